From an optimization exercise on the open Yosys and OpenROAD flow, aimed at small area, a short achievable clock period and few clock cycles; shortcuts taken in it are not production practice. Where RTL was checked, it was by simulation tests only, not by an equivalence proof against the original. Order is by start time. A run may have started before the one above it ended, and the first run may already hold edits. The series may have gaps, and a smaller design here may also do less where the tests do not look. The RTL of runs 4 to 6 and 10 to 13 was laid out without a check of its function.

<file path="design.v">
module mult_generic #(parameter n = 18, parameter m = 36) (x, a, m1);
	input signed [n-1:0] x;
	input signed [m-1:0] a;
	output signed [59:0] m1;
	wire signed [m+n-1:0] temp;
	wire [5:0] sign_ext;	
	assign temp =  x * a;
	assign sign_ext = {6{temp[m+n-1]}};	
	assign m1 = {sign_ext, temp};
endmodule
module sum_generic #(parameter n = 60) (q, p, s);
	input signed [n-1:0] q, p;
	output signed [n-1:0] s;
	assign s = p + q;	
endmodule
module ff_gen_hab2 #(parameter n = 60) (rst, clk, hab, d, q);
	input rst, clk;
	input [1:0] hab;
	input [n-1:0] d;
	output [n-1:0] q;
	reg [n-1:0] qn, qp;
	always@* begin
		case(hab)
			0 : qn = 0; 
			1 : qn = d; 
			default : qn = qp;
		endcase
	end
	always@(posedge clk, posedge rst) begin
		if(rst)
			qp <= 0;
		else
			qp <= qn;	
	end
	assign q = qp;
endmodule
module contador #(parameter m = 6) (rst, clk, opc, n, z, i);
	input rst,clk;
	input [1:0] opc;
	input [m-1:0] n;
	output z;
	output [m-1:0] i;
	reg [m-1:0] qp, qn;
	always@*
		case(opc)
			0 : qn = 0; 
			1 : qn  = qp;
			2 : qn = qp -1;
			3 : qn = n;
			default : qn = qp;			
		endcase
	assign z = (qp == 0)? 1:0;
	always@(posedge clk, posedge rst)
		begin
			if(rst)
				qp <= 0;
			else
				qp <= qn;
		end
	assign i = qp;
endmodule
module fsm_mac (rst, clk, stf, z, lda, ldr, eof, opc);
	input rst, clk, stf, z;
	output reg [1:0] lda;
	output reg ldr, eof;
	output reg [1:0] opc;
	reg [2:0] qp, qn;
	always@(qp, stf, z) begin
		case(qp)
			0 : begin
				opc = 3; lda = 0; ldr = 0; eof = 1;
				if(stf)
					qn = 1;
				else
					qn = qp;
				end
			1 :	begin
				opc = 1; lda = 1; ldr = 0; eof = 0;
				qn = 2;
				end
			2 : begin
				opc = 1; lda = 2; ldr = 0; eof = 0;
				if(z)
					qn = 4;
				else
					qn = 3;
				end
			3 : begin
				opc = 2; lda = 2; ldr = 0; eof = 0;
				qn = 1;
				end
			4 : begin
				opc = 0; lda = 2; ldr = 1; eof = 0;
				qn = 0;
				end
			default : begin
				      opc = 0; lda = 0; ldr = 0; eof = 0; 
				      qn = 0;
					  end
		endcase
	end	
	always@(posedge rst, posedge clk) begin
		if(rst)
			qp <= 0;
		else
			qp <= qn;		
	end
endmodule
module ff_gen_hab #(parameter n  = 60) (rst, clk, hab, d, q);
	input rst, clk, hab;
	input [n-1:0] d;
	output [n-1:0] q;
	reg [n-1:0] qp;
	wire [n-1:0] qn;
	assign qn = (hab == 0) ? qp : d; 
	always@(posedge clk, posedge rst) begin
		if(rst)
			qp <= 0;
		else
			qp <= qn;
	end
	assign q = qp;
endmodule
module ajuste (r, s, y);
	input [59:0] r;
	input [5:0] s;
	output reg [17:0] y;
		always@*
		case(s)
			0 : y = r[17:0]; 
			1 : y = r[18:1]; 
			2 : y = r[19:2]; 
			3 : y = r[20:3];
			4 : y = r[21:4];
			5 :	y = r[22:5];
			6 :	y = r[23:6];
			7 : y = r[24:7];
			8 :	y = r[25:8];
			9 :	y = r[26:9];
			10 : y = r[27:10];
			11 : y = r[28:11];
			12 : y = r[29:12];
			13 : y = r[30:13];
			14 : y = r[31:14];
			15 : y = r[32:15];
			16 : y = r[33:16];
			17 : y = r[34:17];
			18 : y = r[35:18];
			19 : y = r[36:19];
			20 : y = r[37:20];
			21 : y = r[38:21];
			22 : y = r[39:22];
			23 : y = r[40:23];
			24 : y = r[41:24];
			25 : y = r[42:25];
			26 : y = r[43:26];
			27 : y = r[44:27];
			28 : y = r[45:28];
			29 : y = r[46:29];
			30 : y = r[47:30];
			31 : y = r[48:31];
			32 : y = r[49:32];
			33 : y = r[50:33];
			34 : y = r[51:34];
			35 : y = r[52:35];
			36 : y = r[53:36];
			37 : y = r[54:37];
			38 : y = r[55:38];
			39 : y = r[56:39];
			40 : y = r[57:40];
			41 : y = r[58:41];
			42 : y = r[59:42]; 
			default y = r[59:42];
		endcase
endmodule
module top_mac(rst, clk, stf, x, a, n, s, eof, i, y);
	input rst, clk, stf;
	input [17:0] x;
	input [35:0] a;
	input [5:0] n;
	input [5:0] s;
	output eof;
	output [5:0] i;
	output [17:0] y;
	wire [59:0] p, q, u, r;
	wire ldr, z;
	wire [1:0] opc, lda;
	mult_generic #(.n(18), .m(36)) mod_mult_generic (x, a, p);
	sum_generic  #(.n(60))         mod_sum_generic  (q, p, u); 
	ff_gen_hab2  #(.n(60))		   mod_ff_gen_hab2	(rst, clk, lda, u, q);
	contador	 #(.m(6))		   mod_contador     (rst, clk, opc, n, z, i);
	fsm_mac		 				   mod_fsm_mac      (rst, clk, stf, z, lda, ldr, eof, opc); 
	ff_gen_hab   #(.n(60))		   mod_ff_gen_hab   (rst, clk, ldr, q, r);
	ajuste      				   mod_ajuste       (r, s, y);
endmodule
</file>
<file path="run.sh">
#!/bin/bash
# synth_recipe.tcl (not shown) runs the flow's synth.tcl, then flattens the netlist and writes it again
# the make line also repeats each setting of config.mk as NAME=value (left out here)
make -C /OpenROAD-flow-scripts/flow DESIGN_CONFIG=/design/flow/config.mk WORK_HOME=/design/flow/orfs CLKGATE_MAP_FILE= SYNTH_SCRIPT=/design/flow/synth_recipe.tcl finish
</file>
<file path="config.mk">
export PLATFORM = sky130hd
export DESIGN_NAME = top_mac
export DESIGN_NICKNAME = top_mac
export VERILOG_FILES = /design/flow/design.v
export SDC_FILE = /design/flow/constraint.sdc
export NUM_CORES = 8
export LEC_CHECK = 0
export CAP_MARGIN = 20
export CORE_MARGIN = 2
export CORE_UTILIZATION = 40
export PLACE_DENSITY = 0.45
export SLEW_MARGIN = 20
</file>
<file path="constraint.sdc">
create_clock -name core_clock -period 9.0 [get_ports {clk}]
set_input_delay 1.8000 -clock core_clock [delete_from_list [all_inputs] [get_ports {clk}]]
set_output_delay 1.8000 -clock core_clock [all_outputs]
set_load 0.01 [all_outputs]
</file>
==> results of run 1 <==
[worst max path at each step]
stage,startpoint,endpoint,slack [ns]
final,x[10],mod_ff_gen_hab2.qp[52],0.42
after global routing,a[15],mod_ff_gen_hab2.qp[48],0.11
after CTS,x[10],mod_ff_gen_hab2.qp[48],0.44
after detailed placement,x[10],mod_ff_gen_hab2.qp[48],0.04
after global placement,x[10],mod_ff_gen_hab2.qp[52],0.09
after floorplan,x[0],mod_ff_gen_hab2.qp[52],0.85
[Yosys cell counts, drive strengths merged (3+ instances only)]
cell type and instances:
a21o 32, nor3 21, or4 3, and4 3, a41oi 3, o31ai 6, nor2 128, dfrtp 129
a222oi 11, o211ai 7, a22oi 146, a221oi 103, a21oi 84, nand3b 4, a211oi 14, nor4 18
o21ai 95, and2 247, o21bai 11, buf 47, nor3b 5, nand2b 13, nand2 492, nand3 37
nor2b 10, a31oi 16, o21a 3, a211o 3, mux2i 19, xnor2 32, nand4 65, or2 5
clkbuf 258, inv 665, xor2 27, a22o 93, ha 163, o2111ai 5, mux2 61, and3 11
fa 698
[state kept, by name, summed over array words and instances, names as in the netlist]
signal / count
mod_ff_gen_hab2.qp: 60
mod_contador.qp: 6
mod_fsm_mac.qp: 3
mod_ff_gen_hab.qp: 60
[routing by layer]
| metal | vias up | global-route usage | wire, um |
|---|---|---|---|
| met1 | 14800 | 0.397 | 52600 |
| met4 | 2 | 0.0909 | 4630 |
| met2 | 1400 | 0.471 | 57000 |
| met3 | 395 | 0.0630 | 10200 |
| met5 | - | 0 | 15 |
| li1 | 12300 | - | - |
[cells by family (layout without fill, tap and decap cells)]
logic type	count (synthesis)	in the layout	synth area share
xor+xnor	59	59	0.0151
fa+ha+maj	861	861	0.468
flops	129	129	0.0944
compound gates	649	649	0.139
simple gates	1067	1067	0.150
mux	80	80	0.0256
other cells	0	3	0
buf+inv	971	987	0.107
[cell type report]
cell class / count / area [um2]
Multi-Input combinational cell: 2716 / 27400
Sequential cell: 129 / 3230
Tap cell: 1144 / 1430
Antenna cell: 3 / 7.51
Clock buffer: 19 / 443
Inverter: 666 / 2500
Timing Repair Buffer: 289 / 2690
Fill cell: 8385 / 47100
Clock inverter: 13 / 151
[through the flow]
stage | hold slack, ns | utilization
3_3_place_gp | 0.493 | 0.438
4_1_cts | 0.514 | 0.445
5_1_grt | 0.534 | 0.445
6_report | 0.511 | 0.446
3_5_place_dp | 0.501 | 0.438
2_1_floorplan | 0.466 | -
[worst reg2reg max path, stage by stage, from the launching register on]
cell                       delay (ns)
sky130_fd_sc_hd__dfrtp_1         0.38
sky130_fd_sc_hd__inv_1           0.12
sky130_fd_sc_hd__fa_1            0.56
sky130_fd_sc_hd__inv_1           0.06
sky130_fd_sc_hd__fa_1            0.48
sky130_fd_sc_hd__fa_1            0.46
sky130_fd_sc_hd__fa_1            0.54
sky130_fd_sc_hd__fa_1            0.49
sky130_fd_sc_hd__ha_1            0.38
sky130_fd_sc_hd__a21oi_1         0.27
sky130_fd_sc_hd__o21ai_0         0.13
sky130_fd_sc_hd__a31oi_1         0.24
sky130_fd_sc_hd__o221ai_1        0.21
sky130_fd_sc_hd__o31ai_1         0.39
sky130_fd_sc_hd__nor3b_2         0.40
sky130_fd_sc_hd__o21ai_2         0.18
sky130_fd_sc_hd__a211o_1         0.29
==> notes.md, run 1 <==
STA
The setup slack after layout is ~0.42 ns. Setup repair after global routing left no endpoint under its margin. The worst clock skew is between 0.02 and 0.025 ns.

The number of pins with negative max-slew slack in the final report was 0. After layout, the minimum clock period comes to 8.58 ns. Setup total negative slack on the finished layout was measured at 0 ns. Measured against its own limit, the worst slew margin works out to 0.0864. The highest attainable clock frequency is between 100 and 150 MHz.

The number of setup violations in the final report is 0. At the pin with the least slew margin, the transition time is approximately 1.4 ns. The share of the clock period used by the worst path is 0.954. The final count of hold timing violations came to 0.

Setup path
The reg-to-reg startpoint is mod_ff_gen_hab2.qp[16]. The kind of critical path is in2reg. The endpoint type of the worst setup path is a register. The worst reg-to-reg path cell count is 16. The number of buffers and inverters on the critical path is 4.

The peak fanout along the critical path is 8. Counting stages on the worst path, the most repeated cell is sky130_fd_sc_hd__fa_1. The logic depth of the worst setup path including buffers is 21. The category of the worst setup path launch point is a primary input. Walking the worst path, the cells encountered are clkdlybuf4s50_1 > nand2_1 > fa_1 > inv_1 > fa_1 > inv_1 > fa_1 > inv_1 > fa_1 > fa_1 > fa_1 > fa_1 > ha_1 > a21oi_1 > o21ai_0 > a31oi_1 > o221ai_1 > o31ai_1 > nor3b_2 > o21ai_2 > a211o_1. The arrival time of data at the critical path endpoint is around 8.9 ns. The biggest cell delay along the critical path is between 0.8 and 0.9 ns. The worst register-to-register path ends at mod_ff_gen_hab2.qp[52]. STA puts the critical path data required time at between 9 and 10 ns.

Grouping stages by cell kind, the critical path spends the most delay in adder cells. The critical-path cell with the highest stage delay is sky130_fd_sc_hd__clkdlybuf4s50_1. The worst register-to-register path has a setup slack of between 3 and 4 ns.

Synth
The dominant cell type by area after synthesis is sky130_fd_sc_hd__fa_1. Synthesis instantiated 75 different standard cells from the library. The synthesized design contains 0 enable-type register cells. The cell count after synthesis is 3816. The number of storage elements in the synthesis netlist is about 130. The fraction of post-synthesis cell area in the top cell type by area is 0.409. The sequential share of the synthesized area is 0.0944. The Yosys step of the flow raised 5 warnings. The netlist area before placement is between 0.03 and 0.04 mm2. The synthesized area per cell is 8.96 um2.

Counting every net in the synthesized netlist gives approximately 4700. After synthesis, the share of flip-flops with an asynchronous set or reset is 1.00. In the post-synthesis netlist, the biggest area contributors are sky130_fd_sc_hd__fa_1 (41%), sky130_fd_sc_hd__dfrtp_1 (9.4%), sky130_fd_sc_hd__inv_1 (7.3%). Among all flip-flop cells after synthesis, the most frequent one is sky130_fd_sc_hd__dfrtp_1.

Die
The placeable core region is between 0.08 and 0.09 mm2. The number of I/O pins is 94. Measured along the y axis, the die boundary spans 296 um. The die is 296 um wide. In this run the core area contains 107 standard-cell rows. The die area is slightly below 0.09 mm2. The initial utilization of the core area, before any placement, comes to 0.402.

Final layout
The most frequent standard cell in the layout excluding fill and tap cells is sky130_fd_sc_hd__fa_1. The finished layout cell area is approximately 0.038 mm2. The share of layout cells above drive strength 1 is 0.0892.

Leaving out fill and tap cells, the most frequent cells in the layout are sky130_fd_sc_hd__fa_1 (698), sky130_fd_sc_hd__inv_1 (664), sky130_fd_sc_hd__nand2_1 (492), sky130_fd_sc_hd__and2_1 (246), sky130_fd_sc_hd__buf_4 (173). The final layout contains ~4700 nets. Relative to the synthesized area, the layout overhead comes to 10.7%.

Once layout is complete, the cells apart from fillers number 4979.

Global route
Entering global routing, the biggest net connects 75 pins. The overall track demand over capacity in global routing is 0.293. The total grt overflow is 0.

The via count of the first global-routing pass is 31600. The global-route wire length before repair is 196000 um. The number of antenna violations at the first check in global routing came to 4.

Placed design
After detailed placement, the total cell area comes to 0.0373 mm2. The congestion estimate from routability-driven global placement came to ~0.95. Timing analysis after detailed placement gives a worst setup slack of 0.0362 ns. The count of port buffers added during placement is just over 90. The placed wire-length estimate is about 94000 um. The number of cells after detailed placement is 4944.

Hold path
For hold timing, the worst endpoint is mod_ff_gen_hab.qp[41]. Along the worst hold path, the cell count comes to 1. The worst min-delay path class is reg2reg. The worst hold path begins at mod_ff_gen_hab.qp[41].

Clock tree
Clock latency on the worst-skew pair, taken at its later pin, is between 0.4 and 0.5 ns. The H-tree generated during clock tree synthesis spans 4 levels. In this run the clock root is driven by a sky130_fd_sc_hd__clkbuf_16. The clock drives roughly 130 sinks. Buffers inserted to repair hold after CTS numbered 0. TritonCTS built the clock tree. Once the clock tree was built, the setup fixing pass inserted 0 buffers. The maximum buffer depth of the clock tree is 2.

The total clock buffers created by CTS is 17. Once the clock tree was built, the resizer swapped 0 gates to a different size. The clock-pin transition on the worst setup and hold timing paths is around 0.06 ns.

Flow run
Across the run, the number of max-cap violations was 0.

Drt
The number of nets with antenna violations after detailed routing is 0. The number of DRC markers after the initial detailed-route iteration is about 3000. The total iterations of the first detailed-routing run is 8. After detailed routing, the total wire length is ~120000 um. The average detailed-routed wire length per instance is 25.0 um. The number of DRC violations after detailed routing is 0. The average vias per placed instance is slightly below 6.

The overall via count from detail_route is between 20000 and 30000.

Run status
The run finished with no timing, DRC or antenna violations.
Testbench counts, summed over its fixed seeds: cycles 97,730.
Power of run 1 is not shown: default switching activity piles up to over one toggle a cycle in this logic, so the estimate is an artifact.
==> run 2: too many edits to list; what changed since run 1 <==
design.v: 195 -> 1689 lines; modules unchanged: 0
  mult_generic: edited, 10 -> 1619 lines, shown in part
  sum_generic: edited, 5 -> 5 lines
  ajuste: edited, 52 -> 8 lines
  top_mac: edited, 20 -> 57 lines
  removed: ff_gen_hab2, contador, fsm_mac, ff_gen_hab
==> module mult_generic, changes in run 2, first 50 of 1629 lines <==
@@ -1,10 +1,1619 @@
-module mult_generic #(parameter n = 18, parameter m = 36) (x, a, m1);
-	input signed [n-1:0] x;
-	input signed [m-1:0] a;
-	output signed [59:0] m1;
-	wire signed [m+n-1:0] temp;
-	wire [5:0] sign_ext;	
-	assign temp =  x * a;
-	assign sign_ext = {6{temp[m+n-1]}};	
-	assign m1 = {sign_ext, temp};
+module mult_generic (x, a, en, keep, q0, q1, d0, d1);
+  input [17:0] x;
+  input [35:0] a;
+  input en, keep;
+  input [59:0] q0, q1;
+  output [59:0] d0, d1;
+  wire neg0, one0, two0;
+  wire [36:0] w0;
+  wire neg1, one1, two1;
+  wire [36:0] w1;
+  wire neg2, one2, two2;
+  wire [36:0] w2;
+  wire neg3, one3, two3;
+  wire [36:0] w3;
+  wire neg4, one4, two4;
+  wire [36:0] w4;
+  wire neg5, one5, two5;
+  wire [36:0] w5;
+  wire neg6, one6, two6;
+  wire [36:0] w6;
+  wire neg7, one7, two7;
+  wire [36:0] w7;
+  wire neg8, one8, two8;
+  wire [36:0] w8;
+  assign neg0 = en & x[1];
+  assign one0 = en & (x[0] ^ 1'b0);
+  assign two0 = en & ((x[1] & ~x[0] & ~1'b0) | (~x[1] & x[0] & 1'b0));
+  assign w0[0] = (one0 & a[0]) ^ neg0;
+  assign w0[1] = ((one0 & a[1]) | (two0 & a[0])) ^ neg0;
+  assign w0[2] = ((one0 & a[2]) | (two0 & a[1])) ^ neg0;
+  assign w0[3] = ((one0 & a[3]) | (two0 & a[2])) ^ neg0;
+  assign w0[4] = ((one0 & a[4]) | (two0 & a[3])) ^ neg0;
+  assign w0[5] = ((one0 & a[5]) | (two0 & a[4])) ^ neg0;
+  assign w0[6] = ((one0 & a[6]) | (two0 & a[5])) ^ neg0;
+  assign w0[7] = ((one0 & a[7]) | (two0 & a[6])) ^ neg0;
+  assign w0[8] = ((one0 & a[8]) | (two0 & a[7])) ^ neg0;
+  assign w0[9] = ((one0 & a[9]) | (two0 & a[8])) ^ neg0;
+  assign w0[10] = ((one0 & a[10]) | (two0 & a[9])) ^ neg0;
+  assign w0[11] = ((one0 & a[11]) | (two0 & a[10])) ^ neg0;
+  assign w0[12] = ((one0 & a[12]) | (two0 & a[11])) ^ neg0;
==> module sum_generic as of run 2 <==
module sum_generic (q, p, s);
	input [59:0] q, p;
	output [59:0] s;
	assign s = p + q;
endmodule
==> module ajuste as of run 2 <==
module ajuste (r, s, y);
	input [59:0] r;
	input [5:0] s;
	output [17:0] y;
	wire big = (s > 6'd42);
	wire [59:0] sh = r >> s;
	assign y = big ? r[59:42] : sh[17:0];
endmodule
==> module top_mac as of run 2 <==
module top_mac(rst, clk, stf, x, a, n, s, eof, i, y);
	input rst, clk, stf;
	input [17:0] x;
	input [35:0] a;
	input [5:0] n;
	input [5:0] s;
	output eof;
	output [5:0] i;
	output [17:0] y;
	localparam [59:0] M1 = 60'h095ffffffffffff;
	reg eof_q, init_q;
	reg [5:0] i_q;
	reg [59:0] q0;
	wire [59:0] q1, d0, d1, r;
	wire en = ~eof_q | stf;
	wire keep = ~(eof_q & (stf | init_q));
	mult_generic mod_mult (.x(x), .a(a), .en(en), .keep(keep), .q0(q0), .q1(q1), .d0(d0), .d1(d1));
	always @(posedge clk)
		q0 <= d0;
	genvar g;
	generate
		for (g = 0; g < 60; g = g + 1) begin : acc1
			if (M1[g]) begin : ff
				reg b;
				always @(posedge clk)
					b <= d1[g];
				assign q1[g] = b;
			end else begin : zero
				assign q1[g] = 1'b0;
			end
		end
	endgenerate
	always @(posedge clk, posedge rst) begin
		if (rst) begin
			eof_q <= 1'b1;
			init_q <= 1'b1;
			i_q <= 6'd0;
		end else begin
			init_q <= 1'b0;
			if (eof_q) begin
				if (stf && n != 6'd0) begin
					eof_q <= 1'b0;
					i_q <= n;
				end
			end else if (i_q == 6'd1) begin
				eof_q <= 1'b1;
				i_q <= 6'd0;
			end else begin
				i_q <= i_q - 6'd1;
			end
		end
	end
	sum_generic mod_sum (.q(q0), .p(q1), .s(r));
	ajuste mod_ajuste (.r(r), .s(s), .y(y));
	assign eof = eof_q;
	assign i = i_q;
endmodule
==> run 2 against run 1 <==
Die area decreased by 22%. Synthesized area decreased by 22%. Utilization decreased by 1.2 points. Wire length decreased by 15%. Critical path depth decreased by 8. Critical endpoint is now y[12]. Hold slack improved by 0.061 ns. Register-to-register slack improved by 0.37 ns. Clock skew decreased by 0.011 ns. Global-route usage increased by 2.0 points.
==> notes.md, run 2 <==
Synth
The synthesized net count is around 3700. The cell count after synthesis is about 3200. The synthesized area per cell is 8.37 um2. The number of enable-type register cells in the synthesized netlist is 0.

Of the post-synthesis cell area, the dominant cell type holds 0.262. Counting flops and latches in the post-synthesis netlist gives between 100 and 150. Counting instances in the post-synthesis netlist gives the leading cell types as sky130_fd_sc_hd__fa_1 (348), sky130_fd_sc_hd__inv_1 (314), sky130_fd_sc_hd__a22oi_1 (292). In the synthesized netlist the dominant register cell turns out to be sky130_fd_sc_hd__dfxtp_1.

The most common cell in the synthesized netlist is sky130_fd_sc_hd__fa_1. The number of warning messages in the yosys log is 1. After synthesis, the cell types taking the most area are sky130_fd_sc_hd__fa_1 (26%), sky130_fd_sc_hd__xnor2_1 (9.5%), sky130_fd_sc_hd__dfxtp_1 (8.4%). Of the synthesized area, sequential elements account for 0.0919. The dominant cell type by area after synthesis is sky130_fd_sc_hd__fa_1. In the synthesized netlist the async set-or-reset flop fraction comes to 0.0667. The number of library cell types mapped by synthesis is 105.

The netlist area before placement is around 0.027 mm2.

Die
The chip height is approximately 260 um. The total area inside the core boundary comes to 0.0657 mm2. The floorplan step defined a die boundary enclosing ~0.069 mm2. The initial utilization of the core area, before any placement, comes to 0.405.

The number of standard-cell rows in the floorplan is between 90 and 100. Measured along the x axis, the die boundary spans around 260 um. The number of I/O pins is between 90 and 100.

Setup path
The worst reg-to-reg path cell count is 15. STA puts the critical path data arrival time at just over 6 ns. At the worst endpoint, the required time is approximately 7.2 ns. The category of the worst setup path launch point is a register. The worst setup path is captured at an output port. The reg-to-reg startpoint is eof_q.

The kind of critical path is reg2out. Setup slack on the worst reg-to-reg path comes out at approximately 3.7 ns. The worst register-to-register path ends at q0[39]. The peak fanout along the critical path is 4.

Final layout
The largest registers in the layout are q0 (60), acc1.ff.b (52), i_q (6). The flip-flop count of the largest register after layout is 60. After filler insertion, the fill cell instance count of the layout stands at about 6600. In the final design database the tool counted roughly 3600 nets. The register containing the most flip-flops in the final layout is q0.

In the final layout, the multi-input gates occupy 0.0218 mm2. Of the cells placed in the final design, the portion with a size suffix greater than 1 is 0.0677. The area added between synthesis and finish is 7.02%. Leaving out fill and tap cells, the most frequent cell in the layout is sky130_fd_sc_hd__fa_1.

In the layout the commonest cells are sky130_fd_sc_hd__fa_1 (348), sky130_fd_sc_hd__inv_1 (312), sky130_fd_sc_hd__a22oi_1 (292), sky130_fd_sc_hd__xnor2_1 (290), sky130_fd_sc_hd__nand2_1 (283). The sequential cells in the finished layout cover a total of ~0.0024 mm2.

Placed design
At the end of routability-driven placement, the weighted congestion stood at 0.990. The count of port buffers added during placement is slightly above 90. The placed wire-length estimate is about 80000 um.

STA
The final count of hold timing violations is 0. The actual transition at the worst max-transition pin is 1.25 ns. Subtracting the final worst setup slack from the clock period gives about 7.8 ns. The number of pins with negative max-slew slack in the final report is 0. Setup repair after global routing left no endpoint under its margin. The normalized max-slew margin is 0.158. Based on the critical path, the design can be clocked at up to roughly 130 MHz.

In the finished design, the share of the clock period the worst path needs comes to 0.870. The number of setup violations in the final report is 0. In the final timing run, aggregate negative setup slack is 0 ns. The worst clock skew is ~0.011 ns.

Hold path
The worst hold path begins at i_q[4]. Counting instances, the worst hold path has a depth of 1. The tightest min-delay check is of the reg2reg type. The endpoint of the worst hold-timing path is i_q[4].

Clock tree
The clock latency reported for the late side of the worst-skew pair is 0.47 ns. The post-cts gate resize count is 0. TritonCTS built the clock tree. The count of hold-fix buffers inserted at cts is 0.

The clock root buffer is sky130_fd_sc_hd__clkbuf_16. In this run the post-CTS setup repair buffer count came out at 0. The clock-pin transition on the worst setup and hold timing paths is 0.07 ns. The clock drives between 100 and 150 sinks. Clock tree synthesis inserted a total of 17 buffers. The clock tree synthesis step divided the H-tree into 4 levels. The maximum buffer depth of the clock tree is 2.

Global route
The total overflow left after global routing is 0. The number of antenna violations at the first check in global routing is 0. The overall track demand over capacity in global routing is 0.313.

The global-route wire length before repair is around 160000 um. Entering global routing, the biggest net connects about 110 pins. The via count of the first global-routing pass is approximately 25000.

Drt
The overall via count from detail_route is approximately 24000. The number of nets with antenna violations after detailed routing is 0. After detailed routing, the average wire length per cell comes to between 20 and 30 um. The final routed wirelength across all metal layers is ~110000 um. The number of DRC markers after the initial detailed-route iteration is approximately 1900. The number of DRC violations after detailed routing is 0. Before antenna repair, the detailed router went through 6 iterations. The average vias per placed instance is roughly 6.

Run status
The flow ran to the end and the layout has no timing, DRC or antenna violations.

Flow run
Across the run, the number of max-cap violations was 0.
==> run 2: per-stage QoR <==
stage               utilization  cell area (um2)  setup WS, ns  hold slack, ns  instances
global placement          0.424            27900          1.76           0.552       3917
detailed placement        0.424            27900          1.81           0.556       3917
global route              0.433            28500          1.11           0.609       3949
finish                    0.433            28500          1.17           0.572       3950
floorplan                     -            26600          2.95           0.572       3177
CTS                       0.433            28500          1.28           0.570       3949
==> run 2: worst max-delay path by stage <==
stage                            start     to  slack, ns  cells past startpoint
after floorplan                   s[0]   y[5]       2.95                     12
after global placement            s[0]  y[14]       1.76                     12
after CTS                 acc1[2].ff.b  y[12]       1.28                     13
after global routing             q0[4]  y[12]       1.11                     13
final                     acc1[2].ff.b  y[12]       1.17                     13
after detailed placement          s[0]   y[8]       1.81                      9
==> run 2: final cells by class <==
type / count / share of cell area
clock inverters: 14 / 0.00488
inverters: 322 / 0.0425
flip-flops and latches: 120 / 0.0859
multi-input cells: 2461 / 0.766
repair buffers: 150 / 0.0471
clock buffers: 18 / 0.0154
well taps: 864 / 0.0380
diodes: 1 / 0.0000879
==> run 2: worst max-delay path, stage by stage (launching register included) <==
cell,delay (ns)
sky130_fd_sc_hd__dfxtp_1,0.32
sky130_fd_sc_hd__ha_1,0.35
sky130_fd_sc_hd__o211ai_1,0.17
sky130_fd_sc_hd__o21ai_1,0.52
sky130_fd_sc_hd__or4b_1,0.66
sky130_fd_sc_hd__a31oi_1,0.79
sky130_fd_sc_hd__xor2_1,0.30
sky130_fd_sc_hd__mux2_2,0.37
sky130_fd_sc_hd__o221ai_1,0.38
sky130_fd_sc_hd__o22ai_1,0.19
sky130_fd_sc_hd__mux2_2,0.31
sky130_fd_sc_hd__a221o_1,0.36
sky130_fd_sc_hd__o32a_1,0.35
sky130_fd_sc_hd__clkdlybuf4s50_1,0.48
==> run 2: kinds of logic (layout without fill, tap and decap cells) <==
family,Yosys count,count (layout),share of synthesized area
and+or+nand+nor,734,734,0.126
adders and majority gates,418,418,0.295
buffers and inverters,596,504,0.0907
other,1,2,0.000141
muxes,121,121,0.0541
DFF,120,120,0.0919
AOI/OAI and AO/OA,827,827,0.223
xor gates and xnor gates,360,360,0.119
==> run 2: metal layers <==
metal  share of wire  track usage  wire, um  up-vias
li1                -            -         -    10700
met1            0.45        0.433     47500    12300
met2            0.46        0.511     49100      999
met3           0.061       0.0399      6430      175
met4           0.029       0.0956      3110        0
met5               0            0         0        -
Testbench counts for the RTL of run 2, summed over its fixed seeds: cycles 32,262.
Power of run 2 is left out for the same reason.
==> run 3: changes to the inputs <==
--- a/config.mk
+++ b/config.mk
@@ -5,8 +5,10 @@
 export SDC_FILE = /design/flow/constraint.sdc
 export NUM_CORES = 8
 export LEC_CHECK = 0
+export ABC_CLOCK_PERIOD_IN_PS = 4500
 export CAP_MARGIN = 20
 export CORE_MARGIN = 2
 export CORE_UTILIZATION = 40
 export PLACE_DENSITY = 0.45
+export SETUP_SLACK_MARGIN = 4.0
 export SLEW_MARGIN = 20
==> run 3 against run 2 <==
Design area rose by 22%. Hold slack got worse by 0.0050 ns. Via count up 7.2%. Wire length up 15%. Utilization increased by 9.6 points. Largest cell class unchanged. Count of clock-buffer cells in the layout grew 4. Non-clock buffer count increased by 228. Fmax grew 19%. Worst setup slack better by 1.3 ns. Final cell count increased by 5.8%. Register-to-register slack better by 0.47 ns. Clock skew rose by 0.0084 ns.
==> notes.md, run 3 <==
Run status
The flow ran to the end and the layout has no timing, DRC or antenna violations.

Synth
The number of storage elements in the synthesis netlist is 120. The cell count after synthesis is approximately 3200. The async set-reset flop share out of synthesis is 0.0667. Among all cell types in the netlist, the one instantiated most often is sky130_fd_sc_hd__fa_1.

Of the post-synthesis cell area, the dominant cell type holds 0.262. The synthesized area per cell is between 8 and 9 um2. The leading register cell type out of synthesis is sky130_fd_sc_hd__dfxtp_1. Counting instances in the post-synthesis netlist gives the leading cell types as sky130_fd_sc_hd__fa_1 (348), sky130_fd_sc_hd__inv_1 (314), sky130_fd_sc_hd__a22oi_1 (292). The sequential share of the synthesized area is 0.0919. The largest total area in the synthesized netlist belongs to sky130_fd_sc_hd__fa_1. In this run, synthesis inferred 0 flip-flops with an integrated enable. When the netlist entered floorplanning its net count stood at between 3000 and 4000.

The number of library cell types mapped by synthesis is 105. The netlist area before placement is roughly 0.027 mm2. Sorting the synthesized cells by area gives the leading types as sky130_fd_sc_hd__fa_1 (26%), sky130_fd_sc_hd__xnor2_1 (9.5%), sky130_fd_sc_hd__dfxtp_1 (8.4%).

For this run, the number of Yosys warnings is 1.

Final layout
The share of layout cells above drive strength 1 is 0.322. The net count of the finished layout is 3791. The register with the most flip-flops in the layout has 60 of them. The finished layout holds approximately 4200 standard cells, fillers aside. The register containing the most flip-flops in the final layout is q0. The antenna diode count is 0. The filler cells instantiated in the layout total ~6000.

In the final layout, the multi-input gates occupy ~0.025 mm2. The largest registers in the layout are q0 (60), acc1.ff.b (52), i_q (6). The area added between synthesis and finish is 30.7%. The footprint of the flip-flops and latches is between 0.002 and 0.0025 mm2. Leaving out fill and tap cells, the most frequent cells in the layout are sky130_fd_sc_hd__nand2_1 (276), sky130_fd_sc_hd__inv_1 (259), sky130_fd_sc_hd__xnor2_1 (224), sky130_fd_sc_hd__fa_1 (203), sky130_fd_sc_hd__a22oi_1 (165). The most frequent standard cell in the layout excluding fill and tap cells is sky130_fd_sc_hd__nand2_1.

Drt
The number of DRC markers after the initial detailed-route iteration is ~2500. Before antenna repair, the detailed router went through 6 iterations. Dividing the detail-routed wire length by the instance count gives ~29 um. The final routed wirelength across all metal layers is 122000 um. The average vias per placed instance is 6.19. The overall via count from detail_route is 25900. The count of nets left with antenna violations once routing finished came out at 0.

The number of DRC violations after detailed routing is 0.

Die
After floorplanning, the core was sized to cover approximately 0.066 mm2. For this configuration, the core starts out at a cell density of 0.405. The number of standard-cell rows in the floorplan is 94. The number of I/O pins is 94. The floorplan step defined a die boundary enclosing 0.0686 mm2. In this run the horizontal extent of the chip is between 200 and 300 um.

The floorplan step set the die height to between 200 and 300 um.

Setup path
The category of the worst setup path launch point is a register. The critical path is of the reg2out type. Together, buffers and inverters on the worst path number 2.

The critical-path cell with the highest stage delay is sky130_fd_sc_hd__clkdlybuf4s50_1. The family with the most delay on the worst path is compound AO/OA/AOI/OAI gates. The endpoint identified for the worst register-to-register timing path is acc1[38].ff.b.

The worst reg-to-reg path cell count is 17. The endpoint type of the worst setup path is an output port. The biggest cell delay along the critical path is 0.54 ns. At the worst endpoint, the arrival time is roughly 4.8 ns. The startpoint identified for the worst register-to-register timing path is eof_q. The signal on the critical path passes through ha_4 > fa_2 > a21o_2 > a221o_2 > a21oi_4 > nor2_4 > o211ai_1 > nand3_2 > buf_4 > xor2_4 > mux2i_4 > a2111o_1 > a21boi_0 > nand3_1 > clkdlybuf4s50_1. The critical path required time is around 7.2 ns. For flop-to-flop paths, the worst setup slack is between 4 and 5 ns.

The peak fanout along the critical path is 7.

Global route
After global routing the overflow that remains totals 0. The largest net degree at the start of global routing is 113. The overall track demand over capacity in global routing is 0.340.

The via count of the first global-routing pass came to about 26000. The first global-routing pass estimated 172000 um of wire. The number of antenna violations at the first check in global routing came to 1.

Placed design
OpenSTA, run right after detailed placement, puts the worst setup slack at ~1.7 ns. The count of port buffers added during placement is slightly above 90. The routability congestion estimate is around 0.94. The placed wire-length estimate is ~80000 um. The number of cells after detailed placement is 3917.

Clock tree
The count of hold-fix buffers inserted at cts is 0. The clock root buffer is sky130_fd_sc_hd__clkbuf_16. The total clock buffers created by CTS is 17. The clock-pin transition on the worst setup and hold timing paths is roughly 0.060 ns. The tree built by TritonCTS fans out to 120 sinks. In this run the number of H-tree levels came out at 4. The clock latency reported for the late side of the worst-skew pair is roughly 0.49 ns. The CTS tree is built.

The maximum buffer depth of the clock tree is 2.

STA
The setup slack after layout is between 2 and 2.5 ns. After routing, the total negative slack on setup checks comes to 0 ns. Clock skew on the completed layout was measured at a little under 0.02 ns. At the pin with the least slew margin, the transition time is around 1.2 ns.

Static timing analysis puts the maximum clock frequency at ~150 MHz. The final count of hold timing violations was 0. The number of pins with negative max-slew slack in the final report came to 0.

The normalized max-slew margin is 0.210. Setup repair after global routing could not meet its margin everywhere. The clock period could shrink to 6.57 ns.

The number of setup violations in the final report is 0. The share of the clock period used by the worst path is 0.730.

Flow run
Max-cap violations in this run came to 0.

Hold path
The hold path startpoint is i_q[4]. The endpoint of the worst hold-timing path is i_q[4]. The hold path depth is 1. The tightest min-delay check is of the reg2reg type.
## run 3: repair_timing
item                       4_1_cts  5_1_grt
setup endpoints to repair      117       92
pin swaps                      217      182
buffers inserted               139       58
gates resized for setup        627      262
gates cloned                    23       12
## run 3: cell families (layout without fill, tap and decap cells)
| logic type | count (synthesis) | count (layout) | synth area share |
|---|---|---|---|
| AOI/OAI and AO/OA | 827 | 827 | 0.223 |
| xor gates and xnor gates | 360 | 360 | 0.119 |
| adders and majority gates | 418 | 418 | 0.295 |
| buffers and inverters | 596 | 732 | 0.0907 |
| DFF | 120 | 120 | 0.0919 |
| muxes | 121 | 121 | 0.0541 |
| other | 1 | 1 | 0.000141 |
| and+or+nand+nor | 734 | 738 | 0.126 |
## run 3: worst max path at each step
stage,slack [ns],depth (start not counted),end,startpoint
5_1_grt,2.31,15,y[17],acc1[0].ff.b
4_1_cts,2.47,15,y[15],acc1[0].ff.b
6_report,2.43,15,y[15],q0[0]
3_5_place_dp,1.67,9,y[12],s[1]
3_3_place_gp,1.69,9,y[12],s[1]
2_1_floorplan,3.50,9,y[17],s[0]
## run 3: through the flow
step	hold slack [ns]	cell area, um2	util
after floorplan	0.572	28000	-
after global placement	0.556	28500	0.434
after detailed placement	0.551	28500	0.434
after CTS	0.570	33000	0.502
after global routing	0.599	34800	0.529
final	0.567	34800	0.529
## run 3: routing by layer
metal  share of wire  GRT usage
met5        0.000066          0
met4           0.063      0.166
met3           0.077     0.0555
met2            0.45      0.540
met1            0.41      0.452
## run 3: area by class of cell
type / count / area share
Clock buffer: 22 / 0.0136
Timing Repair Buffer: 378 / 0.130
Tap cell: 864 / 0.0311
Multi-Input combinational cell: 2465 / 0.714
Clock inverter: 10 / 0.00342
Inverter: 322 / 0.0379
Sequential cell: 120 / 0.0704
## run 3: worst register-to-register path, stage by stage, from the launching register on
cell,delay (ns)
sky130_fd_sc_hd__dfstp_2,0.84
sky130_fd_sc_hd__nor2b_4,0.27
sky130_fd_sc_hd__buf_12,0.14
sky130_fd_sc_hd__buf_12,0.14
sky130_fd_sc_hd__buf_6,0.10
sky130_fd_sc_hd__buf_6,0.09
sky130_fd_sc_hd__nor2_4,0.05
sky130_fd_sc_hd__buf_12,0.15
sky130_fd_sc_hd__clkbuf_16,0.17
sky130_fd_sc_hd__buf_8,0.14
sky130_fd_sc_hd__a22oi_2,0.16
sky130_fd_sc_hd__xnor2_2,0.10
sky130_fd_sc_hd__fa_2,0.40
sky130_fd_sc_hd__fa_1,0.51
sky130_fd_sc_hd__inv_1,0.05
sky130_fd_sc_hd__fa_1,0.47
sky130_fd_sc_hd__fa_1,0.52
sky130_fd_sc_hd__fa_2,0.42
Power of run 3 is left out for the same reason.
==> run 4: changes to the inputs <==
==> design.v (replaced) <==
module mult_generic (x, a, en, keep, q0, q1, d0, d1);
  input [17:0] x;
  input [35:0] a;
  input en, keep;
  input [59:0] q0, q1;
  output [59:0] d0, d1;
  wire neg0, one0, two0;
  wire [36:0] w0;
  wire neg1, one1, two1;
  wire [36:0] w1;
  wire neg2, one2, two2;
  wire [36:0] w2;
  wire neg3, one3, two3;
  wire [36:0] w3;
  wire neg4, one4, two4;
  wire [36:0] w4;
  wire neg5, one5, two5;
  wire [36:0] w5;
  wire neg6, one6, two6;
  wire [36:0] w6;
  wire neg7, one7, two7;
  wire [36:0] w7;
  wire neg8, one8, two8;
  wire [36:0] w8;
  assign neg0 = en & x[1];
  assign one0 = en & (x[0] ^ 1'b0);
  assign two0 = en & ((x[1] & ~x[0] & ~1'b0) | (~x[1] & x[0] & 1'b0));
  assign w0[0] = (one0 & a[0]) ^ neg0;
  assign w0[1] = ((one0 & a[1]) | (two0 & a[0])) ^ neg0;
  assign w0[2] = ((one0 & a[2]) | (two0 & a[1])) ^ neg0;
  assign w0[3] = ((one0 & a[3]) | (two0 & a[2])) ^ neg0;
  assign w0[4] = ((one0 & a[4]) | (two0 & a[3])) ^ neg0;
  assign w0[5] = ((one0 & a[5]) | (two0 & a[4])) ^ neg0;
  assign w0[6] = ((one0 & a[6]) | (two0 & a[5])) ^ neg0;
  assign w0[7] = ((one0 & a[7]) | (two0 & a[6])) ^ neg0;
  assign w0[8] = ((one0 & a[8]) | (two0 & a[7])) ^ neg0;
  assign w0[9] = ((one0 & a[9]) | (two0 & a[8])) ^ neg0;
  assign w0[10] = ((one0 & a[10]) | (two0 & a[9])) ^ neg0;
  assign w0[11] = ((one0 & a[11]) | (two0 & a[10])) ^ neg0;
  assign w0[12] = ((one0 & a[12]) | (two0 & a[11])) ^ neg0;
  assign w0[13] = ((one0 & a[13]) | (two0 & a[12])) ^ neg0;
  assign w0[14] = ((one0 & a[14]) | (two0 & a[13])) ^ neg0;
  assign w0[15] = ((one0 & a[15]) | (two0 & a[14])) ^ neg0;
  assign w0[16] = ((one0 & a[16]) | (two0 & a[15])) ^ neg0;
  assign w0[17] = ((one0 & a[17]) | (two0 & a[16])) ^ neg0;
  assign w0[18] = ((one0 & a[18]) | (two0 & a[17])) ^ neg0;
  assign w0[19] = ((one0 & a[19]) | (two0 & a[18])) ^ neg0;
  assign w0[20] = ((one0 & a[20]) | (two0 & a[19])) ^ neg0;
  assign w0[21] = ((one0 & a[21]) | (two0 & a[20])) ^ neg0;
  assign w0[22] = ((one0 & a[22]) | (two0 & a[21])) ^ neg0;
  assign w0[23] = ((one0 & a[23]) | (two0 & a[22])) ^ neg0;
  assign w0[24] = ((one0 & a[24]) | (two0 & a[23])) ^ neg0;
  assign w0[25] = ((one0 & a[25]) | (two0 & a[24])) ^ neg0;
  assign w0[26] = ((one0 & a[26]) | (two0 & a[25])) ^ neg0;
  assign w0[27] = ((one0 & a[27]) | (two0 & a[26])) ^ neg0;
  assign w0[28] = ((one0 & a[28]) | (two0 & a[27])) ^ neg0;
  assign w0[29] = ((one0 & a[29]) | (two0 & a[28])) ^ neg0;
  assign w0[30] = ((one0 & a[30]) | (two0 & a[29])) ^ neg0;
  assign w0[31] = ((one0 & a[31]) | (two0 & a[30])) ^ neg0;
  assign w0[32] = ((one0 & a[32]) | (two0 & a[31])) ^ neg0;
  assign w0[33] = ((one0 & a[33]) | (two0 & a[32])) ^ neg0;
  assign w0[34] = ((one0 & a[34]) | (two0 & a[33])) ^ neg0;
  assign w0[35] = ((one0 & a[35]) | (two0 & a[34])) ^ neg0;
  assign w0[36] = ((one0 & a[35]) | (two0 & a[35])) ^ neg0;
  assign neg1 = en & x[3];
  assign one1 = en & (x[2] ^ x[1]);
  assign two1 = en & ((x[3] & ~x[2] & ~x[1]) | (~x[3] & x[2] & x[1]));
  assign w1[0] = (one1 & a[0]) ^ neg1;
  assign w1[1] = ((one1 & a[1]) | (two1 & a[0])) ^ neg1;
  assign w1[2] = ((one1 & a[2]) | (two1 & a[1])) ^ neg1;
  assign w1[3] = ((one1 & a[3]) | (two1 & a[2])) ^ neg1;
  assign w1[4] = ((one1 & a[4]) | (two1 & a[3])) ^ neg1;
  assign w1[5] = ((one1 & a[5]) | (two1 & a[4])) ^ neg1;
  assign w1[6] = ((one1 & a[6]) | (two1 & a[5])) ^ neg1;
  assign w1[7] = ((one1 & a[7]) | (two1 & a[6])) ^ neg1;
  assign w1[8] = ((one1 & a[8]) | (two1 & a[7])) ^ neg1;
  assign w1[9] = ((one1 & a[9]) | (two1 & a[8])) ^ neg1;
  assign w1[10] = ((one1 & a[10]) | (two1 & a[9])) ^ neg1;
  assign w1[11] = ((one1 & a[11]) | (two1 & a[10])) ^ neg1;
  assign w1[12] = ((one1 & a[12]) | (two1 & a[11])) ^ neg1;
  assign w1[13] = ((one1 & a[13]) | (two1 & a[12])) ^ neg1;
  assign w1[14] = ((one1 & a[14]) | (two1 & a[13])) ^ neg1;
  assign w1[15] = ((one1 & a[15]) | (two1 & a[14])) ^ neg1;
  assign w1[16] = ((one1 & a[16]) | (two1 & a[15])) ^ neg1;
  assign w1[17] = ((one1 & a[17]) | (two1 & a[16])) ^ neg1;
  assign w1[18] = ((one1 & a[18]) | (two1 & a[17])) ^ neg1;
  assign w1[19] = ((one1 & a[19]) | (two1 & a[18])) ^ neg1;
  assign w1[20] = ((one1 & a[20]) | (two1 & a[19])) ^ neg1;
  assign w1[21] = ((one1 & a[21]) | (two1 & a[20])) ^ neg1;
  assign w1[22] = ((one1 & a[22]) | (two1 & a[21])) ^ neg1;
  assign w1[23] = ((one1 & a[23]) | (two1 & a[22])) ^ neg1;
  assign w1[24] = ((one1 & a[24]) | (two1 & a[23])) ^ neg1;
  assign w1[25] = ((one1 & a[25]) | (two1 & a[24])) ^ neg1;
  assign w1[26] = ((one1 & a[26]) | (two1 & a[25])) ^ neg1;
  assign w1[27] = ((one1 & a[27]) | (two1 & a[26])) ^ neg1;
  assign w1[28] = ((one1 & a[28]) | (two1 & a[27])) ^ neg1;
  assign w1[29] = ((one1 & a[29]) | (two1 & a[28])) ^ neg1;
  assign w1[30] = ((one1 & a[30]) | (two1 & a[29])) ^ neg1;
  assign w1[31] = ((one1 & a[31]) | (two1 & a[30])) ^ neg1;
  assign w1[32] = ((one1 & a[32]) | (two1 & a[31])) ^ neg1;
  assign w1[33] = ((one1 & a[33]) | (two1 & a[32])) ^ neg1;
  assign w1[34] = ((one1 & a[34]) | (two1 & a[33])) ^ neg1;
  assign w1[35] = ((one1 & a[35]) | (two1 & a[34])) ^ neg1;
  assign w1[36] = ((one1 & a[35]) | (two1 & a[35])) ^ neg1;
  assign neg2 = en & x[5];
  assign one2 = en & (x[4] ^ x[3]);
  assign two2 = en & ((x[5] & ~x[4] & ~x[3]) | (~x[5] & x[4] & x[3]));
  assign w2[0] = (one2 & a[0]) ^ neg2;
  assign w2[1] = ((one2 & a[1]) | (two2 & a[0])) ^ neg2;
  assign w2[2] = ((one2 & a[2]) | (two2 & a[1])) ^ neg2;
  assign w2[3] = ((one2 & a[3]) | (two2 & a[2])) ^ neg2;
  assign w2[4] = ((one2 & a[4]) | (two2 & a[3])) ^ neg2;
  assign w2[5] = ((one2 & a[5]) | (two2 & a[4])) ^ neg2;
  assign w2[6] = ((one2 & a[6]) | (two2 & a[5])) ^ neg2;
  assign w2[7] = ((one2 & a[7]) | (two2 & a[6])) ^ neg2;
  assign w2[8] = ((one2 & a[8]) | (two2 & a[7])) ^ neg2;
  assign w2[9] = ((one2 & a[9]) | (two2 & a[8])) ^ neg2;
  assign w2[10] = ((one2 & a[10]) | (two2 & a[9])) ^ neg2;
  assign w2[11] = ((one2 & a[11]) | (two2 & a[10])) ^ neg2;
  assign w2[12] = ((one2 & a[12]) | (two2 & a[11])) ^ neg2;
  assign w2[13] = ((one2 & a[13]) | (two2 & a[12])) ^ neg2;
  assign w2[14] = ((one2 & a[14]) | (two2 & a[13])) ^ neg2;
  assign w2[15] = ((one2 & a[15]) | (two2 & a[14])) ^ neg2;
  assign w2[16] = ((one2 & a[16]) | (two2 & a[15])) ^ neg2;
  assign w2[17] = ((one2 & a[17]) | (two2 & a[16])) ^ neg2;
  assign w2[18] = ((one2 & a[18]) | (two2 & a[17])) ^ neg2;
  assign w2[19] = ((one2 & a[19]) | (two2 & a[18])) ^ neg2;
  assign w2[20] = ((one2 & a[20]) | (two2 & a[19])) ^ neg2;
  assign w2[21] = ((one2 & a[21]) | (two2 & a[20])) ^ neg2;
  assign w2[22] = ((one2 & a[22]) | (two2 & a[21])) ^ neg2;
  assign w2[23] = ((one2 & a[23]) | (two2 & a[22])) ^ neg2;
  assign w2[24] = ((one2 & a[24]) | (two2 & a[23])) ^ neg2;
  assign w2[25] = ((one2 & a[25]) | (two2 & a[24])) ^ neg2;
  assign w2[26] = ((one2 & a[26]) | (two2 & a[25])) ^ neg2;
  assign w2[27] = ((one2 & a[27]) | (two2 & a[26])) ^ neg2;
  assign w2[28] = ((one2 & a[28]) | (two2 & a[27])) ^ neg2;
  assign w2[29] = ((one2 & a[29]) | (two2 & a[28])) ^ neg2;
  assign w2[30] = ((one2 & a[30]) | (two2 & a[29])) ^ neg2;
  assign w2[31] = ((one2 & a[31]) | (two2 & a[30])) ^ neg2;
  assign w2[32] = ((one2 & a[32]) | (two2 & a[31])) ^ neg2;
  assign w2[33] = ((one2 & a[33]) | (two2 & a[32])) ^ neg2;
  assign w2[34] = ((one2 & a[34]) | (two2 & a[33])) ^ neg2;
  assign w2[35] = ((one2 & a[35]) | (two2 & a[34])) ^ neg2;
  assign w2[36] = ((one2 & a[35]) | (two2 & a[35])) ^ neg2;
  assign neg3 = en & x[7];
  assign one3 = en & (x[6] ^ x[5]);
  assign two3 = en & ((x[7] & ~x[6] & ~x[5]) | (~x[7] & x[6] & x[5]));
  assign w3[0] = (one3 & a[0]) ^ neg3;
  assign w3[1] = ((one3 & a[1]) | (two3 & a[0])) ^ neg3;
  assign w3[2] = ((one3 & a[2]) | (two3 & a[1])) ^ neg3;
  assign w3[3] = ((one3 & a[3]) | (two3 & a[2])) ^ neg3;
  assign w3[4] = ((one3 & a[4]) | (two3 & a[3])) ^ neg3;
  assign w3[5] = ((one3 & a[5]) | (two3 & a[4])) ^ neg3;
  assign w3[6] = ((one3 & a[6]) | (two3 & a[5])) ^ neg3;
  assign w3[7] = ((one3 & a[7]) | (two3 & a[6])) ^ neg3;
  assign w3[8] = ((one3 & a[8]) | (two3 & a[7])) ^ neg3;
  assign w3[9] = ((one3 & a[9]) | (two3 & a[8])) ^ neg3;
  assign w3[10] = ((one3 & a[10]) | (two3 & a[9])) ^ neg3;
  assign w3[11] = ((one3 & a[11]) | (two3 & a[10])) ^ neg3;
  assign w3[12] = ((one3 & a[12]) | (two3 & a[11])) ^ neg3;
  assign w3[13] = ((one3 & a[13]) | (two3 & a[12])) ^ neg3;
  assign w3[14] = ((one3 & a[14]) | (two3 & a[13])) ^ neg3;
  assign w3[15] = ((one3 & a[15]) | (two3 & a[14])) ^ neg3;
  assign w3[16] = ((one3 & a[16]) | (two3 & a[15])) ^ neg3;
  assign w3[17] = ((one3 & a[17]) | (two3 & a[16])) ^ neg3;
  assign w3[18] = ((one3 & a[18]) | (two3 & a[17])) ^ neg3;
  assign w3[19] = ((one3 & a[19]) | (two3 & a[18])) ^ neg3;
  assign w3[20] = ((one3 & a[20]) | (two3 & a[19])) ^ neg3;
  assign w3[21] = ((one3 & a[21]) | (two3 & a[20])) ^ neg3;
  assign w3[22] = ((one3 & a[22]) | (two3 & a[21])) ^ neg3;
  assign w3[23] = ((one3 & a[23]) | (two3 & a[22])) ^ neg3;
  assign w3[24] = ((one3 & a[24]) | (two3 & a[23])) ^ neg3;
  assign w3[25] = ((one3 & a[25]) | (two3 & a[24])) ^ neg3;
  assign w3[26] = ((one3 & a[26]) | (two3 & a[25])) ^ neg3;
  assign w3[27] = ((one3 & a[27]) | (two3 & a[26])) ^ neg3;
  assign w3[28] = ((one3 & a[28]) | (two3 & a[27])) ^ neg3;
  assign w3[29] = ((one3 & a[29]) | (two3 & a[28])) ^ neg3;
  assign w3[30] = ((one3 & a[30]) | (two3 & a[29])) ^ neg3;
  assign w3[31] = ((one3 & a[31]) | (two3 & a[30])) ^ neg3;
  assign w3[32] = ((one3 & a[32]) | (two3 & a[31])) ^ neg3;
  assign w3[33] = ((one3 & a[33]) | (two3 & a[32])) ^ neg3;
  assign w3[34] = ((one3 & a[34]) | (two3 & a[33])) ^ neg3;
  assign w3[35] = ((one3 & a[35]) | (two3 & a[34])) ^ neg3;
  assign w3[36] = ((one3 & a[35]) | (two3 & a[35])) ^ neg3;
  assign neg4 = en & x[9];
  assign one4 = en & (x[8] ^ x[7]);
  assign two4 = en & ((x[9] & ~x[8] & ~x[7]) | (~x[9] & x[8] & x[7]));
  assign w4[0] = (one4 & a[0]) ^ neg4;
  assign w4[1] = ((one4 & a[1]) | (two4 & a[0])) ^ neg4;
  assign w4[2] = ((one4 & a[2]) | (two4 & a[1])) ^ neg4;
  assign w4[3] = ((one4 & a[3]) | (two4 & a[2])) ^ neg4;
  assign w4[4] = ((one4 & a[4]) | (two4 & a[3])) ^ neg4;
  assign w4[5] = ((one4 & a[5]) | (two4 & a[4])) ^ neg4;
  assign w4[6] = ((one4 & a[6]) | (two4 & a[5])) ^ neg4;
  assign w4[7] = ((one4 & a[7]) | (two4 & a[6])) ^ neg4;
  assign w4[8] = ((one4 & a[8]) | (two4 & a[7])) ^ neg4;
  assign w4[9] = ((one4 & a[9]) | (two4 & a[8])) ^ neg4;
  assign w4[10] = ((one4 & a[10]) | (two4 & a[9])) ^ neg4;
  assign w4[11] = ((one4 & a[11]) | (two4 & a[10])) ^ neg4;
  assign w4[12] = ((one4 & a[12]) | (two4 & a[11])) ^ neg4;
  assign w4[13] = ((one4 & a[13]) | (two4 & a[12])) ^ neg4;
  assign w4[14] = ((one4 & a[14]) | (two4 & a[13])) ^ neg4;
  assign w4[15] = ((one4 & a[15]) | (two4 & a[14])) ^ neg4;
  assign w4[16] = ((one4 & a[16]) | (two4 & a[15])) ^ neg4;
  assign w4[17] = ((one4 & a[17]) | (two4 & a[16])) ^ neg4;
  assign w4[18] = ((one4 & a[18]) | (two4 & a[17])) ^ neg4;
  assign w4[19] = ((one4 & a[19]) | (two4 & a[18])) ^ neg4;
  assign w4[20] = ((one4 & a[20]) | (two4 & a[19])) ^ neg4;
  assign w4[21] = ((one4 & a[21]) | (two4 & a[20])) ^ neg4;
  assign w4[22] = ((one4 & a[22]) | (two4 & a[21])) ^ neg4;
  assign w4[23] = ((one4 & a[23]) | (two4 & a[22])) ^ neg4;
  assign w4[24] = ((one4 & a[24]) | (two4 & a[23])) ^ neg4;
  assign w4[25] = ((one4 & a[25]) | (two4 & a[24])) ^ neg4;
  assign w4[26] = ((one4 & a[26]) | (two4 & a[25])) ^ neg4;
  assign w4[27] = ((one4 & a[27]) | (two4 & a[26])) ^ neg4;
  assign w4[28] = ((one4 & a[28]) | (two4 & a[27])) ^ neg4;
  assign w4[29] = ((one4 & a[29]) | (two4 & a[28])) ^ neg4;
  assign w4[30] = ((one4 & a[30]) | (two4 & a[29])) ^ neg4;
  assign w4[31] = ((one4 & a[31]) | (two4 & a[30])) ^ neg4;
  assign w4[32] = ((one4 & a[32]) | (two4 & a[31])) ^ neg4;
  assign w4[33] = ((one4 & a[33]) | (two4 & a[32])) ^ neg4;
  assign w4[34] = ((one4 & a[34]) | (two4 & a[33])) ^ neg4;
  assign w4[35] = ((one4 & a[35]) | (two4 & a[34])) ^ neg4;
  assign w4[36] = ((one4 & a[35]) | (two4 & a[35])) ^ neg4;
  assign neg5 = en & x[11];
  assign one5 = en & (x[10] ^ x[9]);
  assign two5 = en & ((x[11] & ~x[10] & ~x[9]) | (~x[11] & x[10] & x[9]));
  assign w5[0] = (one5 & a[0]) ^ neg5;
  assign w5[1] = ((one5 & a[1]) | (two5 & a[0])) ^ neg5;
  assign w5[2] = ((one5 & a[2]) | (two5 & a[1])) ^ neg5;
  assign w5[3] = ((one5 & a[3]) | (two5 & a[2])) ^ neg5;
  assign w5[4] = ((one5 & a[4]) | (two5 & a[3])) ^ neg5;
  assign w5[5] = ((one5 & a[5]) | (two5 & a[4])) ^ neg5;
  assign w5[6] = ((one5 & a[6]) | (two5 & a[5])) ^ neg5;
  assign w5[7] = ((one5 & a[7]) | (two5 & a[6])) ^ neg5;
  assign w5[8] = ((one5 & a[8]) | (two5 & a[7])) ^ neg5;
  assign w5[9] = ((one5 & a[9]) | (two5 & a[8])) ^ neg5;
  assign w5[10] = ((one5 & a[10]) | (two5 & a[9])) ^ neg5;
  assign w5[11] = ((one5 & a[11]) | (two5 & a[10])) ^ neg5;
  assign w5[12] = ((one5 & a[12]) | (two5 & a[11])) ^ neg5;
  assign w5[13] = ((one5 & a[13]) | (two5 & a[12])) ^ neg5;
  assign w5[14] = ((one5 & a[14]) | (two5 & a[13])) ^ neg5;
  assign w5[15] = ((one5 & a[15]) | (two5 & a[14])) ^ neg5;
  assign w5[16] = ((one5 & a[16]) | (two5 & a[15])) ^ neg5;
  assign w5[17] = ((one5 & a[17]) | (two5 & a[16])) ^ neg5;
  assign w5[18] = ((one5 & a[18]) | (two5 & a[17])) ^ neg5;
  assign w5[19] = ((one5 & a[19]) | (two5 & a[18])) ^ neg5;
  assign w5[20] = ((one5 & a[20]) | (two5 & a[19])) ^ neg5;
  assign w5[21] = ((one5 & a[21]) | (two5 & a[20])) ^ neg5;
  assign w5[22] = ((one5 & a[22]) | (two5 & a[21])) ^ neg5;
  assign w5[23] = ((one5 & a[23]) | (two5 & a[22])) ^ neg5;
  assign w5[24] = ((one5 & a[24]) | (two5 & a[23])) ^ neg5;
  assign w5[25] = ((one5 & a[25]) | (two5 & a[24])) ^ neg5;
  assign w5[26] = ((one5 & a[26]) | (two5 & a[25])) ^ neg5;
  assign w5[27] = ((one5 & a[27]) | (two5 & a[26])) ^ neg5;
  assign w5[28] = ((one5 & a[28]) | (two5 & a[27])) ^ neg5;
  assign w5[29] = ((one5 & a[29]) | (two5 & a[28])) ^ neg5;
  assign w5[30] = ((one5 & a[30]) | (two5 & a[29])) ^ neg5;
  assign w5[31] = ((one5 & a[31]) | (two5 & a[30])) ^ neg5;
  assign w5[32] = ((one5 & a[32]) | (two5 & a[31])) ^ neg5;
  assign w5[33] = ((one5 & a[33]) | (two5 & a[32])) ^ neg5;
  assign w5[34] = ((one5 & a[34]) | (two5 & a[33])) ^ neg5;
  assign w5[35] = ((one5 & a[35]) | (two5 & a[34])) ^ neg5;
  assign w5[36] = ((one5 & a[35]) | (two5 & a[35])) ^ neg5;
  assign neg6 = en & x[13];
  assign one6 = en & (x[12] ^ x[11]);
  assign two6 = en & ((x[13] & ~x[12] & ~x[11]) | (~x[13] & x[12] & x[11]));
  assign w6[0] = (one6 & a[0]) ^ neg6;
  assign w6[1] = ((one6 & a[1]) | (two6 & a[0])) ^ neg6;
  assign w6[2] = ((one6 & a[2]) | (two6 & a[1])) ^ neg6;
  assign w6[3] = ((one6 & a[3]) | (two6 & a[2])) ^ neg6;
  assign w6[4] = ((one6 & a[4]) | (two6 & a[3])) ^ neg6;
  assign w6[5] = ((one6 & a[5]) | (two6 & a[4])) ^ neg6;
  assign w6[6] = ((one6 & a[6]) | (two6 & a[5])) ^ neg6;
  assign w6[7] = ((one6 & a[7]) | (two6 & a[6])) ^ neg6;
  assign w6[8] = ((one6 & a[8]) | (two6 & a[7])) ^ neg6;
  assign w6[9] = ((one6 & a[9]) | (two6 & a[8])) ^ neg6;
  assign w6[10] = ((one6 & a[10]) | (two6 & a[9])) ^ neg6;
  assign w6[11] = ((one6 & a[11]) | (two6 & a[10])) ^ neg6;
  assign w6[12] = ((one6 & a[12]) | (two6 & a[11])) ^ neg6;
  assign w6[13] = ((one6 & a[13]) | (two6 & a[12])) ^ neg6;
  assign w6[14] = ((one6 & a[14]) | (two6 & a[13])) ^ neg6;
  assign w6[15] = ((one6 & a[15]) | (two6 & a[14])) ^ neg6;
  assign w6[16] = ((one6 & a[16]) | (two6 & a[15])) ^ neg6;
  assign w6[17] = ((one6 & a[17]) | (two6 & a[16])) ^ neg6;
  assign w6[18] = ((one6 & a[18]) | (two6 & a[17])) ^ neg6;
  assign w6[19] = ((one6 & a[19]) | (two6 & a[18])) ^ neg6;
  assign w6[20] = ((one6 & a[20]) | (two6 & a[19])) ^ neg6;
  assign w6[21] = ((one6 & a[21]) | (two6 & a[20])) ^ neg6;
  assign w6[22] = ((one6 & a[22]) | (two6 & a[21])) ^ neg6;
  assign w6[23] = ((one6 & a[23]) | (two6 & a[22])) ^ neg6;
  assign w6[24] = ((one6 & a[24]) | (two6 & a[23])) ^ neg6;
  assign w6[25] = ((one6 & a[25]) | (two6 & a[24])) ^ neg6;
  assign w6[26] = ((one6 & a[26]) | (two6 & a[25])) ^ neg6;
  assign w6[27] = ((one6 & a[27]) | (two6 & a[26])) ^ neg6;
  assign w6[28] = ((one6 & a[28]) | (two6 & a[27])) ^ neg6;
  assign w6[29] = ((one6 & a[29]) | (two6 & a[28])) ^ neg6;
  assign w6[30] = ((one6 & a[30]) | (two6 & a[29])) ^ neg6;
  assign w6[31] = ((one6 & a[31]) | (two6 & a[30])) ^ neg6;
  assign w6[32] = ((one6 & a[32]) | (two6 & a[31])) ^ neg6;
  assign w6[33] = ((one6 & a[33]) | (two6 & a[32])) ^ neg6;
  assign w6[34] = ((one6 & a[34]) | (two6 & a[33])) ^ neg6;
  assign w6[35] = ((one6 & a[35]) | (two6 & a[34])) ^ neg6;
  assign w6[36] = ((one6 & a[35]) | (two6 & a[35])) ^ neg6;
  assign neg7 = en & x[15];
  assign one7 = en & (x[14] ^ x[13]);
  assign two7 = en & ((x[15] & ~x[14] & ~x[13]) | (~x[15] & x[14] & x[13]));
  assign w7[0] = (one7 & a[0]) ^ neg7;
  assign w7[1] = ((one7 & a[1]) | (two7 & a[0])) ^ neg7;
  assign w7[2] = ((one7 & a[2]) | (two7 & a[1])) ^ neg7;
  assign w7[3] = ((one7 & a[3]) | (two7 & a[2])) ^ neg7;
  assign w7[4] = ((one7 & a[4]) | (two7 & a[3])) ^ neg7;
  assign w7[5] = ((one7 & a[5]) | (two7 & a[4])) ^ neg7;
  assign w7[6] = ((one7 & a[6]) | (two7 & a[5])) ^ neg7;
  assign w7[7] = ((one7 & a[7]) | (two7 & a[6])) ^ neg7;
  assign w7[8] = ((one7 & a[8]) | (two7 & a[7])) ^ neg7;
  assign w7[9] = ((one7 & a[9]) | (two7 & a[8])) ^ neg7;
  assign w7[10] = ((one7 & a[10]) | (two7 & a[9])) ^ neg7;
  assign w7[11] = ((one7 & a[11]) | (two7 & a[10])) ^ neg7;
  assign w7[12] = ((one7 & a[12]) | (two7 & a[11])) ^ neg7;
  assign w7[13] = ((one7 & a[13]) | (two7 & a[12])) ^ neg7;
  assign w7[14] = ((one7 & a[14]) | (two7 & a[13])) ^ neg7;
  assign w7[15] = ((one7 & a[15]) | (two7 & a[14])) ^ neg7;
  assign w7[16] = ((one7 & a[16]) | (two7 & a[15])) ^ neg7;
  assign w7[17] = ((one7 & a[17]) | (two7 & a[16])) ^ neg7;
  assign w7[18] = ((one7 & a[18]) | (two7 & a[17])) ^ neg7;
  assign w7[19] = ((one7 & a[19]) | (two7 & a[18])) ^ neg7;
  assign w7[20] = ((one7 & a[20]) | (two7 & a[19])) ^ neg7;
  assign w7[21] = ((one7 & a[21]) | (two7 & a[20])) ^ neg7;
  assign w7[22] = ((one7 & a[22]) | (two7 & a[21])) ^ neg7;
  assign w7[23] = ((one7 & a[23]) | (two7 & a[22])) ^ neg7;
  assign w7[24] = ((one7 & a[24]) | (two7 & a[23])) ^ neg7;
  assign w7[25] = ((one7 & a[25]) | (two7 & a[24])) ^ neg7;
  assign w7[26] = ((one7 & a[26]) | (two7 & a[25])) ^ neg7;
  assign w7[27] = ((one7 & a[27]) | (two7 & a[26])) ^ neg7;
  assign w7[28] = ((one7 & a[28]) | (two7 & a[27])) ^ neg7;
  assign w7[29] = ((one7 & a[29]) | (two7 & a[28])) ^ neg7;
  assign w7[30] = ((one7 & a[30]) | (two7 & a[29])) ^ neg7;
  assign w7[31] = ((one7 & a[31]) | (two7 & a[30])) ^ neg7;
  assign w7[32] = ((one7 & a[32]) | (two7 & a[31])) ^ neg7;
  assign w7[33] = ((one7 & a[33]) | (two7 & a[32])) ^ neg7;
  assign w7[34] = ((one7 & a[34]) | (two7 & a[33])) ^ neg7;
  assign w7[35] = ((one7 & a[35]) | (two7 & a[34])) ^ neg7;
  assign w7[36] = ((one7 & a[35]) | (two7 & a[35])) ^ neg7;
  assign neg8 = en & x[17];
  assign one8 = en & (x[16] ^ x[15]);
  assign two8 = en & ((x[17] & ~x[16] & ~x[15]) | (~x[17] & x[16] & x[15]));
  assign w8[0] = (one8 & a[0]) ^ neg8;
  assign w8[1] = ((one8 & a[1]) | (two8 & a[0])) ^ neg8;
  assign w8[2] = ((one8 & a[2]) | (two8 & a[1])) ^ neg8;
  assign w8[3] = ((one8 & a[3]) | (two8 & a[2])) ^ neg8;
  assign w8[4] = ((one8 & a[4]) | (two8 & a[3])) ^ neg8;
  assign w8[5] = ((one8 & a[5]) | (two8 & a[4])) ^ neg8;
  assign w8[6] = ((one8 & a[6]) | (two8 & a[5])) ^ neg8;
  assign w8[7] = ((one8 & a[7]) | (two8 & a[6])) ^ neg8;
  assign w8[8] = ((one8 & a[8]) | (two8 & a[7])) ^ neg8;
  assign w8[9] = ((one8 & a[9]) | (two8 & a[8])) ^ neg8;
  assign w8[10] = ((one8 & a[10]) | (two8 & a[9])) ^ neg8;
  assign w8[11] = ((one8 & a[11]) | (two8 & a[10])) ^ neg8;
  assign w8[12] = ((one8 & a[12]) | (two8 & a[11])) ^ neg8;
  assign w8[13] = ((one8 & a[13]) | (two8 & a[12])) ^ neg8;
  assign w8[14] = ((one8 & a[14]) | (two8 & a[13])) ^ neg8;
  assign w8[15] = ((one8 & a[15]) | (two8 & a[14])) ^ neg8;
  assign w8[16] = ((one8 & a[16]) | (two8 & a[15])) ^ neg8;
  assign w8[17] = ((one8 & a[17]) | (two8 & a[16])) ^ neg8;
  assign w8[18] = ((one8 & a[18]) | (two8 & a[17])) ^ neg8;
  assign w8[19] = ((one8 & a[19]) | (two8 & a[18])) ^ neg8;
  assign w8[20] = ((one8 & a[20]) | (two8 & a[19])) ^ neg8;
  assign w8[21] = ((one8 & a[21]) | (two8 & a[20])) ^ neg8;
  assign w8[22] = ((one8 & a[22]) | (two8 & a[21])) ^ neg8;
  assign w8[23] = ((one8 & a[23]) | (two8 & a[22])) ^ neg8;
  assign w8[24] = ((one8 & a[24]) | (two8 & a[23])) ^ neg8;
  assign w8[25] = ((one8 & a[25]) | (two8 & a[24])) ^ neg8;
  assign w8[26] = ((one8 & a[26]) | (two8 & a[25])) ^ neg8;
  assign w8[27] = ((one8 & a[27]) | (two8 & a[26])) ^ neg8;
  assign w8[28] = ((one8 & a[28]) | (two8 & a[27])) ^ neg8;
  assign w8[29] = ((one8 & a[29]) | (two8 & a[28])) ^ neg8;
  assign w8[30] = ((one8 & a[30]) | (two8 & a[29])) ^ neg8;
  assign w8[31] = ((one8 & a[31]) | (two8 & a[30])) ^ neg8;
  assign w8[32] = ((one8 & a[32]) | (two8 & a[31])) ^ neg8;
  assign w8[33] = ((one8 & a[33]) | (two8 & a[32])) ^ neg8;
  assign w8[34] = ((one8 & a[34]) | (two8 & a[33])) ^ neg8;
  assign w8[35] = ((one8 & a[35]) | (two8 & a[34])) ^ neg8;
  assign w8[36] = ((one8 & a[35]) | (two8 & a[35])) ^ neg8;
  wire s7359, c7360;
  assign {c7360, s7359} = {1'b0, neg0} + {1'b0, (keep & q0[0])} + {1'b0, (keep & q1[0])};
  wire s7361, c7362;
  assign {c7362, s7361} = {1'b0, (keep & q0[1])} + {1'b0, (keep & q1[1])} + {1'b0, c7360};
  wire s7363, c7364;
  assign {c7364, s7363} = {1'b0, neg1} + {1'b0, (keep & q0[2])} + {1'b0, (keep & q1[2])};
  wire s7365, c7366;
  assign {c7366, s7365} = {1'b0, w0[2]} + {1'b0, w1[0]} + {1'b0, s7363};
  wire s7367, c7368;
  assign {c7368, s7367} = {1'b0, (keep & q0[3])} + {1'b0, (keep & q1[3])} + {1'b0, c7364};
  wire s7369, c7370;
  assign {c7370, s7369} = {1'b0, w0[3]} + {1'b0, w1[1]} + {1'b0, c7366};
  wire s7371, c7372;
  assign {c7372, s7371} = {1'b0, neg2} + {1'b0, (keep & q0[4])} + {1'b0, (keep & q1[4])};
  wire s7373, c7374;
  assign {c7374, s7373} = {1'b0, w0[4]} + {1'b0, w1[2]} + {1'b0, w2[0]};
  wire s7375, c7376;
  assign {c7376, s7375} = {1'b0, s7371} + {1'b0, c7368} + {1'b0, s7373};
  wire s7377, c7378;
  assign {c7378, s7377} = {1'b0, (keep & q0[5])} + {1'b0, (keep & q1[5])} + {1'b0, c7372};
  wire s7379, c7380;
  assign {c7380, s7379} = {1'b0, w0[5]} + {1'b0, w1[3]} + {1'b0, w2[1]};
  wire s7381, c7382;
  assign {c7382, s7381} = {1'b0, c7374} + {1'b0, s7377} + {1'b0, s7379};
  wire s7383, c7384;
  assign {c7384, s7383} = {1'b0, neg3} + {1'b0, (keep & q0[6])} + {1'b0, (keep & q1[6])};
  wire s7385, c7386;
  assign {c7386, s7385} = {1'b0, w0[6]} + {1'b0, w1[4]} + {1'b0, w2[2]};
  wire s7387, c7388;
  assign {c7388, s7387} = {1'b0, w3[0]} + {1'b0, s7383} + {1'b0, c7378};
  wire s7389, c7390;
  assign {c7390, s7389} = {1'b0, c7380} + {1'b0, s7385} + {1'b0, s7387};
  wire s7391, c7392;
  assign {c7392, s7391} = {1'b0, (keep & q0[7])} + {1'b0, (keep & q1[7])} + {1'b0, c7384};
  wire s7393, c7394;
  assign {c7394, s7393} = {1'b0, w0[7]} + {1'b0, w1[5]} + {1'b0, w2[3]};
  wire s7395, c7396;
  assign {c7396, s7395} = {1'b0, w3[1]} + {1'b0, c7386} + {1'b0, s7391};
  wire s7397, c7398;
  assign {c7398, s7397} = {1'b0, s7393} + {1'b0, c7388} + {1'b0, s7395};
  wire s7399, c7400;
  assign {c7400, s7399} = {1'b0, neg4} + {1'b0, (keep & q0[8])} + {1'b0, (keep & q1[8])};
  wire s7401, c7402;
  assign {c7402, s7401} = {1'b0, w0[8]} + {1'b0, w1[6]} + {1'b0, w2[4]};
  wire s7403, c7404;
  assign {c7404, s7403} = {1'b0, w3[2]} + {1'b0, w4[0]} + {1'b0, s7399};
  wire s7405, c7406;
  assign {c7406, s7405} = {1'b0, c7392} + {1'b0, c7394} + {1'b0, s7401};
  wire s7407, c7408;
  assign {c7408, s7407} = {1'b0, s7403} + {1'b0, c7396} + {1'b0, s7405};
  wire s7409, c7410;
  assign {c7410, s7409} = {1'b0, (keep & q0[9])} + {1'b0, (keep & q1[9])} + {1'b0, c7400};
  wire s7411, c7412;
  assign {c7412, s7411} = {1'b0, w0[9]} + {1'b0, w1[7]} + {1'b0, w2[5]};
  wire s7413, c7414;
  assign {c7414, s7413} = {1'b0, w3[3]} + {1'b0, w4[1]} + {1'b0, c7402};
  wire s7415, c7416;
  assign {c7416, s7415} = {1'b0, c7404} + {1'b0, s7409} + {1'b0, s7411};
  wire s7417, c7418;
  assign {c7418, s7417} = {1'b0, c7406} + {1'b0, s7413} + {1'b0, s7415};
  wire s7419, c7420;
  assign {c7420, s7419} = {1'b0, neg5} + {1'b0, (keep & q0[10])} + {1'b0, (keep & q1[10])};
  wire s7421, c7422;
  assign {c7422, s7421} = {1'b0, w0[10]} + {1'b0, w1[8]} + {1'b0, w2[6]};
  wire s7423, c7424;
  assign {c7424, s7423} = {1'b0, w3[4]} + {1'b0, w4[2]} + {1'b0, w5[0]};
  wire s7425, c7426;
  assign {c7426, s7425} = {1'b0, s7419} + {1'b0, c7410} + {1'b0, c7412};
  wire s7427, c7428;
  assign {c7428, s7427} = {1'b0, s7421} + {1'b0, s7423} + {1'b0, c7414};
  wire s7429, c7430;
  assign {c7430, s7429} = {1'b0, c7416} + {1'b0, s7425} + {1'b0, s7427};
  wire s7431, c7432;
  assign {c7432, s7431} = {1'b0, (keep & q0[11])} + {1'b0, (keep & q1[11])} + {1'b0, c7420};
  wire s7433, c7434;
  assign {c7434, s7433} = {1'b0, w0[11]} + {1'b0, w1[9]} + {1'b0, w2[7]};
  wire s7435, c7436;
  assign {c7436, s7435} = {1'b0, w3[5]} + {1'b0, w4[3]} + {1'b0, w5[1]};
  wire s7437, c7438;
  assign {c7438, s7437} = {1'b0, c7422} + {1'b0, c7424} + {1'b0, s7431};
  wire s7439, c7440;
  assign {c7440, s7439} = {1'b0, s7433} + {1'b0, s7435} + {1'b0, c7426};
  wire s7441, c7442;
  assign {c7442, s7441} = {1'b0, s7437} + {1'b0, c7428} + {1'b0, s7439};
  wire s7443, c7444;
  assign {c7444, s7443} = {1'b0, neg6} + {1'b0, (keep & q0[12])} + {1'b0, (keep & q1[12])};
  wire s7445, c7446;
  assign {c7446, s7445} = {1'b0, w0[12]} + {1'b0, w1[10]} + {1'b0, w2[8]};
  wire s7447, c7448;
  assign {c7448, s7447} = {1'b0, w3[6]} + {1'b0, w4[4]} + {1'b0, w5[2]};
  wire s7449, c7450;
  assign {c7450, s7449} = {1'b0, w6[0]} + {1'b0, s7443} + {1'b0, c7432};
  wire s7451, c7452;
  assign {c7452, s7451} = {1'b0, c7434} + {1'b0, c7436} + {1'b0, s7445};
  wire s7453, c7454;
  assign {c7454, s7453} = {1'b0, s7447} + {1'b0, c7438} + {1'b0, s7449};
  wire s7455, c7456;
  assign {c7456, s7455} = {1'b0, s7451} + {1'b0, c7440} + {1'b0, s7453};
  wire s7457, c7458;
  assign {c7458, s7457} = {1'b0, (keep & q0[13])} + {1'b0, (keep & q1[13])} + {1'b0, c7444};
  wire s7459, c7460;
  assign {c7460, s7459} = {1'b0, w0[13]} + {1'b0, w1[11]} + {1'b0, w2[9]};
  wire s7461, c7462;
  assign {c7462, s7461} = {1'b0, w3[7]} + {1'b0, w4[5]} + {1'b0, w5[3]};
  wire s7463, c7464;
  assign {c7464, s7463} = {1'b0, w6[1]} + {1'b0, c7446} + {1'b0, c7448};
  wire s7465, c7466;
  assign {c7466, s7465} = {1'b0, s7457} + {1'b0, s7459} + {1'b0, s7461};
  wire s7467, c7468;
  assign {c7468, s7467} = {1'b0, c7450} + {1'b0, c7452} + {1'b0, s7463};
  wire s7469, c7470;
  assign {c7470, s7469} = {1'b0, s7465} + {1'b0, c7454} + {1'b0, s7467};
  wire s7471, c7472;
  assign {c7472, s7471} = {1'b0, neg7} + {1'b0, (keep & q0[14])} + {1'b0, (keep & q1[14])};
  wire s7473, c7474;
  assign {c7474, s7473} = {1'b0, w0[14]} + {1'b0, w1[12]} + {1'b0, w2[10]};
  wire s7475, c7476;
  assign {c7476, s7475} = {1'b0, w3[8]} + {1'b0, w4[6]} + {1'b0, w5[4]};
  wire s7477, c7478;
  assign {c7478, s7477} = {1'b0, w6[2]} + {1'b0, w7[0]} + {1'b0, s7471};
  wire s7479, c7480;
  assign {c7480, s7479} = {1'b0, c7458} + {1'b0, c7460} + {1'b0, c7462};
  wire s7481, c7482;
  assign {c7482, s7481} = {1'b0, s7473} + {1'b0, s7475} + {1'b0, s7477};
  wire s7483, c7484;
  assign {c7484, s7483} = {1'b0, c7464} + {1'b0, c7466} + {1'b0, s7479};
  wire s7485, c7486;
  assign {c7486, s7485} = {1'b0, s7481} + {1'b0, c7468} + {1'b0, s7483};
  wire s7487, c7488;
  assign {c7488, s7487} = {1'b0, (keep & q0[15])} + {1'b0, (keep & q1[15])} + {1'b0, c7472};
  wire s7489, c7490;
  assign {c7490, s7489} = {1'b0, w0[15]} + {1'b0, w1[13]} + {1'b0, w2[11]};
  wire s7491, c7492;
  assign {c7492, s7491} = {1'b0, w3[9]} + {1'b0, w4[7]} + {1'b0, w5[5]};
  wire s7493, c7494;
  assign {c7494, s7493} = {1'b0, w6[3]} + {1'b0, w7[1]} + {1'b0, c7474};
  wire s7495, c7496;
  assign {c7496, s7495} = {1'b0, c7476} + {1'b0, c7478} + {1'b0, s7487};
  wire s7497, c7498;
  assign {c7498, s7497} = {1'b0, s7489} + {1'b0, s7491} + {1'b0, c7480};
  wire s7499, c7500;
  assign {c7500, s7499} = {1'b0, s7493} + {1'b0, c7482} + {1'b0, s7495};
  wire s7501, c7502;
  assign {c7502, s7501} = {1'b0, c7484} + {1'b0, s7497} + {1'b0, s7499};
  wire s7503, c7504;
  assign {c7504, s7503} = {1'b0, neg8} + {1'b0, (keep & q0[16])} + {1'b0, (keep & q1[16])};
  wire s7505, c7506;
  assign {c7506, s7505} = {1'b0, w0[16]} + {1'b0, w1[14]} + {1'b0, w2[12]};
  wire s7507, c7508;
  assign {c7508, s7507} = {1'b0, w3[10]} + {1'b0, w4[8]} + {1'b0, w5[6]};
  wire s7509, c7510;
  assign {c7510, s7509} = {1'b0, w6[4]} + {1'b0, w7[2]} + {1'b0, w8[0]};
  wire s7511, c7512;
  assign {c7512, s7511} = {1'b0, s7503} + {1'b0, c7488} + {1'b0, c7490};
  wire s7513, c7514;
  assign {c7514, s7513} = {1'b0, c7492} + {1'b0, s7505} + {1'b0, s7507};
  wire s7515, c7516;
  assign {c7516, s7515} = {1'b0, s7509} + {1'b0, c7494} + {1'b0, c7496};
  wire s7517, c7518;
  assign {c7518, s7517} = {1'b0, s7511} + {1'b0, s7513} + {1'b0, c7498};
  wire s7519, c7520;
  assign {c7520, s7519} = {1'b0, c7500} + {1'b0, s7515} + {1'b0, s7517};
  wire s7521, c7522;
  assign {c7522, s7521} = {1'b0, (keep & q0[17])} + {1'b0, (keep & q1[17])} + {1'b0, c7504};
  wire s7523, c7524;
  assign {c7524, s7523} = {1'b0, w0[17]} + {1'b0, w1[15]} + {1'b0, w2[13]};
  wire s7525, c7526;
  assign {c7526, s7525} = {1'b0, w3[11]} + {1'b0, w4[9]} + {1'b0, w5[7]};
  wire s7527, c7528;
  assign {c7528, s7527} = {1'b0, w6[5]} + {1'b0, w7[3]} + {1'b0, w8[1]};
  wire s7529, c7530;
  assign {c7530, s7529} = {1'b0, c7506} + {1'b0, c7508} + {1'b0, c7510};
  wire s7531, c7532;
  assign {c7532, s7531} = {1'b0, s7521} + {1'b0, s7523} + {1'b0, s7525};
  wire s7533, c7534;
  assign {c7534, s7533} = {1'b0, s7527} + {1'b0, c7512} + {1'b0, c7514};
  wire s7535, c7536;
  assign {c7536, s7535} = {1'b0, s7529} + {1'b0, s7531} + {1'b0, c7516};
  wire s7537, c7538;
  assign {c7538, s7537} = {1'b0, s7533} + {1'b0, c7518} + {1'b0, s7535};
  wire s7539, c7540;
  assign {c7540, s7539} = {1'b0, (keep & q0[18])} + {1'b0, (keep & q1[18])} + {1'b0, w0[18]};
  wire s7541, c7542;
  assign {c7542, s7541} = {1'b0, w1[16]} + {1'b0, w2[14]} + {1'b0, w3[12]};
  wire s7543, c7544;
  assign {c7544, s7543} = {1'b0, w4[10]} + {1'b0, w5[8]} + {1'b0, w6[6]};
  wire s7545, c7546;
  assign {c7546, s7545} = {1'b0, w7[4]} + {1'b0, w8[2]} + {1'b0, c7522};
  wire s7547, c7548;
  assign {c7548, s7547} = {1'b0, c7524} + {1'b0, c7526} + {1'b0, c7528};
  wire s7549, c7550;
  assign {c7550, s7549} = {1'b0, s7539} + {1'b0, s7541} + {1'b0, s7543};
  wire s7551, c7552;
  assign {c7552, s7551} = {1'b0, c7530} + {1'b0, s7545} + {1'b0, c7532};
  wire s7553, c7554;
  assign {c7554, s7553} = {1'b0, s7547} + {1'b0, s7549} + {1'b0, c7534};
  wire s7555, c7556;
  assign {c7556, s7555} = {1'b0, s7551} + {1'b0, c7536} + {1'b0, s7553};
  wire s7557, c7558;
  assign {c7558, s7557} = {1'b0, (keep & q0[19])} + {1'b0, (keep & q1[19])} + {1'b0, w0[19]};
  wire s7559, c7560;
  assign {c7560, s7559} = {1'b0, w1[17]} + {1'b0, w2[15]} + {1'b0, w3[13]};
  wire s7561, c7562;
  assign {c7562, s7561} = {1'b0, w4[11]} + {1'b0, w5[9]} + {1'b0, w6[7]};
  wire s7563, c7564;
  assign {c7564, s7563} = {1'b0, w7[5]} + {1'b0, w8[3]} + {1'b0, c7540};
  wire s7565, c7566;
  assign {c7566, s7565} = {1'b0, c7542} + {1'b0, c7544} + {1'b0, s7557};
  wire s7567, c7568;
  assign {c7568, s7567} = {1'b0, s7559} + {1'b0, s7561} + {1'b0, c7546};
  wire s7569, c7570;
  assign {c7570, s7569} = {1'b0, c7548} + {1'b0, c7550} + {1'b0, s7563};
  wire s7571, c7572;
  assign {c7572, s7571} = {1'b0, s7565} + {1'b0, s7567} + {1'b0, c7552};
  wire s7573, c7574;
  assign {c7574, s7573} = {1'b0, s7569} + {1'b0, c7554} + {1'b0, s7571};
  wire s7575, c7576;
  assign {c7576, s7575} = {1'b0, (keep & q0[20])} + {1'b0, (keep & q1[20])} + {1'b0, w0[20]};
  wire s7577, c7578;
  assign {c7578, s7577} = {1'b0, w1[18]} + {1'b0, w2[16]} + {1'b0, w3[14]};
  wire s7579, c7580;
  assign {c7580, s7579} = {1'b0, w4[12]} + {1'b0, w5[10]} + {1'b0, w6[8]};
  wire s7581, c7582;
  assign {c7582, s7581} = {1'b0, w7[6]} + {1'b0, w8[4]} + {1'b0, c7558};
  wire s7583, c7584;
  assign {c7584, s7583} = {1'b0, c7560} + {1'b0, c7562} + {1'b0, s7575};
  wire s7585, c7586;
  assign {c7586, s7585} = {1'b0, s7577} + {1'b0, s7579} + {1'b0, c7564};
  wire s7587, c7588;
  assign {c7588, s7587} = {1'b0, c7566} + {1'b0, s7581} + {1'b0, s7583};
  wire s7589, c7590;
  assign {c7590, s7589} = {1'b0, c7568} + {1'b0, c7570} + {1'b0, s7585};
  wire s7591, c7592;
  assign {c7592, s7591} = {1'b0, s7587} + {1'b0, c7572} + {1'b0, s7589};
  wire s7593, c7594;
  assign {c7594, s7593} = {1'b0, (keep & q0[21])} + {1'b0, (keep & q1[21])} + {1'b0, w0[21]};
  wire s7595, c7596;
  assign {c7596, s7595} = {1'b0, w1[19]} + {1'b0, w2[17]} + {1'b0, w3[15]};
  wire s7597, c7598;
  assign {c7598, s7597} = {1'b0, w4[13]} + {1'b0, w5[11]} + {1'b0, w6[9]};
  wire s7599, c7600;
  assign {c7600, s7599} = {1'b0, w7[7]} + {1'b0, w8[5]} + {1'b0, c7576};
  wire s7601, c7602;
  assign {c7602, s7601} = {1'b0, c7578} + {1'b0, c7580} + {1'b0, s7593};
  wire s7603, c7604;
  assign {c7604, s7603} = {1'b0, s7595} + {1'b0, s7597} + {1'b0, c7582};
  wire s7605, c7606;
  assign {c7606, s7605} = {1'b0, c7584} + {1'b0, s7599} + {1'b0, s7601};
  wire s7607, c7608;
  assign {c7608, s7607} = {1'b0, c7586} + {1'b0, s7603} + {1'b0, c7588};
  wire s7609, c7610;
  assign {c7610, s7609} = {1'b0, s7605} + {1'b0, c7590} + {1'b0, s7607};
  wire s7611, c7612;
  assign {c7612, s7611} = {1'b0, (keep & q0[22])} + {1'b0, (keep & q1[22])} + {1'b0, w0[22]};
  wire s7613, c7614;
  assign {c7614, s7613} = {1'b0, w1[20]} + {1'b0, w2[18]} + {1'b0, w3[16]};
  wire s7615, c7616;
  assign {c7616, s7615} = {1'b0, w4[14]} + {1'b0, w5[12]} + {1'b0, w6[10]};
  wire s7617, c7618;
  assign {c7618, s7617} = {1'b0, w7[8]} + {1'b0, w8[6]} + {1'b0, c7594};
  wire s7619, c7620;
  assign {c7620, s7619} = {1'b0, c7596} + {1'b0, c7598} + {1'b0, s7611};
  wire s7621, c7622;
  assign {c7622, s7621} = {1'b0, s7613} + {1'b0, s7615} + {1'b0, c7600};
  wire s7623, c7624;
  assign {c7624, s7623} = {1'b0, c7602} + {1'b0, s7617} + {1'b0, s7619};
  wire s7625, c7626;
  assign {c7626, s7625} = {1'b0, c7604} + {1'b0, s7621} + {1'b0, c7606};
  wire s7627, c7628;
  assign {c7628, s7627} = {1'b0, s7623} + {1'b0, c7608} + {1'b0, s7625};
  wire s7629, c7630;
  assign {c7630, s7629} = {1'b0, (keep & q0[23])} + {1'b0, (keep & q1[23])} + {1'b0, w0[23]};
  wire s7631, c7632;
  assign {c7632, s7631} = {1'b0, w1[21]} + {1'b0, w2[19]} + {1'b0, w3[17]};
  wire s7633, c7634;
  assign {c7634, s7633} = {1'b0, w4[15]} + {1'b0, w5[13]} + {1'b0, w6[11]};
  wire s7635, c7636;
  assign {c7636, s7635} = {1'b0, w7[9]} + {1'b0, w8[7]} + {1'b0, c7612};
  wire s7637, c7638;
  assign {c7638, s7637} = {1'b0, c7614} + {1'b0, c7616} + {1'b0, s7629};
  wire s7639, c7640;
  assign {c7640, s7639} = {1'b0, s7631} + {1'b0, s7633} + {1'b0, c7618};
  wire s7641, c7642;
  assign {c7642, s7641} = {1'b0, c7620} + {1'b0, s7635} + {1'b0, s7637};
  wire s7643, c7644;
  assign {c7644, s7643} = {1'b0, c7622} + {1'b0, s7639} + {1'b0, c7624};
  wire s7645, c7646;
  assign {c7646, s7645} = {1'b0, s7641} + {1'b0, c7626} + {1'b0, s7643};
  wire s7647, c7648;
  assign {c7648, s7647} = {1'b0, (keep & q0[24])} + {1'b0, (keep & q1[24])} + {1'b0, w0[24]};
  wire s7649, c7650;
  assign {c7650, s7649} = {1'b0, w1[22]} + {1'b0, w2[20]} + {1'b0, w3[18]};
  wire s7651, c7652;
  assign {c7652, s7651} = {1'b0, w4[16]} + {1'b0, w5[14]} + {1'b0, w6[12]};
  wire s7653, c7654;
  assign {c7654, s7653} = {1'b0, w7[10]} + {1'b0, w8[8]} + {1'b0, c7630};
  wire s7655, c7656;
  assign {c7656, s7655} = {1'b0, c7632} + {1'b0, c7634} + {1'b0, s7647};
  wire s7657, c7658;
  assign {c7658, s7657} = {1'b0, s7649} + {1'b0, s7651} + {1'b0, c7636};
  wire s7659, c7660;
  assign {c7660, s7659} = {1'b0, c7638} + {1'b0, s7653} + {1'b0, s7655};
  wire s7661, c7662;
  assign {c7662, s7661} = {1'b0, c7640} + {1'b0, s7657} + {1'b0, c7642};
  wire s7663, c7664;
  assign {c7664, s7663} = {1'b0, s7659} + {1'b0, c7644} + {1'b0, s7661};
  wire s7665, c7666;
  assign {c7666, s7665} = {1'b0, (keep & q0[25])} + {1'b0, (keep & q1[25])} + {1'b0, w0[25]};
  wire s7667, c7668;
  assign {c7668, s7667} = {1'b0, w1[23]} + {1'b0, w2[21]} + {1'b0, w3[19]};
  wire s7669, c7670;
  assign {c7670, s7669} = {1'b0, w4[17]} + {1'b0, w5[15]} + {1'b0, w6[13]};
  wire s7671, c7672;
  assign {c7672, s7671} = {1'b0, w7[11]} + {1'b0, w8[9]} + {1'b0, c7648};
  wire s7673, c7674;
  assign {c7674, s7673} = {1'b0, c7650} + {1'b0, c7652} + {1'b0, s7665};
  wire s7675, c7676;
  assign {c7676, s7675} = {1'b0, s7667} + {1'b0, s7669} + {1'b0, c7654};
  wire s7677, c7678;
  assign {c7678, s7677} = {1'b0, c7656} + {1'b0, s7671} + {1'b0, s7673};
  wire s7679, c7680;
  assign {c7680, s7679} = {1'b0, c7658} + {1'b0, s7675} + {1'b0, c7660};
  wire s7681, c7682;
  assign {c7682, s7681} = {1'b0, s7677} + {1'b0, c7662} + {1'b0, s7679};
  wire s7683, c7684;
  assign {c7684, s7683} = {1'b0, (keep & q0[26])} + {1'b0, (keep & q1[26])} + {1'b0, w0[26]};
  wire s7685, c7686;
  assign {c7686, s7685} = {1'b0, w1[24]} + {1'b0, w2[22]} + {1'b0, w3[20]};
  wire s7687, c7688;
  assign {c7688, s7687} = {1'b0, w4[18]} + {1'b0, w5[16]} + {1'b0, w6[14]};
  wire s7689, c7690;
  assign {c7690, s7689} = {1'b0, w7[12]} + {1'b0, w8[10]} + {1'b0, c7666};
  wire s7691, c7692;
  assign {c7692, s7691} = {1'b0, c7668} + {1'b0, c7670} + {1'b0, s7683};
  wire s7693, c7694;
  assign {c7694, s7693} = {1'b0, s7685} + {1'b0, s7687} + {1'b0, c7672};
  wire s7695, c7696;
  assign {c7696, s7695} = {1'b0, c7674} + {1'b0, s7689} + {1'b0, s7691};
  wire s7697, c7698;
  assign {c7698, s7697} = {1'b0, c7676} + {1'b0, s7693} + {1'b0, c7678};
  wire s7699, c7700;
  assign {c7700, s7699} = {1'b0, s7695} + {1'b0, c7680} + {1'b0, s7697};
  wire s7701, c7702;
  assign {c7702, s7701} = {1'b0, (keep & q0[27])} + {1'b0, (keep & q1[27])} + {1'b0, w0[27]};
  wire s7703, c7704;
  assign {c7704, s7703} = {1'b0, w1[25]} + {1'b0, w2[23]} + {1'b0, w3[21]};
  wire s7705, c7706;
  assign {c7706, s7705} = {1'b0, w4[19]} + {1'b0, w5[17]} + {1'b0, w6[15]};
  wire s7707, c7708;
  assign {c7708, s7707} = {1'b0, w7[13]} + {1'b0, w8[11]} + {1'b0, c7684};
  wire s7709, c7710;
  assign {c7710, s7709} = {1'b0, c7686} + {1'b0, c7688} + {1'b0, s7701};
  wire s7711, c7712;
  assign {c7712, s7711} = {1'b0, s7703} + {1'b0, s7705} + {1'b0, c7690};
  wire s7713, c7714;
  assign {c7714, s7713} = {1'b0, c7692} + {1'b0, s7707} + {1'b0, s7709};
  wire s7715, c7716;
  assign {c7716, s7715} = {1'b0, c7694} + {1'b0, s7711} + {1'b0, c7696};
  wire s7717, c7718;
  assign {c7718, s7717} = {1'b0, s7713} + {1'b0, c7698} + {1'b0, s7715};
  wire s7719, c7720;
  assign {c7720, s7719} = {1'b0, (keep & q0[28])} + {1'b0, (keep & q1[28])} + {1'b0, w0[28]};
  wire s7721, c7722;
  assign {c7722, s7721} = {1'b0, w1[26]} + {1'b0, w2[24]} + {1'b0, w3[22]};
  wire s7723, c7724;
  assign {c7724, s7723} = {1'b0, w4[20]} + {1'b0, w5[18]} + {1'b0, w6[16]};
  wire s7725, c7726;
  assign {c7726, s7725} = {1'b0, w7[14]} + {1'b0, w8[12]} + {1'b0, c7702};
  wire s7727, c7728;
  assign {c7728, s7727} = {1'b0, c7704} + {1'b0, c7706} + {1'b0, s7719};
  wire s7729, c7730;
  assign {c7730, s7729} = {1'b0, s7721} + {1'b0, s7723} + {1'b0, c7708};
  wire s7731, c7732;
  assign {c7732, s7731} = {1'b0, c7710} + {1'b0, s7725} + {1'b0, s7727};
  wire s7733, c7734;
  assign {c7734, s7733} = {1'b0, c7712} + {1'b0, s7729} + {1'b0, c7714};
  wire s7735, c7736;
  assign {c7736, s7735} = {1'b0, s7731} + {1'b0, c7716} + {1'b0, s7733};
  wire s7737, c7738;
  assign {c7738, s7737} = {1'b0, (keep & q0[29])} + {1'b0, (keep & q1[29])} + {1'b0, w0[29]};
  wire s7739, c7740;
  assign {c7740, s7739} = {1'b0, w1[27]} + {1'b0, w2[25]} + {1'b0, w3[23]};
  wire s7741, c7742;
  assign {c7742, s7741} = {1'b0, w4[21]} + {1'b0, w5[19]} + {1'b0, w6[17]};
  wire s7743, c7744;
  assign {c7744, s7743} = {1'b0, w7[15]} + {1'b0, w8[13]} + {1'b0, c7720};
  wire s7745, c7746;
  assign {c7746, s7745} = {1'b0, c7722} + {1'b0, c7724} + {1'b0, s7737};
  wire s7747, c7748;
  assign {c7748, s7747} = {1'b0, s7739} + {1'b0, s7741} + {1'b0, c7726};
  wire s7749, c7750;
  assign {c7750, s7749} = {1'b0, c7728} + {1'b0, s7743} + {1'b0, s7745};
  wire s7751, c7752;
  assign {c7752, s7751} = {1'b0, c7730} + {1'b0, s7747} + {1'b0, c7732};
  wire s7753, c7754;
  assign {c7754, s7753} = {1'b0, s7749} + {1'b0, c7734} + {1'b0, s7751};
  wire s7755, c7756;
  assign {c7756, s7755} = {1'b0, (keep & q0[30])} + {1'b0, (keep & q1[30])} + {1'b0, w0[30]};
  wire s7757, c7758;
  assign {c7758, s7757} = {1'b0, w1[28]} + {1'b0, w2[26]} + {1'b0, w3[24]};
  wire s7759, c7760;
  assign {c7760, s7759} = {1'b0, w4[22]} + {1'b0, w5[20]} + {1'b0, w6[18]};
  wire s7761, c7762;
  assign {c7762, s7761} = {1'b0, w7[16]} + {1'b0, w8[14]} + {1'b0, c7738};
  wire s7763, c7764;
  assign {c7764, s7763} = {1'b0, c7740} + {1'b0, c7742} + {1'b0, s7755};
  wire s7765, c7766;
  assign {c7766, s7765} = {1'b0, s7757} + {1'b0, s7759} + {1'b0, c7744};
  wire s7767, c7768;
  assign {c7768, s7767} = {1'b0, c7746} + {1'b0, s7761} + {1'b0, s7763};
  wire s7769, c7770;
  assign {c7770, s7769} = {1'b0, c7748} + {1'b0, s7765} + {1'b0, c7750};
  wire s7771, c7772;
  assign {c7772, s7771} = {1'b0, s7767} + {1'b0, c7752} + {1'b0, s7769};
  wire s7773, c7774;
  assign {c7774, s7773} = {1'b0, (keep & q0[31])} + {1'b0, (keep & q1[31])} + {1'b0, w0[31]};
  wire s7775, c7776;
  assign {c7776, s7775} = {1'b0, w1[29]} + {1'b0, w2[27]} + {1'b0, w3[25]};
  wire s7777, c7778;
  assign {c7778, s7777} = {1'b0, w4[23]} + {1'b0, w5[21]} + {1'b0, w6[19]};
  wire s7779, c7780;
  assign {c7780, s7779} = {1'b0, w7[17]} + {1'b0, w8[15]} + {1'b0, c7756};
  wire s7781, c7782;
  assign {c7782, s7781} = {1'b0, c7758} + {1'b0, c7760} + {1'b0, s7773};
  wire s7783, c7784;
  assign {c7784, s7783} = {1'b0, s7775} + {1'b0, s7777} + {1'b0, c7762};
  wire s7785, c7786;
  assign {c7786, s7785} = {1'b0, c7764} + {1'b0, s7779} + {1'b0, s7781};
  wire s7787, c7788;
  assign {c7788, s7787} = {1'b0, c7766} + {1'b0, s7783} + {1'b0, c7768};
  wire s7789, c7790;
  assign {c7790, s7789} = {1'b0, s7785} + {1'b0, c7770} + {1'b0, s7787};
  wire s7791, c7792;
  assign {c7792, s7791} = {1'b0, (keep & q0[32])} + {1'b0, (keep & q1[32])} + {1'b0, w0[32]};
  wire s7793, c7794;
  assign {c7794, s7793} = {1'b0, w1[30]} + {1'b0, w2[28]} + {1'b0, w3[26]};
  wire s7795, c7796;
  assign {c7796, s7795} = {1'b0, w4[24]} + {1'b0, w5[22]} + {1'b0, w6[20]};
  wire s7797, c7798;
  assign {c7798, s7797} = {1'b0, w7[18]} + {1'b0, w8[16]} + {1'b0, c7774};
  wire s7799, c7800;
  assign {c7800, s7799} = {1'b0, c7776} + {1'b0, c7778} + {1'b0, s7791};
  wire s7801, c7802;
  assign {c7802, s7801} = {1'b0, s7793} + {1'b0, s7795} + {1'b0, c7780};
  wire s7803, c7804;
  assign {c7804, s7803} = {1'b0, c7782} + {1'b0, s7797} + {1'b0, s7799};
  wire s7805, c7806;
  assign {c7806, s7805} = {1'b0, c7784} + {1'b0, s7801} + {1'b0, c7786};
  wire s7807, c7808;
  assign {c7808, s7807} = {1'b0, s7803} + {1'b0, c7788} + {1'b0, s7805};
  wire s7809, c7810;
  assign {c7810, s7809} = {1'b0, (keep & q0[33])} + {1'b0, (keep & q1[33])} + {1'b0, w0[33]};
  wire s7811, c7812;
  assign {c7812, s7811} = {1'b0, w1[31]} + {1'b0, w2[29]} + {1'b0, w3[27]};
  wire s7813, c7814;
  assign {c7814, s7813} = {1'b0, w4[25]} + {1'b0, w5[23]} + {1'b0, w6[21]};
  wire s7815, c7816;
  assign {c7816, s7815} = {1'b0, w7[19]} + {1'b0, w8[17]} + {1'b0, c7792};
  wire s7817, c7818;
  assign {c7818, s7817} = {1'b0, c7794} + {1'b0, c7796} + {1'b0, s7809};
  wire s7819, c7820;
  assign {c7820, s7819} = {1'b0, s7811} + {1'b0, s7813} + {1'b0, c7798};
  wire s7821, c7822;
  assign {c7822, s7821} = {1'b0, c7800} + {1'b0, s7815} + {1'b0, s7817};
  wire s7823, c7824;
  assign {c7824, s7823} = {1'b0, c7802} + {1'b0, s7819} + {1'b0, c7804};
  wire s7825, c7826;
  assign {c7826, s7825} = {1'b0, s7821} + {1'b0, c7806} + {1'b0, s7823};
  wire s7827, c7828;
  assign {c7828, s7827} = {1'b0, (keep & q0[34])} + {1'b0, (keep & q1[34])} + {1'b0, w0[34]};
  wire s7829, c7830;
  assign {c7830, s7829} = {1'b0, w1[32]} + {1'b0, w2[30]} + {1'b0, w3[28]};
  wire s7831, c7832;
  assign {c7832, s7831} = {1'b0, w4[26]} + {1'b0, w5[24]} + {1'b0, w6[22]};
  wire s7833, c7834;
  assign {c7834, s7833} = {1'b0, w7[20]} + {1'b0, w8[18]} + {1'b0, c7810};
  wire s7835, c7836;
  assign {c7836, s7835} = {1'b0, c7812} + {1'b0, c7814} + {1'b0, s7827};
  wire s7837, c7838;
  assign {c7838, s7837} = {1'b0, s7829} + {1'b0, s7831} + {1'b0, c7816};
  wire s7839, c7840;
  assign {c7840, s7839} = {1'b0, c7818} + {1'b0, s7833} + {1'b0, s7835};
  wire s7841, c7842;
  assign {c7842, s7841} = {1'b0, c7820} + {1'b0, s7837} + {1'b0, c7822};
  wire s7843, c7844;
  assign {c7844, s7843} = {1'b0, s7839} + {1'b0, c7824} + {1'b0, s7841};
  wire s7845, c7846;
  assign {c7846, s7845} = {1'b0, (keep & q0[35])} + {1'b0, (keep & q1[35])} + {1'b0, w0[35]};
  wire s7847, c7848;
  assign {c7848, s7847} = {1'b0, w1[33]} + {1'b0, w2[31]} + {1'b0, w3[29]};
  wire s7849, c7850;
  assign {c7850, s7849} = {1'b0, w4[27]} + {1'b0, w5[25]} + {1'b0, w6[23]};
  wire s7851, c7852;
  assign {c7852, s7851} = {1'b0, w7[21]} + {1'b0, w8[19]} + {1'b0, c7828};
  wire s7853, c7854;
  assign {c7854, s7853} = {1'b0, c7830} + {1'b0, c7832} + {1'b0, s7845};
  wire s7855, c7856;
  assign {c7856, s7855} = {1'b0, s7847} + {1'b0, s7849} + {1'b0, c7834};
  wire s7857, c7858;
  assign {c7858, s7857} = {1'b0, c7836} + {1'b0, s7851} + {1'b0, s7853};
  wire s7859, c7860;
  assign {c7860, s7859} = {1'b0, c7838} + {1'b0, s7855} + {1'b0, c7840};
  wire s7861, c7862;
  assign {c7862, s7861} = {1'b0, s7857} + {1'b0, c7842} + {1'b0, s7859};
  wire s7863, c7864;
  assign {c7864, s7863} = {1'b0, 1'b1} + {1'b0, (keep & q0[36])} + {1'b0, (keep & q1[36])};
  wire s7865, c7866;
  assign {c7866, s7865} = {1'b0, ~w0[36]} + {1'b0, w1[34]} + {1'b0, w2[32]};
  wire s7867, c7868;
  assign {c7868, s7867} = {1'b0, w3[30]} + {1'b0, w4[28]} + {1'b0, w5[26]};
  wire s7869, c7870;
  assign {c7870, s7869} = {1'b0, w6[24]} + {1'b0, w7[22]} + {1'b0, w8[20]};
  wire s7871, c7872;
  assign {c7872, s7871} = {1'b0, s7863} + {1'b0, c7846} + {1'b0, c7848};
  wire s7873, c7874;
  assign {c7874, s7873} = {1'b0, c7850} + {1'b0, s7865} + {1'b0, s7867};
  wire s7875, c7876;
  assign {c7876, s7875} = {1'b0, s7869} + {1'b0, c7852} + {1'b0, c7854};
  wire s7877, c7878;
  assign {c7878, s7877} = {1'b0, s7871} + {1'b0, s7873} + {1'b0, c7856};
  wire s7879, c7880;
  assign {c7880, s7879} = {1'b0, c7858} + {1'b0, s7875} + {1'b0, s7877};
  wire s7881, c7882;
  assign s7881 = c7860 ^ s7879;
  assign c7882 = c7860 & s7879;
  wire s7883, c7884;
  assign {c7884, s7883} = {1'b0, 1'b1} + {1'b0, (keep & q0[37])} + {1'b0, (keep & q1[37])};
  wire s7885, c7886;
  assign {c7886, s7885} = {1'b0, c7864} + {1'b0, w1[35]} + {1'b0, w2[33]};
  wire s7887, c7888;
  assign {c7888, s7887} = {1'b0, w3[31]} + {1'b0, w4[29]} + {1'b0, w5[27]};
  wire s7889, c7890;
  assign {c7890, s7889} = {1'b0, w6[25]} + {1'b0, w7[23]} + {1'b0, w8[21]};
  wire s7891, c7892;
  assign {c7892, s7891} = {1'b0, s7883} + {1'b0, c7866} + {1'b0, c7868};
  wire s7893, c7894;
  assign {c7894, s7893} = {1'b0, c7870} + {1'b0, s7885} + {1'b0, s7887};
  wire s7895, c7896;
  assign {c7896, s7895} = {1'b0, s7889} + {1'b0, c7872} + {1'b0, c7874};
  wire s7897, c7898;
  assign {c7898, s7897} = {1'b0, s7891} + {1'b0, s7893} + {1'b0, c7876};
  wire s7899, c7900;
  assign {c7900, s7899} = {1'b0, s7895} + {1'b0, c7878} + {1'b0, s7897};
  wire s7901, c7902;
  assign s7901 = c7880 ^ s7899;
  assign c7902 = c7880 & s7899;
  wire s7903, c7904;
  assign {c7904, s7903} = {1'b0, (keep & q0[38])} + {1'b0, (keep & q1[38])} + {1'b0, c7884};
  wire s7905, c7906;
  assign {c7906, s7905} = {1'b0, ~w1[36]} + {1'b0, w2[34]} + {1'b0, w3[32]};
  wire s7907, c7908;
  assign {c7908, s7907} = {1'b0, w4[30]} + {1'b0, w5[28]} + {1'b0, w6[26]};
  wire s7909, c7910;
  assign {c7910, s7909} = {1'b0, w7[24]} + {1'b0, w8[22]} + {1'b0, c7886};
  wire s7911, c7912;
  assign {c7912, s7911} = {1'b0, c7888} + {1'b0, c7890} + {1'b0, s7903};
  wire s7913, c7914;
  assign {c7914, s7913} = {1'b0, s7905} + {1'b0, s7907} + {1'b0, c7892};
  wire s7915, c7916;
  assign {c7916, s7915} = {1'b0, c7894} + {1'b0, s7909} + {1'b0, s7911};
  wire s7917, c7918;
  assign {c7918, s7917} = {1'b0, c7896} + {1'b0, s7913} + {1'b0, s7915};
  wire s7919, c7920;
  assign {c7920, s7919} = {1'b0, c7898} + {1'b0, s7917} + {1'b0, c7900};
  wire s7921, c7922;
  assign {c7922, s7921} = {1'b0, 1'b1} + {1'b0, (keep & q0[39])} + {1'b0, (keep & q1[39])};
  wire s7923, c7924;
  assign {c7924, s7923} = {1'b0, w2[35]} + {1'b0, w3[33]} + {1'b0, w4[31]};
  wire s7925, c7926;
  assign {c7926, s7925} = {1'b0, w5[29]} + {1'b0, w6[27]} + {1'b0, w7[25]};
  wire s7927, c7928;
  assign {c7928, s7927} = {1'b0, w8[23]} + {1'b0, s7921} + {1'b0, c7904};
  wire s7929, c7930;
  assign {c7930, s7929} = {1'b0, c7906} + {1'b0, c7908} + {1'b0, s7923};
  wire s7931, c7932;
  assign {c7932, s7931} = {1'b0, s7925} + {1'b0, c7910} + {1'b0, c7912};
  wire s7933, c7934;
  assign {c7934, s7933} = {1'b0, s7927} + {1'b0, s7929} + {1'b0, c7914};
  wire s7935, c7936;
  assign {c7936, s7935} = {1'b0, c7916} + {1'b0, s7931} + {1'b0, s7933};
  wire s7937, c7938;
  assign s7937 = c7918 ^ s7935;
  assign c7938 = c7918 & s7935;
  wire s7939, c7940;
  assign {c7940, s7939} = {1'b0, (keep & q0[40])} + {1'b0, (keep & q1[40])} + {1'b0, c7922};
  wire s7941, c7942;
  assign {c7942, s7941} = {1'b0, ~w2[36]} + {1'b0, w3[34]} + {1'b0, w4[32]};
  wire s7943, c7944;
  assign {c7944, s7943} = {1'b0, w5[30]} + {1'b0, w6[28]} + {1'b0, w7[26]};
  wire s7945, c7946;
  assign {c7946, s7945} = {1'b0, w8[24]} + {1'b0, c7924} + {1'b0, c7926};
  wire s7947, c7948;
  assign {c7948, s7947} = {1'b0, s7939} + {1'b0, s7941} + {1'b0, s7943};
  wire s7949, c7950;
  assign {c7950, s7949} = {1'b0, c7928} + {1'b0, c7930} + {1'b0, s7945};
  wire s7951, c7952;
  assign {c7952, s7951} = {1'b0, s7947} + {1'b0, c7932} + {1'b0, s7949};
  wire s7953, c7954;
  assign {c7954, s7953} = {1'b0, c7934} + {1'b0, s7951} + {1'b0, c7936};
  wire s7955, c7956;
  assign {c7956, s7955} = {1'b0, 1'b1} + {1'b0, (keep & q0[41])} + {1'b0, (keep & q1[41])};
  wire s7957, c7958;
  assign {c7958, s7957} = {1'b0, w3[35]} + {1'b0, w4[33]} + {1'b0, w5[31]};
  wire s7959, c7960;
  assign {c7960, s7959} = {1'b0, w6[29]} + {1'b0, w7[27]} + {1'b0, w8[25]};
  wire s7961, c7962;
  assign {c7962, s7961} = {1'b0, s7955} + {1'b0, c7940} + {1'b0, c7942};
  wire s7963, c7964;
  assign {c7964, s7963} = {1'b0, c7944} + {1'b0, s7957} + {1'b0, s7959};
  wire s7965, c7966;
  assign {c7966, s7965} = {1'b0, c7946} + {1'b0, c7948} + {1'b0, s7961};
  wire s7967, c7968;
  assign {c7968, s7967} = {1'b0, s7963} + {1'b0, c7950} + {1'b0, s7965};
  wire s7969, c7970;
  assign s7969 = c7952 ^ s7967;
  assign c7970 = c7952 & s7967;
  wire s7971, c7972;
  assign {c7972, s7971} = {1'b0, (keep & q0[42])} + {1'b0, (keep & q1[42])} + {1'b0, c7956};
  wire s7973, c7974;
  assign {c7974, s7973} = {1'b0, ~w3[36]} + {1'b0, w4[34]} + {1'b0, w5[32]};
  wire s7975, c7976;
  assign {c7976, s7975} = {1'b0, w6[30]} + {1'b0, w7[28]} + {1'b0, w8[26]};
  wire s7977, c7978;
  assign {c7978, s7977} = {1'b0, c7958} + {1'b0, c7960} + {1'b0, s7971};
  wire s7979, c7980;
  assign {c7980, s7979} = {1'b0, s7973} + {1'b0, s7975} + {1'b0, c7962};
  wire s7981, c7982;
  assign {c7982, s7981} = {1'b0, c7964} + {1'b0, s7977} + {1'b0, c7966};
  wire s7983, c7984;
  assign {c7984, s7983} = {1'b0, s7979} + {1'b0, c7968} + {1'b0, s7981};
  wire s7985, c7986;
  assign {c7986, s7985} = {1'b0, 1'b1} + {1'b0, (keep & q0[43])} + {1'b0, (keep & q1[43])};
  wire s7987, c7988;
  assign {c7988, s7987} = {1'b0, w4[35]} + {1'b0, w5[33]} + {1'b0, w6[31]};
  wire s7989, c7990;
  assign {c7990, s7989} = {1'b0, w7[29]} + {1'b0, w8[27]} + {1'b0, s7985};
  wire s7991, c7992;
  assign {c7992, s7991} = {1'b0, c7972} + {1'b0, c7974} + {1'b0, c7976};
  wire s7993, c7994;
  assign {c7994, s7993} = {1'b0, s7987} + {1'b0, s7989} + {1'b0, c7978};
  wire s7995, c7996;
  assign {c7996, s7995} = {1'b0, s7991} + {1'b0, c7980} + {1'b0, s7993};
  wire s7997, c7998;
  assign s7997 = c7982 ^ s7995;
  assign c7998 = c7982 & s7995;
  wire s7999, c8000;
  assign {c8000, s7999} = {1'b0, (keep & q0[44])} + {1'b0, (keep & q1[44])} + {1'b0, c7986};
  wire s8001, c8002;
  assign {c8002, s8001} = {1'b0, ~w4[36]} + {1'b0, w5[34]} + {1'b0, w6[32]};
  wire s8003, c8004;
  assign {c8004, s8003} = {1'b0, w7[30]} + {1'b0, w8[28]} + {1'b0, c7988};
  wire s8005, c8006;
  assign {c8006, s8005} = {1'b0, c7990} + {1'b0, s7999} + {1'b0, s8001};
  wire s8007, c8008;
  assign {c8008, s8007} = {1'b0, c7992} + {1'b0, s8003} + {1'b0, s8005};
  wire s8009, c8010;
  assign {c8010, s8009} = {1'b0, c7994} + {1'b0, s8007} + {1'b0, c7996};
  wire s8011, c8012;
  assign {c8012, s8011} = {1'b0, 1'b1} + {1'b0, (keep & q0[45])} + {1'b0, (keep & q1[45])};
  wire s8013, c8014;
  assign {c8014, s8013} = {1'b0, w5[35]} + {1'b0, w6[33]} + {1'b0, w7[31]};
  wire s8015, c8016;
  assign {c8016, s8015} = {1'b0, w8[29]} + {1'b0, s8011} + {1'b0, c8000};
  wire s8017, c8018;
  assign {c8018, s8017} = {1'b0, c8002} + {1'b0, s8013} + {1'b0, c8004};
  wire s8019, c8020;
  assign {c8020, s8019} = {1'b0, s8015} + {1'b0, c8006} + {1'b0, s8017};
  wire s8021, c8022;
  assign s8021 = c8008 ^ s8019;
  assign c8022 = c8008 & s8019;
  wire s8023, c8024;
  assign {c8024, s8023} = {1'b0, (keep & q0[46])} + {1'b0, (keep & q1[46])} + {1'b0, c8012};
  wire s8025, c8026;
  assign {c8026, s8025} = {1'b0, ~w5[36]} + {1'b0, w6[34]} + {1'b0, w7[32]};
  wire s8027, c8028;
  assign {c8028, s8027} = {1'b0, w8[30]} + {1'b0, c8014} + {1'b0, s8023};
  wire s8029, c8030;
  assign {c8030, s8029} = {1'b0, s8025} + {1'b0, c8016} + {1'b0, s8027};
  wire s8031, c8032;
  assign {c8032, s8031} = {1'b0, c8018} + {1'b0, s8029} + {1'b0, c8020};
  wire s8033, c8034;
  assign {c8034, s8033} = {1'b0, 1'b1} + {1'b0, (keep & q0[47])} + {1'b0, (keep & q1[47])};
  wire s8035, c8036;
  assign {c8036, s8035} = {1'b0, w6[35]} + {1'b0, w7[33]} + {1'b0, w8[31]};
  wire s8037, c8038;
  assign {c8038, s8037} = {1'b0, s8033} + {1'b0, c8024} + {1'b0, c8026};
  wire s8039, c8040;
  assign {c8040, s8039} = {1'b0, s8035} + {1'b0, c8028} + {1'b0, s8037};
  wire s8041, c8042;
  assign s8041 = c8030 ^ s8039;
  assign c8042 = c8030 & s8039;
  wire s8043, c8044;
  assign {c8044, s8043} = {1'b0, (keep & q0[48])} + {1'b0, (keep & q1[48])} + {1'b0, c8034};
  wire s8045, c8046;
  assign {c8046, s8045} = {1'b0, ~w6[36]} + {1'b0, w7[34]} + {1'b0, w8[32]};
  wire s8047, c8048;
  assign {c8048, s8047} = {1'b0, c8036} + {1'b0, s8043} + {1'b0, s8045};
  wire s8049, c8050;
  assign {c8050, s8049} = {1'b0, c8038} + {1'b0, s8047} + {1'b0, c8040};
  wire s8051, c8052;
  assign {c8052, s8051} = {1'b0, 1'b1} + {1'b0, (keep & q0[49])} + {1'b0, (keep & q1[49])};
  wire s8053, c8054;
  assign {c8054, s8053} = {1'b0, w7[35]} + {1'b0, w8[33]} + {1'b0, s8051};
  wire s8055, c8056;
  assign {c8056, s8055} = {1'b0, c8044} + {1'b0, c8046} + {1'b0, s8053};
  wire s8057, c8058;
  assign {c8058, s8057} = {1'b0, c8048} + {1'b0, s8055} + {1'b0, c8050};
  wire s8059, c8060;
  assign {c8060, s8059} = {1'b0, (keep & q0[50])} + {1'b0, (keep & q1[50])} + {1'b0, c8052};
  wire s8061, c8062;
  assign {c8062, s8061} = {1'b0, ~w7[36]} + {1'b0, w8[34]} + {1'b0, c8054};
  wire s8063, c8064;
  assign {c8064, s8063} = {1'b0, s8059} + {1'b0, c8056} + {1'b0, s8061};
  wire s8065, c8066;
  assign {c8066, s8065} = {1'b0, 1'b1} + {1'b0, (keep & q0[51])} + {1'b0, (keep & q1[51])};
  wire s8067, c8068;
  assign {c8068, s8067} = {1'b0, w8[35]} + {1'b0, s8065} + {1'b0, c8060};
  wire s8069, c8070;
  assign {c8070, s8069} = {1'b0, c8062} + {1'b0, s8067} + {1'b0, c8064};
  wire s8071, c8072;
  assign {c8072, s8071} = {1'b0, (keep & q0[52])} + {1'b0, (keep & q1[52])} + {1'b0, c8066};
  wire s8073, c8074;
  assign {c8074, s8073} = {1'b0, ~w8[36]} + {1'b0, s8071} + {1'b0, c8068};
  wire s8075, c8076;
  assign {c8076, s8075} = {1'b0, 1'b1} + {1'b0, (keep & q0[53])} + {1'b0, (keep & q1[53])};
  wire s8077, c8078;
  assign {c8078, s8077} = {1'b0, s8075} + {1'b0, c8072} + {1'b0, c8074};
  wire s8079, c8080;
  assign {c8080, s8079} = {1'b0, 1'b1} + {1'b0, (keep & q0[54])} + {1'b0, (keep & q1[54])};
  wire s8081, c8082;
  assign {c8082, s8081} = {1'b0, c8076} + {1'b0, s8079} + {1'b0, c8078};
  wire s8083, c8084;
  assign {c8084, s8083} = {1'b0, 1'b1} + {1'b0, (keep & q0[55])} + {1'b0, (keep & q1[55])};
  wire s8085, c8086;
  assign s8085 = c8080 ^ s8083;
  assign c8086 = c8080 & s8083;
  wire s8087, c8088;
  assign {c8088, s8087} = {1'b0, 1'b1} + {1'b0, (keep & q0[56])} + {1'b0, (keep & q1[56])};
  wire s8089, c8090;
  assign {c8090, s8089} = {1'b0, c8084} + {1'b0, s8087} + {1'b0, c8086};
  wire s8091, c8092;
  assign {c8092, s8091} = {1'b0, 1'b1} + {1'b0, (keep & q0[57])} + {1'b0, (keep & q1[57])};
  wire s8093, c8094;
  assign {c8094, s8093} = {1'b0, c8088} + {1'b0, s8091} + {1'b0, c8090};
  wire s8095, c8096;
  assign {c8096, s8095} = {1'b0, 1'b1} + {1'b0, (keep & q0[58])} + {1'b0, (keep & q1[58])};
  wire s8097, c8098;
  assign {c8098, s8097} = {1'b0, c8092} + {1'b0, s8095} + {1'b0, c8094};
  wire s8099;
  assign s8099 = 1'b1 ^ (keep & q0[59]) ^ c8096;
  wire s8100;
  assign s8100 = s8099 ^ c8098;
  assign d0[0] = w0[0];
  assign d1[0] = s7359;
  assign d0[1] = w0[1];
  assign d1[1] = s7361;
  assign d0[2] = c7362;
  assign d1[2] = s7365;
  assign d0[3] = s7367;
  assign d1[3] = s7369;
  assign d0[4] = c7370;
  assign d1[4] = s7375;
  assign d0[5] = c7376;
  assign d1[5] = s7381;
  assign d0[6] = c7382;
  assign d1[6] = s7389;
  assign d0[7] = c7390;
  assign d1[7] = s7397;
  assign d0[8] = c7398;
  assign d1[8] = s7407;
  assign d0[9] = c7408;
  assign d1[9] = s7417;
  assign d0[10] = c7418;
  assign d1[10] = s7429;
  assign d0[11] = c7430;
  assign d1[11] = s7441;
  assign d0[12] = c7442;
  assign d1[12] = s7455;
  assign d0[13] = c7456;
  assign d1[13] = s7469;
  assign d0[14] = c7470;
  assign d1[14] = s7485;
  assign d0[15] = c7486;
  assign d1[15] = s7501;
  assign d0[16] = c7502;
  assign d1[16] = s7519;
  assign d0[17] = c7520;
  assign d1[17] = s7537;
  assign d0[18] = c7538;
  assign d1[18] = s7555;
  assign d0[19] = c7556;
  assign d1[19] = s7573;
  assign d0[20] = c7574;
  assign d1[20] = s7591;
  assign d0[21] = c7592;
  assign d1[21] = s7609;
  assign d0[22] = c7610;
  assign d1[22] = s7627;
  assign d0[23] = c7628;
  assign d1[23] = s7645;
  assign d0[24] = c7646;
  assign d1[24] = s7663;
  assign d0[25] = c7664;
  assign d1[25] = s7681;
  assign d0[26] = c7682;
  assign d1[26] = s7699;
  assign d0[27] = c7700;
  assign d1[27] = s7717;
  assign d0[28] = c7718;
  assign d1[28] = s7735;
  assign d0[29] = c7736;
  assign d1[29] = s7753;
  assign d0[30] = c7754;
  assign d1[30] = s7771;
  assign d0[31] = c7772;
  assign d1[31] = s7789;
  assign d0[32] = c7790;
  assign d1[32] = s7807;
  assign d0[33] = c7808;
  assign d1[33] = s7825;
  assign d0[34] = c7826;
  assign d1[34] = s7843;
  assign d0[35] = c7844;
  assign d1[35] = s7861;
  assign d0[36] = c7862;
  assign d1[36] = s7881;
  assign d0[37] = c7882;
  assign d1[37] = s7901;
  assign d0[38] = c7902;
  assign d1[38] = s7919;
  assign d0[39] = s7937;
  assign d1[39] = c7920;
  assign d0[40] = c7938;
  assign d1[40] = s7953;
  assign d0[41] = s7969;
  assign d1[41] = c7954;
  assign d0[42] = c7970;
  assign d1[42] = s7983;
  assign d0[43] = s7997;
  assign d1[43] = c7984;
  assign d0[44] = c7998;
  assign d1[44] = s8009;
  assign d0[45] = s8021;
  assign d1[45] = c8010;
  assign d0[46] = c8022;
  assign d1[46] = s8031;
  assign d0[47] = s8041;
  assign d1[47] = c8032;
  assign d0[48] = c8042;
  assign d1[48] = s8049;
  assign d0[49] = s8057;
  assign d1[49] = 1'b0;
  assign d0[50] = s8063;
  assign d1[50] = c8058;
  assign d0[51] = s8069;
  assign d1[51] = 1'b0;
  assign d0[52] = s8073;
  assign d1[52] = c8070;
  assign d0[53] = s8077;
  assign d1[53] = 1'b0;
  assign d0[54] = s8081;
  assign d1[54] = 1'b0;
  assign d0[55] = s8085;
  assign d1[55] = c8082;
  assign d0[56] = s8089;
  assign d1[56] = 1'b0;
  assign d0[57] = s8093;
  assign d1[57] = 1'b0;
  assign d0[58] = s8097;
  assign d1[58] = 1'b0;
  assign d0[59] = s8100;
  assign d1[59] = 1'b0;
endmodule
module sum_generic (q, p, s);
	input [59:0] q, p;
	output [59:0] s;
	wire [59:0] g0 = q & p;
	wire [59:0] p0 = q ^ p;
	wire gg1 = g0[1] | (p0[1] & g0[0]);
	wire pp1 = p0[1] & p0[0];
	wire gg2 = g0[3] | (p0[3] & g0[2]);
	wire pp2 = p0[3] & p0[2];
	wire gg3 = g0[5] | (p0[5] & g0[4]);
	wire pp3 = p0[5] & p0[4];
	wire gg4 = g0[7] | (p0[7] & g0[6]);
	wire pp4 = p0[7] & p0[6];
	wire gg5 = g0[9] | (p0[9] & g0[8]);
	wire pp5 = p0[9] & p0[8];
	wire gg6 = g0[11] | (p0[11] & g0[10]);
	wire pp6 = p0[11] & p0[10];
	wire gg7 = g0[13] | (p0[13] & g0[12]);
	wire pp7 = p0[13] & p0[12];
	wire gg8 = g0[15] | (p0[15] & g0[14]);
	wire pp8 = p0[15] & p0[14];
	wire gg9 = g0[17] | (p0[17] & g0[16]);
	wire pp9 = p0[17] & p0[16];
	wire gg10 = g0[19] | (p0[19] & g0[18]);
	wire pp10 = p0[19] & p0[18];
	wire gg11 = g0[21] | (p0[21] & g0[20]);
	wire pp11 = p0[21] & p0[20];
	wire gg12 = g0[23] | (p0[23] & g0[22]);
	wire pp12 = p0[23] & p0[22];
	wire gg13 = g0[25] | (p0[25] & g0[24]);
	wire pp13 = p0[25] & p0[24];
	wire gg14 = g0[27] | (p0[27] & g0[26]);
	wire pp14 = p0[27] & p0[26];
	wire gg15 = g0[29] | (p0[29] & g0[28]);
	wire pp15 = p0[29] & p0[28];
	wire gg16 = g0[31] | (p0[31] & g0[30]);
	wire pp16 = p0[31] & p0[30];
	wire gg17 = g0[33] | (p0[33] & g0[32]);
	wire pp17 = p0[33] & p0[32];
	wire gg18 = g0[35] | (p0[35] & g0[34]);
	wire pp18 = p0[35] & p0[34];
	wire gg19 = g0[37] | (p0[37] & g0[36]);
	wire pp19 = p0[37] & p0[36];
	wire gg20 = g0[39] | (p0[39] & g0[38]);
	wire pp20 = p0[39] & p0[38];
	wire gg21 = g0[41] | (p0[41] & g0[40]);
	wire pp21 = p0[41] & p0[40];
	wire gg22 = g0[43] | (p0[43] & g0[42]);
	wire pp22 = p0[43] & p0[42];
	wire gg23 = g0[45] | (p0[45] & g0[44]);
	wire pp23 = p0[45] & p0[44];
	wire gg24 = g0[47] | (p0[47] & g0[46]);
	wire pp24 = p0[47] & p0[46];
	wire gg25 = g0[49] | (p0[49] & g0[48]);
	wire pp25 = p0[49] & p0[48];
	wire gg26 = g0[51] | (p0[51] & g0[50]);
	wire pp26 = p0[51] & p0[50];
	wire gg27 = g0[53] | (p0[53] & g0[52]);
	wire pp27 = p0[53] & p0[52];
	wire gg28 = g0[55] | (p0[55] & g0[54]);
	wire pp28 = p0[55] & p0[54];
	wire gg29 = g0[57] | (p0[57] & g0[56]);
	wire pp29 = p0[57] & p0[56];
	wire gg30 = g0[59] | (p0[59] & g0[58]);
	wire pp30 = p0[59] & p0[58];
	wire gg31 = gg2 | (pp2 & gg1);
	wire pp31 = pp2 & pp1;
	wire gg32 = gg4 | (pp4 & gg3);
	wire pp32 = pp4 & pp3;
	wire gg33 = gg6 | (pp6 & gg5);
	wire pp33 = pp6 & pp5;
	wire gg34 = gg8 | (pp8 & gg7);
	wire pp34 = pp8 & pp7;
	wire gg35 = gg10 | (pp10 & gg9);
	wire pp35 = pp10 & pp9;
	wire gg36 = gg12 | (pp12 & gg11);
	wire pp36 = pp12 & pp11;
	wire gg37 = gg14 | (pp14 & gg13);
	wire pp37 = pp14 & pp13;
	wire gg38 = gg16 | (pp16 & gg15);
	wire pp38 = pp16 & pp15;
	wire gg39 = gg18 | (pp18 & gg17);
	wire pp39 = pp18 & pp17;
	wire gg40 = gg20 | (pp20 & gg19);
	wire pp40 = pp20 & pp19;
	wire gg41 = gg22 | (pp22 & gg21);
	wire pp41 = pp22 & pp21;
	wire gg42 = gg24 | (pp24 & gg23);
	wire pp42 = pp24 & pp23;
	wire gg43 = gg26 | (pp26 & gg25);
	wire pp43 = pp26 & pp25;
	wire gg44 = gg28 | (pp28 & gg27);
	wire pp44 = pp28 & pp27;
	wire gg45 = gg30 | (pp30 & gg29);
	wire pp45 = pp30 & pp29;
	wire gg46 = gg32 | (pp32 & gg31);
	wire pp46 = pp32 & pp31;
	wire gg47 = gg34 | (pp34 & gg33);
	wire pp47 = pp34 & pp33;
	wire gg48 = gg36 | (pp36 & gg35);
	wire pp48 = pp36 & pp35;
	wire gg49 = gg38 | (pp38 & gg37);
	wire pp49 = pp38 & pp37;
	wire gg50 = gg40 | (pp40 & gg39);
	wire pp50 = pp40 & pp39;
	wire gg51 = gg42 | (pp42 & gg41);
	wire pp51 = pp42 & pp41;
	wire gg52 = gg44 | (pp44 & gg43);
	wire pp52 = pp44 & pp43;
	wire gg53 = gg47 | (pp47 & gg46);
	wire pp53 = pp47 & pp46;
	wire gg54 = gg49 | (pp49 & gg48);
	wire pp54 = pp49 & pp48;
	wire gg55 = gg51 | (pp51 & gg50);
	wire pp55 = pp51 & pp50;
	wire gg56 = gg54 | (pp54 & gg53);
	wire pp56 = pp54 & pp53;
	wire gg57 = gg55 | (pp55 & gg56);
	wire pp57 = pp55 & pp56;
	wire gg58 = gg48 | (pp48 & gg53);
	wire pp58 = pp48 & pp53;
	wire gg59 = gg50 | (pp50 & gg56);
	wire pp59 = pp50 & pp56;
	wire gg60 = gg52 | (pp52 & gg57);
	wire pp60 = pp52 & pp57;
	wire gg61 = gg33 | (pp33 & gg46);
	wire pp61 = pp33 & pp46;
	wire gg62 = gg35 | (pp35 & gg53);
	wire pp62 = pp35 & pp53;
	wire gg63 = gg37 | (pp37 & gg58);
	wire pp63 = pp37 & pp58;
	wire gg64 = gg39 | (pp39 & gg56);
	wire pp64 = pp39 & pp56;
	wire gg65 = gg41 | (pp41 & gg59);
	wire pp65 = pp41 & pp59;
	wire gg66 = gg43 | (pp43 & gg57);
	wire pp66 = pp43 & pp57;
	wire gg67 = gg45 | (pp45 & gg60);
	wire pp67 = pp45 & pp60;
	wire gg68 = gg3 | (pp3 & gg31);
	wire pp68 = pp3 & pp31;
	wire gg69 = gg5 | (pp5 & gg46);
	wire pp69 = pp5 & pp46;
	wire gg70 = gg7 | (pp7 & gg61);
	wire pp70 = pp7 & pp61;
	wire gg71 = gg9 | (pp9 & gg53);
	wire pp71 = pp9 & pp53;
	wire gg72 = gg11 | (pp11 & gg62);
	wire pp72 = pp11 & pp62;
	wire gg73 = gg13 | (pp13 & gg58);
	wire pp73 = pp13 & pp58;
	wire gg74 = gg15 | (pp15 & gg63);
	wire pp74 = pp15 & pp63;
	wire gg75 = gg17 | (pp17 & gg56);
	wire pp75 = pp17 & pp56;
	wire gg76 = gg19 | (pp19 & gg64);
	wire pp76 = pp19 & pp64;
	wire gg77 = gg21 | (pp21 & gg59);
	wire pp77 = pp21 & pp59;
	wire gg78 = gg23 | (pp23 & gg65);
	wire pp78 = pp23 & pp65;
	wire gg79 = gg25 | (pp25 & gg57);
	wire pp79 = pp25 & pp57;
	wire gg80 = gg27 | (pp27 & gg66);
	wire pp80 = pp27 & pp66;
	wire gg81 = gg29 | (pp29 & gg60);
	wire pp81 = pp29 & pp60;
	wire gg82 = g0[2] | (p0[2] & gg1);
	wire pp82 = p0[2] & pp1;
	wire gg83 = g0[4] | (p0[4] & gg31);
	wire pp83 = p0[4] & pp31;
	wire gg84 = g0[6] | (p0[6] & gg68);
	wire pp84 = p0[6] & pp68;
	wire gg85 = g0[8] | (p0[8] & gg46);
	wire pp85 = p0[8] & pp46;
	wire gg86 = g0[10] | (p0[10] & gg69);
	wire pp86 = p0[10] & pp69;
	wire gg87 = g0[12] | (p0[12] & gg61);
	wire pp87 = p0[12] & pp61;
	wire gg88 = g0[14] | (p0[14] & gg70);
	wire pp88 = p0[14] & pp70;
	wire gg89 = g0[16] | (p0[16] & gg53);
	wire pp89 = p0[16] & pp53;
	wire gg90 = g0[18] | (p0[18] & gg71);
	wire pp90 = p0[18] & pp71;
	wire gg91 = g0[20] | (p0[20] & gg62);
	wire pp91 = p0[20] & pp62;
	wire gg92 = g0[22] | (p0[22] & gg72);
	wire pp92 = p0[22] & pp72;
	wire gg93 = g0[24] | (p0[24] & gg58);
	wire pp93 = p0[24] & pp58;
	wire gg94 = g0[26] | (p0[26] & gg73);
	wire pp94 = p0[26] & pp73;
	wire gg95 = g0[28] | (p0[28] & gg63);
	wire pp95 = p0[28] & pp63;
	wire gg96 = g0[30] | (p0[30] & gg74);
	wire pp96 = p0[30] & pp74;
	wire gg97 = g0[32] | (p0[32] & gg56);
	wire pp97 = p0[32] & pp56;
	wire gg98 = g0[34] | (p0[34] & gg75);
	wire pp98 = p0[34] & pp75;
	wire gg99 = g0[36] | (p0[36] & gg64);
	wire pp99 = p0[36] & pp64;
	wire gg100 = g0[38] | (p0[38] & gg76);
	wire pp100 = p0[38] & pp76;
	wire gg101 = g0[40] | (p0[40] & gg59);
	wire pp101 = p0[40] & pp59;
	wire gg102 = g0[42] | (p0[42] & gg77);
	wire pp102 = p0[42] & pp77;
	wire gg103 = g0[44] | (p0[44] & gg65);
	wire pp103 = p0[44] & pp65;
	wire gg104 = g0[46] | (p0[46] & gg78);
	wire pp104 = p0[46] & pp78;
	wire gg105 = g0[48] | (p0[48] & gg57);
	wire pp105 = p0[48] & pp57;
	wire gg106 = g0[50] | (p0[50] & gg79);
	wire pp106 = p0[50] & pp79;
	wire gg107 = g0[52] | (p0[52] & gg66);
	wire pp107 = p0[52] & pp66;
	wire gg108 = g0[54] | (p0[54] & gg80);
	wire pp108 = p0[54] & pp80;
	wire gg109 = g0[56] | (p0[56] & gg60);
	wire pp109 = p0[56] & pp60;
	wire gg110 = g0[58] | (p0[58] & gg81);
	wire pp110 = p0[58] & pp81;
	assign s[0] = p0[0];
	assign s[1] = p0[1] ^ g0[0];
	assign s[2] = p0[2] ^ gg1;
	assign s[3] = p0[3] ^ gg82;
	assign s[4] = p0[4] ^ gg31;
	assign s[5] = p0[5] ^ gg83;
	assign s[6] = p0[6] ^ gg68;
	assign s[7] = p0[7] ^ gg84;
	assign s[8] = p0[8] ^ gg46;
	assign s[9] = p0[9] ^ gg85;
	assign s[10] = p0[10] ^ gg69;
	assign s[11] = p0[11] ^ gg86;
	assign s[12] = p0[12] ^ gg61;
	assign s[13] = p0[13] ^ gg87;
	assign s[14] = p0[14] ^ gg70;
	assign s[15] = p0[15] ^ gg88;
	assign s[16] = p0[16] ^ gg53;
	assign s[17] = p0[17] ^ gg89;
	assign s[18] = p0[18] ^ gg71;
	assign s[19] = p0[19] ^ gg90;
	assign s[20] = p0[20] ^ gg62;
	assign s[21] = p0[21] ^ gg91;
	assign s[22] = p0[22] ^ gg72;
	assign s[23] = p0[23] ^ gg92;
	assign s[24] = p0[24] ^ gg58;
	assign s[25] = p0[25] ^ gg93;
	assign s[26] = p0[26] ^ gg73;
	assign s[27] = p0[27] ^ gg94;
	assign s[28] = p0[28] ^ gg63;
	assign s[29] = p0[29] ^ gg95;
	assign s[30] = p0[30] ^ gg74;
	assign s[31] = p0[31] ^ gg96;
	assign s[32] = p0[32] ^ gg56;
	assign s[33] = p0[33] ^ gg97;
	assign s[34] = p0[34] ^ gg75;
	assign s[35] = p0[35] ^ gg98;
	assign s[36] = p0[36] ^ gg64;
	assign s[37] = p0[37] ^ gg99;
	assign s[38] = p0[38] ^ gg76;
	assign s[39] = p0[39] ^ gg100;
	assign s[40] = p0[40] ^ gg59;
	assign s[41] = p0[41] ^ gg101;
	assign s[42] = p0[42] ^ gg77;
	assign s[43] = p0[43] ^ gg102;
	assign s[44] = p0[44] ^ gg65;
	assign s[45] = p0[45] ^ gg103;
	assign s[46] = p0[46] ^ gg78;
	assign s[47] = p0[47] ^ gg104;
	assign s[48] = p0[48] ^ gg57;
	assign s[49] = p0[49] ^ gg105;
	assign s[50] = p0[50] ^ gg79;
	assign s[51] = p0[51] ^ gg106;
	assign s[52] = p0[52] ^ gg66;
	assign s[53] = p0[53] ^ gg107;
	assign s[54] = p0[54] ^ gg80;
	assign s[55] = p0[55] ^ gg108;
	assign s[56] = p0[56] ^ gg60;
	assign s[57] = p0[57] ^ gg109;
	assign s[58] = p0[58] ^ gg81;
	assign s[59] = p0[59] ^ gg110;
endmodule
module ajuste (r, s, y);
	input [59:0] r;
	input [5:0] s;
	output [17:0] y;
	wire big = s[4] | (s[3] & (s[2] | (s[1] & s[0])));
	wire [48:0] t5 = s[5] ? {4'd0, r[59:32]} : r[48:0];
	wire e4 = s[4] & ~(s[5] & big);
	wire e3 = s[3] | (s[5] & big);
	wire e2 = s[2] & ~(s[5] & big);
	wire e1 = s[1] | (s[5] & big);
	wire e0 = s[0] & ~(s[5] & big);
	wire [32:0] t4 = e4 ? t5[48:16] : t5[32:0];
	wire [24:0] t3 = e3 ? t4[32:8] : t4[24:0];
	wire [20:0] t2 = e2 ? t3[24:4] : t3[20:0];
	wire [18:0] t1 = e1 ? t2[20:2] : t2[18:0];
	assign y = e0 ? t1[18:1] : t1[17:0];
endmodule
module top_mac(rst, clk, stf, x, a, n, s, eof, i, y);
	input rst, clk, stf;
	input [17:0] x;
	input [35:0] a;
	input [5:0] n;
	input [5:0] s;
	output eof;
	output [5:0] i;
	output [17:0] y;
	localparam [59:0] M1 = 60'h095ffffffffffff;
	reg busy_q, run_q;
	reg [5:0] i_q;
	reg [59:0] q0;
	wire [59:0] q1, d0, d1, r;
	wire en = busy_q | stf;
	wire keep = busy_q | (run_q & ~stf);
	mult_generic mod_mult (.x(x), .a(a), .en(en), .keep(keep), .q0(q0), .q1(q1), .d0(d0), .d1(d1));
	always @(posedge clk)
		q0 <= d0;
	genvar g;
	generate
		for (g = 0; g < 60; g = g + 1) begin : acc1
			if (M1[g]) begin : ff
				reg b;
				always @(posedge clk)
					b <= d1[g];
				assign q1[g] = b;
			end else begin : zero
				assign q1[g] = 1'b0;
			end
		end
	endgenerate
	always @(posedge clk, posedge rst) begin
		if (rst) begin
			busy_q <= 1'b0;
			run_q <= 1'b0;
			i_q <= 6'd0;
		end else begin
			run_q <= 1'b1;
			if (!busy_q) begin
				if (stf && n != 6'd0) begin
					busy_q <= 1'b1;
					i_q <= n;
				end
			end else if (i_q == 6'd1) begin
				busy_q <= 1'b0;
				i_q <= 6'd0;
			end else begin
				i_q <= i_q - 6'd1;
			end
		end
	end
	sum_generic mod_sum (.q(q0), .p(q1), .s(r));
	ajuste mod_ajuste (.r(r), .s(s), .y(y));
	assign eof = ~busy_q;
	assign i = i_q;
endmodule
--- a/config.mk
+++ b/config.mk
@@ -5,10 +5,10 @@
 export SDC_FILE = /design/flow/constraint.sdc
 export NUM_CORES = 8
 export LEC_CHECK = 0
-export ABC_CLOCK_PERIOD_IN_PS = 4500
+export ABC_CLOCK_PERIOD_IN_PS = 5000
 export CAP_MARGIN = 20
 export CORE_MARGIN = 2
 export CORE_UTILIZATION = 40
 export PLACE_DENSITY = 0.45
-export SETUP_SLACK_MARGIN = 4.0
+export SETUP_SLACK_MARGIN = 3.5
 export SLEW_MARGIN = 20
==> run 4 against run 3 <==
Utilization is 4.4 points lower. Worst setup slack worse by 0.069 ns. Critical path depth is 6 higher. Critical endpoint is now y[0]. Highest routed layer is now met4.
==> notes.md, run 4 <==
Run status
The run finished with no timing, DRC or antenna violations.

Setup path
The source of the critical timing path is acc1[0].ff.b. The endpoint type of the worst setup path is an output port. In this run the worst setup path terminates at y[0].

The peak fanout along the critical path is 4. Data on the critical path is required at its endpoint by about 7.2 ns. In this run the critical register-to-register path is captured at acc1[33].ff.b. Setup slack on the worst reg-to-reg path comes out at 4.26 ns. The worst setup path is launched from a register. The worst reg-to-reg path cell count is 14. The critical path is of the reg2out type. STA puts the critical path data arrival time at around 4.8 ns. The worst register-to-register path begins at busy_q.

Global route
The total grt overflow is 0. The number of antenna violations at the first check in global routing is 1. The first global-routing pass estimated roughly 120000 um of wire.

The via count of the first global-routing pass is ~18000. The overall track demand over capacity in global routing is 0.285. Entering global routing, the biggest net connects between 100 and 150 pins.

Final layout
Summing all flip-flop and latch instances after layout gives 0.00244 mm2. In the final layout, the share of cells above drive strength 1 is 0.166. The area added between synthesis and finish is 19.3%. The most frequent standard cell in the layout excluding fill and tap cells is sky130_fd_sc_hd__fa_1. The largest registers in the layout are q0 (60), acc1.ff.b (52), i_q (6). Counting flops per register, the top entry is q0.

Summing all multi-input logic gate instances after layout gives approximately 0.018 mm2. The register with the most flip-flops in the layout has 60 of them. Leaving out fill and tap cells, the most frequent cells in the layout are sky130_fd_sc_hd__fa_1 (338), sky130_fd_sc_hd__xnor2_1 (310), sky130_fd_sc_hd__a22oi_1 (279), sky130_fd_sc_hd__nand2_1 (222), sky130_fd_sc_hd__inv_1 (191). 0 antenna diodes ended up in the layout. For this run, the post-layout net count is between 2000 and 3000. After filler insertion, the fill cell instance count of the layout stands at between 5000 and 6000.

Synth
Of all cell types, the one taking the most synthesized area is sky130_fd_sc_hd__fa_1. After synthesis, the netlist uses 56 different library cells. For this run, the number of Yosys warnings is 1. The cell count after synthesis is ~2300. In the post-synthesis netlist, the biggest area contributors are sky130_fd_sc_hd__fa_1 (35%), sky130_fd_sc_hd__xnor2_1 (13%), sky130_fd_sc_hd__dfxtp_1 (10%). The netlist area before placement is between 0.02 and 0.025 mm2. In the synthesized netlist the dominant register cell turns out to be sky130_fd_sc_hd__dfxtp_1.

The sequential share of the synthesized area is 0.114. In this run, synthesis produced a sequential element count of between 100 and 150. The share of synthesized area in the top cell type comes to 0.348. The commonest cells after synthesis are sky130_fd_sc_hd__fa_1 (373), sky130_fd_sc_hd__xnor2_1 (317), sky130_fd_sc_hd__a22oi_1 (281). Synthesis produced a netlist with a net count of roughly 2800. Counting flops with a built-in enable in the synthesized netlist gives 0.

A synthesized cell averages 9.26 um2. The async set-reset flop share out of synthesis is 0.0667. By instance count, the leading cell after synthesis is sky130_fd_sc_hd__fa_1.

Clock tree
The clock latency reported for the late side of the worst-skew pair is 0.49 ns. After clock tree synthesis, the clock-pin slew on the worst setup and hold paths is ~0.060 ns. The maximum buffer depth of the clock tree is 2. The number of clock buffers added by TritonCTS is 17.

The number of clock sinks is 120. CTS placed an instance of sky130_fd_sc_hd__clkbuf_16 at the clock tree root. The CTS tree is built. The H-tree depth is 4.

Drt
The final routed wirelength across all metal layers is 81900 um. The overall via count from detail_route is 17500. The number of DRC markers after the initial detailed-route iteration is between 1500 and 2000. Dividing the detail-routed wire length by the instance count gives ~27 um. After detailed routing, the number of remaining DRC violations is 0. The average vias per placed instance is 5.73. Before antenna repair, the detailed router went through 5 iterations.

In this run the remaining antenna-violating nets after routing total 0.

STA
The final count of hold timing violations is 0. Setup total negative slack on the finished layout was measured at 0 ns. The normalized max-slew margin is 0.215. Setup repair after global routing could not meet its margin everywhere. The number of pins with negative max-slew slack in the final report came to 0. The share of the clock period used by the worst path is 0.738.

At the pin with the least slew margin, the transition time is 1.18 ns. Static timing analysis puts the maximum clock frequency at 151 MHz. The final critical-path required period is approximately 6.6 ns. Setup violations remaining at the end of the flow were counted as 0. The worst clock skew is between 0.02 and 0.025 ns.

Die
The die is about 240 um wide. The chip height is 236 um. The number of I/O pins is 94. The placeable core region is around 0.053 mm2. The die covers 0.0555 mm2. The effective utilization at floorplan is 0.407. The floorplan has 84 rows.

Placed design
The routability congestion estimate is about 0.9. The placed wire-length estimate is roughly 55000 um. The count of port buffers added during placement is 93.

Hold path
The worst min-delay path class is reg2reg.

Flow run
The number of violations of the max-capacitance limit is 0.
==> run 4: per-stage QoR <==
stage | instances | utilization | instance area (um2) | hold WS [ns] | setup WS [ns]
2_1_floorplan | 2317 | - | 21800 | 0.522 | 3.48
5_1_grt | 3061 | 0.485 | 25600 | 0.560 | 2.10
6_report | 3061 | 0.485 | 25600 | 0.547 | 2.36
3_3_place_gp | 2930 | 0.434 | 22900 | 0.530 | 1.81
3_5_place_dp | 2930 | 0.433 | 22900 | 0.521 | 1.75
4_1_cts | 3003 | 0.466 | 24600 | 0.548 | 2.22
==> run 4: metal layers <==
layer  vias to the layer above  part of all wire  global-route usage
li1                       7717                 -                   -
met1                      8970              0.44               0.401
met2                       710              0.46               0.446
met3                       133             0.081              0.0611
met4                         0             0.025              0.0718
met5                         -                 0                   0
==> run 4: worst min path at each step <==
stage | startpoint | end | slack, ns | cells past startpoint
final | i_q[4] | i_q[4] | 0.55 | 1
after global routing | i_q[4] | i_q[4] | 0.56 | 1
after CTS | i_q[4] | i_q[4] | 0.55 | 1
after detailed placement | i_q[4] | i_q[4] | 0.52 | 1
after global placement | i_q[4] | i_q[4] | 0.53 | 1
after floorplan | busy_q | i_q[1] | 0.52 | 1
==> run 4: worst max-delay path, cell delays in order, from the launching register on <==
cell	delay [ns]
sky130_fd_sc_hd__dfxtp_2	0.34
sky130_fd_sc_hd__ha_4	0.15
sky130_fd_sc_hd__fa_2	0.34
sky130_fd_sc_hd__a211oi_2	0.20
sky130_fd_sc_hd__o21ai_2	0.13
sky130_fd_sc_hd__o2111ai_4	0.28
sky130_fd_sc_hd__a211oi_4	0.11
sky130_fd_sc_hd__o21ai_2	0.17
sky130_fd_sc_hd__buf_6	0.14
sky130_fd_sc_hd__o41ai_4	0.06
sky130_fd_sc_hd__buf_6	0.14
sky130_fd_sc_hd__buf_6	0.11
sky130_fd_sc_hd__o211ai_1	0.16
sky130_fd_sc_hd__nand2_1	0.09
sky130_fd_sc_hd__fa_2	0.51
sky130_fd_sc_hd__a21oi_4	0.22
sky130_fd_sc_hd__a21oi_2	0.10
sky130_fd_sc_hd__buf_4	0.17
sky130_fd_sc_hd__buf_4	0.12
sky130_fd_sc_hd__o21a_1	0.16
sky130_fd_sc_hd__mux4_2	0.47
sky130_fd_sc_hd__buf_6	0.14
==> run 4: repair_timing <==
item | 4_1_cts | 5_1_grt
cloned | 9 | 9
hold buffers | 0 | 0
setup endpoints to repair | 106 | 74
endpoints found under the hold margin | 0 | 0
pin swaps | 54 | 79
resized for setup | 277 | 146
setup buffers | 32 | 49
==> run 4: kinds of logic (layout without fill, tap and decap cells) <==
group                    count (synthesis)  count (layout)  share of synthesized area
XOR/XNOR                               372             372                      0.152
flip-flops                             120             120                      0.114
AND/OR/NAND/NOR                        400             404                     0.0794
adder cells (fa/ha/maj)                447             447                      0.391
buffers and inverters                  403             455                     0.0730
other                                    1               1                   0.000175
multiplexers                            44              44                     0.0224
AO/OA/AOI/OAI                          530             530                      0.168
==> run 4: layout make-up <==
type	instances	area share
Inverter	195	0.0287
Clock inverter	14	0.00489
Timing Repair Buffer	228	0.101
Multi-Input combinational cell	1798	0.719
Tap cell	688	0.0336
Clock buffer	18	0.0172
Sequential cell	120	0.0955
Power of run 4 is left out for the same reason.
==> run 5: changes to the inputs <==
--- a/config.mk
+++ b/config.mk
@@ -10,5 +10,4 @@
 export CORE_MARGIN = 2
 export CORE_UTILIZATION = 40
 export PLACE_DENSITY = 0.45
-export SETUP_SLACK_MARGIN = 3.5
 export SLEW_MARGIN = 20
==> run 5 against run 4 <==
Still clean. Hold slack better by 0.012 ns. Wire length is 6.7% lower. Non-clock buffer count is 92 lower. Clock skew is 0.012 ns lower. Count of clock-buffer cells in the layout is 2 higher. Global-route usage is 0.11 points lower. First-iteration DRC count is 22% lower. Largest cell class unchanged.
==> notes.md, run 5 <==
Synth
For this run, the number of Yosys warnings is 1. Synthesis produced a netlist whose cell count is roughly 2300. Summed over all instances, the cell type with the most area after synthesis is sky130_fd_sc_hd__fa_1. Yosys attributes the largest share of cell area to sky130_fd_sc_hd__fa_1 (35%), sky130_fd_sc_hd__xnor2_1 (13%), sky130_fd_sc_hd__dfxtp_1 (10%). The sequential share of the synthesized area is 0.114. The number of storage elements in the synthesis netlist is between 100 and 150.

By count the netlist is led by sky130_fd_sc_hd__fa_1 (373), sky130_fd_sc_hd__xnor2_1 (317), sky130_fd_sc_hd__a22oi_1 (281). The mapped netlist covers approximately 0.021 mm2. The fraction of post-synthesis cell area in the top cell type by area is 0.348. The most instantiated library cell after synthesis is sky130_fd_sc_hd__fa_1. The synthesized area per cell is between 9 and 10 um2. The number of enable-type register cells in the synthesized netlist is 0. The leading register cell type out of synthesis is sky130_fd_sc_hd__dfxtp_1. In this run, distinct cell masters in the synthesized netlist total between 50 and 60. The async set-reset flop share out of synthesis is 0.0667.

The synthesized net count is between 2000 and 3000.

Setup path
In this run the worst path has a maximum fanout of 4. The arrival time of data at the critical path endpoint is 5.71 ns. The last element of the critical path is y[6]. STA classifies the critical path startpoint as a register.

Data on the critical path is required at its endpoint by roughly 7 ns. The reg-to-reg startpoint is busy_q. The worst setup slack for register-to-register paths is 3.68 ns. Tracing the worst setup path back leads to its startpoint at acc1[0].ff.b. The largest individual stage delay along the critical path comes from the cell sky130_fd_sc_hd__fa_1. Traced cell by cell, the critical path runs through ha_1 > fa_1 > a211oi_1 > o21ai_1 > o2111ai_1 > nand2_1 > inv_1 > o21ai_0 > a21boi_0 > fa_1 > and2_1 > o31ai_1 > a21boi_0 > nand2_1 > o21ai_0 > mux2i_1 > nor2_1 > a21oi_1 > clkdlybuf4s50_1. In this run the critical register-to-register path is captured at acc1[38].ff.b. The kind of critical path is reg2out. The endpoint type of the worst setup path is an output port.

The logic depth of the worst setup path including buffers is 19. The worst reg-to-reg path cell count is 13. The critical path contains buffers and inverters numbering 2 combined. The biggest cell delay along the critical path is about 0.57 ns.

The family with the most delay on the worst path is compound AO/OA/AOI/OAI gates.

Global route
The via count of the first global-routing pass is approximately 18000. The overall track demand over capacity in global routing is 0.284. The first global-routing pass estimated 118000 um of wire. The largest net degree at the start of global routing is 59. The number of antenna violations at the first check in global routing is 1.

The total grt overflow is 0.

Clock tree
The longest clock path from root to sink contains 2 buffers. In this run the number of H-tree levels came out at 4. The clock root buffer is sky130_fd_sc_hd__clkbuf_16. The post-cts gate resize count is 0.

The number of clock sinks is 120. The post-CTS setup buffer count is 0. Buffers inserted during clock tree synthesis total 17. The CTS tree is built. The clock-pin transition on the worst setup and hold timing paths is ~0.060 ns.

The count of hold-fix buffers inserted at cts is 0. The clock latency reported for the late side of the worst-skew pair is 0.49 ns.

Placed design
Detailed placement ended at an HPWL of 57300 um. The routability congestion estimate is approximately 0.85. The count of port buffers added during placement is between 90 and 100.

STA
The number of pins with negative max-slew slack in the final report is 0. Setup repair after global routing left no endpoint under its margin. The worst clock skew is between 0.009 and 0.01 ns. The setup TNS is 0 ns.

For the pin with the worst max-slew slack, the measured transition is roughly 1.2 ns. The highest attainable clock frequency is 133 MHz. The final count of hold timing violations was 0. Final hold analysis gives a worst-case slack of 0.559 ns. The final critical-path required period is roughly 7.5 ns.

Setup violations remaining at the end of the flow were counted as 0. The normalized max-slew margin is 0.231. The share of the clock period used by the worst path is 0.834.

Drt
For this run, the detailed router's first-pass iteration total came to 6. For this block, the routed nets add up to around 76000 um of wire. The number of DRC markers after the initial detailed-route iteration is 1181. The highest metal layer carrying signal wires in the routed design is met5. For this run, design rule violations remaining after detail routing come to 0. The total length of routed met3 wires is between 3000 and 4000 um.

Summed over all nets, wire length on met2 after detailed routing comes to between 30000 and 40000 um. The average vias per placed instance is roughly 5.7. The overall via count from detail_route is roughly 17000.

In the final routed layout, each cell accounts on average for approximately 26 um. The number of nets with antenna violations after detailed routing is 0. For this block, wires on met1 add up to approximately 34000 um.

Flow run
Across the run, the number of max-cap violations was 0.

Die
The die is around 240 um wide. The number of I/O pins is between 90 and 100. The initial utilization of the core area, before any placement, comes to 0.407. The placeable core region is around 0.053 mm2. The die covers around 0.056 mm2. The die is 236 um tall. The floorplan has 84 rows.

Hold path
In this run the worst hold path is classified as reg2reg.

Final layout
The antenna diode count is 0. Across the whole layout, storage elements account for ~0.0024 mm2. Summing all multi-input logic gate instances after layout gives 0.0175 mm2. The net count of the finished layout is between 2000 and 3000. The register containing the most flip-flops in the final layout is q0. From synthesis to final layout, the design area changed by 9.31%. The number of fill cells is 5165. The most frequent standard cell in the layout excluding fill and tap cells is sky130_fd_sc_hd__fa_1. The flip-flop count of the largest register after layout is 60. In the layout the commonest cells are sky130_fd_sc_hd__fa_1 (373), sky130_fd_sc_hd__xnor2_1 (317), sky130_fd_sc_hd__a22oi_1 (281), sky130_fd_sc_hd__nand2_1 (226), sky130_fd_sc_hd__inv_1 (194). The largest registers in the layout are q0 (60), acc1.ff.b (52), i_q (6). Of the cells placed in the final design, the portion with a size suffix greater than 1 is 0.0553.

Run status
The run finished with no timing, DRC or antenna violations.
[run 5: cell count changes in the layout (fill, tap and decap cells not counted), sizes merged, moves of 4 or more]
| cell | before | now |
|---|---|---|
| buf | 145 | 46 |
| bufbuf | 5 | 0 |
| clkbuf | 37 | 20 |
| clkdlybuf4s15 | 4 | 0 |
| clkdlybuf4s50 | 29 | 90 |
| dlygate4sd2 | 9 | 0 |
| dlymetal6s2s | 16 | 0 |
[run 5: how the worst min path moves through the flow]
stage / depth (start not counted) / from / slack (ns) / end
finish: 1 / i_q[4] / 0.56 / i_q[4]
global placement: 1 / i_q[4] / 0.55 / i_q[4]
detailed placement: 1 / i_q[4] / 0.55 / i_q[4]
CTS: 1 / i_q[4] / 0.57 / i_q[4]
global route: 1 / i_q[4] / 0.59 / i_q[4]
floorplan: 1 / busy_q / 0.52 / i_q[1]
[run 5: routing by layer]
layer  track usage  vias to the layer above
met5             0                        -
met4        0.0693                        2
met3        0.0507                       90
met2         0.478                      479
met1         0.379                     8795
li1              -                     7514
[run 5: layout make-up]
class,count,share of cell area
clock buffer,20,0.0195
multi-input combinational,1794,0.748
clock inverter,12,0.00747
sequential,120,0.104
timing repair buffer,136,0.0533
inverter,195,0.0312
tap,688,0.0367
[run 5: logic make-up after synthesis]
group / share of synthesized area
AO/OA/AOI/OAI: 0.168
adder cells (fa/ha/maj): 0.391
buffers and inverters: 0.0730
AND/OR/NAND/NOR: 0.0794
XOR/XNOR: 0.152
flip-flops: 0.114
multiplexers: 0.0224
other: 0.000175
[run 5: through the flow]
step | cell area (um2) | std cells | setup slack [ns] | utilization
after global routing | 23500 | 2965 | 0.991 | 0.445
after CTS | 23400 | 2965 | 1.44 | 0.444
final | 23500 | 2965 | 1.49 | 0.445
after global placement | 22800 | 2933 | 1.78 | 0.432
after floorplan | 21500 | 2317 | 3.02 | -
after detailed placement | 22800 | 2933 | 1.65 | 0.432
[run 5: worst reg2reg max path, delay by kind of cell (launching register included)]
kind | cells | cell delay (ns)
compound gates | 1 | 0.31
xor+xnor | 1 | 0.14
fa+ha+maj | 6 | 2.78
buf+inv | 3 | 0.74
flops | 1 | 0.46
simple gates | 2 | 0.76
Power of run 5 is left out for the same reason.
==> run 6: changes to the inputs <==
==> flow/run.sh (new file) <==
#!/bin/bash
# Layout flow: the standard flow, with every input and output port buffered by a
# sky130_fd_sc_hd__buf_4 (which the resizer may then size) instead of the buffer that
# buffer_ports picks by itself.
set -euo pipefail
export BUFFER_PORTS_ARGS="-buffer_cell sky130_fd_sc_hd__buf_4"
bash standard.sh > standard_flow.log 2>&1
==> standard.sh (new file) <==
#!/bin/bash
# synth_recipe.tcl (not shown) runs the flow's synth.tcl, then flattens the netlist and writes it again
# the make line also repeats each setting of config.mk as NAME=value (left out here)
make -C /OpenROAD-flow-scripts/flow DESIGN_CONFIG=/design/flow/config.mk WORK_HOME=/design/flow/orfs CLKGATE_MAP_FILE= SYNTH_SCRIPT=/design/flow/synth_recipe.tcl "${@:-finish}"
--- a/config.mk
+++ b/config.mk
@@ -10,4 +10,5 @@
 export CORE_MARGIN = 2
 export CORE_UTILIZATION = 40
 export PLACE_DENSITY = 0.45
+export SETUP_SLACK_MARGIN = 3.5
 export SLEW_MARGIN = 20
removed: run.sh
==> run 6 against run 5 <==
Global-route usage down 1.9 points. Synthesized cell count unchanged. Largest cell class unchanged. Still clean. Flip-flop and latch count unchanged. Via count down 0.47%.
==> notes.md, run 6 <==
Run status
The run finished with no timing, DRC or antenna violations.

Drt
Detailed routing inserted a total of between 15000 and 20000 vias. In the detailed route, the total length drawn on met3 is between 4000 and 5000 um. The first detailed-routing pass took 6 iterations. In the routed design, unresolved DRC markers number 0. For this block, wires on met1 add up to 31500 um.

After detailed routing, no signal wire sits above met4. In the routed layout, each cell is associated on average with a via count of between 5 and 6. After the first detailed-routing iteration, the DRC count stood at roughly 1200. In the final routed layout, each cell accounts on average for 24.1 um. The number of nets with antenna violations after detailed routing is 0. The sum of met2 wire segment lengths after detailed routing is between 30000 and 40000 um.

The final layout contains routed wiring with a total length of a little over 70000 um.

STA
The highest attainable clock frequency is around 150 MHz. The number of pins with negative max-slew slack in the final report is 0. The actual transition at the worst max-transition pin is 1.15 ns. The final count of hold timing violations is 0. Clock skew on the completed layout was measured at 0.0131 ns. Setup repair after global routing could not meet its margin everywhere. The share of the clock period used by the worst path is 0.748. Setup violations remaining at the end of the flow were counted as 0. The normalized max-slew margin is 0.234. Adding up every negative setup slack in the final design gives 0 ns. The worst path needs just under 7 ns of the cycle, external delays included.

Global route
The global-route wire length before repair is between 100000 and 150000 um. Across every metal layer, demand over resource in global routing totals 0.265. Entering global routing, the biggest net connects roughly 110 pins.

The via count of the first global-routing pass is between 15000 and 20000. The total grt overflow is 0. The number of antenna violations at the first check in global routing is 3.

Synth
After synthesis, the netlist uses 56 different library cells. The netlist area before placement is 0.0215 mm2. By area the synthesized netlist is led by sky130_fd_sc_hd__fa_1 (35%), sky130_fd_sc_hd__xnor2_1 (13%), sky130_fd_sc_hd__dfxtp_1 (10%).

The synthesized design contains 120 register bits. The dominant cell type by area after synthesis is sky130_fd_sc_hd__fa_1. The share of synthesized area in the top cell type comes to 0.348. By count the netlist is led by sky130_fd_sc_hd__fa_1 (373), sky130_fd_sc_hd__xnor2_1 (317), sky130_fd_sc_hd__a22oi_1 (281). The synthesized net count is approximately 2800.

The async set-reset flop share out of synthesis is 0.0667. The cell count after synthesis is around 2300. A synthesized cell averages slightly above 9 um2. The number of enable-type register cells in the synthesized netlist is 0. The number of warning messages in the yosys log is 1. The most instantiated library cell after synthesis is sky130_fd_sc_hd__fa_1. The leading register cell type out of synthesis is sky130_fd_sc_hd__dfxtp_1. The share of the Yosys chip area taken by registers is 0.114.

Clock tree
The H-tree depth is 4. After clock tree synthesis, the clock-pin slew on the worst setup and hold paths is 0.06 ns. The clock latency reported for the late side of the worst-skew pair is roughly 0.47 ns. The clock root buffer is sky130_fd_sc_hd__clkbuf_16. The number of clock sinks is between 100 and 150. TritonCTS built the clock tree. In this run, post-CTS hold repair placed 0 buffers. The maximum buffer depth of the clock tree is 2.

The total clock buffers created by CTS is 17.

Final layout
In the final design database the tool counted around 2800 nets. The largest registers in the layout are q0 (60), acc1.ff.b (52), i_q (6). The library cells used most frequently in the layout, excluding fill and tap cells, are sky130_fd_sc_hd__fa_1 (349), sky130_fd_sc_hd__xnor2_1 (309), sky130_fd_sc_hd__a22oi_1 (279), sky130_fd_sc_hd__nand2_1 (224), sky130_fd_sc_hd__inv_1 (193). Leaving out fill and tap cells, the most frequent cell in the layout is sky130_fd_sc_hd__fa_1. The register with the most flip-flops in the layout has 60 of them. The share of layout cells above drive strength 1 is 0.156.

The register containing the most flip-flops in the final layout is q0. The area added between synthesis and finish is 13.3%.

Die
The placeable core region is 0.0528 mm2. From bottom edge to top edge, the die measures between 200 and 250 um. For this design the top-level I/O count stands at 94.

The initial utilization of the core area, before any placement, comes to 0.407. The die width is around 240 um. The die area is 0.0555 mm2. The number of standard-cell rows in the floorplan is 84.

Setup path
The critical path required time is about 7.2 ns. The peak fanout along the critical path is 4. The source of the critical timing path is acc1[0].ff.b. The reg-to-reg startpoint is busy_q. The critical path is of the reg2out type. The endpoint type of the worst setup path is an output port.

The arrival time of data at the critical path endpoint is around 5 ns. Across all register-to-register paths, the minimum setup slack is about 4.5 ns. The worst setup path is launched from a register. The worst reg-to-reg path cell count is 11. The capturing point of the worst reg2reg path is acc1[38].ff.b.

Hold path
The endpoint of the worst hold-timing path is i_q[4]. The hold path startpoint is i_q[4]. In this run the worst hold path is classified as reg2reg. The hold path depth is 1.

Placed design
The count of port buffers added during placement is 93. The routability congestion estimate is 0.862. Summed over all nets, the half-perimeter wirelength after detailed placement is between 50000 and 60000 um.

Flow run
Across the run, the number of max-cap violations was 0.
## run 6: cells by family after synthesis
logic type	Yosys count	synth area share
XOR/XNOR	372	0.152
adder cells (fa/ha/maj)	447	0.391
AND/OR/NAND/NOR	400	0.0794
other	1	0.000175
AO/OA/AOI/OAI	530	0.168
buffers and inverters	403	0.0730
flip-flops	120	0.114
multiplexers	44	0.0224
## run 6: metrics by stage
stage,cells,worst slack (ns),utilization,cell area (um2),hold WS [ns]
6_report,2990,2.27,0.461,24300,0.554
5_1_grt,2988,2.07,0.461,24300,0.586
4_1_cts,2979,2.22,0.454,24000,0.558
3_5_place_dp,2920,2.28,0.428,22600,0.538
3_3_place_gp,2920,2.32,0.428,22600,0.533
2_1_floorplan,2317,3.48,-,21800,0.522
## run 6: worst max path at each step
stage          depth (start not counted)       endpoint
6_report                              23          y[16]
2_1_floorplan                         15  acc1[38].ff.b
3_3_place_gp                          14  acc1[25].ff.b
4_1_cts                               21          y[14]
5_1_grt                               23          y[16]
3_5_place_dp                          14  acc1[24].ff.b
## run 6: critical path, cell delays in order (launching register included)
cell                        delay, ns
sky130_fd_sc_hd__dfxtp_2         0.33
sky130_fd_sc_hd__ha_4            0.15
sky130_fd_sc_hd__fa_2            0.34
sky130_fd_sc_hd__a211oi_2        0.22
sky130_fd_sc_hd__o21ai_2         0.10
sky130_fd_sc_hd__o2111ai_2       0.26
sky130_fd_sc_hd__a211oi_4        0.13
sky130_fd_sc_hd__o21ai_4         0.29
sky130_fd_sc_hd__buf_6           0.15
sky130_fd_sc_hd__o41ai_4         0.05
sky130_fd_sc_hd__buf_6           0.15
sky130_fd_sc_hd__buf_6           0.11
sky130_fd_sc_hd__o211ai_1        0.14
sky130_fd_sc_hd__nand2_1         0.11
sky130_fd_sc_hd__fa_2            0.44
sky130_fd_sc_hd__xnor2_4         0.18
sky130_fd_sc_hd__mux2_2          0.28
sky130_fd_sc_hd__a21oi_2         0.14
sky130_fd_sc_hd__o22ai_2         0.08
sky130_fd_sc_hd__mux2_4          0.28
sky130_fd_sc_hd__nand2_4         0.08
sky130_fd_sc_hd__o21ai_4         0.08
sky130_fd_sc_hd__mux2i_1         0.20
sky130_fd_sc_hd__buf_4           0.15
## run 6: cell type report
class	instances	area, um2
flip-flops and latches	120	2450
clock buffers	18	439
clock inverters	14	163
multi-input cells	1795	18300
fillers	5143	28400
inverters	195	732
repair buffers	157	1350
well taps	688	861
diodes	3	7.51
## run 6: layer usage
layer | track usage | vias to the layer above
li1 | - | 7559
met1 | 0.355 | 8579
met2 | 0.426 | 559
met3 | 0.0626 | 103
met4 | 0.0778 | 0
met5 | 0 | -
## run 6: what timing repair did
action / 4_1_cts / 5_1_grt
cloned: 1 / 0
gates resized for setup: 127 / 65
pin swaps: 37 / 32
setup endpoints to repair: 91 / 42
hold endpoints to repair: 0 / 0
setup buffers: 26 / 8
Power of run 6 is left out for the same reason.
==> run 7: changes to the inputs <==
--- a/design.v
+++ b/design.v
@@ -1320,226 +1320,350 @@
 	wire pp29 = p0[57] & p0[56];
 	wire gg30 = g0[59] | (p0[59] & g0[58]);
 	wire pp30 = p0[59] & p0[58];
-	wire gg31 = gg2 | (pp2 & gg1);
-	wire pp31 = pp2 & pp1;
-	wire gg32 = gg4 | (pp4 & gg3);
-	wire pp32 = pp4 & pp3;
-	wire gg33 = gg6 | (pp6 & gg5);
-	wire pp33 = pp6 & pp5;
-	wire gg34 = gg8 | (pp8 & gg7);
-	wire pp34 = pp8 & pp7;
-	wire gg35 = gg10 | (pp10 & gg9);
-	wire pp35 = pp10 & pp9;
-	wire gg36 = gg12 | (pp12 & gg11);
-	wire pp36 = pp12 & pp11;
-	wire gg37 = gg14 | (pp14 & gg13);
-	wire pp37 = pp14 & pp13;
-	wire gg38 = gg16 | (pp16 & gg15);
-	wire pp38 = pp16 & pp15;
-	wire gg39 = gg18 | (pp18 & gg17);
-	wire pp39 = pp18 & pp17;
-	wire gg40 = gg20 | (pp20 & gg19);
-	wire pp40 = pp20 & pp19;
-	wire gg41 = gg22 | (pp22 & gg21);
-	wire pp41 = pp22 & pp21;
-	wire gg42 = gg24 | (pp24 & gg23);
-	wire pp42 = pp24 & pp23;
-	wire gg43 = gg26 | (pp26 & gg25);
-	wire pp43 = pp26 & pp25;
-	wire gg44 = gg28 | (pp28 & gg27);
-	wire pp44 = pp28 & pp27;
-	wire gg45 = gg30 | (pp30 & gg29);
-	wire pp45 = pp30 & pp29;
-	wire gg46 = gg32 | (pp32 & gg31);
-	wire pp46 = pp32 & pp31;
-	wire gg47 = gg34 | (pp34 & gg33);
-	wire pp47 = pp34 & pp33;
-	wire gg48 = gg36 | (pp36 & gg35);
-	wire pp48 = pp36 & pp35;
-	wire gg49 = gg38 | (pp38 & gg37);
-	wire pp49 = pp38 & pp37;
-	wire gg50 = gg40 | (pp40 & gg39);
-	wire pp50 = pp40 & pp39;
-	wire gg51 = gg42 | (pp42 & gg41);
-	wire pp51 = pp42 & pp41;
-	wire gg52 = gg44 | (pp44 & gg43);
-	wire pp52 = pp44 & pp43;
-	wire gg53 = gg47 | (pp47 & gg46);
-	wire pp53 = pp47 & pp46;
-	wire gg54 = gg49 | (pp49 & gg48);
-	wire pp54 = pp49 & pp48;
-	wire gg55 = gg51 | (pp51 & gg50);
-	wire pp55 = pp51 & pp50;
-	wire gg56 = gg54 | (pp54 & gg53);
-	wire pp56 = pp54 & pp53;
-	wire gg57 = gg55 | (pp55 & gg56);
-	wire pp57 = pp55 & pp56;
-	wire gg58 = gg48 | (pp48 & gg53);
-	wire pp58 = pp48 & pp53;
-	wire gg59 = gg50 | (pp50 & gg56);
-	wire pp59 = pp50 & pp56;
-	wire gg60 = gg52 | (pp52 & gg57);
-	wire pp60 = pp52 & pp57;
-	wire gg61 = gg33 | (pp33 & gg46);
-	wire pp61 = pp33 & pp46;
-	wire gg62 = gg35 | (pp35 & gg53);
-	wire pp62 = pp35 & pp53;
-	wire gg63 = gg37 | (pp37 & gg58);
-	wire pp63 = pp37 & pp58;
-	wire gg64 = gg39 | (pp39 & gg56);
-	wire pp64 = pp39 & pp56;
-	wire gg65 = gg41 | (pp41 & gg59);
-	wire pp65 = pp41 & pp59;
-	wire gg66 = gg43 | (pp43 & gg57);
-	wire pp66 = pp43 & pp57;
-	wire gg67 = gg45 | (pp45 & gg60);
-	wire pp67 = pp45 & pp60;
-	wire gg68 = gg3 | (pp3 & gg31);
-	wire pp68 = pp3 & pp31;
-	wire gg69 = gg5 | (pp5 & gg46);
-	wire pp69 = pp5 & pp46;
-	wire gg70 = gg7 | (pp7 & gg61);
-	wire pp70 = pp7 & pp61;
-	wire gg71 = gg9 | (pp9 & gg53);
-	wire pp71 = pp9 & pp53;
-	wire gg72 = gg11 | (pp11 & gg62);
-	wire pp72 = pp11 & pp62;
-	wire gg73 = gg13 | (pp13 & gg58);
-	wire pp73 = pp13 & pp58;
-	wire gg74 = gg15 | (pp15 & gg63);
-	wire pp74 = pp15 & pp63;
-	wire gg75 = gg17 | (pp17 & gg56);
-	wire pp75 = pp17 & pp56;
-	wire gg76 = gg19 | (pp19 & gg64);
-	wire pp76 = pp19 & pp64;
-	wire gg77 = gg21 | (pp21 & gg59);
-	wire pp77 = pp21 & pp59;
-	wire gg78 = gg23 | (pp23 & gg65);
-	wire pp78 = pp23 & pp65;
-	wire gg79 = gg25 | (pp25 & gg57);
-	wire pp79 = pp25 & pp57;
-	wire gg80 = gg27 | (pp27 & gg66);
-	wire pp80 = pp27 & pp66;
-	wire gg81 = gg29 | (pp29 & gg60);
-	wire pp81 = pp29 & pp60;
-	wire gg82 = g0[2] | (p0[2] & gg1);
-	wire pp82 = p0[2] & pp1;
-	wire gg83 = g0[4] | (p0[4] & gg31);
-	wire pp83 = p0[4] & pp31;
-	wire gg84 = g0[6] | (p0[6] & gg68);
-	wire pp84 = p0[6] & pp68;
-	wire gg85 = g0[8] | (p0[8] & gg46);
-	wire pp85 = p0[8] & pp46;
-	wire gg86 = g0[10] | (p0[10] & gg69);
-	wire pp86 = p0[10] & pp69;
-	wire gg87 = g0[12] | (p0[12] & gg61);
-	wire pp87 = p0[12] & pp61;
-	wire gg88 = g0[14] | (p0[14] & gg70);
-	wire pp88 = p0[14] & pp70;
-	wire gg89 = g0[16] | (p0[16] & gg53);
-	wire pp89 = p0[16] & pp53;
-	wire gg90 = g0[18] | (p0[18] & gg71);
-	wire pp90 = p0[18] & pp71;
-	wire gg91 = g0[20] | (p0[20] & gg62);
-	wire pp91 = p0[20] & pp62;
-	wire gg92 = g0[22] | (p0[22] & gg72);
-	wire pp92 = p0[22] & pp72;
-	wire gg93 = g0[24] | (p0[24] & gg58);
-	wire pp93 = p0[24] & pp58;
-	wire gg94 = g0[26] | (p0[26] & gg73);
-	wire pp94 = p0[26] & pp73;
-	wire gg95 = g0[28] | (p0[28] & gg63);
-	wire pp95 = p0[28] & pp63;
-	wire gg96 = g0[30] | (p0[30] & gg74);
-	wire pp96 = p0[30] & pp74;
-	wire gg97 = g0[32] | (p0[32] & gg56);
-	wire pp97 = p0[32] & pp56;
-	wire gg98 = g0[34] | (p0[34] & gg75);
-	wire pp98 = p0[34] & pp75;
-	wire gg99 = g0[36] | (p0[36] & gg64);
-	wire pp99 = p0[36] & pp64;
-	wire gg100 = g0[38] | (p0[38] & gg76);
-	wire pp100 = p0[38] & pp76;
-	wire gg101 = g0[40] | (p0[40] & gg59);
-	wire pp101 = p0[40] & pp59;
-	wire gg102 = g0[42] | (p0[42] & gg77);
-	wire pp102 = p0[42] & pp77;
-	wire gg103 = g0[44] | (p0[44] & gg65);
-	wire pp103 = p0[44] & pp65;
-	wire gg104 = g0[46] | (p0[46] & gg78);
-	wire pp104 = p0[46] & pp78;
-	wire gg105 = g0[48] | (p0[48] & gg57);
-	wire pp105 = p0[48] & pp57;
-	wire gg106 = g0[50] | (p0[50] & gg79);
-	wire pp106 = p0[50] & pp79;
-	wire gg107 = g0[52] | (p0[52] & gg66);
-	wire pp107 = p0[52] & pp66;
-	wire gg108 = g0[54] | (p0[54] & gg80);
-	wire pp108 = p0[54] & pp80;
-	wire gg109 = g0[56] | (p0[56] & gg60);
-	wire pp109 = p0[56] & pp60;
-	wire gg110 = g0[58] | (p0[58] & gg81);
-	wire pp110 = p0[58] & pp81;
+	wire gg31 = g0[2] | (p0[2] & gg1);
+	wire pp31 = p0[2] & pp1;
+	wire gg32 = gg2 | (pp2 & gg1);
+	wire pp32 = pp2 & pp1;
+	wire gg33 = g0[6] | (p0[6] & gg3);
+	wire pp33 = p0[6] & pp3;
+	wire gg34 = gg4 | (pp4 & gg3);
+	wire pp34 = pp4 & pp3;
+	wire gg35 = g0[10] | (p0[10] & gg5);
+	wire pp35 = p0[10] & pp5;
+	wire gg36 = gg6 | (pp6 & gg5);
+	wire pp36 = pp6 & pp5;
+	wire gg37 = g0[14] | (p0[14] & gg7);
+	wire pp37 = p0[14] & pp7;
+	wire gg38 = gg8 | (pp8 & gg7);
+	wire pp38 = pp8 & pp7;
+	wire gg39 = g0[18] | (p0[18] & gg9);
+	wire pp39 = p0[18] & pp9;
+	wire gg40 = gg10 | (pp10 & gg9);
+	wire pp40 = pp10 & pp9;
+	wire gg41 = g0[22] | (p0[22] & gg11);
+	wire pp41 = p0[22] & pp11;
+	wire gg42 = gg12 | (pp12 & gg11);
+	wire pp42 = pp12 & pp11;
+	wire gg43 = g0[26] | (p0[26] & gg13);
+	wire pp43 = p0[26] & pp13;
+	wire gg44 = gg14 | (pp14 & gg13);
+	wire pp44 = pp14 & pp13;
+	wire gg45 = g0[30] | (p0[30] & gg15);
+	wire pp45 = p0[30] & pp15;
+	wire gg46 = gg16 | (pp16 & gg15);
+	wire pp46 = pp16 & pp15;
+	wire gg47 = g0[34] | (p0[34] & gg17);
+	wire pp47 = p0[34] & pp17;
+	wire gg48 = gg18 | (pp18 & gg17);
+	wire pp48 = pp18 & pp17;
+	wire gg49 = g0[38] | (p0[38] & gg19);
+	wire pp49 = p0[38] & pp19;
+	wire gg50 = gg20 | (pp20 & gg19);
+	wire pp50 = pp20 & pp19;
+	wire gg51 = g0[42] | (p0[42] & gg21);
+	wire pp51 = p0[42] & pp21;
+	wire gg52 = gg22 | (pp22 & gg21);
+	wire pp52 = pp22 & pp21;
+	wire gg53 = g0[46] | (p0[46] & gg23);
+	wire pp53 = p0[46] & pp23;
+	wire gg54 = gg24 | (pp24 & gg23);
+	wire pp54 = pp24 & pp23;
+	wire gg55 = g0[50] | (p0[50] & gg25);
+	wire pp55 = p0[50] & pp25;
+	wire gg56 = gg26 | (pp26 & gg25);
+	wire pp56 = pp26 & pp25;
+	wire gg57 = g0[54] | (p0[54] & gg27);
+	wire pp57 = p0[54] & pp27;
+	wire gg58 = gg28 | (pp28 & gg27);
+	wire pp58 = pp28 & pp27;
+	wire gg59 = g0[58] | (p0[58] & gg29);
+	wire pp59 = p0[58] & pp29;
+	wire gg60 = gg30 | (pp30 & gg29);
+	wire pp60 = pp30 & pp29;
+	wire gg61 = g0[4] | (p0[4] & gg32);
+	wire pp61 = p0[4] & pp32;
+	wire gg62 = gg3 | (pp3 & gg32);
+	wire pp62 = pp3 & pp32;
+	wire gg63 = gg33 | (pp33 & gg32);
+	wire pp63 = pp33 & pp32;
+	wire gg64 = gg34 | (pp34 & gg32);
+	wire pp64 = pp34 & pp32;
+	wire gg65 = g0[12] | (p0[12] & gg36);
+	wire pp65 = p0[12] & pp36;
+	wire gg66 = gg7 | (pp7 & gg36);
+	wire pp66 = pp7 & pp36;
+	wire gg67 = gg37 | (pp37 & gg36);
+	wire pp67 = pp37 & pp36;
+	wire gg68 = gg38 | (pp38 & gg36);
+	wire pp68 = pp38 & pp36;
+	wire gg69 = g0[20] | (p0[20] & gg40);
+	wire pp69 = p0[20] & pp40;
+	wire gg70 = gg11 | (pp11 & gg40);
+	wire pp70 = pp11 & pp40;
+	wire gg71 = gg41 | (pp41 & gg40);
+	wire pp71 = pp41 & pp40;
+	wire gg72 = gg42 | (pp42 & gg40);
+	wire pp72 = pp42 & pp40;
+	wire gg73 = g0[28] | (p0[28] & gg44);
+	wire pp73 = p0[28] & pp44;
+	wire gg74 = gg15 | (pp15 & gg44);
+	wire pp74 = pp15 & pp44;
+	wire gg75 = gg45 | (pp45 & gg44);
+	wire pp75 = pp45 & pp44;
+	wire gg76 = gg46 | (pp46 & gg44);
+	wire pp76 = pp46 & pp44;
+	wire gg77 = g0[36] | (p0[36] & gg48);
+	wire pp77 = p0[36] & pp48;
+	wire gg78 = gg19 | (pp19 & gg48);
+	wire pp78 = pp19 & pp48;
+	wire gg79 = gg49 | (pp49 & gg48);
+	wire pp79 = pp49 & pp48;
+	wire gg80 = gg50 | (pp50 & gg48);
+	wire pp80 = pp50 & pp48;
+	wire gg81 = g0[44] | (p0[44] & gg52);
+	wire pp81 = p0[44] & pp52;
+	wire gg82 = gg23 | (pp23 & gg52);
+	wire pp82 = pp23 & pp52;
+	wire gg83 = gg53 | (pp53 & gg52);
+	wire pp83 = pp53 & pp52;
+	wire gg84 = gg54 | (pp54 & gg52);
+	wire pp84 = pp54 & pp52;
+	wire gg85 = g0[52] | (p0[52] & gg56);
+	wire pp85 = p0[52] & pp56;
+	wire gg86 = gg27 | (pp27 & gg56);
+	wire pp86 = pp27 & pp56;
+	wire gg87 = gg57 | (pp57 & gg56);
+	wire pp87 = pp57 & pp56;
+	wire gg88 = gg58 | (pp58 & gg56);
+	wire pp88 = pp58 & pp56;
+	wire gg89 = g0[8] | (p0[8] & gg64);
+	wire pp89 = p0[8] & pp64;
+	wire gg90 = gg5 | (pp5 & gg64);
+	wire pp90 = pp5 & pp64;
+	wire gg91 = gg35 | (pp35 & gg64);
+	wire pp91 = pp35 & pp64;
+	wire gg92 = gg36 | (pp36 & gg64);
+	wire pp92 = pp36 & pp64;
+	wire gg93 = gg65 | (pp65 & gg64);
+	wire pp93 = pp65 & pp64;
+	wire gg94 = gg66 | (pp66 & gg64);
+	wire pp94 = pp66 & pp64;
+	wire gg95 = gg67 | (pp67 & gg64);
+	wire pp95 = pp67 & pp64;
+	wire gg96 = gg68 | (pp68 & gg64);
+	wire pp96 = pp68 & pp64;
+	wire gg97 = g0[24] | (p0[24] & gg72);
+	wire pp97 = p0[24] & pp72;
+	wire gg98 = gg13 | (pp13 & gg72);
+	wire pp98 = pp13 & pp72;
+	wire gg99 = gg43 | (pp43 & gg72);
+	wire pp99 = pp43 & pp72;
+	wire gg100 = gg44 | (pp44 & gg72);
+	wire pp100 = pp44 & pp72;
+	wire gg101 = gg73 | (pp73 & gg72);
+	wire pp101 = pp73 & pp72;
+	wire gg102 = gg74 | (pp74 & gg72);
+	wire pp102 = pp74 & pp72;
+	wire gg103 = gg75 | (pp75 & gg72);
+	wire pp103 = pp75 & pp72;
+	wire gg104 = gg76 | (pp76 & gg72);
+	wire pp104 = pp76 & pp72;
+	wire gg105 = g0[40] | (p0[40] & gg80);
+	wire pp105 = p0[40] & pp80;
+	wire gg106 = gg21 | (pp21 & gg80);
+	wire pp106 = pp21 & pp80;
+	wire gg107 = gg51 | (pp51 & gg80);
+	wire pp107 = pp51 & pp80;
+	wire gg108 = gg52 | (pp52 & gg80);
+	wire pp108 = pp52 & pp80;
+	wire gg109 = gg81 | (pp81 & gg80);
+	wire pp109 = pp81 & pp80;
+	wire gg110 = gg82 | (pp82 & gg80);
+	wire pp110 = pp82 & pp80;
+	wire gg111 = gg83 | (pp83 & gg80);
+	wire pp111 = pp83 & pp80;
+	wire gg112 = gg84 | (pp84 & gg80);
+	wire pp112 = pp84 & pp80;
+	wire gg113 = g0[56] | (p0[56] & gg88);
+	wire pp113 = p0[56] & pp88;
+	wire gg114 = gg29 | (pp29 & gg88);
+	wire pp114 = pp29 & pp88;
+	wire gg115 = gg59 | (pp59 & gg88);
+	wire pp115 = pp59 & pp88;
+	wire gg116 = gg60 | (pp60 & gg88);
+	wire pp116 = pp60 & pp88;
+	wire gg117 = g0[16] | (p0[16] & gg96);
+	wire pp117 = p0[16] & pp96;
+	wire gg118 = gg9 | (pp9 & gg96);
+	wire pp118 = pp9 & pp96;
+	wire gg119 = gg39 | (pp39 & gg96);
+	wire pp119 = pp39 & pp96;
+	wire gg120 = gg40 | (pp40 & gg96);
+	wire pp120 = pp40 & pp96;
+	wire gg121 = gg69 | (pp69 & gg96);
+	wire pp121 = pp69 & pp96;
+	wire gg122 = gg70 | (pp70 & gg96);
+	wire pp122 = pp70 & pp96;
+	wire gg123 = gg71 | (pp71 & gg96);
+	wire pp123 = pp71 & pp96;
+	wire gg124 = gg72 | (pp72 & gg96);
+	wire pp124 = pp72 & pp96;
+	wire gg125 = gg97 | (pp97 & gg96);
+	wire pp125 = pp97 & pp96;
+	wire gg126 = gg98 | (pp98 & gg96);
+	wire pp126 = pp98 & pp96;
+	wire gg127 = gg99 | (pp99 & gg96);
+	wire pp127 = pp99 & pp96;
+	wire gg128 = gg100 | (pp100 & gg96);
+	wire pp128 = pp100 & pp96;
+	wire gg129 = gg101 | (pp101 & gg96);
+	wire pp129 = pp101 & pp96;
+	wire gg130 = gg102 | (pp102 & gg96);
+	wire pp130 = pp102 & pp96;
+	wire gg131 = gg103 | (pp103 & gg96);
+	wire pp131 = pp103 & pp96;
+	wire gg132 = gg104 | (pp104 & gg96);
+	wire pp132 = pp104 & pp96;
+	wire gg133 = g0[48] | (p0[48] & gg112);
+	wire pp133 = p0[48] & pp112;
+	wire gg134 = gg25 | (pp25 & gg112);
+	wire pp134 = pp25 & pp112;
+	wire gg135 = gg55 | (pp55 & gg112);
+	wire pp135 = pp55 & pp112;
+	wire gg136 = gg56 | (pp56 & gg112);
+	wire pp136 = pp56 & pp112;
+	wire gg137 = gg85 | (pp85 & gg112);
+	wire pp137 = pp85 & pp112;
+	wire gg138 = gg86 | (pp86 & gg112);
+	wire pp138 = pp86 & pp112;
+	wire gg139 = gg87 | (pp87 & gg112);
+	wire pp139 = pp87 & pp112;
+	wire gg140 = gg88 | (pp88 & gg112);
+	wire pp140 = pp88 & pp112;
+	wire gg141 = gg113 | (pp113 & gg112);
+	wire pp141 = pp113 & pp112;
+	wire gg142 = gg114 | (pp114 & gg112);
+	wire pp142 = pp114 & pp112;
+	wire gg143 = gg115 | (pp115 & gg112);
+	wire pp143 = pp115 & pp112;
+	wire gg144 = gg116 | (pp116 & gg112);
+	wire pp144 = pp116 & pp112;
+	wire gg145 = g0[32] | (p0[32] & gg132);
+	wire pp145 = p0[32] & pp132;
+	wire gg146 = gg17 | (pp17 & gg132);
+	wire pp146 = pp17 & pp132;
+	wire gg147 = gg47 | (pp47 & gg132);
+	wire pp147 = pp47 & pp132;
+	wire gg148 = gg48 | (pp48 & gg132);
+	wire pp148 = pp48 & pp132;
+	wire gg149 = gg77 | (pp77 & gg132);
+	wire pp149 = pp77 & pp132;
+	wire gg150 = gg78 | (pp78 & gg132);
+	wire pp150 = pp78 & pp132;
+	wire gg151 = gg79 | (pp79 & gg132);
+	wire pp151 = pp79 & pp132;
+	wire gg152 = gg80 | (pp80 & gg132);
+	wire pp152 = pp80 & pp132;
+	wire gg153 = gg105 | (pp105 & gg132);
+	wire pp153 = pp105 & pp132;
+	wire gg154 = gg106 | (pp106 & gg132);
+	wire pp154 = pp106 & pp132;
+	wire gg155 = gg107 | (pp107 & gg132);
+	wire pp155 = pp107 & pp132;
+	wire gg156 = gg108 | (pp108 & gg132);
+	wire pp156 = pp108 & pp132;
+	wire gg157 = gg109 | (pp109 & gg132);
+	wire pp157 = pp109 & pp132;
+	wire gg158 = gg110 | (pp110 & gg132);
+	wire pp158 = pp110 & pp132;
+	wire gg159 = gg111 | (pp111 & gg132);
+	wire pp159 = pp111 & pp132;
+	wire gg160 = gg112 | (pp112 & gg132);
+	wire pp160 = pp112 & pp132;
+	wire gg161 = gg133 | (pp133 & gg132);
+	wire pp161 = pp133 & pp132;
+	wire gg162 = gg134 | (pp134 & gg132);
+	wire pp162 = pp134 & pp132;
+	wire gg163 = gg135 | (pp135 & gg132);
+	wire pp163 = pp135 & pp132;
+	wire gg164 = gg136 | (pp136 & gg132);
+	wire pp164 = pp136 & pp132;
+	wire gg165 = gg137 | (pp137 & gg132);
+	wire pp165 = pp137 & pp132;
+	wire gg166 = gg138 | (pp138 & gg132);
+	wire pp166 = pp138 & pp132;
+	wire gg167 = gg139 | (pp139 & gg132);
+	wire pp167 = pp139 & pp132;
+	wire gg168 = gg140 | (pp140 & gg132);
+	wire pp168 = pp140 & pp132;
+	wire gg169 = gg141 | (pp141 & gg132);
+	wire pp169 = pp141 & pp132;
+	wire gg170 = gg142 | (pp142 & gg132);
+	wire pp170 = pp142 & pp132;
+	wire gg171 = gg143 | (pp143 & gg132);
+	wire pp171 = pp143 & pp132;
+	wire gg172 = gg144 | (pp144 & gg132);
+	wire pp172 = pp144 & pp132;
 	assign s[0] = p0[0];
 	assign s[1] = p0[1] ^ g0[0];
 	assign s[2] = p0[2] ^ gg1;
-	assign s[3] = p0[3] ^ gg82;
-	assign s[4] = p0[4] ^ gg31;
-	assign s[5] = p0[5] ^ gg83;
-	assign s[6] = p0[6] ^ gg68;
-	assign s[7] = p0[7] ^ gg84;
-	assign s[8] = p0[8] ^ gg46;
-	assign s[9] = p0[9] ^ gg85;
-	assign s[10] = p0[10] ^ gg69;
-	assign s[11] = p0[11] ^ gg86;
-	assign s[12] = p0[12] ^ gg61;
-	assign s[13] = p0[13] ^ gg87;
-	assign s[14] = p0[14] ^ gg70;
-	assign s[15] = p0[15] ^ gg88;
-	assign s[16] = p0[16] ^ gg53;
-	assign s[17] = p0[17] ^ gg89;
-	assign s[18] = p0[18] ^ gg71;
-	assign s[19] = p0[19] ^ gg90;
-	assign s[20] = p0[20] ^ gg62;
-	assign s[21] = p0[21] ^ gg91;
-	assign s[22] = p0[22] ^ gg72;
-	assign s[23] = p0[23] ^ gg92;
-	assign s[24] = p0[24] ^ gg58;
-	assign s[25] = p0[25] ^ gg93;
-	assign s[26] = p0[26] ^ gg73;
-	assign s[27] = p0[27] ^ gg94;
-	assign s[28] = p0[28] ^ gg63;
-	assign s[29] = p0[29] ^ gg95;
-	assign s[30] = p0[30] ^ gg74;
-	assign s[31] = p0[31] ^ gg96;
-	assign s[32] = p0[32] ^ gg56;
-	assign s[33] = p0[33] ^ gg97;
-	assign s[34] = p0[34] ^ gg75;
-	assign s[35] = p0[35] ^ gg98;
-	assign s[36] = p0[36] ^ gg64;
-	assign s[37] = p0[37] ^ gg99;
-	assign s[38] = p0[38] ^ gg76;
-	assign s[39] = p0[39] ^ gg100;
-	assign s[40] = p0[40] ^ gg59;
-	assign s[41] = p0[41] ^ gg101;
-	assign s[42] = p0[42] ^ gg77;
-	assign s[43] = p0[43] ^ gg102;
-	assign s[44] = p0[44] ^ gg65;
-	assign s[45] = p0[45] ^ gg103;
-	assign s[46] = p0[46] ^ gg78;
-	assign s[47] = p0[47] ^ gg104;
-	assign s[48] = p0[48] ^ gg57;
-	assign s[49] = p0[49] ^ gg105;
-	assign s[50] = p0[50] ^ gg79;
-	assign s[51] = p0[51] ^ gg106;
-	assign s[52] = p0[52] ^ gg66;
-	assign s[53] = p0[53] ^ gg107;
-	assign s[54] = p0[54] ^ gg80;
-	assign s[55] = p0[55] ^ gg108;
-	assign s[56] = p0[56] ^ gg60;
-	assign s[57] = p0[57] ^ gg109;
-	assign s[58] = p0[58] ^ gg81;
-	assign s[59] = p0[59] ^ gg110;
+	assign s[3] = p0[3] ^ gg31;
+	assign s[4] = p0[4] ^ gg32;
+	assign s[5] = p0[5] ^ gg61;
+	assign s[6] = p0[6] ^ gg62;
+	assign s[7] = p0[7] ^ gg63;
+	assign s[8] = p0[8] ^ gg64;
+	assign s[9] = p0[9] ^ gg89;
+	assign s[10] = p0[10] ^ gg90;
+	assign s[11] = p0[11] ^ gg91;
+	assign s[12] = p0[12] ^ gg92;
+	assign s[13] = p0[13] ^ gg93;
+	assign s[14] = p0[14] ^ gg94;
+	assign s[15] = p0[15] ^ gg95;
+	assign s[16] = p0[16] ^ gg96;
+	assign s[17] = p0[17] ^ gg117;
+	assign s[18] = p0[18] ^ gg118;
+	assign s[19] = p0[19] ^ gg119;
+	assign s[20] = p0[20] ^ gg120;
+	assign s[21] = p0[21] ^ gg121;
+	assign s[22] = p0[22] ^ gg122;
+	assign s[23] = p0[23] ^ gg123;
+	assign s[24] = p0[24] ^ gg124;
+	assign s[25] = p0[25] ^ gg125;
+	assign s[26] = p0[26] ^ gg126;
+	assign s[27] = p0[27] ^ gg127;
+	assign s[28] = p0[28] ^ gg128;
+	assign s[29] = p0[29] ^ gg129;
+	assign s[30] = p0[30] ^ gg130;
+	assign s[31] = p0[31] ^ gg131;
+	assign s[32] = p0[32] ^ gg132;
+	assign s[33] = p0[33] ^ gg145;
+	assign s[34] = p0[34] ^ gg146;
+	assign s[35] = p0[35] ^ gg147;
+	assign s[36] = p0[36] ^ gg148;
+	assign s[37] = p0[37] ^ gg149;
+	assign s[38] = p0[38] ^ gg150;
+	assign s[39] = p0[39] ^ gg151;
+	assign s[40] = p0[40] ^ gg152;
+	assign s[41] = p0[41] ^ gg153;
+	assign s[42] = p0[42] ^ gg154;
+	assign s[43] = p0[43] ^ gg155;
+	assign s[44] = p0[44] ^ gg156;
+	assign s[45] = p0[45] ^ gg157;
+	assign s[46] = p0[46] ^ gg158;
+	assign s[47] = p0[47] ^ gg159;
+	assign s[48] = p0[48] ^ gg160;
+	assign s[49] = p0[49] ^ gg161;
+	assign s[50] = p0[50] ^ gg162;
+	assign s[51] = p0[51] ^ gg163;
+	assign s[52] = p0[52] ^ gg164;
+	assign s[53] = p0[53] ^ gg165;
+	assign s[54] = p0[54] ^ gg166;
+	assign s[55] = p0[55] ^ gg167;
+	assign s[56] = p0[56] ^ gg168;
+	assign s[57] = p0[57] ^ gg169;
+	assign s[58] = p0[58] ^ gg170;
+	assign s[59] = p0[59] ^ gg171;
 endmodule
 module ajuste (r, s, y);
 	input [59:0] r;
==> run 7 against run 6 <==
Synthesized cell count grew 16%. Flip-flop and latch count unchanged. Hold slack lost 0.019 ns. Sequential share of layout area down 1.0 points.
==> notes.md, run 7 <==
Die
Pin placement for this block handled 94 I/O pins. The floorplan step defined a core boundary enclosing around 0.058 mm2. The number of standard-cell rows in the floorplan is slightly below 90. The die area is about 0.06 mm2. The initial utilization of the core area, before any placement, comes to 0.405.

The die width is 246 um. The chip height is about 250 um.

STA
In the finished design, the share of the clock period the worst path needs comes to 0.697. Across the routed clock network, the largest skew measured is between 0.015 and 0.02 ns. For the pin with the worst max-slew slack, the measured transition is 0.941 ns.

Setup repair after global routing could not meet its margin everywhere. The final count of hold timing violations is 0. Setup violations remaining at the end of the flow were counted as 0. The highest attainable clock frequency is 159 MHz. The number of pins with negative max-slew slack in the final report is 0.

The setup TNS is 0 ns. The worst pin sits at a relative slew slack of 0.371. Counting I/O delays and the setup requirement, the final critical path takes around 6.3 ns.

Setup path
The capturing point of the worst reg2reg path is acc1[38].ff.b. The kind of critical path is reg2out. Data on the critical path arrives at its endpoint at about 4.5 ns. The peak fanout along the critical path is 3. The worst setup path is captured at an output port. In this run the critical register-to-register path is launched from busy_q. The number of cells on the worst reg-to-reg path is 13. The category of the worst setup path launch point is a register. The worst setup slack for register-to-register paths is just over 4 ns. The critical path required time is between 7 and 8 ns.

Drt
The detailed router finished its first iteration with 2003 violations. The total iterations of the first detailed-routing run is 6. The average detailed-routed wire length per instance is between 20 and 30 um. Summed over all layers, the routed wires come to 91400 um. After detailed routing, the number of remaining DRC violations is 0. Using the TritonRoute via totals, the vias-per-cell ratio works out to between 6 and 7. The overall via count from detail_route is between 20000 and 25000. The number of nets with antenna violations after detailed routing is 0.

Global route
The first global-routing pass estimated about 140000 um of wire. The via count of the first global-routing pass is 21500. The fraction of met2 tracks used by global routing is 0.474.

The largest net degree at the start of global routing is 47. The total overflow left after global routing is 0. The overall track demand over capacity in global routing is 0.308. met2 is the most crowded layer.

For this run, global-route usage on met1 was measured as 0.439. The met3 layer usage reported by global route is 0.0524. The number of antenna violations at the first check in global routing is 3.

Synth
For this run, the number of Yosys warnings is 1. The mapped netlist covers around 0.023 mm2. Synthesis handed over a netlist of roughly 2700 instances. Yosys instantiated no cell more often than sky130_fd_sc_hd__fa_1. The number of storage elements in the synthesis netlist is 120.

Counting instances in the post-synthesis netlist gives the leading cell types as sky130_fd_sc_hd__fa_1 (351), sky130_fd_sc_hd__xnor2_1 (315), sky130_fd_sc_hd__a22oi_1 (285). Ranked by total cell area, the synthesized netlist is headed by sky130_fd_sc_hd__fa_1 (30%), sky130_fd_sc_hd__xnor2_1 (12%), sky130_fd_sc_hd__dfxtp_1 (9.6%). Yosys mapped the design onto between 80 and 90 distinct sky130hd cell types. Each instance of the synthesized netlist takes up on average around 8.7 um2. The number of enable-type register cells in the synthesized netlist is 0. The dominant cell type by area after synthesis is sky130_fd_sc_hd__fa_1. Of the post-synthesis cell area, the dominant cell type holds 0.301. The async set-reset flop share out of synthesis is 0.0667. Of the synthesized area, sequential elements account for 0.104. The synthesized net count is 3177.

The leading register cell type out of synthesis is sky130_fd_sc_hd__dfxtp_1.

Final layout
The area added between synthesis and finish is 15.7%. The most frequent standard cell in the layout excluding fill and tap cells is sky130_fd_sc_hd__fa_1. The share of layout cells above drive strength 1 is 0.167. The net count of the finished layout is 3174.

The flip-flop count of the largest register after layout is 60. The largest registers in the layout are q0 (60), acc1.ff.b (52), i_q (6). In the layout the commonest cells are sky130_fd_sc_hd__fa_1 (339), sky130_fd_sc_hd__xnor2_1 (311), sky130_fd_sc_hd__a22oi_1 (281), sky130_fd_sc_hd__inv_1 (227), sky130_fd_sc_hd__nand2_1 (217). Counting flops per register, the top entry is q0.

Clock tree
The number of clock sinks is between 100 and 150. Clock tree synthesis selected as its root buffer the cell sky130_fd_sc_hd__clkbuf_16. In this run, CTS created clock tree buffers numbering 17.

The later pin in the worst-skew pair is clocked with a latency of ~0.49 ns. The maximum buffer depth of the clock tree is 2. TritonCTS built the clock tree. In this run the number of H-tree levels came out at 4.

The clock-pin transition on the worst setup and hold timing paths is approximately 0.070 ns. The count of hold-fix buffers inserted at cts is 0.

Hold path
The endpoint of the worst hold-timing path is i_q[5]. The hold path depth is 2. The min-delay analysis places its worst path in the category reg2reg. In this run the most critical hold path is launched from i_q[5].

Placed design
Port buffering added 93 buffers. The routability congestion estimate is approximately 1. Summed over all nets, the half-perimeter wirelength after detailed placement is 66100 um.

Flow run
Across the run, the number of max-cap violations was 0.

Run status
The flow ran to the end and the layout has no timing, DRC or antenna violations.
==> run 7: area by class of cell <==
class	count	area [um2]
fill	5693	30700
multi-input combinational	2106	20300
sequential	120	2450
timing repair buffer	205	1780
tap	765	957
inverter	232	888
clock buffer	20	478
clock inverter	12	138
antenna	1	2.50
==> run 7: how the worst max path moves through the flow <==
stage                   from  endpoint  cells after the start
3_5_place_dp            s[4]      y[0]                     10
4_1_cts        acc1[11].ff.b     y[11]                     13
3_3_place_gp            s[4]     y[10]                     13
2_1_floorplan           s[4]     y[11]                      9
5_1_grt                q0[0]     y[17]                     21
6_report               q0[0]     y[11]                     17
==> run 7: per-stage QoR <==
step / cell area (um2) / std cells / setup WS [ns] / hold WS [ns] / util
after floorplan: 23600 / 2685 / 3.47 / 0.510 / -
after global placement: 24600 / 3347 / 2.18 / 0.521 / 0.426
after detailed placement: 24600 / 3347 / 2.09 / 0.523 / 0.426
after CTS: 26300 / 3430 / 2.62 / 0.536 / 0.455
after global routing: 27000 / 3461 / 2.54 / 0.593 / 0.469
final: 27000 / 3461 / 2.73 / 0.535 / 0.469
==> run 7: worst max-delay path, cell delays in order, from the launching register on <==
cell,delay [ns]
sky130_fd_sc_hd__dfxtp_2,0.34
sky130_fd_sc_hd__ha_4,0.16
sky130_fd_sc_hd__fa_2,0.36
sky130_fd_sc_hd__a211oi_4,0.30
sky130_fd_sc_hd__nor3_4,0.09
sky130_fd_sc_hd__o2111ai_4,0.26
sky130_fd_sc_hd__a211oi_4,0.10
sky130_fd_sc_hd__buf_6,0.15
sky130_fd_sc_hd__nor2_4,0.15
sky130_fd_sc_hd__inv_4,0.06
sky130_fd_sc_hd__fa_2,0.44
sky130_fd_sc_hd__mux2i_1,0.15
sky130_fd_sc_hd__nor2_1,0.06
sky130_fd_sc_hd__a31oi_2,0.29
sky130_fd_sc_hd__a221oi_2,0.14
sky130_fd_sc_hd__mux4_2,0.52
sky130_fd_sc_hd__mux2_4,0.28
sky130_fd_sc_hd__buf_4,0.14
==> run 7: cell families (layout without fill, tap and decap cells) <==
group	count (synthesis)	in the layout	synth area share
AOI/OAI and AO/OA	675	679	0.206
xor gates and xnor gates	365	365	0.137
adders and majority gates	423	423	0.339
buffers and inverters	463	469	0.0746
DFF	120	120	0.104
muxes	47	47	0.0219
other	1	2	0.000160
and+or+nand+nor	591	591	0.117
==> run 7: routing by layer <==
metal | share of wire | wire [um]
met5 | 0.00014 | 13
met1 | 0.46 | 41900
met2 | 0.44 | 40700
met3 | 0.067 | 6160
met4 | 0.029 | 2650
==> run 7: timing repair <==
action | in CTS | in global routing
setup endpoints to repair | 86 | 52
gates cloned | 5 | 0
resized for setup | 146 | 117
setup buffers | 46 | 30
pin swaps | 34 | 43
Testbench counts for the RTL of run 7, summed over its fixed seeds: cycles 32,262.
Power of run 7 is left out for the same reason.
==> run 8: changes to the inputs <==
--- a/config.mk
+++ b/config.mk
@@ -8,7 +8,7 @@
 export ABC_CLOCK_PERIOD_IN_PS = 5000
 export CAP_MARGIN = 20
 export CORE_MARGIN = 2
-export CORE_UTILIZATION = 40
-export PLACE_DENSITY = 0.45
+export CORE_UTILIZATION = 60
+export PLACE_DENSITY = 0.65
 export SETUP_SLACK_MARGIN = 3.5
 export SLEW_MARGIN = 20
==> run 8 against run 7 <==
Global-route usage is 11 points higher. Clock skew decreased by 0.0024 ns. Design area is 0.70% lower. Non-clock buffer count rose by 7. Final cell count is 6.9% lower. Largest cell class unchanged.
==> notes.md, run 8 <==
Global route
The via count of the first global-routing pass is approximately 22000. Summed over all layers, the global routing overflow is 0. The overall track demand over capacity in global routing is 0.415. The first global-routing pass estimated between 100000 and 150000 um of wire.

The number of antenna violations at the first check in global routing is 0. Entering global routing, the biggest net connects 71 pins.

Clock tree
The clock drives 120 sinks. The clock-pin transition on the worst setup and hold timing paths is 0.07 ns. The count of hold-fix buffers inserted at cts is 0. Counting the buffers created by CTS gives 17. The clock root buffer is sky130_fd_sc_hd__clkbuf_16.

In this run the number of H-tree levels came out at 4. In this run the deepest clock path goes through 2 buffers. The CTS tree is built. The clock latency reported for the late side of the worst-skew pair is 0.47 ns.

Synth
The dominant cell type by area after synthesis is sky130_fd_sc_hd__fa_1. The sequential share of the synthesized area is 0.104. Counting flops with a built-in enable in the synthesized netlist gives 0. Averaged over all synthesized cells, the footprint is between 8 and 9 um2. The most instantiated library cell after synthesis is sky130_fd_sc_hd__fa_1.

Synthesis produced a netlist with a net count of around 3200. After synthesis, the share of flip-flops with an asynchronous set or reset is 0.0667. Yosys mapped the design onto between 80 and 90 distinct sky130hd cell types. The leading register cell type out of synthesis is sky130_fd_sc_hd__dfxtp_1. The cell count after synthesis is approximately 2700. The fraction of post-synthesis cell area in the top cell type by area is 0.301. The netlist area before placement is between 0.02 and 0.025 mm2. For this run, the number of Yosys warnings is 1.

Sorting the synthesized cells by how often they occur yields sky130_fd_sc_hd__fa_1 (351), sky130_fd_sc_hd__xnor2_1 (315), sky130_fd_sc_hd__a22oi_1 (285). In the post-synthesis netlist, the biggest area contributors are sky130_fd_sc_hd__fa_1 (30%), sky130_fd_sc_hd__xnor2_1 (12%), sky130_fd_sc_hd__dfxtp_1 (9.6%). Synthesis inferred between 100 and 150 register bits.

Drt
The overall via count from detail_route is ~22000. The count of nets left with antenna violations once routing finished came out at 0. In this run, the number of DRC markers left after iteration 0 of detailed routing was roughly 2700. The average vias per placed instance is 6.82. In the routed design, unresolved DRC markers number 0. In the final routed layout, each cell accounts on average for about 27 um. The final routed wirelength across all metal layers is 86400 um. The first TritonRoute pass finished after 6 iterations.

Final layout
The antenna diode count is 0. The share of layout cells above drive strength 1 is 0.171. The footprint of the flip-flops and latches is ~0.0024 mm2. The number of fill cells is 3065. The area added between synthesis and finish is 14.9%.

After routing the design area is between 0.02 and 0.03 mm2. The top cell types in the final layout, fill and taps aside, are sky130_fd_sc_hd__fa_1 (337), sky130_fd_sc_hd__xnor2_1 (312), sky130_fd_sc_hd__a22oi_1 (283), sky130_fd_sc_hd__inv_1 (227), sky130_fd_sc_hd__nand2_1 (217). At the end of the flow, the number of nets in the layout was around 3200. In the final layout, the multi-input gates occupy slightly above 0.02 mm2. The register containing the most flip-flops in the final layout is q0. The library cell used most frequently in the layout, excluding fill and tap cells, is sky130_fd_sc_hd__fa_1. In the final layout, the registers with the most flip-flops are q0 (60), acc1.ff.b (52), i_q (6). The register with the most flip-flops in the layout has 60 of them.

STA
For the pin with the worst max-slew slack, the measured transition is a little under 1 ns. The number of pins with negative max-slew slack in the final report is 0. The normalized max-slew margin is 0.358. The worst clock skew is 0.0163 ns.

Setup total negative slack on the finished layout was measured at 0 ns. The worst path in the final design needs a cycle of slightly above 6 ns, including I/O delays and setup. Final hold analysis gives a worst-case slack of about 0.53 ns. Setup repair after global routing could not meet its margin everywhere. The final count of hold timing violations came to 0. Derived from the worst setup path, the maximum achievable clock frequency is ~160 MHz.

The number of setup violations in the final report is 0. The share of the clock period used by the worst path is 0.693.

Flow run
The number of violations of the max-capacitance limit is 0.

Run status
The flow ran to the end and the layout has no timing, DRC or antenna violations.

Setup path
The slowest stage of the critical path belongs to the cell sky130_fd_sc_hd__mux4_2. The peak fanout along the critical path is 6. Counting cells, the worst reg-to-reg path comes to 14. The arrival time of data at the critical path endpoint is 4.44 ns. The number of buffers and inverters on the critical path is 3. The biggest cell delay along the critical path is about 0.50 ns. The setup path with the least slack is of type reg2out. The critical path required time is slightly above 7 ns. The family with the most delay on the worst path is compound AO/OA/AOI/OAI gates.

The worst setup path is launched from a register. Walking the worst path, the cells encountered are ha_4 > fa_2 > a211oi_4 > nor3_4 > o2111ai_4 > a211oi_4 > buf_6 > buf_6 > or4_4 > a311o_1 > a211oi_4 > a211oi_2 > mux4_2 > mux2_4 > buf_6. The worst setup path is captured at an output port.

The critical path runs through a total of 15 cells.

Die
The floorplan step defined a die boundary enclosing between 0.04 and 0.05 mm2. In this run the vertical extent of the chip is between 200 and 250 um. The core region is approximately 0.039 mm2. The effective utilization at floorplan is 0.606. In this run the core area contains between 70 and 80 standard-cell rows. between 90 and 100 I/O pins were placed.

The die width is between 200 and 250 um.

Hold path
The path class of the tightest hold or removal check is reg2reg. The hold path depth is 2.

Placed design
Buffers placed on the I/O ports in this run total 93. The routability congestion estimate is just under 1. The standard cell area after detailed placement is roughly 0.024 mm2.

The placed wire-length estimate is 60100 um.
## run 8: area by class of cell
type                       instances  area share
inverter                         232      0.0331
tap                              518      0.0241
multi-input combinational       2106       0.759
timing repair buffer             212      0.0703
sequential                       120      0.0910
timing repair inverter             1    0.000280
clock inverter                    14     0.00638
clock buffer                      18      0.0160
## run 8: worst paths after layout
path                         from  slack [ns]            end
min in group asynchronous     rst        1.29         i_q[0]
max                         q0[0]        2.76          y[11]
min reg2reg                i_q[5]        0.53         i_q[5]
max in group asynchronous     rst        7.47         i_q[5]
min                        i_q[5]        0.53         i_q[5]
max reg2reg                busy_q        3.93  acc1[38].ff.b
## run 8: cells by family (layout without fill, tap and decap cells)
logic type      Yosys count  after routing  synth area share
buf+inv                 463            477            0.0746
compound gates          675            677             0.206
xor+xnor                365            365             0.137
mux                      47             47            0.0219
simple gates            591            593             0.117
other cells               1              1          0.000160
flops                   120            120             0.104
fa+ha+maj               423            423             0.339
## run 8: per-stage QoR
stage                     utilization  std cells  setup slack [ns]
after floorplan                     -       2685              3.47
after global placement          0.629       3097              2.06
after detailed placement        0.629       3097              2.02
after CTS                       0.673       3183              2.64
after global routing            0.696       3221              2.65
final                           0.696       3221              2.76
## run 8: repair_timing
action / 4_1_cts / 5_1_grt
pin swaps: 39 / 38
gates cloned: 3 / 5
gates resized for setup: 144 / 122
hold endpoints to repair: 0 / 0
setup buffers: 51 / 33
setup endpoints to repair: 83 / 50
## run 8: tightest hold or removal path, delay by kind of cell, from the launching register on
| kind | cells | cell delay, ns |
|---|---|---|
| flip-flops | 1 | 0.39 |
| AND/OR/NAND/NOR | 2 | 0.11 |
## run 8: layer usage
layer | up-vias | wire length [um] | GRT usage
li1 | 9189 | - | -
met1 | 10800 | 33300 | 0.571
met2 | 1699 | 37700 | 0.621
met3 | 290 | 11300 | 0.108
met4 | 0 | 4080 | 0.172
met5 | - | 0 | 0.0155
Power of run 8 is left out for the same reason.
==> run 9: changes to the inputs <==
==> config.mk (replaced) <==
export PLATFORM = sky130hd
export DESIGN_NAME = top_mac
export DESIGN_NICKNAME = top_mac
export VERILOG_FILES = /design/flow/design.v
export SDC_FILE = /design/flow/constraint.sdc
export NUM_CORES = 8
export LEC_CHECK = 0
export ABC_AREA = 1
export CAP_MARGIN = 20
export CORE_MARGIN = 2
export CORE_UTILIZATION = 40
export PLACE_DENSITY = 0.45
export SETUP_SLACK_MARGIN = 3.5
export SLEW_MARGIN = 20
==> run 9 against run 8 <==
Fmax rose by 14%. Hold slack better by 0.018 ns. Sequential share of layout area increased by 0.49 points. Largest cell class unchanged. Die area grew 42%. Critical endpoint is now acc1[38].ff.b.
==> notes.md, run 9 <==
Run status
The flow ran to the end and the layout has no timing, DRC or antenna violations.

Setup path
Data on the critical path is required at its endpoint by 9.37 ns. STA classifies the critical path endpoint as a register. The worst setup slack for register-to-register paths is between 4 and 5 ns. The worst reg-to-reg path cell count is 12. The number of buffers and inverters on the critical path is 4. The slowest stage of the critical path belongs to the cell sky130_fd_sc_hd__fa_1.

The family with the most delay on the worst path is adder cells. The endpoint identified for the worst register-to-register timing path is acc1[19].ff.b. The critical path goes through buf_4 > nor2_4 > buf_12 > a21oi_1 > o21ai_2 > buf_4 > o22ai_1 > xor2_1 > fa_1 > fa_2 > fa_2 > fa_1 > inv_1 > fa_2 > fa_1. For the worst setup path, the data arrival time is approximately 5.8 ns.

Along the worst path, the maximum fanout reaches 36. In this run the critical register-to-register path is launched from busy_q. The setup path with the least slack is of type in2reg.

STA classifies the critical path startpoint as a primary input. For this run, the slowest stage of the critical path takes around 0.51 ns.

Synth
Synthesis produced a netlist whose cell count is 2801. Counting distinct cell types in the post-synthesis netlist gives 51. The most instantiated library cell after synthesis is sky130_fd_sc_hd__nand2_1.

Synthesis produced a netlist with a net count of approximately 3300. Sorting the synthesized cells by area gives the leading types as sky130_fd_sc_hd__fa_1 (32%), sky130_fd_sc_hd__xor2_1 (12%), sky130_fd_sc_hd__dfxtp_1 (10%). The fraction of post-synthesis cell area in the top cell type by area is 0.315.

Counting flops and latches in the post-synthesis netlist gives 120. Yosys mapped a number of flops with a built-in enable equal to 0. Summed over all instances, the cell type with the most area after synthesis is sky130_fd_sc_hd__fa_1. The netlist area before placement is 0.0223 mm2. The dominant combinational cell family by area after synthesis is adder cells. Of the total synthesized cell area, the portion taken by XOR and XNOR cells is 0.121. The async set-reset flop share out of synthesis is 0.0667. The area fraction in compound gates after synthesis is 0.135. The most used flip-flop cell after synthesis is sky130_fd_sc_hd__dfxtp_1.

The commonest cells after synthesis are sky130_fd_sc_hd__nand2_1 (443), sky130_fd_sc_hd__inv_1 (394), sky130_fd_sc_hd__fa_1 (351). The fraction of the mapped netlist area in adder cells is 0.356. After synthesis, the share of cell area in mux cells is 0.000505. A synthesized cell averages 7.95 um2. The number of warning messages in the yosys log is 1. The simple-gate share of the synthesized area is 0.174. For this run, the register share of the synthesized area comes to 0.110.

Clock tree
TritonCTS built the clock tree. After clock tree synthesis, the clock-pin slew on the worst setup and hold paths is about 0.060 ns. The total clock buffers created by CTS is 17. The H-tree depth is 4. The clock passes through at most 2 buffers. The tree built by TritonCTS fans out to 120 sinks. The clock root buffer is sky130_fd_sc_hd__clkbuf_16. At the later pin of the worst-skew pair, clock insertion delay measures ~0.50 ns.

Final layout
The area added between synthesis and finish is 15.2%. The share of layout cells above drive strength 1 is 0.149. The antenna diode count is 0. In the final design database the tool counted 3337 nets. In the final layout, the registers with the most flip-flops are q0 (60), acc1.ff.b (52), i_q (6).

The flip-flop count of the largest register after layout is 60. The register containing the most flip-flops in the final layout is q0. The top cell types in the final layout, fill and taps aside, are sky130_fd_sc_hd__nand2_1 (419), sky130_fd_sc_hd__inv_1 (388), sky130_fd_sc_hd__fa_1 (340), sky130_fd_sc_hd__xor2_1 (299), sky130_fd_sc_hd__o22ai_1 (282). The most frequent standard cell in the layout excluding fill and tap cells is sky130_fd_sc_hd__nand2_1.

Drt
The count of nets left with antenna violations once routing finished came out at 0. Wires add up to a little under 90000 um. The total iterations of the first detailed-routing run is 5.

The overall via count from detail_route is 20200. For this block, the initial DRC count from the detailed router was 1654. In the final routed layout, each cell accounts on average for roughly 24 um.

Dividing the detail-routed via count by the number of cells gives ~5.6. The number of DRC violations after detailed routing is 0.

Global route
The largest net degree at the start of global routing is between 40 and 50. The global-route wire length before repair is between 100000 and 150000 um. In the global route stage, overall resource usage came out at 0.306. The via count of the first global-routing pass was 20300. The number of antenna violations at the first check in global routing is 1. The total grt overflow is 0.

Placed design
The placed wire-length estimate is ~64000 um. The pre-CTS setup slack is approximately 2.1 ns. The count of port buffers added during placement is 93. Routability-driven placement finished with a final weighted congestion of between 0.9 and 1.

Hold path
The hold path startpoint is i_q[5]. The min-delay analysis places its worst path in the category reg2reg. Counting instances, the worst hold path has a depth of 2.

The endpoint of the worst hold-timing path is i_q[5].

Die
The die covers ~0.058 mm2. For this configuration, the core starts out at a cell density of 0.404. The core region is roughly 0.055 mm2. The chip height is between 200 and 250 um. During I/O placement, the number of pins put on the boundary was between 90 and 100. The number of standard-cell rows in the floorplan is 86.

In this run the horizontal extent of the chip is ~240 um.

STA
The actual transition at the worst max-transition pin is between 0.9 and 1 ns. The highest attainable clock frequency is about 180 MHz. The clock arrives with about 0.019 ns of skew. Headroom to the max-slew limit came out at 0.352. Setup violations remaining at the end of the flow were counted as 0. The final count of hold timing violations was 0.

In the finished design, the share of the clock period the worst path needs comes to 0.608. Setup repair after global routing could not meet its margin everywhere. The number of pins with negative max-slew slack in the final report is 0. The final critical-path required period is 5.47 ns. The setup TNS is 0 ns. The setup slack after layout is ~3.5 ns.

Flow run
The tool flagged a number of max-cap violations equal to 0.
==> run 9: area by class of cell <==
cell class | count | area, um2
Sequential cell | 120 | 2460
Inverter | 422 | 1650
Timing Repair Buffer | 186 | 1630
Multi-Input combinational cell | 2096 | 18300
Clock buffer | 21 | 460
Timing Repair inverter | 2 | 16.3
Tap cell | 748 | 936
Clock inverter | 11 | 171
Fill cell | 5540 | 29400
==> run 9: timing repair <==
item                                    in CTS  in global routing
setup buffers                               34                 19
resized for setup                           80                156
endpoints found under the setup margin      98                 63
gates cloned                                 6                  3
hold buffers                                 0                  0
pin swaps                                   12                 31
==> run 9: how the worst max path moves through the flow <==
stage	from	end	slack [ns]	cells after the start
CTS	q0[24]	y[2]	3.48	20
detailed placement	stf	acc1[19].ff.b	2.13	13
finish	stf	acc1[38].ff.b	3.53	15
global placement	stf	acc1[40].ff.b	2.19	12
floorplan	stf	acc1[40].ff.b	3.43	13
global route	stf	acc1[38].ff.b	3.43	16
==> run 9: logic make-up after synthesis <==
group           count (synthesis)
fa+ha+maj                     423
flops                         120
mux                             1
simple gates                  871
buf+inv                       589
other cells                     1
xor+xnor                      309
compound gates                487
==> run 9: through the flow <==
step                      area (um2)  utilization  cells  hold slack [ns]
after floorplan                22400            -   2801            0.524
after global placement         23500        0.427   3512            0.553
after detailed placement       23500        0.427   3512            0.536
after CTS                      24800        0.450   3584            0.552
after global routing           25700        0.466   3606            0.593
final                          25700        0.466   3606            0.552
==> run 9: metal layers <==
metal / part of all wire / up-vias / global-route usage
li1: - / 9203 / -
met1: 0.44 / 10000 / 0.429
met2: 0.44 / 845 / 0.465
met3: 0.083 / 122 / 0.0688
met4: 0.030 / 0 / 0.105
met5: 0 / - / 0
==> run 9: worst register-to-register path, stage by stage, from the launching register on <==
cell,delay [ns]
sky130_fd_sc_hd__dfrtp_1,0.52
sky130_fd_sc_hd__nor2_4,0.08
sky130_fd_sc_hd__buf_12,0.16
sky130_fd_sc_hd__nor2_2,0.41
sky130_fd_sc_hd__inv_2,0.36
sky130_fd_sc_hd__buf_6,0.32
sky130_fd_sc_hd__xor2_1,0.23
sky130_fd_sc_hd__fa_1,0.50
sky130_fd_sc_hd__fa_1,0.47
sky130_fd_sc_hd__fa_1,0.43
sky130_fd_sc_hd__inv_1,0.09
sky130_fd_sc_hd__fa_1,0.44
sky130_fd_sc_hd__fa_1,0.54
Power of run 9 is left out for the same reason.
==> run 10: changes to the inputs <==
==> design.v: back to that of run 4 <==
==> run 10 against run 9 <==
Utilization is 0.35 points higher. Non-clock buffer count is 30 lower. Register-to-register slack better by 0.12 ns. Synthesized cell count is 15% lower. Design area is 4.5% lower. Synthesized area is 5.7% lower. Fmax is 6.3% lower. Critical endpoint is now y[2].
==> notes.md, run 10 <==
Setup path
The setup path with the least slack is of type reg2out. The capturing point of the worst reg2reg path is acc1[34].ff.b. The arrival time of data at the critical path endpoint is 4.04 ns.

The critical-path cell with the highest stage delay is sky130_fd_sc_hd__dfxtp_1. The category of the worst setup path launch point is a register. STA classifies the critical path endpoint as an output port. The family with the most delay on the worst path is simple AND/OR/NAND/NOR gates. The worst reg-to-reg path cell count is 13. The number of buffers and inverters on the critical path is 2. The critical path required time is approximately 7.2 ns. For this run, the slowest stage of the critical path takes between 0.4 and 0.5 ns. The worst register-to-register path has a setup slack of 4.51 ns. Of all nets on the critical path, the largest fanout is 5. The signal on the critical path passes through ha_1 > nand2_1 > nor2_1 > nand2_1 > inv_1 > a21oi_4 > nand2_8 > a21oi_4 > o21bai_4 > fa_2 > xnor2_4 > o21ai_1 > nand3b_1 > nand3b_1 > nand3_2 > nand3_2 > nand2_2 > buf_4. The reg-to-reg startpoint is busy_q.

Final layout
Counting the fill cells in the layout gives slightly above 5000. Summing all multi-input logic gate instances after layout gives roughly 0.018 mm2. More flip-flops sit in one register than any other, and that register is q0. The share of layout cells above drive strength 1 is 0.167. The antenna diode count is 0. Summing all flip-flop and latch instances after layout gives between 0.002 and 0.0025 mm2. The top cell types in the final layout, fill and taps aside, are sky130_fd_sc_hd__fa_1 (354), sky130_fd_sc_hd__xor2_1 (306), sky130_fd_sc_hd__nand2_1 (290), sky130_fd_sc_hd__o22ai_1 (286), sky130_fd_sc_hd__inv_1 (279). The largest registers in the layout are q0 (60), acc1.ff.b (52), i_q (6). The register with the most flip-flops in the layout has 60 of them. The net count of the finished layout is roughly 3000. The library cell used most frequently in the layout, excluding fill and tap cells, is sky130_fd_sc_hd__fa_1.

The area added between synthesis and finish is 16.7%.

Synth
Of the synthesized area, sequential elements account for 0.116. The number of warning messages in the yosys log is 1. The cell count after synthesis is about 2400. The mapped netlist covers approximately 0.021 mm2. By area the synthesized netlist is led by sky130_fd_sc_hd__fa_1 (36%), sky130_fd_sc_hd__xor2_1 (13%), sky130_fd_sc_hd__dfxtp_1 (11%).

The most instantiated library cell after synthesis is sky130_fd_sc_hd__fa_1. In this run, synthesis inferred 0 flip-flops with an integrated enable. The synthesized net count is around 2900. The number of library cell types mapped by synthesis is 43. For this run, the leading register cell type out of synthesis is sky130_fd_sc_hd__dfxtp_1. The synthesized area per cell is around 9 um2. sky130_fd_sc_hd__fa_1 takes more of the synthesized area than any other cell.

Counting flops with an async set or reset pin after synthesis yields a share of 0.0667. The number of storage elements in the synthesis netlist is 120. The fraction of post-synthesis cell area in the top cell type by area is 0.355. In the synthesized netlist, the cells that appear most often are sky130_fd_sc_hd__fa_1 (373), sky130_fd_sc_hd__nand2_1 (321), sky130_fd_sc_hd__xor2_1 (313).

STA
On the final layout, the worst hold slack is 0.570 ns. The worst clock skew is between 0.015 and 0.02 ns. The number of pins with negative max-slew slack in the final report is 0. The actual transition at the worst max-transition pin is between 0.8 and 0.9 ns. The normalized max-slew margin is 0.445.

Derived from the worst setup path, the maximum achievable clock frequency is about 170 MHz. Of the available clock period, the critical path in the final layout requires 0.649. The final count of hold timing violations is 0.

The worst path needs ~5.8 ns of the cycle, external delays included. The number of setup violations in the final report is 0. Setup repair after global routing could not meet its margin everywhere.

The setup TNS is 0 ns.

Placed design
Buffers placed on the I/O ports in this run total 93. Routability-driven placement finished with a final weighted congestion of between 0.8 and 0.9. The HPWL after detailed placement is roughly 59000 um.

Clock tree
After clock tree synthesis, the clock-pin slew on the worst setup and hold paths is 0.06 ns. Buffers inserted to repair hold after CTS numbered 0. The CTS tree is built.

The tree is rooted in a sky130_fd_sc_hd__clkbuf_16. The later pin in the worst-skew pair is clocked with a latency of 0.50 ns. The number of clock sinks is 120.

The H-tree depth is 4. Counting along the longest clock path gives a buffer depth of 2. Buffers inserted during clock tree synthesis total 17.

Drt
The overall via count from detail_route is between 15000 and 20000. The first routing iteration left approximately 1700 violations. The total iterations of the first detailed-routing run is 7. In the routed layout, each cell is associated on average with a via count of between 5 and 6. The final routed wirelength across all metal layers is a little over 80000 um. After detailed routing, the average wire length per cell comes to roughly 26 um. The number of DRC violations after detailed routing is 0. The number of nets with antenna violations after detailed routing is 0.

Global route
The number of antenna violations at the first check in global routing is 0. The first global-routing pass estimated 119000 um of wire. The total grt overflow is 0. The via count of the first global-routing pass came to about 18000. The overall track demand over capacity in global routing is 0.298. Entering global routing, the biggest net connects 67 pins.

Die
Pin placement for this block handled 94 I/O pins. The chip height is 233 um. The effective utilization at floorplan is 0.402. The placeable core region is approximately 0.052 mm2.

The floorplan has 84 rows. The die covers 0.0544 mm2. The die width is 233 um.

Hold path
The worst min-delay path class is reg2reg. The endpoint of the worst hold-timing path is i_q[5]. The hold path startpoint is i_q[5]. The hold path depth is 2.

Flow run
The number of violations of the max-capacitance limit is 0.

Run status
The flow ran to the end and the layout has no timing, DRC or antenna violations.
[run 10: changes by cell type in the layout (fill, tap and decap cells not counted), moves of 11 or more]
cell / delta
sky130_fd_sc_hd__fa_1: +14
sky130_fd_sc_hd__buf_4: -37
sky130_fd_sc_hd__inv_1: -109
sky130_fd_sc_hd__dfxtp_1: +11
sky130_fd_sc_hd__a31oi_1: +11
sky130_fd_sc_hd__nor2_1: -46
sky130_fd_sc_hd__a21oi_1: -43
sky130_fd_sc_hd__nand2_1: -129
sky130_fd_sc_hd__nand3_1: -104
[run 10: timing repair]
action | 4_1_cts | 5_1_grt
cloned | 8 | 11
pin swaps | 45 | 44
endpoints found under the setup margin | 90 | 58
resized for setup | 123 | 154
setup buffers | 11 | 19
[run 10: worst register-to-register path, cell delays in order (launching register included)]
cell,delay [ns]
sky130_fd_sc_hd__dfrtp_1,0.48
sky130_fd_sc_hd__nor2_4,0.07
sky130_fd_sc_hd__buf_12,0.15
sky130_fd_sc_hd__buf_4,0.17
sky130_fd_sc_hd__nor2_4,0.28
sky130_fd_sc_hd__inv_6,0.20
sky130_fd_sc_hd__buf_6,0.27
sky130_fd_sc_hd__xor2_1,0.21
sky130_fd_sc_hd__fa_1,0.44
sky130_fd_sc_hd__fa_1,0.54
sky130_fd_sc_hd__fa_1,0.48
sky130_fd_sc_hd__fa_1,0.51
sky130_fd_sc_hd__fa_1,0.54
sky130_fd_sc_hd__inv_1,0.03
[run 10: how the worst max path moves through the flow]
stage                        from             to  slack (ns)  cells after the start
floorplan                     stf  acc1[26].ff.b        3.48                     12
global placement              stf  acc1[38].ff.b        2.21                     15
detailed placement            stf  acc1[25].ff.b        2.11                     13
CTS                  acc1[0].ff.b           y[4]        3.10                     27
global route        acc1[23].ff.b           y[3]        2.98                     18
finish                     q0[31]           y[2]        3.16                     18
[run 10: metal layers]
metal / global-route usage / vias to the layer above / wire, um
met5: 0 / - / 0
met3: 0.0604 / 118 / 6910
met2: 0.468 / 813 / 37300
met4: 0.0848 / 0 / 2350
li1: - / 7967 / -
met1: 0.414 / 9221 / 35000
[run 10: cell type report]
type | instances | share of cell area
multi-input combinational | 1817 | 0.728
inverter | 307 | 0.0505
sequential | 120 | 0.0997
timing repair inverter | 1 | 0.000306
timing repair buffer | 156 | 0.0624
tap | 688 | 0.0351
clock inverter | 12 | 0.00607
clock buffer | 20 | 0.0182
[run 10: through the flow]
| step | cell area, um2 | setup WS (ns) | utilization | std cells |
|---|---|---|---|---|
| 2_1_floorplan | 21100 | 3.48 | - | 2392 |
| 3_3_place_gp | 22100 | 2.21 | 0.423 | 3040 |
| 3_5_place_dp | 22100 | 2.11 | 0.423 | 3040 |
| 4_1_cts | 23500 | 3.10 | 0.449 | 3091 |
| 5_1_grt | 24500 | 2.98 | 0.469 | 3121 |
| 6_report | 24500 | 3.16 | 0.469 | 3121 |
[run 10: kinds of logic after synthesis]
family	synth area share
adders and majority gates	0.399
AOI/OAI and AO/OA	0.145
other	0.000178
DFF	0.116
xor gates and xnor gates	0.136
buffers and inverters	0.0891
and+or+nand+nor	0.114
Power of run 10 is left out for the same reason.
## Run 11: large edit since run 10, in outline
design.v: 1617 -> 1755 lines; modules unchanged: 2
  mult_generic: edited, 1257 -> 1259 lines, shown in part
  sum_generic: edited, 286 -> 422 lines
==> module mult_generic as of run 11, first 47 of 1259 lines <==
module mult_generic (x, a, en, keep, q0, q1, d0, d1);
  input [17:0] x;
  input [35:0] a;
  input en, keep;
  input [59:0] q0, q1;
  output [59:0] d0, d1;
  wire [35:0] ag;
  wire neg0, one0, two0;
  wire [36:0] w0;
  wire neg1, one1, two1;
  wire [36:0] w1;
  wire neg2, one2, two2;
  wire [36:0] w2;
  wire neg3, one3, two3;
  wire [36:0] w3;
  wire neg4, one4, two4;
  wire [36:0] w4;
  wire neg5, one5, two5;
  wire [36:0] w5;
  wire neg6, one6, two6;
  wire [36:0] w6;
  wire neg7, one7, two7;
  wire [36:0] w7;
  wire neg8, one8, two8;
  wire [36:0] w8;
  assign ag = a & {36{en}};
  assign neg0 = x[1];
  assign one0 = x[0] ^ 1'b0;
  assign two0 = (x[1] & ~x[0] & ~1'b0) | (~x[1] & x[0] & 1'b0);
  assign w0[0] = (one0 & ag[0]) ^ neg0;
  assign w0[1] = ((one0 & ag[1]) | (two0 & ag[0])) ^ neg0;
  assign w0[2] = ((one0 & ag[2]) | (two0 & ag[1])) ^ neg0;
  assign w0[3] = ((one0 & ag[3]) | (two0 & ag[2])) ^ neg0;
  assign w0[4] = ((one0 & ag[4]) | (two0 & ag[3])) ^ neg0;
  assign w0[5] = ((one0 & ag[5]) | (two0 & ag[4])) ^ neg0;
  assign w0[6] = ((one0 & ag[6]) | (two0 & ag[5])) ^ neg0;
  assign w0[7] = ((one0 & ag[7]) | (two0 & ag[6])) ^ neg0;
  assign w0[8] = ((one0 & ag[8]) | (two0 & ag[7])) ^ neg0;
  assign w0[9] = ((one0 & ag[9]) | (two0 & ag[8])) ^ neg0;
  assign w0[10] = ((one0 & ag[10]) | (two0 & ag[9])) ^ neg0;
  assign w0[11] = ((one0 & ag[11]) | (two0 & ag[10])) ^ neg0;
  assign w0[12] = ((one0 & ag[12]) | (two0 & ag[11])) ^ neg0;
  assign w0[13] = ((one0 & ag[13]) | (two0 & ag[12])) ^ neg0;
  assign w0[14] = ((one0 & ag[14]) | (two0 & ag[13])) ^ neg0;
  assign w0[15] = ((one0 & ag[15]) | (two0 & ag[14])) ^ neg0;
  assign w0[16] = ((one0 & ag[16]) | (two0 & ag[15])) ^ neg0;
  assign w0[17] = ((one0 & ag[17]) | (two0 & ag[16])) ^ neg0;
==> module sum_generic as of run 11 <==
module sum_generic (q, p, s);
	input [59:0] q, p;
	output [59:0] s;
	wire [59:0] g0 = q & p;
	wire [59:0] p0 = q ^ p;
	wire gg1 = g0[1] | (p0[1] & g0[0]);
	wire pp1 = p0[1] & p0[0];
	wire gg2 = g0[3] | (p0[3] & g0[2]);
	wire pp2 = p0[3] & p0[2];
	wire gg3 = g0[5] | (p0[5] & g0[4]);
	wire pp3 = p0[5] & p0[4];
	wire gg4 = g0[7] | (p0[7] & g0[6]);
	wire pp4 = p0[7] & p0[6];
	wire gg5 = g0[9] | (p0[9] & g0[8]);
	wire pp5 = p0[9] & p0[8];
	wire gg6 = g0[11] | (p0[11] & g0[10]);
	wire pp6 = p0[11] & p0[10];
	wire gg7 = g0[13] | (p0[13] & g0[12]);
	wire pp7 = p0[13] & p0[12];
	wire gg8 = g0[15] | (p0[15] & g0[14]);
	wire pp8 = p0[15] & p0[14];
	wire gg9 = g0[17] | (p0[17] & g0[16]);
	wire pp9 = p0[17] & p0[16];
	wire gg10 = g0[19] | (p0[19] & g0[18]);
	wire pp10 = p0[19] & p0[18];
	wire gg11 = g0[21] | (p0[21] & g0[20]);
	wire pp11 = p0[21] & p0[20];
	wire gg12 = g0[23] | (p0[23] & g0[22]);
	wire pp12 = p0[23] & p0[22];
	wire gg13 = g0[25] | (p0[25] & g0[24]);
	wire pp13 = p0[25] & p0[24];
	wire gg14 = g0[27] | (p0[27] & g0[26]);
	wire pp14 = p0[27] & p0[26];
	wire gg15 = g0[29] | (p0[29] & g0[28]);
	wire pp15 = p0[29] & p0[28];
	wire gg16 = g0[31] | (p0[31] & g0[30]);
	wire pp16 = p0[31] & p0[30];
	wire gg17 = g0[33] | (p0[33] & g0[32]);
	wire pp17 = p0[33] & p0[32];
	wire gg18 = g0[35] | (p0[35] & g0[34]);
	wire pp18 = p0[35] & p0[34];
	wire gg19 = g0[37] | (p0[37] & g0[36]);
	wire pp19 = p0[37] & p0[36];
	wire gg20 = g0[39] | (p0[39] & g0[38]);
	wire pp20 = p0[39] & p0[38];
	wire gg21 = g0[41] | (p0[41] & g0[40]);
	wire pp21 = p0[41] & p0[40];
	wire gg22 = g0[43] | (p0[43] & g0[42]);
	wire pp22 = p0[43] & p0[42];
	wire gg23 = g0[45] | (p0[45] & g0[44]);
	wire pp23 = p0[45] & p0[44];
	wire gg24 = g0[47] | (p0[47] & g0[46]);
	wire pp24 = p0[47] & p0[46];
	wire gg25 = g0[49] | (p0[49] & g0[48]);
	wire pp25 = p0[49] & p0[48];
	wire gg26 = g0[51] | (p0[51] & g0[50]);
	wire pp26 = p0[51] & p0[50];
	wire gg27 = g0[53] | (p0[53] & g0[52]);
	wire pp27 = p0[53] & p0[52];
	wire gg28 = g0[55] | (p0[55] & g0[54]);
	wire pp28 = p0[55] & p0[54];
	wire gg29 = g0[57] | (p0[57] & g0[56]);
	wire pp29 = p0[57] & p0[56];
	wire gg30 = g0[59] | (p0[59] & g0[58]);
	wire pp30 = p0[59] & p0[58];
	wire gg31 = gg2 | (pp2 & gg1);
	wire pp31 = pp2 & pp1;
	wire gg32 = gg3 | (pp3 & gg2);
	wire pp32 = pp3 & pp2;
	wire gg33 = gg4 | (pp4 & gg3);
	wire pp33 = pp4 & pp3;
	wire gg34 = gg5 | (pp5 & gg4);
	wire pp34 = pp5 & pp4;
	wire gg35 = gg6 | (pp6 & gg5);
	wire pp35 = pp6 & pp5;
	wire gg36 = gg7 | (pp7 & gg6);
	wire pp36 = pp7 & pp6;
	wire gg37 = gg8 | (pp8 & gg7);
	wire pp37 = pp8 & pp7;
	wire gg38 = gg9 | (pp9 & gg8);
	wire pp38 = pp9 & pp8;
	wire gg39 = gg10 | (pp10 & gg9);
	wire pp39 = pp10 & pp9;
	wire gg40 = gg11 | (pp11 & gg10);
	wire pp40 = pp11 & pp10;
	wire gg41 = gg12 | (pp12 & gg11);
	wire pp41 = pp12 & pp11;
	wire gg42 = gg13 | (pp13 & gg12);
	wire pp42 = pp13 & pp12;
	wire gg43 = gg14 | (pp14 & gg13);
	wire pp43 = pp14 & pp13;
	wire gg44 = gg15 | (pp15 & gg14);
	wire pp44 = pp15 & pp14;
	wire gg45 = gg16 | (pp16 & gg15);
	wire pp45 = pp16 & pp15;
	wire gg46 = gg17 | (pp17 & gg16);
	wire pp46 = pp17 & pp16;
	wire gg47 = gg18 | (pp18 & gg17);
	wire pp47 = pp18 & pp17;
	wire gg48 = gg19 | (pp19 & gg18);
	wire pp48 = pp19 & pp18;
	wire gg49 = gg20 | (pp20 & gg19);
	wire pp49 = pp20 & pp19;
	wire gg50 = gg21 | (pp21 & gg20);
	wire pp50 = pp21 & pp20;
	wire gg51 = gg22 | (pp22 & gg21);
	wire pp51 = pp22 & pp21;
	wire gg52 = gg23 | (pp23 & gg22);
	wire pp52 = pp23 & pp22;
	wire gg53 = gg24 | (pp24 & gg23);
	wire pp53 = pp24 & pp23;
	wire gg54 = gg25 | (pp25 & gg24);
	wire pp54 = pp25 & pp24;
	wire gg55 = gg26 | (pp26 & gg25);
	wire pp55 = pp26 & pp25;
	wire gg56 = gg27 | (pp27 & gg26);
	wire pp56 = pp27 & pp26;
	wire gg57 = gg28 | (pp28 & gg27);
	wire pp57 = pp28 & pp27;
	wire gg58 = gg29 | (pp29 & gg28);
	wire pp58 = pp29 & pp28;
	wire gg59 = gg30 | (pp30 & gg29);
	wire pp59 = pp30 & pp29;
	wire gg60 = gg32 | (pp32 & gg1);
	wire pp60 = pp32 & pp1;
	wire gg61 = gg33 | (pp33 & gg31);
	wire pp61 = pp33 & pp31;
	wire gg62 = gg34 | (pp34 & gg32);
	wire pp62 = pp34 & pp32;
	wire gg63 = gg35 | (pp35 & gg33);
	wire pp63 = pp35 & pp33;
	wire gg64 = gg36 | (pp36 & gg34);
	wire pp64 = pp36 & pp34;
	wire gg65 = gg37 | (pp37 & gg35);
	wire pp65 = pp37 & pp35;
	wire gg66 = gg38 | (pp38 & gg36);
	wire pp66 = pp38 & pp36;
	wire gg67 = gg39 | (pp39 & gg37);
	wire pp67 = pp39 & pp37;
	wire gg68 = gg40 | (pp40 & gg38);
	wire pp68 = pp40 & pp38;
	wire gg69 = gg41 | (pp41 & gg39);
	wire pp69 = pp41 & pp39;
	wire gg70 = gg42 | (pp42 & gg40);
	wire pp70 = pp42 & pp40;
	wire gg71 = gg43 | (pp43 & gg41);
	wire pp71 = pp43 & pp41;
	wire gg72 = gg44 | (pp44 & gg42);
	wire pp72 = pp44 & pp42;
	wire gg73 = gg45 | (pp45 & gg43);
	wire pp73 = pp45 & pp43;
	wire gg74 = gg46 | (pp46 & gg44);
	wire pp74 = pp46 & pp44;
	wire gg75 = gg47 | (pp47 & gg45);
	wire pp75 = pp47 & pp45;
	wire gg76 = gg48 | (pp48 & gg46);
	wire pp76 = pp48 & pp46;
	wire gg77 = gg49 | (pp49 & gg47);
	wire pp77 = pp49 & pp47;
	wire gg78 = gg50 | (pp50 & gg48);
	wire pp78 = pp50 & pp48;
	wire gg79 = gg51 | (pp51 & gg49);
	wire pp79 = pp51 & pp49;
	wire gg80 = gg52 | (pp52 & gg50);
	wire pp80 = pp52 & pp50;
	wire gg81 = gg53 | (pp53 & gg51);
	wire pp81 = pp53 & pp51;
	wire gg82 = gg54 | (pp54 & gg52);
	wire pp82 = pp54 & pp52;
	wire gg83 = gg55 | (pp55 & gg53);
	wire pp83 = pp55 & pp53;
	wire gg84 = gg56 | (pp56 & gg54);
	wire pp84 = pp56 & pp54;
	wire gg85 = gg57 | (pp57 & gg55);
	wire pp85 = pp57 & pp55;
	wire gg86 = gg58 | (pp58 & gg56);
	wire pp86 = pp58 & pp56;
	wire gg87 = gg59 | (pp59 & gg57);
	wire pp87 = pp59 & pp57;
	wire gg88 = gg62 | (pp62 & gg1);
	wire pp88 = pp62 & pp1;
	wire gg89 = gg63 | (pp63 & gg31);
	wire pp89 = pp63 & pp31;
	wire gg90 = gg64 | (pp64 & gg60);
	wire pp90 = pp64 & pp60;
	wire gg91 = gg65 | (pp65 & gg61);
	wire pp91 = pp65 & pp61;
	wire gg92 = gg66 | (pp66 & gg62);
	wire pp92 = pp66 & pp62;
	wire gg93 = gg67 | (pp67 & gg63);
	wire pp93 = pp67 & pp63;
	wire gg94 = gg68 | (pp68 & gg64);
	wire pp94 = pp68 & pp64;
	wire gg95 = gg69 | (pp69 & gg65);
	wire pp95 = pp69 & pp65;
	wire gg96 = gg70 | (pp70 & gg66);
	wire pp96 = pp70 & pp66;
	wire gg97 = gg71 | (pp71 & gg67);
	wire pp97 = pp71 & pp67;
	wire gg98 = gg72 | (pp72 & gg68);
	wire pp98 = pp72 & pp68;
	wire gg99 = gg73 | (pp73 & gg69);
	wire pp99 = pp73 & pp69;
	wire gg100 = gg74 | (pp74 & gg70);
	wire pp100 = pp74 & pp70;
	wire gg101 = gg75 | (pp75 & gg71);
	wire pp101 = pp75 & pp71;
	wire gg102 = gg76 | (pp76 & gg72);
	wire pp102 = pp76 & pp72;
	wire gg103 = gg77 | (pp77 & gg73);
	wire pp103 = pp77 & pp73;
	wire gg104 = gg78 | (pp78 & gg74);
	wire pp104 = pp78 & pp74;
	wire gg105 = gg79 | (pp79 & gg75);
	wire pp105 = pp79 & pp75;
	wire gg106 = gg80 | (pp80 & gg76);
	wire pp106 = pp80 & pp76;
	wire gg107 = gg81 | (pp81 & gg77);
	wire pp107 = pp81 & pp77;
	wire gg108 = gg82 | (pp82 & gg78);
	wire pp108 = pp82 & pp78;
	wire gg109 = gg83 | (pp83 & gg79);
	wire pp109 = pp83 & pp79;
	wire gg110 = gg84 | (pp84 & gg80);
	wire pp110 = pp84 & pp80;
	wire gg111 = gg85 | (pp85 & gg81);
	wire pp111 = pp85 & pp81;
	wire gg112 = gg86 | (pp86 & gg82);
	wire pp112 = pp86 & pp82;
	wire gg113 = gg87 | (pp87 & gg83);
	wire pp113 = pp87 & pp83;
	wire gg114 = gg92 | (pp92 & gg1);
	wire pp114 = pp92 & pp1;
	wire gg115 = gg93 | (pp93 & gg31);
	wire pp115 = pp93 & pp31;
	wire gg116 = gg94 | (pp94 & gg60);
	wire pp116 = pp94 & pp60;
	wire gg117 = gg95 | (pp95 & gg61);
	wire pp117 = pp95 & pp61;
	wire gg118 = gg96 | (pp96 & gg88);
	wire pp118 = pp96 & pp88;
	wire gg119 = gg97 | (pp97 & gg89);
	wire pp119 = pp97 & pp89;
	wire gg120 = gg98 | (pp98 & gg90);
	wire pp120 = pp98 & pp90;
	wire gg121 = gg99 | (pp99 & gg91);
	wire pp121 = pp99 & pp91;
	wire gg122 = gg100 | (pp100 & gg92);
	wire pp122 = pp100 & pp92;
	wire gg123 = gg101 | (pp101 & gg93);
	wire pp123 = pp101 & pp93;
	wire gg124 = gg102 | (pp102 & gg94);
	wire pp124 = pp102 & pp94;
	wire gg125 = gg103 | (pp103 & gg95);
	wire pp125 = pp103 & pp95;
	wire gg126 = gg104 | (pp104 & gg96);
	wire pp126 = pp104 & pp96;
	wire gg127 = gg105 | (pp105 & gg97);
	wire pp127 = pp105 & pp97;
	wire gg128 = gg106 | (pp106 & gg98);
	wire pp128 = pp106 & pp98;
	wire gg129 = gg107 | (pp107 & gg99);
	wire pp129 = pp107 & pp99;
	wire gg130 = gg108 | (pp108 & gg100);
	wire pp130 = pp108 & pp100;
	wire gg131 = gg109 | (pp109 & gg101);
	wire pp131 = pp109 & pp101;
	wire gg132 = gg110 | (pp110 & gg102);
	wire pp132 = pp110 & pp102;
	wire gg133 = gg111 | (pp111 & gg103);
	wire pp133 = pp111 & pp103;
	wire gg134 = gg112 | (pp112 & gg104);
	wire pp134 = pp112 & pp104;
	wire gg135 = gg113 | (pp113 & gg105);
	wire pp135 = pp113 & pp105;
	wire gg136 = gg122 | (pp122 & gg1);
	wire pp136 = pp122 & pp1;
	wire gg137 = gg123 | (pp123 & gg31);
	wire pp137 = pp123 & pp31;
	wire gg138 = gg124 | (pp124 & gg60);
	wire pp138 = pp124 & pp60;
	wire gg139 = gg125 | (pp125 & gg61);
	wire pp139 = pp125 & pp61;
	wire gg140 = gg126 | (pp126 & gg88);
	wire pp140 = pp126 & pp88;
	wire gg141 = gg127 | (pp127 & gg89);
	wire pp141 = pp127 & pp89;
	wire gg142 = gg128 | (pp128 & gg90);
	wire pp142 = pp128 & pp90;
	wire gg143 = gg129 | (pp129 & gg91);
	wire pp143 = pp129 & pp91;
	wire gg144 = gg130 | (pp130 & gg114);
	wire pp144 = pp130 & pp114;
	wire gg145 = gg131 | (pp131 & gg115);
	wire pp145 = pp131 & pp115;
	wire gg146 = gg132 | (pp132 & gg116);
	wire pp146 = pp132 & pp116;
	wire gg147 = gg133 | (pp133 & gg117);
	wire pp147 = pp133 & pp117;
	wire gg148 = gg134 | (pp134 & gg118);
	wire pp148 = pp134 & pp118;
	wire gg149 = gg135 | (pp135 & gg119);
	wire pp149 = pp135 & pp119;
	wire gg150 = g0[2] | (p0[2] & gg1);
	wire pp150 = p0[2] & pp1;
	wire gg151 = g0[4] | (p0[4] & gg31);
	wire pp151 = p0[4] & pp31;
	wire gg152 = g0[6] | (p0[6] & gg60);
	wire pp152 = p0[6] & pp60;
	wire gg153 = g0[8] | (p0[8] & gg61);
	wire pp153 = p0[8] & pp61;
	wire gg154 = g0[10] | (p0[10] & gg88);
	wire pp154 = p0[10] & pp88;
	wire gg155 = g0[12] | (p0[12] & gg89);
	wire pp155 = p0[12] & pp89;
	wire gg156 = g0[14] | (p0[14] & gg90);
	wire pp156 = p0[14] & pp90;
	wire gg157 = g0[16] | (p0[16] & gg91);
	wire pp157 = p0[16] & pp91;
	wire gg158 = g0[18] | (p0[18] & gg114);
	wire pp158 = p0[18] & pp114;
	wire gg159 = g0[20] | (p0[20] & gg115);
	wire pp159 = p0[20] & pp115;
	wire gg160 = g0[22] | (p0[22] & gg116);
	wire pp160 = p0[22] & pp116;
	wire gg161 = g0[24] | (p0[24] & gg117);
	wire pp161 = p0[24] & pp117;
	wire gg162 = g0[26] | (p0[26] & gg118);
	wire pp162 = p0[26] & pp118;
	wire gg163 = g0[28] | (p0[28] & gg119);
	wire pp163 = p0[28] & pp119;
	wire gg164 = g0[30] | (p0[30] & gg120);
	wire pp164 = p0[30] & pp120;
	wire gg165 = g0[32] | (p0[32] & gg121);
	wire pp165 = p0[32] & pp121;
	wire gg166 = g0[34] | (p0[34] & gg136);
	wire pp166 = p0[34] & pp136;
	wire gg167 = g0[36] | (p0[36] & gg137);
	wire pp167 = p0[36] & pp137;
	wire gg168 = g0[38] | (p0[38] & gg138);
	wire pp168 = p0[38] & pp138;
	wire gg169 = g0[40] | (p0[40] & gg139);
	wire pp169 = p0[40] & pp139;
	wire gg170 = g0[42] | (p0[42] & gg140);
	wire pp170 = p0[42] & pp140;
	wire gg171 = g0[44] | (p0[44] & gg141);
	wire pp171 = p0[44] & pp141;
	wire gg172 = g0[46] | (p0[46] & gg142);
	wire pp172 = p0[46] & pp142;
	wire gg173 = g0[48] | (p0[48] & gg143);
	wire pp173 = p0[48] & pp143;
	wire gg174 = g0[50] | (p0[50] & gg144);
	wire pp174 = p0[50] & pp144;
	wire gg175 = g0[52] | (p0[52] & gg145);
	wire pp175 = p0[52] & pp145;
	wire gg176 = g0[54] | (p0[54] & gg146);
	wire pp176 = p0[54] & pp146;
	wire gg177 = g0[56] | (p0[56] & gg147);
	wire pp177 = p0[56] & pp147;
	wire gg178 = g0[58] | (p0[58] & gg148);
	wire pp178 = p0[58] & pp148;
	assign s[0] = p0[0];
	assign s[1] = p0[1] ^ g0[0];
	assign s[2] = p0[2] ^ gg1;
	assign s[3] = p0[3] ^ gg150;
	assign s[4] = p0[4] ^ gg31;
	assign s[5] = p0[5] ^ gg151;
	assign s[6] = p0[6] ^ gg60;
	assign s[7] = p0[7] ^ gg152;
	assign s[8] = p0[8] ^ gg61;
	assign s[9] = p0[9] ^ gg153;
	assign s[10] = p0[10] ^ gg88;
	assign s[11] = p0[11] ^ gg154;
	assign s[12] = p0[12] ^ gg89;
	assign s[13] = p0[13] ^ gg155;
	assign s[14] = p0[14] ^ gg90;
	assign s[15] = p0[15] ^ gg156;
	assign s[16] = p0[16] ^ gg91;
	assign s[17] = p0[17] ^ gg157;
	assign s[18] = p0[18] ^ gg114;
	assign s[19] = p0[19] ^ gg158;
	assign s[20] = p0[20] ^ gg115;
	assign s[21] = p0[21] ^ gg159;
	assign s[22] = p0[22] ^ gg116;
	assign s[23] = p0[23] ^ gg160;
	assign s[24] = p0[24] ^ gg117;
	assign s[25] = p0[25] ^ gg161;
	assign s[26] = p0[26] ^ gg118;
	assign s[27] = p0[27] ^ gg162;
	assign s[28] = p0[28] ^ gg119;
	assign s[29] = p0[29] ^ gg163;
	assign s[30] = p0[30] ^ gg120;
	assign s[31] = p0[31] ^ gg164;
	assign s[32] = p0[32] ^ gg121;
	assign s[33] = p0[33] ^ gg165;
	assign s[34] = p0[34] ^ gg136;
	assign s[35] = p0[35] ^ gg166;
	assign s[36] = p0[36] ^ gg137;
	assign s[37] = p0[37] ^ gg167;
	assign s[38] = p0[38] ^ gg138;
	assign s[39] = p0[39] ^ gg168;
	assign s[40] = p0[40] ^ gg139;
	assign s[41] = p0[41] ^ gg169;
	assign s[42] = p0[42] ^ gg140;
	assign s[43] = p0[43] ^ gg170;
	assign s[44] = p0[44] ^ gg141;
	assign s[45] = p0[45] ^ gg171;
	assign s[46] = p0[46] ^ gg142;
	assign s[47] = p0[47] ^ gg172;
	assign s[48] = p0[48] ^ gg143;
	assign s[49] = p0[49] ^ gg173;
	assign s[50] = p0[50] ^ gg144;
	assign s[51] = p0[51] ^ gg174;
	assign s[52] = p0[52] ^ gg145;
	assign s[53] = p0[53] ^ gg175;
	assign s[54] = p0[54] ^ gg146;
	assign s[55] = p0[55] ^ gg176;
	assign s[56] = p0[56] ^ gg147;
	assign s[57] = p0[57] ^ gg177;
	assign s[58] = p0[58] ^ gg148;
	assign s[59] = p0[59] ^ gg178;
endmodule
==> flow/run.sh (replaced) <==
#!/bin/bash
# Layout flow: the standard flow (standard.sh) with these changes:
#  - every input and output port is buffered by sky130_fd_sc_hd__buf_4 (then sized by the
#    resizer) instead of the buffer that buffer_ports picks by itself;
#  - after the standard synthesis, flow/polopt.py chooses the polarity of the full adders and
#    swaps simple gates for their complement cells to remove inverters (registers untouched);
#  - clock tree synthesis without dummy loads.
# Each step's output goes to a log file of its own in this folder.
set -euo pipefail
export BUFFER_PORTS_ARGS="-buffer_cell sky130_fd_sc_hd__buf_4"
export CTS_ARGS="-sink_clustering_enable -repair_clock_nets -dont_use_dummy_load"
R=orfs/results/${FLOW_PLATFORM:-sky130hd}/top_mac/base
LIB=$FLOW_HOME/platforms/sky130hd/lib/sky130_fd_sc_hd__tt_025C_1v80.lib
bash standard.sh synth > flow_synth.log 2>&1
cp $R/1_2_yosys.v standard_1_2_yosys.v
python3 flow/polopt.py $LIB standard_1_2_yosys.v $R/1_2_yosys.v > flow_polopt.log 2>&1
bash standard.sh do-1_synth > flow_synth_odb.log 2>&1
bash standard.sh > flow_layout.log 2>&1
==> flow/polopt.py (new file) <==
#!/usr/bin/env python3
"""Polarity optimisation of a mapped sky130hd netlist (the Yosys netlist of the standard
synthesis), done before placement.

Yosys' extract_fa picks each full adder's polarity from the gate netlist around it and
leaves inverters between adders, and between adders and the gates around them. This pass:
  - collapses chains of inverters (except inverters that drive a port),
  - chooses for each full adder whether to use it on inverted inputs (FA is self-dual:
    FA(~a,~b,~c) = (~sum,~carry)),
  - chooses for each simple gate whether to replace it by its complement cell
    (nand2 <-> and2, xor2 <-> xnor2, a21oi <-> a21o, ...),
  - puts back one inv_1 per signal that some load needs inverted,
minimising total cell area by simulated annealing. Registers are not touched.

usage: polopt.py LIBERTY IN.v OUT.v
"""
import re, sys, random, math
from collections import defaultdict

lib = open(sys.argv[1]).read()
AREA, OUTPIN = {}, {}
for m in re.finditer(r'cell\s*\(\s*"(sky130_fd_sc_hd__\w+)"\s*\)\s*\{', lib):
    name = m.group(1)
    seg = lib[m.end():m.end() + 200000]
    nxt = re.search(r'\n\s*cell\s*\(', seg)
    if nxt:
        seg = seg[:nxt.start()]
    a = re.search(r'\barea\s*:\s*([\d.]+)', seg)
    AREA[name] = float(a.group(1)) if a else 0.0
    outs = re.findall(r'pin\s*\(\s*"(\w+)"\s*\)\s*\{[^{}]*?direction\s*:\s*"?output', seg)
    OUTPIN[name] = outs

PAIRS = [('xor2', 'xnor2'), ('xor3', 'xnor3'), ('nand2', 'and2'), ('nand3', 'and3'),
         ('nand4', 'and4'), ('nor2', 'or2'), ('nor3', 'or3'), ('nor4', 'or4'),
         ('nand2b', 'and2b'), ('nand3b', 'and3b'), ('nand4b', 'and4b'), ('nand4bb', 'and4bb'),
         ('nor2b', 'or2b'), ('nor3b', 'or3b'), ('nor4b', 'or4b'), ('nor4bb', 'or4bb'),
         ('a21oi', 'a21o'), ('a22oi', 'a22o'), ('a211oi', 'a211o'), ('a221oi', 'a221o'),
         ('a311oi', 'a311o'), ('a31oi', 'a31o'), ('a32oi', 'a32o'), ('a41oi', 'a41o'),
         ('a2111oi', 'a2111o'), ('a21boi', 'a21bo'), ('a2bb2oi', 'a2bb2o'),
         ('o21ai', 'o21a'), ('o22ai', 'o22a'), ('o211ai', 'o211a'), ('o221ai', 'o221a'),
         ('o311ai', 'o311a'), ('o31ai', 'o31a'), ('o32ai', 'o32a'), ('o41ai', 'o41a'),
         ('o2111ai', 'o2111a'), ('o21bai', 'o21ba'), ('o2bb2ai', 'o2bb2a'), ('mux2i', 'mux2')]
COMP = {}
for p, q in PAIRS:
    COMP[p] = q
    COMP[q] = p
P = 'sky130_fd_sc_hd__'
def complement(t):
    base, drv = t[len(P):].rsplit('_', 1)
    if base not in COMP:
        return None
    cb = COMP[base]
    cands = sorted(int(n[len(P) + len(cb) + 1:]) for n in AREA
                   if n.startswith(P + cb + '_') and n[len(P) + len(cb) + 1:].isdigit())
    if not cands:
        return None
    d = int(drv)
    pick = next((c for c in cands if c >= d), cands[-1])
    return f'{P}{cb}_{pick}'

src = open(sys.argv[2]).read()
m = re.search(r'^module\s+(\S+)\s*\(', src, re.M)
body_start = src.index(';', m.end()) + 1
end = src.rindex('endmodule')
head, body = src[:body_start], src[body_start:end]
inst_re = re.compile(r'^\s*(sky130_fd_sc_hd__\w+)\s+(\S+)\s*\((.*?)\);\s*$', re.S | re.M)
pin_re = re.compile(r'\.(\w+)\(\s*(.*?)\s*\)\s*(?:,|$)', re.S)
decls, cells, pos = [], [], 0
for mm in inst_re.finditer(body):
    decls.append(body[pos:mm.start()])
    pos = mm.end()
    cells.append([mm.group(1), mm.group(2), [(p, n.strip()) for p, n in pin_re.findall(mm.group(3))]])
decl_text = ''.join(decls) + body[pos:]
assert 'assign' not in decl_text

ports_out = set(mm.group(2) for mm in re.finditer(r'^\s*output\s+(\[[^\]]*\]\s*)?(\S+?)\s*;', src, re.M))
def is_port_net(n):
    return n.split('[')[0].strip().lstrip('\\') in ports_out or n.split('[')[0].strip() in ports_out
def outs(t):
    return set(OUTPIN.get(t, []))
def is_inv(t):
    return re.match(P + r'(clk)?inv_\d+$', t) is not None
def is_fa(t):
    return re.match(P + r'fa_\d+$', t) is not None

driver = {}
for ci, (t, nm, pl) in enumerate(cells):
    for p, n in pl:
        if p in outs(t):
            driver[n] = ci
removable = set(ci for ci, c in enumerate(cells) if is_inv(c[0]) and not is_port_net(dict(c[2])['Y']))
def base_of(n):
    par = 0
    while n in driver and driver[n] in removable:
        n = dict(cells[driver[n]][2])['A']
        par ^= 1
    return n, par

# flippable: FAs (inputs and outputs) and complementable gates (output only); none driving a port
kind = {}
comp = {}
for ci, (t, nm, pl) in enumerate(cells):
    if ci in removable:
        continue
    onets = [n for p, n in pl if p in outs(t)]
    if any(is_port_net(n) for n in onets):
        continue
    if is_fa(t):
        kind[ci] = 'fa'
    elif len(onets) == 1:
        c = complement(t)
        if c:
            kind[ci] = 'g'
            comp[ci] = c
loads = []
for ci, (t, nm, pl) in enumerate(cells):
    if ci in removable:
        continue
    for p, n in pl:
        if p in outs(t) or n.startswith("1'") or n == '':
            continue
        b, par = base_of(n)
        loads.append((ci, p, b, par))
by_base = defaultdict(list)
for k, l in enumerate(loads):
    by_base[l[2]].append(k)
touch = defaultdict(set)
for ci in kind:
    for p, n in cells[ci][2]:
        if p in outs(cells[ci][0]):
            touch[ci].add(n)
for k, (ci, p, b, par) in enumerate(loads):
    if kind.get(ci) == 'fa':
        touch[ci].add(b)

INV = AREA[P + 'inv_1']
flip = set()
def need(ci, b, par):
    q = par
    if ci in flip and kind[ci] == 'fa':
        q ^= 1
    d = driver.get(b)
    if d is not None and d in flip:
        q ^= 1
    return q
def cost_base(b):
    return INV if any(need(loads[k][0], b, loads[k][3]) for k in by_base[b]) else 0.0
def gate_cost(ci):
    if ci in flip and kind[ci] == 'g':
        return AREA[comp[ci]] - AREA[cells[ci][0]]
    return 0.0

init = sum(cost_base(b) for b in by_base)
cur = init
var = sorted(kind)
rng = random.Random(1)
best, best_flip = cur, set(flip)
N = int(sys.argv[4]) if len(sys.argv) > 4 else 600000
for step in range(N):
    T = 3.0 * (1 - step / N) + 0.05
    ci = var[rng.randrange(len(var))]
    bs = touch[ci]
    before = sum(cost_base(b) for b in bs) + gate_cost(ci)
    flip ^= {ci}
    after = sum(cost_base(b) for b in bs) + gate_cost(ci)
    d = after - before
    if d <= 0 or rng.random() < math.exp(-d / T):
        cur += d
        if cur < best - 1e-9:
            best, best_flip = cur, set(flip)
    else:
        flip ^= {ci}
flip = best_flip
nfa = sum(1 for c in flip if kind[c] == 'fa')
sys.stderr.write(f'polopt: {len(removable)} inverters, {sum(1 for k in kind.values() if k=="fa")} adders, '
                 f'{sum(1 for k in kind.values() if k=="g")} gates; inverter+swap area {init:.1f} -> {best:.1f}; '
                 f'{nfa} adders and {len(flip)-nfa} gates flipped\n')

inv_net, new_cells, newwires = {}, [], []
def inv_of(b):
    if b not in inv_net:
        k = len(inv_net)
        inv_net[b] = f'polopt_n{k}'
        newwires.append(inv_net[b])
        new_cells.append([P + 'inv_1', f'polopt_i{k}', [('A', b), ('Y', inv_net[b])]])
    return inv_net[b]
load_map = {(ci, p): (b, par) for (ci, p, b, par) in loads}
res = []
for ci, (t, nm, pl) in enumerate(cells):
    if ci in removable:
        continue
    nt = t
    if ci in flip and kind[ci] == 'g':
        nt = comp[ci]
    oo, no = outs(t), outs(nt)
    npl = []
    for p, n in pl:
        if (ci, p) in load_map:
            b, par = load_map[(ci, p)]
            n = inv_of(b) if need(ci, b, par) else b
        if p in oo and nt != t:
            p = next(iter(no))
        npl.append((p, n))
    res.append([nt, nm, npl])
res += new_cells
def emit(c):
    t, nm, pl = c
    return f'  {t} {nm} (\n' + ',\n'.join(f'    .{p}({n}' + (' ' if n.startswith('\\') else '') + ')' for p, n in pl) + '\n  );\n'
open(sys.argv[3], 'w').write(head + '\n' + ''.join(f'  wire {w};\n' for w in newwires)
                              + decl_text.rstrip() + '\n' + ''.join(emit(c) for c in res) + 'endmodule\n')
==> run 11 against run 10 <==
Wire length increased by 13%. Non-clock buffer count increased by 56. Count of clock-buffer cells in the layout decreased by 3. Design area increased by 8.4%. Via count increased by 11%. Largest cell class unchanged. Critical endpoint is now acc1[40].ff.b. Fmax increased by 6.0%. Global-route usage increased by 2.9 points. Synthesized cell count increased by 9.1%. Worst setup slack improved by 0.33 ns. Clock skew increased by 0.015 ns.
==> notes.md, run 11 <==
Drt
The number of nets with antenna violations after detailed routing is 0. The final routed wirelength across all metal layers is a little over 90000 um. In the routed design, unresolved DRC markers number 0. The final route contains 20000 vias. In the routed layout, each cell is associated on average with a via count of 5.85. The number of DRC markers after the initial detailed-route iteration is 2045. The first TritonRoute pass finished after 5 iterations. The average detailed-routed wire length per instance is 26.9 um.

Clock tree
The total clock buffers created by CTS is 17. After clock tree synthesis, the clock-pin slew on the worst setup and hold paths is ~0.05 ns. The clock root buffer is sky130_fd_sc_hd__clkbuf_16.

TritonCTS built the clock tree. For the worst-skew pair, the clock arrives at the later sink with an insertion delay of about 0.5 ns. CTS saw 120 sinks. The H-tree depth is 4. The number of hold buffers added after CTS was 0. The maximum buffer depth of the clock tree is 2.

Setup path
The critical path required time is between 9 and 10 ns. The most critical setup path has its endpoint at acc1[40].ff.b. STA classifies the critical path endpoint as a register.

The worst register-to-register path begins at busy_q. Along the worst path, the maximum fanout reaches 11. For the worst setup path, the data arrival time is 5.88 ns. The source of the critical timing path is stf. The worst setup slack for register-to-register paths is 4.32 ns. The worst setup path is launched from a primary input.

The setup path with the least slack is of type in2reg. The worst register-to-register path ends at acc1[40].ff.b. The worst reg-to-reg path cell count is 14.

Final layout
The area added between synthesis and finish is 19.6%. Summing all multi-input logic gate instances after layout gives 0.0196 mm2. The most frequent standard cell in the layout excluding fill and tap cells is sky130_fd_sc_hd__fa_1. With fillers left out, the area of the finished cells amounts to between 0.02 and 0.03 mm2. Measured on the finished design, the core utilization comes to 0.484. The number of fill cells is ~5400. Across the whole layout, storage elements account for between 0.002 and 0.003 mm2.

The share of layout cells above drive strength 1 is 0.246. In the final design database the tool counted 3196 nets. Counting flops per register, the top entry is q0. The largest registers in the layout are q0 (60), acc1.ff.b (52), i_q (6).

The flip-flop count of the largest register after layout is 60. Leaving out fill and tap cells, the most frequent cells in the layout are sky130_fd_sc_hd__fa_1 (359), sky130_fd_sc_hd__o22ai_1 (278), sky130_fd_sc_hd__nand2_1 (255), sky130_fd_sc_hd__inv_1 (229), sky130_fd_sc_hd__buf_4 (164).

STA
The setup slack after layout is 3.49 ns. The number of pins with negative max-slew slack in the final report is 0. Of the available clock period, the critical path in the final layout requires 0.612. The number of setup violations in the final report is 0. The final critical-path required period is approximately 5.5 ns.

For the pin with the worst max-slew slack, the measured transition is 0.848 ns. Static timing analysis puts the maximum clock frequency at 181 MHz. In this run the tightest slew margin relative to its limit is 0.434. The final count of hold timing violations is 0. The worst clock skew is 0.0316 ns. The setup TNS is 0 ns.

Setup repair after global routing could not meet its margin everywhere.

Placed design
The pre-CTS setup slack is 2.22 ns. In this run the tool buffered the top-level ports with 93 buffer cells. The standard cell area after detailed placement is 0.0232 mm2. The routability congestion estimate is ~0.97.

Once detailed placement completed, the half-perimeter wirelength came to between 60000 and 70000 um.

Die
In this run the horizontal extent of the chip is ~240 um. The chip height is approximately 240 um. The number of I/O pins is between 90 and 100. The number of standard-cell rows in the floorplan is 86. The effective utilization at floorplan is 0.404.

The die area is between 0.05 and 0.06 mm2. In this run the standard cell core region covers about 0.055 mm2.

Synth
The synthesized area per cell is around 8.5 um2. For this run, the number of Yosys warnings is 1. Synthesis handed over a netlist of roughly 2600 instances. Counting every net in the synthesized netlist gives 3125. The netlist area before placement is approximately 0.022 mm2.

Global route
The number of antenna violations at the first check in global routing is 1. The overall track demand over capacity in global routing is 0.326. The via count of the first global-routing pass was about 20000. The largest net degree at the start of global routing is 67. The global-route wire length before repair is roughly 140000 um. The total grt overflow is 0.

Flow run
Across the run, the number of max-cap violations was 0.

Hold path
The hold path depth is 3. The tightest min-delay check is of the reg2reg type.

Run status
The flow ran to the end and the layout has no timing, DRC or antenna violations.
run 11: what timing repair did:
action	in CTS	in global routing
pin swaps	75	85
setup endpoints to repair	88	43
setup buffers	53	32
gates cloned	8	4
resized for setup	323	220
run 11: layer usage:
metal	track usage	share of wire
met1	0.450	0.43
met2	0.515	0.46
met3	0.0524	0.070
met4	0.119	0.038
met5	0	0
run 11: layout make-up:
class                      count  area share
antenna                        1   0.0000941
clock buffer                  17      0.0160
inverter                     258      0.0400
multi-input combinational   2066       0.736
sequential                   120      0.0956
tap                          748      0.0352
timing repair buffer         212      0.0752
timing repair inverter         5     0.00132
run 11: critical path: stages:
cell and delay, ns:
sky130_fd_sc_hd__buf_4 0.15, sky130_fd_sc_hd__or2_4 0.28, sky130_fd_sc_hd__buf_12 0.16, sky130_fd_sc_hd__buf_12 0.16, sky130_fd_sc_hd__buf_12 0.16, sky130_fd_sc_hd__nand2_8 0.11
sky130_fd_sc_hd__o22ai_1 0.10, sky130_fd_sc_hd__xor2_1 0.20, sky130_fd_sc_hd__fa_2 0.41, sky130_fd_sc_hd__fa_1 0.44, sky130_fd_sc_hd__fa_2 0.39, sky130_fd_sc_hd__fa_1 0.48
sky130_fd_sc_hd__fa_2 0.41, sky130_fd_sc_hd__fa_1 0.56, sky130_fd_sc_hd__inv_1 0.04
run 11: through the flow:
step	hold WS [ns]	cells
after floorplan	0.527	2609
after global placement	0.595	3312
after detailed placement	0.599	3312
after CTS	0.616	3390
after global routing	0.650	3426
final	0.607	3427
run 11: how the worst min path moves through the flow:
| stage | endpoint | start |
|---|---|---|
| final | q0[59] | q0[59] |
| after global routing | q0[57] | q0[57] |
| after detailed placement | q0[57] | q0[57] |
| after CTS | q0[59] | q0[59] |
| after floorplan | busy_q | busy_q |
| after global placement | q0[59] | q0[59] |
Power of run 11 is not shown: the default activity estimate is doubtful for this run.
==> run 12: changes to the inputs <==
--- a/design.v
+++ b/design.v
@@ -4,7 +4,6 @@
   input en, keep;
   input [59:0] q0, q1;
   output [59:0] d0, d1;
-  wire [35:0] ag;
   wire neg0, one0, two0;
   wire [36:0] w0;
   wire neg1, one1, two1;
@@ -23,367 +22,366 @@
   wire [36:0] w7;
   wire neg8, one8, two8;
   wire [36:0] w8;
-  assign ag = a & {36{en}};
-  assign neg0 = x[1];
-  assign one0 = x[0] ^ 1'b0;
-  assign two0 = (x[1] & ~x[0] & ~1'b0) | (~x[1] & x[0] & 1'b0);
-  assign w0[0] = (one0 & ag[0]) ^ neg0;
-  assign w0[1] = ((one0 & ag[1]) | (two0 & ag[0])) ^ neg0;
-  assign w0[2] = ((one0 & ag[2]) | (two0 & ag[1])) ^ neg0;
-  assign w0[3] = ((one0 & ag[3]) | (two0 & ag[2])) ^ neg0;
-  assign w0[4] = ((one0 & ag[4]) | (two0 & ag[3])) ^ neg0;
-  assign w0[5] = ((one0 & ag[5]) | (two0 & ag[4])) ^ neg0;
-  assign w0[6] = ((one0 & ag[6]) | (two0 & ag[5])) ^ neg0;
-  assign w0[7] = ((one0 & ag[7]) | (two0 & ag[6])) ^ neg0;
-  assign w0[8] = ((one0 & ag[8]) | (two0 & ag[7])) ^ neg0;
-  assign w0[9] = ((one0 & ag[9]) | (two0 & ag[8])) ^ neg0;
-  assign w0[10] = ((one0 & ag[10]) | (two0 & ag[9])) ^ neg0;
-  assign w0[11] = ((one0 & ag[11]) | (two0 & ag[10])) ^ neg0;
-  assign w0[12] = ((one0 & ag[12]) | (two0 & ag[11])) ^ neg0;
-  assign w0[13] = ((one0 & ag[13]) | (two0 & ag[12])) ^ neg0;
-  assign w0[14] = ((one0 & ag[14]) | (two0 & ag[13])) ^ neg0;
-  assign w0[15] = ((one0 & ag[15]) | (two0 & ag[14])) ^ neg0;
-  assign w0[16] = ((one0 & ag[16]) | (two0 & ag[15])) ^ neg0;
-  assign w0[17] = ((one0 & ag[17]) | (two0 & ag[16])) ^ neg0;
-  assign w0[18] = ((one0 & ag[18]) | (two0 & ag[17])) ^ neg0;
-  assign w0[19] = ((one0 & ag[19]) | (two0 & ag[18])) ^ neg0;
-  assign w0[20] = ((one0 & ag[20]) | (two0 & ag[19])) ^ neg0;
-  assign w0[21] = ((one0 & ag[21]) | (two0 & ag[20])) ^ neg0;
-  assign w0[22] = ((one0 & ag[22]) | (two0 & ag[21])) ^ neg0;
-  assign w0[23] = ((one0 & ag[23]) | (two0 & ag[22])) ^ neg0;
-  assign w0[24] = ((one0 & ag[24]) | (two0 & ag[23])) ^ neg0;
-  assign w0[25] = ((one0 & ag[25]) | (two0 & ag[24])) ^ neg0;
-  assign w0[26] = ((one0 & ag[26]) | (two0 & ag[25])) ^ neg0;
-  assign w0[27] = ((one0 & ag[27]) | (two0 & ag[26])) ^ neg0;
-  assign w0[28] = ((one0 & ag[28]) | (two0 & ag[27])) ^ neg0;
-  assign w0[29] = ((one0 & ag[29]) | (two0 & ag[28])) ^ neg0;
-  assign w0[30] = ((one0 & ag[30]) | (two0 & ag[29])) ^ neg0;
-  assign w0[31] = ((one0 & ag[31]) | (two0 & ag[30])) ^ neg0;
-  assign w0[32] = ((one0 & ag[32]) | (two0 & ag[31])) ^ neg0;
-  assign w0[33] = ((one0 & ag[33]) | (two0 & ag[32])) ^ neg0;
-  assign w0[34] = ((one0 & ag[34]) | (two0 & ag[33])) ^ neg0;
-  assign w0[35] = ((one0 & ag[35]) | (two0 & ag[34])) ^ neg0;
-  assign w0[36] = ((one0 & ag[35]) | (two0 & ag[35])) ^ neg0;
-  assign neg1 = x[3];
-  assign one1 = x[2] ^ x[1];
-  assign two1 = (x[3] & ~x[2] & ~x[1]) | (~x[3] & x[2] & x[1]);
-  assign w1[0] = (one1 & ag[0]) ^ neg1;
-  assign w1[1] = ((one1 & ag[1]) | (two1 & ag[0])) ^ neg1;
-  assign w1[2] = ((one1 & ag[2]) | (two1 & ag[1])) ^ neg1;
-  assign w1[3] = ((one1 & ag[3]) | (two1 & ag[2])) ^ neg1;
-  assign w1[4] = ((one1 & ag[4]) | (two1 & ag[3])) ^ neg1;
-  assign w1[5] = ((one1 & ag[5]) | (two1 & ag[4])) ^ neg1;
-  assign w1[6] = ((one1 & ag[6]) | (two1 & ag[5])) ^ neg1;
-  assign w1[7] = ((one1 & ag[7]) | (two1 & ag[6])) ^ neg1;
-  assign w1[8] = ((one1 & ag[8]) | (two1 & ag[7])) ^ neg1;
-  assign w1[9] = ((one1 & ag[9]) | (two1 & ag[8])) ^ neg1;
-  assign w1[10] = ((one1 & ag[10]) | (two1 & ag[9])) ^ neg1;
-  assign w1[11] = ((one1 & ag[11]) | (two1 & ag[10])) ^ neg1;
-  assign w1[12] = ((one1 & ag[12]) | (two1 & ag[11])) ^ neg1;
-  assign w1[13] = ((one1 & ag[13]) | (two1 & ag[12])) ^ neg1;
-  assign w1[14] = ((one1 & ag[14]) | (two1 & ag[13])) ^ neg1;
-  assign w1[15] = ((one1 & ag[15]) | (two1 & ag[14])) ^ neg1;
-  assign w1[16] = ((one1 & ag[16]) | (two1 & ag[15])) ^ neg1;
-  assign w1[17] = ((one1 & ag[17]) | (two1 & ag[16])) ^ neg1;
-  assign w1[18] = ((one1 & ag[18]) | (two1 & ag[17])) ^ neg1;
-  assign w1[19] = ((one1 & ag[19]) | (two1 & ag[18])) ^ neg1;
-  assign w1[20] = ((one1 & ag[20]) | (two1 & ag[19])) ^ neg1;
-  assign w1[21] = ((one1 & ag[21]) | (two1 & ag[20])) ^ neg1;
-  assign w1[22] = ((one1 & ag[22]) | (two1 & ag[21])) ^ neg1;
-  assign w1[23] = ((one1 & ag[23]) | (two1 & ag[22])) ^ neg1;
-  assign w1[24] = ((one1 & ag[24]) | (two1 & ag[23])) ^ neg1;
-  assign w1[25] = ((one1 & ag[25]) | (two1 & ag[24])) ^ neg1;
-  assign w1[26] = ((one1 & ag[26]) | (two1 & ag[25])) ^ neg1;
-  assign w1[27] = ((one1 & ag[27]) | (two1 & ag[26])) ^ neg1;
-  assign w1[28] = ((one1 & ag[28]) | (two1 & ag[27])) ^ neg1;
-  assign w1[29] = ((one1 & ag[29]) | (two1 & ag[28])) ^ neg1;
-  assign w1[30] = ((one1 & ag[30]) | (two1 & ag[29])) ^ neg1;
-  assign w1[31] = ((one1 & ag[31]) | (two1 & ag[30])) ^ neg1;
-  assign w1[32] = ((one1 & ag[32]) | (two1 & ag[31])) ^ neg1;
-  assign w1[33] = ((one1 & ag[33]) | (two1 & ag[32])) ^ neg1;
-  assign w1[34] = ((one1 & ag[34]) | (two1 & ag[33])) ^ neg1;
-  assign w1[35] = ((one1 & ag[35]) | (two1 & ag[34])) ^ neg1;
-  assign w1[36] = ((one1 & ag[35]) | (two1 & ag[35])) ^ neg1;
-  assign neg2 = x[5];
-  assign one2 = x[4] ^ x[3];
-  assign two2 = (x[5] & ~x[4] & ~x[3]) | (~x[5] & x[4] & x[3]);
-  assign w2[0] = (one2 & ag[0]) ^ neg2;
-  assign w2[1] = ((one2 & ag[1]) | (two2 & ag[0])) ^ neg2;
-  assign w2[2] = ((one2 & ag[2]) | (two2 & ag[1])) ^ neg2;
-  assign w2[3] = ((one2 & ag[3]) | (two2 & ag[2])) ^ neg2;
-  assign w2[4] = ((one2 & ag[4]) | (two2 & ag[3])) ^ neg2;
-  assign w2[5] = ((one2 & ag[5]) | (two2 & ag[4])) ^ neg2;
-  assign w2[6] = ((one2 & ag[6]) | (two2 & ag[5])) ^ neg2;
-  assign w2[7] = ((one2 & ag[7]) | (two2 & ag[6])) ^ neg2;
-  assign w2[8] = ((one2 & ag[8]) | (two2 & ag[7])) ^ neg2;
-  assign w2[9] = ((one2 & ag[9]) | (two2 & ag[8])) ^ neg2;
-  assign w2[10] = ((one2 & ag[10]) | (two2 & ag[9])) ^ neg2;
-  assign w2[11] = ((one2 & ag[11]) | (two2 & ag[10])) ^ neg2;
-  assign w2[12] = ((one2 & ag[12]) | (two2 & ag[11])) ^ neg2;
-  assign w2[13] = ((one2 & ag[13]) | (two2 & ag[12])) ^ neg2;
-  assign w2[14] = ((one2 & ag[14]) | (two2 & ag[13])) ^ neg2;
-  assign w2[15] = ((one2 & ag[15]) | (two2 & ag[14])) ^ neg2;
-  assign w2[16] = ((one2 & ag[16]) | (two2 & ag[15])) ^ neg2;
-  assign w2[17] = ((one2 & ag[17]) | (two2 & ag[16])) ^ neg2;
-  assign w2[18] = ((one2 & ag[18]) | (two2 & ag[17])) ^ neg2;
-  assign w2[19] = ((one2 & ag[19]) | (two2 & ag[18])) ^ neg2;
-  assign w2[20] = ((one2 & ag[20]) | (two2 & ag[19])) ^ neg2;
-  assign w2[21] = ((one2 & ag[21]) | (two2 & ag[20])) ^ neg2;
-  assign w2[22] = ((one2 & ag[22]) | (two2 & ag[21])) ^ neg2;
-  assign w2[23] = ((one2 & ag[23]) | (two2 & ag[22])) ^ neg2;
-  assign w2[24] = ((one2 & ag[24]) | (two2 & ag[23])) ^ neg2;
-  assign w2[25] = ((one2 & ag[25]) | (two2 & ag[24])) ^ neg2;
-  assign w2[26] = ((one2 & ag[26]) | (two2 & ag[25])) ^ neg2;
-  assign w2[27] = ((one2 & ag[27]) | (two2 & ag[26])) ^ neg2;
-  assign w2[28] = ((one2 & ag[28]) | (two2 & ag[27])) ^ neg2;
-  assign w2[29] = ((one2 & ag[29]) | (two2 & ag[28])) ^ neg2;
-  assign w2[30] = ((one2 & ag[30]) | (two2 & ag[29])) ^ neg2;
-  assign w2[31] = ((one2 & ag[31]) | (two2 & ag[30])) ^ neg2;
-  assign w2[32] = ((one2 & ag[32]) | (two2 & ag[31])) ^ neg2;
-  assign w2[33] = ((one2 & ag[33]) | (two2 & ag[32])) ^ neg2;
-  assign w2[34] = ((one2 & ag[34]) | (two2 & ag[33])) ^ neg2;
-  assign w2[35] = ((one2 & ag[35]) | (two2 & ag[34])) ^ neg2;
-  assign w2[36] = ((one2 & ag[35]) | (two2 & ag[35])) ^ neg2;
-  assign neg3 = x[7];
-  assign one3 = x[6] ^ x[5];
-  assign two3 = (x[7] & ~x[6] & ~x[5]) | (~x[7] & x[6] & x[5]);
-  assign w3[0] = (one3 & ag[0]) ^ neg3;
-  assign w3[1] = ((one3 & ag[1]) | (two3 & ag[0])) ^ neg3;
-  assign w3[2] = ((one3 & ag[2]) | (two3 & ag[1])) ^ neg3;
-  assign w3[3] = ((one3 & ag[3]) | (two3 & ag[2])) ^ neg3;
-  assign w3[4] = ((one3 & ag[4]) | (two3 & ag[3])) ^ neg3;
-  assign w3[5] = ((one3 & ag[5]) | (two3 & ag[4])) ^ neg3;
-  assign w3[6] = ((one3 & ag[6]) | (two3 & ag[5])) ^ neg3;
-  assign w3[7] = ((one3 & ag[7]) | (two3 & ag[6])) ^ neg3;
-  assign w3[8] = ((one3 & ag[8]) | (two3 & ag[7])) ^ neg3;
-  assign w3[9] = ((one3 & ag[9]) | (two3 & ag[8])) ^ neg3;
-  assign w3[10] = ((one3 & ag[10]) | (two3 & ag[9])) ^ neg3;
-  assign w3[11] = ((one3 & ag[11]) | (two3 & ag[10])) ^ neg3;
-  assign w3[12] = ((one3 & ag[12]) | (two3 & ag[11])) ^ neg3;
-  assign w3[13] = ((one3 & ag[13]) | (two3 & ag[12])) ^ neg3;
-  assign w3[14] = ((one3 & ag[14]) | (two3 & ag[13])) ^ neg3;
-  assign w3[15] = ((one3 & ag[15]) | (two3 & ag[14])) ^ neg3;
-  assign w3[16] = ((one3 & ag[16]) | (two3 & ag[15])) ^ neg3;
-  assign w3[17] = ((one3 & ag[17]) | (two3 & ag[16])) ^ neg3;
-  assign w3[18] = ((one3 & ag[18]) | (two3 & ag[17])) ^ neg3;
-  assign w3[19] = ((one3 & ag[19]) | (two3 & ag[18])) ^ neg3;
-  assign w3[20] = ((one3 & ag[20]) | (two3 & ag[19])) ^ neg3;
-  assign w3[21] = ((one3 & ag[21]) | (two3 & ag[20])) ^ neg3;
-  assign w3[22] = ((one3 & ag[22]) | (two3 & ag[21])) ^ neg3;
-  assign w3[23] = ((one3 & ag[23]) | (two3 & ag[22])) ^ neg3;
-  assign w3[24] = ((one3 & ag[24]) | (two3 & ag[23])) ^ neg3;
-  assign w3[25] = ((one3 & ag[25]) | (two3 & ag[24])) ^ neg3;
-  assign w3[26] = ((one3 & ag[26]) | (two3 & ag[25])) ^ neg3;
-  assign w3[27] = ((one3 & ag[27]) | (two3 & ag[26])) ^ neg3;
-  assign w3[28] = ((one3 & ag[28]) | (two3 & ag[27])) ^ neg3;
-  assign w3[29] = ((one3 & ag[29]) | (two3 & ag[28])) ^ neg3;
-  assign w3[30] = ((one3 & ag[30]) | (two3 & ag[29])) ^ neg3;
-  assign w3[31] = ((one3 & ag[31]) | (two3 & ag[30])) ^ neg3;
-  assign w3[32] = ((one3 & ag[32]) | (two3 & ag[31])) ^ neg3;
-  assign w3[33] = ((one3 & ag[33]) | (two3 & ag[32])) ^ neg3;
-  assign w3[34] = ((one3 & ag[34]) | (two3 & ag[33])) ^ neg3;
-  assign w3[35] = ((one3 & ag[35]) | (two3 & ag[34])) ^ neg3;
-  assign w3[36] = ((one3 & ag[35]) | (two3 & ag[35])) ^ neg3;
-  assign neg4 = x[9];
-  assign one4 = x[8] ^ x[7];
-  assign two4 = (x[9] & ~x[8] & ~x[7]) | (~x[9] & x[8] & x[7]);
-  assign w4[0] = (one4 & ag[0]) ^ neg4;
-  assign w4[1] = ((one4 & ag[1]) | (two4 & ag[0])) ^ neg4;
-  assign w4[2] = ((one4 & ag[2]) | (two4 & ag[1])) ^ neg4;
-  assign w4[3] = ((one4 & ag[3]) | (two4 & ag[2])) ^ neg4;
-  assign w4[4] = ((one4 & ag[4]) | (two4 & ag[3])) ^ neg4;
-  assign w4[5] = ((one4 & ag[5]) | (two4 & ag[4])) ^ neg4;
-  assign w4[6] = ((one4 & ag[6]) | (two4 & ag[5])) ^ neg4;
-  assign w4[7] = ((one4 & ag[7]) | (two4 & ag[6])) ^ neg4;
-  assign w4[8] = ((one4 & ag[8]) | (two4 & ag[7])) ^ neg4;
-  assign w4[9] = ((one4 & ag[9]) | (two4 & ag[8])) ^ neg4;
-  assign w4[10] = ((one4 & ag[10]) | (two4 & ag[9])) ^ neg4;
-  assign w4[11] = ((one4 & ag[11]) | (two4 & ag[10])) ^ neg4;
-  assign w4[12] = ((one4 & ag[12]) | (two4 & ag[11])) ^ neg4;
-  assign w4[13] = ((one4 & ag[13]) | (two4 & ag[12])) ^ neg4;
-  assign w4[14] = ((one4 & ag[14]) | (two4 & ag[13])) ^ neg4;
-  assign w4[15] = ((one4 & ag[15]) | (two4 & ag[14])) ^ neg4;
-  assign w4[16] = ((one4 & ag[16]) | (two4 & ag[15])) ^ neg4;
-  assign w4[17] = ((one4 & ag[17]) | (two4 & ag[16])) ^ neg4;
-  assign w4[18] = ((one4 & ag[18]) | (two4 & ag[17])) ^ neg4;
-  assign w4[19] = ((one4 & ag[19]) | (two4 & ag[18])) ^ neg4;
-  assign w4[20] = ((one4 & ag[20]) | (two4 & ag[19])) ^ neg4;
-  assign w4[21] = ((one4 & ag[21]) | (two4 & ag[20])) ^ neg4;
-  assign w4[22] = ((one4 & ag[22]) | (two4 & ag[21])) ^ neg4;
-  assign w4[23] = ((one4 & ag[23]) | (two4 & ag[22])) ^ neg4;
-  assign w4[24] = ((one4 & ag[24]) | (two4 & ag[23])) ^ neg4;
-  assign w4[25] = ((one4 & ag[25]) | (two4 & ag[24])) ^ neg4;
-  assign w4[26] = ((one4 & ag[26]) | (two4 & ag[25])) ^ neg4;
-  assign w4[27] = ((one4 & ag[27]) | (two4 & ag[26])) ^ neg4;
-  assign w4[28] = ((one4 & ag[28]) | (two4 & ag[27])) ^ neg4;
-  assign w4[29] = ((one4 & ag[29]) | (two4 & ag[28])) ^ neg4;
-  assign w4[30] = ((one4 & ag[30]) | (two4 & ag[29])) ^ neg4;
-  assign w4[31] = ((one4 & ag[31]) | (two4 & ag[30])) ^ neg4;
-  assign w4[32] = ((one4 & ag[32]) | (two4 & ag[31])) ^ neg4;
-  assign w4[33] = ((one4 & ag[33]) | (two4 & ag[32])) ^ neg4;
-  assign w4[34] = ((one4 & ag[34]) | (two4 & ag[33])) ^ neg4;
-  assign w4[35] = ((one4 & ag[35]) | (two4 & ag[34])) ^ neg4;
-  assign w4[36] = ((one4 & ag[35]) | (two4 & ag[35])) ^ neg4;
-  assign neg5 = x[11];
-  assign one5 = x[10] ^ x[9];
-  assign two5 = (x[11] & ~x[10] & ~x[9]) | (~x[11] & x[10] & x[9]);
-  assign w5[0] = (one5 & ag[0]) ^ neg5;
-  assign w5[1] = ((one5 & ag[1]) | (two5 & ag[0])) ^ neg5;
-  assign w5[2] = ((one5 & ag[2]) | (two5 & ag[1])) ^ neg5;
-  assign w5[3] = ((one5 & ag[3]) | (two5 & ag[2])) ^ neg5;
-  assign w5[4] = ((one5 & ag[4]) | (two5 & ag[3])) ^ neg5;
-  assign w5[5] = ((one5 & ag[5]) | (two5 & ag[4])) ^ neg5;
-  assign w5[6] = ((one5 & ag[6]) | (two5 & ag[5])) ^ neg5;
-  assign w5[7] = ((one5 & ag[7]) | (two5 & ag[6])) ^ neg5;
-  assign w5[8] = ((one5 & ag[8]) | (two5 & ag[7])) ^ neg5;
-  assign w5[9] = ((one5 & ag[9]) | (two5 & ag[8])) ^ neg5;
-  assign w5[10] = ((one5 & ag[10]) | (two5 & ag[9])) ^ neg5;
-  assign w5[11] = ((one5 & ag[11]) | (two5 & ag[10])) ^ neg5;
-  assign w5[12] = ((one5 & ag[12]) | (two5 & ag[11])) ^ neg5;
-  assign w5[13] = ((one5 & ag[13]) | (two5 & ag[12])) ^ neg5;
-  assign w5[14] = ((one5 & ag[14]) | (two5 & ag[13])) ^ neg5;
-  assign w5[15] = ((one5 & ag[15]) | (two5 & ag[14])) ^ neg5;
-  assign w5[16] = ((one5 & ag[16]) | (two5 & ag[15])) ^ neg5;
-  assign w5[17] = ((one5 & ag[17]) | (two5 & ag[16])) ^ neg5;
-  assign w5[18] = ((one5 & ag[18]) | (two5 & ag[17])) ^ neg5;
-  assign w5[19] = ((one5 & ag[19]) | (two5 & ag[18])) ^ neg5;
-  assign w5[20] = ((one5 & ag[20]) | (two5 & ag[19])) ^ neg5;
-  assign w5[21] = ((one5 & ag[21]) | (two5 & ag[20])) ^ neg5;
-  assign w5[22] = ((one5 & ag[22]) | (two5 & ag[21])) ^ neg5;
-  assign w5[23] = ((one5 & ag[23]) | (two5 & ag[22])) ^ neg5;
-  assign w5[24] = ((one5 & ag[24]) | (two5 & ag[23])) ^ neg5;
-  assign w5[25] = ((one5 & ag[25]) | (two5 & ag[24])) ^ neg5;
-  assign w5[26] = ((one5 & ag[26]) | (two5 & ag[25])) ^ neg5;
-  assign w5[27] = ((one5 & ag[27]) | (two5 & ag[26])) ^ neg5;
-  assign w5[28] = ((one5 & ag[28]) | (two5 & ag[27])) ^ neg5;
-  assign w5[29] = ((one5 & ag[29]) | (two5 & ag[28])) ^ neg5;
-  assign w5[30] = ((one5 & ag[30]) | (two5 & ag[29])) ^ neg5;
-  assign w5[31] = ((one5 & ag[31]) | (two5 & ag[30])) ^ neg5;
-  assign w5[32] = ((one5 & ag[32]) | (two5 & ag[31])) ^ neg5;
-  assign w5[33] = ((one5 & ag[33]) | (two5 & ag[32])) ^ neg5;
-  assign w5[34] = ((one5 & ag[34]) | (two5 & ag[33])) ^ neg5;
-  assign w5[35] = ((one5 & ag[35]) | (two5 & ag[34])) ^ neg5;
-  assign w5[36] = ((one5 & ag[35]) | (two5 & ag[35])) ^ neg5;
-  assign neg6 = x[13];
-  assign one6 = x[12] ^ x[11];
-  assign two6 = (x[13] & ~x[12] & ~x[11]) | (~x[13] & x[12] & x[11]);
-  assign w6[0] = (one6 & ag[0]) ^ neg6;
-  assign w6[1] = ((one6 & ag[1]) | (two6 & ag[0])) ^ neg6;
-  assign w6[2] = ((one6 & ag[2]) | (two6 & ag[1])) ^ neg6;
-  assign w6[3] = ((one6 & ag[3]) | (two6 & ag[2])) ^ neg6;
-  assign w6[4] = ((one6 & ag[4]) | (two6 & ag[3])) ^ neg6;
-  assign w6[5] = ((one6 & ag[5]) | (two6 & ag[4])) ^ neg6;
-  assign w6[6] = ((one6 & ag[6]) | (two6 & ag[5])) ^ neg6;
-  assign w6[7] = ((one6 & ag[7]) | (two6 & ag[6])) ^ neg6;
-  assign w6[8] = ((one6 & ag[8]) | (two6 & ag[7])) ^ neg6;
-  assign w6[9] = ((one6 & ag[9]) | (two6 & ag[8])) ^ neg6;
-  assign w6[10] = ((one6 & ag[10]) | (two6 & ag[9])) ^ neg6;
-  assign w6[11] = ((one6 & ag[11]) | (two6 & ag[10])) ^ neg6;
-  assign w6[12] = ((one6 & ag[12]) | (two6 & ag[11])) ^ neg6;
-  assign w6[13] = ((one6 & ag[13]) | (two6 & ag[12])) ^ neg6;
-  assign w6[14] = ((one6 & ag[14]) | (two6 & ag[13])) ^ neg6;
-  assign w6[15] = ((one6 & ag[15]) | (two6 & ag[14])) ^ neg6;
-  assign w6[16] = ((one6 & ag[16]) | (two6 & ag[15])) ^ neg6;
-  assign w6[17] = ((one6 & ag[17]) | (two6 & ag[16])) ^ neg6;
-  assign w6[18] = ((one6 & ag[18]) | (two6 & ag[17])) ^ neg6;
-  assign w6[19] = ((one6 & ag[19]) | (two6 & ag[18])) ^ neg6;
-  assign w6[20] = ((one6 & ag[20]) | (two6 & ag[19])) ^ neg6;
-  assign w6[21] = ((one6 & ag[21]) | (two6 & ag[20])) ^ neg6;
-  assign w6[22] = ((one6 & ag[22]) | (two6 & ag[21])) ^ neg6;
-  assign w6[23] = ((one6 & ag[23]) | (two6 & ag[22])) ^ neg6;
-  assign w6[24] = ((one6 & ag[24]) | (two6 & ag[23])) ^ neg6;
-  assign w6[25] = ((one6 & ag[25]) | (two6 & ag[24])) ^ neg6;
-  assign w6[26] = ((one6 & ag[26]) | (two6 & ag[25])) ^ neg6;
-  assign w6[27] = ((one6 & ag[27]) | (two6 & ag[26])) ^ neg6;
-  assign w6[28] = ((one6 & ag[28]) | (two6 & ag[27])) ^ neg6;
-  assign w6[29] = ((one6 & ag[29]) | (two6 & ag[28])) ^ neg6;
-  assign w6[30] = ((one6 & ag[30]) | (two6 & ag[29])) ^ neg6;
-  assign w6[31] = ((one6 & ag[31]) | (two6 & ag[30])) ^ neg6;
-  assign w6[32] = ((one6 & ag[32]) | (two6 & ag[31])) ^ neg6;
-  assign w6[33] = ((one6 & ag[33]) | (two6 & ag[32])) ^ neg6;
-  assign w6[34] = ((one6 & ag[34]) | (two6 & ag[33])) ^ neg6;
-  assign w6[35] = ((one6 & ag[35]) | (two6 & ag[34])) ^ neg6;
-  assign w6[36] = ((one6 & ag[35]) | (two6 & ag[35])) ^ neg6;
-  assign neg7 = x[15];
-  assign one7 = x[14] ^ x[13];
-  assign two7 = (x[15] & ~x[14] & ~x[13]) | (~x[15] & x[14] & x[13]);
-  assign w7[0] = (one7 & ag[0]) ^ neg7;
-  assign w7[1] = ((one7 & ag[1]) | (two7 & ag[0])) ^ neg7;
-  assign w7[2] = ((one7 & ag[2]) | (two7 & ag[1])) ^ neg7;
-  assign w7[3] = ((one7 & ag[3]) | (two7 & ag[2])) ^ neg7;
-  assign w7[4] = ((one7 & ag[4]) | (two7 & ag[3])) ^ neg7;
-  assign w7[5] = ((one7 & ag[5]) | (two7 & ag[4])) ^ neg7;
-  assign w7[6] = ((one7 & ag[6]) | (two7 & ag[5])) ^ neg7;
-  assign w7[7] = ((one7 & ag[7]) | (two7 & ag[6])) ^ neg7;
-  assign w7[8] = ((one7 & ag[8]) | (two7 & ag[7])) ^ neg7;
-  assign w7[9] = ((one7 & ag[9]) | (two7 & ag[8])) ^ neg7;
-  assign w7[10] = ((one7 & ag[10]) | (two7 & ag[9])) ^ neg7;
-  assign w7[11] = ((one7 & ag[11]) | (two7 & ag[10])) ^ neg7;
-  assign w7[12] = ((one7 & ag[12]) | (two7 & ag[11])) ^ neg7;
-  assign w7[13] = ((one7 & ag[13]) | (two7 & ag[12])) ^ neg7;
-  assign w7[14] = ((one7 & ag[14]) | (two7 & ag[13])) ^ neg7;
-  assign w7[15] = ((one7 & ag[15]) | (two7 & ag[14])) ^ neg7;
-  assign w7[16] = ((one7 & ag[16]) | (two7 & ag[15])) ^ neg7;
-  assign w7[17] = ((one7 & ag[17]) | (two7 & ag[16])) ^ neg7;
-  assign w7[18] = ((one7 & ag[18]) | (two7 & ag[17])) ^ neg7;
-  assign w7[19] = ((one7 & ag[19]) | (two7 & ag[18])) ^ neg7;
-  assign w7[20] = ((one7 & ag[20]) | (two7 & ag[19])) ^ neg7;
-  assign w7[21] = ((one7 & ag[21]) | (two7 & ag[20])) ^ neg7;
-  assign w7[22] = ((one7 & ag[22]) | (two7 & ag[21])) ^ neg7;
-  assign w7[23] = ((one7 & ag[23]) | (two7 & ag[22])) ^ neg7;
-  assign w7[24] = ((one7 & ag[24]) | (two7 & ag[23])) ^ neg7;
-  assign w7[25] = ((one7 & ag[25]) | (two7 & ag[24])) ^ neg7;
-  assign w7[26] = ((one7 & ag[26]) | (two7 & ag[25])) ^ neg7;
-  assign w7[27] = ((one7 & ag[27]) | (two7 & ag[26])) ^ neg7;
-  assign w7[28] = ((one7 & ag[28]) | (two7 & ag[27])) ^ neg7;
-  assign w7[29] = ((one7 & ag[29]) | (two7 & ag[28])) ^ neg7;
-  assign w7[30] = ((one7 & ag[30]) | (two7 & ag[29])) ^ neg7;
-  assign w7[31] = ((one7 & ag[31]) | (two7 & ag[30])) ^ neg7;
-  assign w7[32] = ((one7 & ag[32]) | (two7 & ag[31])) ^ neg7;
-  assign w7[33] = ((one7 & ag[33]) | (two7 & ag[32])) ^ neg7;
-  assign w7[34] = ((one7 & ag[34]) | (two7 & ag[33])) ^ neg7;
-  assign w7[35] = ((one7 & ag[35]) | (two7 & ag[34])) ^ neg7;
-  assign w7[36] = ((one7 & ag[35]) | (two7 & ag[35])) ^ neg7;
-  assign neg8 = x[17];
-  assign one8 = x[16] ^ x[15];
-  assign two8 = (x[17] & ~x[16] & ~x[15]) | (~x[17] & x[16] & x[15]);
-  assign w8[0] = (one8 & ag[0]) ^ neg8;
-  assign w8[1] = ((one8 & ag[1]) | (two8 & ag[0])) ^ neg8;
-  assign w8[2] = ((one8 & ag[2]) | (two8 & ag[1])) ^ neg8;
-  assign w8[3] = ((one8 & ag[3]) | (two8 & ag[2])) ^ neg8;
-  assign w8[4] = ((one8 & ag[4]) | (two8 & ag[3])) ^ neg8;
-  assign w8[5] = ((one8 & ag[5]) | (two8 & ag[4])) ^ neg8;
-  assign w8[6] = ((one8 & ag[6]) | (two8 & ag[5])) ^ neg8;
-  assign w8[7] = ((one8 & ag[7]) | (two8 & ag[6])) ^ neg8;
-  assign w8[8] = ((one8 & ag[8]) | (two8 & ag[7])) ^ neg8;
-  assign w8[9] = ((one8 & ag[9]) | (two8 & ag[8])) ^ neg8;
-  assign w8[10] = ((one8 & ag[10]) | (two8 & ag[9])) ^ neg8;
-  assign w8[11] = ((one8 & ag[11]) | (two8 & ag[10])) ^ neg8;
-  assign w8[12] = ((one8 & ag[12]) | (two8 & ag[11])) ^ neg8;
-  assign w8[13] = ((one8 & ag[13]) | (two8 & ag[12])) ^ neg8;
-  assign w8[14] = ((one8 & ag[14]) | (two8 & ag[13])) ^ neg8;
-  assign w8[15] = ((one8 & ag[15]) | (two8 & ag[14])) ^ neg8;
-  assign w8[16] = ((one8 & ag[16]) | (two8 & ag[15])) ^ neg8;
-  assign w8[17] = ((one8 & ag[17]) | (two8 & ag[16])) ^ neg8;
-  assign w8[18] = ((one8 & ag[18]) | (two8 & ag[17])) ^ neg8;
-  assign w8[19] = ((one8 & ag[19]) | (two8 & ag[18])) ^ neg8;
-  assign w8[20] = ((one8 & ag[20]) | (two8 & ag[19])) ^ neg8;
-  assign w8[21] = ((one8 & ag[21]) | (two8 & ag[20])) ^ neg8;
-  assign w8[22] = ((one8 & ag[22]) | (two8 & ag[21])) ^ neg8;
-  assign w8[23] = ((one8 & ag[23]) | (two8 & ag[22])) ^ neg8;
-  assign w8[24] = ((one8 & ag[24]) | (two8 & ag[23])) ^ neg8;
-  assign w8[25] = ((one8 & ag[25]) | (two8 & ag[24])) ^ neg8;
-  assign w8[26] = ((one8 & ag[26]) | (two8 & ag[25])) ^ neg8;
-  assign w8[27] = ((one8 & ag[27]) | (two8 & ag[26])) ^ neg8;
-  assign w8[28] = ((one8 & ag[28]) | (two8 & ag[27])) ^ neg8;
-  assign w8[29] = ((one8 & ag[29]) | (two8 & ag[28])) ^ neg8;
-  assign w8[30] = ((one8 & ag[30]) | (two8 & ag[29])) ^ neg8;
-  assign w8[31] = ((one8 & ag[31]) | (two8 & ag[30])) ^ neg8;
-  assign w8[32] = ((one8 & ag[32]) | (two8 & ag[31])) ^ neg8;
-  assign w8[33] = ((one8 & ag[33]) | (two8 & ag[32])) ^ neg8;
-  assign w8[34] = ((one8 & ag[34]) | (two8 & ag[33])) ^ neg8;
-  assign w8[35] = ((one8 & ag[35]) | (two8 & ag[34])) ^ neg8;
-  assign w8[36] = ((one8 & ag[35]) | (two8 & ag[35])) ^ neg8;
+  assign neg0 = en & x[1];
+  assign one0 = en & (x[0] ^ 1'b0);
+  assign two0 = en & ((x[1] & ~x[0] & ~1'b0) | (~x[1] & x[0] & 1'b0));
+  assign w0[0] = (one0 & a[0]) ^ neg0;
+  assign w0[1] = ((one0 & a[1]) | (two0 & a[0])) ^ neg0;
+  assign w0[2] = ((one0 & a[2]) | (two0 & a[1])) ^ neg0;
+  assign w0[3] = ((one0 & a[3]) | (two0 & a[2])) ^ neg0;
+  assign w0[4] = ((one0 & a[4]) | (two0 & a[3])) ^ neg0;
+  assign w0[5] = ((one0 & a[5]) | (two0 & a[4])) ^ neg0;
+  assign w0[6] = ((one0 & a[6]) | (two0 & a[5])) ^ neg0;
+  assign w0[7] = ((one0 & a[7]) | (two0 & a[6])) ^ neg0;
+  assign w0[8] = ((one0 & a[8]) | (two0 & a[7])) ^ neg0;
+  assign w0[9] = ((one0 & a[9]) | (two0 & a[8])) ^ neg0;
+  assign w0[10] = ((one0 & a[10]) | (two0 & a[9])) ^ neg0;
+  assign w0[11] = ((one0 & a[11]) | (two0 & a[10])) ^ neg0;
+  assign w0[12] = ((one0 & a[12]) | (two0 & a[11])) ^ neg0;
+  assign w0[13] = ((one0 & a[13]) | (two0 & a[12])) ^ neg0;
+  assign w0[14] = ((one0 & a[14]) | (two0 & a[13])) ^ neg0;
+  assign w0[15] = ((one0 & a[15]) | (two0 & a[14])) ^ neg0;
+  assign w0[16] = ((one0 & a[16]) | (two0 & a[15])) ^ neg0;
+  assign w0[17] = ((one0 & a[17]) | (two0 & a[16])) ^ neg0;
+  assign w0[18] = ((one0 & a[18]) | (two0 & a[17])) ^ neg0;
+  assign w0[19] = ((one0 & a[19]) | (two0 & a[18])) ^ neg0;
+  assign w0[20] = ((one0 & a[20]) | (two0 & a[19])) ^ neg0;
+  assign w0[21] = ((one0 & a[21]) | (two0 & a[20])) ^ neg0;
+  assign w0[22] = ((one0 & a[22]) | (two0 & a[21])) ^ neg0;
+  assign w0[23] = ((one0 & a[23]) | (two0 & a[22])) ^ neg0;
+  assign w0[24] = ((one0 & a[24]) | (two0 & a[23])) ^ neg0;
+  assign w0[25] = ((one0 & a[25]) | (two0 & a[24])) ^ neg0;
+  assign w0[26] = ((one0 & a[26]) | (two0 & a[25])) ^ neg0;
+  assign w0[27] = ((one0 & a[27]) | (two0 & a[26])) ^ neg0;
+  assign w0[28] = ((one0 & a[28]) | (two0 & a[27])) ^ neg0;
+  assign w0[29] = ((one0 & a[29]) | (two0 & a[28])) ^ neg0;
+  assign w0[30] = ((one0 & a[30]) | (two0 & a[29])) ^ neg0;
+  assign w0[31] = ((one0 & a[31]) | (two0 & a[30])) ^ neg0;
+  assign w0[32] = ((one0 & a[32]) | (two0 & a[31])) ^ neg0;
+  assign w0[33] = ((one0 & a[33]) | (two0 & a[32])) ^ neg0;
+  assign w0[34] = ((one0 & a[34]) | (two0 & a[33])) ^ neg0;
+  assign w0[35] = ((one0 & a[35]) | (two0 & a[34])) ^ neg0;
+  assign w0[36] = ((one0 & a[35]) | (two0 & a[35])) ^ neg0;
+  assign neg1 = en & x[3];
+  assign one1 = en & (x[2] ^ x[1]);
+  assign two1 = en & ((x[3] & ~x[2] & ~x[1]) | (~x[3] & x[2] & x[1]));
+  assign w1[0] = (one1 & a[0]) ^ neg1;
+  assign w1[1] = ((one1 & a[1]) | (two1 & a[0])) ^ neg1;
+  assign w1[2] = ((one1 & a[2]) | (two1 & a[1])) ^ neg1;
+  assign w1[3] = ((one1 & a[3]) | (two1 & a[2])) ^ neg1;
+  assign w1[4] = ((one1 & a[4]) | (two1 & a[3])) ^ neg1;
+  assign w1[5] = ((one1 & a[5]) | (two1 & a[4])) ^ neg1;
+  assign w1[6] = ((one1 & a[6]) | (two1 & a[5])) ^ neg1;
+  assign w1[7] = ((one1 & a[7]) | (two1 & a[6])) ^ neg1;
+  assign w1[8] = ((one1 & a[8]) | (two1 & a[7])) ^ neg1;
+  assign w1[9] = ((one1 & a[9]) | (two1 & a[8])) ^ neg1;
+  assign w1[10] = ((one1 & a[10]) | (two1 & a[9])) ^ neg1;
+  assign w1[11] = ((one1 & a[11]) | (two1 & a[10])) ^ neg1;
+  assign w1[12] = ((one1 & a[12]) | (two1 & a[11])) ^ neg1;
+  assign w1[13] = ((one1 & a[13]) | (two1 & a[12])) ^ neg1;
+  assign w1[14] = ((one1 & a[14]) | (two1 & a[13])) ^ neg1;
+  assign w1[15] = ((one1 & a[15]) | (two1 & a[14])) ^ neg1;
+  assign w1[16] = ((one1 & a[16]) | (two1 & a[15])) ^ neg1;
+  assign w1[17] = ((one1 & a[17]) | (two1 & a[16])) ^ neg1;
+  assign w1[18] = ((one1 & a[18]) | (two1 & a[17])) ^ neg1;
+  assign w1[19] = ((one1 & a[19]) | (two1 & a[18])) ^ neg1;
+  assign w1[20] = ((one1 & a[20]) | (two1 & a[19])) ^ neg1;
+  assign w1[21] = ((one1 & a[21]) | (two1 & a[20])) ^ neg1;
+  assign w1[22] = ((one1 & a[22]) | (two1 & a[21])) ^ neg1;
+  assign w1[23] = ((one1 & a[23]) | (two1 & a[22])) ^ neg1;
+  assign w1[24] = ((one1 & a[24]) | (two1 & a[23])) ^ neg1;
+  assign w1[25] = ((one1 & a[25]) | (two1 & a[24])) ^ neg1;
+  assign w1[26] = ((one1 & a[26]) | (two1 & a[25])) ^ neg1;
+  assign w1[27] = ((one1 & a[27]) | (two1 & a[26])) ^ neg1;
+  assign w1[28] = ((one1 & a[28]) | (two1 & a[27])) ^ neg1;
+  assign w1[29] = ((one1 & a[29]) | (two1 & a[28])) ^ neg1;
+  assign w1[30] = ((one1 & a[30]) | (two1 & a[29])) ^ neg1;
+  assign w1[31] = ((one1 & a[31]) | (two1 & a[30])) ^ neg1;
+  assign w1[32] = ((one1 & a[32]) | (two1 & a[31])) ^ neg1;
+  assign w1[33] = ((one1 & a[33]) | (two1 & a[32])) ^ neg1;
+  assign w1[34] = ((one1 & a[34]) | (two1 & a[33])) ^ neg1;
+  assign w1[35] = ((one1 & a[35]) | (two1 & a[34])) ^ neg1;
+  assign w1[36] = ((one1 & a[35]) | (two1 & a[35])) ^ neg1;
+  assign neg2 = en & x[5];
+  assign one2 = en & (x[4] ^ x[3]);
+  assign two2 = en & ((x[5] & ~x[4] & ~x[3]) | (~x[5] & x[4] & x[3]));
+  assign w2[0] = (one2 & a[0]) ^ neg2;
+  assign w2[1] = ((one2 & a[1]) | (two2 & a[0])) ^ neg2;
+  assign w2[2] = ((one2 & a[2]) | (two2 & a[1])) ^ neg2;
+  assign w2[3] = ((one2 & a[3]) | (two2 & a[2])) ^ neg2;
+  assign w2[4] = ((one2 & a[4]) | (two2 & a[3])) ^ neg2;
+  assign w2[5] = ((one2 & a[5]) | (two2 & a[4])) ^ neg2;
+  assign w2[6] = ((one2 & a[6]) | (two2 & a[5])) ^ neg2;
+  assign w2[7] = ((one2 & a[7]) | (two2 & a[6])) ^ neg2;
+  assign w2[8] = ((one2 & a[8]) | (two2 & a[7])) ^ neg2;
+  assign w2[9] = ((one2 & a[9]) | (two2 & a[8])) ^ neg2;
+  assign w2[10] = ((one2 & a[10]) | (two2 & a[9])) ^ neg2;
+  assign w2[11] = ((one2 & a[11]) | (two2 & a[10])) ^ neg2;
+  assign w2[12] = ((one2 & a[12]) | (two2 & a[11])) ^ neg2;
+  assign w2[13] = ((one2 & a[13]) | (two2 & a[12])) ^ neg2;
+  assign w2[14] = ((one2 & a[14]) | (two2 & a[13])) ^ neg2;
+  assign w2[15] = ((one2 & a[15]) | (two2 & a[14])) ^ neg2;
+  assign w2[16] = ((one2 & a[16]) | (two2 & a[15])) ^ neg2;
+  assign w2[17] = ((one2 & a[17]) | (two2 & a[16])) ^ neg2;
+  assign w2[18] = ((one2 & a[18]) | (two2 & a[17])) ^ neg2;
+  assign w2[19] = ((one2 & a[19]) | (two2 & a[18])) ^ neg2;
+  assign w2[20] = ((one2 & a[20]) | (two2 & a[19])) ^ neg2;
+  assign w2[21] = ((one2 & a[21]) | (two2 & a[20])) ^ neg2;
+  assign w2[22] = ((one2 & a[22]) | (two2 & a[21])) ^ neg2;
+  assign w2[23] = ((one2 & a[23]) | (two2 & a[22])) ^ neg2;
+  assign w2[24] = ((one2 & a[24]) | (two2 & a[23])) ^ neg2;
+  assign w2[25] = ((one2 & a[25]) | (two2 & a[24])) ^ neg2;
+  assign w2[26] = ((one2 & a[26]) | (two2 & a[25])) ^ neg2;
+  assign w2[27] = ((one2 & a[27]) | (two2 & a[26])) ^ neg2;
+  assign w2[28] = ((one2 & a[28]) | (two2 & a[27])) ^ neg2;
+  assign w2[29] = ((one2 & a[29]) | (two2 & a[28])) ^ neg2;
+  assign w2[30] = ((one2 & a[30]) | (two2 & a[29])) ^ neg2;
+  assign w2[31] = ((one2 & a[31]) | (two2 & a[30])) ^ neg2;
+  assign w2[32] = ((one2 & a[32]) | (two2 & a[31])) ^ neg2;
+  assign w2[33] = ((one2 & a[33]) | (two2 & a[32])) ^ neg2;
+  assign w2[34] = ((one2 & a[34]) | (two2 & a[33])) ^ neg2;
+  assign w2[35] = ((one2 & a[35]) | (two2 & a[34])) ^ neg2;
+  assign w2[36] = ((one2 & a[35]) | (two2 & a[35])) ^ neg2;
+  assign neg3 = en & x[7];
+  assign one3 = en & (x[6] ^ x[5]);
+  assign two3 = en & ((x[7] & ~x[6] & ~x[5]) | (~x[7] & x[6] & x[5]));
+  assign w3[0] = (one3 & a[0]) ^ neg3;
+  assign w3[1] = ((one3 & a[1]) | (two3 & a[0])) ^ neg3;
+  assign w3[2] = ((one3 & a[2]) | (two3 & a[1])) ^ neg3;
+  assign w3[3] = ((one3 & a[3]) | (two3 & a[2])) ^ neg3;
+  assign w3[4] = ((one3 & a[4]) | (two3 & a[3])) ^ neg3;
+  assign w3[5] = ((one3 & a[5]) | (two3 & a[4])) ^ neg3;
+  assign w3[6] = ((one3 & a[6]) | (two3 & a[5])) ^ neg3;
+  assign w3[7] = ((one3 & a[7]) | (two3 & a[6])) ^ neg3;
+  assign w3[8] = ((one3 & a[8]) | (two3 & a[7])) ^ neg3;
+  assign w3[9] = ((one3 & a[9]) | (two3 & a[8])) ^ neg3;
+  assign w3[10] = ((one3 & a[10]) | (two3 & a[9])) ^ neg3;
+  assign w3[11] = ((one3 & a[11]) | (two3 & a[10])) ^ neg3;
+  assign w3[12] = ((one3 & a[12]) | (two3 & a[11])) ^ neg3;
+  assign w3[13] = ((one3 & a[13]) | (two3 & a[12])) ^ neg3;
+  assign w3[14] = ((one3 & a[14]) | (two3 & a[13])) ^ neg3;
+  assign w3[15] = ((one3 & a[15]) | (two3 & a[14])) ^ neg3;
+  assign w3[16] = ((one3 & a[16]) | (two3 & a[15])) ^ neg3;
+  assign w3[17] = ((one3 & a[17]) | (two3 & a[16])) ^ neg3;
+  assign w3[18] = ((one3 & a[18]) | (two3 & a[17])) ^ neg3;
+  assign w3[19] = ((one3 & a[19]) | (two3 & a[18])) ^ neg3;
+  assign w3[20] = ((one3 & a[20]) | (two3 & a[19])) ^ neg3;
+  assign w3[21] = ((one3 & a[21]) | (two3 & a[20])) ^ neg3;
+  assign w3[22] = ((one3 & a[22]) | (two3 & a[21])) ^ neg3;
+  assign w3[23] = ((one3 & a[23]) | (two3 & a[22])) ^ neg3;
+  assign w3[24] = ((one3 & a[24]) | (two3 & a[23])) ^ neg3;
+  assign w3[25] = ((one3 & a[25]) | (two3 & a[24])) ^ neg3;
+  assign w3[26] = ((one3 & a[26]) | (two3 & a[25])) ^ neg3;
+  assign w3[27] = ((one3 & a[27]) | (two3 & a[26])) ^ neg3;
+  assign w3[28] = ((one3 & a[28]) | (two3 & a[27])) ^ neg3;
+  assign w3[29] = ((one3 & a[29]) | (two3 & a[28])) ^ neg3;
+  assign w3[30] = ((one3 & a[30]) | (two3 & a[29])) ^ neg3;
+  assign w3[31] = ((one3 & a[31]) | (two3 & a[30])) ^ neg3;
+  assign w3[32] = ((one3 & a[32]) | (two3 & a[31])) ^ neg3;
+  assign w3[33] = ((one3 & a[33]) | (two3 & a[32])) ^ neg3;
+  assign w3[34] = ((one3 & a[34]) | (two3 & a[33])) ^ neg3;
+  assign w3[35] = ((one3 & a[35]) | (two3 & a[34])) ^ neg3;
+  assign w3[36] = ((one3 & a[35]) | (two3 & a[35])) ^ neg3;
+  assign neg4 = en & x[9];
+  assign one4 = en & (x[8] ^ x[7]);
+  assign two4 = en & ((x[9] & ~x[8] & ~x[7]) | (~x[9] & x[8] & x[7]));
+  assign w4[0] = (one4 & a[0]) ^ neg4;
+  assign w4[1] = ((one4 & a[1]) | (two4 & a[0])) ^ neg4;
+  assign w4[2] = ((one4 & a[2]) | (two4 & a[1])) ^ neg4;
+  assign w4[3] = ((one4 & a[3]) | (two4 & a[2])) ^ neg4;
+  assign w4[4] = ((one4 & a[4]) | (two4 & a[3])) ^ neg4;
+  assign w4[5] = ((one4 & a[5]) | (two4 & a[4])) ^ neg4;
+  assign w4[6] = ((one4 & a[6]) | (two4 & a[5])) ^ neg4;
+  assign w4[7] = ((one4 & a[7]) | (two4 & a[6])) ^ neg4;
+  assign w4[8] = ((one4 & a[8]) | (two4 & a[7])) ^ neg4;
+  assign w4[9] = ((one4 & a[9]) | (two4 & a[8])) ^ neg4;
+  assign w4[10] = ((one4 & a[10]) | (two4 & a[9])) ^ neg4;
+  assign w4[11] = ((one4 & a[11]) | (two4 & a[10])) ^ neg4;
+  assign w4[12] = ((one4 & a[12]) | (two4 & a[11])) ^ neg4;
+  assign w4[13] = ((one4 & a[13]) | (two4 & a[12])) ^ neg4;
+  assign w4[14] = ((one4 & a[14]) | (two4 & a[13])) ^ neg4;
+  assign w4[15] = ((one4 & a[15]) | (two4 & a[14])) ^ neg4;
+  assign w4[16] = ((one4 & a[16]) | (two4 & a[15])) ^ neg4;
+  assign w4[17] = ((one4 & a[17]) | (two4 & a[16])) ^ neg4;
+  assign w4[18] = ((one4 & a[18]) | (two4 & a[17])) ^ neg4;
+  assign w4[19] = ((one4 & a[19]) | (two4 & a[18])) ^ neg4;
+  assign w4[20] = ((one4 & a[20]) | (two4 & a[19])) ^ neg4;
+  assign w4[21] = ((one4 & a[21]) | (two4 & a[20])) ^ neg4;
+  assign w4[22] = ((one4 & a[22]) | (two4 & a[21])) ^ neg4;
+  assign w4[23] = ((one4 & a[23]) | (two4 & a[22])) ^ neg4;
+  assign w4[24] = ((one4 & a[24]) | (two4 & a[23])) ^ neg4;
+  assign w4[25] = ((one4 & a[25]) | (two4 & a[24])) ^ neg4;
+  assign w4[26] = ((one4 & a[26]) | (two4 & a[25])) ^ neg4;
+  assign w4[27] = ((one4 & a[27]) | (two4 & a[26])) ^ neg4;
+  assign w4[28] = ((one4 & a[28]) | (two4 & a[27])) ^ neg4;
+  assign w4[29] = ((one4 & a[29]) | (two4 & a[28])) ^ neg4;
+  assign w4[30] = ((one4 & a[30]) | (two4 & a[29])) ^ neg4;
+  assign w4[31] = ((one4 & a[31]) | (two4 & a[30])) ^ neg4;
+  assign w4[32] = ((one4 & a[32]) | (two4 & a[31])) ^ neg4;
+  assign w4[33] = ((one4 & a[33]) | (two4 & a[32])) ^ neg4;
+  assign w4[34] = ((one4 & a[34]) | (two4 & a[33])) ^ neg4;
+  assign w4[35] = ((one4 & a[35]) | (two4 & a[34])) ^ neg4;
+  assign w4[36] = ((one4 & a[35]) | (two4 & a[35])) ^ neg4;
+  assign neg5 = en & x[11];
+  assign one5 = en & (x[10] ^ x[9]);
+  assign two5 = en & ((x[11] & ~x[10] & ~x[9]) | (~x[11] & x[10] & x[9]));
+  assign w5[0] = (one5 & a[0]) ^ neg5;
+  assign w5[1] = ((one5 & a[1]) | (two5 & a[0])) ^ neg5;
+  assign w5[2] = ((one5 & a[2]) | (two5 & a[1])) ^ neg5;
+  assign w5[3] = ((one5 & a[3]) | (two5 & a[2])) ^ neg5;
+  assign w5[4] = ((one5 & a[4]) | (two5 & a[3])) ^ neg5;
+  assign w5[5] = ((one5 & a[5]) | (two5 & a[4])) ^ neg5;
+  assign w5[6] = ((one5 & a[6]) | (two5 & a[5])) ^ neg5;
+  assign w5[7] = ((one5 & a[7]) | (two5 & a[6])) ^ neg5;
+  assign w5[8] = ((one5 & a[8]) | (two5 & a[7])) ^ neg5;
+  assign w5[9] = ((one5 & a[9]) | (two5 & a[8])) ^ neg5;
+  assign w5[10] = ((one5 & a[10]) | (two5 & a[9])) ^ neg5;
+  assign w5[11] = ((one5 & a[11]) | (two5 & a[10])) ^ neg5;
+  assign w5[12] = ((one5 & a[12]) | (two5 & a[11])) ^ neg5;
+  assign w5[13] = ((one5 & a[13]) | (two5 & a[12])) ^ neg5;
+  assign w5[14] = ((one5 & a[14]) | (two5 & a[13])) ^ neg5;
+  assign w5[15] = ((one5 & a[15]) | (two5 & a[14])) ^ neg5;
+  assign w5[16] = ((one5 & a[16]) | (two5 & a[15])) ^ neg5;
+  assign w5[17] = ((one5 & a[17]) | (two5 & a[16])) ^ neg5;
+  assign w5[18] = ((one5 & a[18]) | (two5 & a[17])) ^ neg5;
+  assign w5[19] = ((one5 & a[19]) | (two5 & a[18])) ^ neg5;
+  assign w5[20] = ((one5 & a[20]) | (two5 & a[19])) ^ neg5;
+  assign w5[21] = ((one5 & a[21]) | (two5 & a[20])) ^ neg5;
+  assign w5[22] = ((one5 & a[22]) | (two5 & a[21])) ^ neg5;
+  assign w5[23] = ((one5 & a[23]) | (two5 & a[22])) ^ neg5;
+  assign w5[24] = ((one5 & a[24]) | (two5 & a[23])) ^ neg5;
+  assign w5[25] = ((one5 & a[25]) | (two5 & a[24])) ^ neg5;
+  assign w5[26] = ((one5 & a[26]) | (two5 & a[25])) ^ neg5;
+  assign w5[27] = ((one5 & a[27]) | (two5 & a[26])) ^ neg5;
+  assign w5[28] = ((one5 & a[28]) | (two5 & a[27])) ^ neg5;
+  assign w5[29] = ((one5 & a[29]) | (two5 & a[28])) ^ neg5;
+  assign w5[30] = ((one5 & a[30]) | (two5 & a[29])) ^ neg5;
+  assign w5[31] = ((one5 & a[31]) | (two5 & a[30])) ^ neg5;
+  assign w5[32] = ((one5 & a[32]) | (two5 & a[31])) ^ neg5;
+  assign w5[33] = ((one5 & a[33]) | (two5 & a[32])) ^ neg5;
+  assign w5[34] = ((one5 & a[34]) | (two5 & a[33])) ^ neg5;
+  assign w5[35] = ((one5 & a[35]) | (two5 & a[34])) ^ neg5;
+  assign w5[36] = ((one5 & a[35]) | (two5 & a[35])) ^ neg5;
+  assign neg6 = en & x[13];
+  assign one6 = en & (x[12] ^ x[11]);
+  assign two6 = en & ((x[13] & ~x[12] & ~x[11]) | (~x[13] & x[12] & x[11]));
+  assign w6[0] = (one6 & a[0]) ^ neg6;
+  assign w6[1] = ((one6 & a[1]) | (two6 & a[0])) ^ neg6;
+  assign w6[2] = ((one6 & a[2]) | (two6 & a[1])) ^ neg6;
+  assign w6[3] = ((one6 & a[3]) | (two6 & a[2])) ^ neg6;
+  assign w6[4] = ((one6 & a[4]) | (two6 & a[3])) ^ neg6;
+  assign w6[5] = ((one6 & a[5]) | (two6 & a[4])) ^ neg6;
+  assign w6[6] = ((one6 & a[6]) | (two6 & a[5])) ^ neg6;
+  assign w6[7] = ((one6 & a[7]) | (two6 & a[6])) ^ neg6;
+  assign w6[8] = ((one6 & a[8]) | (two6 & a[7])) ^ neg6;
+  assign w6[9] = ((one6 & a[9]) | (two6 & a[8])) ^ neg6;
+  assign w6[10] = ((one6 & a[10]) | (two6 & a[9])) ^ neg6;
+  assign w6[11] = ((one6 & a[11]) | (two6 & a[10])) ^ neg6;
+  assign w6[12] = ((one6 & a[12]) | (two6 & a[11])) ^ neg6;
+  assign w6[13] = ((one6 & a[13]) | (two6 & a[12])) ^ neg6;
+  assign w6[14] = ((one6 & a[14]) | (two6 & a[13])) ^ neg6;
+  assign w6[15] = ((one6 & a[15]) | (two6 & a[14])) ^ neg6;
+  assign w6[16] = ((one6 & a[16]) | (two6 & a[15])) ^ neg6;
+  assign w6[17] = ((one6 & a[17]) | (two6 & a[16])) ^ neg6;
+  assign w6[18] = ((one6 & a[18]) | (two6 & a[17])) ^ neg6;
+  assign w6[19] = ((one6 & a[19]) | (two6 & a[18])) ^ neg6;
+  assign w6[20] = ((one6 & a[20]) | (two6 & a[19])) ^ neg6;
+  assign w6[21] = ((one6 & a[21]) | (two6 & a[20])) ^ neg6;
+  assign w6[22] = ((one6 & a[22]) | (two6 & a[21])) ^ neg6;
+  assign w6[23] = ((one6 & a[23]) | (two6 & a[22])) ^ neg6;
+  assign w6[24] = ((one6 & a[24]) | (two6 & a[23])) ^ neg6;
+  assign w6[25] = ((one6 & a[25]) | (two6 & a[24])) ^ neg6;
+  assign w6[26] = ((one6 & a[26]) | (two6 & a[25])) ^ neg6;
+  assign w6[27] = ((one6 & a[27]) | (two6 & a[26])) ^ neg6;
+  assign w6[28] = ((one6 & a[28]) | (two6 & a[27])) ^ neg6;
+  assign w6[29] = ((one6 & a[29]) | (two6 & a[28])) ^ neg6;
+  assign w6[30] = ((one6 & a[30]) | (two6 & a[29])) ^ neg6;
+  assign w6[31] = ((one6 & a[31]) | (two6 & a[30])) ^ neg6;
+  assign w6[32] = ((one6 & a[32]) | (two6 & a[31])) ^ neg6;
+  assign w6[33] = ((one6 & a[33]) | (two6 & a[32])) ^ neg6;
+  assign w6[34] = ((one6 & a[34]) | (two6 & a[33])) ^ neg6;
+  assign w6[35] = ((one6 & a[35]) | (two6 & a[34])) ^ neg6;
+  assign w6[36] = ((one6 & a[35]) | (two6 & a[35])) ^ neg6;
+  assign neg7 = en & x[15];
+  assign one7 = en & (x[14] ^ x[13]);
+  assign two7 = en & ((x[15] & ~x[14] & ~x[13]) | (~x[15] & x[14] & x[13]));
+  assign w7[0] = (one7 & a[0]) ^ neg7;
+  assign w7[1] = ((one7 & a[1]) | (two7 & a[0])) ^ neg7;
+  assign w7[2] = ((one7 & a[2]) | (two7 & a[1])) ^ neg7;
+  assign w7[3] = ((one7 & a[3]) | (two7 & a[2])) ^ neg7;
+  assign w7[4] = ((one7 & a[4]) | (two7 & a[3])) ^ neg7;
+  assign w7[5] = ((one7 & a[5]) | (two7 & a[4])) ^ neg7;
+  assign w7[6] = ((one7 & a[6]) | (two7 & a[5])) ^ neg7;
+  assign w7[7] = ((one7 & a[7]) | (two7 & a[6])) ^ neg7;
+  assign w7[8] = ((one7 & a[8]) | (two7 & a[7])) ^ neg7;
+  assign w7[9] = ((one7 & a[9]) | (two7 & a[8])) ^ neg7;
+  assign w7[10] = ((one7 & a[10]) | (two7 & a[9])) ^ neg7;
+  assign w7[11] = ((one7 & a[11]) | (two7 & a[10])) ^ neg7;
+  assign w7[12] = ((one7 & a[12]) | (two7 & a[11])) ^ neg7;
+  assign w7[13] = ((one7 & a[13]) | (two7 & a[12])) ^ neg7;
+  assign w7[14] = ((one7 & a[14]) | (two7 & a[13])) ^ neg7;
+  assign w7[15] = ((one7 & a[15]) | (two7 & a[14])) ^ neg7;
+  assign w7[16] = ((one7 & a[16]) | (two7 & a[15])) ^ neg7;
+  assign w7[17] = ((one7 & a[17]) | (two7 & a[16])) ^ neg7;
+  assign w7[18] = ((one7 & a[18]) | (two7 & a[17])) ^ neg7;
+  assign w7[19] = ((one7 & a[19]) | (two7 & a[18])) ^ neg7;
+  assign w7[20] = ((one7 & a[20]) | (two7 & a[19])) ^ neg7;
+  assign w7[21] = ((one7 & a[21]) | (two7 & a[20])) ^ neg7;
+  assign w7[22] = ((one7 & a[22]) | (two7 & a[21])) ^ neg7;
+  assign w7[23] = ((one7 & a[23]) | (two7 & a[22])) ^ neg7;
+  assign w7[24] = ((one7 & a[24]) | (two7 & a[23])) ^ neg7;
+  assign w7[25] = ((one7 & a[25]) | (two7 & a[24])) ^ neg7;
+  assign w7[26] = ((one7 & a[26]) | (two7 & a[25])) ^ neg7;
+  assign w7[27] = ((one7 & a[27]) | (two7 & a[26])) ^ neg7;
+  assign w7[28] = ((one7 & a[28]) | (two7 & a[27])) ^ neg7;
+  assign w7[29] = ((one7 & a[29]) | (two7 & a[28])) ^ neg7;
+  assign w7[30] = ((one7 & a[30]) | (two7 & a[29])) ^ neg7;
+  assign w7[31] = ((one7 & a[31]) | (two7 & a[30])) ^ neg7;
+  assign w7[32] = ((one7 & a[32]) | (two7 & a[31])) ^ neg7;
+  assign w7[33] = ((one7 & a[33]) | (two7 & a[32])) ^ neg7;
+  assign w7[34] = ((one7 & a[34]) | (two7 & a[33])) ^ neg7;
+  assign w7[35] = ((one7 & a[35]) | (two7 & a[34])) ^ neg7;
+  assign w7[36] = ((one7 & a[35]) | (two7 & a[35])) ^ neg7;
+  assign neg8 = en & x[17];
+  assign one8 = en & (x[16] ^ x[15]);
+  assign two8 = en & ((x[17] & ~x[16] & ~x[15]) | (~x[17] & x[16] & x[15]));
+  assign w8[0] = (one8 & a[0]) ^ neg8;
+  assign w8[1] = ((one8 & a[1]) | (two8 & a[0])) ^ neg8;
+  assign w8[2] = ((one8 & a[2]) | (two8 & a[1])) ^ neg8;
+  assign w8[3] = ((one8 & a[3]) | (two8 & a[2])) ^ neg8;
+  assign w8[4] = ((one8 & a[4]) | (two8 & a[3])) ^ neg8;
+  assign w8[5] = ((one8 & a[5]) | (two8 & a[4])) ^ neg8;
+  assign w8[6] = ((one8 & a[6]) | (two8 & a[5])) ^ neg8;
+  assign w8[7] = ((one8 & a[7]) | (two8 & a[6])) ^ neg8;
+  assign w8[8] = ((one8 & a[8]) | (two8 & a[7])) ^ neg8;
+  assign w8[9] = ((one8 & a[9]) | (two8 & a[8])) ^ neg8;
+  assign w8[10] = ((one8 & a[10]) | (two8 & a[9])) ^ neg8;
+  assign w8[11] = ((one8 & a[11]) | (two8 & a[10])) ^ neg8;
+  assign w8[12] = ((one8 & a[12]) | (two8 & a[11])) ^ neg8;
+  assign w8[13] = ((one8 & a[13]) | (two8 & a[12])) ^ neg8;
+  assign w8[14] = ((one8 & a[14]) | (two8 & a[13])) ^ neg8;
+  assign w8[15] = ((one8 & a[15]) | (two8 & a[14])) ^ neg8;
+  assign w8[16] = ((one8 & a[16]) | (two8 & a[15])) ^ neg8;
+  assign w8[17] = ((one8 & a[17]) | (two8 & a[16])) ^ neg8;
+  assign w8[18] = ((one8 & a[18]) | (two8 & a[17])) ^ neg8;
+  assign w8[19] = ((one8 & a[19]) | (two8 & a[18])) ^ neg8;
+  assign w8[20] = ((one8 & a[20]) | (two8 & a[19])) ^ neg8;
+  assign w8[21] = ((one8 & a[21]) | (two8 & a[20])) ^ neg8;
+  assign w8[22] = ((one8 & a[22]) | (two8 & a[21])) ^ neg8;
+  assign w8[23] = ((one8 & a[23]) | (two8 & a[22])) ^ neg8;
+  assign w8[24] = ((one8 & a[24]) | (two8 & a[23])) ^ neg8;
+  assign w8[25] = ((one8 & a[25]) | (two8 & a[24])) ^ neg8;
+  assign w8[26] = ((one8 & a[26]) | (two8 & a[25])) ^ neg8;
+  assign w8[27] = ((one8 & a[27]) | (two8 & a[26])) ^ neg8;
+  assign w8[28] = ((one8 & a[28]) | (two8 & a[27])) ^ neg8;
+  assign w8[29] = ((one8 & a[29]) | (two8 & a[28])) ^ neg8;
+  assign w8[30] = ((one8 & a[30]) | (two8 & a[29])) ^ neg8;
+  assign w8[31] = ((one8 & a[31]) | (two8 & a[30])) ^ neg8;
+  assign w8[32] = ((one8 & a[32]) | (two8 & a[31])) ^ neg8;
+  assign w8[33] = ((one8 & a[33]) | (two8 & a[32])) ^ neg8;
+  assign w8[34] = ((one8 & a[34]) | (two8 & a[33])) ^ neg8;
+  assign w8[35] = ((one8 & a[35]) | (two8 & a[34])) ^ neg8;
+  assign w8[36] = ((one8 & a[35]) | (two8 & a[35])) ^ neg8;
   wire s7359, c7360;
   assign {c7360, s7359} = {1'b0, neg0} + {1'b0, (keep & q0[0])} + {1'b0, (keep & q1[0])};
   wire s7361, c7362;
==> run 12 against run 11 <==
Still clean on timing, DRC and antenna. Fmax is 0.64% higher. First-iteration DRC count is 1.2% lower. Hold slack worse by 0.055 ns. Non-clock buffer count is 28 higher. Utilization is 1.9 points higher. Critical path depth stayed put. Synthesized cell count is 2.6% lower. Clock skew is 0.013 ns lower. Sequential share of layout area is 0.17 points lower. Synthesized area is 2.0% lower. Final cell count is 2.0% lower. Critical path type unchanged. Critical endpoint is now acc1[26].ff.b. Highest routed layer is now met5.
==> notes.md, run 12 <==
Drt
The total iterations of the first detailed-routing run is 5. Once detail routing completed, the nets flagged for antenna violations numbered 0. The detailed router placed approximately 20000 vias in this run. The average vias per placed instance is about 6.0. The number of DRC violations after detailed routing is 0. The final routed wirelength across all metal layers is around 97000 um. In this run, the number of DRC markers left after iteration 0 of detailed routing was roughly 2000. After detailed routing, the average wire length per cell comes to 28.8 um.

STA
The final critical-path required period is roughly 5.5 ns. The normalized max-slew margin is 0.308. The final count of hold timing violations was 0.

The number of pins with negative max-slew slack in the final report was 0. Clock skew on the completed layout was measured at ~0.019 ns. Timing would allow up to 183 MHz. Dividing the final minimum period by the clock period gives 0.608. At the pin with the least slew margin, the transition time is between 1 and 1.5 ns.

Setup repair after global routing could not meet its margin everywhere. The setup TNS is 0 ns. The number of setup violations in the final report is 0.

Clock tree
Counting along the longest clock path gives a buffer depth of 2. The clock-pin transition on the worst setup and hold timing paths is 0.06 ns. The clock root buffer is sky130_fd_sc_hd__clkbuf_16.

TritonCTS built the clock tree. The number of clock sinks is between 100 and 150. The H-tree depth is 4.

The clock latency reported for the late side of the worst-skew pair is 0.47 ns. The total clock buffers created by CTS is 17. Hold repair after CTS inserted 0 buffers.

Final layout
In the layout the commonest cells are sky130_fd_sc_hd__fa_1 (311), sky130_fd_sc_hd__o22ai_1 (310), sky130_fd_sc_hd__inv_1 (270), sky130_fd_sc_hd__nand2_1 (266), sky130_fd_sc_hd__xor2_1 (240). The repair_antennas step left the layout with diodes totalling 0. The largest registers in the layout are q0 (60), acc1.ff.b (52), i_q (6). Leaving out fill and tap cells, the most frequent cell in the layout is sky130_fd_sc_hd__fa_1. The flip-flop count of the largest register after layout is 60.

The net count of the finished layout is 3179. The register containing the most flip-flops in the final layout is q0. The final design utilization is 0.502. From synthesis to final layout, the design area changed by 24.1%. Excluding fillers, the count of instances in the completed layout stands at about 3400. In the final layout, the share of cells above drive strength 1 is 0.281.

The finished cells cover 0.0270 mm2.

Die
The die area is roughly 0.056 mm2. The floorplan step set the die width to ~240 um. The die is 237 um tall. The effective utilization at floorplan is 0.405. The number of I/O pins is 94. The placeable core region is 0.0538 mm2. The number of standard-cell rows in the floorplan is 85.

Synth
The mapped netlist covers around 0.022 mm2. The number of warning messages in the yosys log is 1. Synthesis handed over a netlist of ~2500 instances. A synthesized cell averages 8.58 um2. Synthesis produced a netlist with a net count of about 3100.

Placed design
The standard cell area after detailed placement is approximately 0.023 mm2. The routability congestion estimate is about 0.92. The placed wire-length estimate is 62700 um. The number of cells after detailed placement is 3208. Buffers placed on the I/O ports in this run total 93.

Setup path
The reg-to-reg startpoint is busy_q. STA classifies the critical path startpoint as a primary input. Tracing the worst setup path back leads to its startpoint at stf. Of all nets on the critical path, the largest fanout is 9. STA puts the critical path data required time at approximately 9.4 ns.

The worst setup path is captured at a register. The critical path is of the in2reg type. The arrival time of data at the critical path endpoint is ~6 ns.

Run status
The run finished with no timing, DRC or antenna violations.

Global route
The global-route wire length before repair is roughly 140000 um. For this run, the total global-route usage over all layers was measured as 0.328. The number of antenna violations at the first check in global routing came to 2. For this run the aggregate overflow at the end of global routing stands at 0.

The via count of the first global-routing pass was between 20000 and 25000. Entering global routing, the biggest net connects 42 pins.

Hold path
The worst hold path belongs to the class reg2reg. In this run the most critical hold path is launched from q0[58].

Flow run
Max-cap violations in this run came to 0.
==> run 12: area by class of cell <==
class	instances	area [um2]
fill	5074	26800
multi-input combinational	1976	19300
timing repair buffer	240	2560
sequential	120	2540
inverter	302	1270
tap	696	871
clock buffer	17	425
timing repair inverter	6	47.5
==> run 12: through the flow <==
| stage | setup slack [ns] | hold WS [ns] |
|---|---|---|
| finish | 3.53 | 0.552 |
| global route | 3.41 | 0.621 |
| CTS | 3.50 | 0.563 |
| detailed placement | 2.13 | 0.550 |
| global placement | 2.14 | 0.533 |
| floorplan | 3.48 | 0.504 |
==> run 12: routing by layer <==
metal	wire, um	vias up	part of all wire	global-route usage
li1	-	8598	-	-
met1	40700	10100	0.42	0.457
met3	8850	252	0.092	0.0672
met5	30	-	0.00031	0
met4	5060	4	0.052	0.128
met2	42100	1084	0.44	0.500
==> run 12: critical path, cell delays in order <==
cell and delay [ns]:
sky130_fd_sc_hd__buf_8 0.12, sky130_fd_sc_hd__or2_4 0.32, sky130_fd_sc_hd__buf_12 0.17, sky130_fd_sc_hd__inv_12 0.08, sky130_fd_sc_hd__a21oi_2 0.05, sky130_fd_sc_hd__o21ai_4 0.21, sky130_fd_sc_hd__clkbuf_16 0.31, sky130_fd_sc_hd__o22ai_1 0.09
sky130_fd_sc_hd__xor2_1 0.22, sky130_fd_sc_hd__fa_1 0.42, sky130_fd_sc_hd__fa_1 0.48, sky130_fd_sc_hd__fa_2 0.42, sky130_fd_sc_hd__fa_1 0.51, sky130_fd_sc_hd__fa_1 0.56, sky130_fd_sc_hd__inv_1 0.04
==> run 12: path summary, 6_finish.rpt <==
path / to / slack, ns / cells after the start
max in group asynchronous: i_q[1] / 7.45 / 2
worst max-delay path: acc1[26].ff.b / 3.53 / 15
worst max register to register: acc1[20].ff.b / 4.26 / 12
min in group asynchronous: busy_q / 1.30 / 2
worst min-delay path: q0[58] / 0.55 / 2
worst min register to register: q0[58] / 0.55 / 2
==> run 12: repair_timing <==
action	in CTS	in global routing
cloned	14	15
resized for setup	252	377
setup buffers	44	59
pin swaps	43	145
setup endpoints to repair	87	59
Power of run 12 is left out: the tool's default activity adds up to more than one toggle a clock period on the data nets, which glitch-free logic cannot reach.
==> run 13: changes to the inputs <==
--- a/config.mk
+++ b/config.mk
@@ -10,5 +10,6 @@
 export CORE_MARGIN = 2
 export CORE_UTILIZATION = 40
 export PLACE_DENSITY = 0.45
-export SETUP_SLACK_MARGIN = 3.5
+export SETUP_SLACK_MARGIN = 3.6
 export SLEW_MARGIN = 20
+export TNS_END_PERCENT = 10
==> run 13 against run 12 <==
Register-to-register slack is essentially flat. First-iteration DRC count shrank 6.5%. Via count shrank 2.9%. Fmax shrank 0.92%. Global-route usage grew 0.27 points. Wire length shrank 5.3%. Synthesized area is the same. Utilization shrank 2.6 points. Worst setup slack lost 0.051 ns. Clock skew shrank 0.0035 ns. Critical path depth shrank 3. Die area is the same. Critical endpoint is now acc1[19].ff.b.
==> notes.md, run 13 <==
STA
Setup violations remaining at the end of the flow were counted as 0. At the pin with the least slew margin, the transition time is 1.12 ns. Between clock sinks in the finished design, the worst skew comes to roughly 0.015 ns. The normalized max-slew margin is 0.253. Setup repair after global routing could not meet its margin everywhere. The share of the clock period used by the worst path is 0.614. Timing would allow up to roughly 180 MHz. In the final timing run, aggregate negative setup slack is 0 ns.

The final count of hold timing violations came to 0. The number of pins with negative max-slew slack in the final report came to 0. The final critical-path required period is between 5 and 6 ns.

Synth
A synthesized cell averages between 8 and 9 um2. For this run, the number of Yosys warnings is 1. The netlist area before placement is ~0.022 mm2. The synthesized net count is around 3000.

The cell count after synthesis is ~2500.

Setup path
The critical-path cell with the highest stage delay is sky130_fd_sc_hd__fa_1. In this run the worst setup path terminates at acc1[19].ff.b. The kind of critical path is in2reg. The endpoint identified for the worst register-to-register timing path is acc1[18].ff.b.

STA puts the critical path data required time at roughly 9.4 ns. The worst reg-to-reg path cell count is 12. The number of buffers and inverters on the critical path is 3. The critical path crosses 12 cells after its start point. The arrival time of data at the critical path endpoint is approximately 5.9 ns. The family with the most delay on the worst path is adder cells.

The cell with the most instances on the worst path is sky130_fd_sc_hd__fa_1. The signal on the critical path passes through buf_4 > nor2_1 > nand3b_4 > buf_6 > o22ai_1 > xor2_1 > fa_1 > fa_1 > fa_1 > fa_1 > fa_1 > inv_1. The worst setup slack for register-to-register paths is ~4.3 ns. The startpoint identified for the worst register-to-register timing path is busy_q. In this run the worst setup path begins at x[13].

The worst setup path is launched from a primary input. Of all nets on the critical path, the largest fanout is 18. The endpoint type of the worst setup path is a register. The largest single stage delay on the critical path is 0.55 ns.

Drt
The overall via count from detail_route is approximately 19000. The detail route stage leaves a number of antenna-violating nets equal to 0. For this run, design rule violations remaining after detail routing come to 0. Dividing the detail-routed wire length by the instance count gives roughly 28 um. The number of DRC markers after the initial detailed-route iteration is about 1900. The pre-antenna-repair detailed-routing pass consisted of 6 iterations.

The final layout contains routed wiring with a total length of between 90000 and 100000 um. After detailed routing, the number of vias per cell comes to 5.89.

Global route
The via count of the first global-routing pass is 20100. The overall track demand over capacity in global routing is 0.330. The number of antenna violations at the first check in global routing was 1.

The global-route wire length before repair is about 140000 um. Entering global routing, the biggest net connects between 40 and 50 pins. Global routing finished with a remaining overflow of 0.

Final layout
The register with the most flip-flops in the layout has 60 of them. The area used by multi-input combinational logic is roughly 0.019 mm2. From synthesis to final layout, the design area changed by 17.6%. Of the cells placed in the final design, the portion with a size suffix greater than 1 is 0.216. The largest registers in the layout are q0 (60), acc1.ff.b (52), i_q (6). The register containing the most flip-flops in the final layout is q0. In the layout the commonest cells are sky130_fd_sc_hd__fa_1 (326), sky130_fd_sc_hd__o22ai_1 (311), sky130_fd_sc_hd__nand2_1 (296), sky130_fd_sc_hd__inv_1 (279), sky130_fd_sc_hd__xor2_1 (245). The net count of the finished layout is about 3100. The library cell used most frequently in the layout, excluding fill and tap cells, is sky130_fd_sc_hd__fa_1. The number of fill cells is between 5000 and 6000. In the final layout, flip-flops and latches occupy 0.00251 mm2.

Die
The die covers 0.0564 mm2. The total area inside the core boundary comes to 0.0538 mm2. During I/O placement, the number of pins put on the boundary was 94. The initialized floorplan defines 85 standard-cell rows. The die is approximately 240 um tall.

The die width is approximately 240 um. For this configuration, the core starts out at a cell density of 0.405.

Placed design
The routability congestion estimate is just under 1. Once detailed placement completed, the half-perimeter wirelength came to around 64000 um. Port buffering added 93 buffers.

Clock tree
The clock passes through at most 2 buffers. TritonCTS created 17 clock buffers. The CTS tree is built.

The H-tree depth is 4. The clock-pin transition on the worst setup and hold timing paths is approximately 0.060 ns. The clock reaches the later pin of the worst-skew pair after roughly 0.47 ns.

For this design, the CTS-stage hold fixing added 0 buffers. The clock root buffer is sky130_fd_sc_hd__clkbuf_16. The number of clock sinks is 120.

Flow run
The number of violations of the max-capacitance limit is 0.

Hold path
The worst min-delay path class is reg2reg.

Run status
The flow ran to the end and the layout has no timing, DRC or antenna violations.
## run 13: final cells by class
class,count,area share
Antenna cell,1,0.0000977
Clock buffer,17,0.0166
Inverter,302,0.0483
Multi-Input combinational cell,1974,0.732
Sequential cell,120,0.0980
Tap cell,696,0.0340
Timing Repair Buffer,191,0.0695
Timing Repair inverter,3,0.000977
## run 13: per-layer routing
| metal | track usage | wire length, um | share of wire |
|---|---|---|---|
| met5 | 0 | 0 | 0 |
| met2 | 0.515 | 41000 | 0.45 |
| met4 | 0.104 | 2980 | 0.033 |
| met1 | 0.459 | 40200 | 0.44 |
| met3 | 0.0711 | 7430 | 0.081 |
## run 13: how the worst min path moves through the flow
| stage | endpoint | slack [ns] | cells past startpoint | startpoint |
|---|---|---|---|---|
| global placement | q0[58] | 0.53 | 2 | q0[58] |
| floorplan | q0[58] | 0.50 | 2 | q0[58] |
| CTS | q0[58] | 0.55 | 2 | q0[58] |
| finish | q0[58] | 0.55 | 2 | q0[58] |
| global route | q0[58] | 0.58 | 2 | q0[58] |
| detailed placement | q0[58] | 0.54 | 2 | q0[58] |
## run 13: timing repair
item,4_1_cts,5_1_grt
buffers inserted,47,16
gates cloned,11,1
resized for setup,263,151
pin swaps,49,57
setup endpoints to repair,94,79
## run 13: worst register-to-register path, stage by stage (launching register included)
cell and delay (ns):
sky130_fd_sc_hd__dfrtp_1 0.66, sky130_fd_sc_hd__or2_4 0.44, sky130_fd_sc_hd__buf_4 0.29, sky130_fd_sc_hd__nand3b_4 0.22
sky130_fd_sc_hd__buf_4 0.24, sky130_fd_sc_hd__o22ai_1 0.18, sky130_fd_sc_hd__xor2_1 0.21, sky130_fd_sc_hd__fa_1 0.48
sky130_fd_sc_hd__fa_1 0.41, sky130_fd_sc_hd__fa_1 0.43, sky130_fd_sc_hd__fa_1 0.48, sky130_fd_sc_hd__fa_1 0.56
sky130_fd_sc_hd__inv_1 0.04
## run 13: through the flow
step	hold slack [ns]	instances	setup WS, ns	util	cell area, um2
after floorplan	0.504	2540	3.53	-	22000
after global placement	0.531	3211	2.37	0.426	22900
after detailed placement	0.543	3211	2.33	0.426	22900
after CTS	0.553	3286	3.51	0.463	24900
after global routing	0.585	3303	3.35	0.476	25600
final	0.549	3304	3.47	0.476	25600
Power of run 13 is left out for the same reason.
==> run 14: too many edits to list; what changed since run 13 <==
design.v: 1753 -> 1730 lines; modules unchanged: 2
  mult_generic: edited, 1257 -> 1234 lines, shown in part
  top_mac: edited, 57 -> 57 lines
==> module mult_generic as of run 14, first 46 of 1234 lines <==
module mult_generic (x, a, en, keep, r, d0, d1);
  input [17:0] x;
  input [35:0] a;
  input en, keep;
  input [59:0] r;
  output [59:0] d0, d1;
  wire neg0, one0, two0;
  wire [36:0] w0;
  wire neg1, one1, two1;
  wire [36:0] w1;
  wire neg2, one2, two2;
  wire [36:0] w2;
  wire neg3, one3, two3;
  wire [36:0] w3;
  wire neg4, one4, two4;
  wire [36:0] w4;
  wire neg5, one5, two5;
  wire [36:0] w5;
  wire neg6, one6, two6;
  wire [36:0] w6;
  wire neg7, one7, two7;
  wire [36:0] w7;
  wire neg8, one8, two8;
  wire [36:0] w8;
  assign neg0 = en & x[1];
  assign one0 = en & (x[0] ^ 1'b0);
  assign two0 = en & ((x[1] & ~x[0] & ~1'b0) | (~x[1] & x[0] & 1'b0));
  assign w0[0] = (one0 & a[0]) ^ neg0;
  assign w0[1] = ((one0 & a[1]) | (two0 & a[0])) ^ neg0;
  assign w0[2] = ((one0 & a[2]) | (two0 & a[1])) ^ neg0;
  assign w0[3] = ((one0 & a[3]) | (two0 & a[2])) ^ neg0;
  assign w0[4] = ((one0 & a[4]) | (two0 & a[3])) ^ neg0;
  assign w0[5] = ((one0 & a[5]) | (two0 & a[4])) ^ neg0;
  assign w0[6] = ((one0 & a[6]) | (two0 & a[5])) ^ neg0;
  assign w0[7] = ((one0 & a[7]) | (two0 & a[6])) ^ neg0;
  assign w0[8] = ((one0 & a[8]) | (two0 & a[7])) ^ neg0;
  assign w0[9] = ((one0 & a[9]) | (two0 & a[8])) ^ neg0;
  assign w0[10] = ((one0 & a[10]) | (two0 & a[9])) ^ neg0;
  assign w0[11] = ((one0 & a[11]) | (two0 & a[10])) ^ neg0;
  assign w0[12] = ((one0 & a[12]) | (two0 & a[11])) ^ neg0;
  assign w0[13] = ((one0 & a[13]) | (two0 & a[12])) ^ neg0;
  assign w0[14] = ((one0 & a[14]) | (two0 & a[13])) ^ neg0;
  assign w0[15] = ((one0 & a[15]) | (two0 & a[14])) ^ neg0;
  assign w0[16] = ((one0 & a[16]) | (two0 & a[15])) ^ neg0;
  assign w0[17] = ((one0 & a[17]) | (two0 & a[16])) ^ neg0;
  assign w0[18] = ((one0 & a[18]) | (two0 & a[17])) ^ neg0;
==> module top_mac, changes in run 14 <==
@@ -7,14 +7,14 @@
 	output eof;
 	output [5:0] i;
 	output [17:0] y;
-	localparam [59:0] M1 = 60'h095ffffffffffff;
+	localparam [59:0] M1 = 60'h1157ffffffff520;
 	reg busy_q, run_q;
 	reg [5:0] i_q;
 	reg [59:0] q0;
 	wire [59:0] q1, d0, d1, r;
 	wire en = busy_q | stf;
 	wire keep = busy_q | (run_q & ~stf);
-	mult_generic mod_mult (.x(x), .a(a), .en(en), .keep(keep), .q0(q0), .q1(q1), .d0(d0), .d1(d1));
+	mult_generic mod_mult (.x(x), .a(a), .en(en), .keep(keep), .r(r), .d0(d0), .d1(d1));
 	always @(posedge clk)
 		q0 <= d0;
 	genvar g;
==> run 14 against run 13 <==
Sequential share of layout area shrank 0.81 points. Synthesized area shrank 5.8%. Clock skew grew 0.0071 ns. Synthesized cell count shrank 5.8%. Via count shrank 3.0%. Global-route usage shrank 0.67 points. Critical path depth shrank 2. Count of clock-buffer cells in the layout shrank 8. Flip-flop and latch count shrank 10. Fmax grew 0.20%. Worst setup slack gained 0.011 ns.
==> notes.md, run 14 <==
Synth
The number of warning messages in the yosys log is 1. After technology mapping, the gate count stands at 2393. The netlist area before placement is 0.0205 mm2. The synthesized area per cell is ~8.6 um2.

The synthesized net count is approximately 2900.

Setup path
The peak fanout along the critical path is 16. The critical path required time is approximately 9 ns. The endpoint type of the worst setup path is a register. The kind of critical path is in2reg. The worst setup path is launched from a primary input. The arrival time of data at the critical path endpoint is between 5 and 6 ns.

STA
The final count of hold timing violations is 0. Measured against its own limit, the worst slew margin works out to 0.339. The final critical-path required period is approximately 5.5 ns.

Based on the critical path, the design can be clocked at up to 181 MHz. For the pin with the worst max-slew slack, the measured transition is ~0.99 ns. Setup repair after global routing could not meet its margin everywhere. The worst clock skew is between 0.02 and 0.025 ns. The number of pins with negative max-slew slack in the final report is 0. The setup TNS is 0 ns. Setup violations remaining at the end of the flow were counted as 0. Of the available clock period, the critical path in the final layout requires 0.613.

Final layout
The antenna diode count is 0. In the layout the commonest cells are sky130_fd_sc_hd__fa_1 (261), sky130_fd_sc_hd__nand2_1 (240), sky130_fd_sc_hd__inv_1 (230), sky130_fd_sc_hd__o22ai_1 (219), sky130_fd_sc_hd__buf_4 (145). The largest registers in the layout are q0 (60), acc1.ff.b (42), i_q (6). The share of layout cells above drive strength 1 is 0.290.

The most frequent standard cell in the layout excluding fill and tap cells is sky130_fd_sc_hd__fa_1. The number of fill cells is approximately 5000. The area growth from synthesis to layout is 23.5%.

At the end of the flow, the number of nets in the layout was approximately 3000. The flip-flop count of the largest register after layout is 60. Counting flops per register, the top entry is q0.

Global route
Global routing finished with a remaining overflow of 0. The overall track demand over capacity in global routing is 0.324. The via count of the first global-routing pass came to 19100. The first global-routing pass estimated between 100000 and 150000 um of wire. Entering global routing, the biggest net connects 52 pins.

The number of antenna violations at the first check in global routing came to 1.

Die
The floorplan step set the die width to 231 um. The die is roughly 230 um tall. The number of standard-cell rows in the floorplan is 83. In this run the count of I/O pins placed on the die edge is 94. The die covers 0.0531 mm2. The placeable core region is between 0.05 and 0.06 mm2. For this configuration, the core starts out at a cell density of 0.402.

Drt
The first detailed-routing pass took 5 iterations. The highest metal layer with signal wires is met5. Summed over all nets, wire length on met3 after detailed routing comes to approximately 8600 um. Using the TritonRoute via totals, the vias-per-cell ratio works out to 6.00. Summed over all nets, wire length on met2 after detailed routing comes to between 30000 and 40000 um.

The met1 wire length is roughly 38000 um. The number of nets with antenna violations after detailed routing is 0. In the final routed layout, each cell accounts on average for around 28 um. The number of DRC markers after the initial detailed-route iteration is approximately 1700.

Across all layers, the routed design uses between 15000 and 20000 vias. After detailed routing, the number of remaining DRC violations is 0. After detailed routing, the total wire length is ~89000 um.

Clock tree
The clock-pin transition on the worst setup and hold timing paths is around 0.070 ns. The clock latency reported for the late side of the worst-skew pair is 0.40 ns. The clock root buffer is sky130_fd_sc_hd__clkbuf_16. In this run the number of H-tree levels came out at 3. CTS saw between 100 and 150 sinks.

TritonCTS built the clock tree. In this run, post-CTS hold repair placed 0 buffers. No sink is reached through more buffers than the 2 on the longest clock path. The total clock buffers created by CTS is 9.

Flow run
The number of violations of the max-capacitance limit is 0.

Hold path
The worst hold path belongs to the class reg2reg.

Run status
The run finished with no timing, DRC or antenna violations.

Placed design
The wire-length estimate of the detail-placed layout is 61800 um. The congestion estimate from routability-driven global placement came to 0.901. The count of port buffers added during placement is 93.
==> run 14: area by class of cell <==
class | count | area, um2 | area share
Multi-Input combinational cell | 1870 | 18500 | 0.731
Sequential cell | 110 | 2280 | 0.0900
Timing Repair Buffer | 204 | 2040 | 0.0804
Inverter | 263 | 1260 | 0.0496
Tap cell | 680 | 851 | 0.0336
Clock buffer | 9 | 225 | 0.00889
Timing Repair inverter | 9 | 159 | 0.00627
==> run 14: what timing repair did <==
item / in CTS / in global routing
buffers inserted: 36 / 44
endpoints found under the setup margin: 103 / 76
pin swaps: 78 / 180
gates resized for setup: 320 / 306
cloned: 8 / 14
==> run 14: worst paths after layout <==
path,startpoint,endpoint,slack (ns),cells past startpoint
worst max-delay path,a[17],acc1[36].ff.b,3.49,10
worst min register to register,q0[0],q0[0],0.57,2
worst min-delay path,q0[0],q0[0],0.57,2
min in group asynchronous,rst,i_q[5],1.38,2
worst max register to register,q0[15],acc1[40].ff.b,3.60,16
max in group asynchronous,rst,i_q[0],7.37,2
==> run 14: layer usage <==
layer	track usage	vias up
li1	-	8184
met1	0.461	9486
met2	0.501	1021
met3	0.0665	183
met4	0.0847	2
met5	0	-
==> run 14: stage by stage <==
stage                     utilization  hold slack [ns]  instances  setup WS (ns)  instance area [um2]
final                           0.497            0.571       3145           3.49                25300
after global routing            0.497            0.604       3145           3.37                25300
after CTS                       0.457            0.556       3087           3.50                23300
after detailed placement        0.422            0.544       3034           2.22                21500
after global placement          0.422            0.544       3034           2.25                21500
after floorplan                     -            0.482       2393           3.58                20700
==> run 14: critical path, cell delays in order <==
cell                      delay [ns]
sky130_fd_sc_hd__buf_4          0.13
sky130_fd_sc_hd__inv_1          0.71
sky130_fd_sc_hd__o22ai_1        0.23
sky130_fd_sc_hd__xnor2_1        0.21
sky130_fd_sc_hd__fa_1           0.49
sky130_fd_sc_hd__fa_2           0.41
sky130_fd_sc_hd__fa_2           0.41
sky130_fd_sc_hd__fa_1           0.52
sky130_fd_sc_hd__fa_2           0.41
sky130_fd_sc_hd__fa_1           0.44
Testbench counts for the RTL of run 14, summed over its fixed seeds: cycles 32,262.
Power of run 14 is not shown: the default activity estimate is doubtful for this run.
==> run 15: changes to the inputs <==
--- a/flow/run.sh
+++ b/flow/run.sh
@@ -4,11 +4,13 @@
 #    resizer) instead of the buffer that buffer_ports picks by itself;
 #  - after the standard synthesis, flow/polopt.py chooses the polarity of the full adders and
 #    swaps simple gates for their complement cells to remove inverters (registers untouched);
-#  - clock tree synthesis without dummy loads.
+#  - clock tree synthesis without dummy loads;
+#  - no second timing repair after global routing (the one after clock tree synthesis stays).
 # Each step's output goes to a log file of its own in this folder.
 set -euo pipefail
 export BUFFER_PORTS_ARGS="-buffer_cell sky130_fd_sc_hd__buf_4"
 export CTS_ARGS="-sink_clustering_enable -repair_clock_nets -dont_use_dummy_load"
+export SKIP_INCREMENTAL_REPAIR=1
 R=orfs/results/${FLOW_PLATFORM:-sky130hd}/top_mac/base
 LIB=$FLOW_HOME/platforms/sky130hd/lib/sky130_fd_sc_hd__tt_025C_1v80.lib
 bash standard.sh synth > flow_synth.log 2>&1
==> run 15 against run 14 <==
Still clean. Utilization down 4.0 points. Highest routed layer unchanged. Worst setup slack worse by 0.040 ns. Hold slack got worse by 0.014 ns.
==> notes.md, run 15 <==
Run status
The run finished with no timing, DRC or antenna violations.

STA
In the final timing run, aggregate negative setup slack is 0 ns. Clock skew on the completed layout was measured at slightly above 0.02 ns. The normalized max-slew margin is 0.364. The number of pins with negative max-slew slack in the final report is 0.

The number of setup violations in the final report is 0. For the pin with the worst max-slew slack, the measured transition is 0.953 ns. On the final layout, the worst hold slack is ~0.56 ns.

The final critical-path required period is about 5.6 ns. The final count of hold timing violations was 0. In the finished design, the share of the clock period the worst path needs comes to 0.617.

The highest attainable clock frequency is ~180 MHz.

Drt
The routed design uses approximately 37000 um of met2 wire. Dividing the detail-routed wire length by the instance count gives 27.5 um. After detailed routing, the met3 layer carries roughly 7400 um of wire. The number of DRC markers after the initial detailed-route iteration is between 1500 and 2000. After detailed routing, the number of remaining DRC violations is 0. The routed layout has between 15000 and 20000 vias. The total iterations of the first detailed-routing run is 7. The final routed wirelength across all metal layers is roughly 85000 um. The detail route stage leaves a number of antenna-violating nets equal to 0. Using the TritonRoute via totals, the vias-per-cell ratio works out to about 6.

Signal routing reaches up to met5. After detailed routing, the wire length on met1 is between 30000 and 40000 um.

Hold path
The worst min-delay path class is reg2reg. The worst hold path was traced through 2 stages. In this run the most critical hold path is launched from q0[0].

Setup path
The arrival time of data at the critical path endpoint is just under 6 ns. The worst reg-to-reg path cell count is 20. The slowest stage of the critical path belongs to the cell sky130_fd_sc_hd__fa_1. On the worst path, the slowest cell contributes a delay of roughly 0.55 ns. The critical path required time is just over 9 ns. The endpoint type of the worst setup path is a register. In this run the worst path has a maximum fanout of 19. Tracing the worst setup path back leads to its startpoint at stf. The startpoint identified for the worst register-to-register timing path is q0[13]. The critical path is of the in2reg type.

Traced cell by cell, the critical path runs through buf_4 > nor2_4 > buf_12 > inv_8 > and3b_4 > buf_12 > inv_16 > o22ai_1 > xnor2_1 > fa_1 > fa_1 > fa_1 > fa_1 > fa_1 > ha_1. The worst setup path is launched from a primary input. The most numerous cell type found on the critical path is sky130_fd_sc_hd__fa_1.

Global route
In the global route stage, overall resource usage came out at 0.324. The first global-routing pass estimated about 130000 um of wire. The via count of the first global-routing pass came to between 15000 and 20000. The total grt overflow is 0.

Entering global routing, the biggest net connects between 50 and 60 pins. The number of antenna violations at the first check in global routing is 1.

Die
The die width is around 230 um. The die area is about 0.053 mm2. The total area inside the core boundary comes to a little over 0.05 mm2.

The die is approximately 230 um tall. The number of I/O pins is 94. The effective utilization at floorplan is 0.402. The floorplan has 83 rows.

Flow run
The number of violations of the max-capacitance limit is 0.

Clock tree
The post-CTS setup buffer count is 36. The cell sitting at the root of the clock tree is a sky130_fd_sc_hd__clkbuf_16. The longest clock path from root to sink contains 2 buffers.

The number of clock sinks is 110. TritonCTS built the clock tree. The clock tree synthesis step divided the H-tree into 3 levels. Clock tree synthesis inserted a total of 9 buffers. In this run, post-CTS repair resized a total of 320 instances. The number of hold buffers added after CTS was 0. Clock-pin slew was measured on the worst setup and hold paths at ~0.070 ns.

The clock reaches the later pin of the worst-skew pair after approximately 0.4 ns.

Final layout
After filler insertion, the fill cell instance count of the layout stands at ~5000. The share of layout cells above drive strength 1 is 0.189. The area used by multi-input combinational logic is roughly 0.017 mm2. The top cell types in the final layout, fill and taps aside, are sky130_fd_sc_hd__fa_1 (292), sky130_fd_sc_hd__nand2_1 (268), sky130_fd_sc_hd__o22ai_1 (263), sky130_fd_sc_hd__inv_1 (235), sky130_fd_sc_hd__xnor2_1 (152). The flip-flop count of the largest register after layout is 60. The largest registers in the layout are q0 (60), acc1.ff.b (42), i_q (6).

The most frequent standard cell in the layout excluding fill and tap cells is sky130_fd_sc_hd__fa_1. The final design utilization is 0.457. After the last flow step, the layout net total stands at roughly 2900. The register containing the most flip-flops in the final layout is q0. Registers take 0.00226 mm2. The finished layout cell area is around 0.023 mm2.

The area added between synthesis and finish is 13.5%.

Placed design
Routability-driven placement finished with a final weighted congestion of 0.901. Port buffering added 93 buffers. Summed over all nets, the half-perimeter wirelength after detailed placement is about 60000 um. The standard cell area after detailed placement is around 0.022 mm2.

Synth
In the synthesized netlist, the number of instances is 2393. The number of warning messages in the yosys log is 1. The synthesized net count is 2878. The synthesized area per cell is ~8.6 um2. Summing every instance area after synthesis gives 0.0205 mm2.
==> run 15: critical path: cells and delay by family <==
family | cells | cell delay (ns)
buffers and inverters | 5 | 0.67
and+or+nand+nor | 2 | 0.33
AOI/OAI and AO/OA | 1 | 0.11
xor gates and xnor gates | 1 | 0.26
adders and majority gates | 6 | 2.66
==> run 15: area by class of cell <==
cell class,instances,share of cell area
tap,680,0.0365
inverter,263,0.0488
timing repair inverter,3,0.00113
clock buffer,9,0.00967
sequential,110,0.0971
antenna,1,0.000107
timing repair buffer,153,0.0564
multi-input combinational,1869,0.750
==> run 15: path summary, 6_finish.rpt <==
| path | to | slack (ns) |
|---|---|---|
| max | acc1[31].ff.b | 3.45 |
| max reg2reg | acc1[42].ff.b | 3.53 |
| min reg2reg | q0[0] | 0.56 |
| max in group asynchronous | busy_q | 7.38 |
| min | q0[0] | 0.56 |
| min in group asynchronous | i_q[5] | 1.38 |
==> run 15: layer usage <==
layer	up-vias	track usage
met5	-	0
met4	2	0.0847
met3	143	0.0665
met2	923	0.501
met1	9274	0.461
li1	8073	-
==> run 15: metrics by stage <==
step                      cells  setup slack (ns)
after global routing       3087              3.23
after global placement     3034              2.25
final                      3088              3.45
after CTS                  3087              3.50
after detailed placement   3034              2.22
after floorplan            2393              3.58
Power of run 15 is not shown: the default activity estimate is doubtful for this run.

## port drivers added, routing unchanged
No port has a modelled driver above. Below, the same layouts with a new extraction and two added sets of constraints. Step 1 sets driving cells, clkbuf_16 on the clock port and buf_2 on the other inputs (assumed; they add their load-dependent delay and slew). Step 2 times the ports against the registers' clock, not the clock port: input delays grow and output delays shrink by t, the midpoint of the rising clock arrivals with the driver on. Three values: ideal, step 1, step 2; two values: the first two.
run	t, ns	slack for setup (ns)	worst slew at a driven data input, ns
run 1	0.479	0.418 / 0.445 / -0.033	0.12
run 2	0.540	1.170 / 1.102 / 1.642	0.06
run 3	0.547	2.429 / 2.359 / 2.515	0.06
run 4	0.547	2.360 / 2.297 / 2.410	0.04
run 5	0.550	1.492 / 1.431 / 1.765	0.09
run 6	0.526	2.272 / 2.211 / 2.605	0.09
run 7	0.546	2.726 / 2.656 / 2.772	0.06
run 8	0.524	2.762 / 2.699 / 2.779	0.07
run 9	0.550	3.527 / 3.534 / 3.009	0.08
run 10	0.552	3.160 / 3.099 / 3.073	0.04
run 11	0.541	3.490 / 3.440 / 2.984	0.12
run 12	0.510	3.525 / 3.533 / 3.023	0.06
run 13	0.522	3.475 / 3.499 / 2.982	0.05
run 14	0.449	3.486 / 3.425 / 3.076	0.05
run 15	0.444	3.445 / 3.444 / 3.043	0.05
Met with ideal ports but missed after step 2: setup timing in run 1. The setup slack of run 9, which loses most, moves by +0.007 ns with the drivers and by -0.518 ns with both steps.
